What follows belongs to an exercise in optimizing a design on an open flow for small area; a production flow would make more cautious choices.
Where RTL was checked, it was by simulation tests only, not by an equivalence proof against the original.
Order is by start time. A run may have started before the one above it ended, and the first run may already hold edits.
Some runs may be left out. An edit can pass the tests and still lose a function that they never use.
The RTL of runs 3 to 7, 12 to 17, 19, 20, 22 and 25 was laid out without a check of its function.
Power and IR drop assume default switching activity.

### design/flow/constraint.sdc
create_clock -name core_clock -period 10.0 [get_ports {clk}]
set_input_delay 2.0000 -clock core_clock [delete_from_list [all_inputs] [get_ports {clk}]]
set_output_delay 2.0000 -clock core_clock [all_outputs]
set_load 0.01 [all_outputs]
### design/flow/design.v
`timescale 1ps / 1ps
module tv80_reg ( 
  DOBH, DOAL, DOCL, DOBL, DOCH, DOAH, 
  AddrC, AddrA, AddrB, DIH, DIL, clk, CEN, WEH, WEL
  );
    input  [2:0] AddrC;
    output [7:0] DOBH;
    input  [2:0] AddrA;
    input  [2:0] AddrB;
    input  [7:0] DIH;
    output [7:0] DOAL;
    output [7:0] DOCL;
    input  [7:0] DIL;
    output [7:0] DOBL;
    output [7:0] DOCH;
    output [7:0] DOAH;
    input  clk, CEN, WEH, WEL;
  reg [7:0] RegsH [0:7];
  reg [7:0] RegsL [0:7];
  always @(posedge clk)
    begin
      if (CEN)
        begin
          if (WEH) RegsH[AddrA] <= DIH;
          if (WEL) RegsL[AddrA] <= DIL;
        end
    end
  assign DOAH = RegsH[AddrA];
  assign DOAL = RegsL[AddrA];
  assign DOBH = RegsH[AddrB];
  assign DOBL = RegsL[AddrB];
  assign DOCH = RegsH[AddrC];
  assign DOCL = RegsL[AddrC];
  wire [7:0] B = RegsH[0];
  wire [7:0] C = RegsL[0];
  wire [7:0] D = RegsH[1];
  wire [7:0] E = RegsL[1];
  wire [7:0] H = RegsH[2];
  wire [7:0] L = RegsL[2];
  wire [15:0] IX = { RegsH[3], RegsL[3] };
  wire [15:0] IY = { RegsH[7], RegsL[7] };
endmodule
`timescale 1ps / 1ps
module tv80_alu ( 
  Q, F_Out, 
  Arith16, Z16, ALU_Op, IR, ISet, BusA, BusB, F_In
  );
  parameter		Mode   = 0;
  parameter		Flag_C = 0;
  parameter		Flag_N = 1;
  parameter		Flag_P = 2;
  parameter		Flag_X = 3;
  parameter		Flag_H = 4;
  parameter		Flag_Y = 5;
  parameter		Flag_Z = 6;
  parameter		Flag_S = 7;
  input 		Arith16;
  input 		Z16;
  input [3:0]           ALU_Op ;
  input [5:0]           IR;
  input [1:0]           ISet;
  input [7:0]           BusA;
  input [7:0]           BusB;
  input [7:0]           F_In;
  output [7:0]          Q;
  output [7:0]          F_Out;
  reg [7:0]             Q;
  reg [7:0]             F_Out;
  function [4:0] AddSub4;
    input [3:0] A;
    input [3:0] B;
    input Sub;
    input Carry_In;
    begin
      AddSub4 = { 1'b0, A } + { 1'b0, (Sub)?~B:B } + {4'h0,Carry_In};
    end
  endfunction  
  function [3:0] AddSub3;
    input [2:0] A;
    input [2:0] B;
    input Sub;
    input Carry_In;
    begin
      AddSub3 = { 1'b0, A } + { 1'b0, (Sub)?~B:B } + {3'h0,Carry_In};
    end
  endfunction  
  function [1:0] AddSub1;
    input A;
    input B;
    input Sub;
    input Carry_In;
    begin
      AddSub1 = { 1'b0, A } + { 1'b0, (Sub)?~B:B } + {1'h0,Carry_In};
    end
  endfunction  
  reg UseCarry;
  reg Carry7_v;
  reg OverFlow_v;
  reg HalfCarry_v;
  reg Carry_v;
  reg [7:0] Q_v;
  reg [7:0] BitMask;
  always @( ALU_Op or BusA or BusB or F_In or IR)
    begin
      case (IR[5:3])
        3'b000 : BitMask = 8'b00000001;
        3'b001 : BitMask = 8'b00000010;
        3'b010 : BitMask = 8'b00000100; 
        3'b011 : BitMask = 8'b00001000; 
        3'b100 : BitMask = 8'b00010000; 
        3'b101 : BitMask = 8'b00100000; 
        3'b110 : BitMask = 8'b01000000; 
        default: BitMask = 8'b10000000; 
      endcase  
      UseCarry = ~ ALU_Op[2] && ALU_Op[0];
      { HalfCarry_v, Q_v[3:0] } = AddSub4(BusA[3:0], BusB[3:0], ALU_Op[1], ALU_Op[1] ^ (UseCarry && F_In[Flag_C]) );
      { Carry7_v, Q_v[6:4]  } = AddSub3(BusA[6:4], BusB[6:4], ALU_Op[1], HalfCarry_v);
      { Carry_v, Q_v[7] } = AddSub1(BusA[7], BusB[7], ALU_Op[1], Carry7_v);
      OverFlow_v = Carry_v ^ Carry7_v;
    end  
  reg [7:0] Q_t;
  reg [8:0] DAA_Q;
  always @ ( ALU_Op or Arith16 or BitMask or BusA or BusB
	    or Carry_v or F_In or HalfCarry_v or IR or ISet
	    or OverFlow_v or Q_v or Z16)
    begin
      Q_t = 8'hxx;
      DAA_Q = {9{1'bx}};
      F_Out = F_In;
      case (ALU_Op)
	4'b0000, 4'b0001,  4'b0010, 4'b0011, 4'b0100, 4'b0101, 4'b0110, 4'b0111 :
          begin
	    F_Out[Flag_N] = 1'b0;
	    F_Out[Flag_C] = 1'b0;
	    case (ALU_Op[2:0])
	      3'b000, 3'b001 :  
                begin
		  Q_t = Q_v;
		  F_Out[Flag_C] = Carry_v;
		  F_Out[Flag_H] = HalfCarry_v;
		  F_Out[Flag_P] = OverFlow_v;
                end
	      3'b010, 3'b011, 3'b111 :  
                begin
		  Q_t = Q_v;
		  F_Out[Flag_N] = 1'b1;
		  F_Out[Flag_C] = ~ Carry_v;
		  F_Out[Flag_H] = ~ HalfCarry_v;
		  F_Out[Flag_P] = OverFlow_v;
                end
	      3'b100 :  
                begin
		  Q_t[7:0] = BusA & BusB;
		  F_Out[Flag_H] = 1'b1;
                end
	      3'b101 :  
                begin
		  Q_t[7:0] = BusA ^ BusB;
		  F_Out[Flag_H] = 1'b0;
                end
	      default :  
                begin
		  Q_t[7:0] = BusA | BusB;
		  F_Out[Flag_H] = 1'b0;
                end
	    endcase  
	    if (ALU_Op[2:0] == 3'b111 ) 
              begin  
		F_Out[Flag_X] = BusB[3];
		F_Out[Flag_Y] = BusB[5];
	      end 
            else 
              begin
		F_Out[Flag_X] = Q_t[3];
		F_Out[Flag_Y] = Q_t[5];
	      end
	    if (Q_t[7:0] == 8'b00000000 ) 
              begin
		F_Out[Flag_Z] = 1'b1;
		if (Z16 == 1'b1 ) 
                  begin
		    F_Out[Flag_Z] = F_In[Flag_Z];	 
		  end
	      end 
            else 
              begin
		F_Out[Flag_Z] = 1'b0;
	      end  
	    F_Out[Flag_S] = Q_t[7];
	    case (ALU_Op[2:0])
	      3'b000, 3'b001, 3'b010, 3'b011, 3'b111 :  
                ;
	      default :
	        F_Out[Flag_P] = ~(^Q_t);                    
	    endcase  
	    if (Arith16 == 1'b1 ) 
              begin
		F_Out[Flag_S] = F_In[Flag_S];
		F_Out[Flag_Z] = F_In[Flag_Z];
		F_Out[Flag_P] = F_In[Flag_P];
	      end
          end  
	4'b1100 :
          begin
	    F_Out[Flag_H] = F_In[Flag_H];
	    F_Out[Flag_C] = F_In[Flag_C];
	    DAA_Q[7:0] = BusA;
	    DAA_Q[8] = 1'b0;
	    if (F_In[Flag_N] == 1'b0 ) 
              begin
		if (DAA_Q[3:0] > 9 || F_In[Flag_H] == 1'b1 ) 
                  begin
		    if ((DAA_Q[3:0] > 9) ) 
                      begin
			F_Out[Flag_H] = 1'b1;
		      end 
                    else 
                      begin
			F_Out[Flag_H] = 1'b0;
		      end
		    DAA_Q = DAA_Q + 6;
		  end  
		if (DAA_Q[8:4] > 9 || F_In[Flag_C] == 1'b1 ) 
                  begin
		    DAA_Q = DAA_Q + 96;  
		  end
	      end 
            else 
              begin
		if (DAA_Q[3:0] > 9 || F_In[Flag_H] == 1'b1 ) 
                  begin
		    if (DAA_Q[3:0] > 5 ) 
                      begin
			F_Out[Flag_H] = 1'b0;
		      end
		    DAA_Q[7:0] = DAA_Q[7:0] - 6;
		  end
		if (BusA > 153 || F_In[Flag_C] == 1'b1 ) 
                  begin
		    DAA_Q = DAA_Q - 352;  
		  end
	      end  
	    F_Out[Flag_X] = DAA_Q[3];
	    F_Out[Flag_Y] = DAA_Q[5];
	    F_Out[Flag_C] = F_In[Flag_C] || DAA_Q[8];
	    Q_t = DAA_Q[7:0];
	    if (DAA_Q[7:0] == 8'b00000000 ) 
              begin
		F_Out[Flag_Z] = 1'b1;
	      end 
            else 
              begin
		F_Out[Flag_Z] = 1'b0;
	      end
	    F_Out[Flag_S] = DAA_Q[7];
	    F_Out[Flag_P] = ~ (^DAA_Q);
          end  
	4'b1101, 4'b1110 :
          begin
	    Q_t[7:4] = BusA[7:4];
	    if (ALU_Op[0] == 1'b1 ) 
              begin
		Q_t[3:0] = BusB[7:4];
	      end 
            else 
              begin
		Q_t[3:0] = BusB[3:0];
	      end
	    F_Out[Flag_H] = 1'b0;
	    F_Out[Flag_N] = 1'b0;
	    F_Out[Flag_X] = Q_t[3];
	    F_Out[Flag_Y] = Q_t[5];
	    if (Q_t[7:0] == 8'b00000000 ) 
              begin
		F_Out[Flag_Z] = 1'b1;
	      end 
            else 
              begin
		F_Out[Flag_Z] = 1'b0;
	      end
	    F_Out[Flag_S] = Q_t[7];
            F_Out[Flag_P] = ~(^Q_t);
          end  
	4'b1001 :
          begin
	    Q_t[7:0] = BusB & BitMask;
	    F_Out[Flag_S] = Q_t[7];
	    if (Q_t[7:0] == 8'b00000000 ) 
              begin
		F_Out[Flag_Z] = 1'b1;
		F_Out[Flag_P] = 1'b1;
	      end 
            else 
              begin
		F_Out[Flag_Z] = 1'b0;
		F_Out[Flag_P] = 1'b0;
	      end
	    F_Out[Flag_H] = 1'b1;
	    F_Out[Flag_N] = 1'b0;
	    F_Out[Flag_X] = 1'b0;
	    F_Out[Flag_Y] = 1'b0;
	    if (IR[2:0] != 3'b110 ) 
              begin
		F_Out[Flag_X] = BusB[3];
		F_Out[Flag_Y] = BusB[5];
	      end
          end  
	4'b1010 :
	  Q_t[7:0] = BusB | BitMask;
	4'b1011 :
	  Q_t[7:0] = BusB & ~ BitMask;
	4'b1000 :
          begin
	    case (IR[5:3])
	      3'b000 :  
                begin
		  Q_t[7:1] = BusA[6:0];
		  Q_t[0] = BusA[7];
		  F_Out[Flag_C] = BusA[7];
                end
	      3'b010 :  
                begin
		  Q_t[7:1] = BusA[6:0];
		  Q_t[0] = F_In[Flag_C];
		  F_Out[Flag_C] = BusA[7];
                end
	      3'b001 :  
                begin
		  Q_t[6:0] = BusA[7:1];
		  Q_t[7] = BusA[0];
		  F_Out[Flag_C] = BusA[0];
                end
	      3'b011 :  
                begin                        
		  Q_t[6:0] = BusA[7:1];
		  Q_t[7] = F_In[Flag_C];
		  F_Out[Flag_C] = BusA[0];
                end
	      3'b100 :  
                begin
		  Q_t[7:1] = BusA[6:0];
		  Q_t[0] = 1'b0;
		  F_Out[Flag_C] = BusA[7];
                end
	      3'b110 :  
                begin
		  if (Mode == 3 ) 
                    begin
		      Q_t[7:4] = BusA[3:0];
		      Q_t[3:0] = BusA[7:4];
		      F_Out[Flag_C] = 1'b0;                            
		    end 
                  else 
                    begin
		      Q_t[7:1] = BusA[6:0];
		      Q_t[0] = 1'b1;
		      F_Out[Flag_C] = BusA[7];
		    end  
                end  
	      3'b101 :  
                begin
		  Q_t[6:0] = BusA[7:1];
		  Q_t[7] = BusA[7];
		  F_Out[Flag_C] = BusA[0];
                end
	      default :  
                begin
		  Q_t[6:0] = BusA[7:1];
		  Q_t[7] = 1'b0;
		  F_Out[Flag_C] = BusA[0];
                end
	    endcase  
	    F_Out[Flag_H] = 1'b0;
	    F_Out[Flag_N] = 1'b0;
	    F_Out[Flag_X] = Q_t[3];
	    F_Out[Flag_Y] = Q_t[5];
	    F_Out[Flag_S] = Q_t[7];
	    if (Q_t[7:0] == 8'b00000000 ) 
              begin
		F_Out[Flag_Z] = 1'b1;
	      end 
            else 
              begin
		F_Out[Flag_Z] = 1'b0;
	      end
            F_Out[Flag_P] = ~(^Q_t);
	    if (ISet == 2'b00 ) 
              begin
		F_Out[Flag_P] = F_In[Flag_P];
		F_Out[Flag_S] = F_In[Flag_S];
		F_Out[Flag_Z] = F_In[Flag_Z];
	      end
          end  
	default :
	  ;
      endcase  
      Q = Q_t;
    end  
endmodule  
`timescale 1ps / 1ps
module tv80_mcode 
  ( 
  MCycles, TStates, Prefix, Inc_PC, Inc_WZ, IncDec_16, Read_To_Reg, 
  Read_To_Acc, Set_BusA_To, Set_BusB_To, ALU_Op, Save_ALU, PreserveC, 
  Arith16, Set_Addr_To, IORQ, Jump, JumpE, JumpXY, Call, RstP, LDZ, 
  LDW, LDSPHL, Special_LD, ExchangeDH, ExchangeRp, ExchangeAF, 
  ExchangeRS, I_DJNZ, I_CPL, I_CCF, I_SCF, I_RETN, I_BT, I_BC, I_BTR, 
  I_RLD, I_RRD, I_INRC, SetDI, SetEI, IMode, Halt, NoRead, Write, 
  IR, ISet, MCycle, F, NMICycle, IntCycle
  );
  parameter             Mode   = 0;
  parameter             Flag_C = 0;
  parameter             Flag_N = 1;
  parameter             Flag_P = 2;
  parameter             Flag_X = 3;
  parameter             Flag_H = 4;
  parameter             Flag_Y = 5;
  parameter             Flag_Z = 6;
  parameter             Flag_S = 7;
  input [7:0]           IR;
  input [1:0]           ISet                    ;
  input [6:0]           MCycle                  ;
  input [7:0]           F                       ;
  input                 NMICycle                ;
  input                 IntCycle                ;
  output [2:0]          MCycles                 ;
  output [2:0]          TStates                 ;
  output [1:0]          Prefix                  ;  
  output                Inc_PC                  ;
  output                Inc_WZ                  ;
  output [3:0]          IncDec_16               ;  
  output                Read_To_Reg             ;
  output                Read_To_Acc             ;
  output [3:0]          Set_BusA_To     ;  
  output [3:0]          Set_BusB_To     ;  
  output [3:0]          ALU_Op                  ;
  output                Save_ALU                ;
  output                PreserveC               ;
  output                Arith16                 ;
  output [2:0]          Set_Addr_To             ;  
  output                IORQ                    ;
  output                Jump                    ;
  output                JumpE                   ;
  output                JumpXY                  ;
  output                Call                    ;
  output                RstP                    ;
  output                LDZ                     ;
  output                LDW                     ;
  output                LDSPHL                  ;
  output [2:0]          Special_LD              ;  
  output                ExchangeDH              ;
  output                ExchangeRp              ;
  output                ExchangeAF              ;
  output                ExchangeRS              ;
  output                I_DJNZ                  ;
  output                I_CPL                   ;
  output                I_CCF                   ;
  output                I_SCF                   ;
  output                I_RETN                  ;
  output                I_BT                    ;
  output                I_BC                    ;
  output                I_BTR                   ;
  output                I_RLD                   ;
  output                I_RRD                   ;
  output                I_INRC                  ;
  output                SetDI                   ;
  output                SetEI                   ;
  output [1:0]          IMode                   ;
  output                Halt                    ;
  output                NoRead                  ;
  output                Write   ;                
  reg [2:0]             MCycles                 ;
  reg [2:0]             TStates                 ;
  reg [1:0]             Prefix                  ;  
  reg                   Inc_PC                  ;
  reg                   Inc_WZ                  ;
  reg [3:0]             IncDec_16               ;  
  reg                   Read_To_Reg             ;
  reg                   Read_To_Acc             ;
  reg [3:0]             Set_BusA_To     ;  
  reg [3:0]             Set_BusB_To     ;  
  reg [3:0]             ALU_Op                  ;
  reg                   Save_ALU                ;
  reg                   PreserveC               ;
  reg                   Arith16                 ;
  reg [2:0]             Set_Addr_To             ;  
  reg                   IORQ                    ;
  reg                   Jump                    ;
  reg                   JumpE                   ;
  reg                   JumpXY                  ;
  reg                   Call                    ;
  reg                   RstP                    ;
  reg                   LDZ                     ;
  reg                   LDW                     ;
  reg                   LDSPHL                  ;
  reg [2:0]             Special_LD              ;  
  reg                   ExchangeDH              ;
  reg                   ExchangeRp              ;
  reg                   ExchangeAF              ;
  reg                   ExchangeRS              ;
  reg                   I_DJNZ                  ;
  reg                   I_CPL                   ;
  reg                   I_CCF                   ;
  reg                   I_SCF                   ;
  reg                   I_RETN                  ;
  reg                   I_BT                    ;
  reg                   I_BC                    ;
  reg                   I_BTR                   ;
  reg                   I_RLD                   ;
  reg                   I_RRD                   ;
  reg                   I_INRC                  ;
  reg                   SetDI                   ;
  reg                   SetEI                   ;
  reg [1:0]             IMode                   ;
  reg                   Halt                    ;
  reg                   NoRead                  ;
  reg                   Write   ;                
  parameter             aNone   = 3'b111;
  parameter             aBC     = 3'b000;
  parameter             aDE     = 3'b001;
  parameter             aXY     = 3'b010;
  parameter             aIOA    = 3'b100;
  parameter             aSP     = 3'b101;
  parameter             aZI     = 3'b110;
  function is_cc_true;
    input [7:0] FF;
    input [2:0] cc;
    begin
      if (Mode == 3 ) 
        begin
          case (cc)
            3'b000  : is_cc_true = FF[7] == 1'b0;  
            3'b001  : is_cc_true = FF[7] == 1'b1;  
            3'b010  : is_cc_true = FF[4] == 1'b0;  
            3'b011  : is_cc_true = FF[4] == 1'b1;  
            3'b100  : is_cc_true = 0;
            3'b101  : is_cc_true = 0;
            3'b110  : is_cc_true = 0;
            3'b111  : is_cc_true = 0;
          endcase
        end 
      else 
        begin
          case (cc)
            3'b000  : is_cc_true = FF[6] == 1'b0;  
            3'b001  : is_cc_true = FF[6] == 1'b1;  
            3'b010  : is_cc_true = FF[0] == 1'b0;  
            3'b011  : is_cc_true = FF[0] == 1'b1;  
            3'b100  : is_cc_true = FF[2] == 1'b0;  
            3'b101  : is_cc_true = FF[2] == 1'b1;  
            3'b110  : is_cc_true = FF[7] == 1'b0;  
            3'b111  : is_cc_true = FF[7] == 1'b1;  
          endcase
        end
    end
  endfunction  
  reg [2:0] DDD;
  reg [2:0] SSS;
  reg [1:0] DPAIR;
  always @ ( F or IR or ISet or IntCycle or MCycle
            or NMICycle)
    begin
      DDD = IR[5:3];
      SSS = IR[2:0];
      DPAIR = IR[5:4];
      MCycles = 3'b001;
      if (MCycle[0] ) 
        begin
          TStates = 3'b100;
        end 
      else 
        begin
          TStates = 3'b011;
        end
      Prefix = 2'b00;
      Inc_PC = 1'b0;
      Inc_WZ = 1'b0;
      IncDec_16 = 4'b0000;
      Read_To_Acc = 1'b0;
      Read_To_Reg = 1'b0;
      Set_BusB_To = 4'b0000;
      Set_BusA_To = 4'b0000;
      ALU_Op = { 1'b0, IR[5:3] };
      Save_ALU = 1'b0;
      PreserveC = 1'b0;
      Arith16 = 1'b0;
      IORQ = 1'b0;
      Set_Addr_To = aNone;
      Jump = 1'b0;
      JumpE = 1'b0;
      JumpXY = 1'b0;
      Call = 1'b0;
      RstP = 1'b0;
      LDZ = 1'b0;
      LDW = 1'b0;
      LDSPHL = 1'b0;
      Special_LD = 3'b000;
      ExchangeDH = 1'b0;
      ExchangeRp = 1'b0;
      ExchangeAF = 1'b0;
      ExchangeRS = 1'b0;
      I_DJNZ = 1'b0;
      I_CPL = 1'b0;
      I_CCF = 1'b0;
      I_SCF = 1'b0;
      I_RETN = 1'b0;
      I_BT = 1'b0;
      I_BC = 1'b0;
      I_BTR = 1'b0;
      I_RLD = 1'b0;
      I_RRD = 1'b0;
      I_INRC = 1'b0;
      SetDI = 1'b0;
      SetEI = 1'b0;
      IMode = 2'b11;
      Halt = 1'b0;
      NoRead = 1'b0;
      Write = 1'b0;
      case (ISet)
        2'b00  :
          begin
            casez (IR)
              8'b01zzzzzz :
                begin
                  if (IR[5:0] == 6'b110110)
                    Halt = 1'b1;
                  else if (IR[2:0] == 3'b110)
                    begin
                      MCycles = 3'b010;
                      if (MCycle[0])
                        Set_Addr_To = aXY;
                      if (MCycle[1])
                        begin
                          Set_BusA_To[2:0] = DDD;
                          Read_To_Reg = 1'b1;
                        end
                    end  
                  else if (IR[5:3] == 3'b110)
                    begin
                      MCycles = 3'b010;
                      if (MCycle[0])
                        begin
                          Set_Addr_To = aXY;
                          Set_BusB_To[2:0] = SSS;
                          Set_BusB_To[3] = 1'b0;
                        end
                      if (MCycle[1])
                        Write = 1'b1;
                    end  
                  else
                    begin
                      Set_BusB_To[2:0] = SSS;
                      ExchangeRp = 1'b1;
                      Set_BusA_To[2:0] = DDD;
                      Read_To_Reg = 1'b1;
                    end  
                end  
              8'b00zzz110 :
                begin
                  if (IR[5:3] == 3'b110)
                    begin
                      MCycles = 3'b011;
                      if (MCycle[1])
                        begin
                          Inc_PC = 1'b1;
                          Set_Addr_To = aXY;
                          Set_BusB_To[2:0] = SSS;
                          Set_BusB_To[3] = 1'b0;
                        end
                      if (MCycle[2])
                        Write = 1'b1;
                    end  
                  else
                    begin
                      MCycles = 3'b010;
                      if (MCycle[1])
                        begin
                          Inc_PC = 1'b1;
                          Set_BusA_To[2:0] = DDD;
                          Read_To_Reg = 1'b1;
                        end
                    end
                end
              8'b00001010  :
                begin
                  MCycles = 3'b010;
                  if (MCycle[0])
                    Set_Addr_To = aBC;
                  if (MCycle[1])
                    Read_To_Acc = 1'b1;
                end  
              8'b00011010  :
                begin
                  MCycles = 3'b010;
                  if (MCycle[0])
                    Set_Addr_To = aDE;
                  if (MCycle[1])
                    Read_To_Acc = 1'b1;
                end  
              8'b00111010  :
                begin
                  if (Mode == 3 ) 
                    begin
                      MCycles = 3'b010;
                      if (MCycle[0])
                        Set_Addr_To = aXY;
                      if (MCycle[1])
                        begin
                          Read_To_Acc = 1'b1;
                          IncDec_16 = 4'b1110;
                        end
                    end 
                  else 
                    begin
                      MCycles = 3'b100;
                      if (MCycle[1])
                        begin
                          Inc_PC = 1'b1;
                          LDZ = 1'b1;
                        end
                      if (MCycle[2])
                        begin
                          Set_Addr_To = aZI;
                          Inc_PC = 1'b1;
                        end
                      if (MCycle[3])
                        begin
                          Read_To_Acc = 1'b1;
                        end
                    end  
                end  
              8'b00000010  :
                begin
                  MCycles = 3'b010;
                  if (MCycle[0])
                    begin
                      Set_Addr_To = aBC;
                      Set_BusB_To = 4'b0111;
                    end
                  if (MCycle[1])
                    begin
                      Write = 1'b1;
                    end
                end  
              8'b00010010  :
                begin
                  MCycles = 3'b010;
                  case (1'b1)  
                    MCycle[0] :
                      begin
                        Set_Addr_To = aDE;
                        Set_BusB_To = 4'b0111;
                      end
                    MCycle[1] :
                      Write = 1'b1;
                    default :;
                  endcase  
                end  
              8'b00110010  :
                begin
                  if (Mode == 3 ) 
                    begin
                      MCycles = 3'b010;
                      case (1'b1)  
                        MCycle[0] :
                          begin
                            Set_Addr_To = aXY;
                            Set_BusB_To = 4'b0111;
                          end
                        MCycle[1] :
                          begin
                            Write = 1'b1;
                            IncDec_16 = 4'b1110;
                          end
                        default :;
                      endcase  
                    end 
                  else 
                    begin
                      MCycles = 3'b100;
                      case (1'b1)  
                        MCycle[1] :
                          begin
                            Inc_PC = 1'b1;
                            LDZ = 1'b1;
                          end
                        MCycle[2] :
                          begin
                            Set_Addr_To = aZI;
                            Inc_PC = 1'b1;
                            Set_BusB_To = 4'b0111;
                          end
                        MCycle[3] :
                          begin
                            Write = 1'b1;
                          end
                        default :;
                      endcase
                    end  
                end  
              8'b00000001,8'b00010001,8'b00100001,8'b00110001  :
                begin
                  MCycles = 3'b011;
                  case (1'b1)  
                    MCycle[1] :
                      begin
                        Inc_PC = 1'b1;
                        Read_To_Reg = 1'b1;
                        if (DPAIR == 2'b11 ) 
                          begin
                            Set_BusA_To[3:0] = 4'b1000;
                          end 
                        else 
                          begin
                            Set_BusA_To[2:1] = DPAIR;
                            Set_BusA_To[0] = 1'b1;
                          end
                      end  
                    MCycle[2] :
                      begin
                        Inc_PC = 1'b1;
                        Read_To_Reg = 1'b1;
                        if (DPAIR == 2'b11 ) 
                          begin
                            Set_BusA_To[3:0] = 4'b1001;
                          end 
                        else 
                          begin
                            Set_BusA_To[2:1] = DPAIR;
                            Set_BusA_To[0] = 1'b0;
                          end
                      end  
                    default :;
                  endcase  
                end  
              8'b00101010  :
                begin
                  if (Mode == 3 ) 
                    begin
                      MCycles = 3'b010;
                      case (1'b1)  
                        MCycle[0] :
                          Set_Addr_To = aXY;
                        MCycle[1] :
                          begin
                            Read_To_Acc = 1'b1;
                            IncDec_16 = 4'b0110;
                          end
                        default :;
                      endcase
                    end 
                  else 
                    begin
                      MCycles = 3'b101;
                      case (1'b1)  
                        MCycle[1] :
                          begin
                            Inc_PC = 1'b1;
                            LDZ = 1'b1;
                          end
                        MCycle[2] :
                          begin
                            Set_Addr_To = aZI;
                            Inc_PC = 1'b1;
                            LDW = 1'b1;
                          end
                        MCycle[3] :
                          begin
                            Set_BusA_To[2:0] = 3'b101;  
                            Read_To_Reg = 1'b1;
                            Inc_WZ = 1'b1;
                            Set_Addr_To = aZI;
                          end
                        MCycle[4] :
                          begin
                            Set_BusA_To[2:0] = 3'b100;  
                            Read_To_Reg = 1'b1;
                          end
                        default :;
                      endcase
                    end  
                end  
              8'b00100010  :
                begin
                  if (Mode == 3 ) 
                    begin
                      MCycles = 3'b010;
                      case (1'b1)  
                        MCycle[0] :
                          begin
                            Set_Addr_To = aXY;
                            Set_BusB_To = 4'b0111;
                          end
                        MCycle[1] :
                          begin
                            Write = 1'b1;
                            IncDec_16 = 4'b0110;
                          end
                        default :;
                      endcase
                    end 
                  else 
                    begin
                      MCycles = 3'b101;
                      case (1'b1)  
                        MCycle[1] :
                          begin
                            Inc_PC = 1'b1;
                            LDZ = 1'b1;
                          end
                        MCycle[2] :
                          begin
                            Set_Addr_To = aZI;
                            Inc_PC = 1'b1;
                            LDW = 1'b1;
                            Set_BusB_To = 4'b0101;  
                          end
                        MCycle[3] :
                          begin
                            Inc_WZ = 1'b1;
                            Set_Addr_To = aZI;
                            Write = 1'b1;
                            Set_BusB_To = 4'b0100;  
                          end
                        MCycle[4] :                          
                          Write = 1'b1;
                        default :;
                      endcase
                    end  
                end  
              8'b11111001  :
                begin
                  TStates = 3'b110;
                  LDSPHL = 1'b1;
                end
              8'b11zz0101 :
                begin
                  MCycles = 3'b011;
                  case (1'b1)  
                    MCycle[0] :
                      begin
                        TStates = 3'b101;
                        IncDec_16 = 4'b1111;
                        Set_Addr_To = aSP;
                        if (DPAIR == 2'b11 ) 
                          begin
                            Set_BusB_To = 4'b0111;
                          end 
                        else
                          begin
                            Set_BusB_To[2:1] = DPAIR;
                            Set_BusB_To[0] = 1'b0;
                            Set_BusB_To[3] = 1'b0;
                          end
                      end  
                    MCycle[1] :
                      begin
                        IncDec_16 = 4'b1111;
                        Set_Addr_To = aSP;
                        if (DPAIR == 2'b11 ) 
                          begin
                            Set_BusB_To = 4'b1011;
                          end 
                        else 
                          begin
                            Set_BusB_To[2:1] = DPAIR;
                            Set_BusB_To[0] = 1'b1;
                            Set_BusB_To[3] = 1'b0;
                          end
                        Write = 1'b1;
                      end  
                    MCycle[2] :
                      Write = 1'b1;
                    default :;
                  endcase  
                end  
              8'b11zz0001 :
                begin
                  MCycles = 3'b011;
                  case (1'b1)  
                    MCycle[0] :
                      Set_Addr_To = aSP;
                    MCycle[1] :
                      begin
                        IncDec_16 = 4'b0111;
                        Set_Addr_To = aSP;
                        Read_To_Reg = 1'b1;
                        if (DPAIR == 2'b11 ) 
                          begin
                            Set_BusA_To[3:0] = 4'b1011;
                          end 
                        else 
                          begin
                            Set_BusA_To[2:1] = DPAIR;
                            Set_BusA_To[0] = 1'b1;
                          end
                      end  
                    MCycle[2] :
                      begin
                        IncDec_16 = 4'b0111;
                        Read_To_Reg = 1'b1;
                        if (DPAIR == 2'b11 ) 
                          begin
                            Set_BusA_To[3:0] = 4'b0111;
                          end 
                        else 
                          begin
                            Set_BusA_To[2:1] = DPAIR;
                            Set_BusA_To[0] = 1'b0;
                          end
                      end  
                    default :;
                  endcase  
                end  
              8'b11101011  :
                begin
                  if (Mode != 3 ) 
                    begin
                      ExchangeDH = 1'b1;
                    end
                end
              8'b00001000  :
                begin
                  if (Mode == 3 ) 
                    begin
                      MCycles = 3'b101;
                      case (1'b1)  
                        MCycle[1] :
                          begin
                            Inc_PC = 1'b1;
                            LDZ = 1'b1;
                          end
                        MCycle[2] :
                          begin
                            Set_Addr_To = aZI;
                            Inc_PC = 1'b1;
                            LDW = 1'b1;
                            Set_BusB_To = 4'b1000;
                          end
                        MCycle[3] :
                          begin
                            Inc_WZ = 1'b1;
                            Set_Addr_To = aZI;
                            Write = 1'b1;
                            Set_BusB_To = 4'b1001;
                          end
                        MCycle[4] :
                          Write = 1'b1;
                        default :;
                      endcase
                    end 
                  else if (Mode < 2 ) 
                    begin
                      ExchangeAF = 1'b1;
                    end
                end  
              8'b11011001  :
                begin
                  if (Mode == 3 ) 
                    begin
                      MCycles = 3'b011;
                      case (1'b1)  
                        MCycle[0] :
                          Set_Addr_To = aSP;
                        MCycle[1] :
                          begin
                            IncDec_16 = 4'b0111;
                            Set_Addr_To = aSP;
                            LDZ = 1'b1;
                          end
                        MCycle[2] :
                          begin
                            Jump = 1'b1;
                            IncDec_16 = 4'b0111;
                            I_RETN = 1'b1;
                            SetEI = 1'b1;
                          end
                        default :;
                      endcase
                    end 
                  else if (Mode < 2 ) 
                    begin
                      ExchangeRS = 1'b1;
                    end
                end  
              8'b11100011  :
                begin
                  if (Mode != 3 ) 
                    begin
                      MCycles = 3'b101;
                      case (1'b1)  
                        MCycle[0] :
                          Set_Addr_To = aSP;
                        MCycle[1] :
                          begin
                            Read_To_Reg = 1'b1;
                            Set_BusA_To = 4'b0101;
                            Set_BusB_To = 4'b0101;
                            Set_Addr_To = aSP;
                          end
                        MCycle[2] :
                          begin
                            IncDec_16 = 4'b0111;
                            Set_Addr_To = aSP;
                            TStates = 3'b100;
                            Write = 1'b1;
                          end
                        MCycle[3] :
                          begin
                            Read_To_Reg = 1'b1;
                            Set_BusA_To = 4'b0100;
                            Set_BusB_To = 4'b0100;
                            Set_Addr_To = aSP;
                          end
                        MCycle[4] :
                          begin
                            IncDec_16 = 4'b1111;
                            TStates = 3'b101;
                            Write = 1'b1;
                          end
                        default :;
                      endcase
                    end  
                end  
              8'b10zzzzzz :
                begin
                  if (IR[2:0] == 3'b110)
                    begin
                      MCycles = 3'b010;
                      case (1'b1)  
                        MCycle[0] :
                          Set_Addr_To = aXY;
                        MCycle[1] :
                          begin
                            Read_To_Reg = 1'b1;
                            Save_ALU = 1'b1;
                            Set_BusB_To[2:0] = SSS;
                            Set_BusA_To[2:0] = 3'b111;
                          end
                        default :;
                      endcase  
                    end  
                  else
                    begin
                      Set_BusB_To[2:0] = SSS;
                      Set_BusA_To[2:0] = 3'b111;
                      Read_To_Reg = 1'b1;
                      Save_ALU = 1'b1;
                    end  
                end  
              8'b11zzz110 :
                begin
                  MCycles = 3'b010;
                  if (MCycle[1] ) 
                    begin
                      Inc_PC = 1'b1;
                      Read_To_Reg = 1'b1;
                      Save_ALU = 1'b1;
                      Set_BusB_To[2:0] = SSS;
                      Set_BusA_To[2:0] = 3'b111;
                    end
                end
              8'b00zzz100 :
                begin
                  if (IR[5:3] == 3'b110)
                    begin
                      MCycles = 3'b011;
                      case (1'b1)  
                        MCycle[0] :
                          Set_Addr_To = aXY;
                        MCycle[1] :
                          begin
                            TStates = 3'b100;
                            Set_Addr_To = aXY;
                            Read_To_Reg = 1'b1;
                            Save_ALU = 1'b1;
                            PreserveC = 1'b1;
                            ALU_Op = 4'b0000;
                            Set_BusB_To = 4'b1010;
                            Set_BusA_To[2:0] = DDD;
                          end  
                        MCycle[2] :
                          Write = 1'b1;
                        default :;
                      endcase  
                    end  
                  else
                    begin
                      Set_BusB_To = 4'b1010;
                      Set_BusA_To[2:0] = DDD;
                      Read_To_Reg = 1'b1;
                      Save_ALU = 1'b1;
                      PreserveC = 1'b1;
                      ALU_Op = 4'b0000;
                    end
                end
              8'b00zzz101 :
                begin               
                  if (IR[5:3] == 3'b110)
                    begin
                      MCycles = 3'b011;
                      case (1'b1)  
                        MCycle[0] :
                          Set_Addr_To = aXY;
                        MCycle[1] :
                          begin
                            TStates = 3'b100;
                            Set_Addr_To = aXY;
                            ALU_Op = 4'b0010;
                            Read_To_Reg = 1'b1;
                            Save_ALU = 1'b1;
                            PreserveC = 1'b1;
                            Set_BusB_To = 4'b1010;
                            Set_BusA_To[2:0] = DDD;
                          end  
                        MCycle[2] :
                          Write = 1'b1;
                        default :;
                      endcase  
                    end
                  else
                    begin
                      Set_BusB_To = 4'b1010;
                      Set_BusA_To[2:0] = DDD;
                      Read_To_Reg = 1'b1;
                      Save_ALU = 1'b1;
                      PreserveC = 1'b1;
                      ALU_Op = 4'b0010;
                    end
                end
              8'b00100111  :
                begin
                  Set_BusA_To[2:0] = 3'b111;
                  Read_To_Reg = 1'b1;
                  ALU_Op = 4'b1100;
                  Save_ALU = 1'b1;
                end
              8'b00101111  :
                I_CPL = 1'b1;
              8'b00111111  :
                I_CCF = 1'b1;
              8'b00110111  :
                I_SCF = 1'b1;
              8'b00000000  :
                begin
                  if (NMICycle == 1'b1 ) 
                    begin
                      MCycles = 3'b011;
                      case (1'b1)  
                        MCycle[0] :
                          begin
                            TStates = 3'b101;
                            IncDec_16 = 4'b1111;
                            Set_Addr_To = aSP;
                            Set_BusB_To = 4'b1101;
                          end
                        MCycle[1] :
                          begin
                            TStates = 3'b100;
                            Write = 1'b1;
                            IncDec_16 = 4'b1111;
                            Set_Addr_To = aSP;
                            Set_BusB_To = 4'b1100;
                          end
                        MCycle[2] :
                          begin
                            TStates = 3'b100;
                            Write = 1'b1;
                          end
                        default :;
                      endcase  
                    end 
                  else if (IntCycle == 1'b1 ) 
                    begin
                      MCycles = 3'b101;
                      case (1'b1)  
                        MCycle[0] :
                          begin
                            LDZ = 1'b1;
                            TStates = 3'b101;
                            IncDec_16 = 4'b1111;
                            Set_Addr_To = aSP;
                            Set_BusB_To = 4'b1101;
                          end
                        MCycle[1] :
                          begin
                            TStates = 3'b100;
                            Write = 1'b1;
                            IncDec_16 = 4'b1111;
                            Set_Addr_To = aSP;
                            Set_BusB_To = 4'b1100;
                          end
                        MCycle[2] :
                          begin
                            TStates = 3'b100;
                            Write = 1'b1;
                          end
                        MCycle[3] :
                          begin
                            Inc_PC = 1'b1;
                            LDZ = 1'b1;
                          end
                        MCycle[4] :
                          Jump = 1'b1;
                        default :;
                      endcase
                    end
                end  
              8'b11110011  :
                SetDI = 1'b1;
              8'b11111011  :
                SetEI = 1'b1;
              8'b00zz1001  :
                begin
                  MCycles = 3'b011;
                  case (1'b1)  
                    MCycle[1] :
                      begin
                        NoRead = 1'b1;
                        ALU_Op = 4'b0000;
                        Read_To_Reg = 1'b1;
                        Save_ALU = 1'b1;
                        Set_BusA_To[2:0] = 3'b101;
                        case (IR[5:4])
                          0,1,2  :
                            begin
                              Set_BusB_To[2:1] = IR[5:4];
                              Set_BusB_To[0] = 1'b1;
                            end
                          default :
                            Set_BusB_To = 4'b1000;
                        endcase  
                        TStates = 3'b100;
                        Arith16 = 1'b1;
                      end  
                    MCycle[2] :
                      begin
                        NoRead = 1'b1;
                        Read_To_Reg = 1'b1;
                        Save_ALU = 1'b1;
                        ALU_Op = 4'b0001;
                        Set_BusA_To[2:0] = 3'b100;
                        case (IR[5:4])
                          0,1,2  :
                            Set_BusB_To[2:1] = IR[5:4];
                          default :
                            Set_BusB_To = 4'b1001;
                        endcase
                        Arith16 = 1'b1;
                      end  
                    default :;
                  endcase  
                end  
              8'b00zz0011 :
                begin
                  TStates = 3'b110;
                  IncDec_16[3:2] = 2'b01;
                  IncDec_16[1:0] = DPAIR;
                end
              8'b00zz1011 :
                begin
                  TStates = 3'b110;
                  IncDec_16[3:2] = 2'b11;
                  IncDec_16[1:0] = DPAIR;
                end
              8'b00000111,
                  8'b00010111,
                  8'b00001111,
                  8'b00011111 :
                    begin
                      Set_BusA_To[2:0] = 3'b111;
                      ALU_Op = 4'b1000;
                      Read_To_Reg = 1'b1;
                      Save_ALU = 1'b1;
                    end  
              8'b11000011  :
                begin
                  MCycles = 3'b011;
                  if (MCycle[1])
                    begin
                      Inc_PC = 1'b1;
                      LDZ = 1'b1;
                    end
                  if (MCycle[2])
                    begin
                      Inc_PC = 1'b1;
                      Jump = 1'b1;
                    end
                end  
              8'b11zzz010  :
                begin
                  if (IR[5] == 1'b1 && Mode == 3 ) 
                    begin
                      case (IR[4:3])
                        2'b00  :
                          begin
                            MCycles = 3'b010;
                            case (1'b1)  
                              MCycle[0] :
                                begin
                                  Set_Addr_To = aBC;
                                  Set_BusB_To   = 4'b0111;
                                end
                              MCycle[1] :
                                begin
                                  Write = 1'b1;
                                  IORQ = 1'b1;
                                end
                              default :;
                            endcase  
                          end  
                        2'b01  :
                          begin
                            MCycles = 3'b100;
                            case (1'b1)  
                              MCycle[1] :
                                begin
                                  Inc_PC = 1'b1;
                                  LDZ = 1'b1;
                                end
                              MCycle[2] :
                                begin
                                  Set_Addr_To = aZI;
                                  Inc_PC = 1'b1;
                                  Set_BusB_To = 4'b0111;
                                end
                              MCycle[3] :
                                Write = 1'b1;
                              default :;
                            endcase  
                          end  
                        2'b10  :
                          begin
                            MCycles = 3'b010;
                            case (1'b1)  
                              MCycle[0] :
                                Set_Addr_To = aBC;
                              MCycle[1] :
                                begin
                                  Read_To_Acc = 1'b1;
                                  IORQ = 1'b1;
                                end
                              default :;
                            endcase  
                          end  
                        2'b11  :
                          begin
                            MCycles = 3'b100;
                            case (1'b1)  
                              MCycle[1] :
                                begin
                                  Inc_PC = 1'b1;
                                  LDZ = 1'b1;
                                end
                              MCycle[2] :
                                begin
                                  Set_Addr_To = aZI;
                                  Inc_PC = 1'b1;
                                end
                              MCycle[3] :
                                Read_To_Acc = 1'b1;
                              default :;
                            endcase  
                          end
                      endcase
                    end 
                  else 
                    begin
                      MCycles = 3'b011;
                      case (1'b1)  
                        MCycle[1] :
                          begin
                            Inc_PC = 1'b1;
                            LDZ = 1'b1;
                          end
                        MCycle[2] :
                          begin
                            Inc_PC = 1'b1;
                            if (is_cc_true(F, IR[5:3]) ) 
                              begin
                                Jump = 1'b1;
                              end
                          end
                        default :;
                      endcase
                    end  
                end  
              8'b00011000  :
                begin
                  if (Mode != 2 ) 
                    begin
                      MCycles = 3'b011;
                      case (1'b1)  
                        MCycle[1] :
                          Inc_PC = 1'b1;
                        MCycle[2] :
                          begin
                            NoRead = 1'b1;
                            JumpE = 1'b1;
                            TStates = 3'b101;
                          end
                        default :;
                      endcase
                    end  
                end  
              8'b001zz000  :
                begin
                  if (Mode != 2 ) 
                    begin
                      MCycles = 3'd3;
                      case (1'b1)  
                        MCycle[1] :
                          begin
                            Inc_PC = 1'b1;
                            case (IR[4:3])
                              0 : MCycles = (F[Flag_Z]) ? 3'd2 : 3'd3;
                              1 : MCycles = (!F[Flag_Z]) ? 3'd2 : 3'd3;
                              2 : MCycles = (F[Flag_C]) ? 3'd2 : 3'd3;
                              3 : MCycles = (!F[Flag_C]) ? 3'd2 : 3'd3;
                            endcase
                          end
                        MCycle[2] :
                          begin
                            NoRead = 1'b1;
                            JumpE = 1'b1;
                            TStates = 3'd5;
                          end
                        default :;
                      endcase
                    end  
                end  
              8'b11101001  :
                JumpXY = 1'b1;
              8'b00010000  :
                begin
                  if (Mode == 3 ) 
                    begin
                      I_DJNZ = 1'b1;
                    end 
                  else if (Mode < 2 ) 
                    begin
                      MCycles = 3'b011;
                      case (1'b1)  
                        MCycle[0] :
                          begin
                            TStates = 3'b101;
                            I_DJNZ = 1'b1;
                            Set_BusB_To = 4'b1010;
                            Set_BusA_To[2:0] = 3'b000;
                            Read_To_Reg = 1'b1;
                            Save_ALU = 1'b1;
                            ALU_Op = 4'b0010;
                          end
                        MCycle[1] :
                          begin
                            I_DJNZ = 1'b1;
                            Inc_PC = 1'b1;
                          end
                        MCycle[2] :
                          begin
                            NoRead = 1'b1;
                            JumpE = 1'b1;
                            TStates = 3'b101;
                          end
                        default :;
                      endcase
                    end  
                end  
              8'b11001101  :
                begin
                  MCycles = 3'b101;
                  case (1'b1)  
                    MCycle[1] :
                      begin
                        Inc_PC = 1'b1;
                        LDZ = 1'b1;
                      end
                    MCycle[2] :
                      begin
                        IncDec_16 = 4'b1111;
                        Inc_PC = 1'b1;
                        TStates = 3'b100;
                        Set_Addr_To = aSP;
                        LDW = 1'b1;
                        Set_BusB_To = 4'b1101;
                      end
                    MCycle[3] :
                      begin
                        Write = 1'b1;
                        IncDec_16 = 4'b1111;
                        Set_Addr_To = aSP;
                        Set_BusB_To = 4'b1100;
                      end
                    MCycle[4] :
                      begin
                        Write = 1'b1;
                        Call = 1'b1;
                      end
                    default :;
                  endcase  
                end  
              8'b11zzz100  :
                begin
                  if (IR[5] == 1'b0 || Mode != 3 ) 
                    begin
                      MCycles = 3'b101;
                      case (1'b1)  
                        MCycle[1] :
                          begin
                            Inc_PC = 1'b1;
                            LDZ = 1'b1;
                          end
                        MCycle[2] :
                          begin
                            Inc_PC = 1'b1;
                            LDW = 1'b1;
                            if (is_cc_true(F, IR[5:3]) ) 
                              begin
                                IncDec_16 = 4'b1111;
                                Set_Addr_To = aSP;
                                TStates = 3'b100;
                                Set_BusB_To = 4'b1101;
                              end 
                            else 
                              begin
                                MCycles = 3'b011;
                              end  
                          end  
                        MCycle[3] :
                          begin
                            Write = 1'b1;
                            IncDec_16 = 4'b1111;
                            Set_Addr_To = aSP;
                            Set_BusB_To = 4'b1100;
                          end
                        MCycle[4] :
                          begin
                            Write = 1'b1;
                            Call = 1'b1;
                          end
                        default :;
                      endcase
                    end  
                end  
              8'b11001001  :
                begin
                  MCycles = 3'b011;
                  case (1'b1)  
                    MCycle[0] :
                      begin
                        TStates = 3'b101;
                        Set_Addr_To = aSP;
                      end
                    MCycle[1] :
                      begin
                        IncDec_16 = 4'b0111;
                        Set_Addr_To = aSP;
                        LDZ = 1'b1;
                      end
                    MCycle[2] :
                      begin
                        Jump = 1'b1;
                        IncDec_16 = 4'b0111;
                      end
                    default :;
                  endcase  
                end  
              8'b11000000,8'b11001000,8'b11010000,8'b11011000,8'b11100000,8'b11101000,8'b11110000,8'b11111000  :
                begin                  
                  if (IR[5] == 1'b1 && Mode == 3 ) 
                    begin
                      case (IR[4:3])
                        2'b00  :
                          begin
                            MCycles = 3'b011;
                            case (1'b1)  
                              MCycle[1] :
                                begin
                                  Inc_PC = 1'b1;
                                  Set_Addr_To = aIOA;
                                  Set_BusB_To   = 4'b0111;
                                end
                              MCycle[2] :
                                Write = 1'b1;
                              default :;
                            endcase  
                          end  
                        2'b01  :
                          begin
                            MCycles = 3'b011;
                            case (1'b1)  
                              MCycle[1] :
                                begin
                                  ALU_Op = 4'b0000;
                                  Inc_PC = 1'b1;
                                  Read_To_Reg = 1'b1;
                                  Save_ALU = 1'b1;
                                  Set_BusA_To = 4'b1000;
                                  Set_BusB_To = 4'b0110;
                                end
                              MCycle[2] :
                                begin
                                  NoRead = 1'b1;
                                  Read_To_Reg = 1'b1;
                                  Save_ALU = 1'b1;
                                  ALU_Op = 4'b0001;
                                  Set_BusA_To = 4'b1001;
                                  Set_BusB_To = 4'b1110;         
                                end
                              default :;
                            endcase  
                          end  
                        2'b10  :
                          begin
                            MCycles = 3'b011;
                            case (1'b1)  
                              MCycle[1] :
                                begin
                                  Inc_PC = 1'b1;
                                  Set_Addr_To = aIOA;
                                end
                              MCycle[2] :
                                Read_To_Acc = 1'b1;
                              default :;
                            endcase  
                          end  
                        2'b11  :
                          begin
                            MCycles = 3'b101;
                            case (1'b1)  
                              MCycle[1] :
                                begin
                                  Inc_PC = 1'b1;
                                  LDZ = 1'b1;
                                end
                              MCycle[2] :
                                begin
                                  Set_Addr_To = aZI;
                                  Inc_PC = 1'b1;
                                  LDW = 1'b1;
                                end
                              MCycle[3] :
                                begin
                                  Set_BusA_To[2:0] = 3'b101;  
                                  Read_To_Reg = 1'b1;
                                  Inc_WZ = 1'b1;
                                  Set_Addr_To = aZI;
                                end
                              MCycle[4] :
                                begin
                                  Set_BusA_To[2:0] = 3'b100;  
                                  Read_To_Reg = 1'b1;
                                end
                              default :;
                            endcase  
                          end  
                      endcase  
                    end 
                  else 
                    begin
                      MCycles = 3'b011;
                      case (1'b1)  
                        MCycle[0] :
                          begin
                            if (is_cc_true(F, IR[5:3]) )                              
                              begin
                                Set_Addr_To = aSP;
                              end 
                            else 
                              begin
                                MCycles = 3'b001;
                              end
                            TStates = 3'b101;
                          end  
                        MCycle[1] :
                          begin
                            IncDec_16 = 4'b0111;
                            Set_Addr_To = aSP;
                            LDZ = 1'b1;
                          end
                        MCycle[2] :
                          begin
                            Jump = 1'b1;
                            IncDec_16 = 4'b0111;
                          end
                        default :;
                      endcase
                    end  
                end  
              8'b11000111,8'b11001111,8'b11010111,8'b11011111,8'b11100111,8'b11101111,8'b11110111,8'b11111111  :
                begin
                  MCycles = 3'b011;
                  case (1'b1)  
                    MCycle[0] :
                      begin
                        TStates = 3'b101;
                        IncDec_16 = 4'b1111;
                        Set_Addr_To = aSP;
                        Set_BusB_To = 4'b1101;
                      end
                    MCycle[1] :
                      begin
                        Write = 1'b1;
                        IncDec_16 = 4'b1111;
                        Set_Addr_To = aSP;
                        Set_BusB_To = 4'b1100;
                      end
                    MCycle[2] :
                      begin
                        Write = 1'b1;
                        RstP = 1'b1;
                      end
                    default :;
                  endcase  
                end  
              8'b11011011  :
                begin
                  if (Mode != 3 ) 
                    begin
                      MCycles = 3'b011;
                      case (1'b1)  
                        MCycle[1] :
                          begin
                            Inc_PC = 1'b1;
                            Set_Addr_To = aIOA;
                          end
                        MCycle[2] :
                          begin
                            Read_To_Acc = 1'b1;
                            IORQ = 1'b1;
                          end
                        default :;
                      endcase
                    end  
                end  
              8'b11010011  :
                begin
                  if (Mode != 3 ) 
                    begin
                      MCycles = 3'b011;
                      case (1'b1)  
                        MCycle[1] :
                          begin
                            Inc_PC = 1'b1;
                            Set_Addr_To = aIOA;
                            Set_BusB_To = 4'b0111;
                          end
                        MCycle[2] :
                          begin
                            Write = 1'b1;
                            IORQ = 1'b1;
                          end
                        default :;
                      endcase
                    end  
                end  
              8'b11001011  :
                begin
                  if (Mode != 2 ) 
                    begin
                      Prefix = 2'b01;
                    end
                end              
              8'b11101101  :
                begin
                  if (Mode < 2 ) 
                    begin
                      Prefix = 2'b10;
                    end
                end
              8'b11011101,8'b11111101  :
                begin
                  if (Mode < 2 ) 
                    begin
                      Prefix = 2'b11;
                    end
                end
            endcase  
          end  
        2'b01  :
          begin
            Set_BusA_To[2:0] = IR[2:0];
            Set_BusB_To[2:0] = IR[2:0];
            casez (IR)
              8'b00000000,8'b00000001,8'b00000010,8'b00000011,8'b00000100,8'b00000101,8'b00000111,
              8'b00010000,8'b00010001,8'b00010010,8'b00010011,8'b00010100,8'b00010101,8'b00010111,
              8'b00001000,8'b00001001,8'b00001010,8'b00001011,8'b00001100,8'b00001101,8'b00001111,
              8'b00011000,8'b00011001,8'b00011010,8'b00011011,8'b00011100,8'b00011101,8'b00011111,
              8'b00100000,8'b00100001,8'b00100010,8'b00100011,8'b00100100,8'b00100101,8'b00100111,
              8'b00101000,8'b00101001,8'b00101010,8'b00101011,8'b00101100,8'b00101101,8'b00101111,
              8'b00110000,8'b00110001,8'b00110010,8'b00110011,8'b00110100,8'b00110101,8'b00110111,
              8'b00111000,8'b00111001,8'b00111010,8'b00111011,8'b00111100,8'b00111101,8'b00111111 :
                begin
                  if (MCycle[0] ) begin
                    ALU_Op = 4'b1000;
                    Read_To_Reg = 1'b1;
                    Save_ALU = 1'b1;
                  end
                end  
              8'b00zzz110  :
                begin
                  MCycles = 3'b011;
                  case (1'b1)  
                    MCycle[0], MCycle[6] :
                      Set_Addr_To = aXY;
                    MCycle[1] :
                      begin
                        ALU_Op = 4'b1000;
                        Read_To_Reg = 1'b1;
                        Save_ALU = 1'b1;
                        Set_Addr_To = aXY;
                        TStates = 3'b100;
                      end
                    MCycle[2] :
                      Write = 1'b1;
                    default :;
                  endcase  
                end  
              8'b01000000,8'b01000001,8'b01000010,8'b01000011,8'b01000100,8'b01000101,8'b01000111,
                  8'b01001000,8'b01001001,8'b01001010,8'b01001011,8'b01001100,8'b01001101,8'b01001111,
                  8'b01010000,8'b01010001,8'b01010010,8'b01010011,8'b01010100,8'b01010101,8'b01010111,
                  8'b01011000,8'b01011001,8'b01011010,8'b01011011,8'b01011100,8'b01011101,8'b01011111,
                  8'b01100000,8'b01100001,8'b01100010,8'b01100011,8'b01100100,8'b01100101,8'b01100111,
                  8'b01101000,8'b01101001,8'b01101010,8'b01101011,8'b01101100,8'b01101101,8'b01101111,
                  8'b01110000,8'b01110001,8'b01110010,8'b01110011,8'b01110100,8'b01110101,8'b01110111,
                  8'b01111000,8'b01111001,8'b01111010,8'b01111011,8'b01111100,8'b01111101,8'b01111111 :
                    begin
                      if (MCycle[0] )
                        begin
                          Set_BusB_To[2:0] = IR[2:0];
                          ALU_Op = 4'b1001;
                        end
                    end  
              8'b01000110,8'b01001110,8'b01010110,8'b01011110,8'b01100110,8'b01101110,8'b01110110,8'b01111110  :
                begin
                  MCycles = 3'b010;
                  case (1'b1)  
                    MCycle[0], MCycle[6] :
                      Set_Addr_To = aXY;
                    MCycle[1] :
                      begin
                        ALU_Op = 4'b1001;
                        TStates = 3'b100;
                      end
                    default :;
                  endcase  
                end  
              8'b11000000,8'b11000001,8'b11000010,8'b11000011,8'b11000100,8'b11000101,8'b11000111,
                  8'b11001000,8'b11001001,8'b11001010,8'b11001011,8'b11001100,8'b11001101,8'b11001111,
                  8'b11010000,8'b11010001,8'b11010010,8'b11010011,8'b11010100,8'b11010101,8'b11010111,
                  8'b11011000,8'b11011001,8'b11011010,8'b11011011,8'b11011100,8'b11011101,8'b11011111,
                  8'b11100000,8'b11100001,8'b11100010,8'b11100011,8'b11100100,8'b11100101,8'b11100111,
                  8'b11101000,8'b11101001,8'b11101010,8'b11101011,8'b11101100,8'b11101101,8'b11101111,
                  8'b11110000,8'b11110001,8'b11110010,8'b11110011,8'b11110100,8'b11110101,8'b11110111,
                  8'b11111000,8'b11111001,8'b11111010,8'b11111011,8'b11111100,8'b11111101,8'b11111111 :
                    begin
                      if (MCycle[0] ) 
                        begin
                          ALU_Op = 4'b1010;
                          Read_To_Reg = 1'b1;
                          Save_ALU = 1'b1;
                        end
                    end  
              8'b11000110,8'b11001110,8'b11010110,8'b11011110,8'b11100110,8'b11101110,8'b11110110,8'b11111110  :
                begin
                  MCycles = 3'b011;
                  case (1'b1)  
                    MCycle[0], MCycle[6] :
                      Set_Addr_To = aXY;
                    MCycle[1] :
                      begin
                        ALU_Op = 4'b1010;
                        Read_To_Reg = 1'b1;
                        Save_ALU = 1'b1;
                        Set_Addr_To = aXY;
                        TStates = 3'b100;
                      end
                    MCycle[2] :
                      Write = 1'b1;
                    default :;
                  endcase  
                end  
              8'b10000000,8'b10000001,8'b10000010,8'b10000011,8'b10000100,8'b10000101,8'b10000111,
                  8'b10001000,8'b10001001,8'b10001010,8'b10001011,8'b10001100,8'b10001101,8'b10001111,
                  8'b10010000,8'b10010001,8'b10010010,8'b10010011,8'b10010100,8'b10010101,8'b10010111,
                  8'b10011000,8'b10011001,8'b10011010,8'b10011011,8'b10011100,8'b10011101,8'b10011111,
                  8'b10100000,8'b10100001,8'b10100010,8'b10100011,8'b10100100,8'b10100101,8'b10100111,
                  8'b10101000,8'b10101001,8'b10101010,8'b10101011,8'b10101100,8'b10101101,8'b10101111,
                  8'b10110000,8'b10110001,8'b10110010,8'b10110011,8'b10110100,8'b10110101,8'b10110111,
                  8'b10111000,8'b10111001,8'b10111010,8'b10111011,8'b10111100,8'b10111101,8'b10111111 :
                    begin
                      if (MCycle[0] ) 
                        begin
                          ALU_Op = 4'b1011;
                          Read_To_Reg = 1'b1;
                          Save_ALU = 1'b1;
                        end
                    end  
              8'b10000110,8'b10001110,8'b10010110,8'b10011110,8'b10100110,8'b10101110,8'b10110110,8'b10111110  :
                begin
                  MCycles = 3'b011;
                  case (1'b1)  
                    MCycle[0], MCycle[6] :
                      Set_Addr_To = aXY;
                    MCycle[1] :
                      begin
                        ALU_Op = 4'b1011;
                        Read_To_Reg = 1'b1;
                        Save_ALU = 1'b1;
                        Set_Addr_To = aXY;
                        TStates = 3'b100;
                      end
                    MCycle[2] :
                      Write = 1'b1;
                    default :;
                  endcase  
                end  
            endcase  
          end  
        default :
          begin : default_ed_block
            casez (IR)
              8'b01010111  :
                begin
                  Special_LD = 3'b100;
                  TStates = 3'b101;
                end
              8'b01011111  :
                begin
                  Special_LD = 3'b101;
                  TStates = 3'b101;
                end
              8'b01000111  :
                begin
                  Special_LD = 3'b110;
                  TStates = 3'b101;
                end
              8'b01001111  :
                begin
                  Special_LD = 3'b111;
                  TStates = 3'b101;
                end
              8'b01001011,8'b01011011,8'b01101011,8'b01111011  :
                begin
                  MCycles = 3'b101;
                  case (1'b1)  
                    MCycle[1] :
                      begin
                        Inc_PC = 1'b1;
                        LDZ = 1'b1;
                      end
                    MCycle[2] :
                      begin
                        Set_Addr_To = aZI;
                        Inc_PC = 1'b1;
                        LDW = 1'b1;
                      end
                    MCycle[3] :
                      begin
                        Read_To_Reg = 1'b1;
                        if (IR[5:4] == 2'b11 ) 
                          begin
                            Set_BusA_To = 4'b1000;
                          end 
                        else 
                          begin
                            Set_BusA_To[2:1] = IR[5:4];
                            Set_BusA_To[0] = 1'b1;
                          end
                        Inc_WZ = 1'b1;
                        Set_Addr_To = aZI;
                      end  
                    MCycle[4] :
                      begin
                        Read_To_Reg = 1'b1;
                        if (IR[5:4] == 2'b11 ) 
                          begin
                            Set_BusA_To = 4'b1001;
                          end 
                        else 
                          begin
                            Set_BusA_To[2:1] = IR[5:4];
                            Set_BusA_To[0] = 1'b0;
                          end
                      end  
                    default :;
                  endcase  
                end  
              8'b01000011,8'b01010011,8'b01100011,8'b01110011  :
                begin
                  MCycles = 3'b101;
                  case (1'b1)  
                    MCycle[1] :
                      begin
                        Inc_PC = 1'b1;
                        LDZ = 1'b1;
                      end
                    MCycle[2] :
                      begin
                        Set_Addr_To = aZI;
                        Inc_PC = 1'b1;
                        LDW = 1'b1;
                        if (IR[5:4] == 2'b11 ) 
                          begin
                            Set_BusB_To = 4'b1000;
                          end 
                        else 
                          begin
                            Set_BusB_To[2:1] = IR[5:4];
                            Set_BusB_To[0] = 1'b1;
                            Set_BusB_To[3] = 1'b0;
                          end
                      end  
                    MCycle[3] :
                      begin
                        Inc_WZ = 1'b1;
                        Set_Addr_To = aZI;
                        Write = 1'b1;
                        if (IR[5:4] == 2'b11 ) 
                          begin
                            Set_BusB_To = 4'b1001;
                          end 
                        else 
                          begin
                            Set_BusB_To[2:1] = IR[5:4];
                            Set_BusB_To[0] = 1'b0;
                            Set_BusB_To[3] = 1'b0;
                          end
                      end  
                    MCycle[4] :
                      begin
                        Write = 1'b1;
                      end
                    default :;
                  endcase  
                end  
              8'b10100000 , 8'b10101000 , 8'b10110000 , 8'b10111000  :
                begin
                  MCycles = 3'b100;
                  case (1'b1)  
                    MCycle[0] :
                      begin
                        Set_Addr_To = aXY;
                        IncDec_16 = 4'b1100;  
                      end
                    MCycle[1] :
                      begin
                        Set_BusB_To = 4'b0110;
                        Set_BusA_To[2:0] = 3'b111;
                        ALU_Op = 4'b0000;
                        Set_Addr_To = aDE;
                        if (IR[3] == 1'b0 ) 
                          begin
                            IncDec_16 = 4'b0110;  
                          end 
                        else 
                          begin
                            IncDec_16 = 4'b1110;
                          end
                      end  
                    MCycle[2] :
                      begin
                        I_BT = 1'b1;
                        TStates = 3'b101;
                        Write = 1'b1;
                        if (IR[3] == 1'b0 ) 
                          begin
                            IncDec_16 = 4'b0101;  
                          end 
                        else 
                          begin
                            IncDec_16 = 4'b1101;
                          end
                      end  
                    MCycle[3] :
                      begin
                        NoRead = 1'b1;
                        TStates = 3'b101;
                      end
                    default :;
                  endcase  
                end  
              8'b10100001 , 8'b10101001 , 8'b10110001 , 8'b10111001  :
                begin
                  MCycles = 3'b100;
                  case (1'b1)  
                    MCycle[0] :
                      begin
                        Set_Addr_To = aXY;
                        IncDec_16 = 4'b1100;  
                      end
                    MCycle[1] :
                      begin
                        Set_BusB_To = 4'b0110;
                        Set_BusA_To[2:0] = 3'b111;
                        ALU_Op = 4'b0111;
                        Save_ALU = 1'b1;
                        PreserveC = 1'b1;
                        if (IR[3] == 1'b0 ) 
                          begin
                            IncDec_16 = 4'b0110;
                          end 
                        else 
                          begin
                            IncDec_16 = 4'b1110;
                          end
                      end  
                    MCycle[2] :
                      begin
                        NoRead = 1'b1;
                        I_BC = 1'b1;
                        TStates = 3'b101;
                      end
                    MCycle[3] :
                      begin
                        NoRead = 1'b1;
                        TStates = 3'b101;
                      end
                    default :;
                  endcase  
                end  
              8'b01000100,8'b01001100,8'b01010100,8'b01011100,8'b01100100,8'b01101100,8'b01110100,8'b01111100  :
                begin
                  ALU_Op = 4'b0010;
                  Set_BusB_To = 4'b0111;
                  Set_BusA_To = 4'b1010;
                  Read_To_Acc = 1'b1;
                  Save_ALU = 1'b1;
                end
              8'b01000110,8'b01001110,8'b01100110,8'b01101110  :
                begin
                  IMode = 2'b00;
                end
              8'b01010110,8'b01110110  :
                IMode = 2'b01;
              8'b01011110,8'b01110111  :
                IMode = 2'b10;
              8'b01001010,8'b01011010,8'b01101010,8'b01111010  :
                begin
                  MCycles = 3'b011;
                  case (1'b1)  
                    MCycle[1] :
                      begin
                        NoRead = 1'b1;
                        ALU_Op = 4'b0001;
                        Read_To_Reg = 1'b1;
                        Save_ALU = 1'b1;
                        Set_BusA_To[2:0] = 3'b101;
                        case (IR[5:4])
                          0,1,2  :
                            begin
                              Set_BusB_To[2:1] = IR[5:4];
                              Set_BusB_To[0] = 1'b1;
                            end
                          default :
                            Set_BusB_To = 4'b1000;
                        endcase
                        TStates = 3'b100;
                      end  
                    MCycle[2] :
                      begin
                        NoRead = 1'b1;
                        Read_To_Reg = 1'b1;
                        Save_ALU = 1'b1;
                        ALU_Op = 4'b0001;
                        Set_BusA_To[2:0] = 3'b100;
                        case (IR[5:4])
                          0,1,2  :
                            begin
                              Set_BusB_To[2:1] = IR[5:4];
                              Set_BusB_To[0] = 1'b0;
                            end
                          default :
                            Set_BusB_To = 4'b1001;
                        endcase  
                      end  
                    default :;
                  endcase  
                end  
              8'b01000010,8'b01010010,8'b01100010,8'b01110010  :
                begin
                  MCycles = 3'b011;
                  case (1'b1)  
                    MCycle[1] :
                      begin
                        NoRead = 1'b1;
                        ALU_Op = 4'b0011;
                        Read_To_Reg = 1'b1;
                        Save_ALU = 1'b1;
                        Set_BusA_To[2:0] = 3'b101;
                        case (IR[5:4])
                          0,1,2  :
                            begin
                              Set_BusB_To[2:1] = IR[5:4];
                              Set_BusB_To[0] = 1'b1;
                            end
                          default :
                            Set_BusB_To = 4'b1000;
                        endcase
                        TStates = 3'b100;
                      end  
                    MCycle[2] :
                      begin
                        NoRead = 1'b1;
                        ALU_Op = 4'b0011;
                        Read_To_Reg = 1'b1;
                        Save_ALU = 1'b1;
                        Set_BusA_To[2:0] = 3'b100;
                        case (IR[5:4])
                          0,1,2  :
                            Set_BusB_To[2:1] = IR[5:4];
                          default :
                            Set_BusB_To = 4'b1001;
                        endcase
                      end  
                    default :;
                  endcase  
                end  
              8'b01101111  :
                begin
                  MCycles = 3'b100;
                  case (1'b1)  
                    MCycle[1] :
                      begin
                        NoRead = 1'b1;
                        Set_Addr_To = aXY;
                      end
                    MCycle[2] :
                      begin
                        Read_To_Reg = 1'b1;
                        Set_BusB_To[2:0] = 3'b110;
                        Set_BusA_To[2:0] = 3'b111;
                        ALU_Op = 4'b1101;
                        TStates = 3'b100;
                        Set_Addr_To = aXY;
                        Save_ALU = 1'b1;
                      end
                    MCycle[3] :
                      begin
                        I_RLD = 1'b1;
                        Write = 1'b1;
                      end
                    default :;
                  endcase  
                end  
              8'b01100111  :
                begin
                  MCycles = 3'b100;
                  case (1'b1)  
                    MCycle[1] :
                      Set_Addr_To = aXY;
                    MCycle[2] :
                      begin
                        Read_To_Reg = 1'b1;
                        Set_BusB_To[2:0] = 3'b110;
                        Set_BusA_To[2:0] = 3'b111;
                        ALU_Op = 4'b1110;
                        TStates = 3'b100;
                        Set_Addr_To = aXY;
                        Save_ALU = 1'b1;
                      end
                    MCycle[3] :
                      begin
                        I_RRD = 1'b1;
                        Write = 1'b1;
                      end
                    default :;
                  endcase  
                end  
              8'b01000101,8'b01001101,8'b01010101,8'b01011101,8'b01100101,8'b01101101,8'b01110101,8'b01111101  :
                begin
                  MCycles = 3'b011;
                  case (1'b1)  
                    MCycle[0] :
                      Set_Addr_To = aSP;
                    MCycle[1] :
                      begin
                        IncDec_16 = 4'b0111;
                        Set_Addr_To = aSP;
                        LDZ = 1'b1;
                      end
                    MCycle[2] :
                      begin
                        Jump = 1'b1;
                        IncDec_16 = 4'b0111;
                        I_RETN = 1'b1;
                      end
                    default :;
                  endcase  
                end  
              8'b01000000,8'b01001000,8'b01010000,8'b01011000,8'b01100000,8'b01101000,8'b01110000,8'b01111000  :
                begin
                  MCycles = 3'b010;
                  case (1'b1)  
                    MCycle[0] :
                      Set_Addr_To = aBC;
                    MCycle[1] :
                      begin
                        IORQ = 1'b1;
                        if (IR[5:3] != 3'b110 ) 
                          begin
                            Read_To_Reg = 1'b1;
                            Set_BusA_To[2:0] = IR[5:3];
                          end
                        I_INRC = 1'b1;
                      end
                    default :;
                  endcase  
                end  
              8'b01000001,8'b01001001,8'b01010001,8'b01011001,8'b01100001,8'b01101001,8'b01110001,8'b01111001  :
                begin
                  MCycles = 3'b010;
                  case (1'b1)  
                    MCycle[0] :
                      begin
                        Set_Addr_To = aBC;
                        Set_BusB_To[2:0]        = IR[5:3];
                        if (IR[5:3] == 3'b110 ) 
                          begin
                            Set_BusB_To[3] = 1'b1;
                          end
                      end
                    MCycle[1] :
                      begin
                        Write = 1'b1;
                        IORQ = 1'b1;
                      end
                    default :;
                  endcase  
                end  
              8'b10100010 , 8'b10101010 , 8'b10110010 , 8'b10111010  :
                begin
                  MCycles = 3'b100;
                  case (1'b1)  
                    MCycle[0] :
                      begin
                        Set_Addr_To = aBC;
                        Set_BusB_To = 4'b1010;
                        Set_BusA_To = 4'b0000;
                        Read_To_Reg = 1'b1;
                        Save_ALU = 1'b1;
                        ALU_Op = 4'b0010;
                      end
                    MCycle[1] :
                      begin
                        IORQ = 1'b1;
                        Set_BusB_To = 4'b0110;
                        Set_Addr_To = aXY;
                      end
                    MCycle[2] :
                      begin
                        if (IR[3] == 1'b0 ) 
                          begin
			    IncDec_16 = 4'b0110;
                          end 
                        else 
                          begin
			    IncDec_16 = 4'b1110;
                          end
                        TStates = 3'b100;
                        Write = 1'b1;
                        I_BTR = 1'b1;
                      end  
                    MCycle[3] :
                      begin
                        NoRead = 1'b1;
                        TStates = 3'b101;
                      end
                    default :;
                  endcase  
                end  
              8'b10100011 , 8'b10101011 , 8'b10110011 , 8'b10111011  :
                begin
                  MCycles = 3'b100;
                  case (1'b1)  
                    MCycle[0] :
                      begin
                        TStates = 3'b101;
                        Set_Addr_To = aXY;
                        Set_BusB_To = 4'b1010;
                        Set_BusA_To = 4'b0000;
                        Read_To_Reg = 1'b1;
                        Save_ALU = 1'b1;
                        ALU_Op = 4'b0010;
                      end
                    MCycle[1] :
                      begin
                        Set_BusB_To = 4'b0110;
                        Set_Addr_To = aBC;
                        if (IR[3] == 1'b0 ) 
                          begin
                            IncDec_16 = 4'b0110;
                          end 
                        else 
                          begin
                            IncDec_16 = 4'b1110;
                          end
                      end
                    MCycle[2] :
                      begin
                        if (IR[3] == 1'b0 ) 
                          begin
                            IncDec_16 = 4'b0010;
                          end 
                        else 
                          begin
                            IncDec_16 = 4'b1010;
                          end
                        IORQ = 1'b1;
                        Write = 1'b1;
                        I_BTR = 1'b1;
                      end  
                    MCycle[3] :
                      begin
                        NoRead = 1'b1;
                        TStates = 3'b101;
                      end
                    default :;
                  endcase  
                end  
              default : ;
            endcase  
          end  
      endcase  
      if (Mode == 1 ) 
        begin
          if (MCycle[0] ) 
            begin
            end 
          else 
            begin
              TStates = 3'b011;
            end
        end
      if (Mode == 3 ) 
        begin
          if (MCycle[0] ) 
            begin
            end 
          else 
            begin
              TStates = 3'b100;
            end
        end
      if (Mode < 2 ) 
        begin
          if (MCycle[5] ) 
            begin
              Inc_PC = 1'b1;
              if (Mode == 1 ) 
                begin
                  Set_Addr_To = aXY;
                  TStates = 3'b100;
                  Set_BusB_To[2:0] = SSS;
                  Set_BusB_To[3] = 1'b0;
                end
              if (IR == 8'b00110110 || IR == 8'b11001011 ) 
                begin
                  Set_Addr_To = aNone;
                end
            end
          if (MCycle[6] ) 
            begin
              if (Mode == 0 ) 
                begin
                  TStates = 3'b101;
                end
              if (ISet != 2'b01 ) 
                begin
                  Set_Addr_To = aXY;
                end
              Set_BusB_To[2:0] = SSS;
              Set_BusB_To[3] = 1'b0;
              if (IR == 8'b00110110 || ISet == 2'b01 ) 
                begin
                  Inc_PC = 1'b1;
                end 
              else 
                begin
                  NoRead = 1'b1;
                end
            end
        end  
    end  
endmodule  
`timescale 1ps / 1ps
module tv80_core ( 
  m1_n, iorq, no_read, write, rfsh_n, halt_n, busak_n, A, dout, mc,
  ts, intcycle_n, IntE, stop,
  reset_n, clk, cen, wait_n, int_n, nmi_n, busrq_n, dinst, di
  );
  parameter Mode = 1;    
  parameter IOWait = 1;  
  parameter Flag_C = 0;
  parameter Flag_N = 1;
  parameter Flag_P = 2;
  parameter Flag_X = 3;
  parameter Flag_H = 4;
  parameter Flag_Y = 5;
  parameter Flag_Z = 6;
  parameter Flag_S = 7;
  input     reset_n;            
  input     clk;                
  input     cen;                
  input     wait_n;             
  input     int_n;              
  input     nmi_n;              
  input     busrq_n;            
  output    m1_n;               
  output    iorq;               
  output    no_read;            
  output    write;              
  output    rfsh_n;             
  output    halt_n;             
  output    busak_n;            
  output [15:0] A; 
  input [7:0]   dinst;  
  input [7:0]   di;     
  output [7:0]  dout;     
  output [6:0]  mc;     
  output [6:0]  ts;     
  output        intcycle_n;     
  output        IntE;           
  output        stop;           
  reg    m1_n;          
  reg    iorq; 
  reg    halt_n;                
  reg    busak_n;               
  reg [15:0] A; 
  reg [7:0]  dout;        
  reg [6:0]  mc;        
  reg [6:0]  ts;        
  reg   intcycle_n;     
  reg   IntE;           
  reg   stop;           
  parameter     aNone    = 3'b111;
  parameter     aBC      = 3'b000;
  parameter     aDE      = 3'b001;
  parameter     aXY      = 3'b010;
  parameter     aIOA     = 3'b100;
  parameter     aSP      = 3'b101;
  parameter     aZI      = 3'b110;
  reg [7:0]     ACC, F;
  reg [7:0]     Ap, Fp;
  reg [7:0]     I;
  reg [15:0]    SP, PC;
  reg [7:0]     RegDIH;
  reg [7:0]     RegDIL;
  wire [15:0]   RegBusA;
  wire [15:0]   RegBusB;
  wire [15:0]   RegBusC;
  reg [2:0]     RegAddrA_r;
  reg [2:0]     RegAddrA;
  reg [2:0]     RegAddrB_r;
  reg [2:0]     RegAddrB;
  reg [2:0]     RegAddrC;
  reg           RegWEH;
  reg           RegWEL;
  reg           Alternate;
  reg [15:0]    TmpAddr;         
  reg [7:0]     IR;              
  reg [1:0]     ISet;            
  reg [15:0]    RegBusA_r;
  reg [15:0]    ID16;
  reg [7:0]     Save_Mux;
  reg [6:0]     tstate;
  reg [6:0]     mcycle;
  reg           last_mcycle, last_tstate;
  reg           IntE_FF1;
  reg           IntE_FF2;
  reg           Halt_FF;
  reg           BusReq_s;
  reg           BusAck;
  reg           ClkEn;
  reg           NMI_s;
  reg           INT_s;
  reg [1:0]     IStatus;
  reg [7:0]     DI_Reg;
  reg           T_Res;
  reg [1:0]     XY_State;
  reg [2:0]     Pre_XY_F_M;
  reg           NextIs_XY_Fetch;
  reg           XY_Ind;
  reg           No_BTR;
  reg           BTR_r;
  reg           Auto_Wait;
  reg           Auto_Wait_t1;
  reg           Auto_Wait_t2;
  reg           IncDecZ;
  reg [7:0]     BusB;
  reg [7:0]     BusA;
  wire [7:0]    ALU_Q;
  wire [7:0]    F_Out;
  reg [4:0]     Read_To_Reg_r;
  reg           Arith16_r;
  reg           Z16_r;
  reg [3:0]     ALU_Op_r;
  reg           Save_ALU_r;
  reg           PreserveC_r;
  reg [2:0]     mcycles;
  wire [2:0]    mcycles_d;
  wire [2:0]    tstates;
  reg           IntCycle;
  reg           NMICycle;
  wire          Inc_PC;
  wire          Inc_WZ;
  wire [3:0]    IncDec_16;
  wire [1:0]    Prefix;
  wire          Read_To_Acc;
  wire          Read_To_Reg;
  wire [3:0]     Set_BusB_To;
  wire [3:0]     Set_BusA_To;
  wire [3:0]     ALU_Op;
  wire           Save_ALU;
  wire           PreserveC;
  wire           Arith16;
  wire [2:0]     Set_Addr_To;
  wire           Jump;
  wire           JumpE;
  wire           JumpXY;
  wire           Call;
  wire           RstP;
  wire           LDZ;
  wire           LDW;
  wire           LDSPHL;
  wire           iorq_i;
  wire [2:0]     Special_LD;
  wire           ExchangeDH;
  wire           ExchangeRp;
  wire           ExchangeAF;
  wire           ExchangeRS;
  wire           I_DJNZ;
  wire           I_CPL;
  wire           I_CCF;
  wire           I_SCF;
  wire           I_RETN;
  wire           I_BT;
  wire           I_BC;
  wire           I_BTR;
  wire           I_RLD;
  wire           I_RRD;
  wire           I_INRC;
  wire           SetDI;
  wire           SetEI;
  wire [1:0]     IMode;
  wire           Halt;
  reg [15:0]     PC16;
  reg [15:0]     PC16_B;
  reg [15:0]     SP16, SP16_A, SP16_B;
  reg [15:0]     ID16_B;
  reg            Oldnmi_n;
  tv80_mcode #(Mode, Flag_C, Flag_N, Flag_P, Flag_X, Flag_H, Flag_Y, Flag_Z, Flag_S) i_mcode
    (
     .IR                   (IR),
     .ISet                 (ISet),
     .MCycle               (mcycle),
     .F                    (F),
     .NMICycle             (NMICycle),
     .IntCycle             (IntCycle),
     .MCycles              (mcycles_d),
     .TStates              (tstates),
     .Prefix               (Prefix),
     .Inc_PC               (Inc_PC),
     .Inc_WZ               (Inc_WZ),
     .IncDec_16            (IncDec_16),
     .Read_To_Acc          (Read_To_Acc),
     .Read_To_Reg          (Read_To_Reg),
     .Set_BusB_To          (Set_BusB_To),
     .Set_BusA_To          (Set_BusA_To),
     .ALU_Op               (ALU_Op),
     .Save_ALU             (Save_ALU),
     .PreserveC            (PreserveC),
     .Arith16              (Arith16),
     .Set_Addr_To          (Set_Addr_To),
     .IORQ                 (iorq_i),
     .Jump                 (Jump),
     .JumpE                (JumpE),
     .JumpXY               (JumpXY),
     .Call                 (Call),
     .RstP                 (RstP),
     .LDZ                  (LDZ),
     .LDW                  (LDW),
     .LDSPHL               (LDSPHL),
     .Special_LD           (Special_LD),
     .ExchangeDH           (ExchangeDH),
     .ExchangeRp           (ExchangeRp),
     .ExchangeAF           (ExchangeAF),
     .ExchangeRS           (ExchangeRS),
     .I_DJNZ               (I_DJNZ),
     .I_CPL                (I_CPL),
     .I_CCF                (I_CCF),
     .I_SCF                (I_SCF),
     .I_RETN               (I_RETN),
     .I_BT                 (I_BT),
     .I_BC                 (I_BC),
     .I_BTR                (I_BTR),
     .I_RLD                (I_RLD),
     .I_RRD                (I_RRD),
     .I_INRC               (I_INRC),
     .SetDI                (SetDI),
     .SetEI                (SetEI),
     .IMode                (IMode),
     .Halt                 (Halt),
     .NoRead               (no_read),
     .Write                (write)
     );
  tv80_alu #(Mode, Flag_C, Flag_N, Flag_P, Flag_X, Flag_H, Flag_Y, Flag_Z, Flag_S) i_alu
    (
     .Arith16              (Arith16_r),
     .Z16                  (Z16_r),
     .ALU_Op               (ALU_Op_r),
     .IR                   (IR[5:0]),
     .ISet                 (ISet),
     .BusA                 (BusA),
     .BusB                 (BusB),
     .F_In                 (F),
     .Q                    (ALU_Q),
     .F_Out                (F_Out)
     );
  function [6:0] number_to_bitvec;
    input [2:0] num;
    begin
      case (num)
        1 : number_to_bitvec = 7'b0000001;
        2 : number_to_bitvec = 7'b0000010;
        3 : number_to_bitvec = 7'b0000100;
        4 : number_to_bitvec = 7'b0001000;
        5 : number_to_bitvec = 7'b0010000;
        6 : number_to_bitvec = 7'b0100000;
        7 : number_to_bitvec = 7'b1000000;
        default : number_to_bitvec = 7'bx;
      endcase  
    end
  endfunction  
  function [2:0] mcyc_to_number;
    input [6:0] mcyc;
    begin
      casez (mcyc)
        7'b1zzzzzz : mcyc_to_number = 3'h7;
        7'b01zzzzz : mcyc_to_number = 3'h6;
        7'b001zzzz : mcyc_to_number = 3'h5;
        7'b0001zzz : mcyc_to_number = 3'h4;
        7'b00001zz : mcyc_to_number = 3'h3;
        7'b000001z : mcyc_to_number = 3'h2;
        7'b0000001 : mcyc_to_number = 3'h1;
        default : mcyc_to_number = 3'h1;
      endcase
    end
  endfunction
  always @( mcycle or mcycles or tstate or tstates)
    begin
      case (mcycles)
        1 : last_mcycle = mcycle[0];
        2 : last_mcycle = mcycle[1];
        3 : last_mcycle = mcycle[2];
        4 : last_mcycle = mcycle[3];
        5 : last_mcycle = mcycle[4];
        6 : last_mcycle = mcycle[5];
        7 : last_mcycle = mcycle[6];
        default : last_mcycle = 1'bx;
      endcase  
      case (tstates)
        0 : last_tstate = tstate[0];
        1 : last_tstate = tstate[1];
        2 : last_tstate = tstate[2];
        3 : last_tstate = tstate[3];
        4 : last_tstate = tstate[4];
        5 : last_tstate = tstate[5];
        6 : last_tstate = tstate[6];
        default : last_tstate = 1'bx;
      endcase
    end  
  always @( ALU_Q or BusAck or BusB or DI_Reg
	   or ExchangeRp or IR or Save_ALU_r or Set_Addr_To or XY_Ind
	   or XY_State or cen or last_tstate or mcycle)
    begin
      ClkEn = cen && ~ BusAck;
      if (last_tstate)
        T_Res = 1'b1;
      else T_Res = 1'b0;
      if (XY_State != 2'b00 && XY_Ind == 1'b0 &&
          ((Set_Addr_To == aXY) ||
           (mcycle[0] && IR == 8'b11001011) ||
           (mcycle[0] && IR == 8'b00110110)))
        NextIs_XY_Fetch = 1'b1;
      else 
        NextIs_XY_Fetch = 1'b0;
      if (ExchangeRp)
        Save_Mux = BusB;
      else if (!Save_ALU_r)
        Save_Mux = DI_Reg;
      else
        Save_Mux = ALU_Q;
    end  
  always @ (posedge clk or negedge reset_n)
    begin
      if (reset_n == 1'b0 ) 
        begin
          PC <= 0;   
          A <= 0;
          TmpAddr <= 0;
          IR <= 8'b00000000;
          ISet <= 2'b00;
          XY_State <= 2'b00;
          IStatus <= 2'b00;
          mcycles <= 3'b000;
          dout <= 8'b00000000;
          ACC <= 8'hFF;
          F <= 8'hFF;
          Ap <= 8'hFF;
          Fp <= 8'hFF;
          I <= 0;
          SP <= 16'hFFFF;
          Alternate <= 1'b0;
          Read_To_Reg_r <= 5'b00000;
          Arith16_r <= 1'b0;
          BTR_r <= 1'b0;
          Z16_r <= 1'b0;
          ALU_Op_r <= 4'b0000;
          Save_ALU_r <= 1'b0;
          PreserveC_r <= 1'b0;
          XY_Ind <= 1'b0;
        end 
      else 
        begin
          if (ClkEn == 1'b1 ) 
            begin
              ALU_Op_r <= 4'b0000;
              Save_ALU_r <= 1'b0;
              Read_To_Reg_r <= 5'b00000;
              mcycles <= mcycles_d;
              if (IMode != 2'b11 ) 
                begin
                  IStatus <= IMode;
                end
              Arith16_r <= Arith16;
              PreserveC_r <= PreserveC;
              if (ISet == 2'b10 && ALU_Op[2] == 1'b0 && ALU_Op[0] == 1'b1 && mcycle[2] ) 
                begin
                  Z16_r <= 1'b1;
                end 
              else 
                begin
                  Z16_r <= 1'b0;
                end
              if (mcycle[0] && (tstate[1] | tstate[2] | tstate[3] )) 
                begin
                  if (tstate[2] && wait_n == 1'b1 ) 
                    begin
                      if (Jump == 1'b0 && Call == 1'b0 && NMICycle == 1'b0 && IntCycle == 1'b0 && ~ (Halt_FF == 1'b1 || Halt == 1'b1) ) 
                        begin
                          PC <= PC16;
                        end
                      if (IntCycle == 1'b1 && IStatus == 2'b01 ) 
                        begin
                          IR <= 8'b11111111;
                        end 
                      else if (Halt_FF == 1'b1 || (IntCycle == 1'b1 && IStatus == 2'b10) || NMICycle == 1'b1 ) 
                        begin
                          IR <= 8'b00000000;
			  TmpAddr[7:0] <= dinst;  
                        end 
                      else 
                        begin
                          IR <= dinst;
                        end
                      ISet <= 2'b00;
                      if (Prefix != 2'b00 ) 
                        begin
                          if (Prefix == 2'b11 ) 
                            begin
                              if (IR[5] == 1'b1 ) 
                                begin
                                  XY_State <= 2'b10;
                                end 
                              else 
                                begin
                                  XY_State <= 2'b01;
                                end
                            end 
                          else 
                            begin
                              if (Prefix == 2'b10 ) 
                                begin
                                  XY_State <= 2'b00;
                                  XY_Ind <= 1'b0;
                                end
                              ISet <= Prefix;
                            end
                        end 
                      else 
                        begin
                          XY_State <= 2'b00;
                          XY_Ind <= 1'b0;
                        end
                    end  
                end 
              else 
                begin
                  if (mcycle[5] ) 
                    begin
                      XY_Ind <= 1'b1;
                      if (Prefix == 2'b01 ) 
                        begin
                          ISet <= 2'b01;
                        end
                    end
                  if (T_Res == 1'b1 ) 
                    begin
                      BTR_r <= (I_BT || I_BC || I_BTR) && ~ No_BTR;
                      if (Jump == 1'b1 ) 
                        begin
                          A[15:8] <= DI_Reg;
                          A[7:0] <= TmpAddr[7:0];
                          PC[15:8] <= DI_Reg;
                          PC[7:0] <= TmpAddr[7:0];
                        end 
                      else if (JumpXY == 1'b1 ) 
                        begin
                          A <= RegBusC;
                          PC <= RegBusC;
                        end else if (Call == 1'b1 || RstP == 1'b1 ) 
                          begin
                            A <= TmpAddr;
                            PC <= TmpAddr;
                          end 
                        else if (last_mcycle && NMICycle == 1'b1 ) 
                          begin
                            A <= 16'b0000000001100110;
                            PC <= 16'b0000000001100110;
                          end 
                        else if (mcycle[2] && IntCycle == 1'b1 && IStatus == 2'b10 ) 
                          begin
                            A[15:8] <= I;
                            A[7:0] <= TmpAddr[7:0];
                            PC[15:8] <= I;
                            PC[7:0] <= TmpAddr[7:0];
                          end 
                        else 
                          begin
                            case (Set_Addr_To)
                              aXY :
                                begin
                                  if (XY_State == 2'b00 ) 
                                    begin
                                      A <= RegBusC;
                                    end 
                                  else 
                                    begin
                                      if (NextIs_XY_Fetch == 1'b1 )
                                        begin
                                          A <= PC;
                                        end 
                                      else 
                                        begin
                                          A <= TmpAddr;
                                        end
                                    end  
                                end  
                              aIOA :
                                begin
                                  if (Mode == 3 ) 
                                    begin
                                      A[15:8] <= 8'hFF;
                                    end 
                                  else if (Mode == 2 ) 
                                    begin
                                      A[15:8] <= DI_Reg;
                                    end 
                                  else 
                                    begin
                                      A[15:8] <= ACC;
                                    end
                                  A[7:0] <= DI_Reg;
                                end  
                              aSP :
                                begin
                                  A <= SP;
                                end
                              aBC :
                                begin
                                  if (Mode == 3 && iorq_i == 1'b1 ) 
                                    begin
                                      A[15:8] <= 8'hFF;
                                      A[7:0] <= RegBusC[7:0];
                                    end 
                                  else 
                                    begin
                                      A <= RegBusC;
                                    end
                                end  
                              aDE :
                                begin
                                  A <= RegBusC;
                                end
                              aZI :
                                begin                                  
                                  if (Inc_WZ == 1'b1 ) 
                                    begin
                                      A <= TmpAddr + 1;
                                    end 
                                  else 
                                    begin
                                      A[15:8] <= DI_Reg;
                                      A[7:0] <= TmpAddr[7:0];
                                    end
                                end  
                              default   :
                                begin                                    
                                  A <= PC;
                                end
                            endcase  
                          end  
                      Save_ALU_r <= Save_ALU;
                      ALU_Op_r <= ALU_Op;
                      if (I_CPL == 1'b1 ) 
                        begin
                          ACC <= ~ ACC;
                          F[Flag_Y] <= ~ ACC[5];
                          F[Flag_H] <= 1'b1;
                          F[Flag_X] <= ~ ACC[3];
                          F[Flag_N] <= 1'b1;
                        end
                      if (I_CCF == 1'b1 ) 
                        begin
                          F[Flag_C] <= ~ F[Flag_C];
                          F[Flag_Y] <= ACC[5];
                          F[Flag_H] <= F[Flag_C];
                          F[Flag_X] <= ACC[3];
                          F[Flag_N] <= 1'b0;
                        end
                      if (I_SCF == 1'b1 ) 
                        begin
                          F[Flag_C] <= 1'b1;
                          F[Flag_Y] <= ACC[5];
                          F[Flag_H] <= 1'b0;
                          F[Flag_X] <= ACC[3];
                          F[Flag_N] <= 1'b0;
                        end
                    end  
                  if (tstate[2] && wait_n == 1'b1 ) 
                    begin
                      if (ISet == 2'b01 && mcycle[6] ) 
                        begin
                          IR <= dinst;
                        end
                      if (JumpE == 1'b1 ) 
                        begin
                          PC <= PC16;
                        end 
                      else if (Inc_PC == 1'b1 ) 
                        begin
                          PC <= PC16;
                        end
                      if (BTR_r == 1'b1 ) 
                        begin
                          PC <= PC16;
                        end
                      if (RstP == 1'b1 ) 
                        begin
                          TmpAddr <= { 10'h0, IR[5:3], 3'h0 };
                        end
                    end
                  if (tstate[3] && mcycle[5] ) 
                    begin
                      TmpAddr <= SP16;
                    end
                  if ((tstate[2] && wait_n == 1'b1) || (tstate[4] && mcycle[0]) ) 
                    begin
                      if (IncDec_16[2:0] == 3'b111 ) 
                        begin
                          SP <= SP16;
                        end
                    end
                  if (LDSPHL == 1'b1 ) 
                    begin
                      SP <= RegBusC;
                    end
                  if (ExchangeAF == 1'b1 ) 
                    begin
                      Ap <= ACC;
                      ACC <= Ap;
                      Fp <= F;
                      F <= Fp;
                    end
                  if (ExchangeRS == 1'b1 ) 
                    begin
                      Alternate <= ~ Alternate;
                    end
                end  
              if (tstate[3] ) 
                begin
                  if (LDZ == 1'b1 ) 
                    begin
                      TmpAddr[7:0] <= DI_Reg;
                    end
                  if (LDW == 1'b1 ) 
                    begin
                      TmpAddr[15:8] <= DI_Reg;
                    end
                  if (Special_LD[2] == 1'b1 ) 
                    begin
                      case (Special_LD[1:0])
                        2'b00 :
                          begin
                            ACC <= I;
                            F[Flag_P] <= IntE_FF2;
			    F[Flag_Z] <= (I == 0);
			    F[Flag_S] <= I[7];
			    F[Flag_H] <= 0;
			    F[Flag_N] <= 0; 
                          end
                        2'b01 :
                          begin
                            ACC <= 0;
                            F[Flag_P] <= IntE_FF2;
			    F[Flag_Z] <= (I == 0);
			    F[Flag_S] <= I[7];
			    F[Flag_H] <= 0;
			    F[Flag_N] <= 0; 
                          end
                        2'b10 :
                          I <= ACC;
                        default : ;
                      endcase
                    end
                end  
              if ((I_DJNZ == 1'b0 && Save_ALU_r == 1'b1) || ALU_Op_r == 4'b1001 ) 
                begin
                  if (Mode == 3 ) 
                    begin
                      F[6] <= F_Out[6];
                      F[5] <= F_Out[5];
                      F[7] <= F_Out[7];
                      if (PreserveC_r == 1'b0 ) 
                        begin
                          F[4] <= F_Out[4];
                        end
                    end 
                  else 
                    begin
                      F[7:1] <= F_Out[7:1];
                      if (PreserveC_r == 1'b0 ) 
                        begin
                          F[Flag_C] <= F_Out[0];
                        end
                    end
                end  
              if (T_Res == 1'b1 && I_INRC == 1'b1 ) 
                begin
                  F[Flag_H] <= 1'b0;
                  F[Flag_N] <= 1'b0;
                  if (DI_Reg[7:0] == 8'b00000000 ) 
                    begin
                      F[Flag_Z] <= 1'b1;
                    end 
                  else 
                    begin
                      F[Flag_Z] <= 1'b0;
                    end
                  F[Flag_S] <= DI_Reg[7];
                  F[Flag_P] <= ~ (^DI_Reg[7:0]);
                end  
              if (tstate[1] && Auto_Wait_t1 == 1'b0 ) 
                begin
                  dout <= BusB;
                  if (I_RLD == 1'b1 ) 
                    begin
                      dout[3:0] <= BusA[3:0];
                      dout[7:4] <= BusB[3:0];
                    end
                  if (I_RRD == 1'b1 ) 
                    begin
                      dout[3:0] <= BusB[7:4];
                      dout[7:4] <= BusA[3:0];
                    end
                end
              if (T_Res == 1'b1 ) 
                begin
                  Read_To_Reg_r[3:0] <= Set_BusA_To;
                  Read_To_Reg_r[4] <= Read_To_Reg;
                  if (Read_To_Acc == 1'b1 ) 
                    begin
                      Read_To_Reg_r[3:0] <= 4'b0111;
                      Read_To_Reg_r[4] <= 1'b1;
                    end
                end
              if (tstate[1] && I_BT == 1'b1 ) 
                begin
                  F[Flag_X] <= ALU_Q[3];
                  F[Flag_Y] <= ALU_Q[1];
                  F[Flag_H] <= 1'b0;
                  F[Flag_N] <= 1'b0;
                end
              if (I_BC == 1'b1 || I_BT == 1'b1 ) 
                begin
                  F[Flag_P] <= IncDecZ;
                end
              if ((tstate[1] && Save_ALU_r == 1'b0 && Auto_Wait_t1 == 1'b0) ||
                  (Save_ALU_r == 1'b1 && ALU_Op_r != 4'b0111) ) 
                begin
                  case (Read_To_Reg_r)
                    5'b10111 :
                      ACC <= Save_Mux;
                    5'b10110 :
                      dout <= Save_Mux;
                    5'b11000 :
                      SP[7:0] <= Save_Mux;
                    5'b11001 :
                      SP[15:8] <= Save_Mux;
                    5'b11011 :
                      F <= Save_Mux;
                    default : ;
                  endcase
                end  
            end  
        end  
    end
  always @ (posedge clk)
    begin
      if (ClkEn == 1'b1 ) 
        begin
          RegAddrA_r <=  { Alternate, Set_BusA_To[2:1] };
          if (XY_Ind == 1'b0 && XY_State != 2'b00 && Set_BusA_To[2:1] == 2'b10 ) 
            begin
              RegAddrA_r <= { XY_State[1],  2'b11 };
            end
          RegAddrB_r <= { Alternate, Set_BusB_To[2:1] };
          if (XY_Ind == 1'b0 && XY_State != 2'b00 && Set_BusB_To[2:1] == 2'b10 ) 
            begin
              RegAddrB_r <= { XY_State[1],  2'b11 };
            end
          RegAddrC <= { Alternate,  Set_Addr_To[1:0] };
          if ((JumpXY == 1'b1 || LDSPHL == 1'b1) ) 
            begin
              RegAddrC <= { Alternate, 2'b10 };
            end
          if (((JumpXY == 1'b1 || LDSPHL == 1'b1) && XY_State != 2'b00) || (mcycle[5]) ) 
            begin
              RegAddrC <= { XY_State[1],  2'b11 };
            end
          if (I_DJNZ == 1'b1 && Save_ALU_r == 1'b1 && Mode < 2 ) 
            begin
              IncDecZ <= F_Out[Flag_Z];
            end
          if ((tstate[2] || (tstate[3] && mcycle[0])) && IncDec_16[2:0] == 3'b100 ) 
            begin
              if (ID16 == 0 ) 
                begin
                  IncDecZ <= 1'b0;
                end 
              else 
                begin
                  IncDecZ <= 1'b1;
                end
            end
          RegBusA_r <= RegBusA;
        end
    end  
  always @( Alternate or ExchangeDH or IncDec_16
	   or RegAddrA_r or RegAddrB_r or XY_State or mcycle or tstate)
    begin
      if ((tstate[2] || (tstate[3] && mcycle[0] && IncDec_16[2] == 1'b1)) && XY_State == 2'b00)
        RegAddrA = { Alternate, IncDec_16[1:0] };
      else if ((tstate[2] || (tstate[3] && mcycle[0] && IncDec_16[2] == 1'b1)) && IncDec_16[1:0] == 2'b10)
        RegAddrA = { XY_State[1], 2'b11 };
      else if (ExchangeDH == 1'b1 && tstate[3])
        RegAddrA = { Alternate, 2'b10 };
      else if (ExchangeDH == 1'b1 && tstate[4])
        RegAddrA = { Alternate, 2'b01 };
      else
        RegAddrA = RegAddrA_r;
      if (ExchangeDH == 1'b1 && tstate[3])
        RegAddrB = { Alternate, 2'b01 };
      else
        RegAddrB = RegAddrB_r;
    end  
  always @( ALU_Op_r or Auto_Wait_t1 or ExchangeDH
	   or IncDec_16 or Read_To_Reg_r or Save_ALU_r or mcycle
	   or tstate or wait_n)
    begin
      RegWEH = 1'b0;
      RegWEL = 1'b0;
      if ((tstate[1] && ~Save_ALU_r && ~Auto_Wait_t1) ||
          (Save_ALU_r && (ALU_Op_r != 4'b0111)) ) 
        begin
          case (Read_To_Reg_r)
            5'b10000 , 5'b10001 , 5'b10010 , 5'b10011 , 5'b10100 , 5'b10101 :
              begin
                RegWEH = ~ Read_To_Reg_r[0];
                RegWEL = Read_To_Reg_r[0];
              end  
            default : ;
          endcase  
        end  
      if (ExchangeDH && (tstate[3] || tstate[4]) ) 
        begin
          RegWEH = 1'b1;
          RegWEL = 1'b1;
        end
      if (IncDec_16[2] && ((tstate[2] && wait_n && ~mcycle[0]) || (tstate[3] && mcycle[0])) ) 
        begin
          case (IncDec_16[1:0])
            2'b00 , 2'b01 , 2'b10 :
              begin
                RegWEH = 1'b1;
                RegWEL = 1'b1;
              end  
            default : ;
          endcase
        end
    end  
  always @( ExchangeDH or ID16 or IncDec_16 or RegBusA_r
	   or RegBusB or Save_Mux or mcycle or tstate)
    begin
      RegDIH = Save_Mux;
      RegDIL = Save_Mux;
      if (ExchangeDH == 1'b1 && tstate[3] ) 
        begin
          RegDIH = RegBusB[15:8];
          RegDIL = RegBusB[7:0];
        end
      else if (ExchangeDH == 1'b1 && tstate[4] ) 
        begin
          RegDIH = RegBusA_r[15:8];
          RegDIL = RegBusA_r[7:0];
        end
      else if (IncDec_16[2] == 1'b1 && ((tstate[2] && ~mcycle[0]) || (tstate[3] && mcycle[0])) ) 
        begin
          RegDIH = ID16[15:8];
          RegDIL = ID16[7:0];
        end
    end
  tv80_reg i_reg
    (
     .clk                  (clk),
     .CEN                  (ClkEn),
     .WEH                  (RegWEH),
     .WEL                  (RegWEL),
     .AddrA                (RegAddrA),
     .AddrB                (RegAddrB),
     .AddrC                (RegAddrC),
     .DIH                  (RegDIH),
     .DIL                  (RegDIL),
     .DOAH                 (RegBusA[15:8]),
     .DOAL                 (RegBusA[7:0]),
     .DOBH                 (RegBusB[15:8]),
     .DOBL                 (RegBusB[7:0]),
     .DOCH                 (RegBusC[15:8]),
     .DOCL                 (RegBusC[7:0])
     );
  always @ (posedge clk)
    begin
      if (ClkEn == 1'b1 ) 
        begin
          case (Set_BusB_To)
            4'b0111 :
              BusB <= ACC;
            4'b0000 , 4'b0001 , 4'b0010 , 4'b0011 , 4'b0100 , 4'b0101 :
              begin
                if (Set_BusB_To[0] == 1'b1 ) 
                  begin
                    BusB <= RegBusB[7:0];
                  end 
                else 
                  begin
                    BusB <= RegBusB[15:8];
                  end
              end
            4'b0110 :
              BusB <= DI_Reg;
            4'b1000 :
              BusB <= SP[7:0];
            4'b1001 :
              BusB <= SP[15:8];
            4'b1010 :
              BusB <= 8'b00000001;
            4'b1011 :
              BusB <= F;
            4'b1100 :
              BusB <= PC[7:0];
            4'b1101 :
              BusB <= PC[15:8];
            4'b1110 :
              BusB <= 8'b00000000;
            default :
              BusB <= 8'h0;
          endcase
          case (Set_BusA_To)
            4'b0111 :
              BusA <= ACC;
            4'b0000 , 4'b0001 , 4'b0010 , 4'b0011 , 4'b0100 , 4'b0101 :
              begin
                if (Set_BusA_To[0] == 1'b1 )
                  begin
                    BusA <= RegBusA[7:0];
                  end 
                else 
                  begin
                    BusA <= RegBusA[15:8];
                  end
              end
            4'b0110 :
              BusA <= DI_Reg;
            4'b1000 :
              BusA <= SP[7:0];
            4'b1001 :
              BusA <= SP[15:8];
            4'b1010 :
              BusA <= 8'b00000000;
            default :
              BusA <=  8'h0;
          endcase
        end
    end
  assign rfsh_n = 1'b1;
  always @( BusAck or Halt_FF or I_DJNZ or IntCycle
	   or IntE_FF1 or di or iorq_i or mcycle or tstate)
    begin
      mc = mcycle;
      ts = tstate;
      DI_Reg = di;
      halt_n = ~ Halt_FF;
      busak_n = ~ BusAck;
      intcycle_n = ~ IntCycle;
      IntE = IntE_FF1;
      iorq = iorq_i;
      stop = I_DJNZ;
    end
  always @ (posedge clk or negedge reset_n)
    begin : sync_inputs
      if (~reset_n) 
        begin
          BusReq_s <= 1'b0;
          INT_s <= 1'b0;
          NMI_s <= 1'b0;
          Oldnmi_n <= 1'b0;
        end 
      else
        begin
          if (cen == 1'b1 ) 
            begin
              BusReq_s <= ~ busrq_n;
              INT_s <= ~ int_n;
              if (NMICycle == 1'b1 ) 
                begin
                  NMI_s <= 1'b0;
                end 
              else if (nmi_n == 1'b0 && Oldnmi_n == 1'b1 ) 
                begin
                  NMI_s <= 1'b1;
                end
              Oldnmi_n <= nmi_n;
            end
        end
    end
  always @ (posedge clk or negedge reset_n)
    begin
      if (reset_n == 1'b0 ) 
        begin
          mcycle <= 7'b0000001;
          tstate <= 7'b0000001;
          Pre_XY_F_M <= 3'b000;
          Halt_FF <= 1'b0;
          BusAck <= 1'b0;
          NMICycle <= 1'b0;
          IntCycle <= 1'b0;
          IntE_FF1 <= 1'b0;
          IntE_FF2 <= 1'b0;
          No_BTR <= 1'b0;
          Auto_Wait_t1 <= 1'b0;
          Auto_Wait_t2 <= 1'b0;
          m1_n <= 1'b1;
        end 
      else
        begin
          if (cen == 1'b1 ) 
            begin
              if (T_Res == 1'b1 ) 
                begin
                  Auto_Wait_t1 <= 1'b0;
                end 
              else 
                begin
		  Auto_Wait_t1 <= Auto_Wait || (iorq_i & ~Auto_Wait_t2);
                end
              Auto_Wait_t2 <= Auto_Wait_t1 & !T_Res;
              No_BTR <= (I_BT && (~ IR[4] || ~ F[Flag_P])) ||
                        (I_BC && (~ IR[4] || F[Flag_Z] || ~ F[Flag_P])) ||
                        (I_BTR && (~ IR[4] || F[Flag_Z]));
              if (tstate[2] ) 
                begin
                  if (SetEI == 1'b1 ) 
                    begin
                      if (!NMICycle)
                        IntE_FF1 <= 1'b1;
                      IntE_FF2 <= 1'b1;
                    end
                  if (I_RETN == 1'b1 ) 
                    begin
                      IntE_FF1 <= IntE_FF2;
                    end
                end
              if (tstate[3] ) 
                begin
                  if (SetDI == 1'b1 ) 
                    begin
                      IntE_FF1 <= 1'b0;
                      IntE_FF2 <= 1'b0;
                    end
                end
              if (IntCycle == 1'b1 || NMICycle == 1'b1 ) 
                begin
                  Halt_FF <= 1'b0;
                end
              if (mcycle[0] && tstate[2] && wait_n == 1'b1 ) 
                begin
                  m1_n <= 1'b1;
                end
              if (BusReq_s == 1'b1 && BusAck == 1'b1 ) 
                begin
                end 
              else 
                begin
                  BusAck <= 1'b0;
                  if (tstate[2] && wait_n == 1'b0 ) 
                    begin
                    end 
                  else if (T_Res == 1'b1 ) 
                    begin
                      if (Halt == 1'b1 ) 
                        begin
                          Halt_FF <= 1'b1;
                        end
                      if (BusReq_s == 1'b1 ) 
                        begin
                          BusAck <= 1'b1;
                        end 
                      else 
                        begin
                          tstate <= 7'b0000010;
                          if (NextIs_XY_Fetch == 1'b1 ) 
                            begin
                              mcycle <= 7'b0100000;
                              Pre_XY_F_M <= mcyc_to_number(mcycle);
                              if (IR == 8'b00110110 && Mode == 0 ) 
                                begin
                                  Pre_XY_F_M <= 3'b010;
                                end
                            end 
                          else if ((mcycle[6]) || (mcycle[5] && Mode == 1 && ISet != 2'b01) ) 
                            begin
                              mcycle <= number_to_bitvec(Pre_XY_F_M + 1);
                            end 
                          else if ((last_mcycle) ||
                                   No_BTR == 1'b1 ||
                                   (mcycle[1] && I_DJNZ == 1'b1 && IncDecZ == 1'b1) ) 
                            begin
                              m1_n <= 1'b0;
                              mcycle <= 7'b0000001;
                              IntCycle <= 1'b0;
                              NMICycle <= 1'b0;
                              if (NMI_s == 1'b1 && Prefix == 2'b00 ) 
                                begin
                                  NMICycle <= 1'b1;
                                  IntE_FF1 <= 1'b0;
                                end 
                              else if ((IntE_FF1 == 1'b1 && INT_s == 1'b1) && Prefix == 2'b00 && SetEI == 1'b0 ) 
                                begin
                                  IntCycle <= 1'b1;
                                  IntE_FF1 <= 1'b0;
                                  IntE_FF2 <= 1'b0;
                                end
                            end 
                          else 
                            begin
                              mcycle <= { mcycle[5:0], mcycle[6] };
                            end
                        end
                    end 
                  else 
                    begin    
                      if ( ~(Auto_Wait == 1'b1 && Auto_Wait_t2 == 1'b0) &&
                           ~(IOWait == 1 && iorq_i == 1'b1 && Auto_Wait_t1 == 1'b0) ) 
                        begin
                          tstate <= { tstate[5:0], tstate[6] };
                        end
                    end
                end
              if (tstate[0]) 
                begin
                  m1_n <= 1'b0;
                end
            end
        end
    end
  always @( BTR_r or DI_Reg or IncDec_16 or JumpE or PC
	   or RegBusA or RegBusC or SP or tstate)
    begin
      if (JumpE == 1'b1 ) 
        begin
          PC16_B = { {8{DI_Reg[7]}}, DI_Reg };
        end 
      else if (BTR_r == 1'b1 ) 
        begin
          PC16_B = -2;
        end
      else
        begin
          PC16_B = 1;
        end
      if (tstate[3])
        begin
          SP16_A = RegBusC;
          SP16_B = { {8{DI_Reg[7]}}, DI_Reg };
        end
      else
        begin
          SP16_A = SP;
          if (IncDec_16[3] == 1'b1)
            SP16_B = -1;
          else
            SP16_B = 1;
        end
      if (IncDec_16[3])  
        ID16_B = -1;
      else
        ID16_B = 1;
      ID16 = RegBusA + ID16_B;
      PC16 = PC + PC16_B;
      SP16 = SP16_A + SP16_B;
    end  
  always @( IntCycle or NMICycle or mcycle)
    begin
      Auto_Wait = 1'b0;
      if (IntCycle == 1'b1 || NMICycle == 1'b1 ) 
        begin
          if (mcycle[0] ) 
            begin
              Auto_Wait = 1'b1;
            end
        end
    end  
endmodule  
`timescale 1ps / 1ps
module tv80s
#(
    parameter Mode    = 0,   
    parameter T2Write = 1,   
    parameter IOWait  = 1    
)
(
    input         reset_n, 
    input         clk, 
    input         cen,       
    input         wait_n, 
    input         int_n, 
    input         nmi_n, 
    input         busrq_n, 
    output        busak_n, 
    output        m1_n, 
    output        mreq_n, 
    output        iorq_n, 
    output        rd_n, 
    output        wr_n, 
    output        rfsh_n, 
    output        halt_n, 
    output [15:0] A, 
    input  [7:0]  di,
    output [7:0]  dout
);
  reg           mreq_n_reg; 
  reg           iorq_n_reg; 
  reg           rd_n_reg; 
  reg           wr_n_reg;
  reg  [7:0]    di_reg;
  wire          intcycle_n;
  wire          no_read;
  wire          write;
  wire          iorq;
  wire [6:0]    mcycle;
  wire [6:0]    tstate;
  assign mreq_n = mreq_n_reg;
  assign iorq_n = iorq_n_reg;
  assign rd_n   = rd_n_reg;
  assign wr_n   = wr_n_reg;
  tv80_core #(Mode, IOWait) i_tv80_core
  (
    .cen         (cen),
    .m1_n        (m1_n),
    .iorq        (iorq),
    .no_read     (no_read),
    .write       (write),
    .rfsh_n      (rfsh_n),
    .halt_n      (halt_n),
    .wait_n      (wait_n),
    .int_n       (int_n),
    .nmi_n       (nmi_n),
    .reset_n     (reset_n),
    .busrq_n     (busrq_n),
    .busak_n     (busak_n),
    .clk         (clk),
    .IntE        (),
    .stop        (),
    .A           (A),
    .dinst       (di),      
    .di          (di_reg),  
    .dout        (dout),
    .mc          (mcycle),
    .ts          (tstate),
    .intcycle_n  (intcycle_n)
  );
  always @(posedge clk or negedge reset_n) begin
    if (!reset_n) begin
      rd_n_reg   <= 1'b1;
      wr_n_reg   <= 1'b1;
      iorq_n_reg <= 1'b1;
      mreq_n_reg <= 1'b1;
      di_reg     <= 8'b0;
    end
    else if (cen) begin
      rd_n_reg   <= 1'b1;
      wr_n_reg   <= 1'b1;
      iorq_n_reg <= 1'b1;
      mreq_n_reg <= 1'b1;
      if (mcycle[0]) begin
        if (tstate[1] || (tstate[2] && (wait_n == 1'b0))) begin
          rd_n_reg   <= ~intcycle_n;
          mreq_n_reg <= ~intcycle_n;
          iorq_n_reg <= intcycle_n;
        end
      end else begin
        if ((tstate[1] || (tstate[2] && (wait_n == 1'b0))) && (no_read == 1'b0) && (write == 1'b0)) begin
          rd_n_reg   <= 1'b0;
          iorq_n_reg <= ~iorq;
          mreq_n_reg <= iorq;
        end
        if (T2Write == 0) begin
          if (tstate[2] && write) begin
            wr_n_reg   <= 1'b0;
            iorq_n_reg <= ~iorq;
            mreq_n_reg <= iorq;
          end
        end else begin
          if ((tstate[1] || (tstate[2] && (wait_n == 1'b0))) && write) begin
            wr_n_reg   <= 1'b0;
            iorq_n_reg <= ~iorq;
            mreq_n_reg <= iorq;
          end
        end
      end
      if (tstate[2] && wait_n)
        di_reg <= di;
    end
  end
endmodule
### design/flow/run.sh
#!/bin/bash
# synth_recipe.tcl (not shown) runs the flow's synth.tcl, then flattens the netlist and writes it again
# the make line also repeats each setting of config.mk as NAME=value (left out here)
make -C /OpenROAD-flow-scripts/flow DESIGN_CONFIG=/design/flow/config.mk WORK_HOME=/design/flow/orfs CLKGATE_MAP_FILE= SYNTH_SCRIPT=/design/flow/synth_recipe.tcl finish
### design/flow/config.mk
export PLATFORM = sky130hd
export DESIGN_NAME = tv80s
export DESIGN_NICKNAME = tv80s
export VERILOG_FILES = /design/flow/design.v
export SDC_FILE = /design/flow/constraint.sdc
export NUM_CORES = 8
export LEC_CHECK = 0
export CAP_MARGIN = 20
export CORE_MARGIN = 2
export CORE_UTILIZATION = 40
export SLEW_MARGIN = 20
==> out/qor.csv, run 1 <==
metric,value,unit
row count,107,
Post-CTS Resized,0,
worst min path class,register to register,
WP data required,10370,ps
Stages on worst setup path,33,
"CP delay by family, top",compound AO/OA/AOI/OAI gates,
final worst setup slack,676,ps
CTS root buf,clkbuf_16,
H-tree levels,2,
Avg Inst Size Synth,7.82,sq um
Synth Register Bits,358,
r2r worst-path depth,33,
CTS Sinks,358,
1st-iter DRT viols,6950,
share of flip-flops with an asynchronous set or reset,52.5,%
Die W,298,um
Post-synth EDFFs,170,
status,"complete, no violations",
CP Data Arrival Time,9690,ps
num ports,47,
period utilisation layout,93.2,%
CP startpoint kind,register,
"Top FF cell, synth",edfxtp_1,
DR pass1 iterations,10,
total gr overflow,0,
depth of the worst hold-timing path,2,
worst clock skew,26.0,ps
Tmin final,9320,ps
synth unique cells,120,
CTS Buffer Depth,3,
"slowest stage delay, CP",770,ps
Initial Util,40.5,%
slew margin rel.,16.5,%
final count of negative-setup-slack endpoints,0,
Crit Path Class,register to register,
routed length per instance,38.3,um
Filler cells,8632,
core area,85500,sq um
nets,4493,
most frequent cells in the layout,"nand2_1 (545), nor2_1 (423), a21oi_1 (346)",
"Net Count, Synth",4557,
Worst setup EP type,register,
Mapped Area,34600,sq um
post-route ant nets,0,
Layout Utilization,44.7,%
worst-path fanout max,25,
fmax,107,MHz
GRT Total Usage,46.2,%
post-CTS setup buffers,0,
WL final,212000,um
biggest regs,"i_tv80_core.i_reg.RegsH x64, i_tv80_core.i_reg.RegsL x64",
MaxCap Viol Count,0,
post-synthesis sequential area ratio,28.5,%
die height,298,um
Non-Filler Instances,5553,
yosys warns,5,
first-pass GRT wire length,294000,um
via count,40400,
clk slew on worst S/H paths,60,ps
RSZ-0062 raised after global routing,false,
Syn-to-layout area delta,10.5,%
DP HPWL,162000,um
Fin. Hold Viols,0,
Vias/cell,7.27,
DRC violations left,0,
Worst Max-Slew Pin Slew,1220,ps
CP max-delay cell,ha_1,
total negative slack,0,ps
pre-CTS setup slack,1100,ps
Placed Cells,5464,
"Buf+Inv Stages, Crit Path",2,
final number of max-transition violations,0,
CTS tree,yes,
CTS Hold Buffers Added,0,
cts bufs inserted,44,
"most common cell after layout, fill and taps aside",nand2_1,
die area,89000,sq um
vias in the first global route,36700,
antenna violations before repair,13,
buffers added on ports,45,
Worst-Skew Late Latency,640,ps
Syn Inst Count,4431,
share of cells above drive strength 1,12.6,%
gp weighted congestion,1.10,
largest net degree at the start of global routing,70,
-- stage by stage --
stage / hold WS (ps) / instance area [sq um]
3_5_place_dp: 468 / 36800
2_1_floorplan: 444 / 34600
3_3_place_gp: 460 / 36800
5_1_grt: 500 / 38300
4_1_cts: 478 / 38200
6_report: 472 / 38300
-- final cells by class --
class                      instances  area (sq um)  share of cell area (%)
timing repair buffer             264          2140                    5.58
clock inverter                    26           274                   0.716
tap                             1144          1430                    3.74
sequential                       358          9890                    25.8
inverter                         124           468                    1.22
clock buffer                      55          1210                    3.17
antenna                            7          17.5                  0.0458
multi-input combinational       3575         22800                    59.7
-- worst reg2reg max path: cells and delay by family, from the launching register on --
family / cells / cell delay [ps]
simple gates: 11 / 2970
compound gates: 17 / 3820
xor+xnor: 1 / 110
fa+ha+maj: 2 / 1120
flops: 1 / 540
buf+inv: 2 / 520
-- cell usage after synthesis, types with 18 or more instances --
| cell | count | area share, % |
|---|---|---|
| nand2b_1 | 42 | 0.76 |
| inv_1 | 120 | 1.3 |
| o22ai_1 | 100 | 1.8 |
| a22o_1 | 41 | 1.0 |
| ha_1 | 103 | 3.7 |
| or3_1 | 26 | 0.47 |
| mux2i_1 | 114 | 3.3 |
| nor2b_1 | 48 | 0.87 |
| or2_2 | 24 | 0.43 |
| xnor2_1 | 66 | 1.7 |
| edfxtp_1 | 170 | 15 |
| clkbuf_1 | 264 | 2.9 |
| mux4_2 | 33 | 2.1 |
| dfstp_2 | 55 | 4.2 |
| o221ai_1 | 41 | 1.0 |
| nor3_1 | 110 | 1.6 |
| a21oi_1 | 346 | 5.0 |
| o211ai_1 | 43 | 0.93 |
| o21ai_1 | 27 | 0.39 |
| and3_1 | 49 | 0.88 |
| nor4_1 | 34 | 0.61 |
| a31oi_1 | 90 | 1.6 |
| mux2_2 | 49 | 1.6 |
| buf_1 | 38 | 0.41 |
| xor2_1 | 33 | 0.83 |
| buf_2 | 45 | 0.65 |
| o21bai_1 | 22 | 0.48 |
| a221oi_1 | 64 | 1.6 |
| nor2_1 | 429 | 4.6 |
| o31ai_1 | 24 | 0.52 |
| nand2_1 | 547 | 5.9 |
| nand4_1 | 37 | 0.67 |
| nand3_1 | 124 | 1.8 |
| a21o_1 | 40 | 0.87 |
| o21a_1 | 18 | 0.39 |
| o21ai_0 | 330 | 4.8 |
| dfrtp_1 | 133 | 9.6 |
| and2_1 | 27 | 0.49 |
| a22oi_1 | 80 | 1.7 |
| a211oi_1 | 67 | 1.5 |
-- worst paths after layout --
check	startpoint	end	slack [ps]
min	iorq_n_reg$_DFFE_PN1P_	iorq_n_reg$_DFFE_PN1P_	470
max	i_tv80_core.IR[6]$_DFFE_PN0P_	i_tv80_core.IncDecZ$_DFFE_PP_	680
min reg2reg	iorq_n_reg$_DFFE_PN1P_	iorq_n_reg$_DFFE_PN1P_	470
min in group asynchronous	reset_n	i_tv80_core.dout[2]$_DFFE_PN0P_	1360
max in group asynchronous	reset_n	i_tv80_core.TmpAddr[6]$_DFFE_PN0P_	7230
max reg2reg	i_tv80_core.IR[6]$_DFFE_PN0P_	i_tv80_core.IncDecZ$_DFFE_PP_	680
-- per-layer routing --
metal | wire, um | vias up | track usage, %
met5 | 101 | - | 0
met4 | 13700 | 14 | 23.7
met3 | 30800 | 761 | 17.7
met2 | 84800 | 3320 | 65.2
met1 | 83000 | 19700 | 61.1
li1 | - | 16600 | -
-- cells by family after synthesis --
group                      Yosys count  synth area share (%)
AOI/OAI and AO/OA                 1569                  30.1
xor gates and xnor gates           100                  2.55
adders and majority gates          113                  4.24
buffers and inverters              498                  5.97
DFF                                358                  28.5
muxes                              197                  7.07
other                                1                0.0108
and+or+nand+nor                   1595                  21.6
Power of run 1 is not shown: the default activity estimate is doubtful for this run.
==> inputs of run 2 (changes only) <==
--- a/design/flow/config.mk
+++ b/design/flow/config.mk
@@ -7,5 +7,7 @@
 export LEC_CHECK = 0
 export CAP_MARGIN = 20
 export CORE_MARGIN = 2
-export CORE_UTILIZATION = 40
+export CORE_UTILIZATION = 65
+export CTS_BUF_LIST = sky130_fd_sc_hd__clkbuf_4 sky130_fd_sc_hd__clkbuf_8
+export GPL_TIMING_DRIVEN = 0
 export SLEW_MARGIN = 20
==> run 2 against run 1 <==
  * The flow now stops in global routing (5_1_grt)
  * Synthesized area is the same
  * Synthesized cell count is the same
==> out/qor.csv, run 2 <==
metric,value,unit,change
xor and xnor area share after synthesis,2.55,%,unchanged
Initial Util,65.8,%,was 40.5%
CTS root buf,clkbuf_8,,was clkbuf_16
CTS Buffer Depth,3,,unchanged
post-CTS setup buffers,0,,unchanged
"Top FF cell, synth",edfxtp_1,,unchanged
largest net degree at the start of global routing,102,,
DP HPWL,140000,um,was 162000 um
Synth Area in Compound Gates,30.1,%,unchanged
Die W,235,um,was 298 um
gp weighted congestion,1.39,,was 1.10
CTS Hold Buffers Added,0,,unchanged
Syn Inst Count,4431,,unchanged
status,did not finish,,"was complete, no violations"
die height,235,um,was 298 um
cts bufs inserted,57,,was 44
top-area cell type share of the netlist area,14.7,%,unchanged
Post-synth EDFFs,170,,unchanged
num ports,47,,unchanged
tool error,[ERROR GRT-0116] Global routing finished with congestion. Check the congestion regions in the DRC Viewer.,,
CTS Sinks,358,,unchanged
mux contribution to synthesized area,7.07,%,unchanged
Stop stage,global routing (5_1_grt),,
H-tree levels,2,,unchanged
main combinational cell family by area after synthesis,compound AO/OA/AOI/OAI gates,,unchanged
most common cell in the synthesized netlist,nand2_1,,unchanged
synth unique cells,120,,unchanged
Synth Register Bits,358,,unchanged
share of flip-flops with an asynchronous set or reset,52.5,%,unchanged
Post-CTS Resized,5,,was 0
adder-cell share of the synthesized area,4.24,%,unchanged
Synth area leaders,"edfxtp_1 (15%), dfrtp_1 (9.6%), nand2_1 (5.9%)",,unchanged
yosys warns,5,,unchanged
post-synthesis sequential area ratio,28.5,%,unchanged
dominant cell type by area after synthesis,edfxtp_1,,unchanged
Avg Inst Size Synth,7.82,sq um,unchanged
buffers added on ports,45,,unchanged
"Net Count, Synth",4557,,unchanged
row count,84,,was 107
Mapped Area,34600,sq um,unchanged
post-synthesis simple-gate area fraction,21.6,%,unchanged
Synth top cells by count,"nand2_1 (547), nor2_1 (429), a21oi_1 (346), o21ai_0 (330), clkbuf_1 (264)",,unchanged
-- run 2: logic make-up after synthesis --
logic type	count (synthesis)
XOR/XNOR	100
other	1
AND/OR/NAND/NOR	1595
AO/OA/AOI/OAI	1569
buffers and inverters	498
adder cells (fa/ha/maj)	113
multiplexers	197
flip-flops	358
-- run 2: stage by stage --
step | worst slack [ps] | area, sq um | util [%] | cells
floorplan | 2700 | 34600 | - | 4431
global placement | -1040 | 36000 | 68.3 | 5164
detailed placement | -407 | 36200 | 68.7 | 5177
CTS | 20.6 | 37500 | 71.1 | 5278
-- run 2: worst min-delay path by stage --
| stage | startpoint | endpoint | slack (ps) | depth (start not counted) |
|---|---|---|---|---|
| after floorplan | i_tv80_core.Z16_r$_DFFE_PN0P_ | i_tv80_core.Z16_r$_DFFE_PN0P_ | 440 | 2 |
| after global placement | i_tv80_core.A[9]$_DFFE_PN0P_ | i_tv80_core.A[9]$_DFFE_PN0P_ | 460 | 2 |
| after detailed placement | i_tv80_core.A[0]$_DFFE_PN0P_ | i_tv80_core.A[0]$_DFFE_PN0P_ | 470 | 2 |
| after CTS | i_tv80_core.Fp[1]$_DFFE_PN1P_ | i_tv80_core.Fp[1]$_DFFE_PN1P_ | 480 | 2 |
==> inputs of run 3 (changes only) <==
--- a/design/flow/design.v
+++ b/design/flow/design.v
@@ -1,7 +1,6 @@
-`timescale 1ps / 1ps
 module tv80_reg ( 
   DOBH, DOAL, DOCL, DOBL, DOCH, DOAH, 
-  AddrC, AddrA, AddrB, DIH, DIL, clk, CEN, WEH, WEL
+  AddrC, AddrA, AddrB, DIH, DIL, clk, CEN, WEH, WEL, DHswap
   );
     input  [2:0] AddrC;
     output [7:0] DOBH;
@@ -15,30 +14,56 @@
     output [7:0] DOCH;
     output [7:0] DOAH;
     input  clk, CEN, WEH, WEL;
+    input  [1:0] DHswap;
+  function [2:0] phys;
+    input [2:0] a;
+    input [1:0] sw;
+    begin
+      phys = a;
+      if ((a[1:0] == 2'b01 || a[1:0] == 2'b10) && sw[a[2]])
+        phys[1:0] = ~a[1:0];
+    end
+  endfunction
+  wire [2:0] pA = phys(AddrA, DHswap);
+  wire [2:0] pB = phys(AddrB, DHswap);
+  wire [2:0] pC = phys(AddrC, DHswap);
   reg [7:0] RegsH [0:7];
   reg [7:0] RegsL [0:7];
+  integer i;
   always @(posedge clk)
     begin
       if (CEN)
         begin
-          if (WEH) RegsH[AddrA] <= DIH;
-          if (WEL) RegsL[AddrA] <= DIL;
+          for (i = 0; i < 8; i = i + 1) begin
+            if (WEH && pA == i) RegsH[i] <= DIH;
+            if (WEL && pA == i) RegsL[i] <= DIL;
+          end
         end
     end
-  assign DOAH = RegsH[AddrA];
-  assign DOAL = RegsL[AddrA];
-  assign DOBH = RegsH[AddrB];
-  assign DOBL = RegsL[AddrB];
-  assign DOCH = RegsH[AddrC];
-  assign DOCL = RegsL[AddrC];
-  wire [7:0] B = RegsH[0];
-  wire [7:0] C = RegsL[0];
-  wire [7:0] D = RegsH[1];
-  wire [7:0] E = RegsL[1];
-  wire [7:0] H = RegsH[2];
-  wire [7:0] L = RegsL[2];
-  wire [15:0] IX = { RegsH[3], RegsL[3] };
-  wire [15:0] IY = { RegsH[7], RegsL[7] };
+  reg [7:0] sa, sb, sc;
+  reg [7:0] ah, al, bh, bl, ch, cl;
+  always @* begin
+    for (i = 0; i < 8; i = i + 1) begin
+      sa[i] = (pA == i);
+      sb[i] = (pB == i);
+      sc[i] = (pC == i);
+    end
+    ah = 0; al = 0; bh = 0; bl = 0; ch = 0; cl = 0;
+    for (i = 0; i < 8; i = i + 1) begin
+      ah = ah | ({8{sa[i]}} & RegsH[i]);
+      al = al | ({8{sa[i]}} & RegsL[i]);
+      bh = bh | ({8{sb[i]}} & RegsH[i]);
+      bl = bl | ({8{sb[i]}} & RegsL[i]);
+      ch = ch | ({8{sc[i]}} & RegsH[i]);
+      cl = cl | ({8{sc[i]}} & RegsL[i]);
+    end
+  end
+  assign DOAH = ah;
+  assign DOAL = al;
+  assign DOBH = bh;
+  assign DOBL = bl;
+  assign DOCH = ch;
+  assign DOCL = cl;
 endmodule
 `timescale 1ps / 1ps
 module tv80_alu ( 
@@ -100,7 +125,7 @@
   reg Carry_v;
   reg [7:0] Q_v;
   reg [7:0] BitMask;
-  always @( ALU_Op or BusA or BusB or F_In or IR)
+  always @*
     begin
       case (IR[5:3])
         3'b000 : BitMask = 8'b00000001;
@@ -120,9 +145,7 @@
     end  
   reg [7:0] Q_t;
   reg [8:0] DAA_Q;
-  always @ ( ALU_Op or Arith16 or BitMask or BusA or BusB
-	    or Carry_v or F_In or HalfCarry_v or IR or ISet
-	    or OverFlow_v or Q_v or Z16)
+  always @*
     begin
       Q_t = 8'hxx;
       DAA_Q = {9{1'bx}};
@@ -557,8 +580,7 @@
   reg [2:0] DDD;
   reg [2:0] SSS;
   reg [1:0] DPAIR;
-  always @ ( F or IR or ISet or IntCycle or MCycle
-            or NMICycle)
+  always @*
     begin
       DDD = IR[5:3];
       SSS = IR[2:0];
@@ -2660,7 +2682,7 @@
   reg [15:0]    TmpAddr;         
   reg [7:0]     IR;              
   reg [1:0]     ISet;            
-  reg [15:0]    RegBusA_r;
+  reg [1:0]     DHswap;          
   reg [15:0]    ID16;
   reg [7:0]     Save_Mux;
   reg [6:0]     tstate;
@@ -2847,7 +2869,7 @@
       endcase
     end
   endfunction
-  always @( mcycle or mcycles or tstate or tstates)
+  always @*
     begin
       case (mcycles)
         1 : last_mcycle = mcycle[0];
@@ -2870,9 +2892,7 @@
         default : last_tstate = 1'bx;
       endcase
     end  
-  always @( ALU_Q or BusAck or BusB or DI_Reg
-	   or ExchangeRp or IR or Save_ALU_r or Set_Addr_To or XY_Ind
-	   or XY_State or cen or last_tstate or mcycle)
+  always @*
     begin
       ClkEn = cen && ~ BusAck;
       if (last_tstate)
@@ -3345,7 +3365,7 @@
             end
           if ((tstate[2] || (tstate[3] && mcycle[0])) && IncDec_16[2:0] == 3'b100 ) 
             begin
-              if (ID16 == 0 ) 
+              if (RegBusA == (IncDec_16[3] ? 16'h0001 : 16'hFFFF) ) 
                 begin
                   IncDecZ <= 1'b0;
                 end 
@@ -3354,11 +3374,11 @@
                   IncDecZ <= 1'b1;
                 end
             end
-          RegBusA_r <= RegBusA;
+          if (ExchangeDH == 1'b1 && tstate[4])
+            DHswap[Alternate] <= ~DHswap[Alternate];
         end
     end  
-  always @( Alternate or ExchangeDH or IncDec_16
-	   or RegAddrA_r or RegAddrB_r or XY_State or mcycle or tstate)
+  always @*
     begin
       if ((tstate[2] || (tstate[3] && mcycle[0] && IncDec_16[2] == 1'b1)) && XY_State == 2'b00)
         RegAddrA = { Alternate, IncDec_16[1:0] };
@@ -3375,9 +3395,7 @@
       else
         RegAddrB = RegAddrB_r;
     end  
-  always @( ALU_Op_r or Auto_Wait_t1 or ExchangeDH
-	   or IncDec_16 or Read_To_Reg_r or Save_ALU_r or mcycle
-	   or tstate or wait_n)
+  always @*
     begin
       RegWEH = 1'b0;
       RegWEL = 1'b0;
@@ -3393,11 +3411,6 @@
             default : ;
           endcase  
         end  
-      if (ExchangeDH && (tstate[3] || tstate[4]) ) 
-        begin
-          RegWEH = 1'b1;
-          RegWEL = 1'b1;
-        end
       if (IncDec_16[2] && ((tstate[2] && wait_n && ~mcycle[0]) || (tstate[3] && mcycle[0])) ) 
         begin
           case (IncDec_16[1:0])
@@ -3410,22 +3423,11 @@
           endcase
         end
     end  
-  always @( ExchangeDH or ID16 or IncDec_16 or RegBusA_r
-	   or RegBusB or Save_Mux or mcycle or tstate)
+  always @*
     begin
       RegDIH = Save_Mux;
       RegDIL = Save_Mux;
-      if (ExchangeDH == 1'b1 && tstate[3] ) 
-        begin
-          RegDIH = RegBusB[15:8];
-          RegDIL = RegBusB[7:0];
-        end
-      else if (ExchangeDH == 1'b1 && tstate[4] ) 
-        begin
-          RegDIH = RegBusA_r[15:8];
-          RegDIL = RegBusA_r[7:0];
-        end
-      else if (IncDec_16[2] == 1'b1 && ((tstate[2] && ~mcycle[0]) || (tstate[3] && mcycle[0])) ) 
+      if (IncDec_16[2] == 1'b1 && ((tstate[2] && ~mcycle[0]) || (tstate[3] && mcycle[0])) ) 
         begin
           RegDIH = ID16[15:8];
           RegDIL = ID16[7:0];
@@ -3435,6 +3437,7 @@
     (
      .clk                  (clk),
      .CEN                  (ClkEn),
+     .DHswap               (DHswap),
      .WEH                  (RegWEH),
      .WEL                  (RegWEL),
      .AddrA                (RegAddrA),
@@ -3514,8 +3517,7 @@
         end
     end
   assign rfsh_n = 1'b1;
-  always @( BusAck or Halt_FF or I_DJNZ or IntCycle
-	   or IntE_FF1 or di or iorq_i or mcycle or tstate)
+  always @*
     begin
       mc = mcycle;
       ts = tstate;
@@ -3694,8 +3696,7 @@
             end
         end
     end
-  always @( BTR_r or DI_Reg or IncDec_16 or JumpE or PC
-	   or RegBusA or RegBusC or SP or tstate)
+  always @*
     begin
       if (JumpE == 1'b1 ) 
         begin
@@ -3730,7 +3731,7 @@
       PC16 = PC + PC16_B;
       SP16 = SP16_A + SP16_B;
     end  
-  always @( IntCycle or NMICycle or mcycle)
+  always @*
     begin
       Auto_Wait = 1'b0;
       if (IntCycle == 1'b1 || NMICycle == 1'b1 ) 
==> design/flow/config.mk (replaced) <==
export PLATFORM = sky130hd
export DESIGN_NAME = tv80s
export DESIGN_NICKNAME = tv80s
export VERILOG_FILES = /design/flow/design.v
export SDC_FILE = /design/flow/constraint.sdc
export NUM_CORES = 8
export LEC_CHECK = 0
export CAP_MARGIN = 20
export CORE_MARGIN = 2
export CORE_UTILIZATION = 40
export SLEW_MARGIN = 20
==> run 3 against run 2 <==
  * The run now finishes clean
  * Synthesized cell count shrank 2.6%
  * Synthesized area decreased by 3.3%
==> out/qor.csv, run 3 <==
metric,value,unit,change
Antenna Diode Count,0,,
share of cells above drive strength 1,11.7,%,
"Net Count, Synth",4442,,was 4557
Worst-Skew Late Latency,620,ps,
total negative slack,0,ps,
DR pass1 iterations,10,,
Mapped Area,33500,sq um,was 34600 sq um
Syn-to-layout area delta,11.2,%,
slew margin rel.,13.5,%,
fmax,107,MHz,
Avg Inst Size Synth,7.76,sq um,was 7.82 sq um
"Buf+Inv Stages, Crit Path",2,,
H-tree levels,2,,unchanged
CTS tree,yes,,
"most common cell after layout, fill and taps aside",nand2_1,,
worst-path fanout max,14,,
CTS Buffer Depth,3,,unchanged
num ports,47,,unchanged
worst clock skew,45.8,ps,
most frequent cells in the layout,"nand2_1 (477), nor2_1 (404), a21oi_1 (390)",,
worst min path class,register to register,,
Worst Max-Slew Pin Slew,1280,ps,
RSZ-0062 raised after global routing,false,,
cts bufs inserted,41,,was 57
yosys warns,7,,was 5
vias in the first global route,36400,,
CP Data Arrival Time,9830,ps,
CP max-delay cell,dfrtp_1,,
row count,106,,was 84
biggest regs,"i_tv80_core.i_reg.RegsH x64, i_tv80_core.i_reg.RegsL x64",,
die area,86100,sq um,
clk slew on worst S/H paths,70,ps,
Syn Inst Count,4318,,was 4431
CTS Sinks,344,,was 358
die height,293,um,was 235 um
total gr overflow,0,,
CTS Hold Buffers Added,0,,unchanged
nets,4405,,
Worst setup EP type,register,,
DP HPWL,160000,um,was 140000 um
post-synthesis sequential area ratio,28.2,%,was 28.5%
routed length per instance,38.7,um,
Post-synth EDFFs,156,,was 170
most common cell in the synthesized netlist,nand2_1,,unchanged
Synth Register Bits,344,,was 358
Die W,293,um,was 235 um
Synth top cells by count,"nand2_1 (478), nor2_1 (409), a21oi_1 (393), o21ai_0 (295), clkbuf_1 (257)",,"was nand2_1 (547), nor2_1 (429), a21oi_1 (346), o21ai_0 (330), clkbuf_1 (264)"
buffers added on ports,45,,unchanged
Initial Util,40.2,%,was 65.8%
antenna violations before repair,13,,
Layout Utilization,44.7,%,
post-CTS setup buffers,0,,unchanged
CP startpoint kind,register,,
DRC violations left,0,,
"CP delay by family, top",compound AO/OA/AOI/OAI gates,,
Tmin final,9390,ps,
period utilisation layout,93.9,%,
1st-iter DRT viols,6092,,
synth unique cells,120,,unchanged
GRT Total Usage,47.1,%,
"Top FF cell, synth",edfxtp_1,,unchanged
via count,39100,,
CTS root buf,clkbuf_16,,was clkbuf_8
MaxCap Viol Count,0,,
largest net degree at the start of global routing,77,,
Synth area leaders,"edfxtp_1 (14%), dfrtp_1 (9.9%), a21oi_1 (5.9%)",,"was edfxtp_1 (15%), dfrtp_1 (9.6%), nand2_1 (5.9%)"
dominant cell type by area after synthesis,edfxtp_1,,unchanged
WP data required,10440,ps,
"slowest stage delay, CP",610,ps,
top-area cell type share of the netlist area,14.0,%,was 14.7%
WL final,209000,um,
first-pass GRT wire length,288000,um,
core area,83300,sq um,
Vias/cell,7.25,,
Post-CTS Resized,0,,was 5
Crit Path Class,register to register,,
Fin. Hold Viols,0,,
final count of negative-setup-slack endpoints,0,,
gp weighted congestion,1.12,,was 1.39
post-route ant nets,0,,
final number of max-transition violations,0,,
share of flip-flops with an asynchronous set or reset,54.7,%,was 52.5%
status,"complete, no violations",,was did not finish
"most used cell, CP",o21ai_0,,
run 3: cell types whose count changed after synthesis, sizes merged, moves of 31 or more:
cell / delta
mux4: -31
nand2: -72
mux2i: +53
a222oi: +35
a21oi: +46
o21ai: -49
run 3: cells by family (layout without fill, tap and decap cells):
logic type / after synthesis / after routing / synth area share [%]
xor+xnor: 104 / 104 / 2.79
simple gates: 1487 / 1487 / 21.1
mux: 219 / 219 / 6.80
other cells: 1 / 1 / 0.0112
flops: 344 / 344 / 28.2
fa+ha+maj: 109 / 109 / 4.25
compound gates: 1558 / 1558 / 30.8
buf+inv: 496 / 491 / 6.02
run 3: layer usage:
| metal | wire (um) | GRT usage, % | vias up | part of all wire (%) |
|---|---|---|---|---|
| met3 | 27700 | 16.5 | 762 | 13 |
| met1 | 79200 | 59.7 | 19000 | 38 |
| met4 | 16200 | 28.9 | 19 | 7.7 |
| li1 | - | - | 16300 | - |
| met5 | 194 | 0.0567 | - | 0.093 |
| met2 | 85400 | 68.3 | 3084 | 41 |
run 3: cell type report:
| type | instances | area (sq um) |
|---|---|---|
| Inverter | 146 | 549 |
| Sequential cell | 344 | 9470 |
| Fill cell | 8557 | 46000 |
| Tap cell | 1080 | 1350 |
| Clock inverter | 23 | 293 |
| Timing Repair Buffer | 270 | 2190 |
| Multi-Input combinational cell | 3478 | 22200 |
| Clock buffer | 52 | 1150 |
run 3: final timing paths:
check / from / endpoint / slack, ps / depth (start not counted)
worst min register to register: i_tv80_core.m1_n$_DFFE_PN1P_ / i_tv80_core.m1_n$_DFFE_PN1P_ / 480 / 2
min in group asynchronous: reset_n / i_tv80_core.dout[6]$_DFFE_PN0P_ / 1390 / 1
max in group asynchronous: reset_n / i_tv80_core.tstate[3]$_DFFE_PN0P_ / 7100 / 2
worst max-delay path: i_tv80_core.IR[6]$_DFFE_PN0P_ / i_tv80_core.i_reg.RegsH[7][6]$_DFFE_PP_ / 610 / 30
worst max register to register: i_tv80_core.IR[6]$_DFFE_PN0P_ / i_tv80_core.i_reg.RegsH[7][6]$_DFFE_PP_ / 610 / 30
worst min-delay path: i_tv80_core.m1_n$_DFFE_PN1P_ / i_tv80_core.m1_n$_DFFE_PN1P_ / 480 / 2
run 3: metrics by stage:
stage                     area, sq um  std cells  hold WS (ps)  worst slack [ps]
after floorplan                 33500       4318           439              2590
after global placement          35800       5317           459              1320
after detailed placement        35800       5318           474              1130
after CTS                       37200       5393           485              1110
after global routing            37200       5393           501               244
final                           37200       5393           482               611
run 3: tightest hold or removal path, cell delays in order, from the launching register on:
cell,delay (ps)
dfstp_2,380
inv_1,50
o32ai_1,60
Power of run 3 is not shown: the default activity estimate is doubtful for this run.
==> inputs of run 4 (changes only) <==
--- a/design/flow/design.v
+++ b/design/flow/design.v
@@ -65,7 +65,6 @@
   assign DOCH = ch;
   assign DOCL = cl;
 endmodule
-`timescale 1ps / 1ps
 module tv80_alu ( 
   Q, F_Out, 
   Arith16, Z16, ALU_Op, IR, ISet, BusA, BusB, F_In
@@ -91,335 +90,142 @@
   output [7:0]          F_Out;
   reg [7:0]             Q;
   reg [7:0]             F_Out;
-  function [4:0] AddSub4;
-    input [3:0] A;
-    input [3:0] B;
-    input Sub;
-    input Carry_In;
-    begin
-      AddSub4 = { 1'b0, A } + { 1'b0, (Sub)?~B:B } + {4'h0,Carry_In};
-    end
-  endfunction  
-  function [3:0] AddSub3;
-    input [2:0] A;
-    input [2:0] B;
-    input Sub;
-    input Carry_In;
-    begin
-      AddSub3 = { 1'b0, A } + { 1'b0, (Sub)?~B:B } + {3'h0,Carry_In};
-    end
-  endfunction  
-  function [1:0] AddSub1;
-    input A;
-    input B;
-    input Sub;
-    input Carry_In;
-    begin
-      AddSub1 = { 1'b0, A } + { 1'b0, (Sub)?~B:B } + {1'h0,Carry_In};
-    end
-  endfunction  
-  reg UseCarry;
-  reg Carry7_v;
-  reg OverFlow_v;
-  reg HalfCarry_v;
-  reg Carry_v;
-  reg [7:0] Q_v;
+  wire [3:0] lo    = BusA[3:0];
+  wire [3:0] hi    = BusA[7:4];
+  wire       lo_gt9 = lo[3] & (lo[2] | lo[1]);
+  wire       lo_gt5 = lo[3] | (lo[2] & lo[1]);
+  wire       c1    = lo_gt9 | F_In[Flag_H];
+  wire       hi_gt9 = hi[3] & (hi[2] | hi[1]);
+  wire       c2    = F_In[Flag_C] | hi_gt9 | (hi == 4'd9 & lo_gt9);   
+  wire       daa   = (ALU_Op == 4'b1100);
+  wire       sub   = daa ? F_In[Flag_N] : ALU_Op[1];
+  wire       cin   = sub ^ (~ALU_Op[2] & ALU_Op[0] & F_In[Flag_C]);
+  wire [7:0] opb   = daa ? {1'b0, c2, c2, 1'b0, 1'b0, c1, c1, 1'b0} : BusB;
+  wire [7:0] bx    = opb ^ {8{sub}};
+  wire [8:0] sum   = {1'b0, BusA} + {1'b0, bx} + {8'b0, cin};
+  wire       hc    = BusA[4] ^ bx[4] ^ sum[4];    
+  wire       c7    = BusA[7] ^ bx[7] ^ sum[7];    
+  wire       ovf   = sum[8] ^ c7;
+  wire       a_ge60 = BusA[7] | (BusA[6] & BusA[5]);
+  wire       a_ge66 = BusA[7] | (BusA[6] & BusA[5] & (BusA[4] | BusA[3] | (BusA[2] & BusA[1])));
+  wire       a_lt6  = (BusA[7:3] == 5'b0) & ~(BusA[2] & BusA[1]);
+  wire       d8    = F_In[Flag_N] ? (c2 & (c1 ? (a_ge66 | a_lt6) : a_ge60)) : sum[8];
   reg [7:0] BitMask;
-  always @*
-    begin
-      case (IR[5:3])
-        3'b000 : BitMask = 8'b00000001;
-        3'b001 : BitMask = 8'b00000010;
-        3'b010 : BitMask = 8'b00000100; 
-        3'b011 : BitMask = 8'b00001000; 
-        3'b100 : BitMask = 8'b00010000; 
-        3'b101 : BitMask = 8'b00100000; 
-        3'b110 : BitMask = 8'b01000000; 
-        default: BitMask = 8'b10000000; 
-      endcase  
-      UseCarry = ~ ALU_Op[2] && ALU_Op[0];
-      { HalfCarry_v, Q_v[3:0] } = AddSub4(BusA[3:0], BusB[3:0], ALU_Op[1], ALU_Op[1] ^ (UseCarry && F_In[Flag_C]) );
-      { Carry7_v, Q_v[6:4]  } = AddSub3(BusA[6:4], BusB[6:4], ALU_Op[1], HalfCarry_v);
-      { Carry_v, Q_v[7] } = AddSub1(BusA[7], BusB[7], ALU_Op[1], Carry7_v);
-      OverFlow_v = Carry_v ^ Carry7_v;
-    end  
-  reg [7:0] Q_t;
-  reg [8:0] DAA_Q;
-  always @*
-    begin
-      Q_t = 8'hxx;
-      DAA_Q = {9{1'bx}};
-      F_Out = F_In;
-      case (ALU_Op)
-	4'b0000, 4'b0001,  4'b0010, 4'b0011, 4'b0100, 4'b0101, 4'b0110, 4'b0111 :
-          begin
-	    F_Out[Flag_N] = 1'b0;
-	    F_Out[Flag_C] = 1'b0;
-	    case (ALU_Op[2:0])
-	      3'b000, 3'b001 :  
-                begin
-		  Q_t = Q_v;
-		  F_Out[Flag_C] = Carry_v;
-		  F_Out[Flag_H] = HalfCarry_v;
-		  F_Out[Flag_P] = OverFlow_v;
-                end
-	      3'b010, 3'b011, 3'b111 :  
-                begin
-		  Q_t = Q_v;
-		  F_Out[Flag_N] = 1'b1;
-		  F_Out[Flag_C] = ~ Carry_v;
-		  F_Out[Flag_H] = ~ HalfCarry_v;
-		  F_Out[Flag_P] = OverFlow_v;
-                end
-	      3'b100 :  
-                begin
-		  Q_t[7:0] = BusA & BusB;
-		  F_Out[Flag_H] = 1'b1;
-                end
-	      3'b101 :  
-                begin
-		  Q_t[7:0] = BusA ^ BusB;
-		  F_Out[Flag_H] = 1'b0;
-                end
-	      default :  
-                begin
-		  Q_t[7:0] = BusA | BusB;
-		  F_Out[Flag_H] = 1'b0;
-                end
-	    endcase  
-	    if (ALU_Op[2:0] == 3'b111 ) 
-              begin  
-		F_Out[Flag_X] = BusB[3];
-		F_Out[Flag_Y] = BusB[5];
-	      end 
-            else 
-              begin
-		F_Out[Flag_X] = Q_t[3];
-		F_Out[Flag_Y] = Q_t[5];
-	      end
-	    if (Q_t[7:0] == 8'b00000000 ) 
-              begin
-		F_Out[Flag_Z] = 1'b1;
-		if (Z16 == 1'b1 ) 
-                  begin
-		    F_Out[Flag_Z] = F_In[Flag_Z];	 
-		  end
-	      end 
-            else 
-              begin
-		F_Out[Flag_Z] = 1'b0;
-	      end  
-	    F_Out[Flag_S] = Q_t[7];
-	    case (ALU_Op[2:0])
-	      3'b000, 3'b001, 3'b010, 3'b011, 3'b111 :  
-                ;
-	      default :
-	        F_Out[Flag_P] = ~(^Q_t);                    
-	    endcase  
-	    if (Arith16 == 1'b1 ) 
-              begin
-		F_Out[Flag_S] = F_In[Flag_S];
-		F_Out[Flag_Z] = F_In[Flag_Z];
-		F_Out[Flag_P] = F_In[Flag_P];
-	      end
-          end  
-	4'b1100 :
-          begin
-	    F_Out[Flag_H] = F_In[Flag_H];
-	    F_Out[Flag_C] = F_In[Flag_C];
-	    DAA_Q[7:0] = BusA;
-	    DAA_Q[8] = 1'b0;
-	    if (F_In[Flag_N] == 1'b0 ) 
-              begin
-		if (DAA_Q[3:0] > 9 || F_In[Flag_H] == 1'b1 ) 
-                  begin
-		    if ((DAA_Q[3:0] > 9) ) 
-                      begin
-			F_Out[Flag_H] = 1'b1;
-		      end 
-                    else 
-                      begin
-			F_Out[Flag_H] = 1'b0;
-		      end
-		    DAA_Q = DAA_Q + 6;
-		  end  
-		if (DAA_Q[8:4] > 9 || F_In[Flag_C] == 1'b1 ) 
-                  begin
-		    DAA_Q = DAA_Q + 96;  
-		  end
-	      end 
-            else 
-              begin
-		if (DAA_Q[3:0] > 9 || F_In[Flag_H] == 1'b1 ) 
-                  begin
-		    if (DAA_Q[3:0] > 5 ) 
-                      begin
-			F_Out[Flag_H] = 1'b0;
-		      end
-		    DAA_Q[7:0] = DAA_Q[7:0] - 6;
-		  end
-		if (BusA > 153 || F_In[Flag_C] == 1'b1 ) 
-                  begin
-		    DAA_Q = DAA_Q - 352;  
-		  end
-	      end  
-	    F_Out[Flag_X] = DAA_Q[3];
-	    F_Out[Flag_Y] = DAA_Q[5];
-	    F_Out[Flag_C] = F_In[Flag_C] || DAA_Q[8];
-	    Q_t = DAA_Q[7:0];
-	    if (DAA_Q[7:0] == 8'b00000000 ) 
-              begin
-		F_Out[Flag_Z] = 1'b1;
-	      end 
-            else 
-              begin
-		F_Out[Flag_Z] = 1'b0;
-	      end
-	    F_Out[Flag_S] = DAA_Q[7];
-	    F_Out[Flag_P] = ~ (^DAA_Q);
-          end  
-	4'b1101, 4'b1110 :
-          begin
-	    Q_t[7:4] = BusA[7:4];
-	    if (ALU_Op[0] == 1'b1 ) 
-              begin
-		Q_t[3:0] = BusB[7:4];
-	      end 
-            else 
-              begin
-		Q_t[3:0] = BusB[3:0];
-	      end
-	    F_Out[Flag_H] = 1'b0;
-	    F_Out[Flag_N] = 1'b0;
-	    F_Out[Flag_X] = Q_t[3];
-	    F_Out[Flag_Y] = Q_t[5];
-	    if (Q_t[7:0] == 8'b00000000 ) 
-              begin
-		F_Out[Flag_Z] = 1'b1;
-	      end 
-            else 
-              begin
-		F_Out[Flag_Z] = 1'b0;
-	      end
-	    F_Out[Flag_S] = Q_t[7];
-            F_Out[Flag_P] = ~(^Q_t);
-          end  
-	4'b1001 :
-          begin
-	    Q_t[7:0] = BusB & BitMask;
-	    F_Out[Flag_S] = Q_t[7];
-	    if (Q_t[7:0] == 8'b00000000 ) 
-              begin
-		F_Out[Flag_Z] = 1'b1;
-		F_Out[Flag_P] = 1'b1;
-	      end 
-            else 
-              begin
-		F_Out[Flag_Z] = 1'b0;
-		F_Out[Flag_P] = 1'b0;
-	      end
-	    F_Out[Flag_H] = 1'b1;
-	    F_Out[Flag_N] = 1'b0;
-	    F_Out[Flag_X] = 1'b0;
-	    F_Out[Flag_Y] = 1'b0;
-	    if (IR[2:0] != 3'b110 ) 
-              begin
-		F_Out[Flag_X] = BusB[3];
-		F_Out[Flag_Y] = BusB[5];
-	      end
-          end  
-	4'b1010 :
-	  Q_t[7:0] = BusB | BitMask;
-	4'b1011 :
-	  Q_t[7:0] = BusB & ~ BitMask;
-	4'b1000 :
-          begin
-	    case (IR[5:3])
-	      3'b000 :  
-                begin
-		  Q_t[7:1] = BusA[6:0];
-		  Q_t[0] = BusA[7];
-		  F_Out[Flag_C] = BusA[7];
-                end
-	      3'b010 :  
-                begin
-		  Q_t[7:1] = BusA[6:0];
-		  Q_t[0] = F_In[Flag_C];
-		  F_Out[Flag_C] = BusA[7];
-                end
-	      3'b001 :  
-                begin
-		  Q_t[6:0] = BusA[7:1];
-		  Q_t[7] = BusA[0];
-		  F_Out[Flag_C] = BusA[0];
-                end
-	      3'b011 :  
-                begin                        
-		  Q_t[6:0] = BusA[7:1];
-		  Q_t[7] = F_In[Flag_C];
-		  F_Out[Flag_C] = BusA[0];
-                end
-	      3'b100 :  
-                begin
-		  Q_t[7:1] = BusA[6:0];
-		  Q_t[0] = 1'b0;
-		  F_Out[Flag_C] = BusA[7];
-                end
-	      3'b110 :  
-                begin
-		  if (Mode == 3 ) 
-                    begin
-		      Q_t[7:4] = BusA[3:0];
-		      Q_t[3:0] = BusA[7:4];
-		      F_Out[Flag_C] = 1'b0;                            
-		    end 
-                  else 
-                    begin
-		      Q_t[7:1] = BusA[6:0];
-		      Q_t[0] = 1'b1;
-		      F_Out[Flag_C] = BusA[7];
-		    end  
-                end  
-	      3'b101 :  
-                begin
-		  Q_t[6:0] = BusA[7:1];
-		  Q_t[7] = BusA[7];
-		  F_Out[Flag_C] = BusA[0];
-                end
-	      default :  
-                begin
-		  Q_t[6:0] = BusA[7:1];
-		  Q_t[7] = 1'b0;
-		  F_Out[Flag_C] = BusA[0];
-                end
-	    endcase  
-	    F_Out[Flag_H] = 1'b0;
-	    F_Out[Flag_N] = 1'b0;
-	    F_Out[Flag_X] = Q_t[3];
-	    F_Out[Flag_Y] = Q_t[5];
-	    F_Out[Flag_S] = Q_t[7];
-	    if (Q_t[7:0] == 8'b00000000 ) 
-              begin
-		F_Out[Flag_Z] = 1'b1;
-	      end 
-            else 
-              begin
-		F_Out[Flag_Z] = 1'b0;
-	      end
-            F_Out[Flag_P] = ~(^Q_t);
-	    if (ISet == 2'b00 ) 
-              begin
-		F_Out[Flag_P] = F_In[Flag_P];
-		F_Out[Flag_S] = F_In[Flag_S];
-		F_Out[Flag_Z] = F_In[Flag_Z];
-	      end
-          end  
-	default :
-	  ;
-      endcase  
-      Q = Q_t;
-    end  
-endmodule  
+  always @* begin
+    BitMask = 8'b0;
+    BitMask[IR[5:3]] = 1'b1;
+  end
+  reg       rfill;
+  reg [7:0] rot;
+  always @* begin
+    if (IR[3] == 1'b0) begin
+      case (IR[5:4])
+        2'b00: rfill = BusA[7];
+        2'b01: rfill = F_In[Flag_C];
+        2'b10: rfill = 1'b0;
+        default: rfill = 1'b1;
+      endcase
+      rot = {BusA[6:0], rfill};
+    end else begin
+      case (IR[5:4])
+        2'b00: rfill = BusA[0];
+        2'b01: rfill = F_In[Flag_C];
+        2'b10: rfill = BusA[7];
+        default: rfill = 1'b0;
+      endcase
+      rot = {rfill, BusA[7:1]};
+    end
+  end
+  wire parity = ~(^Q);
+  wire zero   = (Q == 8'b0);
+  always @* begin
+    case (ALU_Op)
+      4'b0000, 4'b0001, 4'b0010, 4'b0011, 4'b0111: Q = sum[7:0];
+      4'b0100: Q = BusA & BusB;
+      4'b0101: Q = BusA ^ BusB;
+      4'b0110: Q = BusA | BusB;
+      4'b1100: Q = sum[7:0];
+      4'b1101: Q = {BusA[7:4], BusB[7:4]};
+      4'b1110: Q = {BusA[7:4], BusB[3:0]};
+      4'b1001: Q = BusB & BitMask;
+      4'b1010: Q = BusB | BitMask;
+      4'b1011: Q = BusB & ~BitMask;
+      4'b1000: Q = rot;
+      default: Q = 8'bx;
+    endcase
+  end
+  always @* begin
+    F_Out = F_In;
+    case (ALU_Op)
+      4'b0000, 4'b0001, 4'b0010, 4'b0011, 4'b0100, 4'b0101, 4'b0110, 4'b0111: begin
+        F_Out[Flag_N] = (ALU_Op[2:0] == 3'b010) | (ALU_Op[2:0] == 3'b011) | (ALU_Op[2:0] == 3'b111);
+        if (ALU_Op[2:0] == 3'b100 || ALU_Op[2:0] == 3'b101 || ALU_Op[2:0] == 3'b110) begin
+          F_Out[Flag_C] = 1'b0;
+          F_Out[Flag_H] = (ALU_Op[2:0] == 3'b100);
+          F_Out[Flag_P] = parity;
+        end else begin
+          F_Out[Flag_C] = sum[8] ^ sub;
+          F_Out[Flag_H] = hc ^ sub;
+          F_Out[Flag_P] = ovf;
+        end
+        if (ALU_Op[2:0] == 3'b111) begin
+          F_Out[Flag_X] = BusB[3];
+          F_Out[Flag_Y] = BusB[5];
+        end else begin
+          F_Out[Flag_X] = Q[3];
+          F_Out[Flag_Y] = Q[5];
+        end
+        F_Out[Flag_Z] = zero & (~Z16 | F_In[Flag_Z]);
+        F_Out[Flag_S] = Q[7];
+        if (Arith16) begin
+          F_Out[Flag_S] = F_In[Flag_S];
+          F_Out[Flag_Z] = F_In[Flag_Z];
+          F_Out[Flag_P] = F_In[Flag_P];
+        end
+      end
+      4'b1100: begin
+        F_Out[Flag_H] = F_In[Flag_N] ? (F_In[Flag_H] & ~lo_gt5) : lo_gt9;
+        F_Out[Flag_C] = c2;
+        F_Out[Flag_X] = Q[3];
+        F_Out[Flag_Y] = Q[5];
+        F_Out[Flag_Z] = zero;
+        F_Out[Flag_S] = Q[7];
+        F_Out[Flag_P] = parity ^ d8;
+      end
+      4'b1101, 4'b1110: begin
+        F_Out[Flag_H] = 1'b0;
+        F_Out[Flag_N] = 1'b0;
+        F_Out[Flag_X] = Q[3];
+        F_Out[Flag_Y] = Q[5];
+        F_Out[Flag_Z] = zero;
+        F_Out[Flag_S] = Q[7];
+        F_Out[Flag_P] = parity;
+      end
+      4'b1001: begin
+        F_Out[Flag_S] = Q[7];
+        F_Out[Flag_Z] = zero;
+        F_Out[Flag_P] = zero;
+        F_Out[Flag_H] = 1'b1;
+        F_Out[Flag_N] = 1'b0;
+        F_Out[Flag_X] = (IR[2:0] != 3'b110) & BusB[3];
+        F_Out[Flag_Y] = (IR[2:0] != 3'b110) & BusB[5];
+      end
+      4'b1000: begin
+        F_Out[Flag_C] = IR[3] ? BusA[0] : BusA[7];
+        F_Out[Flag_H] = 1'b0;
+        F_Out[Flag_N] = 1'b0;
+        F_Out[Flag_X] = Q[3];
+        F_Out[Flag_Y] = Q[5];
+        if (ISet != 2'b00) begin
+          F_Out[Flag_S] = Q[7];
+          F_Out[Flag_Z] = zero;
+          F_Out[Flag_P] = parity;
+        end
+      end
+      default: ;
+    endcase
+  end
+endmodule
 `timescale 1ps / 1ps
 module tv80_mcode 
   ( 
==> run 4 against run 3 <==
  * Non-clock buffer count shrank 47
  * Clock skew down 24 ps
  * Largest cell class unchanged
  * Setup slack better by 1200 ps
  * First-iteration DRC count is 5.7% higher
  * Fmax rose by 14%
  * Synthesized area decreased by 0.69%
  * Count of clock-buffer cells in the layout up 6
  * Sequential share of layout area up 0.50 points
  * Synthesized cell count is 1.2% lower
  * Still clean on timing, DRC and antenna
==> out/qor.csv, run 4 <==
metric,value,unit,change
status,"complete, no violations",,unchanged
Vias/cell,7.36,,was 7.25
"CP delay by family, top",compound AO/OA/AOI/OAI gates,,unchanged
period utilisation layout,82.2,%,was 93.9%
CTS Hold Buffers Added,0,,unchanged
buffers added on ports,45,,unchanged
via count,39100,,about the same
CTS Buffer Depth,3,,unchanged
"Net Count, Synth",4355,,was 4442
largest net degree at the start of global routing,83,,was 77
xor and xnor area share after synthesis,2.10,%,was 2.79%
cts bufs inserted,43,,was 41
Synth Area in Compound Gates,32.5,%,was 30.8%
total gr overflow,0,,unchanged
row count,105,,was 106
post-CTS setup buffers,0,,unchanged
Synth Register Bits,344,,unchanged
post-synthesis sequential area ratio,28.4,%,was 28.2%
share of cells above drive strength 1,12.1,%,was 11.7%
RSZ-0062 raised after global routing,false,,unchanged
1st-iter DRT viols,6440,,was 6092
Post-synth EDFFs,156,,unchanged
Worst Max-Slew Pin Slew,1210,ps,was 1280 ps
DP HPWL,153000,um,was 160000 um
synth unique cells,142,,was 120
Avg Inst Size Synth,7.80,sq um,was 7.76 sq um
dominant cell type by area after synthesis,edfxtp_1,,unchanged
Die W,292,um,was 293 um
CTS root buf,clkbuf_16,,unchanged
WL final,200000,um,was 209000 um
adder-cell share of the synthesized area,2.93,%,was 4.25%
"most common cell after layout, fill and taps aside",nand2_1,,unchanged
Sequential Area,9470,sq um,about the same
Synth area leaders,"edfxtp_1 (14%), dfrtp_1 (10%), a21oi_1 (5.9%)",,"was edfxtp_1 (14%), dfrtp_1 (9.9%), a21oi_1 (5.9%)"
worst min path class,register to register,,unchanged
"most used cell, CP",a21oi_1,,was o21ai_0
post-route ant nets,0,,unchanged
post-synthesis simple-gate area fraction,22.8,%,was 21.1%
main combinational cell family by area after synthesis,compound AO/OA/AOI/OAI gates,,unchanged
mux contribution to synthesized area,5.36,%,was 6.80%
CP startpoint kind,register,,unchanged
total negative slack,0,ps,unchanged
core area,82200,sq um,was 83300 sq um
dpl cell area,35100,sq um,was 35800 sq um
top-area cell type share of the netlist area,14.1,%,was 14.0%
Synth top cells by count,"nand2_1 (502), nor2_1 (427), a21oi_1 (392), o21ai_0 (316), clkbuf_1 (243)",,"was nand2_1 (478), nor2_1 (409), a21oi_1 (393), o21ai_0 (295), clkbuf_1 (257)"
die height,292,um,was 293 um
worst-path fanout max,30,,was 14
antenna violations before repair,16,,was 13
final count of negative-setup-slack endpoints,0,,unchanged
design area,36600,sq um,was 37200 sq um
first-pass GRT wire length,278000,um,was 288000 um
CP max-delay cell,dfrtp_2,,was dfrtp_1
die area,85500,sq um,was 86100 sq um
Initial Util,40.5,%,was 40.2%
biggest regs,"i_tv80_core.i_reg.RegsH x64, i_tv80_core.i_reg.RegsL x64",,unchanged
DR pass1 iterations,15,,was 10
CP Data Arrival Time,8720,ps,was 9830 ps
Worst setup EP type,register,,unchanged
MaxCap Viol Count,0,,unchanged
GRT Total Usage,45.2,%,was 47.1%
yosys warns,7,,unchanged
Crit Path Class,register to register,,unchanged
Post-CTS Resized,0,,unchanged
worst clock skew,21.9,ps,was 45.8 ps
DRC violations left,0,,unchanged
Syn Inst Count,4265,,was 4318
"Buf+Inv Stages, Crit Path",1,,was 2
area taken by multi-input logic gates,22000,sq um,was 22200 sq um
CTS Sinks,344,,unchanged
fmax,122,MHz,was 107 MHz
WP data required,10510,ps,was 10440 ps
Filler cells,8308,,was 8557
CTS tree,yes,,unchanged
gp weighted congestion,1.11,,was 1.12
"slowest stage delay, CP",720,ps,was 610 ps
most frequent cells in the layout,"nand2_1 (501), nor2_1 (414), a21oi_1 (392)",,"was nand2_1 (477), nor2_1 (404), a21oi_1 (390)"
share of flip-flops with an asynchronous set or reset,54.7,%,unchanged
num ports,47,,unchanged
Fin. Hold Viols,0,,unchanged
slew margin rel.,18.7,%,was 13.5%
Mapped Area,33300,sq um,was 33500 sq um
H-tree levels,2,,unchanged
most common cell in the synthesized netlist,nand2_1,,unchanged
Worst-Skew Late Latency,620,ps,about the same
Syn-to-layout area delta,9.85,%,was 11.2%
Tmin final,8220,ps,was 9390 ps
"Top FF cell, synth",edfxtp_1,,unchanged
clk slew on worst S/H paths,60,ps,was 70 ps
final number of max-transition violations,0,,unchanged
routed length per instance,37.7,um,was 38.7 um
nets,4281,,was 4405
vias in the first global route,35300,,was 36400
run 4: changes by cell type after synthesis, moves of 16 or more:
cell and delta:
o21ai_0 +21, inv_1 -39, nor3_1 +23, a22oi_1 -16, a221oi_1 +20, mux2i_1 -53
buf_6 +16, nor2_1 +18, or3_1 -25, ha_1 -31, nand3_1 +26, o22ai_1 -52
a31oi_1 +16, nand2_1 +24
run 4: metal layers:
metal	up-vias	part of all wire [%]	global-route usage, %
met5	-	0.045	0
met4	6	4.7	17.5
met3	578	15	17.5
met2	3157	39	62.4
met1	19200	41	62.7
li1	16100	-	-
run 4: through the flow:
| step | std cells | utilization, % | hold WS [ps] | setup WS, ps |
|---|---|---|---|---|
| after floorplan | 4265 | - | 444 | 2940 |
| after global placement | 5215 | 42.6 | 461 | 2270 |
| after detailed placement | 5215 | 42.7 | 470 | 2130 |
| after CTS | 5293 | 44.4 | 485 | 2110 |
| after global routing | 5294 | 44.4 | 509 | 1380 |
| final | 5308 | 44.5 | 482 | 1790 |
run 4: cell families after synthesis:
family          after synthesis
compound gates             1583
simple gates               1564
buf+inv                     449
flops                       344
mux                         170
xor+xnor                     79
fa+ha+maj                    75
other cells                   1
run 4: final timing paths:
kind                                          startpoint                              end  slack [ps]  cells after the start
setup / recovery           i_tv80_core.IR[0]$_DFFE_PN0P_   i_tv80_core.PC[15]$_DFFE_PN0P_        1790                     29
hold / removal              i_tv80_core.A[7]$_DFFE_PN0P_     i_tv80_core.A[7]$_DFFE_PN0P_         480                      2
setup reg to reg           i_tv80_core.IR[0]$_DFFE_PN0P_   i_tv80_core.PC[15]$_DFFE_PN0P_        1790                     29
hold reg to reg             i_tv80_core.A[7]$_DFFE_PN0P_     i_tv80_core.A[7]$_DFFE_PN0P_         480                      2
max in group asynchronous                        reset_n    i_tv80_core.IR[5]$_DFFE_PN0P_        7150                      2
min in group asynchronous                        reset_n  i_tv80_core.dout[5]$_DFFE_PN0P_        1430                      1
run 4: area by class of cell:
cell class	count	area share [%]
Clock inverter	20	0.722
Sequential cell	344	25.9
Tap cell	1070	3.66
Inverter	107	1.10
Timing Repair Buffer	223	5.05
Antenna cell	14	0.0958
Multi-Input combinational cell	3472	60.3
Clock buffer	58	3.15
run 4: tightest hold or removal path, delay by kind of cell (launching register included):
| kind | cells | cell delay [ps] |
|---|---|---|
| DFF | 1 | 340 |
| AOI/OAI and AO/OA | 1 | 60 |
| and+or+nand+nor | 1 | 40 |
Power of run 4 is not shown: the default activity estimate is doubtful for this run.
==> inputs of run 5 (changes only) <==
--- a/design/flow/design.v
+++ b/design/flow/design.v
@@ -2573,9 +2573,9 @@
   wire [1:0]     IMode;
   wire           Halt;
   reg [15:0]     PC16;
-  reg [15:0]     PC16_B;
-  reg [15:0]     SP16, SP16_A, SP16_B;
-  reg [15:0]     ID16_B;
+  reg [7:0]      PC16_B;
+  reg [15:0]     SP16, SP16_A;
+  reg [7:0]      SP16_B;
   reg            Oldnmi_n;
   tv80_mcode #(Mode, Flag_C, Flag_N, Flag_P, Flag_X, Flag_H, Flag_Y, Flag_Z, Flag_S) i_mcode
     (
@@ -2645,6 +2645,37 @@
      .Q                    (ALU_Q),
      .F_Out                (F_Out)
      );
+  function [15:0] incdec16;
+    input [15:0] a;
+    input        dec;
+    reg   [15:0] x, c;
+    integer      k;
+    begin
+      x = a ^ {16{dec}};
+      c[0] = 1'b1;
+      for (k = 1; k < 16; k = k + 1)
+        c[k] = c[k-1] & x[k-1];
+      incdec16 = a ^ c;
+    end
+  endfunction
+  function [15:0] add16s8;
+    input [15:0] a;
+    input [7:0]  b;
+    reg   [8:0]  lo;
+    reg   [7:0]  x, c;
+    reg          inc, dec;
+    integer      k;
+    begin
+      lo  = {1'b0, a[7:0]} + {1'b0, b};
+      inc = lo[8] & ~b[7];
+      dec = ~lo[8] & b[7];
+      x = a[15:8] ^ {8{dec}};
+      c[0] = inc | dec;
+      for (k = 1; k < 8; k = k + 1)
+        c[k] = c[k-1] & x[k-1];
+      add16s8 = {a[15:8] ^ c, lo[7:0]};
+    end
+  endfunction
   function [6:0] number_to_bitvec;
     input [2:0] num;
     begin
@@ -2923,7 +2954,7 @@
                                 begin                                  
                                   if (Inc_WZ == 1'b1 ) 
                                     begin
-                                      A <= TmpAddr + 1;
+                                      A <= incdec16(TmpAddr, 1'b0);
                                     end 
                                   else 
                                     begin
@@ -3504,38 +3535,25 @@
     end
   always @*
     begin
-      if (JumpE == 1'b1 ) 
-        begin
-          PC16_B = { {8{DI_Reg[7]}}, DI_Reg };
-        end 
-      else if (BTR_r == 1'b1 ) 
-        begin
-          PC16_B = -2;
-        end
+      if (JumpE == 1'b1)
+        PC16_B = DI_Reg;
+      else if (BTR_r == 1'b1)
+        PC16_B = 8'hFE;            
       else
-        begin
-          PC16_B = 1;
-        end
+        PC16_B = 8'h01;
       if (tstate[3])
         begin
           SP16_A = RegBusC;
-          SP16_B = { {8{DI_Reg[7]}}, DI_Reg };
+          SP16_B = DI_Reg;
         end
       else
         begin
           SP16_A = SP;
-          if (IncDec_16[3] == 1'b1)
-            SP16_B = -1;
-          else
-            SP16_B = 1;
+          SP16_B = IncDec_16[3] ? 8'hFF : 8'h01;
         end
-      if (IncDec_16[3])  
-        ID16_B = -1;
-      else
-        ID16_B = 1;
-      ID16 = RegBusA + ID16_B;
-      PC16 = PC + PC16_B;
-      SP16 = SP16_A + SP16_B;
+      ID16 = incdec16(RegBusA, IncDec_16[3]);
+      PC16 = add16s8(PC, PC16_B);
+      SP16 = add16s8(SP16_A, SP16_B);
     end  
   always @*
     begin
==> run 5 against run 4 <==
  * Via count down 2.9%
  * Worst hold slack got worse by 5.7 ps
  * Count of clock-buffer cells in the layout shrank 4
  * Largest cell class unchanged
  * Synthesized cell count shrank 2.1%
  * Non-clock buffer count decreased by 1
==> out/qor.csv, run 5 <==
metric,value,unit,change
worst hold start,i_tv80_core.Read_To_Reg_r[4]$_DFFE_PN0P_,,was i_tv80_core.A[7]$_DFFE_PN0P_
buffers added on ports,45,,unchanged
total gr overflow,0,,unchanged
share of cells above drive strength 1,10.8,%,was 12.1%
CP startpoint kind,register,,unchanged
GRT Total Usage,44.4,%,was 45.2%
reg-to-reg endpoint,i_tv80_core.SP[14]$_DFFE_PN1P_,,was i_tv80_core.PC[15]$_DFFE_PN0P_
row count,103,,was 105
Synth area leaders,"edfxtp_1 (15%), dfrtp_1 (10%), o21ai_0 (5.4%)",,"was edfxtp_1 (14%), dfrtp_1 (10%), a21oi_1 (5.9%)"
1st-iter DRT viols,6987,,was 6440
post-route ant nets,0,,unchanged
most common cell in the synthesized netlist,nand2_1,,unchanged
clk slew on worst S/H paths,70,ps,was 60 ps
H-tree levels,2,,unchanged
Reg2Reg Setup Slack,1400,ps,was 1790 ps
DRC violations left,0,,unchanged
gp weighted congestion,1.11,,about the same
Fin. Hold Viols,0,,unchanged
die height,287,um,was 292 um
post-CTS setup buffers,0,,unchanged
Die W,287,um,was 292 um
Crit Path Class,register to register,,unchanged
routed wl met3,28300,um,was 30000 um
Syn-to-layout area delta,10.3,%,was 9.85%
CP Data Arrival Time,9150,ps,was 8720 ps
"slowest stage delay, CP",710,ps,was 720 ps
Avg Inst Size Synth,7.69,sq um,was 7.80 sq um
top-area cell type share of the netlist area,14.6,%,was 14.1%
num ports,47,,unchanged
DR pass1 iterations,8,,was 15
Initial Util,40.5,%,about the same
most frequent cells in the layout,"nand2_1 (450), nor2_1 (422), a21oi_1 (341), o21ai_0 (341), buf_4 (175)",,"was nand2_1 (501), nor2_1 (414), a21oi_1 (392)"
via count,38000,,was 39100
status,"complete, no violations",,unchanged
worst clock skew,54.8,ps,was 21.9 ps
post-synthesis sequential area ratio,29.4,%,was 28.4%
DR WL met2,75600,um,was 78900 um
worst min path class,register to register,,unchanged
Layout Utilization,44.7,%,was 44.5%
Synth top cells by count,"nand2_1 (451), nor2_1 (426), o21ai_0 (345), a21oi_1 (344), clkbuf_1 (263)",,"was nand2_1 (502), nor2_1 (427), a21oi_1 (392), o21ai_0 (316), clkbuf_1 (243)"
"most used cell, CP",a21oi_1,,unchanged
CTS Sinks,344,,unchanged
WL final,189000,um,was 200000 um
final count of negative-setup-slack endpoints,0,,unchanged
die area,82600,sq um,was 85500 sq um
Syn Inst Count,4175,,was 4265
WP data required,10550,ps,was 10510 ps
"Top FF cell, synth",edfxtp_1,,unchanged
worst r2r src,i_tv80_core.IR[6]$_DFFE_PN0P_,,was i_tv80_core.IR[0]$_DFFE_PN0P_
Synth Register Bits,344,,unchanged
RSZ-0062 raised after global routing,false,,unchanged
cts bufs inserted,42,,was 43
depth of the worst hold-timing path,2,,unchanged
Vias/cell,7.33,,was 7.36
Worst Max-Slew Pin Slew,1250,ps,was 1210 ps
total negative slack,0,ps,unchanged
Post-CTS Resized,0,,unchanged
Worst setup EP type,register,,unchanged
antenna violations before repair,16,,unchanged
routed length per instance,36.5,um,was 37.7 um
biggest regs,"i_tv80_core.i_reg.RegsH x64, i_tv80_core.i_reg.RegsL x64",,unchanged
max layer used,met5,,unchanged
CTS tree,yes,,unchanged
Tmin final,8600,ps,was 8220 ps
CTS Buffer Depth,3,,unchanged
Mapped Area,32100,sq um,was 33300 sq um
vias in the first global route,34500,,was 35300
CTS root buf,clkbuf_16,,unchanged
first-pass GRT wire length,265000,um,was 278000 um
r2r worst-path depth,32,,was 29
Post-synth EDFFs,156,,unchanged
nets,4159,,was 4281
yosys warns,7,,unchanged
DP HPWL,143000,um,was 153000 um
dominant cell type by area after synthesis,edfxtp_1,,unchanged
synth unique cells,119,,was 142
WHS Endpoint,i_tv80_core.Read_To_Reg_r[4]$_DFFE_PN0P_,,was i_tv80_core.A[7]$_DFFE_PN0P_
final number of max-transition violations,0,,unchanged
largest net degree at the start of global routing,112,,was 83
CTS Hold Buffers Added,0,,unchanged
MaxCap Viol Count,0,,unchanged
CP max-delay cell,ha_1,,was dfrtp_2
M1 WL,73200,um,was 81500 um
period utilisation layout,86.0,%,was 82.2%
core area,79300,sq um,was 82200 sq um
Worst-Skew Late Latency,630,ps,was 620 ps
"most common cell after layout, fill and taps aside",nand2_1,,unchanged
worst-path fanout max,16,,was 30
share of flip-flops with an asynchronous set or reset,54.7,%,unchanged
fmax,116,MHz,was 122 MHz
"Net Count, Synth",4251,,was 4355
Filler cells,8045,,was 8308
slew margin rel.,16.1,%,was 18.7%
run 5: layout make-up:
class / instances / area (sq um) / share of cell area (%)
multi-input combinational: 3357 / 20900 / 59.1
tap: 1050 / 1310 / 3.71
timing repair buffer: 222 / 1810 / 5.10
antenna: 12 / 30.0 / 0.0848
sequential: 344 / 9470 / 26.7
clock buffer: 54 / 1120 / 3.15
inverter: 116 / 437 / 1.23
clock inverter: 23 / 317 / 0.894
run 5: per-stage QoR:
stage	std cells	hold WS (ps)	area (sq um)	setup slack, ps
2_1_floorplan	4175	438	32100	2780
3_3_place_gp	5089	458	33900	1920
4_1_cts	5166	479	35400	1710
6_report	5178	476	35400	1400
3_5_place_dp	5089	463	33900	1730
5_1_grt	5170	505	35400	992
run 5: cells by family after synthesis:
kind of cell / Yosys count / share of synthesized area, %
AO/OA/AOI/OAI: 1545 / 32.1
AND/OR/NAND/NOR: 1508 / 22.4
flip-flops: 344 / 29.4
other: 1 / 0.0117
adder cells (fa/ha/maj): 62 / 2.50
multiplexers: 169 / 5.51
XOR/XNOR: 72 / 1.96
buffers and inverters: 474 / 6.11
run 5: how the worst max path moves through the flow:
stage	startpoint	end	slack, ps	cells after the start
after floorplan	i_tv80_core.IR[3]$_DFFE_PN0P_	i_tv80_core.SP[14]$_DFFE_PN1P_	2780	37
after detailed placement	i_tv80_core.IR[6]$_DFFE_PN0P_	i_tv80_core.SP[14]$_DFFE_PN1P_	1730	32
after CTS	i_tv80_core.IR[6]$_DFFE_PN0P_	i_tv80_core.SP[14]$_DFFE_PN1P_	1710	32
after global placement	i_tv80_core.IR[6]$_DFFE_PN0P_	i_tv80_core.SP[14]$_DFFE_PN1P_	1920	32
final	i_tv80_core.IR[6]$_DFFE_PN0P_	i_tv80_core.SP[14]$_DFFE_PN1P_	1400	32
after global routing	i_tv80_core.IR[6]$_DFFE_PN0P_	i_tv80_core.SP[14]$_DFFE_PN1P_	990	32
run 5: worst max-delay path: cells and delay by family (launching register included):
| kind | cells | cell delay [ps] |
|---|---|---|
| and+or+nand+nor | 10 | 3410 |
| DFF | 1 | 570 |
| AOI/OAI and AO/OA | 14 | 2620 |
| buffers and inverters | 4 | 560 |
| xor gates and xnor gates | 1 | 230 |
| adders and majority gates | 3 | 1160 |
run 5: per-layer routing:
| layer | GRT usage, % | vias to the layer above |
|---|---|---|
| met1 | 58.6 | 18400 |
| met2 | 62.5 | 3155 |
| met5 | 0.523 | - |
| met3 | 17.3 | 687 |
| li1 | - | 15700 |
| met4 | 22.6 | 12 |
Power of run 5 is not shown: the default activity estimate is doubtful for this run.
==> inputs of run 6 (changes only) <==
--- a/design/flow/config.mk
+++ b/design/flow/config.mk
@@ -8,4 +8,5 @@
 export CAP_MARGIN = 20
 export CORE_MARGIN = 2
 export CORE_UTILIZATION = 40
+export GPL_TIMING_DRIVEN = 0
 export SLEW_MARGIN = 20
==> run 6 against run 5 <==
  * The layout now fails its checks (setup timing)
  * Sequential share of layout area is 0.49 points lower
  * Routed wire length is 14% higher
  * Global-route usage is 5.6 points higher
  * Synthesized area stayed put
  * Critical path type unchanged
  * Largest cell class unchanged
==> out/qor.csv, run 6 <==
metric,value,unit,change
CTS Sinks,344,,unchanged
Die W,287,um,unchanged
Initial Util,40.5,%,unchanged
Syn-to-layout area delta,12.2,%,was 10.3%
die height,287,um,unchanged
yosys warns,7,,unchanged
slew margin rel.,8.12,%,was 16.1%
Fin. Hold Viols,0,,unchanged
DRC violations left,0,,unchanged
post-route ant nets,0,,unchanged
final worst setup slack,-1.54,ps,was 1400 ps
Tmin final,10000,ps,was 8600 ps
num ports,47,,unchanged
Placed Cells,5296,,was 5089
Worst setup EP type,register,,unchanged
gp weighted congestion,1.12,,was 1.11
RSZ-0062 raised after global routing,false,,unchanged
"Buf+Inv Stages, Crit Path",9,,was 4
total gr overflow,0,,unchanged
Failed Checks,setup timing,,
"Top FF cell, synth",edfxtp_1,,unchanged
final number of max-transition violations,0,,unchanged
clk slew on worst S/H paths,80,ps,was 70 ps
share of cells above drive strength 1,9.12,%,was 10.8%
worst min path class,register to register,,unchanged
DR pass1 iterations,12,,was 8
worst clock skew,48.5,ps,was 54.8 ps
CP max-delay cell,buf_1,,was ha_1
CTS Buffer Depth,3,,unchanged
core area,79300,sq um,unchanged
"CP delay by family, top",buffers and inverters,,was simple AND/OR/NAND/NOR gates
fmax,100,MHz,was 116 MHz
CP Data Arrival Time,10550,ps,was 9150 ps
biggest regs,"i_tv80_core.i_reg.RegsH x64, i_tv80_core.i_reg.RegsL x64",,unchanged
hold slack,472,ps,was 476 ps
Crit Path Class,register to register,,unchanged
Vias/cell,7.53,,was 7.33
antenna violations before repair,18,,was 16
buffers added on ports,45,,unchanged
CP startpoint kind,register,,unchanged
post-synthesis sequential area ratio,29.4,%,unchanged
Synth Register Bits,344,,unchanged
Avg Inst Size Synth,7.69,sq um,unchanged
nets,4373,,was 4159
"Net Count, Synth",4251,,unchanged
DP HPWL,168000,um,was 143000 um
total negative slack,-1.54,ps,was 0 ps
CTS Hold Buffers Added,0,,unchanged
MaxCap Viol Count,0,,unchanged
Synth top cells by count,"nand2_1 (451), nor2_1 (426), o21ai_0 (345), a21oi_1 (344), clkbuf_1 (263)",,unchanged
via count,40600,,was 38000
Mapped Area,32100,sq um,unchanged
routed length per instance,39.8,um,was 36.5 um
die area,82600,sq um,unchanged
H-tree levels,2,,unchanged
CTS root buf,clkbuf_16,,unchanged
Layout Utilization,45.5,%,was 44.7%
first-pass GRT wire length,291000,um,was 265000 um
WL final,215000,um,was 189000 um
Non-Filler Instances,5395,,was 5178
Worst Max-Slew Pin Slew,1370,ps,was 1250 ps
Post-synth EDFFs,156,,unchanged
vias in the first global route,36200,,was 34500
dominant cell type by area after synthesis,edfxtp_1,,unchanged
Syn Inst Count,4175,,unchanged
top-area cell type share of the netlist area,14.6,%,unchanged
"most common cell after layout, fill and taps aside",nand2_1,,unchanged
status,finished with violations,,"was complete, no violations"
GRT Total Usage,50.0,%,was 44.4%
row count,103,,unchanged
"slowest stage delay, CP",670,ps,was 710 ps
CTS tree,yes,,unchanged
largest net degree at the start of global routing,97,,was 112
Synth area leaders,"edfxtp_1 (15%), dfrtp_1 (10%), o21ai_0 (5.4%)",,unchanged
worst-path fanout max,10,,was 16
share of flip-flops with an asynchronous set or reset,54.7,%,unchanged
1st-iter DRT viols,7675,,was 6987
synth unique cells,119,,unchanged
most frequent cells in the layout,"nand2_1 (450), nor2_1 (419), a21oi_1 (340)",,"was nand2_1 (450), nor2_1 (422), a21oi_1 (341), o21ai_0 (341), buf_4 (175)"
WP data required,10540,ps,was 10550 ps
cts bufs inserted,43,,was 42
most common cell in the synthesized netlist,nand2_1,,unchanged
final count of negative-setup-slack endpoints,1,,was 0
period utilisation layout,100,%,was 86.0%
Worst-Skew Late Latency,630,ps,about the same
[run 6: cell counts after synthesis]
No cell type changed its count.
[run 6: what timing repair did]
item,CTS,global route
pin swaps,0,1
buffers inserted,0,4
setup endpoints to repair,8,13
gates resized for setup,6,23
hold endpoints to repair,0,0
[run 6: cells by family after synthesis]
kind of cell	after synthesis	share of synthesized area [%]
adders and majority gates	62	2.50
xor gates and xnor gates	72	1.96
DFF	344	29.4
other	1	0.0117
and+or+nand+nor	1508	22.4
muxes	169	5.51
buffers and inverters	474	6.11
AOI/OAI and AO/OA	1545	32.1
[run 6: final timing paths]
kind                            cells after the start                               end                      startpoint  slack [ps]
worst min register to register                      1     i_tv80_core.BTR_r$_DFFE_PN0P_  i_tv80_core.No_BTR$_DFFE_PN0P_         470
worst max-delay path                               34    i_tv80_core.PC[15]$_DFFE_PN0P_   i_tv80_core.IR[4]$_DFFE_PN0P_          -2
min in group asynchronous                           1  i_tv80_core.IntE_FF2$_DFFE_PN0P_                         reset_n        1180
worst max register to register                     34    i_tv80_core.PC[15]$_DFFE_PN0P_   i_tv80_core.IR[4]$_DFFE_PN0P_          -2
max in group asynchronous                           3     i_tv80_core.Fp[7]$_DFFE_PN1P_                         reset_n        7530
worst min-delay path                                1     i_tv80_core.BTR_r$_DFFE_PN0P_  i_tv80_core.No_BTR$_DFFE_PN0P_         470
[run 6: layout make-up]
| type | instances | area (sq um) |
|---|---|---|
| Multi-Input combinational cell | 3357 | 21100 |
| Clock inverter | 28 | 303 |
| Fill cell | 8060 | 43200 |
| Clock buffer | 52 | 1130 |
| Inverter | 116 | 439 |
| Timing Repair Buffer | 77 | 762 |
| Tap cell | 1050 | 1310 |
| Antenna cell | 13 | 32.5 |
| Sequential cell | 344 | 9460 |
| Buffer | 358 | 1540 |
[run 6: per-layer routing]
layer / vias to the layer above / share of wire (%) / track usage, %
met1: 19700 / 39 / 67.7
met2: 3959 / 37 / 65.8
met5: - / 0.22 / 1.40
li1: 16100 / - / -
met4: 24 / 6.0 / 22.5
met3: 793 / 18 / 24.3
[run 6: per-stage QoR]
stage | instance area [sq um] | worst slack, ps
floorplan | 32100 | 2780
global placement | 33900 | -1760
detailed placement | 34400 | -806
CTS | 35900 | 27.5
global route | 36000 | 153
finish | 36100 | -1.54
Power of run 6 is not shown: the default activity estimate is doubtful for this run.
==> inputs of run 7 (changes only) <==
--- a/design/flow/config.mk
+++ b/design/flow/config.mk
@@ -8,5 +8,5 @@
 export CAP_MARGIN = 20
 export CORE_MARGIN = 2
 export CORE_UTILIZATION = 40
-export GPL_TIMING_DRIVEN = 0
+export CTS_BUF_LIST = sky130_fd_sc_hd__clkbuf_4 sky130_fd_sc_hd__clkbuf_8
 export SLEW_MARGIN = 20
==> run 7 against run 6 <==
  * The run now finishes clean
  * Sequential share of layout area up 0.51 points
  * Cell count fell by 3.1%
  * Count of clock-buffer cells in the layout up 39
  * Non-clock buffer count fell by 213
  * Utilization shrank 0.82 points
  * Synthesized area is the same
  * Routed wire length is 12% lower
  * Synthesized cell count did not move
  * Global-route usage fell by 5.4 points
  * Highest routed layer unchanged
==> out/qor.csv, run 7 <==
metric,value,unit,change
Worst Max-Slew Pin Slew,1270,ps,was 1370 ps
vias in the first global route,34800,,was 36200
Filler cells,8097,,was 8060
final number of max-transition violations,0,,unchanged
r2r worst-path depth,32,,was 34
worst-path fanout max,16,,was 10
DP HPWL,143000,um,was 168000 um
CTS tree,yes,,unchanged
buffers added on ports,45,,unchanged
H-tree levels,3,,was 2
Synth Register Bits,344,,unchanged
period utilisation layout,86.0,%,was 100%
CTS Sinks,344,,unchanged
dominant cell type by area after synthesis,edfxtp_1,,unchanged
nets,4186,,was 4373
fmax,116,MHz,was 100 MHz
via count,38300,,was 40600
Worst setup EP type,register,,unchanged
biggest regs,"i_tv80_core.i_reg.RegsH x64, i_tv80_core.i_reg.RegsL x64",,unchanged
share of cells above drive strength 1,12.0,%,was 9.12%
Fin. Hold Viols,0,,unchanged
num ports,47,,unchanged
CTS root buf,clkbuf_8,,was clkbuf_16
post-synthesis sequential area ratio,29.4,%,unchanged
routed length per instance,36.3,um,was 39.8 um
largest net degree at the start of global routing,112,,was 97
clk slew on worst S/H paths,70,ps,was 80 ps
CP startpoint kind,register,,unchanged
worst hold start,iorq_n_reg$_DFFE_PN1P_,,was i_tv80_core.No_BTR$_DFFE_PN0P_
Sequential Area,9470,sq um,was 9460 sq um
row count,103,,unchanged
top-area cell type share of the netlist area,14.6,%,unchanged
"Net Count, Synth",4251,,unchanged
most frequent cells in the layout,"nand2_1 (450), nor2_1 (422), o21ai_0 (342)",,"was nand2_1 (450), nor2_1 (419), a21oi_1 (340)"
Critical Path Source,i_tv80_core.IR[6]$_DFFE_PN0P_,,was i_tv80_core.IR[4]$_DFFE_PN0P_
CP Data Arrival Time,9230,ps,was 10550 ps
worst clock skew,60.9,ps,was 48.5 ps
RSZ-0062 raised after global routing,false,,unchanged
gp weighted congestion,1.11,,was 1.12
Post-CTS Resized,0,,was 6
GRT Total Usage,44.6,%,was 50.0%
Syn Inst Count,4175,,unchanged
die area,82600,sq um,unchanged
Tmin final,8600,ps,was 10000 ps
final count of negative-setup-slack endpoints,0,,was 1
post-route ant nets,0,,unchanged
antenna violations before repair,15,,was 18
DRC violations left,0,,unchanged
cts bufs inserted,69,,was 43
MaxCap Viol Count,0,,unchanged
Synth top cells by count,"nand2_1 (451), nor2_1 (426), o21ai_0 (345), a21oi_1 (344), clkbuf_1 (263)",,unchanged
post-CTS setup buffers,0,,unchanged
CP max-delay cell,ha_1,,was buf_1
total negative slack,0,ps,was -1.54 ps
first-pass GRT wire length,265000,um,was 291000 um
"most common cell after layout, fill and taps aside",nand2_1,,unchanged
Mapped Area,32100,sq um,unchanged
depth of the worst hold-timing path,2,,was 1
"most used cell, CP",a21oi_1,,
area taken by multi-input logic gates,20900,sq um,was 21100 sq um
Post-synth EDFFs,156,,unchanged
WP data required,10630,ps,was 10540 ps
Worst-Skew Late Latency,720,ps,was 630 ps
Syn-to-layout area delta,10.2,%,was 12.2%
worst r2r src,i_tv80_core.IR[6]$_DFFE_PN0P_,,was i_tv80_core.IR[4]$_DFFE_PN0P_
CTS Hold Buffers Added,0,,unchanged
Initial Util,40.5,%,unchanged
DR pass1 iterations,9,,was 12
status,"complete, no violations",,was finished with violations
most common cell in the synthesized netlist,nand2_1,,unchanged
worst min path class,register to register,,unchanged
core area,79300,sq um,unchanged
"slowest stage delay, CP",700,ps,was 670 ps
WL final,190000,um,was 215000 um
Die W,287,um,unchanged
slew margin rel.,15.3,%,was 8.12%
CTS Buffer Depth,3,,unchanged
Avg Inst Size Synth,7.69,sq um,unchanged
"Top FF cell, synth",edfxtp_1,,unchanged
Crit Path Class,register to register,,unchanged
synth unique cells,119,,unchanged
total gr overflow,0,,unchanged
1st-iter DRT viols,6894,,was 7675
Synth area leaders,"edfxtp_1 (15%), dfrtp_1 (10%), o21ai_0 (5.4%)",,unchanged
die height,287,um,unchanged
Vias/cell,7.32,,was 7.53
yosys warns,7,,unchanged
share of flip-flops with an asynchronous set or reset,54.7,%,unchanged
==> run 7: changes by cell type in the layout (fill, tap and decap cells not counted), sizes merged, moves of 2 or more <==
cell,delta
buf,+51
clkinv,+9
inv,+4
clkbuf,-224
clkinvlp,-5
bufinv,-2
==> run 7: per-stage QoR <==
step                      cells  util (%)  hold WS, ps  instance area (sq um)  worst slack, ps
final                      5227      44.7          478                  35400             1400
after global routing       5217      44.6          504                  35400              972
after CTS                  5214      44.6          479                  35400             1670
after detailed placement   5089      42.8          463                  33900             1730
after global placement     5089      42.8          458                  33900             1920
after floorplan            4175         -          438                  32100             2780
==> run 7: worst paths after layout <==
| check | to | slack (ps) |
|---|---|---|
| max | i_tv80_core.SP[14]$_DFFE_PN1P_ | 1400 |
| min | iorq_n_reg$_DFFE_PN1P_ | 480 |
| max reg2reg | i_tv80_core.SP[14]$_DFFE_PN1P_ | 1400 |
| min reg2reg | iorq_n_reg$_DFFE_PN1P_ | 480 |
| max in group asynchronous | i_tv80_core.dout[5]$_DFFE_PN0P_ | 7410 |
| min in group asynchronous | i_tv80_core.IntCycle$_DFFE_PN0P_ | 1300 |
==> run 7: metal layers <==
layer | global-route usage (%) | wire, um | part of all wire [%]
met1 | 59.0 | 74200 | 39
met2 | 62.8 | 75700 | 40
met3 | 17.0 | 27700 | 15
met4 | 22.9 | 12100 | 6.4
met5 | 0.0581 | 62 | 0.033
==> run 7: cell families after synthesis <==
| kind of cell | synth area share, % |
|---|---|
| buffers and inverters | 6.11 |
| other | 0.0117 |
| muxes | 5.51 |
| DFF | 29.4 |
| adders and majority gates | 2.50 |
| and+or+nand+nor | 22.4 |
| AOI/OAI and AO/OA | 32.1 |
| xor gates and xnor gates | 1.96 |
==> run 7: worst max-delay path, delay by kind of cell, from the launching register on <==
family / cells / cell delay [ps]
simple gates: 10 / 3410
buf+inv: 4 / 560
xor+xnor: 1 / 220
compound gates: 14 / 2610
fa+ha+maj: 3 / 1150
flops: 1 / 560
==> run 7: final cells by class <==
class                      count  area share [%]
clock inverter                34           0.795
antenna                       13          0.0919
clock buffer                  91            3.20
timing repair buffer         222            5.11
multi-input combinational   3357            59.1
tap                         1050            3.71
sequential                   344            26.7
inverter                     116            1.23
Power of run 7 is not shown: the default activity estimate is doubtful for this run.
==> inputs of run 8 (changes only) <==
--- a/design/flow/design.v
+++ b/design/flow/design.v
@@ -2749,6 +2749,47 @@
       else
         Save_Mux = ALU_Q;
     end  
+  reg        s_jp, s_jxy, s_call, s_nmi, s_im2, s_def, s_jmp;
+  reg        a_dt, a_c, a_t, a_pc, a_io, a_sp, a_inc;
+  reg [15:0] A_next;
+  reg [15:0] TmpAddr_inc;
+  always @*
+    begin
+      s_jp   = Jump;
+      s_jxy  = ~Jump & JumpXY;
+      s_call = ~Jump & ~JumpXY & (Call | RstP);
+      s_nmi  = ~Jump & ~JumpXY & ~(Call | RstP) & last_mcycle & NMICycle;
+      s_im2  = ~Jump & ~JumpXY & ~(Call | RstP) & ~(last_mcycle & NMICycle) &
+               mcycle[2] & IntCycle & (IStatus == 2'b10);
+      s_def  = ~Jump & ~JumpXY & ~(Call | RstP) & ~(last_mcycle & NMICycle) &
+               ~(mcycle[2] & IntCycle & (IStatus == 2'b10));
+      s_jmp  = ~s_def;
+      a_dt  = s_jp | (s_def & (Set_Addr_To == aZI) & ~Inc_WZ);
+      a_c   = s_jxy | (s_def & (((Set_Addr_To == aXY) & (XY_State == 2'b00)) |
+                                 (Set_Addr_To == aBC) | (Set_Addr_To == aDE)));
+      a_t   = s_call | (s_def & (Set_Addr_To == aXY) & (XY_State != 2'b00) & ~NextIs_XY_Fetch);
+      a_pc  = s_def & (((Set_Addr_To == aXY) & (XY_State != 2'b00) & NextIs_XY_Fetch) |
+                       (Set_Addr_To == 3'b011) | (Set_Addr_To == aNone));
+      a_io  = s_def & (Set_Addr_To == aIOA);
+      a_sp  = s_def & (Set_Addr_To == aSP);
+      a_inc = s_def & (Set_Addr_To == aZI) & Inc_WZ;
+      TmpAddr_inc = incdec16(TmpAddr, 1'b0);
+      A_next[15:8] = ({8{a_dt}}  & DI_Reg)         |
+                     ({8{a_c}}   & RegBusC[15:8])  |
+                     ({8{a_t}}   & TmpAddr[15:8])  |
+                     ({8{s_im2}} & I)              |
+                     ({8{a_pc}}  & PC[15:8])       |
+                     ({8{a_io}}  & ACC)            |
+                     ({8{a_sp}}  & SP[15:8])       |
+                     ({8{a_inc}} & TmpAddr_inc[15:8]);
+      A_next[7:0]  = ({8{a_dt | a_t | s_im2}} & TmpAddr[7:0]) |
+                     ({8{a_c}}   & RegBusC[7:0])   |
+                     ({8{s_nmi}} & 8'h66)          |
+                     ({8{a_pc}}  & PC[7:0])        |
+                     ({8{a_io}}  & DI_Reg)         |
+                     ({8{a_sp}}  & SP[7:0])        |
+                     ({8{a_inc}} & TmpAddr_inc[7:0]);
+    end
   always @ (posedge clk or negedge reset_n)
     begin
       if (reset_n == 1'b0 ) 
@@ -2865,109 +2906,9 @@
                   if (T_Res == 1'b1 ) 
                     begin
                       BTR_r <= (I_BT || I_BC || I_BTR) && ~ No_BTR;
-                      if (Jump == 1'b1 ) 
-                        begin
-                          A[15:8] <= DI_Reg;
-                          A[7:0] <= TmpAddr[7:0];
-                          PC[15:8] <= DI_Reg;
-                          PC[7:0] <= TmpAddr[7:0];
-                        end 
-                      else if (JumpXY == 1'b1 ) 
-                        begin
-                          A <= RegBusC;
-                          PC <= RegBusC;
-                        end else if (Call == 1'b1 || RstP == 1'b1 ) 
-                          begin
-                            A <= TmpAddr;
-                            PC <= TmpAddr;
-                          end 
-                        else if (last_mcycle && NMICycle == 1'b1 ) 
-                          begin
-                            A <= 16'b0000000001100110;
-                            PC <= 16'b0000000001100110;
-                          end 
-                        else if (mcycle[2] && IntCycle == 1'b1 && IStatus == 2'b10 ) 
-                          begin
-                            A[15:8] <= I;
-                            A[7:0] <= TmpAddr[7:0];
-                            PC[15:8] <= I;
-                            PC[7:0] <= TmpAddr[7:0];
-                          end 
-                        else 
-                          begin
-                            case (Set_Addr_To)
-                              aXY :
-                                begin
-                                  if (XY_State == 2'b00 ) 
-                                    begin
-                                      A <= RegBusC;
-                                    end 
-                                  else 
-                                    begin
-                                      if (NextIs_XY_Fetch == 1'b1 )
-                                        begin
-                                          A <= PC;
-                                        end 
-                                      else 
-                                        begin
-                                          A <= TmpAddr;
-                                        end
-                                    end  
-                                end  
-                              aIOA :
-                                begin
-                                  if (Mode == 3 ) 
-                                    begin
-                                      A[15:8] <= 8'hFF;
-                                    end 
-                                  else if (Mode == 2 ) 
-                                    begin
-                                      A[15:8] <= DI_Reg;
-                                    end 
-                                  else 
-                                    begin
-                                      A[15:8] <= ACC;
-                                    end
-                                  A[7:0] <= DI_Reg;
-                                end  
-                              aSP :
-                                begin
-                                  A <= SP;
-                                end
-                              aBC :
-                                begin
-                                  if (Mode == 3 && iorq_i == 1'b1 ) 
-                                    begin
-                                      A[15:8] <= 8'hFF;
-                                      A[7:0] <= RegBusC[7:0];
-                                    end 
-                                  else 
-                                    begin
-                                      A <= RegBusC;
-                                    end
-                                end  
-                              aDE :
-                                begin
-                                  A <= RegBusC;
-                                end
-                              aZI :
-                                begin                                  
-                                  if (Inc_WZ == 1'b1 ) 
-                                    begin
-                                      A <= incdec16(TmpAddr, 1'b0);
-                                    end 
-                                  else 
-                                    begin
-                                      A[15:8] <= DI_Reg;
-                                      A[7:0] <= TmpAddr[7:0];
-                                    end
-                                end  
-                              default   :
-                                begin                                    
-                                  A <= PC;
-                                end
-                            endcase  
-                          end  
+                      A <= A_next;
+                      if (s_jmp)
+                        PC <= A_next;
                       Save_ALU_r <= Save_ALU;
                       ALU_Op_r <= ALU_Op;
                       if (I_CPL == 1'b1 ) 
@@ -3212,7 +3153,12 @@
                 end
             end
           if (ExchangeDH == 1'b1 && tstate[4])
-            DHswap[Alternate] <= ~DHswap[Alternate];
+            begin
+              if (Alternate)
+                DHswap[1] <= ~DHswap[1];
+              else
+                DHswap[0] <= ~DHswap[0];
+            end
         end
     end  
   always @*
==> design/flow/flow/run.sh (new file) <==
#!/bin/bash
# Standard ORFS flow, with an area-oriented ABC mapping script (deepsyn) in
# place of ORFS's speed script; timing is then repaired by OpenROAD as usual.
set -euo pipefail
rm -rf scripts_local
cp -r "$FLOW_HOME/scripts" scripts_local
cp flow/abc_map.script scripts_local/abc_speed.script
bash standard.sh SCRIPTS_DIR="$PWD/scripts_local" > standard.log 2>&1
==> design/flow/flow/abc_map.script (new file) <==
&get -n
&st
&deepsyn -J 20
&dch
&nf -R 1000
&put
topo
stime -c
==> design/flow/standard.sh (new file) <==
#!/bin/bash
# synth_recipe.tcl (not shown) runs the flow's synth.tcl, then flattens the netlist and writes it again
# the make line also repeats each setting of config.mk as NAME=value (left out here)
make -C /OpenROAD-flow-scripts/flow DESIGN_CONFIG=/design/flow/config.mk WORK_HOME=/design/flow/orfs CLKGATE_MAP_FILE= SYNTH_SCRIPT=/design/flow/synth_recipe.tcl "${@:-finish}"
--- a/design/flow/config.mk
+++ b/design/flow/config.mk
@@ -8,5 +8,4 @@
 export CAP_MARGIN = 20
 export CORE_MARGIN = 2
 export CORE_UTILIZATION = 40
-export CTS_BUF_LIST = sky130_fd_sc_hd__clkbuf_4 sky130_fd_sc_hd__clkbuf_8
 export SLEW_MARGIN = 20
removed: design/flow/run.sh
==> run 8 against run 7 <==
  * Still clean
  * Sequential share of layout area rose by 7.2 points
  * Utilization up 2.5 points
  * Die area fell by 25%
  * Clock skew fell by 23 ps
  * Sequential cell count unchanged
  * Critical path depth increased by 1
  * Synthesized cell count shrank 34%
  * Cell area down 21%
  * Critical endpoint is now i_tv80_core.i_reg.RegsH[6][6]$_DFFE_PP_
==> out/qor.csv, run 8 <==
metric,value,unit,change
num ports,47,,unchanged
Critical Path Source,i_tv80_core.IR[6]$_DFFE_PN0P_,,unchanged
CP startpoint kind,register,,unchanged
CTS root buf,clkbuf_16,,was clkbuf_8
CP Data Arrival Time,9760,ps,was 9230 ps
post-CTS setup buffers,0,,unchanged
total negative slack,0,ps,unchanged
nets,3054,,was 4186
die height,248,um,was 287 um
CTS tree,yes,,unchanged
final number of max-transition violations,0,,unchanged
DP HPWL,101000,um,was 143000 um
worst-path fanout max,9,,was 16
largest net degree at the start of global routing,78,,was 112
worst r2r src,i_tv80_core.IR[6]$_DFFE_PN0P_,,unchanged
Mapped Area,23900,sq um,was 32100 sq um
Worst-Skew Late Latency,600,ps,was 720 ps
Post-synth EDFFs,156,,unchanged
worst min path class,register to register,,unchanged
Tmin final,9420,ps,was 8600 ps
Fin. Hold Viols,0,,unchanged
routed length per instance,35.3,um,was 36.3 um
post-synthesis sequential area ratio,39.6,%,was 29.4%
antenna violations before repair,7,,was 15
Worst setup EP type,register,,unchanged
top-area cell type share of the netlist area,19.6,%,was 14.6%
Synth top cells by count,"nand2_1 (394), nor2_1 (305), a21oi_1 (192), o21ai_0 (191), edfxtp_1 (156)",,"was nand2_1 (451), nor2_1 (426), o21ai_0 (345), a21oi_1 (344), clkbuf_1 (263)"
"slowest stage delay, CP",720,ps,was 700 ps
total gr overflow,0,,unchanged
worst clock skew,38.1,ps,was 60.9 ps
yosys warns,7,,unchanged
dominant cell type by area after synthesis,edfxtp_1,,unchanged
WHS Endpoint,i_tv80_core.A[11]$_DFFE_PN0P_,,was iorq_n_reg$_DFFE_PN1P_
Syn-to-layout area delta,16.7,%,was 10.2%
Synth Register Bits,344,,unchanged
most frequent cells in the layout,"nand2_1 (393), nor2_1 (305), a21oi_1 (191)",,"was nand2_1 (450), nor2_1 (422), o21ai_0 (342)"
gp weighted congestion,1.07,,was 1.11
WL final,134000,um,was 190000 um
r2r worst-path depth,33,,was 32
DRC violations left,0,,unchanged
Vias/cell,7.30,,was 7.32
"Top FF cell, synth",edfxtp_1,,unchanged
vias in the first global route,25900,,was 34800
"most common cell after layout, fill and taps aside",nand2_1,,unchanged
Worst Max-Slew Pin Slew,1210,ps,was 1270 ps
slew margin rel.,19.2,%,was 15.3%
CP max-delay cell,or4_1,,was ha_1
Synth area leaders,"edfxtp_1 (20%), dfrtp_1 (14%), nand2_1 (6.2%)",,"was edfxtp_1 (15%), dfrtp_1 (10%), o21ai_0 (5.4%)"
fmax,106,MHz,was 116 MHz
final count of negative-setup-slack endpoints,0,,unchanged
die area,61600,sq um,was 82600 sq um
via count,27600,,was 38300
Reg2Reg Setup Slack,580,ps,was 1400 ps
worst hold start,i_tv80_core.A[11]$_DFFE_PN0P_,,was iorq_n_reg$_DFFE_PN1P_
status,"complete, no violations",,unchanged
Syn Inst Count,2752,,was 4175
GRT Total Usage,42.8,%,was 44.6%
share of cells above drive strength 1,9.67,%,was 12.0%
1st-iter DRT viols,4856,,was 6894
first-pass GRT wire length,189000,um,was 265000 um
depth of the worst hold-timing path,1,,was 2
H-tree levels,2,,was 3
RSZ-0062 raised after global routing,false,,unchanged
reg-to-reg endpoint,i_tv80_core.i_reg.RegsH[6][6]$_DFFE_PP_,,was i_tv80_core.SP[14]$_DFFE_PN1P_
CTS Hold Buffers Added,0,,unchanged
most common cell in the synthesized netlist,nand2_1,,unchanged
post-route ant nets,0,,unchanged
CTS Buffer Depth,3,,unchanged
row count,89,,was 103
CTS Sinks,344,,unchanged
biggest regs,"i_tv80_core.i_reg.RegsH x64, i_tv80_core.i_reg.RegsL x64",,unchanged
cts bufs inserted,41,,was 69
MaxCap Viol Count,0,,unchanged
WP data required,10340,ps,was 10630 ps
Die W,248,um,was 287 um
buffers added on ports,45,,unchanged
Avg Inst Size Synth,8.67,sq um,was 7.69 sq um
share of flip-flops with an asynchronous set or reset,54.7,%,unchanged
Crit Path Class,register to register,,unchanged
period utilisation layout,94.2,%,was 86.0%
"Net Count, Synth",2828,,was 4251
DR pass1 iterations,9,,unchanged
synth unique cells,67,,was 119
Initial Util,40.4,%,was 40.5%
clk slew on worst S/H paths,60,ps,was 70 ps
core area,59000,sq um,was 79300 sq um
[run 8: worst max path at each step]
stage / end / slack [ps]
floorplan: i_tv80_core.i_reg.RegsH[0][6]$_DFFE_PP_ / 320
CTS: i_tv80_core.i_reg.RegsH[2][7]$_DFFE_PP_ / 360
finish: i_tv80_core.i_reg.RegsH[6][6]$_DFFE_PP_ / 580
detailed placement: i_tv80_core.i_reg.RegsH[1][7]$_DFFE_PP_ / 380
global placement: i_tv80_core.i_reg.RegsH[5][6]$_DFFE_PP_ / 540
global route: i_tv80_core.i_reg.RegsH[6][6]$_DFFE_PP_ / 20
[run 8: layout make-up]
class	instances	area (sq um)
Fill cell	5763	31200
Multi-Input combinational cell	2325	14300
Sequential cell	344	9460
Timing Repair Buffer	184	1500
Clock buffer	52	1130
Tap cell	773	967
Inverter	82	308
Clock inverter	21	224
Antenna cell	1	2.50
[run 8: repair_timing]
action / 4_1_cts / 5_1_grt
endpoints found under the hold margin: 0 / 0
setup endpoints to repair: 0 / 64
resized for setup: 0 / 5
[run 8: kinds of logic after synthesis]
logic type	share of synthesized area [%]
flip-flops	39.6
buffers and inverters	1.32
multiplexers	1.73
AND/OR/NAND/NOR	22.4
adder cells (fa/ha/maj)	3.32
AO/OA/AOI/OAI	29.7
other	0.0157
XOR/XNOR	1.80
[run 8: per-layer routing]
metal | share of wire (%) | GRT usage [%]
met1 | 38 | 57.2
met2 | 41 | 62.7
met3 | 14 | 12.6
met4 | 6.6 | 21.9
met5 | 0.065 | 0
[run 8: through the flow]
stage | setup WS, ps | area [sq um] | std cells | hold WS, ps | util (%)
3_3_place_gp | 538 | 26400 | 3707 | 466 | 44.8
3_5_place_dp | 380 | 26500 | 3708 | 469 | 44.8
4_1_cts | 359 | 27800 | 3781 | 486 | 47.1
6_report | 577 | 27800 | 3782 | 481 | 47.2
5_1_grt | 23.4 | 27800 | 3781 | 507 | 47.2
2_1_floorplan | 324 | 23900 | 2752 | 439 | -
[run 8: worst max-delay path: cells and delay by family, from the launching register on]
kind	cells	cell delay, ps
buffers and inverters	2	370
adder cells (fa/ha/maj)	1	330
AO/OA/AOI/OAI	8	1950
XOR/XNOR	1	160
multiplexers	3	970
AND/OR/NAND/NOR	18	4920
flip-flops	1	500
Power of run 8 is not shown: the default activity estimate is doubtful for this run.
==> inputs of run 9 (changes only) <==
==> design/flow/flow/run.sh (replaced) <==
#!/bin/bash
# ORFS flow (standard.sh) with:
#  - an area-oriented ABC script (deepsyn + area-recovering mapping) in place
#    of ORFS's speed script; OpenROAD repairs timing as usual afterwards,
#  - CTS without dummy loads and with larger sink clusters,
#  - port buffers from the smallest buffer cell,
#  - a higher placement density.
set -euo pipefail
rm -rf scripts_local
cp -r "$FLOW_HOME/scripts" scripts_local
cp flow/abc_map.script scripts_local/abc_speed.script
bash standard.sh SCRIPTS_DIR="$PWD/scripts_local" \
  "CTS_ARGS=-sink_clustering_enable -repair_clock_nets -dont_use_dummy_load -sink_clustering_size 24 -sink_clustering_max_diameter 80" \
  "BUFFER_PORTS_ARGS=-buffer_cell sky130_fd_sc_hd__buf_1" \
  PLACE_DENSITY=0.75 \
  finish > standard.log 2>&1
==> design/flow/flow/abc_map.script (replaced) <==
&get -n
&st
&deepsyn -J 20
&dch
&nf -R 20
&put
topo
stime -c
==> run 9 against run 8 <==
  * Cell area is 2.9% lower
  * Synthesized cell count is 0.11% lower
  * Fmax is 1.3% higher
  * Count of clock-buffer cells in the layout is 25 lower
  * Critical path type unchanged
  * Highest routed layer unchanged
  * Register-to-register slack better by 120 ps
  * Sequential share of layout area is 1.0 points higher
  * Cell count is 1.1% lower
  * First-iteration DRC count is 9.2% higher
  * Sequential cell count stayed put
  * Critical endpoint is now i_tv80_core.i_reg.RegsH[4][6]$_DFFE_PP_
  * Non-clock buffer count is 5 higher
  * Utilization is 1.5 points lower
  * Clock skew is 68 ps higher
==> out/qor.csv, run 9 <==
metric,value,unit,change
Vias/cell,7.28,,was 7.30
Worst-Skew Late Latency,620,ps,was 600 ps
nets,3042,,was 3054
clk slew on worst S/H paths,90,ps,was 60 ps
final number of max-transition violations,0,,unchanged
slew margin rel.,16.7,%,was 19.2%
Synth top cells by count,"nand2_1 (381), nor2_1 (306), a21oi_1 (195), o21ai_0 (174), edfxtp_1 (156)",,"was nand2_1 (394), nor2_1 (305), a21oi_1 (192), o21ai_0 (191), edfxtp_1 (156)"
Post-CTS Resized,0,,unchanged
buffers added on ports,45,,unchanged
Worst setup EP type,register,,unchanged
num ports,47,,unchanged
final count of negative-setup-slack endpoints,0,,unchanged
r2r worst-path depth,27,,was 33
most frequent cells in the layout,"nand2_1 (380), nor2_1 (305), a21oi_1 (193)",,"was nand2_1 (393), nor2_1 (305), a21oi_1 (191)"
DRC violations left,0,,unchanged
worst min path class,register to register,,unchanged
fmax,108,MHz,was 106 MHz
Syn-to-layout area delta,12.7,%,was 16.7%
Crit Path Class,register to register,,unchanged
CTS root buf,clkbuf_16,,unchanged
total gr overflow,0,,unchanged
worst r2r src,i_tv80_core.IR[3]$_DFFE_PN0P_,,was i_tv80_core.IR[6]$_DFFE_PN0P_
DP HPWL,97800,um,was 101000 um
hold slack,488,ps,was 481 ps
1st-iter DRT viols,5305,,was 4856
antenna violations before repair,8,,was 7
post-CTS setup buffers,0,,unchanged
die area,61900,sq um,was 61600 sq um
CTS Buffer Depth,3,,unchanged
yosys warns,7,,unchanged
worst-path fanout max,15,,was 9
worst clock skew,106,ps,was 38.1 ps
"most common cell after layout, fill and taps aside",nand2_1,,unchanged
WP data required,10360,ps,was 10340 ps
CP startpoint kind,register,,unchanged
H-tree levels,1,,was 2
CP max-delay cell,dfrtp_1,,was or4_1
die height,249,um,was 248 um
share of cells above drive strength 1,8.64,%,was 9.67%
reg-to-reg endpoint,i_tv80_core.i_reg.RegsH[4][6]$_DFFE_PP_,,was i_tv80_core.i_reg.RegsH[6][6]$_DFFE_PP_
Tmin final,9300,ps,was 9420 ps
biggest regs,"i_tv80_core.i_reg.RegsH x64, i_tv80_core.i_reg.RegsL x64",,unchanged
DR pass1 iterations,11,,was 9
post-route ant nets,0,,unchanged
Placed Cells,3709,,was 3708
total negative slack,0,ps,unchanged
"slowest stage delay, CP",700,ps,was 720 ps
"Top FF cell, synth",edfxtp_1,,unchanged
Initial Util,40.5,%,was 40.4%
synth unique cells,72,,was 67
Reg2Reg Setup Slack,700,ps,was 580 ps
core area,59100,sq um,was 59000 sq um
CTS tree,yes,,unchanged
row count,89,,unchanged
dominant cell type by area after synthesis,edfxtp_1,,unchanged
cts bufs inserted,27,,was 41
first-pass GRT wire length,183000,um,was 189000 um
Fin. Hold Viols,0,,unchanged
top-area cell type share of the netlist area,19.5,%,was 19.6%
via count,27200,,was 27600
"Net Count, Synth",2825,,was 2828
status,"complete, no violations",,unchanged
share of flip-flops with an asynchronous set or reset,54.7,%,unchanged
dpl cell area,26300,sq um,was 26500 sq um
post-synthesis sequential area ratio,39.4,%,was 39.6%
routed length per instance,34.0,um,was 35.3 um
largest net degree at the start of global routing,149,,was 78
MaxCap Viol Count,0,,unchanged
CTS Sinks,344,,unchanged
Synth Register Bits,344,,unchanged
Avg Inst Size Synth,8.72,sq um,was 8.67 sq um
period utilisation layout,93.0,%,was 94.2%
RSZ-0062 raised after global routing,false,,unchanged
CP Data Arrival Time,9660,ps,was 9760 ps
Synth area leaders,"edfxtp_1 (20%), dfrtp_1 (14%), dfstp_2 (6.0%)",,"was edfxtp_1 (20%), dfrtp_1 (14%), nand2_1 (6.2%)"
design area,27000,sq um,was 27800 sq um
WL final,127000,um,was 134000 um
Die W,249,um,was 248 um
Syn Inst Count,2749,,was 2752
Worst Max-Slew Pin Slew,1250,ps,was 1210 ps
vias in the first global route,25400,,was 25900
most common cell in the synthesized netlist,nand2_1,,unchanged
Mapped Area,24000,sq um,was 23900 sq um
CTS Hold Buffers Added,0,,unchanged
Worst Setup EP,i_tv80_core.i_reg.RegsH[4][6]$_DFFE_PP_,,was i_tv80_core.i_reg.RegsH[6][6]$_DFFE_PP_
Non-Filler Instances,3741,,was 3782
GRT Total Usage,39.8,%,was 42.8%
Post-synth EDFFs,156,,unchanged
gp weighted congestion,1.09,,was 1.07
Critical Path Source,i_tv80_core.IR[3]$_DFFE_PN0P_,,was i_tv80_core.IR[6]$_DFFE_PN0P_
==> run 9: metrics by stage <==
step / utilization [%] / worst slack [ps]
floorplan: - / 914
global placement: 44.5 / 939
detailed placement: 44.5 / 692
CTS: 45.7 / 723
global route: 45.7 / 209
finish: 45.7 / 698
==> run 9: cells by family after synthesis <==
group                    share of synthesized area, %
other                                          0.0156
multiplexers                                     1.88
XOR/XNOR                                         1.94
adder cells (fa/ha/maj)                          3.31
AO/OA/AOI/OAI                                    29.8
buffers and inverters                            1.36
AND/OR/NAND/NOR                                  22.2
flip-flops                                       39.4
==> run 9: worst max-delay path: cells and delay by family (launching register included) <==
| kind | cells | cell delay, ps |
|---|---|---|
| buffers and inverters | 3 | 600 |
| xor gates and xnor gates | 1 | 170 |
| DFF | 1 | 700 |
| adders and majority gates | 1 | 320 |
| AOI/OAI and AO/OA | 8 | 3280 |
| and+or+nand+nor | 12 | 3330 |
| muxes | 2 | 720 |
==> run 9: cell type report <==
type	count	area (sq um)
diodes	4	10.0
clock buffers	27	676
fillers	5780	32100
inverters	85	319
multi-input cells	2319	14300
flip-flops and latches	344	9460
well taps	773	967
repair buffers	189	1260
==> run 9: worst min path at each step <==
stage,from,end,slack [ps],cells after the start
global route,i_tv80_core.Read_To_Reg_r[4]$_DFFE_PN0P_,i_tv80_core.Read_To_Reg_r[4]$_DFFE_PN0P_,510,2
floorplan,i_tv80_core.Read_To_Reg_r[4]$_DFFE_PN0P_,i_tv80_core.Read_To_Reg_r[4]$_DFFE_PN0P_,440,2
CTS,i_tv80_core.Read_To_Reg_r[4]$_DFFE_PN0P_,i_tv80_core.Read_To_Reg_r[4]$_DFFE_PN0P_,490,2
finish,i_tv80_core.Read_To_Reg_r[4]$_DFFE_PN0P_,i_tv80_core.Read_To_Reg_r[4]$_DFFE_PN0P_,490,2
global placement,i_tv80_core.Read_To_Reg_r[4]$_DFFE_PN0P_,i_tv80_core.Read_To_Reg_r[4]$_DFFE_PN0P_,460,2
detailed placement,i_tv80_core.Read_To_Reg_r[4]$_DFFE_PN0P_,i_tv80_core.Read_To_Reg_r[4]$_DFFE_PN0P_,470,2
==> run 9: metal layers <==
layer / up-vias / share of wire [%] / GRT usage, % / routed length, um
li1: 11400 / - / - / -
met3: 534 / 12 / 10.2 / 15900
met1: 13100 / 39 / 53.2 / 49200
met5: - / 0.031 / 0 / 40
met4: 6 / 6.7 / 19.7 / 8500
met2: 2208 / 42 / 59.9 / 53700
Power of run 9 is not shown: the default activity estimate is doubtful for this run.
==> inputs of run 10 (changes only) <==
==> design/flow/flow/abc_map.script (replaced) <==
&get -n
&st
&deepsyn -J 20
&dch
&nf -R 1000
&put
topo
stime -c
==> run 10 against run 9 <==
  * Routed wire length fell by 3.9%
  * Cell count fell by 0.53%
  * Global-route usage fell by 0.95 points
  * Register-to-register slack got worse by 130 ps
  * Clock skew rose by 16 ps
  * Via count rose by 0.77%
  * Critical path type unchanged
  * Critical path depth rose by 5
  * Largest cell class unchanged
  * Highest routed layer unchanged
  * Die area fell by 0.49%
  * Fmax fell by 1.4%
  * Non-clock buffer count fell by 22
==> out/qor.csv, run 10 <==
metric,value,unit,change
Non-Filler Instances,3721,,was 3741
CTS Buffer Depth,3,,unchanged
Die W,248,um,was 249 um
synth unique cells,67,,was 72
Post-synth EDFFs,156,,unchanged
"slowest stage delay, CP",630,ps,was 700 ps
Syn Inst Count,2752,,was 2749
WP data required,10280,ps,was 10360 ps
DR pass1 iterations,13,,was 11
post-route ant nets,0,,unchanged
buffers added on ports,45,,unchanged
fmax,106,MHz,was 108 MHz
Reg2Reg Setup Slack,570,ps,was 700 ps
num ports,47,,unchanged
largest net degree at the start of global routing,160,,was 149
total gr overflow,0,,unchanged
final number of max-transition violations,0,,unchanged
Tmin final,9430,ps,was 9300 ps
core area,59000,sq um,was 59100 sq um
Layout Utilization,45.3,%,was 45.7%
GRT Total Usage,38.9,%,was 39.8%
die area,61600,sq um,was 61900 sq um
CP startpoint kind,register,,unchanged
Synth top cells by count,"nand2_1 (394), nor2_1 (305), a21oi_1 (192), o21ai_0 (191), edfxtp_1 (156)",,"was nand2_1 (381), nor2_1 (306), a21oi_1 (195), o21ai_0 (174), edfxtp_1 (156)"
biggest regs,"i_tv80_core.i_reg.RegsH x64, i_tv80_core.i_reg.RegsL x64",,unchanged
WL final,122000,um,was 127000 um
share of cells above drive strength 1,7.95,%,was 8.64%
antenna violations before repair,9,,was 8
worst-path fanout max,14,,was 15
Filler cells,5803,,was 5780
worst min path class,register to register,,unchanged
CTS tree,yes,,unchanged
"most common cell after layout, fill and taps aside",nand2_1,,unchanged
worst clock skew,122,ps,was 106 ps
RSZ-0062 raised after global routing,false,,unchanged
Mapped Area,23900,sq um,was 24000 sq um
most frequent cells in the layout,"nand2_1 (394), nor2_1 (304), a21oi_1 (189)",,"was nand2_1 (380), nor2_1 (305), a21oi_1 (193)"
"Net Count, Synth",2828,,was 2825
Synth area leaders,"edfxtp_1 (20%), dfrtp_1 (14%), nand2_1 (6.2%)",,"was edfxtp_1 (20%), dfrtp_1 (14%), dfstp_2 (6.0%)"
Initial Util,40.4,%,was 40.5%
CP max-delay cell,or4_1,,was dfrtp_1
clk slew on worst S/H paths,100,ps,was 90 ps
Vias/cell,7.38,,was 7.28
total negative slack,0,ps,unchanged
1st-iter DRT viols,5745,,was 5305
Avg Inst Size Synth,8.67,sq um,was 8.72 sq um
period utilisation layout,94.3,%,was 93.0%
nets,3023,,was 3042
most common cell in the synthesized netlist,nand2_1,,unchanged
H-tree levels,1,,unchanged
Fin. Hold Viols,0,,unchanged
final count of negative-setup-slack endpoints,0,,unchanged
Worst Max-Slew Pin Slew,1190,ps,was 1250 ps
MaxCap Viol Count,0,,unchanged
Synth Register Bits,344,,unchanged
die height,248,um,was 249 um
first-pass GRT wire length,176000,um,was 183000 um
CP Data Arrival Time,9720,ps,was 9660 ps
CTS Hold Buffers Added,0,,unchanged
routed length per instance,32.9,um,was 34.0 um
slew margin rel.,19.7,%,was 16.7%
Worst-Skew Late Latency,650,ps,was 620 ps
vias in the first global route,25400,,about the same
top-area cell type share of the netlist area,19.6,%,was 19.5%
CTS Sinks,344,,unchanged
Syn-to-layout area delta,12.1,%,was 12.7%
share of flip-flops with an asynchronous set or reset,54.7,%,unchanged
cts bufs inserted,27,,unchanged
Worst setup EP type,register,,unchanged
DP HPWL,90900,um,was 97800 um
status,"complete, no violations",,unchanged
Placed Cells,3691,,was 3709
gp weighted congestion,1.09,,about the same
CTS root buf,clkbuf_16,,unchanged
row count,89,,unchanged
post-synthesis sequential area ratio,39.6,%,was 39.4%
"Top FF cell, synth",edfxtp_1,,unchanged
yosys warns,7,,unchanged
dominant cell type by area after synthesis,edfxtp_1,,unchanged
DRC violations left,0,,unchanged
Crit Path Class,register to register,,unchanged
via count,27400,,was 27200
==> run 10: cell types whose count changed after synthesis, sizes merged, moves of 6 or more <==
cell	previous run	this run
nand2	381	394
a31oi	25	35
nor3	100	115
a22oi	65	71
and3	44	51
nor4	39	28
nand2b	25	31
a211oi	37	27
o21ai	174	191
o31ai	23	15
==> run 10: final timing paths <==
check                                                          from                                       end  depth (start not counted)
max                                   i_tv80_core.IR[7]$_DFFE_PN0P_   i_tv80_core.i_reg.RegsH[5][5]$_DFFE_PP_                         32
min                        i_tv80_core.Read_To_Reg_r[4]$_DFFE_PN0P_  i_tv80_core.Read_To_Reg_r[4]$_DFFE_PN0P_                          2
max reg2reg                           i_tv80_core.IR[7]$_DFFE_PN0P_   i_tv80_core.i_reg.RegsH[5][5]$_DFFE_PP_                         32
min reg2reg                i_tv80_core.Read_To_Reg_r[4]$_DFFE_PN0P_  i_tv80_core.Read_To_Reg_r[4]$_DFFE_PN0P_                          2
max in group asynchronous                                   reset_n           i_tv80_core.dout[0]$_DFFE_PN0P_                          2
min in group asynchronous                                   reset_n         i_tv80_core.mcycle[1]$_DFFE_PN0P_                          1
==> run 10: kinds of logic (layout without fill, tap and decap cells) <==
logic type	after synthesis	count (layout)	share of synthesized area (%)
AND/OR/NAND/NOR	1167	1167	22.4
AO/OA/AOI/OAI	1011	1011	29.7
flip-flops	344	344	39.6
buffers and inverters	83	276	1.32
adder cells (fa/ha/maj)	61	61	3.32
XOR/XNOR	49	49	1.80
multiplexers	36	36	1.73
other	1	4	0.0157
==> run 10: repair_timing <==
action | 4_1_cts | 5_1_grt
gates resized for setup | 0 | 2
setup buffers | 0 | 0
endpoints found under the setup margin | 0 | 32
==> run 10: layer usage <==
metal	global-route usage [%]	part of all wire (%)
met5	0	0.051
met1	51.1	37
met2	57.0	41
met3	11.8	15
met4	21.5	7.6
==> run 10: layout make-up <==
| type | instances | area [sq um] | share of cell area (%) |
|---|---|---|---|
| multi-input cells | 2325 | 14200 | 53.2 |
| flip-flops and latches | 344 | 9460 | 35.4 |
| repair buffers | 167 | 1100 | 4.12 |
| well taps | 773 | 967 | 3.62 |
| clock buffers | 27 | 676 | 2.53 |
| inverters | 82 | 308 | 1.15 |
| diodes | 3 | 7.51 | 0.0281 |
==> run 10: worst max-delay path, delay by kind of cell, from the launching register on <==
family | cells | cell delay (ps)
mux | 3 | 990
fa+ha+maj | 1 | 370
simple gates | 17 | 4370
flops | 1 | 500
buf+inv | 2 | 390
xor+xnor | 1 | 170
compound gates | 8 | 2390
==> run 10: per-stage QoR <==
stage / cell area, sq um / setup WS, ps / hold slack, ps
floorplan: 23900 / 324 / 439
global placement: 26000 / 759 / 457
detailed placement: 26000 / 578 / 465
CTS: 26700 / 627 / 488
global route: 26700 / 120 / 518
finish: 26700 / 565 / 483
Power of run 10 is not shown: the default activity estimate is doubtful for this run.
==> inputs of run 11 (changes only) <==
--- a/design/flow/design.v
+++ b/design/flow/design.v
@@ -2491,8 +2491,10 @@
   reg [1:0]     DHswap;          
   reg [15:0]    ID16;
   reg [7:0]     Save_Mux;
-  reg [6:0]     tstate;
-  reg [6:0]     mcycle;
+  reg [2:0]     ts_b;
+  reg [2:0]     mc_b;
+  wire [6:0]    tstate = 7'b0000001 << ts_b;
+  wire [6:0]    mcycle = 7'b0000001 << mc_b;
   reg           last_mcycle, last_tstate;
   reg           IntE_FF1;
   reg           IntE_FF2;
@@ -3343,8 +3345,8 @@
     begin
       if (reset_n == 1'b0 ) 
         begin
-          mcycle <= 7'b0000001;
-          tstate <= 7'b0000001;
+          mc_b <= 3'd0;
+          ts_b <= 3'd0;
           Pre_XY_F_M <= 3'b000;
           Halt_FF <= 1'b0;
           BusAck <= 1'b0;
@@ -3423,11 +3425,11 @@
                         end 
                       else 
                         begin
-                          tstate <= 7'b0000010;
+                          ts_b <= 3'd1;
                           if (NextIs_XY_Fetch == 1'b1 ) 
                             begin
-                              mcycle <= 7'b0100000;
-                              Pre_XY_F_M <= mcyc_to_number(mcycle);
+                              mc_b <= 3'd5;
+                              Pre_XY_F_M <= mc_b + 3'd1;
                               if (IR == 8'b00110110 && Mode == 0 ) 
                                 begin
                                   Pre_XY_F_M <= 3'b010;
@@ -3435,14 +3437,14 @@
                             end 
                           else if ((mcycle[6]) || (mcycle[5] && Mode == 1 && ISet != 2'b01) ) 
                             begin
-                              mcycle <= number_to_bitvec(Pre_XY_F_M + 1);
+                              mc_b <= Pre_XY_F_M;
                             end 
                           else if ((last_mcycle) ||
                                    No_BTR == 1'b1 ||
                                    (mcycle[1] && I_DJNZ == 1'b1 && IncDecZ == 1'b1) ) 
                             begin
                               m1_n <= 1'b0;
-                              mcycle <= 7'b0000001;
+                              mc_b <= 3'd0;
                               IntCycle <= 1'b0;
                               NMICycle <= 1'b0;
                               if (NMI_s == 1'b1 && Prefix == 2'b00 ) 
@@ -3459,7 +3461,7 @@
                             end 
                           else 
                             begin
-                              mcycle <= { mcycle[5:0], mcycle[6] };
+                              mc_b <= (mc_b == 3'd6) ? 3'd0 : mc_b + 3'd1;
                             end
                         end
                     end 
@@ -3468,7 +3470,7 @@
                       if ( ~(Auto_Wait == 1'b1 && Auto_Wait_t2 == 1'b0) &&
                            ~(IOWait == 1 && iorq_i == 1'b1 && Auto_Wait_t1 == 1'b0) ) 
                         begin
-                          tstate <= { tstate[5:0], tstate[6] };
+                          ts_b <= (ts_b == 3'd6) ? 3'd0 : ts_b + 3'd1;
                         end
                     end
                 end
==> run 11 against run 10 <==
  * Cell count about the same
  * Critical path type unchanged
  * Critical path depth unchanged
  * Register-to-register slack improved by 480 ps
  * Fmax increased by 5.4%
  * Global-route usage increased by 0.40 points
  * Die area decreased by 1.2%
  * Via count decreased by 2.1%
  * Count of clock-buffer cells in the layout unchanged
  * Still clean
  * Synthesized cell count increased by 0.33%
  * Sequential cell count decreased by 8
  * Synthesized area decreased by 1.2%
==> out/qor.csv, run 11 <==
metric,value,unit,change
status,"complete, no violations",,unchanged
buffers added on ports,45,,unchanged
Post-CTS Resized,0,,unchanged
dpl cell area,25800,sq um,was 26000 sq um
clk slew on worst S/H paths,90,ps,was 100 ps
total gr overflow,0,,unchanged
antenna violations before repair,2,,was 9
row count,88,,was 89
"most used cell, CP",nor2_1,,
MaxCap Viol Count,0,,unchanged
worst clock skew,79.6,ps,was 122 ps
num ports,47,,unchanged
slew margin rel.,10.1,%,was 19.7%
design area,26500,sq um,was 26700 sq um
CTS Hold Buffers Added,0,,unchanged
Worst setup EP type,register,,unchanged
most common cell in the synthesized netlist,nand2_1,,unchanged
H-tree levels,1,,unchanged
WL final,122000,um,about the same
Initial Util,40.6,%,was 40.4%
gp weighted congestion,1.06,,was 1.09
RSZ-0062 raised after global routing,false,,unchanged
1st-iter DRT viols,4950,,was 5745
CTS root buf,clkbuf_16,,unchanged
core area,58000,sq um,was 59000 sq um
most frequent cells in the layout,"nand2_1 (400), nor2_1 (333), a21oi_1 (240)",,"was nand2_1 (394), nor2_1 (304), a21oi_1 (189)"
DR pass1 iterations,11,,was 13
share of cells above drive strength 1,7.78,%,was 7.95%
Worst-Skew Late Latency,630,ps,was 650 ps
Reg2Reg Setup Slack,1050,ps,was 570 ps
via count,26900,,was 27400
DRC violations left,0,,unchanged
post-CTS setup buffers,0,,unchanged
vias in the first global route,25200,,was 25400
Synth top cells by count,"nand2_1 (400), nor2_1 (333), a21oi_1 (243), o21ai_0 (179), edfxtp_1 (156)",,"was nand2_1 (394), nor2_1 (305), a21oi_1 (192), o21ai_0 (191), edfxtp_1 (156)"
nets,3040,,was 3023
final number of max-transition violations,0,,unchanged
Fin. Hold Viols,0,,unchanged
worst min path class,register to register,,unchanged
Non-Filler Instances,3723,,was 3721
"Top FF cell, synth",edfxtp_1,,unchanged
post-synthesis sequential area ratio,39.3,%,was 39.6%
WP data required,10300,ps,was 10280 ps
Tmin final,8950,ps,was 9430 ps
Syn Inst Count,2761,,was 2752
Layout Utilization,45.6,%,was 45.3%
die area,60900,sq um,was 61600 sq um
dominant cell type by area after synthesis,edfxtp_1,,unchanged
Synth area leaders,"edfxtp_1 (20%), dfrtp_1 (13%), nand2_1 (6.4%)",,"was edfxtp_1 (20%), dfrtp_1 (14%), nand2_1 (6.2%)"
Worst Max-Slew Pin Slew,1350,ps,was 1190 ps
Post-synth EDFFs,156,,unchanged
CP startpoint kind,register,,unchanged
final count of negative-setup-slack endpoints,0,,unchanged
share of flip-flops with an asynchronous set or reset,53.6,%,was 54.7%
Placed Cells,3694,,was 3691
Die W,247,um,was 248 um
CTS Buffer Depth,3,,unchanged
total negative slack,0,ps,unchanged
"Net Count, Synth",2843,,was 2828
yosys warns,7,,unchanged
fmax,112,MHz,was 106 MHz
die height,247,um,was 248 um
GRT Total Usage,39.3,%,was 38.9%
synth unique cells,69,,was 67
DP HPWL,91700,um,was 90900 um
Vias/cell,7.22,,was 7.38
largest net degree at the start of global routing,145,,was 160
"most common cell after layout, fill and taps aside",nand2_1,,unchanged
biggest regs,"i_tv80_core.i_reg.RegsH x64, i_tv80_core.i_reg.RegsL x64",,unchanged
Mapped Area,23600,sq um,was 23900 sq um
period utilisation layout,89.5,%,was 94.3%
worst-path fanout max,15,,was 14
cts bufs inserted,27,,unchanged
CP Data Arrival Time,9260,ps,was 9720 ps
post-route ant nets,0,,unchanged
CP max-delay cell,o21ai_0,,was or4_1
Synth Register Bits,336,,was 344
Crit Path Class,register to register,,unchanged
Filler cells,5650,,was 5803
Avg Inst Size Synth,8.54,sq um,was 8.67 sq um
first-pass GRT wire length,176000,um,about the same
CTS tree,yes,,unchanged
routed length per instance,32.7,um,was 32.9 um
"slowest stage delay, CP",690,ps,was 630 ps
Syn-to-layout area delta,12.3,%,was 12.1%
top-area cell type share of the netlist area,19.9,%,was 19.6%
CTS Sinks,336,,was 344
run 11: cell types whose count changed after synthesis, sizes merged, moves of 15 or more:
cell	delta
and3	-23
a221oi	-15
nand3	+22
a21oi	+51
and2	+15
a22o	-29
nor2	+28
o221ai	-15
run 11: cell type report:
cell class                      count  area (sq um)  share of cell area (%)
Multi-Input combinational cell   2343         14200                    53.5
Sequential cell                   336          9260                    34.9
Timing Repair Buffer              169          1120                    4.21
Tap cell                          765           957                    3.61
Clock buffer                       27           676                    2.55
Inverter                           81           304                    1.15
Antenna cell                        2          5.00                  0.0189
run 11: stage by stage:
stage                     worst slack [ps]  hold slack [ps]
after floorplan                       1550              432
after global placement                1750              456
after CTS                             1480              483
after detailed placement              1510              463
after global routing                   332              505
final                                 1050              481
run 11: cell families (layout without fill, tap and decap cells):
logic type | after synthesis | after routing | synth area share [%]
buffers and inverters | 82 | 277 | 1.32
adders and majority gates | 67 | 67 | 3.68
AOI/OAI and AO/OA | 973 | 973 | 28.7
other | 1 | 3 | 0.0159
and+or+nand+nor | 1207 | 1207 | 23.2
xor gates and xnor gates | 67 | 67 | 2.49
DFF | 336 | 336 | 39.3
muxes | 28 | 28 | 1.32
run 11: worst paths after layout:
| path | from | to | cells after the start |
|---|---|---|---|
| max | i_tv80_core.IR[6]$_DFFE_PN0P_ | i_tv80_core.i_reg.RegsH[2][7]$_DFFE_PP_ | 32 |
| min | i_tv80_core.A[8]$_DFFE_PN0P_ | i_tv80_core.A[8]$_DFFE_PN0P_ | 2 |
| max reg2reg | i_tv80_core.IR[6]$_DFFE_PN0P_ | i_tv80_core.i_reg.RegsH[2][7]$_DFFE_PP_ | 32 |
| min reg2reg | i_tv80_core.A[8]$_DFFE_PN0P_ | i_tv80_core.A[8]$_DFFE_PN0P_ | 2 |
| max in group asynchronous | reset_n | i_tv80_core.TmpAddr[8]$_DFFE_PN0P_ | 2 |
| min in group asynchronous | reset_n | i_tv80_core.BusReq_s$_DFFE_PN0P_ | 1 |
run 11: per-layer routing:
layer  GRT usage, %  share of wire [%]  vias to the layer above
li1               -                  -                    11300
met5              0              0.019                        -
met3           11.3                 13                      536
met1           51.4                 38                    12800
met4           21.4                6.8                        4
met2           58.4                 42                     2264
run 11: worst max-delay path, delay by kind of cell (launching register included):
kind / cells / cell delay (ps)
buffers and inverters: 2 / 330
xor gates and xnor gates: 1 / 70
adders and majority gates: 1 / 310
AOI/OAI and AO/OA: 10 / 3110
DFF: 1 / 500
and+or+nand+nor: 18 / 4320
Power of run 11 is not shown: the default activity estimate is doubtful for this run.
==> inputs of run 12 (changes only) <==
--- a/design/flow/design.v
+++ b/design/flow/design.v
@@ -3169,16 +3169,9 @@
         RegAddrA = { Alternate, IncDec_16[1:0] };
       else if ((tstate[2] || (tstate[3] && mcycle[0] && IncDec_16[2] == 1'b1)) && IncDec_16[1:0] == 2'b10)
         RegAddrA = { XY_State[1], 2'b11 };
-      else if (ExchangeDH == 1'b1 && tstate[3])
-        RegAddrA = { Alternate, 2'b10 };
-      else if (ExchangeDH == 1'b1 && tstate[4])
-        RegAddrA = { Alternate, 2'b01 };
       else
         RegAddrA = RegAddrA_r;
-      if (ExchangeDH == 1'b1 && tstate[3])
-        RegAddrB = { Alternate, 2'b01 };
-      else
-        RegAddrB = RegAddrB_r;
+      RegAddrB = RegAddrB_r;
     end  
   always @*
     begin
==> run 12 against run 11 <==
  * Worst hold slack is essentially flat
  * Synthesized area grew 1.3%
  * Routed wire length shrank 4.3%
  * Die area grew 1.3%
  * Non-clock buffer count shrank 10
  * Cell count grew 0.35%
  * Count of clock-buffer cells in the layout is the same
  * Critical path type unchanged
  * Largest cell class unchanged
==> out/qor.csv, run 12 <==
metric,value,unit,change
buffers added on ports,45,,unchanged
worst hold start,i_tv80_core.Oldnmi_n$_DFFE_PN0P_,,was i_tv80_core.A[8]$_DFFE_PN0P_
antenna violations before repair,4,,was 2
via count,27300,,was 26900
most frequent cells in the layout,"nand2_1 (393), nor2_1 (329), a21oi_1 (229)",,"was nand2_1 (400), nor2_1 (333), a21oi_1 (240)"
nets,3045,,was 3040
worst min path class,register to register,,unchanged
Avg Inst Size Synth,8.60,sq um,was 8.54 sq um
H-tree levels,1,,unchanged
final count of negative-setup-slack endpoints,0,,unchanged
CTS Buffer Depth,3,,unchanged
post-CTS setup buffers,0,,unchanged
row count,89,,was 88
worst clock skew,114,ps,was 79.6 ps
DR pass1 iterations,12,,was 11
Mapped Area,23900,sq um,was 23600 sq um
CP Data Arrival Time,9620,ps,was 9260 ps
share of flip-flops with an asynchronous set or reset,53.6,%,unchanged
routed length per instance,31.2,um,was 32.7 um
first-pass GRT wire length,170000,um,was 176000 um
Filler cells,5832,,was 5650
DP HPWL,86600,um,was 91700 um
share of cells above drive strength 1,7.60,%,was 7.78%
Tmin final,9290,ps,was 8950 ps
fmax,108,MHz,was 112 MHz
largest net degree at the start of global routing,157,,was 145
GRT Total Usage,37.1,%,was 39.3%
dominant cell type by area after synthesis,edfxtp_1,,unchanged
depth of the worst hold-timing path,1,,was 2
"Net Count, Synth",2858,,was 2843
Reg2Reg Setup Slack,710,ps,was 1050 ps
Worst setup EP type,register,,unchanged
biggest regs,"i_tv80_core.i_reg.RegsH x64, i_tv80_core.i_reg.RegsL x64",,unchanged
yosys warns,7,,unchanged
Synth area leaders,"edfxtp_1 (20%), dfrtp_1 (13%), nand2_1 (6.2%)",,"was edfxtp_1 (20%), dfrtp_1 (13%), nand2_1 (6.4%)"
Syn-to-layout area delta,11.9,%,was 12.3%
Fin. Hold Viols,0,,unchanged
die area,61700,sq um,was 60900 sq um
CTS Sinks,336,,unchanged
"Buf+Inv Stages, Crit Path",2,,unchanged
"most common cell after layout, fill and taps aside",nand2_1,,unchanged
CP startpoint kind,register,,unchanged
total negative slack,0,ps,unchanged
DRC violations left,0,,unchanged
MaxCap Viol Count,0,,unchanged
core area,59000,sq um,was 58000 sq um
cts bufs inserted,27,,unchanged
synth unique cells,73,,was 69
CTS tree,yes,,unchanged
final worst setup slack,706,ps,was 1050 ps
r2r worst-path depth,31,,was 32
pre-CTS setup slack,905,ps,was 1510 ps
clk slew on worst S/H paths,70,ps,was 90 ps
final number of max-transition violations,0,,unchanged
WP data required,10330,ps,was 10300 ps
1st-iter DRT viols,5155,,was 4950
Syn Inst Count,2776,,was 2761
slew margin rel.,21.1,%,was 10.1%
num ports,47,,unchanged
worst-path fanout max,21,,was 15
WL final,116000,um,was 122000 um
vias in the first global route,25400,,was 25200
status,"complete, no violations",,unchanged
Post-CTS Resized,0,,unchanged
Initial Util,40.5,%,was 40.6%
reg-to-reg endpoint,i_tv80_core.i_reg.RegsH[2][7]$_DFFE_PP_,,unchanged
Crit Path Class,register to register,,unchanged
Die W,248,um,was 247 um
most common cell in the synthesized netlist,nand2_1,,unchanged
CP max-delay cell,dfrtp_1,,was o21ai_0
post-route ant nets,0,,unchanged
WHS Endpoint,i_tv80_core.Oldnmi_n$_DFFE_PN0P_,,was i_tv80_core.A[8]$_DFFE_PN0P_
Post-synth EDFFs,156,,unchanged
period utilisation layout,92.9,%,was 89.5%
CTS root buf,clkbuf_16,,unchanged
"CP delay by family, top",simple AND/OR/NAND/NOR gates,,unchanged
CTS Hold Buffers Added,0,,unchanged
Synth top cells by count,"nand2_1 (394), nor2_1 (331), a21oi_1 (230), o21ai_0 (185), edfxtp_1 (156)",,"was nand2_1 (400), nor2_1 (333), a21oi_1 (243), o21ai_0 (179), edfxtp_1 (156)"
top-area cell type share of the netlist area,19.6,%,was 19.9%
"slowest stage delay, CP",720,ps,was 690 ps
Vias/cell,7.30,,was 7.22
gp weighted congestion,1.14,,was 1.06
"Top FF cell, synth",edfxtp_1,,unchanged
Synth Register Bits,336,,unchanged
worst r2r src,i_tv80_core.IR[0]$_DFFE_PN0P_,,was i_tv80_core.IR[6]$_DFFE_PN0P_
die height,248,um,was 247 um
post-synthesis sequential area ratio,38.8,%,was 39.3%
RSZ-0062 raised after global routing,false,,unchanged
Worst Max-Slew Pin Slew,1180,ps,was 1350 ps
Worst-Skew Late Latency,630,ps,about the same
total gr overflow,0,,unchanged
==> run 12: cell count changes in the layout (fill, tap and decap cells not counted), sizes merged, moves of 9 or more <==
cell and delta:
a21oi -13, nand2b +9, a22oi +25, nor3 -21
nor4 +12, o221a -13, mux2 +15, nand3 -43
a211oi +13, a21o +16, buf -10
==> run 12: cell type report <==
cell class / instances / area (sq um) / share of cell area, %
multi-input cells: 2366 / 14500 / 54.3
repair buffers: 159 / 1040 / 3.90
inverters: 73 / 274 / 1.03
well taps: 773 / 967 / 3.62
diodes: 2 / 5.00 / 0.0187
clock buffers: 27 / 676 / 2.53
flip-flops and latches: 336 / 9260 / 34.6
==> run 12: kinds of logic after synthesis <==
family          after synthesis  share of synthesized area [%]
simple gates               1179                           22.7
compound gates             1002                           29.0
flops                       336                           38.8
buf+inv                      74                           1.18
fa+ha+maj                    67                           3.64
xor+xnor                     67                           2.46
mux                          50                           2.30
other cells                   1                         0.0157
==> run 12: per-layer routing <==
metal  wire length, um  GRT usage (%)
met1             42200           46.9
met2             47100           53.8
met3             17500           13.2
met4              9650           23.5
met5                41              0
==> run 12: worst max-delay path by stage <==
stage                                              from                                      end  slack (ps)  cells past startpoint
after CTS                 i_tv80_core.IR[3]$_DFFE_PN0P_  i_tv80_core.i_reg.RegsH[6][4]$_DFFE_PP_         920                     36
final                     i_tv80_core.IR[0]$_DFFE_PN0P_  i_tv80_core.i_reg.RegsH[2][7]$_DFFE_PP_         710                     31
after global routing      i_tv80_core.IR[3]$_DFFE_PN0P_  i_tv80_core.i_reg.RegsH[1][5]$_DFFE_PP_           7                     37
after detailed placement  i_tv80_core.IR[3]$_DFFE_PN0P_  i_tv80_core.i_reg.RegsH[3][4]$_DFFE_PP_         910                     36
after floorplan           i_tv80_core.IR[3]$_DFFE_PN0P_  i_tv80_core.i_reg.RegsH[0][4]$_DFFE_PP_         990                     34
after global placement    i_tv80_core.IR[3]$_DFFE_PN0P_  i_tv80_core.i_reg.RegsH[0][4]$_DFFE_PP_        1220                     36
==> run 12: per-stage QoR <==
stage	instances	util, %	cell area, sq um	hold WS, ps
after floorplan	2776	-	23900	449
after global placement	3707	44.1	26000	461
after detailed placement	3707	44.1	26000	467
after CTS	3734	45.2	26700	482
after global routing	3734	45.3	26700	498
final	3736	45.3	26700	481
Power of run 12 is not shown: the default activity estimate is doubtful for this run.
==> inputs of run 13 (changes only) <==
--- a/design/flow/design.v
+++ b/design/flow/design.v
@@ -1,6 +1,6 @@
 module tv80_reg ( 
-  DOBH, DOAL, DOCL, DOBL, DOCH, DOAH, 
-  AddrC, AddrA, AddrB, DIH, DIL, clk, CEN, WEH, WEL, DHswap
+  DOBH, DOAL, DOBL, DOAH, 
+  AddrC, AddrA, AddrB, SelC, DIH, DIL, clk, CEN, WEH, WEL, DHswap
   );
     input  [2:0] AddrC;
     output [7:0] DOBH;
@@ -8,13 +8,12 @@
     input  [2:0] AddrB;
     input  [7:0] DIH;
     output [7:0] DOAL;
-    output [7:0] DOCL;
     input  [7:0] DIL;
     output [7:0] DOBL;
-    output [7:0] DOCH;
     output [7:0] DOAH;
     input  clk, CEN, WEH, WEL;
     input  [1:0] DHswap;
+    input        SelC;    
   function [2:0] phys;
     input [2:0] a;
     input [1:0] sw;
@@ -27,6 +26,7 @@
   wire [2:0] pA = phys(AddrA, DHswap);
   wire [2:0] pB = phys(AddrB, DHswap);
   wire [2:0] pC = phys(AddrC, DHswap);
+  wire [2:0] pR = SelC ? pC : pA;
   reg [7:0] RegsH [0:7];
   reg [7:0] RegsL [0:7];
   integer i;
@@ -40,30 +40,25 @@
           end
         end
     end
-  reg [7:0] sa, sb, sc;
-  reg [7:0] ah, al, bh, bl, ch, cl;
+  reg [7:0] sa, sb;
+  reg [7:0] ah, al, bh, bl;
   always @* begin
     for (i = 0; i < 8; i = i + 1) begin
-      sa[i] = (pA == i);
+      sa[i] = (pR == i);
       sb[i] = (pB == i);
-      sc[i] = (pC == i);
     end
-    ah = 0; al = 0; bh = 0; bl = 0; ch = 0; cl = 0;
+    ah = 0; al = 0; bh = 0; bl = 0;
     for (i = 0; i < 8; i = i + 1) begin
       ah = ah | ({8{sa[i]}} & RegsH[i]);
       al = al | ({8{sa[i]}} & RegsL[i]);
       bh = bh | ({8{sb[i]}} & RegsH[i]);
       bl = bl | ({8{sb[i]}} & RegsL[i]);
-      ch = ch | ({8{sc[i]}} & RegsH[i]);
-      cl = cl | ({8{sc[i]}} & RegsL[i]);
     end
   end
   assign DOAH = ah;
   assign DOAL = al;
   assign DOBH = bh;
   assign DOBL = bl;
-  assign DOCH = ch;
-  assign DOCL = cl;
 endmodule
 module tv80_alu ( 
   Q, F_Out, 
@@ -2477,6 +2472,11 @@
   wire [15:0]   RegBusA;
   wire [15:0]   RegBusB;
   wire [15:0]   RegBusC;
+  wire          RegSelC;
+  assign RegBusC = RegBusA;
+  wire          BusA_steal = RegSelC &
+                             ~Set_BusA_To[3] & ~(Set_BusA_To[2] & Set_BusA_To[1]) &
+                             (Set_BusB_To[3] | (Set_BusB_To[2] & Set_BusB_To[1]));
   reg [2:0]     RegAddrA_r;
   reg [2:0]     RegAddrA;
   reg [2:0]     RegAddrB_r;
@@ -2792,6 +2792,9 @@
                      ({8{a_sp}}  & SP[7:0])        |
                      ({8{a_inc}} & TmpAddr_inc[7:0]);
     end
+  assign RegSelC = (T_Res & a_c) |
+                   (LDSPHL & ~(mcycle[0] & (tstate[1] | tstate[2] | tstate[3]))) |
+                   (tstate[3] & mcycle[5]);
   always @ (posedge clk or negedge reset_n)
     begin
       if (reset_n == 1'b0 ) 
@@ -3171,7 +3174,7 @@
         RegAddrA = { XY_State[1], 2'b11 };
       else
         RegAddrA = RegAddrA_r;
-      RegAddrB = RegAddrB_r;
+      RegAddrB = BusA_steal ? RegAddrA_r : RegAddrB_r;
     end  
   always @*
     begin
@@ -3227,8 +3230,7 @@
      .DOAL                 (RegBusA[7:0]),
      .DOBH                 (RegBusB[15:8]),
      .DOBL                 (RegBusB[7:0]),
-     .DOCH                 (RegBusC[15:8]),
-     .DOCL                 (RegBusC[7:0])
+     .SelC                 (RegSelC)
      );
   always @ (posedge clk)
     begin
@@ -3274,11 +3276,11 @@
               begin
                 if (Set_BusA_To[0] == 1'b1 )
                   begin
-                    BusA <= RegBusA[7:0];
+                    BusA <= BusA_steal ? RegBusB[7:0] : RegBusA[7:0];
                   end 
                 else 
                   begin
-                    BusA <= RegBusA[15:8];
+                    BusA <= BusA_steal ? RegBusB[15:8] : RegBusA[15:8];
                   end
               end
             4'b0110 :
==> run 13 against run 12 <==
  * Still clean on timing, DRC and antenna
  * Setup slack got worse by 84 ps
  * Utilization rose by 1.3 points
  * Via count fell by 2.6%
  * First-iteration DRC count fell by 12%
  * Clock skew rose by 4.3 ps
  * Die area fell by 1.9%
  * Fmax fell by 0.89%
  * Global-route usage rose by 3.2 points
  * Routed wire length rose by 7.1%
  * Synthesized area fell by 1.9%
  * Synthesized cell count fell by 2.2%
  * Cell count rose by 0.70%
  * Critical path type unchanged
  * Critical endpoint is now i_tv80_core.SP[15]$_DFFE_PN1P_
==> out/qor.csv, run 13 <==
metric,value,unit,change
Worst-Skew Late Latency,640,ps,was 630 ps
synth unique cells,70,,was 73
"Buf+Inv Stages, Crit Path",6,,was 2
core area,57800,sq um,was 59000 sq um
H-tree levels,1,,unchanged
r2r worst-path depth,57,,was 31
design area,26900,sq um,was 26700 sq um
status,"complete, no violations",,unchanged
dpl cell area,26200,sq um,was 26000 sq um
Synth top cells by count,"nand2_1 (407), nor2_1 (342), a21oi_1 (224), o21ai_0 (188), edfxtp_1 (156)",,"was nand2_1 (394), nor2_1 (331), a21oi_1 (230), o21ai_0 (185), edfxtp_1 (156)"
CTS root buf,clkbuf_16,,unchanged
Worst setup EP type,register,,unchanged
WHS Endpoint,i_tv80_core.Read_To_Reg_r[4]$_DFFE_PN0P_,,was i_tv80_core.Oldnmi_n$_DFFE_PN0P_
GRT Total Usage,40.3,%,was 37.1%
WL final,125000,um,was 116000 um
Fin. Hold Viols,0,,unchanged
first-pass GRT wire length,178000,um,was 170000 um
CTS Buffer Depth,3,,unchanged
final count of negative-setup-slack endpoints,0,,unchanged
CP Data Arrival Time,9910,ps,was 9620 ps
Synth area leaders,"edfxtp_1 (20%), dfrtp_1 (14%), nand2_1 (6.5%)",,"was edfxtp_1 (20%), dfrtp_1 (13%), nand2_1 (6.2%)"
Syn-to-layout area delta,14.9,%,was 11.9%
cts bufs inserted,25,,was 27
WP data required,10540,ps,was 10330 ps
"most used cell, CP",a21oi_1,,
Vias/cell,7.06,,was 7.30
slew margin rel.,20.2,%,was 21.1%
routed length per instance,33.1,um,was 31.2 um
worst min path class,register to register,,unchanged
via count,26600,,was 27300
Synth Register Bits,336,,unchanged
share of flip-flops with an asynchronous set or reset,53.6,%,unchanged
nets,3083,,was 3045
"slowest stage delay, CP",410,ps,was 720 ps
Worst Max-Slew Pin Slew,1190,ps,was 1180 ps
"Net Count, Synth",2800,,was 2858
MaxCap Viol Count,0,,unchanged
depth of the worst hold-timing path,1,,unchanged
worst clock skew,118,ps,was 114 ps
Crit Path Class,register to register,,unchanged
clk slew on worst S/H paths,90,ps,was 70 ps
share of cells above drive strength 1,10.7,%,was 7.60%
row count,88,,was 89
period utilisation layout,93.8,%,was 92.9%
Mapped Area,23400,sq um,was 23900 sq um
DP HPWL,96700,um,was 86600 um
CTS tree,yes,,unchanged
"CP delay by family, top",compound AO/OA/AOI/OAI gates,,was simple AND/OR/NAND/NOR gates
reg-to-reg endpoint,i_tv80_core.SP[15]$_DFFE_PN1P_,,was i_tv80_core.i_reg.RegsH[2][7]$_DFFE_PP_
Die W,246,um,was 248 um
CTS Sinks,336,,unchanged
DR pass1 iterations,13,,was 12
CP startpoint kind,register,,unchanged
Avg Inst Size Synth,8.63,sq um,was 8.60 sq um
"Top FF cell, synth",edfxtp_1,,unchanged
die height,246,um,was 248 um
Reg2Reg Setup Slack,620,ps,was 710 ps
Syn Inst Count,2715,,was 2776
gp weighted congestion,1.11,,was 1.14
final number of max-transition violations,0,,unchanged
most frequent cells in the layout,"nand2_1 (407), nor2_1 (337), a21oi_1 (222)",,"was nand2_1 (393), nor2_1 (329), a21oi_1 (229)"
"most common cell after layout, fill and taps aside",nand2_1,,unchanged
most common cell in the synthesized netlist,nand2_1,,unchanged
num ports,47,,unchanged
Post-synth EDFFs,156,,unchanged
buffers added on ports,45,,unchanged
post-route ant nets,0,,unchanged
DRC violations left,0,,unchanged
dominant cell type by area after synthesis,edfxtp_1,,unchanged
total gr overflow,0,,unchanged
yosys warns,7,,unchanged
die area,60500,sq um,was 61700 sq um
largest net degree at the start of global routing,69,,was 157
worst hold start,i_tv80_core.Read_To_Reg_r[4]$_DFFE_PN0P_,,was i_tv80_core.Oldnmi_n$_DFFE_PN0P_
top-area cell type share of the netlist area,20.0,%,was 19.6%
CTS Hold Buffers Added,0,,unchanged
antenna violations before repair,4,,unchanged
post-synthesis sequential area ratio,39.5,%,was 38.8%
1st-iter DRT viols,4512,,was 5155
Initial Util,40.5,%,about the same
CP max-delay cell,dfrtp_1,,unchanged
Tmin final,9380,ps,was 9290 ps
vias in the first global route,24800,,was 25400
biggest regs,"i_tv80_core.i_reg.RegsH x64, i_tv80_core.i_reg.RegsL x64",,unchanged
worst-path fanout max,7,,was 21
fmax,107,MHz,was 108 MHz
worst r2r src,i_tv80_core.IR[6]$_DFFE_PN0P_,,was i_tv80_core.IR[0]$_DFFE_PN0P_
[run 13: cell types whose count changed after synthesis, moves of 13 or more]
cell,delta
nand3_1,+13
a22oi_1,-46
a211oi_1,-21
o211ai_1,+21
o22ai_1,-19
nor3_1,-15
nand2_1,+13
[run 13: worst max path at each step]
stage | start | to | depth (start not counted)
after CTS | i_tv80_core.IR[6]$_DFFE_PN0P_ | i_tv80_core.SP[15]$_DFFE_PN1P_ | 55
after global placement | i_tv80_core.IR[6]$_DFFE_PN0P_ | i_tv80_core.SP[15]$_DFFE_PN1P_ | 54
after floorplan | i_tv80_core.IR[3]$_DFFE_PN0P_ | i_tv80_core.SP[15]$_DFFE_PN1P_ | 51
after global routing | i_tv80_core.IR[6]$_DFFE_PN0P_ | i_tv80_core.SP[15]$_DFFE_PN1P_ | 56
final | i_tv80_core.IR[6]$_DFFE_PN0P_ | i_tv80_core.SP[15]$_DFFE_PN1P_ | 57
after detailed placement | i_tv80_core.IR[6]$_DFFE_PN0P_ | i_tv80_core.SP[15]$_DFFE_PN1P_ | 53
[run 13: per-stage QoR]
step	worst slack (ps)	util (%)	hold WS (ps)	cells	setup TNS (ps)
after floorplan	48.6	-	438	2715	0
after global placement	345	45.3	454	3734	0
after detailed placement	214	45.3	463	3734	0
after CTS	209	46.4	479	3759	0
after global routing	-23.2	46.5	500	3761	-23.2
final	623	46.5	482	3762	0
[run 13: cell type report]
type / count / area (sq um)
fill: 5679 / 30900
multi-input combinational: 2301 / 14000
sequential: 336 / 9260
timing repair buffer: 257 / 1770
tap: 765 / 957
clock buffer: 25 / 626
inverter: 77 / 289
antenna: 1 / 2.50
[run 13: cell families after synthesis]
group | Yosys count | synth area share [%]
buf+inv | 78 | 1.27
other cells | 1 | 0.0160
xor+xnor | 64 | 2.39
compound gates | 933 | 27.4
mux | 58 | 2.69
fa+ha+maj | 70 | 3.87
flops | 336 | 39.5
simple gates | 1175 | 22.8
[run 13: routing by layer]
layer,routed length (um),track usage (%),up-vias
li1,-,-,11100
met1,47900,54.0,12700
met2,51600,58.3,2197
met3,16700,10.9,469
met4,8540,23.2,4
met5,27,0,-
[run 13: what timing repair did]
action	4_1_cts	5_1_grt
resized for setup	0	18
endpoints found under the setup margin	0	11
setup buffers	0	1
hold endpoints to repair	0	0
Power of run 13 is left out: the tool's default activity adds up to more than one toggle a clock period on the data nets, which glitch-free logic cannot reach.
==> inputs of run 14 (changes only) <==
--- a/design/flow/design.v
+++ b/design/flow/design.v
@@ -2775,7 +2775,7 @@
       a_io  = s_def & (Set_Addr_To == aIOA);
       a_sp  = s_def & (Set_Addr_To == aSP);
       a_inc = s_def & (Set_Addr_To == aZI) & Inc_WZ;
-      TmpAddr_inc = incdec16(TmpAddr, 1'b0);
+      TmpAddr_inc = PC16;    
       A_next[15:8] = ({8{a_dt}}  & DI_Reg)         |
                      ({8{a_c}}   & RegBusC[15:8])  |
                      ({8{a_t}}   & TmpAddr[15:8])  |
@@ -3478,25 +3478,27 @@
     end
   always @*
     begin
-      if (JumpE == 1'b1)
+      if (T_Res)
+        PC16_B = 8'h01;
+      else if (JumpE == 1'b1)
         PC16_B = DI_Reg;
       else if (BTR_r == 1'b1)
         PC16_B = 8'hFE;            
       else
         PC16_B = 8'h01;
-      if (tstate[3])
+      PC16 = add16s8(T_Res ? TmpAddr : PC, PC16_B);
+      if (tstate[3] & mcycle[5])
         begin
-          SP16_A = RegBusC;
+          SP16_A = RegBusA;
           SP16_B = DI_Reg;
         end
       else
         begin
-          SP16_A = SP;
+          SP16_A = (IncDec_16[1:0] == 2'b11) ? SP : RegBusA;
           SP16_B = IncDec_16[3] ? 8'hFF : 8'h01;
         end
-      ID16 = incdec16(RegBusA, IncDec_16[3]);
-      PC16 = add16s8(PC, PC16_B);
       SP16 = add16s8(SP16_A, SP16_B);
+      ID16 = SP16;
     end  
   always @*
     begin
==> run 14 against run 13 <==
  * Still clean on timing, DRC and antenna
  * Sequential share of layout area rose by 0.54 points
  * Setup slack got worse by 78 ps
  * Critical path depth fell by 8
  * Critical path type unchanged
  * Highest routed layer unchanged
==> out/qor.csv, run 14 <==
metric,value,unit,change
synth unique cells,67,,was 70
num ports,47,,unchanged
worst clock skew,104,ps,was 118 ps
Synth area leaders,"edfxtp_1 (20%), dfrtp_1 (14%), dfstp_2 (6.1%)",,"was edfxtp_1 (20%), dfrtp_1 (14%), nand2_1 (6.5%)"
status,"complete, no violations",,unchanged
H-tree levels,1,,unchanged
first-pass GRT wire length,167000,um,was 178000 um
dominant cell type by area after synthesis,edfxtp_1,,unchanged
"most common cell after layout, fill and taps aside",nand2_1,,unchanged
GRT Total Usage,37.5,%,was 40.3%
CTS root buf,clkbuf_16,,unchanged
post-route ant nets,0,,unchanged
routed length per instance,31.1,um,was 33.1 um
final number of max-transition violations,0,,unchanged
1st-iter DRT viols,5056,,was 4512
core area,56500,sq um,was 57800 sq um
DP HPWL,86200,um,was 96700 um
"most used cell, CP",a21oi_1,,unchanged
CTS Buffer Depth,3,,unchanged
largest net degree at the start of global routing,79,,was 69
DRC violations left,0,,unchanged
WP data required,10520,ps,was 10540 ps
top-area cell type share of the netlist area,20.4,%,was 20.0%
fmax,106,MHz,was 107 MHz
Die W,243,um,was 246 um
Avg Inst Size Synth,8.73,sq um,was 8.63 sq um
"Top FF cell, synth",edfxtp_1,,unchanged
most frequent cells in the layout,"nand2_1 (355), nor2_1 (336), buf_4 (200)",,"was nand2_1 (407), nor2_1 (337), a21oi_1 (222)"
Syn-to-layout area delta,15.6,%,was 14.9%
Synth Register Bits,336,,unchanged
Mapped Area,22900,sq um,was 23400 sq um
Vias/cell,7.09,,was 7.06
Worst setup EP type,register,,unchanged
total negative slack,0,ps,unchanged
pre-CTS setup slack,124,ps,was 214 ps
CP Data Arrival Time,9980,ps,was 9910 ps
die area,59200,sq um,was 60500 sq um
Syn Inst Count,2624,,was 2715
Crit Path Class,register to register,,unchanged
yosys warns,7,,unchanged
worst min path class,register to register,,unchanged
Post-synth EDFFs,156,,unchanged
share of cells above drive strength 1,11.4,%,was 10.7%
cts bufs inserted,27,,was 25
die height,243,um,was 246 um
Fin. Hold Viols,0,,unchanged
clk slew on worst S/H paths,70,ps,was 90 ps
"Net Count, Synth",2695,,was 2800
gp weighted congestion,1.11,,about the same
Worst-Skew Late Latency,640,ps,about the same
period utilisation layout,94.6,%,was 93.8%
CTS Sinks,336,,unchanged
total gr overflow,0,,unchanged
CP max-delay cell,dfrtp_1,,unchanged
Tmin final,9460,ps,was 9380 ps
MaxCap Viol Count,0,,unchanged
Worst Max-Slew Pin Slew,1160,ps,was 1190 ps
final worst setup slack,544,ps,was 623 ps
hold slack,484,ps,was 482 ps
"slowest stage delay, CP",380,ps,was 410 ps
final count of negative-setup-slack endpoints,0,,unchanged
CTS tree,yes,,unchanged
slew margin rel.,22.0,%,was 20.2%
Initial Util,40.6,%,was 40.5%
antenna violations before repair,3,,was 4
WL final,114000,um,was 125000 um
worst-path fanout max,6,,was 7
most common cell in the synthesized netlist,nand2_1,,unchanged
share of flip-flops with an asynchronous set or reset,53.6,%,unchanged
biggest regs,"i_tv80_core.i_reg.RegsH x64, i_tv80_core.i_reg.RegsL x64",,unchanged
Filler cells,5510,,was 5679
row count,87,,was 88
buffers added on ports,45,,unchanged
vias in the first global route,24400,,was 24800
Layout Utilization,46.9,%,was 46.5%
via count,25900,,was 26600
DR pass1 iterations,10,,was 13
post-synthesis sequential area ratio,40.4,%,was 39.5%
nets,2969,,was 3083
Synth top cells by count,"nand2_1 (357), nor2_1 (345), a21oi_1 (187), o21ai_0 (179), edfxtp_1 (156)",,"was nand2_1 (407), nor2_1 (342), a21oi_1 (224), o21ai_0 (188), edfxtp_1 (156)"
CP startpoint kind,register,,unchanged
run 14: worst paths after layout:
kind,startpoint,endpoint,slack (ps),cells past startpoint
max reg2reg,i_tv80_core.IR[7]$_DFFE_PN0P_,i_tv80_core.SP[14]$_DFFE_PN1P_,540,49
max,i_tv80_core.IR[7]$_DFFE_PN0P_,i_tv80_core.SP[14]$_DFFE_PN1P_,540,49
min,i_tv80_core.A[6]$_DFFE_PN0P_,i_tv80_core.A[6]$_DFFE_PN0P_,480,2
min reg2reg,i_tv80_core.A[6]$_DFFE_PN0P_,i_tv80_core.A[6]$_DFFE_PN0P_,480,2
max in group asynchronous,reset_n,i_tv80_core.IR[4]$_DFFE_PN0P_,7270,2
min in group asynchronous,reset_n,i_tv80_core.TmpAddr[6]$_DFFE_PN0P_,1480,1
run 14: critical path, delay by kind of cell, from the launching register on:
family	cells	cell delay (ps)
AO/OA/AOI/OAI	23	3950
AND/OR/NAND/NOR	17	3080
adder cells (fa/ha/maj)	4	1030
buffers and inverters	3	400
flip-flops	1	380
multiplexers	1	380
XOR/XNOR	1	160
run 14: per-stage QoR:
step / std cells / cell area [sq um]
6_report: 3653 / 26500
5_1_grt: 3652 / 26500
4_1_cts: 3650 / 26300
3_5_place_dp: 3623 / 25600
3_3_place_gp: 3623 / 25600
2_1_floorplan: 2624 / 23000
run 14: layout make-up:
class                      instances  area (sq um)  area share (%)
antenna                            1          2.50         0.00945
clock buffer                      27           676            2.55
inverter                          86           324            1.22
multi-input combinational       2201         13600            51.3
sequential                       336          9260            35.0
tap                              756           946            3.57
timing repair buffer             246          1690            6.36
run 14: repair_timing:
action                     4_1_cts  5_1_grt
setup endpoints to repair        0       78
setup buffers                    0        1
resized for setup                0       33
hold buffers                     0        0
run 14: cell families (layout without fill, tap and decap cells):
family | count (synthesis) | after routing | share of synthesized area [%]
fa+ha+maj | 56 | 56 | 3.19
flops | 336 | 336 | 40.4
buf+inv | 87 | 359 | 1.44
simple gates | 1108 | 1108 | 21.8
mux | 58 | 58 | 2.77
other cells | 1 | 2 | 0.0164
xor+xnor | 49 | 49 | 1.87
compound gates | 929 | 929 | 28.5
run 14: metal layers:
layer	wire length (um)	vias to the layer above	GRT usage [%]	part of all wire (%)
li1	-	10800	-	-
met2	46600	2245	54.8	41
met1	42900	12300	49.9	38
met4	8250	2	20.9	7.3
met5	13	-	0	0.011
met3	15900	541	10.4	14
Power of run 14 is left out for the same reason.
==> inputs of run 15 (changes only) <==
--- a/design/flow/design.v
+++ b/design/flow/design.v
@@ -1,6 +1,6 @@
 module tv80_reg ( 
   DOBH, DOAL, DOBL, DOAH, 
-  AddrC, AddrA, AddrB, SelC, DIH, DIL, clk, CEN, WEH, WEL, DHswap
+  AddrC, AddrA, AddrA_r, AddrB, SelC, IncDecT, DIH, DIL, clk, CEN, WEH, WEL, DHswap
   );
     input  [2:0] AddrC;
     output [7:0] DOBH;
@@ -13,7 +13,9 @@
     output [7:0] DOAH;
     input  clk, CEN, WEH, WEL;
     input  [1:0] DHswap;
-    input        SelC;    
+    input  [2:0] AddrA_r;   
+    input        SelC;      
+    input        IncDecT;   
   function [2:0] phys;
     input [2:0] a;
     input [1:0] sw;
@@ -26,7 +28,8 @@
   wire [2:0] pA = phys(AddrA, DHswap);
   wire [2:0] pB = phys(AddrB, DHswap);
   wire [2:0] pC = phys(AddrC, DHswap);
-  wire [2:0] pR = SelC ? pC : pA;
+  wire [2:0] pAr = phys(AddrA_r, DHswap);
+  wire [2:0] pR = IncDecT ? pA : (SelC ? pC : pAr);
   reg [7:0] RegsH [0:7];
   reg [7:0] RegsL [0:7];
   integer i;
@@ -3222,6 +3225,8 @@
      .WEH                  (RegWEH),
      .WEL                  (RegWEL),
      .AddrA                (RegAddrA),
+     .AddrA_r              (RegAddrA_r),
+     .IncDecT              (tstate[2] | (tstate[3] & mcycle[0])),
      .AddrB                (RegAddrB),
      .AddrC                (RegAddrC),
      .DIH                  (RegDIH),
@@ -3478,7 +3483,7 @@
     end
   always @*
     begin
-      if (T_Res)
+      if (~tstate[2])
         PC16_B = 8'h01;
       else if (JumpE == 1'b1)
         PC16_B = DI_Reg;
@@ -3486,7 +3491,7 @@
         PC16_B = 8'hFE;            
       else
         PC16_B = 8'h01;
-      PC16 = add16s8(T_Res ? TmpAddr : PC, PC16_B);
+      PC16 = add16s8(tstate[2] ? PC : TmpAddr, PC16_B);
       if (tstate[3] & mcycle[5])
         begin
           SP16_A = RegBusA;
==> run 15 against run 14 <==
  * Clock skew decreased by 35 ps
  * Fmax is 1.7% higher
  * Synthesized area fell by 0.25%
  * Still clean on timing, DRC and antenna
  * Routed wire length up 6.4%
  * Worst hold slack worse by 2.9 ps
  * Highest routed layer unchanged
  * First-iteration DRC count down 12%
  * Count of clock-buffer cells in the layout shrank 1
  * Utilization up 0.56 points
  * Synthesized cell count rose by 0.61%
  * Largest cell class unchanged
  * Non-clock buffer count up 65
==> out/qor.csv, run 15 <==
metric,value,unit,change
WHS Endpoint,i_tv80_core.mc_b[2]$_DFFE_PN0P_,,was i_tv80_core.A[6]$_DFFE_PN0P_
final number of max-transition violations,0,,unchanged
via count,26200,,was 25900
status,"complete, no violations",,unchanged
Syn-to-layout area delta,17.0,%,was 15.6%
"CP delay by family, top",compound AO/OA/AOI/OAI gates,,unchanged
worst hold start,i_tv80_core.Pre_XY_F_M[2]$_DFFE_PN0P_,,was i_tv80_core.A[6]$_DFFE_PN0P_
design area,26700,sq um,was 26500 sq um
share of cells above drive strength 1,12.4,%,was 11.4%
WP data required,10330,ps,was 10520 ps
Filler cells,5589,,was 5510
Vias/cell,7.02,,was 7.09
CP max-delay cell,mux2_1,,was dfrtp_1
"most common cell after layout, fill and taps aside",nand2_1,,unchanged
gp weighted congestion,1.10,,was 1.11
Initial Util,40.5,%,was 40.6%
clk slew on worst S/H paths,70,ps,about the same
total negative slack,0,ps,unchanged
CP Data Arrival Time,9620,ps,was 9980 ps
post-synthesis sequential area ratio,40.5,%,was 40.4%
Die W,243,um,about the same
post-route ant nets,0,,unchanged
CTS tree,yes,,unchanged
CTS Sinks,336,,unchanged
"Top FF cell, synth",edfxtp_1,,unchanged
routed length per instance,32.3,um,was 31.1 um
most frequent cells in the layout,"nand2_1 (379), nor2_1 (330), buf_4 (264)",,"was nand2_1 (355), nor2_1 (336), buf_4 (200)"
worst r2r src,i_tv80_core.IR[4]$_DFFE_PN0P_,,was i_tv80_core.IR[7]$_DFFE_PN0P_
GRT Total Usage,39.7,%,was 37.5%
MaxCap Viol Count,0,,unchanged
dominant cell type by area after synthesis,edfxtp_1,,unchanged
period utilisation layout,92.9,%,was 94.6%
Synth area leaders,"edfxtp_1 (20%), dfrtp_1 (14%), nand2_1 (6.2%)",,"was edfxtp_1 (20%), dfrtp_1 (14%), dfstp_2 (6.1%)"
Fin. Hold Viols,0,,unchanged
DR pass1 iterations,10,,unchanged
reg-to-reg endpoint,i_tv80_core.i_reg.RegsH[6][6]$_DFFE_PP_,,was i_tv80_core.SP[14]$_DFFE_PN1P_
Avg Inst Size Synth,8.66,sq um,was 8.73 sq um
slew margin rel.,21.2,%,was 22.0%
DP HPWL,93000,um,was 86200 um
dpl cell area,26000,sq um,was 25600 sq um
Worst-Skew Late Latency,610,ps,was 640 ps
Syn Inst Count,2640,,was 2624
CP startpoint kind,register,,unchanged
"Net Count, Synth",2711,,was 2695
die area,59100,sq um,was 59200 sq um
most common cell in the synthesized netlist,nand2_1,,unchanged
"slowest stage delay, CP",400,ps,was 380 ps
"most used cell, CP",a21oi_1,,unchanged
synth unique cells,70,,was 67
CTS root buf,clkbuf_16,,unchanged
final count of negative-setup-slack endpoints,0,,unchanged
share of flip-flops with an asynchronous set or reset,53.6,%,unchanged
yosys warns,7,,unchanged
worst clock skew,68.2,ps,was 104 ps
total gr overflow,0,,unchanged
worst min path class,register to register,,unchanged
nets,3049,,was 2969
hold slack,481,ps,was 484 ps
buffers added on ports,45,,unchanged
first-pass GRT wire length,174000,um,was 167000 um
antenna violations before repair,6,,was 3
fmax,108,MHz,was 106 MHz
Tmin final,9290,ps,was 9460 ps
Post-synth EDFFs,156,,unchanged
Mapped Area,22900,sq um,about the same
largest net degree at the start of global routing,74,,was 79
worst-path fanout max,14,,was 6
Synth top cells by count,"nand2_1 (380), nor2_1 (332), o21ai_0 (216), a21oi_1 (164), edfxtp_1 (156)",,"was nand2_1 (357), nor2_1 (345), a21oi_1 (187), o21ai_0 (179), edfxtp_1 (156)"
num ports,47,,unchanged
H-tree levels,1,,unchanged
1st-iter DRT viols,4443,,was 5056
top-area cell type share of the netlist area,20.5,%,was 20.4%
die height,243,um,about the same
CTS Hold Buffers Added,0,,unchanged
core area,56400,sq um,was 56500 sq um
Layout Utilization,47.4,%,was 46.9%
row count,87,,unchanged
Critical Path Source,i_tv80_core.IR[4]$_DFFE_PN0P_,,was i_tv80_core.IR[7]$_DFFE_PN0P_
vias in the first global route,24600,,was 24400
cts bufs inserted,26,,was 27
Reg2Reg Setup Slack,710,ps,was 540 ps
CTS Buffer Depth,3,,unchanged
WL final,121000,um,was 114000 um
Worst setup EP type,register,,unchanged
biggest regs,"i_tv80_core.i_reg.RegsH x64, i_tv80_core.i_reg.RegsL x64",,unchanged
r2r worst-path depth,46,,was 49
depth of the worst hold-timing path,2,,unchanged
Crit Path Class,register to register,,unchanged
DRC violations left,0,,unchanged
Synth Register Bits,336,,unchanged
"Buf+Inv Stages, Crit Path",3,,unchanged
Worst Max-Slew Pin Slew,1170,ps,was 1160 ps
run 15: worst min-delay path, delay by kind of cell, from the launching register on:
kind | cells | cell delay [ps]
flops | 1 | 350
simple gates | 2 | 100
run 15: routing by layer:
layer | up-vias | routed length [um] | track usage (%)
li1 | 11000 | - | -
met1 | 12500 | 44900 | 51.3
met2 | 2227 | 50200 | 58.1
met3 | 560 | 16100 | 11.3
met4 | 6 | 9660 | 25.2
met5 | - | 34 | 0
run 15: cell type report:
class | instances | area, sq um | share of cell area [%]
antenna | 5 | 12.5 | 0.0468
tap | 756 | 946 | 3.54
clock buffer | 26 | 651 | 2.43
sequential | 336 | 9260 | 34.6
multi-input combinational | 2206 | 13300 | 49.8
timing repair buffer | 311 | 2190 | 8.21
inverter | 97 | 364 | 1.36
run 15: cell families (layout without fill, tap and decap cells):
family / Yosys count / after routing / share of synthesized area [%]
buf+inv: 98 / 434 / 1.63
xor+xnor: 55 / 55 / 2.11
flops: 336 / 336 / 40.5
compound gates: 916 / 916 / 27.7
mux: 58 / 58 / 2.74
other cells: 1 / 6 / 0.0164
simple gates: 1120 / 1120 / 22.1
fa+ha+maj: 56 / 56 / 3.20
run 15: through the flow:
step,instances,worst slack (ps)
after floorplan,2640,22.8
after global placement,3704,530
after detailed placement,3704,430
after CTS,3730,344
after global routing,3732,-9.53
final,3737,706
run 15: worst max path at each step:
stage                                                    to  depth (start not counted)
finish              i_tv80_core.i_reg.RegsH[6][6]$_DFFE_PP_                         46
global route                 i_tv80_core.SP[14]$_DFFE_PN1P_                         49
global placement    i_tv80_core.i_reg.RegsH[4][7]$_DFFE_PP_                         40
detailed placement  i_tv80_core.i_reg.RegsH[4][7]$_DFFE_PP_                         43
CTS                 i_tv80_core.i_reg.RegsH[4][7]$_DFFE_PP_                         47
floorplan           i_tv80_core.i_reg.RegsH[0][6]$_DFFE_PP_                         50
run 15: timing repair:
| action | 4_1_cts | 5_1_grt |
|---|---|---|
| setup endpoints to repair | 0 | 68 |
| setup buffers | 0 | 2 |
| gates resized for setup | 0 | 19 |
Power of run 15 is not shown: the default activity estimate is doubtful for this run.
==> inputs of run 16 (changes only) <==
--- a/design/flow/design.v
+++ b/design/flow/design.v
@@ -2492,6 +2492,19 @@
   reg [7:0]     IR;              
   reg [1:0]     ISet;            
   reg [1:0]     DHswap;          
+  reg [2:0]     id_addr_r;       
+  reg           id_w_r;          
+  reg           id_dir_r;        
+  reg           id_z_r;          
+  reg           id_sp_r;         
+  reg [2:0]     RegAddrA_r_d;
+  wire          f_rr = (ISet == 2'b00) & (IR[7:6] == 2'b00) & (IR[2:0] == 3'b011) & (IR[5:4] != 2'b11);  
+  wire          f_bc = (ISet == 2'b10) & (IR[7:5] == 3'b101) & (IR[2:1] == 2'b00);   
+  wire          f_w  = f_rr | f_bc;                       
+  wire [1:0]    f_pair = f_rr ? IR[5:4] : 2'b00;
+  wire          f_dir = f_rr ? IR[3] : 1'b1;
+  wire          f_z  = f_w & (f_pair == 2'b00);            
+  wire          m1t3 = tstate[3] & mcycle[0];
   reg [15:0]    ID16;
   reg [7:0]     Save_Mux;
   reg [2:0]     ts_b;
@@ -3126,11 +3139,17 @@
     begin
       if (ClkEn == 1'b1 ) 
         begin
-          RegAddrA_r <=  { Alternate, Set_BusA_To[2:1] };
-          if (XY_Ind == 1'b0 && XY_State != 2'b00 && Set_BusA_To[2:1] == 2'b10 ) 
-            begin
-              RegAddrA_r <= { XY_State[1],  2'b11 };
-            end
+          RegAddrA_r <= RegAddrA_r_d;
+          if (XY_State == 2'b00)
+            id_addr_r <= { Alternate, IncDec_16[1:0] };
+          else if (IncDec_16[1:0] == 2'b10)
+            id_addr_r <= { XY_State[1], 2'b11 };
+          else
+            id_addr_r <= RegAddrA_r_d;
+          id_w_r   <= IncDec_16[2] & (IncDec_16[1:0] != 2'b11);
+          id_dir_r <= IncDec_16[3];
+          id_z_r   <= (IncDec_16[2:0] == 3'b100);
+          id_sp_r  <= (IncDec_16[1:0] == 2'b11);
           RegAddrB_r <= { Alternate, Set_BusB_To[2:1] };
           if (XY_Ind == 1'b0 && XY_State != 2'b00 && Set_BusB_To[2:1] == 2'b10 ) 
             begin
@@ -3149,9 +3168,9 @@
             begin
               IncDecZ <= F_Out[Flag_Z];
             end
-          if ((tstate[2] || (tstate[3] && mcycle[0])) && IncDec_16[2:0] == 3'b100 ) 
+          if ((tstate[2] & id_z_r) | (m1t3 & f_z))
             begin
-              if (RegBusA == (IncDec_16[3] ? 16'h0001 : 16'hFFFF) ) 
+              if (RegBusA == ((tstate[2] ? id_dir_r : f_dir) ? 16'h0001 : 16'hFFFF) ) 
                 begin
                   IncDecZ <= 1'b0;
                 end 
@@ -3171,9 +3190,14 @@
     end  
   always @*
     begin
-      if ((tstate[2] || (tstate[3] && mcycle[0] && IncDec_16[2] == 1'b1)) && XY_State == 2'b00)
-        RegAddrA = { Alternate, IncDec_16[1:0] };
-      else if ((tstate[2] || (tstate[3] && mcycle[0] && IncDec_16[2] == 1'b1)) && IncDec_16[1:0] == 2'b10)
+      RegAddrA_r_d = { Alternate, Set_BusA_To[2:1] };
+      if (XY_Ind == 1'b0 && XY_State != 2'b00 && Set_BusA_To[2:1] == 2'b10 )
+        RegAddrA_r_d = { XY_State[1],  2'b11 };
+      if (tstate[2])
+        RegAddrA = id_addr_r;
+      else if (m1t3 & f_w & (XY_State == 2'b00))
+        RegAddrA = { Alternate, f_pair };
+      else if (m1t3 & f_w & (f_pair == 2'b10))
         RegAddrA = { XY_State[1], 2'b11 };
       else
         RegAddrA = RegAddrA_r;
@@ -3195,23 +3219,17 @@
             default : ;
           endcase  
         end  
-      if (IncDec_16[2] && ((tstate[2] && wait_n && ~mcycle[0]) || (tstate[3] && mcycle[0])) ) 
+      if ((tstate[2] & wait_n & ~mcycle[0] & id_w_r) | (m1t3 & f_w))
         begin
-          case (IncDec_16[1:0])
-            2'b00 , 2'b01 , 2'b10 :
-              begin
-                RegWEH = 1'b1;
-                RegWEL = 1'b1;
-              end  
-            default : ;
-          endcase
+          RegWEH = 1'b1;
+          RegWEL = 1'b1;
         end
     end  
   always @*
     begin
       RegDIH = Save_Mux;
       RegDIL = Save_Mux;
-      if (IncDec_16[2] == 1'b1 && ((tstate[2] && ~mcycle[0]) || (tstate[3] && mcycle[0])) ) 
+      if ((tstate[2] & ~mcycle[0] & id_w_r) | (m1t3 & f_w))
         begin
           RegDIH = ID16[15:8];
           RegDIL = ID16[7:0];
@@ -3497,10 +3515,15 @@
           SP16_A = RegBusA;
           SP16_B = DI_Reg;
         end
+      else if (m1t3)
+        begin
+          SP16_A = RegBusA;
+          SP16_B = f_dir ? 8'hFF : 8'h01;
+        end
       else
         begin
-          SP16_A = (IncDec_16[1:0] == 2'b11) ? SP : RegBusA;
-          SP16_B = IncDec_16[3] ? 8'hFF : 8'h01;
+          SP16_A = id_sp_r ? SP : RegBusA;
+          SP16_B = id_dir_r ? 8'hFF : 8'h01;
         end
       SP16 = add16s8(SP16_A, SP16_B);
       ID16 = SP16;
--- a/design/flow/flow/run.sh
+++ b/design/flow/flow/run.sh
@@ -2,6 +2,9 @@
 # ORFS flow (standard.sh) with:
 #  - an area-oriented ABC script (deepsyn + area-recovering mapping) in place
 #    of ORFS's speed script; OpenROAD repairs timing as usual afterwards,
+#  - the buffers that timing-driven global placement inserts removed again
+#    right after it (repair_design / repair_timing add back what is needed),
+#    with a 0.15 ns setup margin for repair_timing,
 #  - CTS without dummy loads and with larger sink clusters,
 #  - port buffers from the smallest buffer cell,
 #  - a higher placement density.
@@ -13,4 +16,6 @@
   "CTS_ARGS=-sink_clustering_enable -repair_clock_nets -dont_use_dummy_load -sink_clustering_size 24 -sink_clustering_max_diameter 80" \
   "BUFFER_PORTS_ARGS=-buffer_cell sky130_fd_sc_hd__buf_1" \
   PLACE_DENSITY=0.75 \
+  POST_GLOBAL_PLACE_TCL="$PWD/flow/post_gpl.tcl" \
+  SETUP_SLACK_MARGIN=0.15 \
   finish > standard.log 2>&1
==> design/flow/flow/post_gpl.tcl (new file) <==
# Drop the buffers that timing-driven global placement added (instances named
# place*): each buffer's loads are moved back to its input net. repair_design
# and repair_timing later add back only the buffers that are needed.
set block [ord::get_db_block]
set n 0
foreach inst [$block getInsts] {
  if {![string match "place*" [$inst getName]]} { continue }
  set master [$inst getMaster]
  if {![string match "sky130_fd_sc_hd__buf_*" [$master getName]]} { continue }
  set in_net [[$inst findITerm A] getNet]
  set out_net [[$inst findITerm X] getNet]
  if {$in_net == "NULL" || $out_net == "NULL"} { continue }
  if {[llength [$out_net getBTerms]] > 0} { continue }
  foreach it [$out_net getITerms] {
    if {[$it getInst] == $inst} { continue }
    $it disconnect
    $it connect $in_net
  }
  odb::dbInst_destroy $inst
  odb::dbNet_destroy $out_net
  incr n
}
puts "post-gpl: removed $n placement buffers"
==> run 16 against run 15 <==
  * Utilization shrank 1.3 points
  * Cell count shrank 4.0%
  * Non-clock buffer count shrank 206
  * Synthesized cell count grew 1.9%
  * Routed wire length grew 0.62%
  * Synthesized area grew 2.4%
  * Fmax shrank 2.9%
  * Register-to-register slack lost 280 ps
  * Still clean
  * Clock skew grew 2.2 ps
==> out/qor.csv, run 16 <==
metric,value,unit,change
worst r2r src,i_tv80_core.IR[1]$_DFFE_PN0P_,,was i_tv80_core.IR[4]$_DFFE_PN0P_
CTS Sinks,343,,was 336
Filler cells,5608,,was 5589
first-pass GRT wire length,174000,um,about the same
Tmin final,9570,ps,was 9290 ps
Crit Path Class,register to register,,unchanged
core area,57800,sq um,was 56400 sq um
CTS Hold Buffers Added,0,,unchanged
Syn Inst Count,2690,,was 2640
DR pass1 iterations,12,,was 10
MaxCap Viol Count,0,,unchanged
Layout Utilization,46.1,%,was 47.4%
"most common cell after layout, fill and taps aside",nand2_1,,unchanged
routed length per instance,33.9,um,was 32.3 um
most frequent cells in the layout,"nand2_1 (396), nor2_1 (302), a21oi_1 (182)",,"was nand2_1 (379), nor2_1 (330), buf_4 (264)"
Sequential Area,9490,sq um,was 9260 sq um
main combinational cell family by area after synthesis,compound AO/OA/AOI/OAI gates,,unchanged
worst min path class,register to register,,unchanged
Worst Max-Slew Pin Slew,1300,ps,was 1170 ps
vias in the first global route,24300,,was 24600
DP HPWL,89000,um,was 93000 um
CP Data Arrival Time,9870,ps,was 9620 ps
"Net Count, Synth",2761,,was 2711
"most used cell, CP",nor2_1,,was a21oi_1
total negative slack,0,ps,unchanged
CP max-delay cell,nor2_1,,was mux2_1
post-synthesis sequential area ratio,40.5,%,about the same
buffers added on ports,45,,unchanged
depth of the worst hold-timing path,1,,was 2
top-area cell type share of the netlist area,20.9,%,was 20.5%
status,"complete, no violations",,unchanged
CTS Buffer Depth,3,,unchanged
worst-path fanout max,16,,was 14
num ports,47,,unchanged
die area,60400,sq um,was 59100 sq um
Initial Util,40.5,%,about the same
nets,2893,,was 3049
Synth top cells by count,"nand2_1 (407), nor2_1 (335), a21oi_1 (190), edfxtp_1 (163), o21ai_0 (157)",,"was nand2_1 (380), nor2_1 (332), o21ai_0 (216), a21oi_1 (164), edfxtp_1 (156)"
dominant cell type by area after synthesis,edfxtp_1,,unchanged
WL final,122000,um,was 121000 um
DRC violations left,0,,unchanged
share of cells above drive strength 1,10.0,%,was 12.4%
"slowest stage delay, CP",570,ps,was 400 ps
Mapped Area,23400,sq um,was 22900 sq um
die height,246,um,was 243 um
most common cell in the synthesized netlist,nand2_1,,unchanged
xor and xnor area share after synthesis,1.91,%,was 2.11%
Fin. Hold Viols,0,,unchanged
r2r worst-path depth,42,,was 46
Vias/cell,7.36,,was 7.02
RSZ-0062 raised after global routing,false,,
slew margin rel.,12.8,%,was 21.2%
Synth area leaders,"edfxtp_1 (21%), dfrtp_1 (14%), nand2_1 (6.5%)",,"was edfxtp_1 (20%), dfrtp_1 (14%), nand2_1 (6.2%)"
Worst setup EP type,register,,unchanged
period utilisation layout,95.7,%,was 92.9%
post-synthesis simple-gate area fraction,23.4,%,was 22.1%
GRT Total Usage,39.2,%,was 39.7%
mux contribution to synthesized area,2.92,%,was 2.74%
H-tree levels,1,,unchanged
worst hold start,i_tv80_core.A[15]$_DFFE_PN0P_,,was i_tv80_core.Pre_XY_F_M[2]$_DFFE_PN0P_
yosys warns,7,,unchanged
Avg Inst Size Synth,8.70,sq um,was 8.66 sq um
CP startpoint kind,register,,unchanged
clk slew on worst S/H paths,70,ps,about the same
via count,26400,,was 26200
1st-iter DRT viols,5286,,was 4443
post-route ant nets,0,,unchanged
"Top FF cell, synth",edfxtp_1,,unchanged
final count of negative-setup-slack endpoints,0,,unchanged
Die W,246,um,was 243 um
CTS root buf,clkbuf_16,,unchanged
Critical Path Source,i_tv80_core.IR[1]$_DFFE_PN0P_,,was i_tv80_core.IR[4]$_DFFE_PN0P_
WP data required,10300,ps,was 10330 ps
Post-synth EDFFs,163,,was 156
Worst-Skew Late Latency,610,ps,about the same
share of flip-flops with an asynchronous set or reset,52.5,%,was 53.6%
CTS tree,yes,,unchanged
biggest regs,"i_tv80_core.i_reg.RegsH x64, i_tv80_core.i_reg.RegsL x64",,unchanged
Synth Area in Compound Gates,26.9,%,was 27.7%
cts bufs inserted,26,,unchanged
antenna violations before repair,5,,was 6
Syn-to-layout area delta,13.9,%,was 17.0%
largest net degree at the start of global routing,145,,was 74
total gr overflow,0,,unchanged
fmax,104,MHz,was 108 MHz
synth unique cells,71,,was 70
adder-cell share of the synthesized area,3.12,%,was 3.20%
area taken by multi-input logic gates,14400,sq um,was 13300 sq um
row count,88,,was 87
worst clock skew,70.3,ps,was 68.2 ps
Synth Register Bits,343,,was 336
final number of max-transition violations,0,,unchanged
-- run 16: cell types whose count changed after synthesis, moves of 11 or more --
cell / delta
a211oi_1: -11
a21oi_1: +26
clkinv_1: -20
nand2_1: +27
nand3_1: +15
o21a_1: +14
o21ai_0: -59
-- run 16: path summary, 6_finish.rpt --
kind | to | slack (ps)
max in group asynchronous | i_tv80_core.Read_To_Reg_r[3]$_DFFE_PN0P_ | 7600
worst max register to register | i_tv80_core.i_reg.RegsH[6][1]$_DFFE_PP_ | 430
min in group asynchronous | i_tv80_core.INT_s$_DFFE_PN0P_ | 1270
worst min-delay path | i_tv80_core.A[15]$_DFFE_PN0P_ | 480
worst min register to register | i_tv80_core.A[15]$_DFFE_PN0P_ | 480
worst max-delay path | i_tv80_core.i_reg.RegsH[6][1]$_DFFE_PP_ | 430
-- run 16: cells by family (layout without fill, tap and decap cells) --
logic type      Yosys count  count (layout)
flops                   343             343
compound gates          901             901
fa+ha+maj                56              56
mux                      63              63
simple gates           1197            1197
other cells               1               3
xor+xnor                 51              51
buf+inv                  78             208
-- run 16: stage by stage --
stage               setup WS [ps]  std cells  area [sq um]  hold slack [ps]
finish                        426       3587         26600              481
global route                  137       3585         26600              518
CTS                           158       3570         26300              487
detailed placement          -2740       3513         24900              470
global placement              500       3725         26300              464
floorplan                     466       2690         23400              446
-- run 16: cell type report --
type	instances	share of cell area (%)
antenna	2	0.0188
inverter	77	1.14
multi-input combinational	2269	54.1
clock buffer	26	2.44
timing repair buffer	105	3.10
sequential	343	35.6
tap	765	3.59
-- run 16: metal layers --
| layer | global-route usage [%] | routed length [um] |
|---|---|---|
| met2 | 55.2 | 48000 |
| met4 | 19.3 | 8050 |
| met3 | 13.8 | 19600 |
| met1 | 53.2 | 45900 |
| met5 | 0 | 65 |
-- run 16: worst max-delay path: cells and delay by family (launching register included) --
kind                       cells  cell delay, ps
and+or+nand+nor               20            3710
AOI/OAI and AO/OA             14            3060
adders and majority gates      3             900
DFF                            1             490
xor gates and xnor gates       1             410
buffers and inverters          3             400
muxes                          1             320
-- run 16: repair_timing --
item                       CTS  global route
pin swaps                    7            12
setup buffers               31            14
setup endpoints to repair  159            86
gates resized for setup    110            48
Power of run 16 is not shown: the default activity estimate is doubtful for this run.
==> inputs of run 17 (changes only) <==
--- a/design/flow/design.v
+++ b/design/flow/design.v
@@ -2498,11 +2498,16 @@
   reg           id_z_r;          
   reg           id_sp_r;         
   reg [2:0]     RegAddrA_r_d;
-  wire          f_rr = (ISet == 2'b00) & (IR[7:6] == 2'b00) & (IR[2:0] == 3'b011) & (IR[5:4] != 2'b11);  
-  wire          f_bc = (ISet == 2'b10) & (IR[7:5] == 3'b101) & (IR[2:1] == 2'b00);   
+  wire [7:0]    IR_nx = (IntCycle & (IStatus == 2'b01)) ? 8'hFF :
+                        (Halt_FF | (IntCycle & (IStatus == 2'b10)) | NMICycle) ? 8'h00 : dinst;
+  wire [1:0]    ISet_nx = ((Prefix == 2'b01) | (Prefix == 2'b10)) ? Prefix : 2'b00;
+  wire [1:0]    XY_nx = (Prefix == 2'b11) ? (IR[5] ? 2'b10 : 2'b01) :
+                        (Prefix == 2'b01) ? XY_State : 2'b00;
+  wire          f_rr = (ISet_nx == 2'b00) & (IR_nx[7:6] == 2'b00) & (IR_nx[2:0] == 3'b011) & (IR_nx[5:4] != 2'b11);  
+  wire          f_bc = (ISet_nx == 2'b10) & (IR_nx[7:5] == 3'b101) & (IR_nx[2:1] == 2'b00);   
   wire          f_w  = f_rr | f_bc;                       
-  wire [1:0]    f_pair = f_rr ? IR[5:4] : 2'b00;
-  wire          f_dir = f_rr ? IR[3] : 1'b1;
+  wire [1:0]    f_pair = f_rr ? IR_nx[5:4] : 2'b00;
+  wire          f_dir = f_rr ? IR_nx[3] : 1'b1;
   wire          f_z  = f_w & (f_pair == 2'b00);            
   wire          m1t3 = tstate[3] & mcycle[0];
   reg [15:0]    ID16;
@@ -3140,16 +3145,32 @@
       if (ClkEn == 1'b1 ) 
         begin
           RegAddrA_r <= RegAddrA_r_d;
-          if (XY_State == 2'b00)
-            id_addr_r <= { Alternate, IncDec_16[1:0] };
-          else if (IncDec_16[1:0] == 2'b10)
-            id_addr_r <= { XY_State[1], 2'b11 };
+          if (mcycle[0] & tstate[2] & wait_n)
+            begin
+              if (XY_nx == 2'b00)
+                id_addr_r <= { Alternate, f_pair };
+              else if (f_pair == 2'b10)
+                id_addr_r <= { XY_nx[1], 2'b11 };
+              else
+                id_addr_r <= RegAddrA_r_d;
+              id_w_r   <= f_w;
+              id_dir_r <= f_dir;
+              id_z_r   <= f_z;
+              id_sp_r  <= 1'b0;
+            end
           else
-            id_addr_r <= RegAddrA_r_d;
-          id_w_r   <= IncDec_16[2] & (IncDec_16[1:0] != 2'b11);
-          id_dir_r <= IncDec_16[3];
-          id_z_r   <= (IncDec_16[2:0] == 3'b100);
-          id_sp_r  <= (IncDec_16[1:0] == 2'b11);
+            begin
+              if (XY_State == 2'b00)
+                id_addr_r <= { Alternate, IncDec_16[1:0] };
+              else if (IncDec_16[1:0] == 2'b10)
+                id_addr_r <= { XY_State[1], 2'b11 };
+              else
+                id_addr_r <= RegAddrA_r_d;
+              id_w_r   <= IncDec_16[2] & (IncDec_16[1:0] != 2'b11);
+              id_dir_r <= IncDec_16[3];
+              id_z_r   <= (IncDec_16[2:0] == 3'b100);
+              id_sp_r  <= (IncDec_16[1:0] == 2'b11);
+            end
           RegAddrB_r <= { Alternate, Set_BusB_To[2:1] };
           if (XY_Ind == 1'b0 && XY_State != 2'b00 && Set_BusB_To[2:1] == 2'b10 ) 
             begin
@@ -3168,9 +3189,9 @@
             begin
               IncDecZ <= F_Out[Flag_Z];
             end
-          if ((tstate[2] & id_z_r) | (m1t3 & f_z))
+          if ((tstate[2] | m1t3) & id_z_r)
             begin
-              if (RegBusA == ((tstate[2] ? id_dir_r : f_dir) ? 16'h0001 : 16'hFFFF) ) 
+              if (RegBusA == (id_dir_r ? 16'h0001 : 16'hFFFF) ) 
                 begin
                   IncDecZ <= 1'b0;
                 end 
@@ -3193,12 +3214,8 @@
       RegAddrA_r_d = { Alternate, Set_BusA_To[2:1] };
       if (XY_Ind == 1'b0 && XY_State != 2'b00 && Set_BusA_To[2:1] == 2'b10 )
         RegAddrA_r_d = { XY_State[1],  2'b11 };
-      if (tstate[2])
+      if (tstate[2] | m1t3)
         RegAddrA = id_addr_r;
-      else if (m1t3 & f_w & (XY_State == 2'b00))
-        RegAddrA = { Alternate, f_pair };
-      else if (m1t3 & f_w & (f_pair == 2'b10))
-        RegAddrA = { XY_State[1], 2'b11 };
       else
         RegAddrA = RegAddrA_r;
       RegAddrB = BusA_steal ? RegAddrA_r : RegAddrB_r;
@@ -3219,7 +3236,7 @@
             default : ;
           endcase  
         end  
-      if ((tstate[2] & wait_n & ~mcycle[0] & id_w_r) | (m1t3 & f_w))
+      if (((tstate[2] & wait_n & ~mcycle[0]) | m1t3) & id_w_r)
         begin
           RegWEH = 1'b1;
           RegWEL = 1'b1;
@@ -3229,7 +3246,7 @@
     begin
       RegDIH = Save_Mux;
       RegDIL = Save_Mux;
-      if ((tstate[2] & ~mcycle[0] & id_w_r) | (m1t3 & f_w))
+      if (((tstate[2] & ~mcycle[0]) | m1t3) & id_w_r)
         begin
           RegDIH = ID16[15:8];
           RegDIL = ID16[7:0];
@@ -3515,11 +3532,6 @@
           SP16_A = RegBusA;
           SP16_B = DI_Reg;
         end
-      else if (m1t3)
-        begin
-          SP16_A = RegBusA;
-          SP16_B = f_dir ? 8'hFF : 8'h01;
-        end
       else
         begin
           SP16_A = id_sp_r ? SP : RegBusA;
==> run 17 against run 16 <==
  * Count of clock-buffer cells in the layout up 2
  * Routed wire length up 14%
  * First-iteration DRC count down 0.49%
  * Via count up 1.3%
  * Critical path type unchanged
  * Largest cell class unchanged
==> out/qor.csv, run 17 <==
metric,value,unit,change
status,"complete, no violations",,unchanged
post-synthesis sequential area ratio,40.6,%,was 40.5%
pre-CTS setup slack,-4650,ps,was -2740 ps
CP max-delay cell,a21oi_1,,was nor2_1
CTS Sinks,343,,unchanged
Syn Inst Count,2711,,was 2690
Syn-to-layout area delta,14.6,%,was 13.9%
"slowest stage delay, CP",730,ps,was 570 ps
Die W,245,um,was 246 um
CP startpoint kind,register,,unchanged
row count,88,,unchanged
WP data required,10350,ps,was 10300 ps
final count of negative-setup-slack endpoints,0,,unchanged
largest net degree at the start of global routing,140,,was 145
Reg2Reg Setup Slack,440,ps,was 430 ps
Post-synth EDFFs,163,,unchanged
RSZ-0062 raised after global routing,false,,unchanged
CTS Buffer Depth,3,,unchanged
"most used cell, CP",nand2_1,,was nor2_1
H-tree levels,1,,unchanged
r2r worst-path depth,26,,was 42
vias in the first global route,24800,,was 24300
"Net Count, Synth",2788,,was 2761
reg-to-reg endpoint,i_tv80_core.BusA[2]$_DFFE_PP_,,was i_tv80_core.i_reg.RegsH[6][1]$_DFFE_PP_
Avg Inst Size Synth,8.60,sq um,was 8.70 sq um
Tmin final,9560,ps,was 9570 ps
Worst setup EP type,register,,unchanged
Vias/cell,7.39,,was 7.36
Fin. Hold Viols,0,,unchanged
dominant cell type by area after synthesis,edfxtp_1,,unchanged
Mapped Area,23300,sq um,was 23400 sq um
CTS tree,yes,,unchanged
Worst-Skew Late Latency,660,ps,was 610 ps
most frequent cells in the layout,"nand2_1 (359), nor2_1 (345), a21oi_1 (188)",,"was nand2_1 (396), nor2_1 (302), a21oi_1 (182)"
Synth area leaders,"edfxtp_1 (21%), dfrtp_1 (14%), nor2_1 (6.2%)",,"was edfxtp_1 (21%), dfrtp_1 (14%), nand2_1 (6.5%)"
"Top FF cell, synth",edfxtp_1,,unchanged
worst clock skew,108,ps,was 70.3 ps
routed length per instance,38.4,um,was 33.9 um
antenna violations before repair,10,,was 5
DRC violations left,0,,unchanged
num ports,47,,unchanged
synth unique cells,67,,was 71
Worst Max-Slew Pin Slew,1320,ps,was 1300 ps
1st-iter DRT viols,5260,,was 5286
clk slew on worst S/H paths,90,ps,was 70 ps
final number of max-transition violations,0,,unchanged
DP HPWL,105000,um,was 89000 um
Synth Register Bits,343,,unchanged
MaxCap Viol Count,0,,unchanged
CP Data Arrival Time,9920,ps,was 9870 ps
DR pass1 iterations,10,,was 12
Initial Util,40.4,%,was 40.5%
fmax,105,MHz,was 104 MHz
slew margin rel.,11.7,%,was 12.8%
WL final,139000,um,was 122000 um
Synth top cells by count,"nor2_1 (386), nand2_1 (376), a21oi_1 (202), o21ai_0 (192), edfxtp_1 (163)",,"was nand2_1 (407), nor2_1 (335), a21oi_1 (190), edfxtp_1 (163), o21ai_0 (157)"
first-pass GRT wire length,193000,um,was 174000 um
post-route ant nets,0,,unchanged
share of flip-flops with an asynchronous set or reset,52.5,%,unchanged
WHS Endpoint,i_tv80_core.Fp[5]$_DFFE_PN1P_,,was i_tv80_core.A[15]$_DFFE_PN0P_
worst-path fanout max,16,,unchanged
CTS root buf,clkbuf_16,,unchanged
total gr overflow,0,,unchanged
core area,57700,sq um,was 57800 sq um
CTS Hold Buffers Added,0,,unchanged
via count,26700,,was 26400
buffers added on ports,45,,unchanged
share of cells above drive strength 1,10.9,%,was 10.0%
most common cell in the synthesized netlist,nor2_1,,was nand2_1
worst r2r src,i_tv80_core.IR[6]$_DFFE_PN0P_,,was i_tv80_core.IR[1]$_DFFE_PN0P_
nets,2929,,was 2893
period utilisation layout,95.6,%,was 95.7%
cts bufs inserted,28,,was 26
"most common cell after layout, fill and taps aside",nand2_1,,unchanged
die height,245,um,was 246 um
worst hold start,i_tv80_core.F[5]$_DFFE_PN1P_,,was i_tv80_core.A[15]$_DFFE_PN0P_
depth of the worst hold-timing path,2,,was 1
yosys warns,7,,unchanged
top-area cell type share of the netlist area,21.0,%,was 20.9%
worst min path class,register to register,,unchanged
GRT Total Usage,45.1,%,was 39.2%
biggest regs,"i_tv80_core.i_reg.RegsH x64, i_tv80_core.i_reg.RegsL x64",,unchanged
final worst setup slack,437,ps,was 426 ps
die area,60300,sq um,was 60400 sq um
Crit Path Class,register to register,,unchanged
run 17: how the worst max path moves through the flow:
stage,from,cells past startpoint,endpoint
final,i_tv80_core.IR[6]$_DFFE_PN0P_,26,i_tv80_core.BusA[2]$_DFFE_PP_
after global routing,i_tv80_core.mc_b[0]$_DFFE_PN0P_,42,i_tv80_core.i_reg.RegsH[5][7]$_DFFE_PP_
after CTS,i_tv80_core.IR[6]$_DFFE_PN0P_,46,i_tv80_core.i_reg.RegsH[4][7]$_DFFE_PP_
after detailed placement,i_tv80_core.IR[3]$_DFFE_PN0P_,41,i_tv80_core.i_reg.RegsH[2][7]$_DFFE_PP_
after global placement,i_tv80_core.IR[4]$_DFFE_PN0P_,50,i_tv80_core.i_reg.RegsH[0][7]$_DFFE_PP_
after floorplan,i_tv80_core.IR[5]$_DFFE_PN0P_,47,i_tv80_core.i_reg.RegsH[0][7]$_DFFE_PP_
run 17: timing repair:
action / in CTS / in global routing
setup buffers: 24 / 19
endpoints found under the hold margin: 0 / 0
pin swaps: 9 / 14
setup endpoints to repair: 209 / 97
cloned: 0 / 0
resized for setup: 126 / 47
run 17: layout make-up:
cell class	instances	area, sq um
Fill cell	5777	31000
Multi-Input combinational cell	2272	14300
Sequential cell	343	9490
Tap cell	765	957
Timing Repair Buffer	112	871
Clock buffer	28	701
Inverter	95	379
Antenna cell	3	7.51
run 17: critical path, delay by kind of cell (launching register included):
kind / cells / cell delay (ps)
AOI/OAI and AO/OA: 10 / 4230
adders and majority gates: 1 / 350
and+or+nand+nor: 12 / 3330
muxes: 1 / 520
DFF: 1 / 460
buffers and inverters: 2 / 420
run 17: stage by stage:
| step | TNS (ps) | hold WS [ps] | instances | utilization, % | area (sq um) |
|---|---|---|---|---|---|
| after floorplan | 0 | 446 | 2711 | - | 23300 |
| after detailed placement | -635130 | 472 | 3542 | 43.3 | 25000 |
| after global routing | 0 | 469 | 3615 | 46.3 | 26700 |
| final | 0 | 458 | 3618 | 46.3 | 26700 |
| after CTS | 0 | 448 | 3594 | 45.7 | 26400 |
| after global placement | 0 | 458 | 3823 | 46.4 | 26800 |
run 17: routing by layer:
metal  GRT usage [%]  vias to the layer above  routed length [um]
met5               0                        -                  69
met4            19.7                       10                7570
met3            15.8                      474               19800
met2            65.2                     2266               56700
met1            60.8                    13100               54700
li1                -                    10900                   -
run 17: cells by family after synthesis:
| logic type | count (synthesis) | synth area share (%) |
|---|---|---|
| AO/OA/AOI/OAI | 953 | 28.2 |
| buffers and inverters | 96 | 1.56 |
| AND/OR/NAND/NOR | 1160 | 22.2 |
| multiplexers | 44 | 2.00 |
| XOR/XNOR | 52 | 1.95 |
| flip-flops | 343 | 40.6 |
| adder cells (fa/ha/maj) | 62 | 3.45 |
| other | 1 | 0.0161 |
Power of run 17 is not shown: the default activity estimate is doubtful for this run.
==> inputs of run 18 (changes only) <==
==> design/flow/design.v: back to that of run 11 <==
==> run 18 against run 17 <==
  * Cell area decreased by 2.0%
  * Global-route usage decreased by 6.2 points
  * Synthesized area grew 1.1%
  * First-iteration DRC count decreased by 8.5%
  * Non-clock buffer count shrank 39
  * Cell count rose by 0.22%
  * Sequential cell count is 7 lower
  * Clock skew down 24 ps
  * Utilization down 1.2 points
  * Synthesized cell count is 1.8% higher
  * Worst hold slack better by 21 ps
  * Largest cell class unchanged
==> out/qor.csv, run 18 <==
metric,value,unit,change
DRC violations left,0,,unchanged
Synth area leaders,"edfxtp_1 (20%), dfrtp_1 (13%), nand2_1 (6.4%)",,"was edfxtp_1 (21%), dfrtp_1 (14%), nor2_1 (6.2%)"
Stages on worst setup path,31,,was 26
worst hold start,i_tv80_core.Read_To_Reg_r[4]$_DFFE_PN0P_,,was i_tv80_core.F[5]$_DFFE_PN1P_
worst-path fanout max,22,,was 16
CTS Sinks,336,,was 343
pre-CTS setup slack,-940,ps,was -4650 ps
antenna violations before repair,3,,was 10
most frequent cells in the layout,"nand2_1 (398), nor2_1 (316), a21oi_1 (234)",,"was nand2_1 (359), nor2_1 (345), a21oi_1 (188)"
fmax,107,MHz,was 105 MHz
Die W,247,um,was 245 um
total gr overflow,0,,unchanged
WP data required,10360,ps,was 10350 ps
"slowest stage delay, CP",950,ps,was 730 ps
core area,58000,sq um,was 57700 sq um
slew margin rel.,19.4,%,was 11.7%
routed length per instance,33.4,um,was 38.4 um
Crit Path Class,register to register,,unchanged
die area,60900,sq um,was 60300 sq um
biggest regs,"i_tv80_core.i_reg.RegsH x64, i_tv80_core.i_reg.RegsL x64",,unchanged
largest net degree at the start of global routing,143,,was 140
period utilisation layout,93.8,%,was 95.6%
Worst-Skew Late Latency,630,ps,was 660 ps
final number of max-transition violations,0,,unchanged
Syn Inst Count,2761,,was 2711
CP max-delay cell,nand2_1,,was a21oi_1
final worst setup slack,624,ps,was 437 ps
WHS Endpoint,i_tv80_core.Read_To_Reg_r[4]$_DFFE_PN0P_,,was i_tv80_core.Fp[5]$_DFFE_PN1P_
grt met2 use,57.7,%,was 65.2%
worst min path class,register to register,,unchanged
Syn-to-layout area delta,11.0,%,was 14.6%
yosys warns,7,,unchanged
DR pass1 iterations,14,,was 10
Worst Max-Slew Pin Slew,1210,ps,was 1320 ps
Tmin final,9380,ps,was 9560 ps
"Buf+Inv Stages, Crit Path",1,,was 2
dominant cell type by area after synthesis,edfxtp_1,,unchanged
worst r2r src,i_tv80_core.mc_b[0]$_DFFE_PN0P_,,was i_tv80_core.IR[6]$_DFFE_PN0P_
CP Data Arrival Time,9740,ps,was 9920 ps
Synth Register Bits,336,,was 343
CTS tree,yes,,unchanged
num ports,47,,unchanged
Worst setup EP type,register,,unchanged
Avg Inst Size Synth,8.54,sq um,was 8.60 sq um
Initial Util,40.6,%,was 40.4%
met1 usage,51.7,%,was 60.8%
CTS Buffer Depth,3,,unchanged
buffers added on ports,45,,unchanged
post-route ant nets,0,,unchanged
first-pass GRT wire length,174000,um,was 193000 um
vias in the first global route,24800,,about the same
MaxCap Viol Count,0,,unchanged
cts bufs inserted,28,,unchanged
WL final,121000,um,was 139000 um
Synth top cells by count,"nand2_1 (400), nor2_1 (333), a21oi_1 (243), o21ai_0 (179), edfxtp_1 (156)",,"was nor2_1 (386), nand2_1 (376), a21oi_1 (202), o21ai_0 (192), edfxtp_1 (163)"
die height,247,um,was 245 um
total negative slack,0,ps,unchanged
DP HPWL,90700,um,was 105000 um
synth unique cells,69,,was 67
Vias/cell,7.34,,was 7.39
most common cell in the synthesized netlist,nand2_1,,was nor2_1
RSZ-0062 raised after global routing,false,,unchanged
nets,2945,,was 2929
clk slew on worst S/H paths,90,ps,about the same
status,"complete, no violations",,unchanged
CP startpoint kind,register,,unchanged
"most used cell, CP",nand2_1,,unchanged
depth of the worst hold-timing path,2,,unchanged
share of flip-flops with an asynchronous set or reset,53.6,%,was 52.5%
H-tree levels,1,,unchanged
"Top FF cell, synth",edfxtp_1,,unchanged
Reg2Reg Setup Slack,620,ps,was 440 ps
CTS root buf,clkbuf_16,,unchanged
"CP delay by family, top",simple AND/OR/NAND/NOR gates,,was compound AO/OA/AOI/OAI gates
Mapped Area,23600,sq um,was 23300 sq um
Fin. Hold Viols,0,,unchanged
final count of negative-setup-slack endpoints,0,,unchanged
row count,88,,unchanged
top-area cell type share of the netlist area,19.9,%,was 21.0%
1st-iter DRT viols,4813,,was 5260
r2r worst-path depth,31,,was 26
met3 Use GR,9.64,%,was 15.8%
reg-to-reg endpoint,i_tv80_core.i_reg.RegsH[6][7]$_DFFE_PP_,,was i_tv80_core.BusA[2]$_DFFE_PP_
CTS Hold Buffers Added,0,,unchanged
"Net Count, Synth",2843,,was 2788
post-synthesis sequential area ratio,39.3,%,was 40.6%
Antenna Diode Count,0,,was 3
most used routing layer,met2,,unchanged
via count,26600,,was 26700
GRT Total Usage,38.9,%,was 45.1%
"most common cell after layout, fill and taps aside",nand2_1,,unchanged
worst clock skew,84.2,ps,was 108 ps
Post-synth EDFFs,156,,was 163
share of cells above drive strength 1,6.99,%,was 10.9%
-- run 18: cell count changes in the layout (fill, tap and decap cells not counted), sizes merged, moves of 12 or more --
cell | previous run | this run
o221a | 2 | 15
a221o | 5 | 26
o21ai | 192 | 179
a21oi | 202 | 243
clkinv | 93 | 79
buf | 110 | 72
nand3 | 108 | 122
o2111ai | 19 | 7
mux2i | 23 | 4
nor3 | 68 | 115
nand2 | 376 | 400
nor2 | 386 | 333
-- run 18: area by class of cell --
class                   count  area [sq um]
inverters                  81           314
clock buffers              28           701
well taps                 765           957
repair buffers             73           502
multi-input cells        2343         14400
fillers                  5648         31800
flip-flops and latches    336          9270
-- run 18: per-stage QoR --
| stage | hold slack [ps] | instance area [sq um] | util, % | instances |
|---|---|---|---|---|
| final | 478 | 26200 | 45.1 | 3626 |
| after CTS | 480 | 26000 | 44.9 | 3619 |
| after floorplan | 432 | 23600 | - | 2761 |
| after global placement | 456 | 25800 | 44.4 | 3694 |
| after global routing | 504 | 26200 | 45.1 | 3626 |
| after detailed placement | 463 | 25300 | 43.6 | 3591 |
-- run 18: routing by layer --
layer	part of all wire, %	wire (um)	up-vias
li1	-	-	11100
met1	38	46500	12800
met2	42	50600	2192
met3	12	15100	559
met4	7.1	8630	10
met5	0.11	136	-
-- run 18: how the worst max path moves through the flow --
stage	start	to	slack, ps
CTS	i_tv80_core.IR[3]$_DFFE_PN0P_	i_tv80_core.i_reg.RegsH[1][6]$_DFFE_PP_	320
global placement	i_tv80_core.IR[6]$_DFFE_PN0P_	i_tv80_core.i_reg.RegsH[3][7]$_DFFE_PP_	1750
finish	i_tv80_core.mc_b[0]$_DFFE_PN0P_	i_tv80_core.i_reg.RegsH[6][7]$_DFFE_PP_	620
detailed placement	i_tv80_core.IR[4]$_DFFE_PN0P_	i_tv80_core.i_reg.RegsH[2][7]$_DFFE_PP_	-940
global route	i_tv80_core.IR[7]$_DFFE_PN0P_	i_tv80_core.i_reg.RegsH[2][7]$_DFFE_PP_	260
floorplan	i_tv80_core.IR[3]$_DFFE_PN0P_	i_tv80_core.i_reg.RegsH[0][7]$_DFFE_PP_	1550
-- run 18: logic make-up after synthesis --
logic type               after synthesis  share of synthesized area [%]
AO/OA/AOI/OAI                        973                           28.7
XOR/XNOR                              67                           2.49
adder cells (fa/ha/maj)               67                           3.68
AND/OR/NAND/NOR                     1207                           23.2
buffers and inverters                 82                           1.32
other                                  1                         0.0159
flip-flops                           336                           39.3
multiplexers                          28                           1.32
-- run 18: tightest hold or removal path: stages, from the launching register on --
cell and delay [ps]:
dfrtp_1 350, nand2_1 50, nand2_1 50
-- run 18: what timing repair did --
item / CTS / global route
setup endpoints to repair: 112 / 72
resized for setup: 18 / 12
setup buffers: 0 / 3
pin swaps: 0 / 2
Power of run 18 is not shown: the default activity estimate is doubtful for this run.
==> inputs of run 19 (changes only) <==
--- a/design/flow/design.v
+++ b/design/flow/design.v
@@ -1,6 +1,6 @@
 module tv80_reg ( 
-  DOBH, DOAL, DOCL, DOBL, DOCH, DOAH, 
-  AddrC, AddrA, AddrB, DIH, DIL, clk, CEN, WEH, WEL, DHswap
+  DOBH, DOAL, DOBL, DOAH, 
+  AddrC, AddrA, AddrA_r, AddrB, SelC, IncDecT, DIH, DIL, clk, CEN, WEH, WEL, DHswap
   );
     input  [2:0] AddrC;
     output [7:0] DOBH;
@@ -8,13 +8,14 @@
     input  [2:0] AddrB;
     input  [7:0] DIH;
     output [7:0] DOAL;
-    output [7:0] DOCL;
     input  [7:0] DIL;
     output [7:0] DOBL;
-    output [7:0] DOCH;
     output [7:0] DOAH;
     input  clk, CEN, WEH, WEL;
     input  [1:0] DHswap;
+    input  [2:0] AddrA_r;   
+    input        SelC;      
+    input        IncDecT;   
   function [2:0] phys;
     input [2:0] a;
     input [1:0] sw;
@@ -27,6 +28,8 @@
   wire [2:0] pA = phys(AddrA, DHswap);
   wire [2:0] pB = phys(AddrB, DHswap);
   wire [2:0] pC = phys(AddrC, DHswap);
+  wire [2:0] pAr = phys(AddrA_r, DHswap);
+  wire [2:0] pR = IncDecT ? pA : (SelC ? pC : pAr);
   reg [7:0] RegsH [0:7];
   reg [7:0] RegsL [0:7];
   integer i;
@@ -40,30 +43,25 @@
           end
         end
     end
-  reg [7:0] sa, sb, sc;
-  reg [7:0] ah, al, bh, bl, ch, cl;
+  reg [7:0] sa, sb;
+  reg [7:0] ah, al, bh, bl;
   always @* begin
     for (i = 0; i < 8; i = i + 1) begin
-      sa[i] = (pA == i);
+      sa[i] = (pR == i);
       sb[i] = (pB == i);
-      sc[i] = (pC == i);
     end
-    ah = 0; al = 0; bh = 0; bl = 0; ch = 0; cl = 0;
+    ah = 0; al = 0; bh = 0; bl = 0;
     for (i = 0; i < 8; i = i + 1) begin
       ah = ah | ({8{sa[i]}} & RegsH[i]);
       al = al | ({8{sa[i]}} & RegsL[i]);
       bh = bh | ({8{sb[i]}} & RegsH[i]);
       bl = bl | ({8{sb[i]}} & RegsL[i]);
-      ch = ch | ({8{sc[i]}} & RegsH[i]);
-      cl = cl | ({8{sc[i]}} & RegsL[i]);
     end
   end
   assign DOAH = ah;
   assign DOAL = al;
   assign DOBH = bh;
   assign DOBL = bl;
-  assign DOCH = ch;
-  assign DOCL = cl;
 endmodule
 module tv80_alu ( 
   Q, F_Out, 
@@ -2477,6 +2475,11 @@
   wire [15:0]   RegBusA;
   wire [15:0]   RegBusB;
   wire [15:0]   RegBusC;
+  wire          RegSelC;
+  assign RegBusC = RegBusA;
+  wire          BusA_steal = RegSelC &
+                             ~Set_BusA_To[3] & ~(Set_BusA_To[2] & Set_BusA_To[1]) &
+                             (Set_BusB_To[3] | (Set_BusB_To[2] & Set_BusB_To[1]));
   reg [2:0]     RegAddrA_r;
   reg [2:0]     RegAddrA;
   reg [2:0]     RegAddrB_r;
@@ -2489,6 +2492,24 @@
   reg [7:0]     IR;              
   reg [1:0]     ISet;            
   reg [1:0]     DHswap;          
+  reg [2:0]     id_addr_r;       
+  reg           id_w_r;          
+  reg           id_dir_r;        
+  reg           id_z_r;          
+  reg           id_sp_r;         
+  reg [2:0]     RegAddrA_r_d;
+  wire [7:0]    IR_nx = (IntCycle & (IStatus == 2'b01)) ? 8'hFF :
+                        (Halt_FF | (IntCycle & (IStatus == 2'b10)) | NMICycle) ? 8'h00 : dinst;
+  wire [1:0]    ISet_nx = ((Prefix == 2'b01) | (Prefix == 2'b10)) ? Prefix : 2'b00;
+  wire [1:0]    XY_nx = (Prefix == 2'b11) ? (IR[5] ? 2'b10 : 2'b01) :
+                        (Prefix == 2'b01) ? XY_State : 2'b00;
+  wire          f_rr = (ISet_nx == 2'b00) & (IR_nx[7:6] == 2'b00) & (IR_nx[2:0] == 3'b011) & (IR_nx[5:4] != 2'b11);  
+  wire          f_bc = (ISet_nx == 2'b10) & (IR_nx[7:5] == 3'b101) & (IR_nx[2:1] == 2'b00);   
+  wire          f_w  = f_rr | f_bc;                       
+  wire [1:0]    f_pair = f_rr ? IR_nx[5:4] : 2'b00;
+  wire          f_dir = f_rr ? IR_nx[3] : 1'b1;
+  wire          f_z  = f_w & (f_pair == 2'b00);            
+  wire          m1t3 = tstate[3] & mcycle[0];
   reg [15:0]    ID16;
   reg [7:0]     Save_Mux;
   reg [2:0]     ts_b;
@@ -2775,7 +2796,7 @@
       a_io  = s_def & (Set_Addr_To == aIOA);
       a_sp  = s_def & (Set_Addr_To == aSP);
       a_inc = s_def & (Set_Addr_To == aZI) & Inc_WZ;
-      TmpAddr_inc = incdec16(TmpAddr, 1'b0);
+      TmpAddr_inc = PC16;    
       A_next[15:8] = ({8{a_dt}}  & DI_Reg)         |
                      ({8{a_c}}   & RegBusC[15:8])  |
                      ({8{a_t}}   & TmpAddr[15:8])  |
@@ -2792,6 +2813,16 @@
                      ({8{a_sp}}  & SP[7:0])        |
                      ({8{a_inc}} & TmpAddr_inc[7:0]);
     end
+  reg a_c_r, ldsphl_r;
+  always @ (posedge clk)
+    if (ClkEn)
+      begin
+        a_c_r    <= a_c;
+        ldsphl_r <= LDSPHL;
+      end
+  assign RegSelC = (a_c_r & ~(tstate[2] | (tstate[3] & mcycle[0]))) |
+                   (ldsphl_r & ~(mcycle[0] & (tstate[1] | tstate[2] | tstate[3]))) |
+                   (tstate[3] & mcycle[5]);
   always @ (posedge clk or negedge reset_n)
     begin
       if (reset_n == 1'b0 ) 
@@ -3120,10 +3151,32 @@
     begin
       if (ClkEn == 1'b1 ) 
         begin
-          RegAddrA_r <=  { Alternate, Set_BusA_To[2:1] };
-          if (XY_Ind == 1'b0 && XY_State != 2'b00 && Set_BusA_To[2:1] == 2'b10 ) 
+          RegAddrA_r <= RegAddrA_r_d;
+          if (mcycle[0] & tstate[2] & wait_n)
+            begin
+              if (XY_nx == 2'b00)
+                id_addr_r <= { Alternate, f_pair };
+              else if (f_pair == 2'b10)
+                id_addr_r <= { XY_nx[1], 2'b11 };
+              else
+                id_addr_r <= RegAddrA_r_d;
+              id_w_r   <= f_w;
+              id_dir_r <= f_dir;
+              id_z_r   <= f_z;
+              id_sp_r  <= 1'b0;
+            end
+          else
             begin
-              RegAddrA_r <= { XY_State[1],  2'b11 };
+              if (XY_State == 2'b00)
+                id_addr_r <= { Alternate, IncDec_16[1:0] };
+              else if (IncDec_16[1:0] == 2'b10)
+                id_addr_r <= { XY_State[1], 2'b11 };
+              else
+                id_addr_r <= RegAddrA_r_d;
+              id_w_r   <= IncDec_16[2] & (IncDec_16[1:0] != 2'b11);
+              id_dir_r <= IncDec_16[3];
+              id_z_r   <= (IncDec_16[2:0] == 3'b100);
+              id_sp_r  <= (IncDec_16[1:0] == 2'b11);
             end
           RegAddrB_r <= { Alternate, Set_BusB_To[2:1] };
           if (XY_Ind == 1'b0 && XY_State != 2'b00 && Set_BusB_To[2:1] == 2'b10 ) 
@@ -3143,9 +3196,9 @@
             begin
               IncDecZ <= F_Out[Flag_Z];
             end
-          if ((tstate[2] || (tstate[3] && mcycle[0])) && IncDec_16[2:0] == 3'b100 ) 
+          if ((tstate[2] | m1t3) & id_z_r)
             begin
-              if (RegBusA == (IncDec_16[3] ? 16'h0001 : 16'hFFFF) ) 
+              if (RegBusA == (id_dir_r ? 16'h0001 : 16'hFFFF) ) 
                 begin
                   IncDecZ <= 1'b0;
                 end 
@@ -3165,20 +3218,14 @@
     end  
   always @*
     begin
-      if ((tstate[2] || (tstate[3] && mcycle[0] && IncDec_16[2] == 1'b1)) && XY_State == 2'b00)
-        RegAddrA = { Alternate, IncDec_16[1:0] };
-      else if ((tstate[2] || (tstate[3] && mcycle[0] && IncDec_16[2] == 1'b1)) && IncDec_16[1:0] == 2'b10)
-        RegAddrA = { XY_State[1], 2'b11 };
-      else if (ExchangeDH == 1'b1 && tstate[3])
-        RegAddrA = { Alternate, 2'b10 };
-      else if (ExchangeDH == 1'b1 && tstate[4])
-        RegAddrA = { Alternate, 2'b01 };
+      RegAddrA_r_d = { Alternate, Set_BusA_To[2:1] };
+      if (XY_Ind == 1'b0 && XY_State != 2'b00 && Set_BusA_To[2:1] == 2'b10 )
+        RegAddrA_r_d = { XY_State[1],  2'b11 };
+      if (tstate[2] | m1t3)
+        RegAddrA = id_addr_r;
       else
         RegAddrA = RegAddrA_r;
-      if (ExchangeDH == 1'b1 && tstate[3])
-        RegAddrB = { Alternate, 2'b01 };
-      else
-        RegAddrB = RegAddrB_r;
+      RegAddrB = BusA_steal ? RegAddrA_r : RegAddrB_r;
     end  
   always @*
     begin
@@ -3196,23 +3243,17 @@
             default : ;
           endcase  
         end  
-      if (IncDec_16[2] && ((tstate[2] && wait_n && ~mcycle[0]) || (tstate[3] && mcycle[0])) ) 
+      if (((tstate[2] & wait_n & ~mcycle[0]) | m1t3) & id_w_r)
         begin
-          case (IncDec_16[1:0])
-            2'b00 , 2'b01 , 2'b10 :
-              begin
-                RegWEH = 1'b1;
-                RegWEL = 1'b1;
-              end  
-            default : ;
-          endcase
+          RegWEH = 1'b1;
+          RegWEL = 1'b1;
         end
     end  
   always @*
     begin
       RegDIH = Save_Mux;
       RegDIL = Save_Mux;
-      if (IncDec_16[2] == 1'b1 && ((tstate[2] && ~mcycle[0]) || (tstate[3] && mcycle[0])) ) 
+      if (((tstate[2] & ~mcycle[0]) | m1t3) & id_w_r)
         begin
           RegDIH = ID16[15:8];
           RegDIL = ID16[7:0];
@@ -3226,6 +3267,8 @@
      .WEH                  (RegWEH),
      .WEL                  (RegWEL),
      .AddrA                (RegAddrA),
+     .AddrA_r              (RegAddrA_r),
+     .IncDecT              (tstate[2] | (tstate[3] & mcycle[0])),
      .AddrB                (RegAddrB),
      .AddrC                (RegAddrC),
      .DIH                  (RegDIH),
@@ -3234,8 +3277,7 @@
      .DOAL                 (RegBusA[7:0]),
      .DOBH                 (RegBusB[15:8]),
      .DOBL                 (RegBusB[7:0]),
-     .DOCH                 (RegBusC[15:8]),
-     .DOCL                 (RegBusC[7:0])
+     .SelC                 (RegSelC)
      );
   always @ (posedge clk)
     begin
@@ -3281,11 +3323,11 @@
               begin
                 if (Set_BusA_To[0] == 1'b1 )
                   begin
-                    BusA <= RegBusA[7:0];
+                    BusA <= BusA_steal ? RegBusB[7:0] : RegBusA[7:0];
                   end 
                 else 
                   begin
-                    BusA <= RegBusA[15:8];
+                    BusA <= BusA_steal ? RegBusB[15:8] : RegBusA[15:8];
                   end
               end
             4'b0110 :
@@ -3483,25 +3525,27 @@
     end
   always @*
     begin
-      if (JumpE == 1'b1)
+      if (~tstate[2])
+        PC16_B = 8'h01;
+      else if (JumpE == 1'b1)
         PC16_B = DI_Reg;
       else if (BTR_r == 1'b1)
         PC16_B = 8'hFE;            
       else
         PC16_B = 8'h01;
-      if (tstate[3])
+      PC16 = add16s8(tstate[2] ? PC : TmpAddr, PC16_B);
+      if (tstate[3] & mcycle[5])
         begin
-          SP16_A = RegBusC;
+          SP16_A = RegBusA;
           SP16_B = DI_Reg;
         end
       else
         begin
-          SP16_A = SP;
-          SP16_B = IncDec_16[3] ? 8'hFF : 8'h01;
+          SP16_A = id_sp_r ? SP : RegBusA;
+          SP16_B = id_dir_r ? 8'hFF : 8'h01;
         end
-      ID16 = incdec16(RegBusA, IncDec_16[3]);
-      PC16 = add16s8(PC, PC16_B);
       SP16 = add16s8(SP16_A, SP16_B);
+      ID16 = SP16;
     end  
   always @*
     begin
--- a/design/flow/flow/run.sh
+++ b/design/flow/flow/run.sh
@@ -4,7 +4,8 @@
 #    of ORFS's speed script; OpenROAD repairs timing as usual afterwards,
 #  - the buffers that timing-driven global placement inserts removed again
 #    right after it (repair_design / repair_timing add back what is needed),
-#    with a 0.15 ns setup margin for repair_timing,
+#    with a 0.15 ns setup margin for repair_timing, and a slightly
+#    pessimistic wire RC for the repair after global routing,
 #  - CTS without dummy loads and with larger sink clusters,
 #  - port buffers from the smallest buffer cell,
 #  - a higher placement density.
@@ -18,4 +19,5 @@
   PLACE_DENSITY=0.75 \
   POST_GLOBAL_PLACE_TCL="$PWD/flow/post_gpl.tcl" \
   SETUP_SLACK_MARGIN=0.15 \
+  PRE_GLOBAL_ROUTE_TCL="$PWD/flow/pre_grt.tcl" \
   finish > standard.log 2>&1
==> design/flow/flow/abc_map.script (replaced) <==
&get -n
&st
&deepsyn -J 20
&dch
&nf -R 1000 -C 32 -F 10 -A 10
&put
topo
stime -c
==> design/flow/flow/pre_grt.tcl (new file) <==
# Make the global-route parasitic estimate more pessimistic than the
# platform's (wires 10% more resistive and capacitive), so that the timing
# repair after global routing leaves margin for detailed routing.
set rc_scale 1.1
foreach {layer c r} {
  li1  1.499e-04   7.176e-02
  met1 1.72375E-04 8.929e-04
  met2 1.36233E-04 8.929e-04
  met3 2.14962E-04 1.567e-04
  met4 1.48128E-04 1.567e-04
  met5 1.54087E-04 1.781e-05
} {
  set_layer_rc -layer $layer -capacitance [expr {$c * $rc_scale}] -resistance [expr {$r * $rc_scale}]
}
set_wire_rc -signal -layer met1
set_wire_rc -clock -layer met3
puts "pre-grt: layer RC scaled by $rc_scale"
==> run 19 against run 18 <==
  * Synthesized area grew 0.17%
  * Routed wire length shrank 2.0%
  * Critical endpoint is now i_tv80_core.PC[1]$_DFFE_PN0P_
  * Utilization shrank 0.69 points
  * Still clean on timing, DRC and antenna
==> out/qor.csv, run 19 <==
metric,value,unit,change
biggest regs,"i_tv80_core.i_reg.RegsH x64, i_tv80_core.i_reg.RegsL x64",,unchanged
die height,247,um,about the same
CP Data Arrival Time,9750,ps,was 9740 ps
Syn Inst Count,2683,,was 2761
1st-iter DRT viols,4899,,was 4813
most frequent cells in the layout,"nand2_1 (337), nor2_1 (321), a21oi_1 (199)",,"was nand2_1 (398), nor2_1 (316), a21oi_1 (234)"
antenna violations before repair,1,,was 3
CP startpoint kind,register,,unchanged
synth unique cells,70,,was 69
status,"complete, no violations",,unchanged
reg-to-reg endpoint,i_tv80_core.PC[1]$_DFFE_PN0P_,,was i_tv80_core.i_reg.RegsH[6][7]$_DFFE_PP_
"Top FF cell, synth",edfxtp_1,,unchanged
vias in the first global route,24100,,was 24800
CTS Hold Buffers Added,0,,unchanged
WP data required,10410,ps,was 10360 ps
final count of negative-setup-slack endpoints,0,,unchanged
share of cells above drive strength 1,6.12,%,was 6.99%
WL final,119000,um,was 121000 um
final number of max-transition violations,0,,unchanged
largest net degree at the start of global routing,137,,was 143
worst-path fanout max,24,,was 22
CTS root buf,clkbuf_16,,unchanged
Filler cells,5780,,was 5648
dominant cell type by area after synthesis,edfxtp_1,,unchanged
Fin. Hold Viols,0,,unchanged
Mapped Area,23600,sq um,about the same
area taken by multi-input logic gates,14000,sq um,was 14400 sq um
total negative slack,0,ps,unchanged
Antenna Diode Count,0,,unchanged
worst clock skew,112,ps,was 84.2 ps
slew margin rel.,17.2,%,was 19.4%
"most common cell after layout, fill and taps aside",nand2_1,,unchanged
Post-synth EDFFs,165,,was 156
core area,58700,sq um,was 58000 sq um
Synth Register Bits,345,,was 336
clk slew on worst S/H paths,70,ps,was 90 ps
r2r worst-path depth,25,,was 31
GRT Total Usage,37.8,%,was 38.9%
nets,2853,,was 2945
CTS Sinks,345,,was 336
CTS Buffer Depth,3,,unchanged
Synth area leaders,"edfxtp_1 (21%), dfrtp_1 (13%), dfstp_2 (5.9%)",,"was edfxtp_1 (20%), dfrtp_1 (13%), nand2_1 (6.4%)"
worst min path class,register to register,,unchanged
share of flip-flops with an asynchronous set or reset,52.2,%,was 53.6%
DRC violations left,0,,unchanged
buffers added on ports,45,,unchanged
cts bufs inserted,29,,was 28
Reg2Reg Setup Slack,660,ps,was 620 ps
Syn-to-layout area delta,10.4,%,was 11.0%
row count,89,,was 88
Avg Inst Size Synth,8.80,sq um,was 8.54 sq um
post-CTS setup buffers,0,,unchanged
Crit Path Class,register to register,,unchanged
num ports,47,,unchanged
H-tree levels,1,,unchanged
DP HPWL,87400,um,was 90700 um
worst r2r src,i_tv80_core.IR[4]$_DFFE_PN0P_,,was i_tv80_core.mc_b[0]$_DFFE_PN0P_
Worst-Skew Late Latency,650,ps,was 630 ps
RSZ-0062 raised after global routing,false,,unchanged
Worst Setup EP,i_tv80_core.PC[1]$_DFFE_PN0P_,,was i_tv80_core.i_reg.RegsH[6][7]$_DFFE_PP_
Initial Util,40.2,%,was 40.6%
Worst Max-Slew Pin Slew,1230,ps,was 1210 ps
MaxCap Viol Count,0,,unchanged
CTS tree,yes,,unchanged
period utilisation layout,93.4,%,was 93.8%
top-area cell type share of the netlist area,21.0,%,was 19.9%
DR pass1 iterations,10,,was 14
fmax,107,MHz,about the same
yosys warns,7,,unchanged
via count,26200,,was 26600
Vias/cell,7.39,,was 7.34
die area,61000,sq um,was 60900 sq um
Sequential Area,9540,sq um,was 9270 sq um
Tmin final,9340,ps,was 9380 ps
"Net Count, Synth",2757,,was 2843
Die W,247,um,about the same
total gr overflow,0,,unchanged
routed length per instance,33.4,um,about the same
Worst setup EP type,register,,unchanged
most common cell in the synthesized netlist,nor2_1,,was nand2_1
post-route ant nets,0,,unchanged
post-synthesis sequential area ratio,40.3,%,was 39.3%
Synth top cells by count,"nor2_1 (345), nand2_1 (340), a21oi_1 (207), o21ai_0 (182), edfxtp_1 (165)",,"was nand2_1 (400), nor2_1 (333), a21oi_1 (243), o21ai_0 (179), edfxtp_1 (156)"
first-pass GRT wire length,170000,um,was 174000 um
Critical Path Source,i_tv80_core.IR[4]$_DFFE_PN0P_,,was i_tv80_core.mc_b[0]$_DFFE_PN0P_
## run 19: changes by cell type after synthesis, moves of 18 or more
cell / before / now
a21oi_1: 243 / 207
nand2_1: 400 / 340
nor3_1: 115 / 80
nand3_1: 122 / 75
a22oi_1: 73 / 91
o221ai_1: 9 / 30
a21o_1: 9 / 32
## run 19: cell families after synthesis
kind of cell | after synthesis | share of synthesized area (%)
flip-flops | 345 | 40.3
buffers and inverters | 95 | 1.53
AND/OR/NAND/NOR | 1082 | 21.0
AO/OA/AOI/OAI | 984 | 29.1
XOR/XNOR | 64 | 2.37
adder cells (fa/ha/maj) | 59 | 3.25
other | 1 | 0.0159
multiplexers | 53 | 2.43
## run 19: layer usage
metal | wire length, um | vias up | GRT usage, %
met1 | 44600 | 12600 | 50.2
met3 | 17600 | 555 | 12.3
met4 | 7730 | 0 | 18.6
met2 | 48600 | 2327 | 55.3
met5 | 0 | - | 0
li1 | - | 10800 | -
## run 19: how the worst min path moves through the flow
stage | start | endpoint | slack, ps | cells after the start
floorplan | i_tv80_core.Read_To_Reg_r[4]$_DFFE_PN0P_ | i_tv80_core.Read_To_Reg_r[4]$_DFFE_PN0P_ | 440 | 2
global placement | i_tv80_core.Read_To_Reg_r[4]$_DFFE_PN0P_ | i_tv80_core.Read_To_Reg_r[4]$_DFFE_PN0P_ | 460 | 2
detailed placement | i_tv80_core.Read_To_Reg_r[4]$_DFFE_PN0P_ | i_tv80_core.Read_To_Reg_r[4]$_DFFE_PN0P_ | 470 | 2
CTS | i_tv80_core.Read_To_Reg_r[4]$_DFFE_PN0P_ | i_tv80_core.Read_To_Reg_r[4]$_DFFE_PN0P_ | 480 | 2
global route | i_tv80_core.A[8]$_DFFE_PN0P_ | i_tv80_core.A[8]$_DFFE_PN0P_ | 500 | 1
finish | i_tv80_core.A[1]$_DFFE_PN0P_ | i_tv80_core.A[1]$_DFFE_PN0P_ | 470 | 2
## run 19: metrics by stage
step	worst slack [ps]	util, %	hold slack (ps)	cells	area, sq um
floorplan	2460	-	440	2683	23600
global placement	1720	43.6	458	3603	25600
detailed placement	31.9	43.0	467	3518	25200
CTS	368	44.2	479	3547	26000
global route	158	44.4	499	3550	26100
finish	659	44.4	472	3550	26100
## run 19: cell type report
class | count | share of cell area, %
clock buffers | 29 | 2.78
inverters | 94 | 1.40
multi-input cells | 2243 | 53.7
flip-flops and latches | 345 | 36.6
well taps | 773 | 3.71
repair buffers | 66 | 1.83
## run 19: timing repair
item	4_1_cts	5_1_grt
endpoints found under the hold margin	0	0
resized for setup	1	10
setup endpoints to repair	11	67
## run 19: critical path, stage by stage (launching register included)
cell	delay (ps)
dfrtp_2	880
clkinvlp_4	640
ha_1	450
nor3_1	210
a21oi_1	70
o21ai_0	90
a21oi_1	60
a21oi_1	680
and2_0	370
nor2_1	220
o21ai_0	250
nand2_1	70
nor2_1	140
a21oi_1	130
a211oi_1	660
o21ai_0	210
a221oi_1	420
o21ai_1	280
buf_4	250
nor2_1	450
nand2_2	360
buf_12	290
nor2_2	780
clkinv_1	520
nand2_1	430
o221ai_1	190
Power of run 19 is not shown: the default activity estimate is doubtful for this run.
==> inputs of run 20 (changes only) <==
--- a/design/flow/flow/run.sh
+++ b/design/flow/flow/run.sh
@@ -6,7 +6,7 @@
 #    right after it (repair_design / repair_timing add back what is needed),
 #    with a 0.15 ns setup margin for repair_timing, and a slightly
 #    pessimistic wire RC for the repair after global routing,
-#  - CTS without dummy loads and with larger sink clusters,
+#  - CTS without dummy loads, with clkbuf_8 leaf buffers,
 #  - port buffers from the smallest buffer cell,
 #  - a higher placement density.
 set -euo pipefail
@@ -14,7 +14,7 @@
 cp -r "$FLOW_HOME/scripts" scripts_local
 cp flow/abc_map.script scripts_local/abc_speed.script
 bash standard.sh SCRIPTS_DIR="$PWD/scripts_local" \
-  "CTS_ARGS=-sink_clustering_enable -repair_clock_nets -dont_use_dummy_load -sink_clustering_size 24 -sink_clustering_max_diameter 80" \
+  "CTS_ARGS=-sink_clustering_enable -repair_clock_nets -dont_use_dummy_load -sink_clustering_size 16 -sink_clustering_max_diameter 60 -buf_list sky130_fd_sc_hd__clkbuf_8 -root_buf sky130_fd_sc_hd__clkbuf_16" \
   "BUFFER_PORTS_ARGS=-buffer_cell sky130_fd_sc_hd__buf_1" \
   PLACE_DENSITY=0.75 \
   POST_GLOBAL_PLACE_TCL="$PWD/flow/post_gpl.tcl" \
==> run 20 against run 19 <==
  * Cell area shrank 0.49%
  * Largest cell class unchanged
  * Clock skew fell by 26 ps
  * Die area unchanged
  * Synthesized area did not move
  * Routed wire length about the same
  * Synthesized cell count did not move
  * Highest routed layer is now met5
  * Setup slack worse by 4.1 ps
  * Count of clock-buffer cells in the layout rose by 8
  * Still clean on timing, DRC and antenna
  * Critical endpoint is now i_tv80_core.BusA[4]$_DFFE_PP_
  * Sequential share of layout area rose by 0.18 points
==> out/qor.csv, run 20 <==
metric,value,unit,change
status,"complete, no violations",,unchanged
WHS Endpoint,i_tv80_core.A[1]$_DFFE_PN0P_,,unchanged
"most common cell after layout, fill and taps aside",nand2_1,,unchanged
GRT Total Usage,38.0,%,was 37.8%
nets,2863,,was 2853
num ports,47,,unchanged
clk slew on worst S/H paths,80,ps,was 70 ps
post-synthesis simple-gate area fraction,21.0,%,unchanged
Worst setup EP type,register,,unchanged
"Top FF cell, synth",edfxtp_1,,unchanged
CP startpoint kind,register,,unchanged
die height,247,um,unchanged
largest net degree at the start of global routing,137,,unchanged
Mapped Area,23600,sq um,unchanged
"Net Count, Synth",2757,,unchanged
worst hold start,i_tv80_core.A[1]$_DFFE_PN0P_,,unchanged
worst-path fanout max,24,,unchanged
1st-iter DRT viols,4963,,was 4899
post-route ant nets,0,,unchanged
Avg Inst Size Synth,8.80,sq um,unchanged
fmax,107,MHz,about the same
share of cells above drive strength 1,6.49,%,was 6.12%
share of flip-flops with an asynchronous set or reset,52.2,%,unchanged
Syn Inst Count,2683,,unchanged
Synth Area in Compound Gates,29.1,%,unchanged
cts bufs inserted,37,,was 29
top-area cell type share of the netlist area,21.0,%,unchanged
Worst Max-Slew Pin Slew,1110,ps,was 1230 ps
vias in the first global route,24100,,about the same
first-pass GRT wire length,170000,um,about the same
Initial Util,40.2,%,unchanged
routed length per instance,33.3,um,was 33.4 um
antenna violations before repair,2,,was 1
CTS root buf,clkbuf_16,,unchanged
worst r2r src,i_tv80_core.IR[4]$_DFFE_PN0P_,,unchanged
H-tree levels,2,,was 1
synth unique cells,70,,unchanged
Reg2Reg Setup Slack,650,ps,was 660 ps
yosys warns,7,,unchanged
most common cell in the synthesized netlist,nor2_1,,unchanged
Synth Register Bits,345,,unchanged
hold slack,471,ps,was 472 ps
RSZ-0062 raised after global routing,false,,unchanged
final count of negative-setup-slack endpoints,0,,unchanged
CTS Sinks,345,,unchanged
reg-to-reg endpoint,i_tv80_core.BusA[4]$_DFFE_PP_,,was i_tv80_core.PC[1]$_DFFE_PN0P_
Post-synth EDFFs,165,,unchanged
final number of max-transition violations,0,,unchanged
Fin. Hold Viols,0,,unchanged
DRC violations left,0,,unchanged
via count,26200,,about the same
Synth top cells by count,"nor2_1 (345), nand2_1 (340), a21oi_1 (207), o21ai_0 (182), edfxtp_1 (165)",,unchanged
worst clock skew,86.0,ps,was 112 ps
depth of the worst hold-timing path,2,,unchanged
worst min path class,register to register,,unchanged
CP Data Arrival Time,9640,ps,was 9750 ps
total gr overflow,0,,unchanged
Crit Path Class,register to register,,unchanged
die area,61000,sq um,unchanged
mux contribution to synthesized area,2.43,%,unchanged
slew margin rel.,25.1,%,was 17.2%
Antenna Diode Count,0,,unchanged
dominant cell type by area after synthesis,edfxtp_1,,unchanged
post-synthesis sequential area ratio,40.3,%,unchanged
WP data required,10300,ps,was 10410 ps
CTS tree,yes,,unchanged
DP HPWL,87400,um,unchanged
buffers added on ports,45,,unchanged
Synth area leaders,"edfxtp_1 (21%), dfrtp_1 (13%), dfstp_2 (5.9%)",,unchanged
row count,89,,unchanged
core area,58700,sq um,unchanged
WL final,119000,um,about the same
main combinational cell family by area after synthesis,compound AO/OA/AOI/OAI gates,,unchanged
Vias/cell,7.36,,was 7.39
most frequent cells in the layout,"nand2_1 (336), nor2_1 (319), a21oi_1 (200)",,"was nand2_1 (337), nor2_1 (321), a21oi_1 (199)"
Die W,247,um,unchanged
total negative slack,0,ps,unchanged
biggest regs,"i_tv80_core.i_reg.RegsH x64, i_tv80_core.i_reg.RegsL x64",,unchanged
CTS Hold Buffers Added,0,,unchanged
adder-cell share of the synthesized area,3.25,%,unchanged
MaxCap Viol Count,0,,unchanged
CTS Buffer Depth,3,,unchanged
Tmin final,9350,ps,was 9340 ps
period utilisation layout,93.5,%,was 93.4%
r2r worst-path depth,22,,was 25
xor and xnor area share after synthesis,2.37,%,unchanged
DR pass1 iterations,12,,was 10
Worst-Skew Late Latency,580,ps,was 650 ps
Syn-to-layout area delta,9.84,%,was 10.4%
==> run 20: metrics by stage <==
step,cell area [sq um],instances,utilization (%),setup slack [ps]
6_report,25900,3560,44.2,655
5_1_grt,25900,3560,44.2,154
3_3_place_gp,25600,3603,43.6,1720
3_5_place_dp,25200,3518,43.0,31.9
4_1_cts,25800,3555,44.0,411
2_1_floorplan,23600,2683,-,2460
==> run 20: what timing repair did <==
item | 4_1_cts | 5_1_grt
buffers inserted | 0 | 1
setup endpoints to repair | 7 | 51
resized for setup | 1 | 10
==> run 20: worst max-delay path by stage <==
stage / end / slack (ps) / cells past startpoint / from
after floorplan: i_tv80_core.SP[15]$_DFFE_PN1P_ / 2460 / 37 / i_tv80_core.mc_b[1]$_DFFE_PN0P_
after global placement: i_tv80_core.A[14]$_DFFE_PN0P_ / 1720 / 36 / i_tv80_core.IR[6]$_DFFE_PN0P_
after detailed placement: i_tv80_core.BusA[4]$_DFFE_PP_ / 30 / 23 / i_tv80_core.IR[3]$_DFFE_PN0P_
after CTS: i_tv80_core.BusA[4]$_DFFE_PP_ / 410 / 23 / i_tv80_core.IR[3]$_DFFE_PN0P_
after global routing: i_tv80_core.PC[14]$_DFFE_PN0P_ / 150 / 36 / i_tv80_core.IR[6]$_DFFE_PN0P_
final: i_tv80_core.BusA[4]$_DFFE_PP_ / 650 / 22 / i_tv80_core.IR[4]$_DFFE_PN0P_
==> run 20: area by class of cell <==
type | count | area, sq um
clock buffer | 37 | 566
inverter | 94 | 364
tap | 773 | 967
timing repair buffer | 68 | 509
sequential | 345 | 9540
multi-input combinational | 2243 | 14000
fill | 5812 | 32700
==> run 20: cell families after synthesis <==
| kind of cell | Yosys count |
|---|---|
| AOI/OAI and AO/OA | 984 |
| xor gates and xnor gates | 64 |
| adders and majority gates | 59 |
| buffers and inverters | 95 |
| DFF | 345 |
| muxes | 53 |
| other | 1 |
| and+or+nand+nor | 1082 |
==> run 20: layer usage <==
layer,GRT usage (%),wire [um]
met5,0,27
met1,50.0,44500
met3,12.9,17800
met4,19.5,7750
met2,55.1,48500
==> run 20: worst max-delay path, cell delays in order, from the launching register on <==
cell and delay (ps):
dfrtp_2 890, clkinvlp_4 650, ha_1 450, a221oi_1 360
o21ai_0 140, a21oi_1 140, a21oi_1 190, and2_0 340
nor2_1 540, a21oi_1 170, a31oi_1 530, a311oi_1 340
a31oi_1 470, a21boi_1 590, a21oi_1 280, buf_4 260
a31oi_1 330, o221ai_1 440, nor3_4 900, a22oi_1 220
nand4_1 320, clkinv_1 190, o21ai_0 340
Power of run 20 is not shown: the default activity estimate is doubtful for this run.
==> inputs of run 21 (changes only) <==
--- a/design/flow/design.v
+++ b/design/flow/design.v
@@ -2548,7 +2548,6 @@
   reg [3:0]     ALU_Op_r;
   reg           Save_ALU_r;
   reg           PreserveC_r;
-  reg [2:0]     mcycles;
   wire [2:0]    mcycles_d;
   wire [2:0]    tstates;
   reg           IntCycle;
@@ -2731,7 +2730,7 @@
   endfunction
   always @*
     begin
-      case (mcycles)
+      case (mcycles_d)
         1 : last_mcycle = mcycle[0];
         2 : last_mcycle = mcycle[1];
         3 : last_mcycle = mcycle[2];
@@ -2834,7 +2833,6 @@
           ISet <= 2'b00;
           XY_State <= 2'b00;
           IStatus <= 2'b00;
-          mcycles <= 3'b000;
           dout <= 8'b00000000;
           ACC <= 8'hFF;
           F <= 8'hFF;
@@ -2859,7 +2857,6 @@
               ALU_Op_r <= 4'b0000;
               Save_ALU_r <= 1'b0;
               Read_To_Reg_r <= 5'b00000;
-              mcycles <= mcycles_d;
               if (IMode != 2'b11 ) 
                 begin
                   IStatus <= IMode;
==> run 21 against run 20 <==
  * Synthesized area down 0.95%
  * Largest cell class unchanged
  * Die area fell by 0.94%
  * Non-clock buffer count decreased by 9
  * Via count fell by 1.2%
  * Critical endpoint is now i_tv80_core.PC[4]$_DFFE_PN0P_
==> out/qor.csv, run 21 <==
metric,value,unit,change
status,"complete, no violations",,unchanged
DRC violations left,0,,unchanged
die height,246,um,was 247 um
row count,88,,was 89
depth of the worst hold-timing path,2,,unchanged
most frequent cells in the layout,"nor2_1 (351), nand2_1 (347), o21ai_0 (187)",,"was nand2_1 (336), nor2_1 (319), a21oi_1 (200)"
post-synthesis sequential area ratio,40.4,%,was 40.3%
clk slew on worst S/H paths,100,ps,was 80 ps
Crit Path Class,register to register,,unchanged
WP data required,10460,ps,was 10300 ps
total gr overflow,0,,unchanged
RSZ-0062 raised after global routing,false,,unchanged
Initial Util,40.5,%,was 40.2%
MaxCap Viol Count,0,,unchanged
buffers added on ports,45,,unchanged
first-pass GRT wire length,166000,um,was 170000 um
total negative slack,0,ps,unchanged
Synth area leaders,"edfxtp_1 (21%), dfrtp_1 (13%), dfstp_2 (6.0%)",,"was edfxtp_1 (21%), dfrtp_1 (13%), dfstp_2 (5.9%)"
vias in the first global route,24100,,about the same
Filler cells,5693,,was 5812
dpl cell area,24900,sq um,was 25200 sq um
num ports,47,,unchanged
top-area cell type share of the netlist area,21.2,%,was 21.0%
CP startpoint kind,register,,unchanged
Synth top cells by count,"nor2_1 (367), nand2_1 (350), a21oi_1 (191), o21ai_0 (190), edfxtp_1 (165)",,"was nor2_1 (345), nand2_1 (340), a21oi_1 (207), o21ai_0 (182), edfxtp_1 (165)"
Tmin final,9190,ps,was 9350 ps
CP Data Arrival Time,9650,ps,was 9640 ps
Die W,246,um,was 247 um
most common cell in the synthesized netlist,nor2_1,,unchanged
"most used cell, CP",a21oi_1,,unchanged
slew margin rel.,19.1,%,was 25.1%
Mapped Area,23400,sq um,was 23600 sq um
die area,60400,sq um,was 61000 sq um
biggest regs,"i_tv80_core.i_reg.RegsH x64, i_tv80_core.i_reg.RegsL x64",,unchanged
"slowest stage delay, CP",960,ps,was 900 ps
Vias/cell,7.31,,was 7.36
Synth Register Bits,342,,was 345
worst path cell trace,"clkinv_1, nand2_1, nor2_1, a2111oi_0, a22o_1, a21oi_1, nor2_1, nor3_1, a21oi_1, a2111oi_1, nor3_1, a21oi_1, a21oi_1, a31o_1, nor2_1, nand2_4, a21oi_1, nand2_1, clkinv_1, nor2_1, a22oi_1, o21ai_0",,"was clkinvlp_4, ha_1, a221oi_1, o21ai_0, a21oi_1, a21oi_1, and2_0, nor2_1, a21oi_1, a31oi_1, a311oi_1, a31oi_1, a21boi_1, a21oi_1, buf_4, a31oi_1, o221ai_1, nor3_4, a22oi_1, nand4_1, clkinv_1, o21ai_0"
synth unique cells,68,,was 70
Syn-to-layout area delta,9.25,%,was 9.84%
"Net Count, Synth",2755,,was 2757
final count of negative-setup-slack endpoints,0,,unchanged
share of cells above drive strength 1,6.12,%,was 6.49%
yosys warns,7,,unchanged
CTS tree,yes,,unchanged
Synth Area in Compound Gates,28.9,%,was 29.1%
CTS root buf,clkbuf_16,,unchanged
DR pass1 iterations,13,,was 12
share of flip-flops with an asynchronous set or reset,51.8,%,was 52.2%
xor and xnor area share after synthesis,1.91,%,was 2.37%
WL final,115000,um,was 119000 um
CTS Hold Buffers Added,0,,unchanged
worst clock skew,78.1,ps,was 86.0 ps
mux contribution to synthesized area,2.29,%,was 2.43%
post-route ant nets,0,,unchanged
reg-to-reg endpoint,i_tv80_core.PC[4]$_DFFE_PN0P_,,was i_tv80_core.BusA[4]$_DFFE_PP_
Worst-Skew Late Latency,570,ps,was 580 ps
Syn Inst Count,2680,,was 2683
H-tree levels,2,,unchanged
Worst Max-Slew Pin Slew,1210,ps,was 1110 ps
routed length per instance,32.4,um,was 33.3 um
worst-path fanout max,33,,was 24
Post-synth EDFFs,165,,unchanged
largest net degree at the start of global routing,139,,was 137
"Top FF cell, synth",edfxtp_1,,unchanged
core area,57800,sq um,was 58700 sq um
CTS Sinks,342,,was 345
nets,2853,,was 2863
worst r2r src,i_tv80_core.IR[5]$_DFFE_PN0P_,,was i_tv80_core.IR[4]$_DFFE_PN0P_
main combinational cell family by area after synthesis,compound AO/OA/AOI/OAI gates,,unchanged
worst min path class,register to register,,unchanged
final number of max-transition violations,0,,unchanged
via count,25900,,was 26200
DP HPWL,84300,um,was 87400 um
fmax,109,MHz,was 107 MHz
period utilisation layout,91.9,%,was 93.5%
WHS Endpoint,i_tv80_core.Fp[0]$_DFFE_PN1P_,,was i_tv80_core.A[1]$_DFFE_PN0P_
dominant cell type by area after synthesis,edfxtp_1,,unchanged
Avg Inst Size Synth,8.73,sq um,was 8.80 sq um
Worst setup EP type,register,,unchanged
antenna violations before repair,4,,was 2
"most common cell after layout, fill and taps aside",nor2_1,,was nand2_1
Fin. Hold Viols,0,,unchanged
cts bufs inserted,38,,was 37
design area,25600,sq um,was 25900 sq um
Reg2Reg Setup Slack,810,ps,was 650 ps
GRT Total Usage,37.1,%,was 38.0%
r2r worst-path depth,22,,unchanged
post-synthesis simple-gate area fraction,21.5,%,was 21.0%
CP max-delay cell,dfrtp_2,,was nor3_4
CTS Buffer Depth,3,,unchanged
adder-cell share of the synthesized area,3.34,%,was 3.25%
1st-iter DRT viols,5397,,was 4963
worst hold start,i_tv80_core.Fp[0]$_DFFE_PN1P_,,was i_tv80_core.A[1]$_DFFE_PN0P_
-- run 21: cell types whose count changed after synthesis, moves of 10 or more --
cell	change
a21oi_1	-16
a221o_1	+32
a22oi_1	-16
nand2_1	+10
nand3_1	+13
nand4_1	+10
nor2_1	+22
nor4_1	-16
o211ai_1	-11
-- run 21: kinds of logic (layout without fill, tap and decap cells) --
kind of cell	after synthesis	in the layout
simple gates	1115	1115
flops	342	342
mux	50	50
compound gates	960	960
xor+xnor	51	51
fa+ha+maj	60	60
other cells	1	4
buf+inv	101	197
-- run 21: metal layers --
metal  global-route usage, %  share of wire (%)  up-vias
met5                       0              0.024        -
li1                        -                  -    10700
met3                    10.1                 14      614
met4                    22.7                7.6        4
met1                    48.7                 37    12200
met2                    54.2                 41     2349
-- run 21: stage by stage --
stage | util (%) | setup slack, ps | hold WS [ps] | std cells
global placement | 43.7 | 1540 | 463 | 3585
CTS | 44.1 | 615 | 488 | 3540
floorplan | - | 2660 | 446 | 2680
global route | 44.2 | 226 | 508 | 3541
finish | 44.2 | 809 | 488 | 3544
detailed placement | 43.1 | 612 | 469 | 3502
-- run 21: worst max path at each step --
stage / start / to / slack [ps] / cells past startpoint
floorplan: i_tv80_core.mc_b[0]$_DFFE_PN0P_ / i_tv80_core.i_reg.RegsH[0][7]$_DFFE_PP_ / 2660 / 33
detailed placement: i_tv80_core.IR[1]$_DFFE_PN0P_ / i_tv80_core.PC[0]$_DFFE_PN0P_ / 610 / 22
global route: i_tv80_core.IR[1]$_DFFE_PN0P_ / i_tv80_core.A[14]$_DFFE_PN0P_ / 230 / 32
finish: i_tv80_core.IR[5]$_DFFE_PN0P_ / i_tv80_core.PC[4]$_DFFE_PN0P_ / 810 / 22
CTS: i_tv80_core.IR[1]$_DFFE_PN0P_ / i_tv80_core.PC[0]$_DFFE_PN0P_ / 620 / 22
global placement: i_tv80_core.ts_b[1]$_DFFE_PN0P_ / i_tv80_core.i_reg.RegsH[1][7]$_DFFE_PP_ / 1540 / 34
-- run 21: layout make-up --
class                      instances  area [sq um]  area share [%]
multi-input combinational       2237         13800            54.0
sequential                       342          9460            37.0
tap                              765           957            3.75
clock buffer                      38           579            2.27
inverter                         100           378            1.48
timing repair buffer              59           373            1.46
antenna                            3          7.51          0.0294
-- run 21: what timing repair did --
item	4_1_cts	5_1_grt
buffers inserted	0	0
gates resized for setup	0	7
endpoints found under the setup margin	0	83
-- run 21: worst max-delay path: cells and delay by family, from the launching register on --
| kind | cells | cell delay (ps) |
|---|---|---|
| AND/OR/NAND/NOR | 9 | 4020 |
| flip-flops | 1 | 960 |
| buffers and inverters | 2 | 1360 |
| AO/OA/AOI/OAI | 11 | 2700 |
Power of run 21 is not shown: the default activity estimate is doubtful for this run.
==> inputs of run 22 (changes only) <==
--- a/design/flow/design.v
+++ b/design/flow/design.v
@@ -2466,10 +2466,15 @@
   parameter     aIOA     = 3'b100;
   parameter     aSP      = 3'b101;
   parameter     aZI      = 3'b110;
-  reg [7:0]     ACC, F;
-  reg [7:0]     Ap, Fp;
+  reg [7:0]     ACC_n, F_n;
+  wire [7:0]    ACC = ~ACC_n;
+  wire [7:0]    F = ~F_n;
+  reg [7:0]     Ap_n, Fp_n;
+  wire [7:0]    Ap = ~Ap_n;
+  wire [7:0]    Fp = ~Fp_n;
   reg [7:0]     I;
-  reg [15:0]    SP, PC;
+  reg [15:0]    SP_n, PC;
+  wire [15:0]   SP = ~SP_n;
   reg [7:0]     RegDIH;
   reg [7:0]     RegDIL;
   wire [15:0]   RegBusA;
@@ -2834,12 +2839,12 @@
           XY_State <= 2'b00;
           IStatus <= 2'b00;
           dout <= 8'b00000000;
-          ACC <= 8'hFF;
-          F <= 8'hFF;
-          Ap <= 8'hFF;
-          Fp <= 8'hFF;
+          ACC_n <= ~(8'hFF);
+          F_n <= ~(8'hFF);
+          Ap_n <= ~(8'hFF);
+          Fp_n <= ~(8'hFF);
           I <= 0;
-          SP <= 16'hFFFF;
+          SP_n <= ~(16'hFFFF);
           Alternate <= 1'b0;
           Read_To_Reg_r <= 5'b00000;
           Arith16_r <= 1'b0;
@@ -2943,27 +2948,27 @@
                       ALU_Op_r <= ALU_Op;
                       if (I_CPL == 1'b1 ) 
                         begin
-                          ACC <= ~ ACC;
-                          F[Flag_Y] <= ~ ACC[5];
-                          F[Flag_H] <= 1'b1;
-                          F[Flag_X] <= ~ ACC[3];
-                          F[Flag_N] <= 1'b1;
+                          ACC_n <= ~(~ ACC);
+                          F_n[Flag_Y] <= ~(~ ACC[5]);
+                          F_n[Flag_H] <= ~(1'b1);
+                          F_n[Flag_X] <= ~(~ ACC[3]);
+                          F_n[Flag_N] <= ~(1'b1);
                         end
                       if (I_CCF == 1'b1 ) 
                         begin
-                          F[Flag_C] <= ~ F[Flag_C];
-                          F[Flag_Y] <= ACC[5];
-                          F[Flag_H] <= F[Flag_C];
-                          F[Flag_X] <= ACC[3];
-                          F[Flag_N] <= 1'b0;
+                          F_n[Flag_C] <= ~(~ F[Flag_C]);
+                          F_n[Flag_Y] <= ~(ACC[5]);
+                          F_n[Flag_H] <= ~(F[Flag_C]);
+                          F_n[Flag_X] <= ~(ACC[3]);
+                          F_n[Flag_N] <= ~(1'b0);
                         end
                       if (I_SCF == 1'b1 ) 
                         begin
-                          F[Flag_C] <= 1'b1;
-                          F[Flag_Y] <= ACC[5];
-                          F[Flag_H] <= 1'b0;
-                          F[Flag_X] <= ACC[3];
-                          F[Flag_N] <= 1'b0;
+                          F_n[Flag_C] <= ~(1'b1);
+                          F_n[Flag_Y] <= ~(ACC[5]);
+                          F_n[Flag_H] <= ~(1'b0);
+                          F_n[Flag_X] <= ~(ACC[3]);
+                          F_n[Flag_N] <= ~(1'b0);
                         end
                     end  
                   if (tstate[2] && wait_n == 1'b1 ) 
@@ -2997,19 +3002,19 @@
                     begin
                       if (IncDec_16[2:0] == 3'b111 ) 
                         begin
-                          SP <= SP16;
+                          SP_n <= ~(SP16);
                         end
                     end
                   if (LDSPHL == 1'b1 ) 
                     begin
-                      SP <= RegBusC;
+                      SP_n <= ~(RegBusC);
                     end
                   if (ExchangeAF == 1'b1 ) 
                     begin
-                      Ap <= ACC;
-                      ACC <= Ap;
-                      Fp <= F;
-                      F <= Fp;
+                      Ap_n <= ~(ACC);
+                      ACC_n <= ~(Ap);
+                      Fp_n <= ~(F);
+                      F_n <= ~(Fp);
                     end
                   if (ExchangeRS == 1'b1 ) 
                     begin
@@ -3031,21 +3036,21 @@
                       case (Special_LD[1:0])
                         2'b00 :
                           begin
-                            ACC <= I;
-                            F[Flag_P] <= IntE_FF2;
-			    F[Flag_Z] <= (I == 0);
-			    F[Flag_S] <= I[7];
-			    F[Flag_H] <= 0;
-			    F[Flag_N] <= 0; 
+                            ACC_n <= ~(I);
+                            F_n[Flag_P] <= ~(IntE_FF2);
+			    F_n[Flag_Z] <= ~((I == 0));
+			    F_n[Flag_S] <= ~(I[7]);
+			    F_n[Flag_H] <= ~(0);
+			    F_n[Flag_N] <= ~(0);
                           end
                         2'b01 :
                           begin
-                            ACC <= 0;
-                            F[Flag_P] <= IntE_FF2;
-			    F[Flag_Z] <= (I == 0);
-			    F[Flag_S] <= I[7];
-			    F[Flag_H] <= 0;
-			    F[Flag_N] <= 0; 
+                            ACC_n <= ~(0);
+                            F_n[Flag_P] <= ~(IntE_FF2);
+			    F_n[Flag_Z] <= ~((I == 0));
+			    F_n[Flag_S] <= ~(I[7]);
+			    F_n[Flag_H] <= ~(0);
+			    F_n[Flag_N] <= ~(0);
                           end
                         2'b10 :
                           I <= ACC;
@@ -3057,37 +3062,37 @@
                 begin
                   if (Mode == 3 ) 
                     begin
-                      F[6] <= F_Out[6];
-                      F[5] <= F_Out[5];
-                      F[7] <= F_Out[7];
+                      F_n[6] <= ~(F_Out[6]);
+                      F_n[5] <= ~(F_Out[5]);
+                      F_n[7] <= ~(F_Out[7]);
                       if (PreserveC_r == 1'b0 ) 
                         begin
-                          F[4] <= F_Out[4];
+                          F_n[4] <= ~(F_Out[4]);
                         end
                     end 
                   else 
                     begin
-                      F[7:1] <= F_Out[7:1];
+                      F_n[7:1] <= ~(F_Out[7:1]);
                       if (PreserveC_r == 1'b0 ) 
                         begin
-                          F[Flag_C] <= F_Out[0];
+                          F_n[Flag_C] <= ~(F_Out[0]);
                         end
                     end
                 end  
               if (T_Res == 1'b1 && I_INRC == 1'b1 ) 
                 begin
-                  F[Flag_H] <= 1'b0;
-                  F[Flag_N] <= 1'b0;
+                  F_n[Flag_H] <= ~(1'b0);
+                  F_n[Flag_N] <= ~(1'b0);
                   if (DI_Reg[7:0] == 8'b00000000 ) 
                     begin
-                      F[Flag_Z] <= 1'b1;
+                      F_n[Flag_Z] <= ~(1'b1);
                     end 
                   else 
                     begin
-                      F[Flag_Z] <= 1'b0;
+                      F_n[Flag_Z] <= ~(1'b0);
                     end
-                  F[Flag_S] <= DI_Reg[7];
-                  F[Flag_P] <= ~ (^DI_Reg[7:0]);
+                  F_n[Flag_S] <= ~(DI_Reg[7]);
+                  F_n[Flag_P] <= ~(~ (^DI_Reg[7:0]));
                 end  
               if (tstate[1] && Auto_Wait_t1 == 1'b0 ) 
                 begin
@@ -3115,29 +3120,29 @@
                 end
               if (tstate[1] && I_BT == 1'b1 ) 
                 begin
-                  F[Flag_X] <= ALU_Q[3];
-                  F[Flag_Y] <= ALU_Q[1];
-                  F[Flag_H] <= 1'b0;
-                  F[Flag_N] <= 1'b0;
+                  F_n[Flag_X] <= ~(ALU_Q[3]);
+                  F_n[Flag_Y] <= ~(ALU_Q[1]);
+                  F_n[Flag_H] <= ~(1'b0);
+                  F_n[Flag_N] <= ~(1'b0);
                 end
               if (I_BC == 1'b1 || I_BT == 1'b1 ) 
                 begin
-                  F[Flag_P] <= IncDecZ;
+                  F_n[Flag_P] <= ~(IncDecZ);
                 end
               if ((tstate[1] && Save_ALU_r == 1'b0 && Auto_Wait_t1 == 1'b0) ||
                   (Save_ALU_r == 1'b1 && ALU_Op_r != 4'b0111) ) 
                 begin
                   case (Read_To_Reg_r)
                     5'b10111 :
-                      ACC <= Save_Mux;
+                      ACC_n <= ~(Save_Mux);
                     5'b10110 :
                       dout <= Save_Mux;
                     5'b11000 :
-                      SP[7:0] <= Save_Mux;
+                      SP_n[7:0] <= ~(Save_Mux);
                     5'b11001 :
-                      SP[15:8] <= Save_Mux;
+                      SP_n[15:8] <= ~(Save_Mux);
                     5'b11011 :
-                      F <= Save_Mux;
+                      F_n <= ~(Save_Mux);
                     default : ;
                   endcase
                 end  
==> run 22 against run 21 <==
  * Still clean on timing, DRC and antenna
  * Fmax down 2.1%
  * Critical path depth grew 1
  * Synthesized cell count down 0.30%
  * Sequential share of layout area is 0.36 points lower
  * Register-to-register slack got worse by 200 ps
  * Setup slack got worse by 200 ps
  * Via count is 0.46% higher
  * Sequential cell count did not move
  * Utilization increased by 0.24 points
  * Global-route usage fell by 0.17 points
  * Critical endpoint is now i_tv80_core.BusA[5]$_DFFE_PP_
  * Largest cell class unchanged
==> out/qor.csv, run 22 <==
metric,value,unit,change
post-synthesis sequential area ratio,40.3,%,was 40.4%
WL final,114000,um,was 115000 um
routed length per instance,32.1,um,was 32.4 um
Synth top cells by count,"nand2_1 (329), nor2_1 (324), a21oi_1 (197), o21ai_0 (195), dfrtp_1 (172)",,"was nor2_1 (367), nand2_1 (350), a21oi_1 (191), o21ai_0 (190), edfxtp_1 (165)"
final count of negative-setup-slack endpoints,0,,unchanged
most common cell in the synthesized netlist,nand2_1,,was nor2_1
MaxCap Viol Count,0,,unchanged
die height,245,um,was 246 um
vias in the first global route,24100,,about the same
top-area cell type share of the netlist area,21.3,%,was 21.2%
reg-to-reg endpoint,i_tv80_core.BusA[5]$_DFFE_PP_,,was i_tv80_core.PC[4]$_DFFE_PN0P_
biggest regs,"i_tv80_core.i_reg.RegsH x64, i_tv80_core.i_reg.RegsL x64",,unchanged
post-route ant nets,0,,unchanged
Crit Path Class,register to register,,unchanged
period utilisation layout,93.9,%,was 91.9%
antenna violations before repair,3,,was 4
Non-Filler Instances,3539,,was 3544
status,"complete, no violations",,unchanged
Worst setup EP type,register,,unchanged
cts bufs inserted,38,,unchanged
Worst Setup EP,i_tv80_core.BusA[5]$_DFFE_PP_,,was i_tv80_core.PC[4]$_DFFE_PN0P_
Mapped Area,23300,sq um,was 23400 sq um
share of cells above drive strength 1,4.98,%,was 6.12%
first-pass GRT wire length,164000,um,was 166000 um
RSZ-0062 raised after global routing,false,,unchanged
worst min path class,register to register,,unchanged
"slowest stage delay, CP",840,ps,was 960 ps
nets,2847,,was 2853
CTS Sinks,342,,unchanged
DP HPWL,83900,um,was 84300 um
buffers added on ports,45,,unchanged
WP data required,10310,ps,was 10460 ps
"Buf+Inv Stages, Crit Path",0,,was 2
clk slew on worst S/H paths,80,ps,was 100 ps
CP startpoint kind,register,,unchanged
1st-iter DRT viols,5604,,was 5397
most frequent cells in the layout,"nand2_1 (326), nor2_1 (306), a21oi_1 (191)",,"was nor2_1 (351), nand2_1 (347), o21ai_0 (187)"
GRT Total Usage,36.9,%,was 37.1%
Synth Register Bits,342,,unchanged
CTS root buf,clkbuf_16,,unchanged
Syn-to-layout area delta,10.0,%,was 9.25%
worst r2r src,i_tv80_core.IR[1]$_DFFE_PN0P_,,was i_tv80_core.IR[5]$_DFFE_PN0P_
via count,26000,,was 25900
DRC violations left,0,,unchanged
r2r worst-path depth,23,,was 22
CTS tree,yes,,unchanged
Syn Inst Count,2672,,was 2680
Worst Max-Slew Pin Slew,1250,ps,was 1210 ps
fmax,106,MHz,was 109 MHz
worst-path fanout max,33,,unchanged
CP Data Arrival Time,9700,ps,was 9650 ps
num ports,47,,unchanged
Vias/cell,7.35,,was 7.31
Critical Path Source,i_tv80_core.IR[1]$_DFFE_PN0P_,,was i_tv80_core.IR[5]$_DFFE_PN0P_
Avg Inst Size Synth,8.72,sq um,was 8.73 sq um
worst path cell trace,"nor2_2, nand2_1, nor2_1, nor2_1, nand2_1, nor3_1, nor4_2, nand4_1, nor3_1, nand2b_1, o311a_1, nand2b_1, a21oi_1, nor2_1, or3_1, nand2_1, nand2_1, mux2i_1, nor2b_2, a22o_1, a221oi_1, nand3_1, a221o_1",,"was clkinv_1, nand2_1, nor2_1, a2111oi_0, a22o_1, a21oi_1, nor2_1, nor3_1, a21oi_1, a2111oi_1, nor3_1, a21oi_1, a21oi_1, a31o_1, nor2_1, nand2_4, a21oi_1, nand2_1, clkinv_1, nor2_1, a22oi_1, o21ai_0"
H-tree levels,2,,unchanged
core area,57700,sq um,was 57800 sq um
Worst-Skew Late Latency,580,ps,was 570 ps
yosys warns,7,,unchanged
Initial Util,40.4,%,was 40.5%
DR pass1 iterations,10,,was 13
worst clock skew,92.8,ps,was 78.1 ps
dominant cell type by area after synthesis,edfxtp_1,,unchanged
Post-synth EDFFs,165,,unchanged
largest net degree at the start of global routing,138,,was 139
Placed Cells,3494,,was 3502
CTS Buffer Depth,3,,unchanged
"Net Count, Synth",2747,,was 2755
CP max-delay cell,mux2i_1,,was dfrtp_2
row count,88,,unchanged
"most used cell, CP",nand2_1,,was a21oi_1
slew margin rel.,17.0,%,was 19.1%
Synth area leaders,"edfxtp_1 (21%), dfrtp_1 (18%), nand2_1 (5.3%)",,"was edfxtp_1 (21%), dfrtp_1 (13%), dfstp_2 (6.0%)"
Stages on worst setup path,23,,was 22
final number of max-transition violations,0,,unchanged
Die W,245,um,was 246 um
Tmin final,9390,ps,was 9190 ps
synth unique cells,70,,was 68
Reg2Reg Setup Slack,610,ps,was 810 ps
"CP delay by family, top",simple AND/OR/NAND/NOR gates,,unchanged
die area,60200,sq um,was 60400 sq um
"most common cell after layout, fill and taps aside",nand2_1,,was nor2_1
total gr overflow,0,,unchanged
"Top FF cell, synth",dfrtp_1,,was edfxtp_1
Fin. Hold Viols,0,,unchanged
share of flip-flops with an asynchronous set or reset,51.8,%,unchanged
## run 22: changes by cell type after synthesis, moves of 16 or more
cell      change
a211oi_1     +18
a221o_1      -19
a22oi_1      -38
dfrtp_1      +48
dfstp_2      -48
nand2_1      -21
nor2_1       -43
nor3_1       +16
o221ai_1     +18
o22ai_1      +19
## run 22: stage by stage
step	cell area, sq um	hold WS (ps)	TNS [ps]	utilization, %	setup slack, ps
after floorplan	23300	445	0	-	1920
after global placement	25300	455	0	43.8	1610
after detailed placement	24800	471	-773	43.0	-69.5
after CTS	25400	479	0	44.1	279
after global routing	25600	501	0	44.4	130
final	25600	470	0	44.5	608
## run 22: timing repair
item,in CTS,in global routing
cloned,0,0
buffers inserted,0,0
setup endpoints to repair,35,102
resized for setup,9,31
hold buffers,0,0
endpoints found under the hold margin,0,0
## run 22: worst reg2reg max path, stage by stage, from the launching register on
cell and delay [ps]:
dfrtp_2 700, nor2_2 520, nand2_1 500, nor2_1 420, nor2_1 150, nand2_1 170, nor3_1 120, nor4_2 600
nand4_1 330, nor3_1 390, nand2b_1 340, o311a_1 460, nand2b_1 150, a21oi_1 470, nor2_1 140, or3_1 440
nand2_1 240, nand2_1 380, mux2i_1 840, nor2b_2 400, a22o_1 350, a221oi_1 240, nand3_1 370, a221o_1 420
## run 22: final cells by class
| type | instances | area (sq um) |
|---|---|---|
| Fill cell | 5653 | 32000 |
| Antenna cell | 4 | 10.0 |
| Clock buffer | 38 | 579 |
| Multi-Input combinational cell | 2227 | 13900 |
| Sequential cell | 342 | 9400 |
| Timing Repair Buffer | 61 | 399 |
| Inverter | 102 | 393 |
| Tap cell | 765 | 957 |
## run 22: logic make-up after synthesis
family	share of synthesized area, %
buf+inv	1.68
compound gates	28.5
xor+xnor	2.14
simple gates	21.8
fa+ha+maj	3.35
mux	2.21
other cells	0.0161
flops	40.3
## run 22: how the worst min path moves through the flow
stage	cells past startpoint	slack, ps	to	from
6_report	2	470	i_tv80_core.A[4]$_DFFE_PN0P_	i_tv80_core.A[4]$_DFFE_PN0P_
5_1_grt	2	500	i_tv80_core.A[4]$_DFFE_PN0P_	i_tv80_core.A[4]$_DFFE_PN0P_
4_1_cts	2	480	i_tv80_core.A[4]$_DFFE_PN0P_	i_tv80_core.A[4]$_DFFE_PN0P_
3_5_place_dp	2	470	i_tv80_core.A[4]$_DFFE_PN0P_	i_tv80_core.A[4]$_DFFE_PN0P_
3_3_place_gp	2	460	i_tv80_core.Ap_n[7]$_DFFE_PN0P_	i_tv80_core.Ap_n[7]$_DFFE_PN0P_
2_1_floorplan	2	440	i_tv80_core.Ap_n[7]$_DFFE_PN0P_	i_tv80_core.Ap_n[7]$_DFFE_PN0P_
## run 22: per-layer routing
layer | vias to the layer above | part of all wire, % | track usage, % | wire length, um
met5 | - | 0.011 | 0 | 12
met2 | 2392 | 41 | 53.8 | 46700
met4 | 2 | 7.7 | 21.5 | 8710
met1 | 12200 | 36 | 48.0 | 41400
li1 | 10700 | - | - | -
met3 | 663 | 15 | 11.6 | 16900
Power of run 22 is not shown: default switching activity piles up to over one toggle a cycle in this logic, so the estimate is an artifact.
==> inputs of run 23 (changes only) <==
==> design/flow/design.v: back to that of run 21 <==
--- a/design/flow/flow/run.sh
+++ b/design/flow/flow/run.sh
@@ -2,6 +2,8 @@
 # ORFS flow (standard.sh) with:
 #  - an area-oriented ABC script (deepsyn + area-recovering mapping) in place
 #    of ORFS's speed script; OpenROAD repairs timing as usual afterwards,
+#  - no extraction of adders into half/full-adder cells before ABC, so that
+#    ABC optimizes the arithmetic together with the rest of the logic,
 #  - the buffers that timing-driven global placement inserts removed again
 #    right after it (repair_design / repair_timing add back what is needed),
 #    with a 0.15 ns setup margin for repair_timing, and a slightly
@@ -13,7 +15,7 @@
 rm -rf scripts_local
 cp -r "$FLOW_HOME/scripts" scripts_local
 cp flow/abc_map.script scripts_local/abc_speed.script
-bash standard.sh SCRIPTS_DIR="$PWD/scripts_local" \
+bash standard.sh SCRIPTS_DIR="$PWD/scripts_local" ADDER_MAP_FILE= \
   "CTS_ARGS=-sink_clustering_enable -repair_clock_nets -dont_use_dummy_load -sink_clustering_size 16 -sink_clustering_max_diameter 60 -buf_list sky130_fd_sc_hd__clkbuf_8 -root_buf sky130_fd_sc_hd__clkbuf_16" \
   "BUFFER_PORTS_ARGS=-buffer_cell sky130_fd_sc_hd__buf_1" \
   PLACE_DENSITY=0.75 \
==> run 23 against run 22 <==
  * Still clean on timing, DRC and antenna
  * Setup slack better by 95 ps
  * Routed wire length fell by 2.9%
  * Synthesized area shrank 6.5%
  * Clock skew down 38 ps
  * First-iteration DRC count shrank 14%
  * Sequential cell count unchanged
==> out/qor.csv, run 23 <==
metric,value,unit,change
status,"complete, no violations",,unchanged
CTS Sinks,342,,unchanged
die height,237,um,was 245 um
WP data required,10410,ps,was 10310 ps
CTS Hold Buffers Added,0,,unchanged
post-synthesis sequential area ratio,43.4,%,was 40.3%
vias in the first global route,22600,,was 24100
"Net Count, Synth",2463,,was 2747
yosys warns,7,,unchanged
Synth Area in Compound Gates,27.2,%,was 28.5%
CP Data Arrival Time,9700,ps,about the same
Vias/cell,7.37,,was 7.35
H-tree levels,2,,unchanged
WL final,110000,um,was 114000 um
largest net degree at the start of global routing,139,,was 138
RSZ-0062 raised after global routing,false,,unchanged
Worst-Skew Late Latency,560,ps,was 580 ps
fmax,108,MHz,was 106 MHz
Fin. Hold Viols,0,,unchanged
Synth area leaders,"edfxtp_1 (23%), dfrtp_1 (14%), dfstp_2 (6.4%)",,"was edfxtp_1 (21%), dfrtp_1 (18%), nand2_1 (5.3%)"
Worst Max-Slew Pin Slew,1260,ps,was 1250 ps
biggest regs,"i_tv80_core.i_reg.RegsH x64, i_tv80_core.i_reg.RegsL x64",,unchanged
Post-synth EDFFs,165,,unchanged
post-route ant nets,0,,unchanged
die area,56400,sq um,was 60200 sq um
most frequent cells in the layout,"nand2_1 (335), nor2_1 (287), o21ai_0 (176)",,"was nand2_1 (326), nor2_1 (306), a21oi_1 (191)"
Leak,8.28,nW,
core area,53800,sq um,was 57700 sq um
1st-iter DRT viols,4798,,was 5604
"most common cell after layout, fill and taps aside",nand2_1,,unchanged
routed length per instance,34.0,um,was 32.1 um
worst clock skew,54.5,ps,was 92.8 ps
antenna violations before repair,3,,unchanged
DR pass1 iterations,11,,was 10
worst-path fanout max,14,,was 33
Syn Inst Count,2448,,was 2672
Synth Register Bits,342,,unchanged
grt met2 use,57.5,%,was 53.8%
synth unique cells,72,,was 70
total gr overflow,0,,unchanged
VDD IR max,0.000212,V,
post-synthesis simple-gate area fraction,22.0,%,was 21.8%
share of cells above drive strength 1,7.24,%,was 4.98%
Initial Util,40.5,%,was 40.4%
first-pass GRT wire length,159000,um,was 164000 um
total negative slack,0,ps,unchanged
share of flip-flops with an asynchronous set or reset,51.8,%,unchanged
clk slew on worst S/H paths,90,ps,was 80 ps
most common cell in the synthesized netlist,nand2_1,,unchanged
Worst setup EP type,register,,unchanged
Mapped Area,21800,sq um,was 23300 sq um
"Top FF cell, synth",edfxtp_1,,was dfrtp_1
cts bufs inserted,36,,was 38
CTS Buffer Depth,3,,unchanged
DP HPWL,82300,um,was 83900 um
top-area cell type share of the netlist area,22.7,%,was 21.3%
MaxCap Viol Count,0,,unchanged
PwrDens,357,nW/um^2,
period utilisation layout,93.0,%,was 93.9%
Synth top cells by count,"nand2_1 (337), nor2_1 (311), o21ai_0 (187), edfxtp_1 (165), a21oi_1 (163)",,"was nand2_1 (329), nor2_1 (324), a21oi_1 (197), o21ai_0 (195), dfrtp_1 (172)"
CTS root buf,clkbuf_16,,unchanged
buffers added on ports,45,,unchanged
Filler cells,5276,,was 5653
num ports,47,,unchanged
dpl cell area,23400,sq um,was 24800 sq um
final count of negative-setup-slack endpoints,0,,unchanged
Crit Path Class,register to register,,unchanged
Tmin final,9300,ps,was 9390 ps
Avg Inst Size Synth,8.90,sq um,was 8.72 sq um
nets,2571,,was 2847
final number of max-transition violations,0,,unchanged
CTS tree,yes,,unchanged
adder-cell share of the synthesized area,0.276,%,was 3.35%
DRC violations left,0,,unchanged
worst min path class,register to register,,unchanged
Syn-to-layout area delta,10.1,%,was 10.0%
met3 Use GR,10.7,%,was 11.6%
mux contribution to synthesized area,2.57,%,was 2.21%
design area,24000,sq um,was 25600 sq um
xor and xnor area share after synthesis,3.21,%,was 2.14%
CP startpoint kind,register,,unchanged
GRT Total Usage,38.4,%,was 36.9%
via count,24000,,was 26000
most used routing layer,met2,,unchanged
Die W,237,um,was 245 um
dominant cell type by area after synthesis,edfxtp_1,,unchanged
main combinational cell family by area after synthesis,compound AO/OA/AOI/OAI gates,,unchanged
slew margin rel.,15.5,%,was 17.0%
post-CTS setup buffers,0,,unchanged
row count,85,,was 88
met1 usage,50.7,%,was 48.0%
Layout Utilization,44.6,%,was 44.5%
## run 23: metal layers
metal	part of all wire (%)	wire length, um
met1	38	41800
met2	43	47000
met3	13	14600
met4	6.4	7070
met5	0	0
## run 23: report_power, final
group / leakage (nW) / total, mW / switching [mW] / internal (mW)
clock: 0.285 / 0.855 / 0.487 / 0.368
sequential: 3.65 / 2.67 / 0.676 / 1.99
combinational: 4.35 / 5.04 / 3.58 / 1.46
## run 23: final cells by class
cell class	instances	area (sq um)	area share [%]
multi-input combinational	2029	12300	51.4
sequential	342	9460	39.4
tap	696	871	3.63
clock buffer	36	552	2.30
timing repair buffer	71	499	2.08
inverter	76	292	1.21
antenna	1	2.50	0.0104
## run 23: cells by family (layout without fill, tap and decap cells)
family                   Yosys count  count (layout)
AND/OR/NAND/NOR                 1044            1044
AO/OA/AOI/OAI                    846             846
flip-flops                       342             342
XOR/XNOR                          80              80
buffers and inverters             77             183
multiplexers                      52              52
adder cells (fa/ha/maj)            6               6
other                              1               2
## run 23: worst max-delay path: stages, from the launching register on
cell and delay [ps]:
dfrtp_1 870, and2_0 960, nand3_1 690, or2_0 660, or3_1 580, nand2_1 140, nor4_1 90, o211ai_1 220
nand2_1 80, a221o_1 540, clkinv_1 230, nand2_1 160, nor2_1 620, a221oi_1 150, a211oi_1 240, a211o_1 180
nand2_1 80, nand3_1 390, nor3_1 120, nor2_1 760, clkinv_1 390, a22oi_1 280, nand4_1 130, a221o_1 330
nor2b_1 200, a21oi_1 60
## run 23: final timing paths
path | depth (start not counted) | slack [ps] | endpoint | start
worst max register to register | 25 | 700 | i_tv80_core.PC[13]$_DFFE_PN0P_ | i_tv80_core.IR[7]$_DFFE_PN0P_
worst max-delay path | 25 | 700 | i_tv80_core.PC[13]$_DFFE_PN0P_ | i_tv80_core.IR[7]$_DFFE_PN0P_
worst min register to register | 2 | 490 | i_tv80_core.A[8]$_DFFE_PN0P_ | i_tv80_core.A[8]$_DFFE_PN0P_
min in group asynchronous | 1 | 1330 | i_tv80_core.mc_b[1]$_DFFE_PN0P_ | reset_n
worst min-delay path | 2 | 490 | i_tv80_core.A[8]$_DFFE_PN0P_ | i_tv80_core.A[8]$_DFFE_PN0P_
max in group asynchronous | 2 | 7670 | i_tv80_core.IR[5]$_DFFE_PN0P_ | reset_n
## run 23: through the flow
step / worst slack [ps] / hold slack, ps / power [mW] / cells
2_1_floorplan: 2230 / 445 / 5.21 / 2448
3_3_place_gp: 2130 / 467 / 7.48 / 3305
3_5_place_dp: 514 / 478 / 7.34 / 3213
4_1_cts: 474 / 484 / 8.20 / 3249
5_1_grt: 230 / 523 / 9.09 / 3250
6_report: 703 / 490 / 8.56 / 3251
## run 23: repair_timing
item / CTS / global route
endpoints found under the setup margin: 0 / 54
gates resized for setup: 0 / 4
hold endpoints to repair: 0 / 0
==> inputs of run 24 (changes only) <==
--- a/design/flow/flow/run.sh
+++ b/design/flow/flow/run.sh
@@ -10,7 +10,6 @@
 #    pessimistic wire RC for the repair after global routing,
 #  - CTS without dummy loads, with clkbuf_8 leaf buffers,
 #  - port buffers from the smallest buffer cell,
-#  - a higher placement density.
 set -euo pipefail
 rm -rf scripts_local
 cp -r "$FLOW_HOME/scripts" scripts_local
--- a/design/flow/config.mk
+++ b/design/flow/config.mk
@@ -5,7 +5,7 @@
 export SDC_FILE = /design/flow/constraint.sdc
 export NUM_CORES = 8
 export LEC_CHECK = 0
-export CAP_MARGIN = 20
+export CAP_MARGIN = 5
 export CORE_MARGIN = 2
 export CORE_UTILIZATION = 40
-export SLEW_MARGIN = 20
+export SLEW_MARGIN = 5
==> run 24 against run 23 <==
  * Utilization decreased by 0.21 points
  * Synthesized area did not move
  * Sequential cell count stayed put
  * Register-to-register slack worse by 50 ps
  * Largest power group unchanged
  * Sequential share of layout area rose by 0.18 points
  * Via count is 1.1% higher
  * Combinational power is essentially flat
  * Die area is the same
==> out/qor.csv, run 24 <==
metric,value,unit,change
Psw,4.75,mW,was 4.74 mW
Vias/cell,7.46,,was 7.37
clk slew on worst S/H paths,90,ps,about the same
CTS Buffer Depth,3,,unchanged
Post-synth EDFFs,165,,unchanged
DR pass1 iterations,14,,was 11
Syn Inst Count,2448,,unchanged
design area,23900,sq um,was 24000 sq um
Syn-to-layout area delta,9.60,%,was 10.1%
nets,2567,,was 2571
H-tree levels,2,,unchanged
fmax,107,MHz,was 108 MHz
"most common cell after layout, fill and taps aside",nand2_1,,unchanged
Sequential Area,9460,sq um,unchanged
final number of max-transition violations,0,,unchanged
CTS tree,yes,,unchanged
buffers added on ports,45,,unchanged
slew margin rel.,7.22,%,was 15.5%
CTS Hold Buffers Added,0,,unchanged
area taken by multi-input logic gates,12300,sq um,about the same
die height,237,um,unchanged
num ports,47,,unchanged
WL final,111000,um,was 110000 um
Crit Path Class,register to register,,unchanged
via count,24200,,was 24000
1st-iter DRT viols,5074,,was 4798
share of flip-flops with an asynchronous set or reset,51.8,%,unchanged
DP HPWL,82100,um,was 82300 um
RSZ-0062 raised after global routing,false,,unchanged
CTS root buf,clkbuf_16,,unchanged
MaxCap Viol Count,0,,unchanged
vias in the first global route,22400,,was 22600
Synth Register Bits,342,,unchanged
worst min path class,register to register,,unchanged
post-route ant nets,0,,unchanged
Internal,3.79,mW,was 3.82 mW
Post-CTS Resized,0,,unchanged
"Top FF cell, synth",edfxtp_1,,unchanged
dominant cell type by area after synthesis,edfxtp_1,,unchanged
share of cells above drive strength 1,6.63,%,was 7.24%
Synth area leaders,"edfxtp_1 (23%), dfrtp_1 (14%), dfstp_2 (6.4%)",,unchanged
first-pass GRT wire length,158000,um,was 159000 um
worst clock skew,75.9,ps,was 54.5 ps
Worst Max-Slew Pin Slew,1390,ps,was 1260 ps
core area,53800,sq um,unchanged
DRC violations left,0,,unchanged
Synth top cells by count,"nand2_1 (337), nor2_1 (311), o21ai_0 (187), edfxtp_1 (165), a21oi_1 (163)",,unchanged
worst-path fanout max,14,,unchanged
register share of total power,31.3,%,was 31.1%
synth unique cells,72,,unchanged
row count,85,,unchanged
dpl cell area,23200,sq um,was 23400 sq um
Antenna Diode Count,0,,was 1
most frequent cells in the layout,"nand2_1 (335), nor2_1 (295), o21ai_0 (181)",,"was nand2_1 (335), nor2_1 (287), o21ai_0 (176)"
Fin. Hold Viols,0,,unchanged
Tmin final,9350,ps,was 9300 ps
cts bufs inserted,35,,was 36
period utilisation layout,93.5,%,was 93.0%
routed length per instance,34.2,um,was 34.0 um
hold slack,487,ps,was 490 ps
Placed Cells,3209,,was 3213
CTS Sinks,342,,unchanged
Mapped Area,21800,sq um,unchanged
sw frac,55.6,%,was 55.4%
CP startpoint kind,register,,unchanged
GRT Total Usage,38.2,%,was 38.4%
Worst-Skew Late Latency,560,ps,about the same
Comb power frac,58.7,%,was 58.9%
biggest regs,"i_tv80_core.i_reg.RegsH x64, i_tv80_core.i_reg.RegsL x64",,unchanged
most common cell in the synthesized netlist,nand2_1,,unchanged
PwrDens,358,nW/um^2,was 357 nW/um^2
antenna violations before repair,1,,was 3
total gr overflow,0,,unchanged
Initial Util,40.5,%,unchanged
CP Data Arrival Time,9740,ps,was 9700 ps
WP data required,10390,ps,was 10410 ps
total negative slack,0,ps,unchanged
Layout Utilization,44.4,%,was 44.6%
die area,56400,sq um,unchanged
post-CTS setup buffers,0,,unchanged
top-area cell type share of the netlist area,22.7,%,unchanged
clock share of power,10.0,%,about the same
Die W,237,um,unchanged
VDD IR max,0.000209,V,was 0.000212 V
"Net Count, Synth",2463,,unchanged
post-synthesis sequential area ratio,43.4,%,unchanged
Leak,8.23,nW,was 8.28 nW
Filler cells,5297,,was 5276
status,"complete, no violations",,unchanged
Worst setup EP type,register,,unchanged
final count of negative-setup-slack endpoints,0,,unchanged
largest net degree at the start of global routing,139,,unchanged
Avg Inst Size Synth,8.90,sq um,unchanged
yosys warns,7,,unchanged
Non-Filler Instances,3246,,was 3251
==> run 24: layout make-up <==
| cell class | instances | area share [%] |
|---|---|---|
| Clock buffer | 35 | 2.25 |
| Inverter | 76 | 1.22 |
| Multi-Input combinational cell | 2029 | 51.3 |
| Sequential cell | 342 | 39.6 |
| Tap cell | 696 | 3.65 |
| Timing Repair Buffer | 68 | 2.01 |
==> run 24: worst max-delay path, stage by stage, from the launching register on <==
cell and delay, ps:
dfrtp_1 820, and2_0 1020, nand3_1 700, or2_0 630
or3_1 560, nand2_1 150, nor4_1 80, o211ai_1 210
nand2_1 80, a221o_1 560, clkinv_1 240, nand2_1 150
nor2_1 600, a221oi_1 150, a211oi_1 240, a211o_1 170
nand2_1 70, nand3_1 360, nor3_1 110, nor2_1 810
clkinv_1 380, a22oi_1 290, nand4_1 130, a221o_1 380
nor2b_1 200, a21oi_1 60
==> run 24: per-stage QoR <==
step | power (mW) | setup slack, ps
2_1_floorplan | 5.21 | 2230
3_3_place_gp | 7.48 | 2130
3_5_place_dp | 7.32 | 191
4_1_cts | 8.18 | 213
5_1_grt | 9.05 | 236
6_report | 8.55 | 650
==> run 24: power groups by stage <==
stage / registers, mW / clock network [mW] / logic, mW
2_1_floorplan: 2.35 / 0 / 2.86
3_3_place_gp: 2.44 / 0 / 5.04
3_5_place_dp: 2.65 / 0 / 4.67
4_1_cts: 2.62 / 0.861 / 4.69
5_1_grt: 2.71 / 0.940 / 5.40
6_report: 2.68 / 0.855 / 5.01
==> run 24: kinds of logic after synthesis <==
| logic type | share of synthesized area [%] |
|---|---|
| fa+ha+maj | 0.276 |
| xor+xnor | 3.21 |
| other cells | 0.0172 |
| buf+inv | 1.34 |
| flops | 43.4 |
| compound gates | 27.2 |
| mux | 2.57 |
| simple gates | 22.0 |
==> run 24: path summary, 6_finish.rpt <==
kind | from | to | slack, ps | cells after the start
max | i_tv80_core.IR[7]$_DFFE_PN0P_ | i_tv80_core.PC[13]$_DFFE_PN0P_ | 650 | 25
min | i_tv80_core.A[8]$_DFFE_PN0P_ | i_tv80_core.A[8]$_DFFE_PN0P_ | 490 | 2
max reg2reg | i_tv80_core.IR[7]$_DFFE_PN0P_ | i_tv80_core.PC[13]$_DFFE_PN0P_ | 650 | 25
min reg2reg | i_tv80_core.A[8]$_DFFE_PN0P_ | i_tv80_core.A[8]$_DFFE_PN0P_ | 490 | 2
max in group asynchronous | reset_n | i_tv80_core.IR[5]$_DFFE_PN0P_ | 7660 | 2
min in group asynchronous | reset_n | i_tv80_core.IR[7]$_DFFE_PN0P_ | 1340 | 1
==> run 24: routing by layer <==
| layer | vias up | track usage (%) | routed length [um] | share of wire (%) |
|---|---|---|---|---|
| li1 | 9842 | - | - | - |
| met1 | 11800 | 51.1 | 42000 | 38 |
| met2 | 2123 | 57.2 | 46900 | 42 |
| met3 | 490 | 9.84 | 14900 | 13 |
| met4 | 2 | 19.5 | 7060 | 6.4 |
| met5 | - | 0 | 10 | 0.0090 |
==> inputs of run 25 (changes only) <==
--- a/design/flow/design.v
+++ b/design/flow/design.v
@@ -2812,15 +2812,8 @@
                      ({8{a_sp}}  & SP[7:0])        |
                      ({8{a_inc}} & TmpAddr_inc[7:0]);
     end
-  reg a_c_r, ldsphl_r;
-  always @ (posedge clk)
-    if (ClkEn)
-      begin
-        a_c_r    <= a_c;
-        ldsphl_r <= LDSPHL;
-      end
-  assign RegSelC = (a_c_r & ~(tstate[2] | (tstate[3] & mcycle[0]))) |
-                   (ldsphl_r & ~(mcycle[0] & (tstate[1] | tstate[2] | tstate[3]))) |
+  assign RegSelC = (T_Res & a_c) |
+                   (LDSPHL & ~(mcycle[0] & (tstate[1] | tstate[2] | tstate[3]))) |
                    (tstate[3] & mcycle[5]);
   always @ (posedge clk or negedge reset_n)
     begin
==> run 25 against run 24 <==
  * Still clean on timing, DRC and antenna
  * Synthesized cell count shrank 0.57%
  * Highest routed layer unchanged
  * Fmax is 0.22% higher
  * Critical path depth grew 18
==> out/qor.csv, run 25 <==
metric,value,unit,change
die height,238,um,was 237 um
Initial Util,40.5,%,about the same
Avg Inst Size Synth,8.97,sq um,was 8.90 sq um
Crit Path Class,register to register,,unchanged
share of flip-flops with an asynchronous set or reset,52.1,%,was 51.8%
worst-path fanout max,13,,was 14
Worst Max-Slew Pin Slew,1480,ps,was 1390 ps
top-area cell type share of the netlist area,22.4,%,was 22.7%
pre-CTS setup slack,-4330,ps,was 191 ps
total gr overflow,0,,unchanged
die area,56500,sq um,was 56400 sq um
Fin. Hold Viols,0,,unchanged
DP HPWL,80000,um,was 82100 um
biggest regs,"i_tv80_core.i_reg.RegsH x64, i_tv80_core.i_reg.RegsL x64",,unchanged
Tmin final,9330,ps,was 9350 ps
status,"complete, no violations",,unchanged
nets,2602,,was 2567
dominant cell type by area after synthesis,edfxtp_1,,unchanged
first-pass GRT wire length,158000,um,about the same
routed length per instance,33.6,um,was 34.2 um
Reg2Reg Setup Slack,670,ps,was 650 ps
DR pass1 iterations,13,,was 14
CTS root buf,clkbuf_16,,unchanged
WP data required,10400,ps,was 10390 ps
DRC violations left,0,,unchanged
GRT Total Usage,37.8,%,was 38.2%
buffers added on ports,45,,unchanged
worst min path class,register to register,,unchanged
CP max-delay cell,dfrtp_2,,was and2_0
cts bufs inserted,37,,was 35
1st-iter DRT viols,4643,,was 5074
Synth top cells by count,"nand2_1 (304), nor2_1 (299), o21ai_0 (185), a21oi_1 (182), edfxtp_1 (163)",,"was nand2_1 (337), nor2_1 (311), o21ai_0 (187), edfxtp_1 (165), a21oi_1 (163)"
CTS tree,yes,,unchanged
Mapped Area,21800,sq um,about the same
Synth Area in Compound Gates,28.6,%,was 27.2%
synth unique cells,65,,was 72
final number of max-transition violations,0,,unchanged
"Top FF cell, synth",edfxtp_1,,unchanged
share of cells above drive strength 1,11.0,%,was 6.63%
"most used cell, CP",nand2_1,,unchanged
vias in the first global route,22600,,was 22400
MaxCap Viol Count,0,,unchanged
slew margin rel.,1.60,%,was 7.22%
"slowest stage delay, CP",530,ps,was 1020 ps
period utilisation layout,93.3,%,was 93.5%
antenna violations before repair,3,,was 1
clk slew on worst S/H paths,100,ps,was 90 ps
Worst setup EP type,register,,unchanged
"Net Count, Synth",2449,,was 2463
Worst-Skew Late Latency,560,ps,about the same
CTS Buffer Depth,3,,unchanged
"most common cell after layout, fill and taps aside",nand2_1,,unchanged
largest net degree at the start of global routing,158,,was 139
CTS Hold Buffers Added,0,,unchanged
yosys warns,7,,unchanged
Syn-to-layout area delta,13.4,%,was 9.60%
final count of negative-setup-slack endpoints,0,,unchanged
Synth Register Bits,340,,was 342
via count,24500,,was 24200
core area,53900,sq um,was 53800 sq um
WL final,110000,um,was 111000 um
adder-cell share of the synthesized area,0.275,%,was 0.276%
CTS Sinks,340,,was 342
most common cell in the synthesized netlist,nand2_1,,unchanged
final worst setup slack,670,ps,was 650 ps
row count,85,,unchanged
Syn Inst Count,2434,,was 2448
Synth area leaders,"edfxtp_1 (22%), dfrtp_1 (14%), dfstp_2 (6.4%)",,"was edfxtp_1 (23%), dfrtp_1 (14%), dfstp_2 (6.4%)"
fmax,107,MHz,about the same
Vias/cell,7.46,,about the same
xor and xnor area share after synthesis,3.45,%,was 3.21%
CP Data Arrival Time,9730,ps,was 9740 ps
mux contribution to synthesized area,2.83,%,was 2.57%
Die W,238,um,was 237 um
CP startpoint kind,register,,unchanged
H-tree levels,2,,unchanged
main combinational cell family by area after synthesis,compound AO/OA/AOI/OAI gates,,unchanged
num ports,47,,unchanged
most frequent cells in the layout,"nand2_1 (296), nor2_1 (269), o21ai_0 (177)",,"was nand2_1 (335), nor2_1 (295), o21ai_0 (181)"
Layout Utilization,45.9,%,was 44.4%
RSZ-0062 raised after global routing,false,,unchanged
Post-synth EDFFs,163,,was 165
worst clock skew,70.3,ps,was 75.9 ps
post-synthesis sequential area ratio,43.0,%,was 43.4%
post-route ant nets,0,,unchanged
post-synthesis simple-gate area fraction,20.7,%,was 22.0%
[run 25: cell types whose count changed after synthesis, moves of 10 or more]
cell / before / now
nor3_1: 89 / 50
a21oi_1: 163 / 182
xor2_1: 28 / 42
nor2_1: 311 / 299
nor4_1: 27 / 16
a221oi_1: 42 / 57
clkinv_1: 76 / 61
and4_1: 12 / 1
and2_0: 15 / 25
nand2_1: 337 / 304
o211ai_1: 19 / 31
nand3_1: 71 / 103
[run 25: logic make-up (layout without fill, tap and decap cells)]
logic type | Yosys count | in the layout
simple gates | 988 | 988
compound gates | 894 | 894
flops | 340 | 340
xor+xnor | 86 | 86
buf+inv | 62 | 213
mux | 57 | 57
fa+ha+maj | 6 | 6
other cells | 1 | 3
[run 25: final timing paths]
check                      cells after the start                                      end                             start
setup / recovery                              43  i_tv80_core.i_reg.RegsH[4][4]$_DFFE_PP_     i_tv80_core.IR[3]$_DFFE_PN0P_
hold / removal                                 1         i_tv80_core.IntE_FF2$_DFFE_PN0P_  i_tv80_core.IntE_FF1$_DFFE_PN0P_
setup reg to reg                              43  i_tv80_core.i_reg.RegsH[4][4]$_DFFE_PP_     i_tv80_core.IR[3]$_DFFE_PN0P_
hold reg to reg                                1         i_tv80_core.IntE_FF2$_DFFE_PN0P_  i_tv80_core.IntE_FF1$_DFFE_PN0P_
max in group asynchronous                      2      i_tv80_core.PreserveC_r$_DFFE_PN0P_                           reset_n
min in group asynchronous                      1           i_tv80_core.BusAck$_DFFE_PN0P_                           reset_n
[run 25: cell type report]
type                       instances  area (sq um)
sequential                       340          9430
clock buffer                      37           566
fill                            5165         29100
inverter                          61           246
antenna                            2          5.00
multi-input combinational       2032         12800
timing repair buffer             115           882
tap                              696           871
[run 25: worst max-delay path: cells and delay by family (launching register included)]
kind | cells | cell delay (ps)
muxes | 1 | 340
and+or+nand+nor | 18 | 2830
adders and majority gates | 3 | 1240
DFF | 1 | 530
xor gates and xnor gates | 2 | 550
buffers and inverters | 3 | 860
AOI/OAI and AO/OA | 16 | 2830
[run 25: stage by stage]
stage	instances	hold WS, ps	instance area (sq um)	TNS (ps)
after floorplan	2434	449	21800	0
after global placement	3321	468	24000	0
after detailed placement	3184	473	23100	-550560
after CTS	3242	474	24200	0
after global routing	3281	516	24800	0
final	3283	482	24800	0
[run 25: repair_timing]
item / CTS / global route
gates resized for setup: 90 / 65
endpoints found under the setup margin: 209 / 90
buffers inserted: 21 / 37
hold endpoints to repair: 0 / 0
cloned: 0 / 0
pin swaps: 13 / 13
[run 25: layer usage]
| metal | up-vias | wire, um | share of wire [%] | global-route usage (%) |
|---|---|---|---|---|
| met5 | - | 27 | 0.024 | 0 |
| met4 | 4 | 7700 | 7.0 | 21.0 |
| met3 | 579 | 15100 | 14 | 10.6 |
| met2 | 2132 | 45700 | 41 | 55.4 |
| met1 | 11800 | 41800 | 38 | 50.3 |
| li1 | 9951 | - | - | - |
Power of run 25 is not shown: the default activity estimate is doubtful for this run.
==> inputs of run 26 (changes only) <==
--- a/design/flow/design.v
+++ b/design/flow/design.v
@@ -2812,8 +2812,15 @@
                      ({8{a_sp}}  & SP[7:0])        |
                      ({8{a_inc}} & TmpAddr_inc[7:0]);
     end
-  assign RegSelC = (T_Res & a_c) |
-                   (LDSPHL & ~(mcycle[0] & (tstate[1] | tstate[2] | tstate[3]))) |
+  reg a_c_r, ldsphl_r;
+  always @ (posedge clk)
+    if (ClkEn)
+      begin
+        a_c_r    <= a_c;
+        ldsphl_r <= LDSPHL;
+      end
+  assign RegSelC = (a_c_r & ~(tstate[2] | (tstate[3] & mcycle[0]))) |
+                   (ldsphl_r & ~(mcycle[0] & (tstate[1] | tstate[2] | tstate[3]))) |
                    (tstate[3] & mcycle[5]);
   always @ (posedge clk or negedge reset_n)
     begin
==> design/flow/flow/abc_map.script (replaced) <==
&get -n
&st
&deepsyn -J 30
&dch -f
&nf -R 1000 -C 32 -F 10 -A 10 -p
&put
topo
stime -c
==> run 26 against run 25 <==
  * Sequential share of layout area up 1.6 points
  * Still clean on timing, DRC and antenna
  * Synthesized cell count down 0.53%
  * Setup slack worse by 23 ps
  * Highest routed layer unchanged
  * Synthesized area down 0.38%
  * Global-route usage down 0.76 points
  * Critical endpoint is now i_tv80_core.i_reg.RegsH[0][7]$_DFFE_PP_
  * Largest cell class unchanged
  * Die area down 0.37%
==> out/qor.csv, run 26 <==
metric,value,unit,change
status,"complete, no violations",,unchanged
antenna violations before repair,4,,was 3
final count of negative-setup-slack endpoints,0,,unchanged
RSZ-0062 raised after global routing,false,,unchanged
Syn Inst Count,2421,,was 2434
WHS Endpoint,iorq_n_reg$_DFFE_PN1P_,,was i_tv80_core.IntE_FF2$_DFFE_PN0P_
routed length per instance,33.4,um,was 33.6 um
"Net Count, Synth",2436,,was 2449
final worst setup slack,647,ps,was 670 ps
Post-CTS Resized,9,,was 90
"most common cell after layout, fill and taps aside",nor2_1,,was nand2_1
CP max-delay cell,nor2_1,,was dfrtp_2
post-route ant nets,0,,unchanged
dominant cell type by area after synthesis,edfxtp_1,,unchanged
Die W,237,um,was 238 um
period utilisation layout,93.5,%,was 93.3%
total gr overflow,0,,unchanged
die area,56300,sq um,was 56500 sq um
CTS Buffer Depth,3,,unchanged
"Top FF cell, synth",edfxtp_1,,unchanged
CTS Hold Buffers Added,0,,unchanged
via count,23800,,was 24500
Sequential Area,9460,sq um,was 9430 sq um
r2r worst-path depth,30,,was 43
worst clock skew,93.1,ps,was 70.3 ps
Post-synth EDFFs,165,,was 163
Worst Max-Slew Pin Slew,1360,ps,was 1480 ps
share of cells above drive strength 1,6.46,%,was 11.0%
num ports,47,,unchanged
slew margin rel.,9.10,%,was 1.60%
H-tree levels,2,,unchanged
CTS tree,yes,,unchanged
DRC violations left,0,,unchanged
row count,85,,unchanged
Avg Inst Size Synth,8.99,sq um,was 8.97 sq um
Worst setup EP type,register,,unchanged
final number of max-transition violations,0,,unchanged
most frequent cells in the layout,"nor2_1 (300), nand2_1 (290), a21oi_1 (199)",,"was nand2_1 (296), nor2_1 (269), o21ai_0 (177)"
DP HPWL,78700,um,was 80000 um
worst min path class,register to register,,unchanged
Syn-to-layout area delta,9.63,%,was 13.4%
CP Data Arrival Time,9660,ps,was 9730 ps
first-pass GRT wire length,154000,um,was 158000 um
DR pass1 iterations,11,,was 13
biggest regs,"i_tv80_core.i_reg.RegsH x64, i_tv80_core.i_reg.RegsL x64",,unchanged
"Buf+Inv Stages, Crit Path",2,,was 3
Worst-Skew Late Latency,580,ps,was 560 ps
"most used cell, CP",nor2_1,,was nand2_1
reg-to-reg endpoint,i_tv80_core.i_reg.RegsH[0][7]$_DFFE_PP_,,was i_tv80_core.i_reg.RegsH[4][4]$_DFFE_PP_
MaxCap Viol Count,0,,unchanged
"slowest stage delay, CP",990,ps,was 530 ps
Tmin final,9350,ps,was 9330 ps
GRT Total Usage,37.0,%,was 37.8%
WL final,108000,um,was 110000 um
CP startpoint kind,register,,unchanged
depth of the worst hold-timing path,2,,was 1
Fin. Hold Viols,0,,unchanged
Vias/cell,7.40,,was 7.46
Critical Path Source,i_tv80_core.ts_b[2]$_DFFE_PN0P_,,was i_tv80_core.IR[3]$_DFFE_PN0P_
cts bufs inserted,36,,was 37
Filler cells,5225,,was 5165
core area,53800,sq um,was 53900 sq um
worst r2r src,i_tv80_core.ts_b[2]$_DFFE_PN0P_,,was i_tv80_core.IR[3]$_DFFE_PN0P_
"CP delay by family, top",simple AND/OR/NAND/NOR gates,,unchanged
most common cell in the synthesized netlist,nor2_1,,was nand2_1
buffers added on ports,45,,unchanged
pre-CTS setup slack,-490,ps,was -4330 ps
worst-path fanout max,16,,was 13
top-area cell type share of the netlist area,22.8,%,was 22.4%
post-synthesis sequential area ratio,43.4,%,was 43.0%
WP data required,10310,ps,was 10400 ps
1st-iter DRT viols,4463,,was 4643
CTS root buf,clkbuf_16,,unchanged
largest net degree at the start of global routing,162,,was 158
vias in the first global route,22200,,was 22600
area taken by multi-input logic gates,12300,sq um,was 12800 sq um
share of flip-flops with an asynchronous set or reset,51.8,%,was 52.1%
Synth Register Bits,342,,was 340
Synth area leaders,"edfxtp_1 (23%), dfrtp_1 (14%), dfstp_2 (6.4%)",,"was edfxtp_1 (22%), dfrtp_1 (14%), dfstp_2 (6.4%)"
clk slew on worst S/H paths,90,ps,was 100 ps
fmax,107,MHz,about the same
synth unique cells,69,,was 65
Stages on worst setup path,30,,was 43
worst hold start,iorq_n_reg$_DFFE_PN1P_,,was i_tv80_core.IntE_FF1$_DFFE_PN0P_
post-CTS setup buffers,0,,was 21
Synth top cells by count,"nor2_1 (317), nand2_1 (292), a21oi_1 (199), edfxtp_1 (165), o21ai_0 (160)",,"was nand2_1 (304), nor2_1 (299), o21ai_0 (185), a21oi_1 (182), edfxtp_1 (163)"
Initial Util,40.4,%,was 40.5%
nets,2540,,was 2602
CTS Sinks,342,,was 340
Crit Path Class,register to register,,unchanged
die height,237,um,was 238 um
yosys warns,7,,unchanged
Mapped Area,21800,sq um,about the same
Reg2Reg Setup Slack,650,ps,was 670 ps
==> run 26: changes by cell type in the layout (fill, tap and decap cells not counted), sizes merged, moves of 13 or more <==
| cell | previous run | this run |
|---|---|---|
| o221ai | 18 | 41 |
| nor3 | 50 | 75 |
| buf | 112 | 65 |
| a221o | 32 | 18 |
| o21ai | 185 | 160 |
| nand3 | 103 | 69 |
| a21oi | 182 | 199 |
| and4 | 1 | 14 |
| xor2 | 42 | 28 |
| a221oi | 57 | 39 |
| nor2 | 299 | 317 |
| nor2b | 32 | 45 |
| a22o | 26 | 9 |
==> run 26: metal layers <==
layer  global-route usage (%)  vias up  part of all wire (%)
li1                         -     9748                     -
met1                     47.9    11500                    37
met2                     55.9     2037                    43
met3                     10.2      528                    13
met4                     21.0        6                   7.1
met5                        0        -                 0.086
==> run 26: tightest hold or removal path, cell delays in order, from the launching register on <==
cell	delay (ps)
dfstp_2	360
nor2_1	80
nor2_1	40
==> run 26: logic make-up after synthesis <==
kind of cell / Yosys count / share of synthesized area, %
compound gates: 859 / 27.5
buf+inv: 58 / 1.02
simple gates: 1019 / 21.8
flops: 342 / 43.4
other cells: 1 / 0.0172
fa+ha+maj: 6 / 0.276
mux: 53 / 2.62
xor+xnor: 83 / 3.34
==> run 26: how the worst max path moves through the flow <==
stage / slack, ps / end
5_1_grt: 150 / i_tv80_core.i_reg.RegsH[3][7]$_DFFE_PP_
2_1_floorplan: 2300 / i_tv80_core.i_reg.RegsH[0][7]$_DFFE_PP_
3_5_place_dp: -490 / i_tv80_core.i_reg.RegsH[4][6]$_DFFE_PP_
6_report: 650 / i_tv80_core.i_reg.RegsH[0][7]$_DFFE_PP_
3_3_place_gp: 2050 / i_tv80_core.i_reg.RegsH[0][6]$_DFFE_PP_
4_1_cts: 170 / i_tv80_core.i_reg.RegsH[1][6]$_DFFE_PP_
==> run 26: final cells by class <==
class | count | share of cell area [%]
Multi-Input combinational cell | 2021 | 51.5
Inverter | 57 | 0.918
Sequential cell | 342 | 39.6
Tap cell | 696 | 3.65
Clock buffer | 36 | 2.31
Antenna cell | 3 | 0.0315
Timing Repair Buffer | 67 | 1.98
==> run 26: through the flow <==
step	area, sq um	std cells	hold slack (ps)	util, %	TNS [ps]
2_1_floorplan	21800	2421	439	-	0
3_3_place_gp	23700	3278	464	44.1	0
3_5_place_dp	23200	3181	463	43.0	-10610
4_1_cts	23700	3217	480	44.1	0
5_1_grt	23900	3219	504	44.3	0
6_report	23900	3222	485	44.3	0
Power of run 26 is not shown: the default activity estimate is doubtful for this run.
==> inputs of run 27 (changes only) <==
==> design/flow/flow/abc_map.script (replaced) <==
&get -n
&st
&deepsyn -J 20
&dch -f
&nf -R 1000 -C 32 -F 10 -A 10 -p
&put
topo
stime -c
==> run 27 against run 26 <==
  * Cell count unchanged
  * Cell area unchanged
  * Fmax unchanged
  * Largest cell class unchanged
  * Highest routed layer unchanged
  * Non-clock buffer count unchanged
  * Still clean
  * Die area unchanged
  * Utilization unchanged
  * Synthesized area unchanged
  * First-iteration DRC count unchanged
  * Synthesized cell count unchanged
  * Count of clock-buffer cells in the layout unchanged
==> out/qor.csv, run 27 <==
metric,value,unit,change
GRT Total Usage,37.0,%,unchanged
H-tree levels,2,,unchanged
most frequent cells in the layout,"nor2_1 (300), nand2_1 (290), a21oi_1 (199)",,unchanged
CTS tree,yes,,unchanged
DP HPWL,78700,um,unchanged
post-route ant nets,0,,unchanged
worst hold start,iorq_n_reg$_DFFE_PN1P_,,unchanged
"Net Count, Synth",2436,,unchanged
biggest regs,"i_tv80_core.i_reg.RegsH x64, i_tv80_core.i_reg.RegsL x64",,unchanged
share of flip-flops with an asynchronous set or reset,51.8,%,unchanged
"Top FF cell, synth",edfxtp_1,,unchanged
WP data required,10310,ps,about the same
WHS Endpoint,iorq_n_reg$_DFFE_PN1P_,,unchanged
buffers added on ports,45,,unchanged
DR pass1 iterations,11,,unchanged
"most common cell after layout, fill and taps aside",nor2_1,,unchanged
1st-iter DRT viols,4463,,unchanged
Initial Util,40.4,%,unchanged
Syn-to-layout area delta,9.63,%,unchanged
CTS Buffer Depth,3,,unchanged
yosys warns,7,,unchanged
Synth top cells by count,"nor2_1 (317), nand2_1 (292), a21oi_1 (199), edfxtp_1 (165), o21ai_0 (160)",,unchanged
reg-to-reg endpoint,i_tv80_core.i_reg.RegsH[0][7]$_DFFE_PP_,,unchanged
clk slew on worst S/H paths,90,ps,about the same
Synth Register Bits,342,,unchanged
Fin. Hold Viols,0,,unchanged
MaxCap Viol Count,0,,unchanged
total gr overflow,0,,unchanged
row count,85,,unchanged
core area,53800,sq um,unchanged
die area,56300,sq um,unchanged
worst-path fanout max,16,,unchanged
CP startpoint kind,register,,unchanged
period utilisation layout,93.5,%,unchanged
Post-synth EDFFs,165,,unchanged
Syn Inst Count,2421,,unchanged
r2r worst-path depth,30,,unchanged
share of cells above drive strength 1,6.46,%,unchanged
worst min path class,register to register,,unchanged
Reg2Reg Setup Slack,650,ps,about the same
post-CTS setup buffers,0,,unchanged
num ports,47,,unchanged
WL final,108000,um,unchanged
worst r2r src,i_tv80_core.ts_b[2]$_DFFE_PN0P_,,unchanged
synth unique cells,69,,unchanged
depth of the worst hold-timing path,2,,unchanged
routed length per instance,33.4,um,unchanged
final count of negative-setup-slack endpoints,0,,unchanged
top-area cell type share of the netlist area,22.8,%,unchanged
Filler cells,5225,,unchanged
"slowest stage delay, CP",990,ps,about the same
Synth area leaders,"edfxtp_1 (23%), dfrtp_1 (14%), dfstp_2 (6.4%)",,unchanged
Worst setup EP type,register,,unchanged
Die W,237,um,unchanged
RSZ-0062 raised after global routing,false,,unchanged
total negative slack,0,ps,unchanged
dominant cell type by area after synthesis,edfxtp_1,,unchanged
CP max-delay cell,nor2_1,,unchanged
cts bufs inserted,36,,unchanged
most common cell in the synthesized netlist,nor2_1,,unchanged
Vias/cell,7.40,,unchanged
DRC violations left,0,,unchanged
slew margin rel.,9.10,%,unchanged
die height,237,um,unchanged
CP Data Arrival Time,9660,ps,about the same
first-pass GRT wire length,154000,um,unchanged
Avg Inst Size Synth,8.99,sq um,unchanged
CTS Sinks,342,,unchanged
Critical Path Source,i_tv80_core.ts_b[2]$_DFFE_PN0P_,,unchanged
worst clock skew,93.1,ps,unchanged
nets,2540,,unchanged
Worst-Skew Late Latency,580,ps,about the same
status,"complete, no violations",,unchanged
antenna violations before repair,4,,unchanged
Tmin final,9350,ps,unchanged
Crit Path Class,register to register,,unchanged
"most used cell, CP",nor2_1,,unchanged
Worst Max-Slew Pin Slew,1360,ps,unchanged
vias in the first global route,22200,,unchanged
via count,23800,,unchanged
final number of max-transition violations,0,,unchanged
fmax,107,MHz,unchanged
post-synthesis sequential area ratio,43.4,%,unchanged
CTS root buf,clkbuf_16,,unchanged
largest net degree at the start of global routing,162,,unchanged
Mapped Area,21800,sq um,unchanged
dpl cell area,23200,sq um,unchanged
design area,23900,sq um,unchanged
[run 27: cell counts after synthesis]
No cell type changed its count.
[run 27: logic make-up (layout without fill, tap and decap cells)]
kind of cell / after synthesis / count (layout) / share of synthesized area (%)
and+or+nand+nor: 1019 / 1019 / 21.8
xor gates and xnor gates: 83 / 83 / 3.34
AOI/OAI and AO/OA: 859 / 859 / 27.5
adders and majority gates: 6 / 6 / 0.276
muxes: 53 / 53 / 2.62
other: 1 / 4 / 0.0172
buffers and inverters: 58 / 160 / 1.02
DFF: 342 / 342 / 43.4
[run 27: area by class of cell]
type | instances | area, sq um | share of cell area [%]
diodes | 3 | 7.51 | 0.0315
clock buffers | 36 | 552 | 2.31
inverters | 57 | 219 | 0.918
multi-input cells | 2021 | 12300 | 51.5
flip-flops and latches | 342 | 9460 | 39.6
well taps | 696 | 871 | 3.65
repair buffers | 67 | 473 | 1.98
[run 27: layer usage]
layer  part of all wire (%)  GRT usage, %  routed length, um  vias up
li1                       -             -                  -     9748
met1                     37          47.9              40200    11500
met2                     43          55.9              45800     2037
met3                     13          10.2              14000      528
met4                    7.1          21.0               7640        6
met5                  0.086             0                 93        -
[run 27: repair_timing]
| action | in CTS | in global routing |
|---|---|---|
| endpoints found under the setup margin | 52 | 128 |
| gates resized for setup | 9 | 15 |
| hold buffers | 0 | 0 |
[run 27: worst max-delay path by stage]
stage                                         endpoint  slack (ps)  cells past startpoint
3_5_place_dp   i_tv80_core.i_reg.RegsH[4][6]$_DFFE_PP_        -490                     28
4_1_cts        i_tv80_core.i_reg.RegsH[1][6]$_DFFE_PP_         170                     28
5_1_grt        i_tv80_core.i_reg.RegsH[3][7]$_DFFE_PP_         150                     29
3_3_place_gp   i_tv80_core.i_reg.RegsH[0][6]$_DFFE_PP_        2050                     29
2_1_floorplan  i_tv80_core.i_reg.RegsH[0][7]$_DFFE_PP_        2300                     29
6_report       i_tv80_core.i_reg.RegsH[0][7]$_DFFE_PP_         650                     30
[run 27: critical path, delay by kind of cell, from the launching register on]
family                   cells  cell delay [ps]
buffers and inverters        2              240
multiplexers                 1              220
AND/OR/NAND/NOR             13             4180
adder cells (fa/ha/maj)      3             1290
flip-flops                   1              510
AO/OA/AOI/OAI               10             2580
XOR/XNOR                     1              120
[run 27: metrics by stage]
step,utilization [%],cells,hold slack [ps],setup WS (ps)
floorplan,-,2421,439,2300
detailed placement,43.0,3181,463,-490
CTS,44.1,3217,480,171
global route,44.3,3219,504,152
global placement,44.1,3278,464,2050
finish,44.3,3222,485,647
Power of run 27 is not shown: the default activity estimate is doubtful for this run.

-- re-timing with driven ports --
Ports are ideal in the flow. The routed layouts listed here were re-timed in OpenROAD.
Step 1: set_driving_cell puts a clkbuf_16 on clk and a buf_2 on each other input, an assumption about the parent block.
Step 2, shift: input delay + t, output delay - t, t = (earliest + latest rising clock arrival at the registers) / 2. This alone moves slack from input paths to output paths.
Three values: no drivers, after step 1, after step 2; two values: the first two.
run | t (ns) | setup slack, ns | worst setup path after step 2
run 1 | 0.704 | 0.676 / 0.676 / 0.676 | register to register
run 3 | 0.665 | 0.611 / 0.611 / 0.611 | register to register
run 4 | 0.681 | 1.785 / 1.785 / 1.785 | register to register
run 5 | 0.673 | 1.401 / 1.401 / 1.401 | register to register
run 6 | 0.682 | -0.002 / -0.002 / -0.002 | register to register
run 7 | 0.760 | 1.400 / 1.400 / 1.400 | register to register
run 8 | 0.640 | 0.577 / 0.577 / 0.577 | register to register
run 9 | 0.634 | 0.698 / 0.698 / 0.698 | register to register
run 10 | 0.654 | 0.565 / 0.565 / 0.565 | register to register
run 11 | 0.651 | 1.049 / 1.049 / 1.049 | register to register
run 12 | 0.640 | 0.706 / 0.706 / 0.706 | register to register
run 13 | 0.642 | 0.623 / 0.623 / 0.623 | register to register
run 14 | 0.647 | 0.544 / 0.544 / 0.544 | register to register
run 15 | 0.633 | 0.706 / 0.706 / 0.706 | register to register
run 16 | 0.632 | 0.426 / 0.426 / 0.426 | register to register
run 17 | 0.668 | 0.437 / 0.437 / 0.437 | register to register
run 18 | 0.654 | 0.624 / 0.624 / 0.624 | register to register
run 19 | 0.646 | 0.659 / 0.659 / 0.659 | register to register
run 20 | 0.600 | 0.655 / 0.655 / 0.655 | register to register
run 21 | 0.599 | 0.809 / 0.809 / 0.809 | register to register
run 22 | 0.591 | 0.608 / 0.608 / 0.608 | register to register
run 23 | 0.582 | 0.703 / 0.703 / 0.703 | register to register
run 24 | 0.586 | 0.650 / 0.649 / 0.649 | register to register
run 25 | 0.586 | 0.670 / 0.670 / 0.670 | register to register
run 26 | 0.596 | 0.647 / 0.647 / 0.647 | register to register
run 27 | 0.596 | 0.647 / 0.647 / 0.647 | register to register
The setup slack of run 24, which loses most, moves by -0.001 ns with the drivers and by -0.001 ns with both steps.
